This design comes from an exercise in tuning for a short achievable clock period and few clock cycles on the open sky130 flow, not from production work. At most, simulation tests tie the RTL to the original design; equivalence was not proved. Runs are listed by start time; runs that overlapped did not see each other's results, and the first one shown may already differ from the original design. The series may have gaps, and a smaller design here may also do less where the tests do not look. Only the layout flow was run in runs 2, 3, 5 to 12, 14 to 16, 18 to 20, 22, 23, 25 to 28, 30 and 32; the RTL was not checked for function there. The clock port is modelled as an ideal driver; clocking choices that lean on that would not hold on a real chip. Power and IR drop assume default switching activity.

<file path="design/flow/config.mk">
export PLATFORM = sky130hd
export DESIGN_NAME = mipsSystem
export DESIGN_NICKNAME = mipsSystem
export VERILOG_FILES = /design/flow/design.v
export SDC_FILE = /design/flow/constraint.sdc
export NUM_CORES = 8
export LEC_CHECK = 0
export CAP_MARGIN = 20
export CORE_MARGIN = 2
export CORE_UTILIZATION = 40
export PLACE_DENSITY = 0.6
export SLEW_MARGIN = 20
</file>
<file path="design/flow/constraint.sdc">
create_clock -name core_clock -period 11.0 [get_ports {clk}]
set_input_delay 2.2000 -clock core_clock [delete_from_list [all_inputs] [get_ports {clk}]]
set_output_delay 2.2000 -clock core_clock [all_outputs]
set_load 0.01 [all_outputs]
</file>
<file path="design/flow/design.v">
module adder32(in1, in2, out);
input [31:0] in1, in2;
output [31:0] out;
assign out = (in1 + in2);
endmodule
module mux2#(parameter WIDTH = 8)
            (d0, d1, s, y);
	input [WIDTH-1:0] d0, d1;
	input s;
	output [WIDTH-1:0] y;
	assign y = s ? d1 : d0; 
endmodule
module pc(rst, clk, newPc, pc);
input rst, clk;
input [31:0] newPc;
output reg [31:0] pc;
always @(negedge rst or posedge clk)
begin
if (!rst)
	pc <= 0;
else
	pc <= newPc;
end
endmodule
module pcAdd(pc, pcPlus4);
input [31:0] pc;
output [31:0] pcPlus4;
assign pcPlus4=pc+4;
endmodule
module shiftLeft2#(parameter IN_WIDTH = 8, parameter OUT_WIDTH = 8)
            (in, out);
	input [IN_WIDTH-1:0] in;
	output [OUT_WIDTH-1:0] out;
	assign out = in << 2;
endmodule
module signExtend(imm, signImm);
input [15:0] imm;
output [31:0] signImm;
assign signImm={{16{imm[15]}}, imm[15:0]};
endmodule
module alu(srcA, srcB, aluControl, shamt, aluResult, zero);
input [31:0] srcA, srcB;
input [3:0] aluControl;
input [4:0] shamt;
output reg [31:0] aluResult;
output zero;
always @(*)
begin
	case(aluControl)
		4'b0000 : aluResult=srcA&srcB;
		4'b0001 : aluResult=srcA|srcB;
		4'b0010 : aluResult=srcA+srcB;
		4'b0110 : aluResult=srcA-srcB;
		4'b0111 : aluResult=srcA<srcB?1:0;
		4'b1010 : aluResult=srcB<<shamt;
		4'b1100 : aluResult=~(srcA|srcB);
		default : aluResult=0;
	endcase
end
assign zero=aluResult==0?1:0;
endmodule
module controlUnit(opcode, funct, regDst, aluSrc, memToReg, regWrite, memRead, memWrite, branch, jump, aluControl);
input [5:0] opcode, funct;
output regDst, aluSrc, memToReg, regWrite, memRead, memWrite, branch, jump;
output [3:0] aluControl;
wire [1:0] aluOp;
mainDecoder md(opcode, regDst, aluSrc, memToReg, regWrite, memRead, memWrite, branch, jump, aluOp);
aluDecoder ad(funct, aluOp, aluControl);
endmodule
module mainDecoder(opcode, regDst, aluSrc, memToReg, regWrite, memRead, memWrite, branch, jump, aluOp);
input [5:0] opcode;
output regDst, aluSrc, memToReg, regWrite, memRead, memWrite, branch, jump;
output [1:0] aluOp;
reg [9:0] controls;
assign {regDst, aluSrc, memToReg, regWrite, memRead, memWrite, branch, jump, aluOp} = controls;
always @(*)
begin
	case(opcode)
		6'b000000: controls <= 10'b1001000010;  
		6'b100011: controls <= 10'b0111100000;  
		6'b101011: controls <= 10'b0100010000;  
		6'b000100: controls <= 10'b0000001001;  
		6'b001000, 
		6'b001001: controls <= 10'b0101000000;  
		6'b001101: controls <= 10'b0101000000;  
		6'b000010: controls <= 10'b0000000100;  
		default:   controls <= 10'bxxxxxxxxxx;  
    endcase
end
endmodule
module aluDecoder(funct, aluOp, aluControl);
input [5:0] funct;
input [1:0] aluOp;
output reg [3:0] aluControl;
always @(*)
begin
	case(aluOp)
		2'b00: aluControl <= 4'b0010;   
		2'b01: aluControl <= 4'b0110;   
		default:	case(funct)           
			6'b100000,
			6'b100001: aluControl <= 4'b0010;  
			6'b100010,
			6'b100011: aluControl <= 4'b0110;  
			6'b100100: aluControl <= 4'b0000;  
			6'b100101: aluControl <= 4'b0001;  
			6'b101010: aluControl <= 4'b0111;  
			6'b000000: aluControl <= 4'b1010;  
			default:   aluControl <= 4'bxxxx;  
        endcase
    endcase
end
endmodule
module registerFile(clk, regWrite, readReg1, readReg2, writeReg, writeData, readData1, readData2);
	input clk, regWrite;
	input [4:0] readReg1, readReg2, writeReg;
	input [31:0] writeData;
	output [31:0] readData1, readData2;
	reg [31:0] rf [31:0];
	always @(posedge clk) begin
    if (regWrite) rf[writeReg] <= writeData;
	end
	assign readData1 = (readReg1 != 0) ? rf[readReg1] : 0;
	assign readData2 = (readReg2 != 0) ? rf[readReg2] : 0;
endmodule
module mipsSystem(rst, clk, imem_addr, imem_rdata, dmem_we, dmem_addr, dmem_wdata, dmem_rdata, wb_en, wb_reg, wb_data);
input rst, clk;
output [31:0] imem_addr;
input [31:0] imem_rdata;
output dmem_we;
output [31:0] dmem_addr, dmem_wdata;
input [31:0] dmem_rdata;
output wb_en;
output [4:0] wb_reg;
output [31:0] wb_data;
wire [31:0] pcIn, pcOut, pcP4;
wire [31:0] instruction;
wire [27:0] addrShifted;
wire regDst, aluSrc, memToReg, regWrite, memRead, memWrite, branch, jump;
wire [3:0] aluControl;
wire [4:0] writeAddr;
wire [31:0] writeBack, readData1, readData2;
wire [31:0] extendedImm, branchImm, branchAddr, aluIn, aluResult;
wire notZero;
wire [31:0] notJumpAddr, dataRead;
pc pcreg(.rst(rst), .clk(clk), .newPc(pcIn), .pc(pcOut));
pcAdd pcAdder(.pc(pcOut), .pcPlus4(pcP4));
assign imem_addr = pcOut;
assign instruction = imem_rdata;
shiftLeft2 #(26, 28) jumpSL (.in(instruction[25:0]), .out(addrShifted));
controlUnit controller(
.opcode(instruction[31:26]),
.funct(instruction[5:0]),
.regDst(regDst),
.aluSrc(aluSrc),
.memToReg(memToReg),
.regWrite(regWrite),
.memRead(memRead),
.memWrite(memWrite),
.branch(branch),
.jump(jump),
.aluControl(aluControl)
);
mux2 #(5) dstMux (.d0(instruction[20:16]), .d1(instruction[15:11]), .s(regDst), .y(writeAddr));
registerFile regFile(
.clk(clk), .regWrite(regWrite), .readReg1(instruction[25:21]), .readReg2(instruction[20:16]),
.writeReg(writeAddr), .writeData(writeBack), .readData1(readData1), .readData2(readData2));
signExtend signExt(.imm(instruction[15:0]), .signImm(extendedImm));
shiftLeft2 #(32, 32) branchSL (.in(extendedImm), .out(branchImm));
adder32 add32(.in1(pcP4), .in2(branchImm), .out(branchAddr));
alu mainALU(.srcA(readData1), .srcB(aluIn), .aluControl(aluControl), .shamt(instruction[10:6]), .aluResult(aluResult), .zero(notZero));
mux2 #(32) aluMux (.d0(readData2), .d1(extendedImm), .s(aluSrc), .y(aluIn));
mux2 #(32) branchMux (.d0(pcP4), .d1(branchAddr), .s(branch&notZero), .y(notJumpAddr));
mux2 #(32) jumpMux (.d0(notJumpAddr), .d1({pcP4[31:28], addrShifted}), .s(jump), .y(pcIn));
assign dmem_we = memWrite;
assign dmem_addr = aluResult;
assign dmem_wdata = readData2;
assign dataRead = dmem_rdata;
mux2 #(32) readMux (.d0(aluResult), .d1(dataRead), .s(memToReg), .y(writeBack));
assign wb_en = regWrite;
assign wb_reg = writeAddr;
assign wb_data = writeBack;
endmodule
</file>
<file path="design/flow/run.sh">
#!/bin/bash
# synth_recipe.tcl (not shown) runs the flow's synth.tcl, then flattens the netlist and writes it again
# the make line also repeats each setting of config.mk as NAME=value (left out here)
make -C /OpenROAD-flow-scripts/flow DESIGN_CONFIG=/design/flow/config.mk WORK_HOME=/design/flow/orfs CLKGATE_MAP_FILE= SYNTH_SCRIPT=/design/flow/synth_recipe.tcl finish
</file>
==> metrics.log, run 1 <==
[metrics] unrepaired setup endpoints after global routing: false
[metrics] mean routed wirelength per cell: between 30 and 40 um
[metrics] per-cell via count in the routed design: roughly 6.6
[metrics] source of the worst register-to-register timing path: regFile.rf[1][0]
[metrics] Final #Nets: 4630
[metrics] post-route standard cell area excluding fillers: 69630 um2
[metrics] timing-limited maximum frequency: about 0.092 GHz
[metrics] Max FO, Critical Path: 40
[metrics] library cell with the largest summed area after synthesis: edfxtp_1
[metrics] Tcrit/Tclk final: 0.9867
[metrics] Cell Area, Synth: 59210 um2
[metrics] area share of the largest cell type after synthesis: 0.5193
[metrics] number of register bits inferred by synthesis: 1054
[metrics] synthesized netlist cell count: ~4000
[metrics] Total GRT Usage: 0.2955
[metrics] leading register cell type out of synthesis: edfxtp_1
[metrics] sequential fraction of the synthesis area: 0.5320
[metrics] instance count along the most critical hold path: 2
[metrics] cells traversed along the worst timing path: clkbuf_8 > buf_6 > buf_16 > mux4_2 > mux2_2 > a22oi_1 > nand3_1 > o21ai_0 > buf_4 > ha_1 > buf_4 > nor2b_1 > a211oi_1 > o21bai_1 > o21ai_0 > a21oi_1 > o21ai_0 > nand4_1 > o221a_2 > a21oi_2 > buf_12 > clkdlybuf4s50_1
[metrics] cell repeated most along the worst path: o21ai_0
[metrics] area growth from synthesis to layout: 17.60%
[metrics] number of global-route vias before repair: 41629
[metrics] drc violations: 0
[metrics] initial antenna violation count: 19
[metrics] slew at the pin closest to its max-slew limit: 1244 ps
[metrics] Total Negative Setup Slacks: 0 ps
[metrics] final clock skew: roughly 65 ps
[metrics] buffering stage count on the worst path with inverters included: 7
[metrics] buffer levels on the longest clock path: 3
[metrics] hold-fix buffers at CTS: 0
[metrics] length in cells of the worst reg-to-reg path: 28
[metrics] Pre-antenna DRT Iters: 6
[metrics] kind of end point of the critical path: output pin
[metrics] TritonCTS clock tree: done
[metrics] instance count after placement with tap cells included: ~6300
[metrics] DPL Wire Length: ~160000 um
[metrics] total global routing overflow: 0
[metrics] number of flops mapped to enable cells by yosys: about 1000
[metrics] fill count: 12557
[metrics] hold worst-path end: pcreg.pc[31]
[metrics] Max Cap Viol: 0
[metrics] setup-violating endpoint count in the final report: 0
[metrics] Hold Path Class: reg2reg
[metrics] number of distinct standard cells referenced by the synthesized netlist: 100
[metrics] area of the core: 147300 um2
[metrics] Clock Root Buffer: clkbuf_16
[metrics] routability-driven placement congestion ratio: 1.023
[metrics] count of final hold-check violations: 0
[metrics] row count: 141
[metrics] final-report max-slew violation count: 0
[metrics] slack of the worst reg-to-reg path: 3330 ps
[metrics] Reg clk slew, reported paths: roughly 70 ps
[metrics] routed wire length: 226500 um
[metrics] category of the most critical setup path: in2out
[metrics] CP max-delay cell: mux4_2
[metrics] logic depth of the worst setup path including buffers: 22
[metrics] critical path launch point type: input port
[metrics] asr flop ratio synth: 0.02846
[metrics] static power due to leakage: ~24 nW
[metrics] top post-synthesis cells by area: edfxtp_1 (52%), mux4_2 (20%), mux2i_1 (3.1%)
[metrics] DIE AREA: 151100 um2
[metrics] total power density per cell area: 181.5 nW/um2
[metrics] vias: 42798
[metrics] Antenna Nets Post-Route: 0
[metrics] first-pass GRT wire length: 316800 um
[metrics] Max VDD drop: approximately 0.00017 V
[metrics] Area after DPL: approximately 66000 um2
[metrics] number of port buffers: 198
[metrics] count of warnings emitted by yosys: 5
[metrics] minimum period implied by the final worst setup slack: 10850 ps
[metrics] initial core utilization: 0.4020
[metrics] IO Pins: approximately 200
[metrics] die outline height: 388.7 um
[metrics] later-pin clock latency in the skew report: around 740 ps
[metrics] Max H-tree Level: 3
[metrics] Worst Min Path Start: pcreg.pc[31]
[metrics] data required time at the worst endpoint: 8800 ps
[metrics] horizontal die dimension: 388.7 um
[metrics] worst hold margin: 608.1 ps
[metrics] cts bufs inserted: 108
[metrics] arrival time at the worst endpoint: approximately 8700 ps
[metrics] non-filler cells, final: 6460
[metrics] largest net degree at the start of global routing: around 60
[metrics] Worst R2R End: pcreg.pc[13]
[metrics] DRC violation total after the first TritonRoute iteration: 6224
[metrics] family of cells with the greatest summed delay on the critical path: compound AO/OA/AOI/OAI gates
[metrics] layout cells sized above 1: 0.2766
[metrics] status: timing/DRC/antenna clean
[metrics] Synth Area per Inst: 14.79 um2
[metrics] Slew headroom: 0.1704
[metrics] maximum cell stage delay along the critical path: 540 ps
[metrics] clk sinks: 1054
-- worst reg2reg max path, delay by kind of cell (launching register included) --
kind            cells  cell delay [ps]
compound gates     10             3180
simple gates        8             1830
buf+inv             7             1210
mux                 1              460
fa+ha+maj           2              440
flops               1              390
-- cells by family after synthesis --
group / synth area share
fa+ha+maj: 0.02764
xor+xnor: 0.008431
flops: 0.5320
compound gates: 0.09270
buf+inv: 0.03292
other cells: 0.00006333
simple gates: 0.06817
mux: 0.2381
-- metal layers --
layer | global-route usage | routed length, um
met1 | 0.3986 | 85480
met5 | 0 | 75
met4 | 0.1295 | 11910
met3 | 0.07777 | 27570
met2 | 0.4506 | 101400
-- layout by cell type, fill, tap and decap left out, types with 24 or more instances in the layout --
cell             netlist  layout
edfxtp_1            1024    1024
mux4_2               519     519
buf_4                 16     372
clkdlybuf4s50_1        0     186
mux2i_1              181     181
nor2_1               203     170
nand2_1              165     165
inv_1                153     153
ha_1                 126     126
a21oi_1              128     124
clkbuf_16              0     108
a22oi_1               87      86
nand2b_1              79      79
o21ai_0               78      77
nand3_1               67      67
o22ai_1               67      67
nor3_1                62      59
a21o_1                58      57
mux2_2                48      48
nor2b_1               47      46
xnor2_1               35      35
clkinv_1               4      35
nor2_4                 0      33
buf_12                 0      32
dfrtp_1               30      30
and2_1                27      27
a31oi_1               28      27
nor4_1                25      25
clkinv_2               0      25
a211oi_1              24      24
a22o_1                25      24
-- worst max-delay path by stage --
stage / from / endpoint / slack [ps]
finish: imem_rdata[16] / wb_data[0] / 150
floorplan: imem_rdata[21] / wb_data[29] / 10
detailed placement: imem_rdata[17] / wb_data[31] / 70
global placement: imem_rdata[17] / wb_data[31] / 160
global route: imem_rdata[20] / wb_data[29] / 6
CTS: imem_rdata[17] / wb_data[31] / 70
-- synthesized netlist by cell type (all sizes together), types with 25 or more instances --
library cell / number
a21o: 58
a21oi: 130
a22o: 25
a22oi: 88
a31oi: 29
and2: 29
buf: 121
clkbuf: 160
dfrtp: 30
edfxtp: 1024
ha: 126
inv: 158
mux2: 52
mux2i: 181
mux4: 519
nand2: 165
nand2b: 79
nand3: 67
nor2: 204
nor2b: 47
nor3: 62
nor4: 25
o21ai: 83
o22ai: 67
xnor2: 35
-- final cells by class --
type / instances / area, um2 / share of cell area
flip-flops and latches: 1054 / 31500 / 0.4524
inverters: 162 / 608.1 / 0.008733
repair buffers: 602 / 5460 / 0.07841
clock inverters: 80 / 758.2 / 0.01089
clock buffers: 121 / 2751 / 0.03951
diodes: 4 / 10.01 / 0.0001437
multi-input cells: 2507 / 26130 / 0.3753
well taps: 1930 / 2415 / 0.03468
-- power breakdown --
| part | total [W] | switching (W) | internal (W) |
|---|---|---|---|
| logic | 0.00379 | 0.00238 | 0.00141 |
| clock network | 0.00368 | 0.00162 | 0.00206 |
| registers | 0.00516 | 0.0000745 | 0.00509 |
-- timing repair --
item                       4_1_cts  5_1_grt
resized for setup                0       15
buffers inserted                 0        2
setup endpoints to repair        0        5
-- through the flow --
stage | worst slack (ps) | power [W] | utilization
4_1_cts | 67.67 | 0.01260 | 0.4719
6_report | 146.8 | 0.01264 | 0.4727
3_3_place_gp | 161.9 | 0.008935 | 0.4480
2_1_floorplan | 10.87 | 0.007059 | -
3_5_place_dp | 70.17 | 0.008960 | 0.4480
5_1_grt | 5.501 | 0.01304 | 0.4726
-- sequential cells by signal, summed over array words and instances, names as in the netlist --
signal / cells
regFile.rf: 1024
pcreg.pc: 30
Testbench counts, summed over its fixed seeds: cycles 133,414.
==> run 2: changes to the inputs <==
--- a/design/flow/design.v
+++ b/design/flow/design.v
@@ -133,51 +133,126 @@
 output wb_en;
 output [4:0] wb_reg;
 output [31:0] wb_data;
-wire [31:0] pcIn, pcOut, pcP4;
-wire [31:0] instruction;
-wire [27:0] addrShifted;
-wire regDst, aluSrc, memToReg, regWrite, memRead, memWrite, branch, jump;
-wire [3:0] aluControl;
-wire [4:0] writeAddr;
-wire [31:0] writeBack, readData1, readData2;
-wire [31:0] extendedImm, branchImm, branchAddr, aluIn, aluResult;
-wire notZero;
-wire [31:0] notJumpAddr, dataRead;
-pc pcreg(.rst(rst), .clk(clk), .newPc(pcIn), .pc(pcOut));
-pcAdd pcAdder(.pc(pcOut), .pcPlus4(pcP4));
-assign imem_addr = pcOut;
-assign instruction = imem_rdata;
-shiftLeft2 #(26, 28) jumpSL (.in(instruction[25:0]), .out(addrShifted));
-controlUnit controller(
-.opcode(instruction[31:26]),
-.funct(instruction[5:0]),
-.regDst(regDst),
-.aluSrc(aluSrc),
-.memToReg(memToReg),
-.regWrite(regWrite),
-.memRead(memRead),
-.memWrite(memWrite),
-.branch(branch),
-.jump(jump),
-.aluControl(aluControl)
-);
-mux2 #(5) dstMux (.d0(instruction[20:16]), .d1(instruction[15:11]), .s(regDst), .y(writeAddr));
-registerFile regFile(
-.clk(clk), .regWrite(regWrite), .readReg1(instruction[25:21]), .readReg2(instruction[20:16]),
-.writeReg(writeAddr), .writeData(writeBack), .readData1(readData1), .readData2(readData2));
-signExtend signExt(.imm(instruction[15:0]), .signImm(extendedImm));
-shiftLeft2 #(32, 32) branchSL (.in(extendedImm), .out(branchImm));
-adder32 add32(.in1(pcP4), .in2(branchImm), .out(branchAddr));
-alu mainALU(.srcA(readData1), .srcB(aluIn), .aluControl(aluControl), .shamt(instruction[10:6]), .aluResult(aluResult), .zero(notZero));
-mux2 #(32) aluMux (.d0(readData2), .d1(extendedImm), .s(aluSrc), .y(aluIn));
-mux2 #(32) branchMux (.d0(pcP4), .d1(branchAddr), .s(branch&notZero), .y(notJumpAddr));
-mux2 #(32) jumpMux (.d0(notJumpAddr), .d1({pcP4[31:28], addrShifted}), .s(jump), .y(pcIn));
-assign dmem_we = memWrite;
-assign dmem_addr = aluResult;
-assign dmem_wdata = readData2;
-assign dataRead = dmem_rdata;
-mux2 #(32) readMux (.d0(aluResult), .d1(dataRead), .s(memToReg), .y(writeBack));
-assign wb_en = regWrite;
-assign wb_reg = writeAddr;
-assign wb_data = writeBack;
-endmodule
+reg [31:0] pc;
+reg        d_valid;
+reg [31:0] d_ir, d_pc;
+reg        e_valid, e_wr, e_load, e_store, e_br;
+reg [4:0]  e_dst;
+reg [31:0] e_a, e_b, e_imm, e_target;
+reg        e_useimm;
+reg [4:0]  e_shamt;
+reg        e_op_add, e_op_sub, e_op_and, e_op_or, e_op_slt, e_op_sll;
+reg [1:0]  e_fa, e_fb;    
+reg        m_valid, m_wr, m_load, m_we;
+reg [4:0]  m_dst;
+reg [31:0] m_res, m_wdata;
+reg        w_en;
+reg [4:0]  w_dst;
+reg [31:0] w_data;
+wire [31:0] rd1, rd2;
+registerFile regFile(.clk(clk), .regWrite(w_en), .readReg1(d_ir[25:21]), .readReg2(d_ir[20:16]),
+                     .writeReg(w_dst), .writeData(w_data), .readData1(rd1), .readData2(rd2));
+assign wb_en   = w_en;
+assign wb_reg  = w_dst;
+assign wb_data = w_data;
+assign dmem_we    = m_we;
+assign dmem_addr  = m_res;
+assign dmem_wdata = m_wdata;
+wire [31:0] fa = (e_fa == 2'd1) ? m_res : (e_fa == 2'd2) ? w_data : e_a;
+wire [31:0] fb = (e_fb == 2'd1) ? m_res : (e_fb == 2'd2) ? w_data : e_b;
+wire [31:0] srcb = e_useimm ? e_imm : fb;
+wire        subtract = e_op_sub | e_op_slt;
+wire [32:0] sum = {1'b0, fa} + {1'b0, subtract ? ~srcb : srcb} + {32'd0, subtract};
+wire [31:0] alu_res = ({32{e_op_add | e_op_sub}} & sum[31:0])
+                    | ({32{e_op_and}} & (fa & srcb))
+                    | ({32{e_op_or}}  & (fa | srcb))
+                    | ({32{e_op_slt}} & {31'd0, ~sum[32]})
+                    | ({32{e_op_sll}} & (srcb << e_shamt));
+wire e_redirect = e_valid & e_br & (fa == fb);
+wire [5:0] d_op = d_ir[31:26];
+wire [4:0] d_rs = d_ir[25:21];
+wire [4:0] d_rt = d_ir[20:16];
+wire [4:0] d_rd = d_ir[15:11];
+wire [5:0] d_fn = d_ir[5:0];
+wire [31:0] d_sext = {{16{d_ir[15]}}, d_ir[15:0]};
+wire d_rtype = (d_op == 6'b000000);
+wire d_lw    = (d_op == 6'b100011);
+wire d_sw    = (d_op == 6'b101011);
+wire d_beq   = (d_op == 6'b000100);
+wire d_addi  = (d_op == 6'b001000) | (d_op == 6'b001001) | (d_op == 6'b001101);
+wire d_bsame = d_beq & (d_rs == d_rt);       
+wire d_bcond = d_beq & (d_rs != d_rt);
+wire d_wr    = d_rtype | d_lw | d_addi;
+wire [4:0] d_dst = d_rtype ? d_rd : d_rt;
+wire d_sll   = d_rtype & (d_fn == 6'b000000);
+wire d_use_rs = (d_rtype & ~d_sll) | d_lw | d_sw | d_addi | d_bcond;
+wire d_use_rt = d_rtype | d_sw | d_bcond;
+wire [31:0] d_pc4 = d_pc + 32'd4;
+wire [31:0] d_target = d_pc4 + {d_sext[29:0], 2'b00};
+wire stall = d_valid & e_valid & e_load & (e_dst != 5'd0) &
+             ((d_use_rs & (e_dst == d_rs)) | (d_use_rt & (e_dst == d_rt)));
+wire d_redirect = d_valid & d_bsame;
+wire [31:0] d_a = (d_rs == 5'd0) ? 32'd0 : (w_en & (w_dst == d_rs)) ? w_data : rd1;
+wire [31:0] d_b = (d_rt == 5'd0) ? 32'd0 : (w_en & (w_dst == d_rt)) ? w_data : rd2;
+wire [1:0] d_fa = (d_rs != 5'd0 && e_valid && e_wr && e_dst == d_rs) ? 2'd1 :
+                  (d_rs != 5'd0 && m_valid && m_wr && m_dst == d_rs) ? 2'd2 : 2'd0;
+wire [1:0] d_fb = (d_rt != 5'd0 && e_valid && e_wr && e_dst == d_rt) ? 2'd1 :
+                  (d_rt != 5'd0 && m_valid && m_wr && m_dst == d_rt) ? 2'd2 : 2'd0;
+wire f_jump = (imem_rdata[31:26] == 6'b000010);
+wire [31:0] pc4 = pc + 32'd4;
+wire [31:0] pc_next = e_redirect ? e_target :
+                      stall      ? pc :
+                      d_redirect ? d_target :
+                      f_jump     ? {pc4[31:28], imem_rdata[25:0], 2'b00} : pc4;
+assign imem_addr = pc;
+always @(posedge clk or negedge rst) begin
+	if (!rst) begin
+		pc      <= 32'd0;
+		d_valid <= 1'b0;
+		e_valid <= 1'b0;
+		m_valid <= 1'b0;
+		m_we    <= 1'b0;
+		w_en    <= 1'b0;
+	end else begin
+		pc <= pc_next;
+		if (e_redirect | d_redirect) d_valid <= 1'b0;
+		else if (!stall) d_valid <= 1'b1;
+		e_valid <= d_valid & ~e_redirect & ~stall & ~d_bsame;
+		m_valid <= e_valid;
+		m_we    <= e_valid & e_store;
+		w_en    <= m_valid & m_wr;
+	end
+end
+always @(posedge clk) begin
+	if (!(stall & ~e_redirect)) begin
+		d_ir <= imem_rdata;
+		d_pc <= pc;
+	end
+	e_wr     <= d_wr;
+	e_load   <= d_lw;
+	e_store  <= d_sw;
+	e_br     <= d_bcond;
+	e_dst    <= d_dst;
+	e_a      <= d_a;
+	e_b      <= d_b;
+	e_imm    <= d_sext;
+	e_target <= d_target;
+	e_useimm <= ~d_rtype;
+	e_shamt  <= d_ir[10:6];
+	e_op_add <= ~d_rtype | (d_fn == 6'b100000) | (d_fn == 6'b100001);
+	e_op_sub <= d_rtype & ((d_fn == 6'b100010) | (d_fn == 6'b100011));
+	e_op_and <= d_rtype & (d_fn == 6'b100100);
+	e_op_or  <= d_rtype & (d_fn == 6'b100101);
+	e_op_slt <= d_rtype & (d_fn == 6'b101010);
+	e_op_sll <= d_sll;
+	e_fa     <= d_fa;
+	e_fb     <= d_fb;
+	m_wr    <= e_wr;
+	m_load  <= e_load;
+	m_dst   <= e_dst;
+	m_res   <= alu_res;
+	m_wdata <= fb;
+	w_dst  <= m_dst;
+	w_data <= m_load ? dmem_rdata : m_res;
+end
+endmodule
==> metrics.log, run 2 <==
[metrics] status: timing/DRC/antenna clean
[metrics] clk sinks: 1365
[metrics] top cell types by occurrence after synthesis: edfxtp_1 (1088), mux4_2 (627), mux2i_1 (348)
[metrics] commonest cells after routing, fill and taps aside: edfxtp_1 (1088), mux4_2 (627), mux2i_1 (348)
[metrics] routed length on met2: 102300 um
[metrics] slack of the worst reg-to-reg path: 5940 ps
[metrics] area growth from synthesis to layout: 14.36%
[metrics] Max VDD drop: 0.0001362 V
[metrics] routability-driven placement congestion ratio: 0.9464
[metrics] initial antenna violation count: 2
[metrics] Reg clk slew, reported paths: 60 ps
[metrics] per-cell via count in the routed design: 6.247
[metrics] Max Cap Viol: 0
[metrics] number of flip-flops in the largest register: just over 1000
[metrics] number of register bits inferred by synthesis: 1365
[metrics] setup-violating endpoint count in the final report: 0
[metrics] Final #Nets: 4575
[metrics] kind of end point of the critical path: flop
[metrics] synthesized netlist cell count: between 4000 and 5000
[metrics] number of flops mapped to enable cells by yosys: around 1100
[metrics] vias: 42247
[metrics] TritonCTS clock tree: done
[metrics] row count: approximately 150
[metrics] final-report max-slew violation count: 0
[metrics] Post-CTS Setup Bufs: 0
[metrics] total global routing overflow: 0
[metrics] top post-synthesis cells by area: edfxtp_1 (48%), mux4_2 (21%), dfxtp_1 (7.1%)
[metrics] layout cells sized above 1: 0.2413
[metrics] minimum period implied by the final worst setup slack: 5063 ps
[metrics] total power density per cell area: 189.4 nW/um2
[metrics] Hold Path Class: reg2reg
[metrics] non-filler cells, final: 6763
[metrics] critical path launch point type: flop
[metrics] met3 routed WL: 15130 um
[metrics] first-pass GRT wire length: 307300 um
[metrics] Pre-antenna DRT Iters: 6
[metrics] IO Pins: 201
[metrics] buffer levels on the longest clock path: 3
[metrics] mean routed wirelength per cell: 31.55 um
[metrics] leading register cell type out of synthesis: edfxtp_1
[metrics] number of global-route vias before repair: 42467
[metrics] arrival time at the worst endpoint: between 5000 and 6000 ps
[metrics] data required time at the worst endpoint: between 10000 and 15000 ps
[metrics] most flop-heavy register: regFile.rf
[metrics] die outline height: between 400 and 500 um
[metrics] initial core utilization: 0.4020
[metrics] count of final hold-check violations: 0
[metrics] static power due to leakage: 25.37 nW
[metrics] timing-limited maximum frequency: 0.1975 GHz
[metrics] dominant cell by count in the synthesized netlist: edfxtp_1
[metrics] Clock Root Buffer: clkbuf_16
[metrics] library cell with the largest summed area after synthesis: edfxtp_1
[metrics] Total GRT Usage: 0.2449
[metrics] hold-fix buffers at CTS: 0
[metrics] horizontal die dimension: 416.2 um
[metrics] DPL Wire Length: 133400 um
[metrics] drc violations: 0
[metrics] count of warnings emitted by yosys: 2
[metrics] instance count after placement with tap cells included: 6484
[metrics] slew at the pin closest to its max-slew limit: 1095 ps
[metrics] area of the core: 169100 um2
[metrics] detailed-routing wirelength on met1: 88820 um
[metrics] number of distinct standard cells referenced by the synthesized netlist: 90
[metrics] DRC violation total after the first TritonRoute iteration: about 4600
[metrics] later-pin clock latency in the skew report: 800 ps
[metrics] Max FO, Critical Path: 66
[metrics] number of port buffers: 200
[metrics] commonest non-fill, non-tap cell in the layout: edfxtp_1
[metrics] Tcrit/Tclk final: 0.4603
[metrics] category of the most critical setup path: reg2reg
[metrics] Antenna Nets Post-Route: 0
[metrics] cts bufs inserted: 150
[metrics] Synth Area per Inst: around 16 um2
[metrics] unrepaired setup endpoints after global routing: false
[metrics] Slew headroom: 0.2702
[metrics] largest net degree at the start of global routing: 109
[metrics] routed wire length: 213400 um
[metrics] final clock skew: 40.27 ps
[metrics] Total Negative Setup Slacks: 0 ps
[metrics] PostCTS Resize Cnt: 0
[metrics] asr flop ratio synth: 0.02711
[metrics] sequential fraction of the synthesis area: 0.5649
[metrics] Max H-tree Level: 4
[metrics] DIE AREA: 173200 um2
[metrics] area share of the largest cell type after synthesis: 0.4806
[metrics] top sig layer: met4
[metrics] Cell Area, Synth: ~68000 um2
[run 2: cell count changes after synthesis, sizes merged, moves of 37 or more]
cell / previous run / this run
a211oi: 24 / 152
a22oi: 88 / 4
dfxtp: 0 / 240
edfxtp: 1024 / 1088
ha: 126 / 89
inv: 158 / 43
mux2i: 181 / 349
mux4: 519 / 627
nand2b: 79 / 14
o22ai: 67 / 4
xnor2: 35 / 115
[run 2: kinds of logic after synthesis]
family,synth area share
buffers and inverters,0.02146
and+or+nand+nor,0.04524
muxes,0.2701
DFF,0.5649
adders and majority gates,0.01697
xor gates and xnor gates,0.02036
AOI/OAI and AO/OA,0.06089
[run 2: metrics by stage]
step | area [um2] | power [W] | worst slack, ps | utilization | hold slack [ps]
after global routing | 77730 | 0.01524 | 5667 | 0.4597 | 372.6
after floorplan | 67970 | 0.008344 | 6509 | - | 330.5
after global placement | 72790 | 0.009717 | 5906 | 0.4305 | 352.3
final | 77730 | 0.01473 | 5937 | 0.4597 | 358.5
after detailed placement | 72790 | 0.009741 | 5913 | 0.4305 | 352.6
after CTS | 77730 | 0.01479 | 6084 | 0.4597 | 360.6
[run 2: worst paths after layout]
path	start	end	cells after the start
worst min-delay path	e_wr	m_wr	0
max in group asynchronous	rst	pc[31]	2
worst max-delay path	e_fb[1]	d_pc[6]	9
worst max register to register	e_fb[1]	d_pc[6]	9
min in group asynchronous	rst	pc[7]	2
worst min register to register	e_wr	m_wr	0
[run 2: metal layers]
metal  vias up  global-route usage
met2      1770              0.3945
met3       324             0.03850
met1     22371              0.3394
met5         -                   0
li1      17782                   -
met4         0             0.08253
[run 2: where the power goes]
| group | total [W] | leakage [nW] | internal (W) | switching (W) |
|---|---|---|---|---|
| Combinational | 0.00302 | 10.7 | 0.00118 | 0.00184 |
| Sequential | 0.00663 | 12.3 | 0.00632 | 0.000312 |
| Clock | 0.00508 | 2.39 | 0.00289 | 0.00218 |
[run 2: area by class of cell]
class / instances / area (um2)
Tap cell: 2218 / 2775
Clock inverter: 89 / 982.2
Sequential cell: 1365 / 38410
Timing Repair Buffer: 317 / 3025
Fill cell: 14501 / 91360
Clock buffer: 188 / 3956
Inverter: 43 / 161.4
Multi-Input combinational cell: 2541 / 28410
Antenna cell: 2 / 5.005
[run 2: worst max-delay path, cell delays in order, from the launching register on]
cell,delay (ps)
dfxtp_4,1020
mux2i_1,360
mux2i_1,200
xnor2_1,600
nand4_1,180
nor4_2,700
nand3_1,160
buf_4,310
nand2_2,380
buf_4,620
==> run 3: changes to the inputs <==
--- a/design/flow/config.mk
+++ b/design/flow/config.mk
@@ -5,8 +5,10 @@
 export SDC_FILE = /design/flow/constraint.sdc
 export NUM_CORES = 8
 export LEC_CHECK = 0
+export ABC_CLOCK_PERIOD_IN_PS = 3000
 export CAP_MARGIN = 20
 export CORE_MARGIN = 2
 export CORE_UTILIZATION = 40
 export PLACE_DENSITY = 0.6
+export SETUP_SLACK_MARGIN = 5
 export SLEW_MARGIN = 20
==> metrics.log, run 3 <==
[metrics] critical path launch point type: flop
[metrics] hold-fix buffers at CTS: 0
[metrics] total global routing overflow: 0
[metrics] Max Cap Viol: 0
[metrics] area of the core: 169100 um2
[metrics] PostCTS Resize Cnt: 0
[metrics] library cell with the largest summed area after synthesis: edfxtp_1
[metrics] Clock Root Buffer: clkbuf_16
[metrics] horizontal die dimension: 416.2 um
[metrics] TritonCTS clock tree: done
[metrics] area share of the largest cell type after synthesis: 0.4806
[metrics] Total GRT Usage: 0.2449
[metrics] routed wire length: 213400 um
[metrics] number of flops mapped to enable cells by yosys: about 1100
[metrics] setup-violating endpoint count in the final report: 0
[metrics] routability-driven placement congestion ratio: around 0.95
[metrics] Hold Path Class: reg2reg
[metrics] kind of end point of the critical path: flop
[metrics] Max VDD drop: around 0.00014 V
[metrics] total power density per cell area: 189.4 nW/um2
[metrics] mean routed wirelength per cell: approximately 32 um
[metrics] CP max-delay cell: dfxtp_4
[metrics] Post-CTS Setup Bufs: 0
[metrics] area growth from synthesis to layout: 14.36%
[metrics] buffering stage count on the worst path with inverters included: 2
[metrics] first-pass GRT wire length: 307300 um
[metrics] timing-limited maximum frequency: 0.1975 GHz
[metrics] number of port buffers: 200
[metrics] Worst Slack Setup Final: 5937 ps
[metrics] DIE AREA: 173200 um2
[metrics] dominant cell by count in the synthesized netlist: edfxtp_1
[metrics] final-report max-slew violation count: 0
[metrics] initial antenna violation count: 2
[metrics] Reg clk slew, reported paths: 60 ps
[metrics] Cell Area, Synth: 67970 um2
[metrics] number of register bits inferred by synthesis: 1365
[metrics] worst hold margin: approximately 360 ps
[metrics] Synth Area per Inst: 16.00 um2
[metrics] category of the most critical setup path: reg2reg
[metrics] row count: 151
[metrics] top cell types by occurrence after synthesis: edfxtp_1 (1088), mux4_2 (627), mux2i_1 (348)
[metrics] unrepaired setup endpoints after global routing: false
[metrics] count of warnings emitted by yosys: 2
[metrics] drc violations: 0
[metrics] Area after DPL: around 73000 um2
[metrics] die outline height: 416.2 um
[metrics] asr flop ratio synth: 0.02711
[metrics] IO Pins: 201
[metrics] number of flip-flops in the largest register: around 1000
[metrics] cells traversed along the worst timing path: mux2i_1 > mux2i_1 > xnor2_1 > nand4_1 > nor4_2 > nand3_1 > buf_4 > nand2_2 > buf_4
[metrics] commonest non-fill, non-tap cell in the layout: edfxtp_1
[metrics] layout cells sized above 1: 0.2413
[metrics] DPL Wire Length: 133400 um
[metrics] initial core utilization: 0.4020
[metrics] per-cell via count in the routed design: roughly 6.2
[metrics] final clock skew: 40.27 ps
[metrics] minimum period implied by the final worst setup slack: just over 5000 ps
[metrics] worst slack after detailed placement: 5913 ps
[metrics] cts bufs inserted: 150
[metrics] Tcrit/Tclk final: 0.4603
[metrics] vias: 42247
[metrics] status: timing/DRC/antenna clean
[metrics] static power due to leakage: around 25 nW
[metrics] Slew headroom: 0.2702
[metrics] slew at the pin closest to its max-slew limit: 1095 ps
[metrics] family of cells with the greatest summed delay on the critical path: simple AND/OR/NAND/NOR gates
[metrics] sequential fraction of the synthesis area: 0.5649
[metrics] largest net degree at the start of global routing: 109
[metrics] arrival time at the worst endpoint: about 5500 ps
[metrics] number of distinct standard cells referenced by the synthesized netlist: 90
[metrics] synthesized netlist cell count: 4249
[metrics] buffer levels on the longest clock path: 3
[metrics] Antenna Nets Post-Route: 0
[metrics] most flop-heavy register: regFile.rf
[metrics] Final #Nets: 4575
[metrics] share of the core filled with cells: 0.4597
[metrics] DRC violation total after the first TritonRoute iteration: 4633
[metrics] count of final hold-check violations: 0
[metrics] leading register cell type out of synthesis: edfxtp_1
[metrics] later-pin clock latency in the skew report: 800 ps
[metrics] Max FO, Critical Path: between 60 and 70
[metrics] commonest cells after routing, fill and taps aside: edfxtp_1 (1088), mux4_2 (627), mux2i_1 (348)
[metrics] Pre-antenna DRT Iters: 6
[metrics] Max H-tree Level: 4
[metrics] Total Negative Setup Slacks: 0 ps
[metrics] data required time at the worst endpoint: 11410 ps
[metrics] clk sinks: 1365
[metrics] number of global-route vias before repair: 42467
[metrics] top post-synthesis cells by area: edfxtp_1 (48%), mux4_2 (21%), dfxtp_1 (7.1%)
[metrics] maximum cell stage delay along the critical path: 1020 ps
[metrics] post-route standard cell area excluding fillers: 77730 um2
-- run 3: cell counts after synthesis --
No cell type changed its count.
-- run 3: cell type report --
cell class	instances	area [um2]
Multi-Input combinational cell	2541	28410
Clock inverter	89	982.2
Tap cell	2218	2775
Clock buffer	188	3956
Inverter	43	161.4
Sequential cell	1365	38410
Fill cell	14501	91360
Timing Repair Buffer	317	3025
Antenna cell	2	5.005
-- run 3: metal layers --
metal / share of wire / GRT usage / vias to the layer above
met5: 0 / 0 / -
met4: 0.033 / 0.08253 / 0
met3: 0.071 / 0.03850 / 324
met2: 0.48 / 0.3945 / 1770
met1: 0.42 / 0.3394 / 22371
li1: - / - / 17782
-- run 3: final timing paths --
kind                            slack, ps     from  cells after the start      end
worst max-delay path                 5940  e_fb[1]                      9  d_pc[6]
worst min-delay path                  360     e_wr                      0     m_wr
worst max register to register       5940  e_fb[1]                      9  d_pc[6]
worst min register to register        360     e_wr                      0     m_wr
max in group asynchronous            9080      rst                      2   pc[31]
min in group asynchronous            1510      rst                      2    pc[7]
-- run 3: power breakdown --
part           total, W  switching, W  internal, W
registers       0.00663      0.000312      0.00632
clock network   0.00508       0.00218      0.00289
logic           0.00302       0.00184      0.00118
-- run 3: cell families after synthesis --
logic type	after synthesis	synth area share
DFF	1365	0.5649
muxes	1042	0.2701
buffers and inverters	343	0.02146
adders and majority gates	91	0.01697
and+or+nand+nor	642	0.04524
xor gates and xnor gates	158	0.02036
AOI/OAI and AO/OA	608	0.06089
-- run 3: per-stage QoR --
stage | total power [W] | instances
finish | 0.01473 | 6763
global placement | 0.009717 | 6484
global route | 0.01524 | 6762
detailed placement | 0.009741 | 6484
CTS | 0.01479 | 6761
floorplan | 0.008344 | 4249
==> run 4: changes to the inputs <==
--- a/design/flow/design.v
+++ b/design/flow/design.v
@@ -134,8 +134,6 @@
 output [4:0] wb_reg;
 output [31:0] wb_data;
 reg [31:0] pc;
-reg        d_valid;
-reg [31:0] d_ir, d_pc;
 reg        e_valid, e_wr, e_load, e_store, e_br;
 reg [4:0]  e_dst;
 reg [31:0] e_a, e_b, e_imm, e_target;
@@ -149,15 +147,38 @@
 reg        w_en;
 reg [4:0]  w_dst;
 reg [31:0] w_data;
+wire [31:0] ir = imem_rdata;
+wire [5:0] f_op = ir[31:26];
+wire [4:0] f_rs = ir[25:21];
+wire [4:0] f_rt = ir[20:16];
+wire [4:0] f_rd = ir[15:11];
+wire [5:0] f_fn = ir[5:0];
+wire [31:0] f_sext = {{16{ir[15]}}, ir[15:0]};
+wire f_rtype = (f_op == 6'b000000);
+wire f_lw    = (f_op == 6'b100011);
+wire f_sw    = (f_op == 6'b101011);
+wire f_beq   = (f_op == 6'b000100);
+wire f_j     = (f_op == 6'b000010);
+wire f_addi  = (f_op == 6'b001000) | (f_op == 6'b001001) | (f_op == 6'b001101);
+wire f_bsame = f_beq & (f_rs == f_rt);       
+wire f_bcond = f_beq & (f_rs != f_rt);
+wire f_wr    = f_rtype | f_lw | f_addi;
+wire [4:0] f_dst = f_rtype ? f_rd : f_rt;
+wire f_sll   = f_rtype & (f_fn == 6'b000000);
+wire f_use_rs = (f_rtype & ~f_sll) | f_lw | f_sw | f_addi | f_bcond;
+wire f_use_rt = f_rtype | f_sw | f_bcond;
+wire [31:0] pc4 = pc + 32'd4;
+wire [31:0] f_btarget = pc4 + {f_sext[29:0], 2'b00};
+wire [31:0] f_jtarget = {pc4[31:28], ir[25:0], 2'b00};
 wire [31:0] rd1, rd2;
-registerFile regFile(.clk(clk), .regWrite(w_en), .readReg1(d_ir[25:21]), .readReg2(d_ir[20:16]),
+registerFile regFile(.clk(clk), .regWrite(w_en), .readReg1(f_rs), .readReg2(f_rt),
                      .writeReg(w_dst), .writeData(w_data), .readData1(rd1), .readData2(rd2));
-assign wb_en   = w_en;
-assign wb_reg  = w_dst;
-assign wb_data = w_data;
-assign dmem_we    = m_we;
-assign dmem_addr  = m_res;
-assign dmem_wdata = m_wdata;
+wire [31:0] f_a = (f_rs == 5'd0) ? 32'd0 : (w_en & (w_dst == f_rs)) ? w_data : rd1;
+wire [31:0] f_b = (f_rt == 5'd0) ? 32'd0 : (w_en & (w_dst == f_rt)) ? w_data : rd2;
+wire [1:0] f_fa = (f_rs != 5'd0 && e_valid && e_wr && e_dst == f_rs) ? 2'd1 :
+                  (f_rs != 5'd0 && m_valid && m_wr && m_dst == f_rs) ? 2'd2 : 2'd0;
+wire [1:0] f_fb = (f_rt != 5'd0 && e_valid && e_wr && e_dst == f_rt) ? 2'd1 :
+                  (f_rt != 5'd0 && m_valid && m_wr && m_dst == f_rt) ? 2'd2 : 2'd0;
 wire [31:0] fa = (e_fa == 2'd1) ? m_res : (e_fa == 2'd2) ? w_data : e_a;
 wire [31:0] fb = (e_fb == 2'd1) ? m_res : (e_fb == 2'd2) ? w_data : e_b;
 wire [31:0] srcb = e_useimm ? e_imm : fb;
@@ -169,84 +190,54 @@
                     | ({32{e_op_slt}} & {31'd0, ~sum[32]})
                     | ({32{e_op_sll}} & (srcb << e_shamt));
 wire e_redirect = e_valid & e_br & (fa == fb);
-wire [5:0] d_op = d_ir[31:26];
-wire [4:0] d_rs = d_ir[25:21];
-wire [4:0] d_rt = d_ir[20:16];
-wire [4:0] d_rd = d_ir[15:11];
-wire [5:0] d_fn = d_ir[5:0];
-wire [31:0] d_sext = {{16{d_ir[15]}}, d_ir[15:0]};
-wire d_rtype = (d_op == 6'b000000);
-wire d_lw    = (d_op == 6'b100011);
-wire d_sw    = (d_op == 6'b101011);
-wire d_beq   = (d_op == 6'b000100);
-wire d_addi  = (d_op == 6'b001000) | (d_op == 6'b001001) | (d_op == 6'b001101);
-wire d_bsame = d_beq & (d_rs == d_rt);       
-wire d_bcond = d_beq & (d_rs != d_rt);
-wire d_wr    = d_rtype | d_lw | d_addi;
-wire [4:0] d_dst = d_rtype ? d_rd : d_rt;
-wire d_sll   = d_rtype & (d_fn == 6'b000000);
-wire d_use_rs = (d_rtype & ~d_sll) | d_lw | d_sw | d_addi | d_bcond;
-wire d_use_rt = d_rtype | d_sw | d_bcond;
-wire [31:0] d_pc4 = d_pc + 32'd4;
-wire [31:0] d_target = d_pc4 + {d_sext[29:0], 2'b00};
-wire stall = d_valid & e_valid & e_load & (e_dst != 5'd0) &
-             ((d_use_rs & (e_dst == d_rs)) | (d_use_rt & (e_dst == d_rt)));
-wire d_redirect = d_valid & d_bsame;
-wire [31:0] d_a = (d_rs == 5'd0) ? 32'd0 : (w_en & (w_dst == d_rs)) ? w_data : rd1;
-wire [31:0] d_b = (d_rt == 5'd0) ? 32'd0 : (w_en & (w_dst == d_rt)) ? w_data : rd2;
-wire [1:0] d_fa = (d_rs != 5'd0 && e_valid && e_wr && e_dst == d_rs) ? 2'd1 :
-                  (d_rs != 5'd0 && m_valid && m_wr && m_dst == d_rs) ? 2'd2 : 2'd0;
-wire [1:0] d_fb = (d_rt != 5'd0 && e_valid && e_wr && e_dst == d_rt) ? 2'd1 :
-                  (d_rt != 5'd0 && m_valid && m_wr && m_dst == d_rt) ? 2'd2 : 2'd0;
-wire f_jump = (imem_rdata[31:26] == 6'b000010);
-wire [31:0] pc4 = pc + 32'd4;
+wire stall = e_valid & e_load & (e_dst != 5'd0) &
+             ((f_use_rs & (e_dst == f_rs)) | (f_use_rt & (e_dst == f_rt)));
 wire [31:0] pc_next = e_redirect ? e_target :
                       stall      ? pc :
-                      d_redirect ? d_target :
-                      f_jump     ? {pc4[31:28], imem_rdata[25:0], 2'b00} : pc4;
+                      f_j        ? f_jtarget :
+                      f_bsame    ? f_btarget : pc4;
 assign imem_addr = pc;
+assign dmem_we    = m_we;
+assign dmem_addr  = m_res;
+assign dmem_wdata = m_wdata;
+assign wb_en   = w_en;
+assign wb_reg  = w_dst;
+assign wb_data = w_data;
 always @(posedge clk or negedge rst) begin
 	if (!rst) begin
 		pc      <= 32'd0;
-		d_valid <= 1'b0;
 		e_valid <= 1'b0;
 		m_valid <= 1'b0;
 		m_we    <= 1'b0;
 		w_en    <= 1'b0;
 	end else begin
-		pc <= pc_next;
-		if (e_redirect | d_redirect) d_valid <= 1'b0;
-		else if (!stall) d_valid <= 1'b1;
-		e_valid <= d_valid & ~e_redirect & ~stall & ~d_bsame;
+		pc      <= pc_next;
+		e_valid <= ~e_redirect & ~stall & (f_wr | f_sw | f_bcond);
 		m_valid <= e_valid;
 		m_we    <= e_valid & e_store;
 		w_en    <= m_valid & m_wr;
 	end
 end
 always @(posedge clk) begin
-	if (!(stall & ~e_redirect)) begin
-		d_ir <= imem_rdata;
-		d_pc <= pc;
-	end
-	e_wr     <= d_wr;
-	e_load   <= d_lw;
-	e_store  <= d_sw;
-	e_br     <= d_bcond;
-	e_dst    <= d_dst;
-	e_a      <= d_a;
-	e_b      <= d_b;
-	e_imm    <= d_sext;
-	e_target <= d_target;
-	e_useimm <= ~d_rtype;
-	e_shamt  <= d_ir[10:6];
-	e_op_add <= ~d_rtype | (d_fn == 6'b100000) | (d_fn == 6'b100001);
-	e_op_sub <= d_rtype & ((d_fn == 6'b100010) | (d_fn == 6'b100011));
-	e_op_and <= d_rtype & (d_fn == 6'b100100);
-	e_op_or  <= d_rtype & (d_fn == 6'b100101);
-	e_op_slt <= d_rtype & (d_fn == 6'b101010);
-	e_op_sll <= d_sll;
-	e_fa     <= d_fa;
-	e_fb     <= d_fb;
+	e_wr     <= f_wr;
+	e_load   <= f_lw;
+	e_store  <= f_sw;
+	e_br     <= f_bcond;
+	e_dst    <= f_dst;
+	e_a      <= f_a;
+	e_b      <= f_b;
+	e_imm    <= f_sext;
+	e_target <= f_btarget;
+	e_useimm <= ~f_rtype;
+	e_shamt  <= ir[10:6];
+	e_op_add <= ~f_rtype | (f_fn == 6'b100000) | (f_fn == 6'b100001);
+	e_op_sub <= f_rtype & ((f_fn == 6'b100010) | (f_fn == 6'b100011));
+	e_op_and <= f_rtype & (f_fn == 6'b100100);
+	e_op_or  <= f_rtype & (f_fn == 6'b100101);
+	e_op_slt <= f_rtype & (f_fn == 6'b101010);
+	e_op_sll <= f_sll;
+	e_fa     <= f_fa;
+	e_fb     <= f_fb;
 	m_wr    <= e_wr;
 	m_load  <= e_load;
 	m_dst   <= e_dst;
==> design/flow/flow/run.sh (new file) <==
#!/bin/bash
# Standard ORFS layout, with timing repair aimed at a setup margin well above
# the design's period (the SDC is unchanged), so that repair keeps improving
# paths that already meet the 11 ns clock.
set -euo pipefail
MARGIN=${MARGIN:-8.0}
bash standard.sh SETUP_SLACK_MARGIN=$MARGIN ABC_CLOCK_PERIOD_IN_PS=3000 finish > flow_make.log 2>&1
==> design/flow/standard.sh (new file) <==
#!/bin/bash
# synth_recipe.tcl (not shown) runs the flow's synth.tcl, then flattens the netlist and writes it again
# the make line also repeats each setting of config.mk as NAME=value (left out here)
make -C /OpenROAD-flow-scripts/flow DESIGN_CONFIG=/design/flow/config.mk WORK_HOME=/design/flow/orfs CLKGATE_MAP_FILE= SYNTH_SCRIPT=/design/flow/synth_recipe.tcl "${@:-finish}"
==> design/flow/config.mk (replaced) <==
export PLATFORM = sky130hd
export DESIGN_NAME = mipsSystem
export DESIGN_NICKNAME = mipsSystem
export VERILOG_FILES = /design/flow/design.v
export SDC_FILE = /design/flow/constraint.sdc
export NUM_CORES = 8
export LEC_CHECK = 0
export CAP_MARGIN = 20
export CORE_MARGIN = 2
export CORE_UTILIZATION = 40
export PLACE_DENSITY = 0.6
export SLEW_MARGIN = 20
removed: design/flow/run.sh
==> metrics.log, run 4 <==
[metrics] data required time at the worst endpoint: 11680 ps
[metrics] Slew headroom: 0.2681
[metrics] total global routing overflow: 0
[metrics] DRC violation total after the first TritonRoute iteration: 6906
[metrics] final-report max-slew violation count: 0
[metrics] static power due to leakage: 30.34 nW
[metrics] initial antenna violation count: 12
[metrics] layout cells sized above 1: 0.4840
[metrics] commonest non-fill, non-tap cell in the layout: edfxtp_1
[metrics] mean routed wirelength per cell: roughly 37 um
[metrics] number of port buffers: 200
[metrics] leading register cell type out of synthesis: edfxtp_1
[metrics] DPL Wire Length: 130400 um
[metrics] minimum period implied by the final worst setup slack: roughly 4200 ps
[metrics] Cell Area, Synth: approximately 65000 um2
[metrics] TritonCTS clock tree: done
[metrics] routability-driven placement congestion ratio: 0.9288
[metrics] drc violations: 0
[metrics] Tcrit/Tclk final: 0.3779
[metrics] multiplexer share of the synthesized area: 0.2639
[metrics] fill count: 12620
[metrics] count of warnings emitted by yosys: 2
[metrics] number of flip-flops in the largest register: 1024
[metrics] status: timing/DRC/antenna clean
[metrics] most flop-heavy register: regFile.rf
[metrics] combinational family with the most area after synthesis: multiplexers
[metrics] area share of the largest cell type after synthesis: 0.4724
[metrics] total power density per cell area: 182.1 nW/um2
[metrics] number of distinct standard cells referenced by the synthesized netlist: 87
[metrics] count of final hold-check violations: 0
[metrics] CP Capture Point: pc[30]
[metrics] xor/xnor cell area share of the yosys netlist: 0.02341
[metrics] CP startpoint: imem_rdata[0]
[metrics] area growth from synthesis to layout: 35.19%
[metrics] largest net degree at the start of global routing: 87
[metrics] horizontal die dimension: 407.4 um
[metrics] critical path launch point type: input port
[metrics] Hold Path Class: reg2reg
[metrics] Antenna Nets Post-Route: 0
[metrics] later-pin clock latency in the skew report: just over 800 ps
[metrics] Max VDD drop: 0.0001716 V
[metrics] Total GRT Usage: 0.3184
[metrics] final clock skew: 33.10 ps
[metrics] cts bufs inserted: 141
[metrics] Post-Synth Adder-Cell Area: 0.01234
[metrics] timing-limited maximum frequency: 0.2405 GHz
[metrics] routed length on met2: around 120000 um
[metrics] Reg clk slew, reported paths: 60 ps
[metrics] Max Cap Viol: 0
[metrics] Max FO, Critical Path: 2
[metrics] share of synthesized cell area in and, or, nand and nor gates: 0.05050
[metrics] category of the most critical setup path: in2reg
[metrics] post-route standard cell area excluding fillers: 88000 um2
[metrics] detailed-routing wirelength on met1: about 97000 um
[metrics] Pre-antenna DRT Iters: 6
[metrics] source of the worst register-to-register timing path: e_fb[1]
[metrics] Compound-Gate Fraction of Synth Area: 0.06712
[metrics] unrepaired setup endpoints after global routing: true
[metrics] Worst Min Path Start: e_load
[metrics] area of the core: between 150000 and 200000 um2
[metrics] DIE AREA: 166000 um2
[metrics] Synth Area per Inst: 15.63 um2
[metrics] setup-violating endpoint count in the final report: 0
[metrics] top post-synthesis cells by area: edfxtp_1 (47%), mux4_2 (21%), dfxtp_1 (7.4%)
[metrics] asr flop ratio synth: 0.02769
[metrics] top cell types by occurrence after synthesis: edfxtp_1 (1024), mux4_2 (614), mux2i_1 (268)
[metrics] commonest cells after routing, fill and taps aside: edfxtp_1 (1024), mux4_2 (614), buf_4 (429)
[metrics] met3 routed WL: 31680 um
[metrics] number of global-route vias before repair: 45781
[metrics] number of register bits inferred by synthesis: 1300
[metrics] initial core utilization: 0.4013
[metrics] buffer levels on the longest clock path: 3
[metrics] first-pass GRT wire length: 369500 um
[metrics] synthesized netlist cell count: 4165
[metrics] share of the core filled with cells: 0.5425
[metrics] Area after DPL: 70290 um2
[metrics] sequential fraction of the synthesis area: 0.5600
[metrics] Total Negative Setup Slacks: 0 ps
[metrics] IO Pins: between 200 and 250
[metrics] slew at the pin closest to its max-slew limit: 1098 ps
[metrics] arrival time at the worst endpoint: 4840 ps
[metrics] row count: between 100 and 150
[metrics] routed wire length: 271800 um
[metrics] die outline height: 407.4 um
[metrics] Final #Nets: 5102
[metrics] vias: between 40000 and 50000
[metrics] per-cell via count in the routed design: 6.597
[metrics] clk sinks: 1300
[metrics] Max H-tree Level: 4
[metrics] slack of the worst reg-to-reg path: 6870 ps
[metrics] kind of end point of the critical path: flop
[metrics] dominant cell by count in the synthesized netlist: edfxtp_1
[metrics] library cell with the largest summed area after synthesis: edfxtp_1
[metrics] length in cells of the worst reg-to-reg path: 17
[metrics] number of flops mapped to enable cells by yosys: 1024
[metrics] Worst R2R End: m_res[29]
[metrics] Clock Root Buffer: clkbuf_16
[metrics] top sig layer: met5
run 4: changes by cell type in the layout (fill, tap and decap cells not counted), moves of 91 or more:
cell	change
dfxtp_1	-92
mux2i_1	-161
buf_6	+183
buf_4	+324
buf_16	+112
clkdlybuf4s50_1	-166
buf_12	+91
run 4: worst max-delay path, cell delays in order:
cell and delay, ps:
buf_12 110, ha_4 150, fa_2 340, a211oi_2 250
o21bai_2 100, a221o_1 350, and2_4 170, o31a_1 290
o21a_1 220, a41oi_2 170, xnor2_1 120, o41a_1 370
run 4: logic make-up after synthesis:
logic type,Yosys count
AOI/OAI and AO/OA,651
xor gates and xnor gates,174
adders and majority gates,63
buffers and inverters,352
DFF,1300
muxes,941
and+or+nand+nor,684
run 4: timing repair:
item	4_1_cts	5_1_grt
setup endpoints to repair	504	365
pin swaps	162	164
gates resized for setup	1645	301
setup buffers	419	114
cloned	123	6
hold buffers	0	0
run 4: how the worst min path moves through the flow:
| stage | to | slack (ps) | cells after the start |
|---|---|---|---|
| after floorplan | m_load | 330 | 0 |
| after global placement | e_target[0] | 380 | 0 |
| after detailed placement | m_wr | 380 | 0 |
| after CTS | m_load | 390 | 0 |
| after global routing | m_wr | 390 | 0 |
| final | m_load | 400 | 0 |
run 4: cell type report:
cell class,instances,area (um2),share of cell area
Antenna cell,5,12.51,0.0001422
Clock buffer,178,3800,0.04318
Clock inverter,83,852.1,0.009683
Inverter,44,212.7,0.002417
Multi-Input combinational cell,2516,30770,0.3497
Sequential cell,1300,36790,0.4181
Tap cell,2175,2721,0.03093
Timing Repair Buffer,969,12820,0.1457
Timing Repair inverter,1,16.27,0.0001848
run 4: layer usage:
layer / global-route usage / vias up
li1: - / 18701
met1: 0.4070 / 25006
met2: 0.4958 / 3463
met3: 0.08254 / 787
met4: 0.1759 / 10
met5: 0 / -
run 4: metrics by stage:
step	hold WS, ps	instances	setup slack (ps)	total power (W)
after detailed placement	380.0	6343	4920	0.009117
after global placement	376.9	6343	4876	0.009089
after floorplan	331.0	4165	6161	0.007908
after global routing	393.4	7268	6778	0.01641
after CTS	392.4	7146	6852	0.01557
final	398.6	7271	6843	0.01602
run 4: power by group:
group          internal [W]  switching, W  leakage [nW]
combinational       0.00232       0.00255          16.4
clock               0.00276       0.00210          2.27
sequential          0.00600      0.000291          11.6
Testbench counts for the RTL of run 4, summed over its fixed seeds: cycles 139,507.
==> run 5: changes to the inputs <==
--- a/design/flow/design.v
+++ b/design/flow/design.v
@@ -144,6 +144,10 @@
 reg        m_valid, m_wr, m_load, m_we;
 reg [4:0]  m_dst;
 reg [31:0] m_res, m_wdata;
+reg        m_rep;     
+reg        r_en;
+reg [4:0]  r_dst;
+reg [31:0] r_data;
 reg        w_en;
 reg [4:0]  w_dst;
 reg [31:0] w_data;
@@ -190,19 +194,29 @@
                     | ({32{e_op_slt}} & {31'd0, ~sum[32]})
                     | ({32{e_op_sll}} & (srcb << e_shamt));
 wire e_redirect = e_valid & e_br & (fa == fb);
+wire [31:0] zx = fa;
+wire [31:0] zy = subtract ? ~srcb : srcb;
+wire        zsum = &(~(zx ^ zy ^ {zx[30:0] | zy[30:0], subtract}));
+wire        e_zero = (e_op_add | e_op_sub) ? zsum :
+                     e_op_and ? ~|(fa & srcb) : ~|(fa | srcb);
+wire        e_zok = e_valid & e_wr & ~e_load & (e_op_add | e_op_sub | e_op_and | e_op_or);
+wire f_fast = f_bcond & (f_rt == 5'd0) & (f_rs == e_dst) & e_zok;
+wire f_ftaken = f_fast & e_zero;
 wire stall = e_valid & e_load & (e_dst != 5'd0) &
              ((f_use_rs & (e_dst == f_rs)) | (f_use_rt & (e_dst == f_rt)));
 wire [31:0] pc_next = e_redirect ? e_target :
                       stall      ? pc :
                       f_j        ? f_jtarget :
-                      f_bsame    ? f_btarget : pc4;
+                      (f_bsame | f_ftaken) ? f_btarget : pc4;
 assign imem_addr = pc;
 assign dmem_we    = m_we;
 assign dmem_addr  = m_res;
 assign dmem_wdata = m_wdata;
-assign wb_en   = w_en;
-assign wb_reg  = w_dst;
-assign wb_data = w_data;
+wire m_rep_now = m_valid & m_wr & ~m_rep;
+wire e_rep_now = ~m_rep_now & e_valid & e_wr & ~e_load;
+assign wb_en   = r_en;
+assign wb_reg  = r_dst;
+assign wb_data = r_data;
 always @(posedge clk or negedge rst) begin
 	if (!rst) begin
 		pc      <= 32'd0;
@@ -210,9 +224,11 @@
 		m_valid <= 1'b0;
 		m_we    <= 1'b0;
 		w_en    <= 1'b0;
+		r_en    <= 1'b0;
 	end else begin
+		r_en    <= m_rep_now | e_rep_now;
 		pc      <= pc_next;
-		e_valid <= ~e_redirect & ~stall & (f_wr | f_sw | f_bcond);
+		e_valid <= ~e_redirect & ~stall & (f_wr | f_sw | (f_bcond & ~f_fast));
 		m_valid <= e_valid;
 		m_we    <= e_valid & e_store;
 		w_en    <= m_valid & m_wr;
@@ -238,6 +254,9 @@
 	e_op_sll <= f_sll;
 	e_fa     <= f_fa;
 	e_fb     <= f_fb;
+	m_rep   <= e_rep_now;
+	r_dst   <= m_rep_now ? m_dst : e_dst;
+	r_data  <= m_rep_now ? (m_load ? dmem_rdata : m_res) : alu_res;
 	m_wr    <= e_wr;
 	m_load  <= e_load;
 	m_dst   <= e_dst;
==> design/flow/flow/run.sh (replaced) <==
#!/bin/bash
# Standard ORFS layout with two changes to how it is made (the SDC is unchanged):
#  - no extraction of full/half adder cells in synthesis (ADDER_MAP_FILE empty),
#    so that ABC maps the adders for speed;
#  - timing repair aimed at a setup margin well above the 11 ns clock, so that
#    repair keeps improving paths that already meet it.
set -euo pipefail
MARGIN=${MARGIN:-7.5}
bash standard.sh ADDER_MAP_FILE= SETUP_SLACK_MARGIN=$MARGIN ABC_CLOCK_PERIOD_IN_PS=3000 finish > flow_make.log 2>&1
==> metrics.log, run 5 <==
[metrics] Total Negative Setup Slacks: 0 ps
[metrics] fill count: 14047
[metrics] Slew headroom: 0.07487
[metrics] drc violations: 0
[metrics] critical path launch point type: flop
[metrics] layout cells sized above 1: 0.4437
[metrics] total power density per cell area: 171.2 nW/um2
[metrics] Antenna Nets Post-Route: 0
[metrics] routability-driven placement congestion ratio: 0.9824
[metrics] DIE AREA: 181700 um2
[metrics] leading register cell type out of synthesis: edfxtp_1
[metrics] Clock Root Buffer: clkbuf_16
[metrics] commonest cells after routing, fill and taps aside: edfxtp_1 (1024), mux4_2 (606), buf_4 (423)
[metrics] category of the most critical setup path: reg2reg
[metrics] data required time at the worst endpoint: 11690 ps
[metrics] area of the core: 176700 um2
[metrics] minimum period implied by the final worst setup slack: 4565 ps
[metrics] dominant cell by count in the synthesized netlist: edfxtp_1
[metrics] most flop-heavy register: regFile.rf
[metrics] number of global-route vias before repair: 51877
[metrics] initial core utilization: 0.4036
[metrics] vias: 54404
[metrics] status: timing/DRC/antenna clean
[metrics] commonest non-fill, non-tap cell in the layout: edfxtp_1
[metrics] Reg clk slew, reported paths: 60 ps
[metrics] Cell Area, Synth: 71310 um2
[metrics] worst slack after detailed placement: 4450 ps
[metrics] row count: 154
[metrics] setup-violating endpoint count in the final report: 0
[metrics] area share of the largest cell type after synthesis: 0.4312
[metrics] count of warnings emitted by yosys: 2
[metrics] initial antenna violation count: 10
[metrics] number of flops mapped to enable cells by yosys: 1024
[metrics] final-report max-slew violation count: 0
[metrics] synthesized netlist cell count: 5097
[metrics] final clock skew: 59.57 ps
[metrics] switching share of power: 0.3174
[metrics] Max FO, Critical Path: 14
[metrics] mean routed wirelength per cell: 35.25 um
[metrics] hold-fix buffers at CTS: 0
[metrics] library cell with the largest summed area after synthesis: edfxtp_1
[metrics] Worst Slack Setup Final: 6435 ps
[metrics] unrepaired setup endpoints after global routing: true
[metrics] Pre-antenna DRT Iters: 6
[metrics] per-cell via count in the routed design: 6.599
[metrics] TritonCTS clock tree: done
[metrics] largest net degree at the start of global routing: 52
[metrics] later-pin clock latency in the skew report: 830 ps
[metrics] clk sinks: 1339
[metrics] net switching power: 0.005121 W
[metrics] Max Cap Viol: 0
[metrics] IO Pins: about 200
[metrics] arrival time at the worst endpoint: 5250 ps
[metrics] asr flop ratio synth: 0.02763
[metrics] combinational power share: 0.270
[metrics] number of port buffers: 200
[metrics] clock network power share: 0.319
[metrics] DPL Wire Length: 158500 um
[metrics] Total GRT Usage: 0.3044
[metrics] area growth from synthesis to layout: 32.21%
[metrics] Tcrit/Tclk final: 0.4150
[metrics] Hold Path Class: reg2reg
[metrics] cts bufs inserted: approximately 150
[metrics] first-pass GRT wire length: ~390000 um
[metrics] DRC violation total after the first TritonRoute iteration: ~7900
[metrics] top post-synthesis cells by area: edfxtp_1 (43%), mux4_2 (19%), dfxtp_1 (7.8%)
[metrics] kind of end point of the critical path: flop
[metrics] slew at the pin closest to its max-slew limit: between 1000 and 1500 ps
[metrics] total global routing overflow: 0
[metrics] Max VDD drop: 0.0001155 V
[metrics] top cell types by occurrence after synthesis: edfxtp_1 (1024), mux4_2 (606), nor2_1 (358)
[metrics] count of final hold-check violations: 0
[metrics] number of register bits inferred by synthesis: around 1300
[metrics] timing-limited maximum frequency: between 0.2 and 0.25 GHz
[metrics] Final #Nets: just under 6000
[metrics] die outline height: between 400 and 500 um
[metrics] sequential fraction of the synthesis area: 0.5222
[metrics] horizontal die dimension: 426.2 um
[metrics] relative contribution of sequential cells to total power: 0.411
[metrics] Synth Area per Inst: 13.99 um2
[metrics] Max H-tree Level: 4
[metrics] buffer levels on the longest clock path: 3
[metrics] number of flip-flops in the largest register: 1024
[metrics] routed wire length: a little under 300000 um
[metrics] static power due to leakage: about 32 nW
[metrics] number of distinct standard cells referenced by the synthesized netlist: 119
[metrics] Int Pwr: 0.01102 W
==> run 5: cell count changes in the layout (fill, tap and decap cells not counted), sizes merged, moves of 45 or more <==
cell / delta
nor2: +141
o21ai: +100
nand2: +92
xnor2: +88
mux2i: +67
ha: -61
a21oi: +58
nor3: +49
buf: -45
==> run 5: cell families after synthesis <==
| group | after synthesis | share of synthesized area |
|---|---|---|
| and+or+nand+nor | 1080 | 0.07296 |
| buffers and inverters | 456 | 0.02765 |
| AOI/OAI and AO/OA | 907 | 0.08680 |
| muxes | 1042 | 0.2555 |
| DFF | 1339 | 0.5222 |
| xor gates and xnor gates | 269 | 0.03427 |
| adders and majority gates | 4 | 0.0005615 |
==> run 5: power by group through the flow <==
stage	clock, W	combinational [W]	sequential [W]
CTS	0.00519	0.00383	0.00660
global route	0.00540	0.00451	0.00665
global placement	0	0.00291	0.00675
detailed placement	0	0.00293	0.00675
finish	0.00515	0.00435	0.00664
floorplan	0	0.00169	0.00661
==> run 5: metal layers <==
layer / wire length, um / global-route usage / vias to the layer above / share of wire
li1: - / - / 21847 / -
met1: 103000 / 0.3863 / 27949 / 0.35
met2: 136000 / 0.4929 / 3724 / 0.47
met3: 30260 / 0.05994 / 882 / 0.10
met4: 21340 / 0.1638 / 2 / 0.073
met5: 13 / 0 / - / 0.000045
==> run 5: worst paths after layout <==
check                           slack (ps)      to  cells after the start  startpoint
worst max register to register        6440  pc[16]                     14    e_op_sub
worst max-delay path                  6440  pc[16]                     14    e_op_sub
max in group asynchronous             9050   pc[8]                      1         rst
min in group asynchronous             1450  pc[30]                      1         rst
worst min register to register         360    m_wr                      0        e_wr
worst min-delay path                   360    m_wr                      0        e_wr
==> run 5: layout make-up <==
class	instances	area, um2	share of cell area
tap	2340	2928	0.03105
timing repair buffer	939	11390	0.1208
inverter	37	160.2	0.001699
multi-input combinational	3313	37220	0.3948
clock buffer	193	4008	0.04251
sequential	1339	37540	0.3982
clock inverter	80	1023	0.01086
antenna	3	7.507	0.00007963
==> run 5: per-stage QoR <==
step             util  cell area (um2)  std cells  total power (W)  hold WS, ps
2_1_floorplan       -            72740       5097         0.008303        330.6
4_1_cts        0.5080            89750       7994          0.01562        361.6
6_report       0.5336            94280       8244          0.01614        362.0
3_3_place_gp   0.4308            76110       7349         0.009661        342.5
3_5_place_dp   0.4308            76120       7349         0.009688        350.1
5_1_grt        0.5336            94280       8244          0.01656        374.8
==> run 5: timing repair <==
item	4_1_cts	5_1_grt
cloned	80	35
endpoints found under the setup margin	325	370
pin swaps	163	174
setup buffers	292	211
resized for setup	1657	397
==> run 5: worst max-delay path: stages (launching register included) <==
cell and delay [ps]:
dfxtp_4 430, o21ai_0 560, mux2i_4 150, or3_4 430, and4_1 210, a311o_1 320, a2111oi_4 350, nand4_1 260
or4_4 560, a21oi_4 210, o21bai_4 110, buf_12 160, buf_12 120, or3_1 380, a311oi_2 200
==> run 6: changes to the inputs <==
--- a/design/flow/flow/run.sh
+++ b/design/flow/flow/run.sh
@@ -6,4 +6,4 @@
 #    repair keeps improving paths that already meet it.
 set -euo pipefail
 MARGIN=${MARGIN:-7.5}
-bash standard.sh ADDER_MAP_FILE= SETUP_SLACK_MARGIN=$MARGIN ABC_CLOCK_PERIOD_IN_PS=3000 finish > flow_make.log 2>&1
+bash standard.sh SETUP_SLACK_MARGIN=$MARGIN ABC_CLOCK_PERIOD_IN_PS=3000 finish > flow_make.log 2>&1
==> metrics.log, run 6 <==
[metrics] status: timing/DRC/antenna clean
[metrics] critical path launch point type: flop
[metrics] slew at the pin closest to its max-slew limit: 1132 ps
[metrics] total power density per cell area: 175.4 nW/um2
[metrics] horizontal die dimension: 414.9 um
[metrics] first-pass GRT wire length: 344600 um
[metrics] multiplexer share of the synthesized area: 0.2743
[metrics] data required time at the worst endpoint: 11670 ps
[metrics] cts bufs inserted: ~150
[metrics] buffering stage count on the worst path with inverters included: 3
[metrics] post-route standard cell area excluding fillers: 86870 um2
[metrics] TritonCTS clock tree: done
[metrics] Max FO, Critical Path: 7
[metrics] Final #Nets: 5159
[metrics] setup-violating endpoint count in the final report: 0
[metrics] cells traversed along the worst timing path: buf_12 > buf_12 > buf_16 > mux2i_4 > mux2i_4 > mux2i_4 > xor2_4 > ha_4 > a2111oi_4 > nand2_1 > o21ai_2 > a211oi_4 > or4b_4 > a21oi_4 > o21ai_4 > xor2_2 > a221o_2 > mux2_4
[metrics] number of distinct standard cells referenced by the synthesized netlist: 85
[metrics] Slew headroom: 0.2455
[metrics] family of cells with the greatest summed delay on the critical path: compound AO/OA/AOI/OAI gates
[metrics] Antenna Nets Post-Route: 0
[metrics] count of warnings emitted by yosys: 2
[metrics] relative contribution of sequential cells to total power: 0.433
[metrics] number of global-route vias before repair: 45497
[metrics] minimum period implied by the final worst setup slack: 4455 ps
[metrics] row count: 150
[metrics] library cell with the largest summed area after synthesis: edfxtp_1
[metrics] top post-synthesis cells by area: edfxtp_1 (46%), mux4_2 (21%), dfxtp_1 (8.2%)
[metrics] Total Negative Setup Slacks: 0 ps
[metrics] category of the most critical setup path: reg2reg
[metrics] count of final hold-check violations: 0
[metrics] dominant cell by count in the synthesized netlist: edfxtp_1
[metrics] buffer levels on the longest clock path: 3
[metrics] leading register cell type out of synthesis: edfxtp_1
[metrics] timing-limited maximum frequency: 0.2244 GHz
[metrics] vias: 46633
[metrics] sequential fraction of the synthesis area: 0.5513
[metrics] number of flops mapped to enable cells by yosys: 1024
[metrics] Tcrit/Tclk final: 0.4050
[metrics] Int Pwr: approximately 0.011 W
[metrics] cell repeated most along the worst path: mux2i_4
[metrics] Area after DPL: around 73000 um2
[metrics] share of synthesized cell area in and, or, nand and nor gates: 0.04759
[metrics] Total GRT Usage: 0.2796
[metrics] Pre-antenna DRT Iters: 6
[metrics] static power due to leakage: 30.10 nW
[metrics] clk sinks: 1339
[metrics] IO Pins: 201
[metrics] DIE AREA: ~170000 um2
[metrics] DRC violation total after the first TritonRoute iteration: about 6000
[metrics] share of the core filled with cells: 0.5189
[metrics] most flop-heavy register: regFile.rf
[metrics] Synth Area per Inst: 15.45 um2
[metrics] Compound-Gate Fraction of Synth Area: 0.05398
[metrics] layout cells sized above 1: 0.4367
[metrics] arrival time at the worst endpoint: 5120 ps
[metrics] final-report max-slew violation count: 0
[metrics] synthesized netlist cell count: 4373
[metrics] Reg clk slew, reported paths: 60 ps
[metrics] later-pin clock latency in the skew report: 800 ps
[metrics] Max Cap Viol: 0
[metrics] per-cell via count in the routed design: 6.379
[metrics] die outline height: 414.9 um
[metrics] hold-fix buffers at CTS: 0
[metrics] mean routed wirelength per cell: 34.07 um
[metrics] combinational power share: 0.248
[metrics] final clock skew: about 44 ps
[metrics] fill count: roughly 13000
[metrics] DPL Wire Length: 136900 um
[metrics] area of the core: 167400 um2
[metrics] number of port buffers: 200
[metrics] kind of end point of the critical path: flop
[metrics] xor/xnor cell area share of the yosys netlist: 0.02697
[metrics] initial core utilization: 0.4035
[metrics] asr flop ratio synth: 0.02763
[metrics] routed wire length: 249000 um
[metrics] CP max-delay cell: or4b_4
[metrics] commonest cells after routing, fill and taps aside: edfxtp_1 (1024), mux4_2 (622), buf_4 (329)
[metrics] clock network power share: 0.319
[metrics] area of the multi-input gates: 32290 um2
[metrics] area share of the largest cell type after synthesis: 0.4552
[metrics] Cell Area, Synth: just under 70000 um2
[metrics] switching share of power: 0.2996
[metrics] Clock Root Buffer: clkbuf_16
[metrics] drc violations: 0
[metrics] routability-driven placement congestion ratio: 0.9546
[metrics] top cell types by occurrence after synthesis: edfxtp_1 (1024), mux4_2 (622), mux2i_1 (330)
[metrics] instance count after placement with tap cells included: 6592
[metrics] total global routing overflow: 0
[metrics] commonest non-fill, non-tap cell in the layout: edfxtp_1
[metrics] number of register bits inferred by synthesis: roughly 1300
[metrics] FF+latch area: 37460 um2
[metrics] number of flip-flops in the largest register: approximately 1000
[metrics] Hold Path Class: reg2reg
[metrics] net switching power: 0.004565 W
[metrics] Post-Synth Adder-Cell Area: 0.01930
[metrics] area growth from synthesis to layout: 28.60%
[metrics] unrepaired setup endpoints after global routing: true
[metrics] largest net degree at the start of global routing: 85
[metrics] maximum cell stage delay along the critical path: between 500 and 600 ps
[metrics] Max VDD drop: 0.0001636 V
[metrics] Max H-tree Level: 4
[metrics] initial antenna violation count: 9
[metrics] non-filler cells, final: 7310
[metrics] combinational family with the most area after synthesis: multiplexers
## run 6: cell count changes after synthesis, sizes merged, moves of 29 or more
cell	previous run	this run
nand2	252	142
a21oi	214	111
ha	0	101
o21ai	196	109
nor2	362	276
inv	35	120
clkbuf	270	189
xnor2	198	123
nor3	75	30
a211oi	147	109
and3	37	8
## run 6: what timing repair did
action / CTS / global route
setup buffers: 244 / 127
pin swaps: 120 / 126
gates cloned: 60 / 21
gates resized for setup: 1377 / 256
endpoints found under the setup margin: 318 / 561
## run 6: cells by family (layout without fill, tap and decap cells)
family          count (synthesis)  count (layout)
simple gates                  688             695
buf+inv                       432            1154
xor+xnor                      208             208
other cells                     0               2
flops                        1339            1339
mux                          1059            1059
fa+ha+maj                     103             103
compound gates                544             546
## run 6: path summary, 6_finish.rpt
check | from | to | slack, ps | cells past startpoint
max | e_fb[1] | r_data[21] | 6540 | 18
min | e_wr | m_wr | 370 | 0
max reg2reg | e_fb[1] | r_data[21] | 6540 | 18
min reg2reg | e_wr | m_wr | 370 | 0
max in group asynchronous | rst | pc[16] | 9090 | 2
min in group asynchronous | rst | pc[29] | 1390 | 1
## run 6: layout make-up
| type | count | share of cell area |
|---|---|---|
| inverters | 120 | 0.005214 |
| clock buffers | 204 | 0.04687 |
| clock inverters | 58 | 0.006957 |
| flip-flops and latches | 1339 | 0.4313 |
| multi-input cells | 2611 | 0.3718 |
| well taps | 2204 | 0.03175 |
| diodes | 2 | 0.00005762 |
| repair buffers | 772 | 0.1061 |
## run 6: power groups by stage
stage / Sequential [W] / Combinational, W / Clock, W
6_report: 0.00659 / 0.00378 / 0.00486
5_1_grt: 0.00661 / 0.00398 / 0.00511
4_1_cts: 0.00657 / 0.00345 / 0.00490
3_5_place_dp: 0.00669 / 0.00279 / 0
3_3_place_gp: 0.00668 / 0.00277 / 0
2_1_floorplan: 0.00669 / 0.00148 / 0
## run 6: routing by layer
| layer | GRT usage | share of wire | wire (um) |
|---|---|---|---|
| met2 | 0.4499 | 0.47 | 117900 |
| met1 | 0.3653 | 0.37 | 93250 |
| met3 | 0.05523 | 0.096 | 24010 |
| met4 | 0.1309 | 0.055 | 13810 |
| met5 | 0 | 0.00038 | 95 |
## run 6: stage by stage
stage,hold slack (ps),setup WS [ps],power (W)
floorplan,330.6,6325,0.008175
global placement,356.2,4726,0.009453
detailed placement,346.1,4686,0.009479
CTS,368.5,6743,0.01492
global route,374.3,6461,0.01570
finish,367.2,6545,0.01524
==> run 7: changes to the inputs <==
--- a/design/flow/design.v
+++ b/design/flow/design.v
@@ -136,15 +136,19 @@
 reg [31:0] pc;
 reg        e_valid, e_wr, e_load, e_store, e_br;
 reg [4:0]  e_dst;
-reg [31:0] e_a, e_b, e_imm, e_target;
-reg        e_useimm;
+reg [31:0] e_a;           
+reg [31:0] e_bx;          
+reg [31:0] e_sd;          
+reg [31:0] e_target;
 reg [4:0]  e_shamt;
-reg        e_op_add, e_op_sub, e_op_and, e_op_or, e_op_slt, e_op_sll;
-reg [1:0]  e_fa, e_fb;    
-reg        m_valid, m_wr, m_load, m_we;
+reg        e_sub;         
+reg        e_sel_sum, e_op_and, e_op_or, e_op_slt, e_op_sll;
+reg        e_fa, e_fb, e_fs;    
+reg        m_valid, m_wr, m_load, m_rep;
 reg [4:0]  m_dst;
-reg [31:0] m_res, m_wdata;
-reg        m_rep;     
+reg [31:0] m_res;
+reg        o_we;
+reg [31:0] o_addr, o_wdata;
 reg        r_en;
 reg [4:0]  r_dst;
 reg [31:0] r_data;
@@ -169,37 +173,43 @@
 wire f_wr    = f_rtype | f_lw | f_addi;
 wire [4:0] f_dst = f_rtype ? f_rd : f_rt;
 wire f_sll   = f_rtype & (f_fn == 6'b000000);
+wire f_sub   = f_rtype & ((f_fn == 6'b100010) | (f_fn == 6'b100011) | (f_fn == 6'b101010));
 wire f_use_rs = (f_rtype & ~f_sll) | f_lw | f_sw | f_addi | f_bcond;
 wire f_use_rt = f_rtype | f_sw | f_bcond;
 wire [31:0] pc4 = pc + 32'd4;
-wire [31:0] f_btarget = pc4 + {f_sext[29:0], 2'b00};
+wire [16:0] bt_lo = {1'b0, pc4[17:2]} + {1'b0, ir[15:0]};
+wire [13:0] pc4_hi = pc4[31:18];
+wire [13:0] pc4_hi_p1 = pc4_hi + 14'd1;
+wire [13:0] pc4_hi_m1 = pc4_hi - 14'd1;
+wire [13:0] bt_hi = (bt_lo[16] == ir[15]) ? pc4_hi : bt_lo[16] ? pc4_hi_p1 : pc4_hi_m1;
+wire [31:0] f_btarget = {bt_hi, bt_lo[15:0], 2'b00};
 wire [31:0] f_jtarget = {pc4[31:28], ir[25:0], 2'b00};
 wire [31:0] rd1, rd2;
 registerFile regFile(.clk(clk), .regWrite(w_en), .readReg1(f_rs), .readReg2(f_rt),
                      .writeReg(w_dst), .writeData(w_data), .readData1(rd1), .readData2(rd2));
-wire [31:0] f_a = (f_rs == 5'd0) ? 32'd0 : (w_en & (w_dst == f_rs)) ? w_data : rd1;
-wire [31:0] f_b = (f_rt == 5'd0) ? 32'd0 : (w_en & (w_dst == f_rt)) ? w_data : rd2;
-wire [1:0] f_fa = (f_rs != 5'd0 && e_valid && e_wr && e_dst == f_rs) ? 2'd1 :
-                  (f_rs != 5'd0 && m_valid && m_wr && m_dst == f_rs) ? 2'd2 : 2'd0;
-wire [1:0] f_fb = (f_rt != 5'd0 && e_valid && e_wr && e_dst == f_rt) ? 2'd1 :
-                  (f_rt != 5'd0 && m_valid && m_wr && m_dst == f_rt) ? 2'd2 : 2'd0;
-wire [31:0] fa = (e_fa == 2'd1) ? m_res : (e_fa == 2'd2) ? w_data : e_a;
-wire [31:0] fb = (e_fb == 2'd1) ? m_res : (e_fb == 2'd2) ? w_data : e_b;
-wire [31:0] srcb = e_useimm ? e_imm : fb;
-wire        subtract = e_op_sub | e_op_slt;
-wire [32:0] sum = {1'b0, fa} + {1'b0, subtract ? ~srcb : srcb} + {32'd0, subtract};
-wire [31:0] alu_res = ({32{e_op_add | e_op_sub}} & sum[31:0])
-                    | ({32{e_op_and}} & (fa & srcb))
-                    | ({32{e_op_or}}  & (fa | srcb))
-                    | ({32{e_op_slt}} & {31'd0, ~sum[32]})
-                    | ({32{e_op_sll}} & (srcb << e_shamt));
-wire e_redirect = e_valid & e_br & (fa == fb);
-wire [31:0] zx = fa;
-wire [31:0] zy = subtract ? ~srcb : srcb;
-wire        zsum = &(~(zx ^ zy ^ {zx[30:0] | zy[30:0], subtract}));
-wire        e_zero = (e_op_add | e_op_sub) ? zsum :
-                     e_op_and ? ~|(fa & srcb) : ~|(fa | srcb);
-wire        e_zok = e_valid & e_wr & ~e_load & (e_op_add | e_op_sub | e_op_and | e_op_or);
+wire [31:0] m_val = m_load ? dmem_rdata : m_res;
+wire f_a_e = e_valid & e_wr & (e_dst == f_rs);
+wire f_b_e = e_valid & e_wr & (e_dst == f_rt);
+wire f_a_m = m_valid & m_wr & (m_dst == f_rs);
+wire f_b_m = m_valid & m_wr & (m_dst == f_rt);
+wire f_a_w = w_en & (w_dst == f_rs);
+wire f_b_w = w_en & (w_dst == f_rt);
+wire [31:0] f_a = (f_rs == 5'd0) ? 32'd0 : f_a_m ? m_val : f_a_w ? w_data : rd1;
+wire [31:0] f_b = (f_rt == 5'd0) ? 32'd0 : f_b_m ? m_val : f_b_w ? w_data : rd2;
+wire [31:0] ea = e_fa ? m_res : e_a;
+wire [31:0] eb = e_fb ? (m_res ^ {32{e_sub}}) : e_bx;
+wire [32:0] sum1 = {ea, 1'b1} + {eb, e_sub};
+wire [31:0] sum = sum1[32:1];
+wire        carry = (ea[31] & eb[31]) | ((ea[31] | eb[31]) & ~sum[31]);    
+wire [31:0] other = ({32{e_op_and}} & (ea & eb))
+                  | ({32{e_op_or}}  & (ea | eb))
+                  | ({32{e_op_sll}} & (eb << e_shamt));
+wire [31:0] alu_res = e_sel_sum ? sum : {other[31:1], other[0] | (e_op_slt & ~carry)};
+wire        zsum = &(~(ea ^ eb ^ {ea[30:0] | eb[30:0], e_sub}));
+wire        e_redirect = e_valid & e_br & zsum;
+wire        e_zero = e_sel_sum ? zsum : e_op_and ? ~|(ea & eb) : ~|(ea | eb);
+wire        e_zok = e_valid & e_wr & ~e_load & (e_sel_sum | e_op_and | e_op_or);
+wire [31:0] e_sdata = e_fs ? m_res : e_sd;
 wire f_fast = f_bcond & (f_rt == 5'd0) & (f_rs == e_dst) & e_zok;
 wire f_ftaken = f_fast & e_zero;
 wire stall = e_valid & e_load & (e_dst != 5'd0) &
@@ -209,9 +219,9 @@
                       f_j        ? f_jtarget :
                       (f_bsame | f_ftaken) ? f_btarget : pc4;
 assign imem_addr = pc;
-assign dmem_we    = m_we;
-assign dmem_addr  = m_res;
-assign dmem_wdata = m_wdata;
+assign dmem_we    = o_we;
+assign dmem_addr  = o_addr;
+assign dmem_wdata = o_wdata;
 wire m_rep_now = m_valid & m_wr & ~m_rep;
 wire e_rep_now = ~m_rep_now & e_valid & e_wr & ~e_load;
 assign wb_en   = r_en;
@@ -222,47 +232,49 @@
 		pc      <= 32'd0;
 		e_valid <= 1'b0;
 		m_valid <= 1'b0;
-		m_we    <= 1'b0;
+		o_we    <= 1'b0;
 		w_en    <= 1'b0;
 		r_en    <= 1'b0;
 	end else begin
-		r_en    <= m_rep_now | e_rep_now;
 		pc      <= pc_next;
 		e_valid <= ~e_redirect & ~stall & (f_wr | f_sw | (f_bcond & ~f_fast));
 		m_valid <= e_valid;
-		m_we    <= e_valid & e_store;
+		o_we    <= e_valid & e_store;
 		w_en    <= m_valid & m_wr;
+		r_en    <= m_rep_now | e_rep_now;
 	end
 end
 always @(posedge clk) begin
-	e_wr     <= f_wr;
-	e_load   <= f_lw;
-	e_store  <= f_sw;
-	e_br     <= f_bcond;
-	e_dst    <= f_dst;
-	e_a      <= f_a;
-	e_b      <= f_b;
-	e_imm    <= f_sext;
-	e_target <= f_btarget;
-	e_useimm <= ~f_rtype;
-	e_shamt  <= ir[10:6];
-	e_op_add <= ~f_rtype | (f_fn == 6'b100000) | (f_fn == 6'b100001);
-	e_op_sub <= f_rtype & ((f_fn == 6'b100010) | (f_fn == 6'b100011));
-	e_op_and <= f_rtype & (f_fn == 6'b100100);
-	e_op_or  <= f_rtype & (f_fn == 6'b100101);
-	e_op_slt <= f_rtype & (f_fn == 6'b101010);
-	e_op_sll <= f_sll;
-	e_fa     <= f_fa;
-	e_fb     <= f_fb;
-	m_rep   <= e_rep_now;
-	r_dst   <= m_rep_now ? m_dst : e_dst;
-	r_data  <= m_rep_now ? (m_load ? dmem_rdata : m_res) : alu_res;
+	e_wr      <= f_wr;
+	e_load    <= f_lw;
+	e_store   <= f_sw;
+	e_br      <= f_bcond;
+	e_dst     <= f_dst;
+	e_a       <= f_a;
+	e_bx      <= (f_rtype | f_beq) ? (f_b ^ {32{f_sub | f_beq}}) : f_sext;
+	e_sd      <= f_b;
+	e_target  <= f_btarget;
+	e_shamt   <= ir[10:6];
+	e_sub     <= f_sub | f_beq;
+	e_sel_sum <= ~f_rtype | (f_fn == 6'b100000) | (f_fn == 6'b100001) |
+	             (f_fn == 6'b100010) | (f_fn == 6'b100011);
+	e_op_and  <= f_rtype & (f_fn == 6'b100100);
+	e_op_or   <= f_rtype & (f_fn == 6'b100101);
+	e_op_slt  <= f_rtype & (f_fn == 6'b101010);
+	e_op_sll  <= f_sll;
+	e_fa      <= (f_rs != 5'd0) & f_a_e;
+	e_fb      <= (f_rt != 5'd0) & f_b_e & (f_rtype | f_beq);
+	e_fs      <= (f_rt != 5'd0) & f_b_e;
 	m_wr    <= e_wr;
 	m_load  <= e_load;
 	m_dst   <= e_dst;
 	m_res   <= alu_res;
-	m_wdata <= fb;
+	m_rep   <= e_rep_now;
+	if (e_valid & (e_load | e_store)) o_addr <= alu_res;
+	if (e_valid & e_store) o_wdata <= e_sdata;
+	r_dst   <= m_rep_now ? m_dst : e_dst;
+	r_data  <= m_rep_now ? m_val : alu_res;
 	w_dst  <= m_dst;
-	w_data <= m_load ? dmem_rdata : m_res;
-end
-endmodule
+	w_data <= m_val;
+end
+endmodule
==> metrics.log, run 7 <==
[metrics] status: timing/DRC/antenna clean
[metrics] Max Cap Viol: 0
[metrics] DPL Wire Length: 139800 um
[metrics] Int Pwr: 0.01075 W
[metrics] synthesized netlist cell count: 4394
[metrics] dominant cell by count in the synthesized netlist: edfxtp_1
[metrics] Reg clk slew, reported paths: 70 ps
[metrics] row count: 151
[metrics] number of distinct standard cells referenced by the synthesized netlist: 84
[metrics] TritonCTS clock tree: done
[metrics] data required time at the worst endpoint: 11720 ps
[metrics] asr flop ratio synth: 0.02525
[metrics] category of the most critical setup path: in2reg
[metrics] layout cells sized above 1: 0.4439
[metrics] largest net degree at the start of global routing: 66
[metrics] CP max-delay cell: ha_4
[metrics] area of the multi-input gates: 31560 um2
[metrics] initial antenna violation count: 9
[metrics] number of register bits inferred by synthesis: 1386
[metrics] critical path launch point type: input port
[metrics] routed wire length: 260700 um
[metrics] area share of the largest cell type after synthesis: 0.4796
[metrics] buffer levels on the longest clock path: 3
[metrics] sequential fraction of the synthesis area: 0.5697
[metrics] per-cell via count in the routed design: 6.356
[metrics] Max VDD drop: 0.0001947 V
[metrics] number of flops mapped to enable cells by yosys: 1088
[metrics] DIE AREA: 173600 um2
[metrics] mean routed wirelength per cell: between 30 and 40 um
[metrics] cts bufs inserted: between 100 and 150
[metrics] count of warnings emitted by yosys: 2
[metrics] post-route standard cell area excluding fillers: about 88000 um2
[metrics] Pre-antenna DRT Iters: 6
[metrics] final-report max-slew violation count: 0
[metrics] total power density per cell area: about 180 nW/um2
[metrics] number of global-route vias before repair: 45623
[metrics] count of final hold-check violations: 0
[metrics] Clock Root Buffer: clkbuf_16
[metrics] initial core utilization: 0.4025
[metrics] top post-synthesis cells by area: edfxtp_1 (48%), mux4_2 (22%), dfxtp_1 (7.7%)
[metrics] Antenna Nets Post-Route: 0
[metrics] unrepaired setup endpoints after global routing: true
[metrics] setup-violating endpoint count in the final report: 0
[metrics] Area after DPL: between 70000 and 80000 um2
[metrics] slew at the pin closest to its max-slew limit: 1201 ps
[metrics] combinational power share: 0.228
[metrics] clk sinks: 1386
[metrics] clock network power share: 0.312
[metrics] Total Negative Setup Slacks: 0 ps
[metrics] maximum cell stage delay along the critical path: 340 ps
[metrics] fill count: ~14000
[metrics] switching share of power: 0.3065
[metrics] total global routing overflow: 0
[metrics] IO Pins: between 200 and 250
[metrics] non-filler cells, final: around 7300
[metrics] number of flip-flops in the largest register: about 1000
[metrics] area of the core: 169300 um2
[metrics] routability-driven placement congestion ratio: 0.9898
[metrics] DRC violation total after the first TritonRoute iteration: approximately 6300
[metrics] Final #Nets: between 5000 and 6000
[metrics] number of port buffers: 198
[metrics] die outline height: 416.7 um
[metrics] FF+latch area: around 40000 um2
[metrics] horizontal die dimension: 416.7 um
[metrics] static power due to leakage: about 30 nW
[metrics] later-pin clock latency in the skew report: 800 ps
[metrics] instance count after placement with tap cells included: 6596
[metrics] kind of end point of the critical path: flop
[metrics] commonest non-fill, non-tap cell in the layout: edfxtp_1
[metrics] area growth from synthesis to layout: 29.17%
[metrics] commonest cells after routing, fill and taps aside: edfxtp_1 (1088), mux4_2 (657), buf_4 (246)
[metrics] Max H-tree Level: 4
[metrics] Hold Path Class: reg2reg
[metrics] Max FO, Critical Path: 6
[metrics] library cell with the largest summed area after synthesis: edfxtp_1
[metrics] cells traversed along the worst timing path: clkdlybuf4s15_2 > ha_4 > nand4_1 > a211oi_2 > o21ai_2 > o21a_1 > buf_12 > buf_4 > ha_4 > a21boi_4 > a2bb2o_4 > a21oi_4 > a211oi_4 > o21ai_2 > mux2i_2 > mux2_4 > nor2_1
[metrics] Total GRT Usage: 0.2933
[metrics] top cell types by occurrence after synthesis: edfxtp_1 (1088), mux4_2 (657), nor2_1 (296)
[metrics] first-pass GRT wire length: 358200 um
[metrics] Cell Area, Synth: 68130 um2
[metrics] drc violations: 0
[metrics] Tcrit/Tclk final: 0.4585
[metrics] net switching power: 0.004750 W
[metrics] leading register cell type out of synthesis: edfxtp_1
[metrics] arrival time at the worst endpoint: 5760 ps
[metrics] minimum period implied by the final worst setup slack: between 5000 and 6000 ps
[metrics] relative contribution of sequential cells to total power: 0.460
[metrics] vias: 46591
[metrics] timing-limited maximum frequency: 0.1983 GHz
[metrics] Slew headroom: 0.1920
[metrics] Synth Area per Inst: 15.50 um2
[metrics] final clock skew: 18.75 ps
[metrics] most flop-heavy register: regFile.rf
-- run 7: power by group through the flow --
stage / registers, W / logic (W) / clock network (W)
2_1_floorplan: 0.00692 / 0.00160 / 0
3_3_place_gp: 0.00718 / 0.00245 / 0
3_5_place_dp: 0.00720 / 0.00245 / 0
4_1_cts: 0.00709 / 0.00313 / 0.00486
5_1_grt: 0.00718 / 0.00371 / 0.00506
6_report: 0.00713 / 0.00354 / 0.00483
-- run 7: per-stage QoR --
step | hold WS (ps) | utilization | power [W] | setup WS, ps
CTS | 359.4 | 0.5049 | 0.01508 | 6024
floorplan | 330.6 | - | 0.008521 | 5358
detailed placement | 342.0 | 0.4320 | 0.009652 | 3934
finish | 361.0 | 0.5198 | 0.01550 | 5957
global route | 376.3 | 0.5198 | 0.01594 | 5887
global placement | 344.0 | 0.4320 | 0.009635 | 3932
-- run 7: path summary, 6_finish.rpt --
path                       slack (ps)     end  cells after the start            from
hold reg to reg                   360    m_wr                      0            e_wr
max in group asynchronous        8620  pc[27]                      1             rst
min in group asynchronous        1610  pc[22]                      1             rst
setup / recovery                 5960  pc[29]                     17  imem_rdata[12]
setup reg to reg                 6100  pc[29]                     21           pc[3]
hold / removal                    360    m_wr                      0            e_wr
-- run 7: area by class of cell --
class | instances | area share
clock inverter | 65 | 0.006441
multi-input combinational | 2577 | 0.3587
tap | 2218 | 0.03154
timing repair buffer | 754 | 0.1095
clock buffer | 197 | 0.04530
inverter | 129 | 0.005972
antenna | 3 | 0.00008531
sequential | 1386 | 0.4423
timing repair inverter | 1 | 0.0001848
-- run 7: logic make-up (layout without fill, tap and decap cells) --
logic type                 Yosys count  in the layout  share of synthesized area
adders and majority gates           92             92                    0.01730
other                                1              5                 0.00005504
and+or+nand+nor                    714            719                    0.04740
muxes                              955            955                     0.2622
buffers and inverters              437           1146                    0.02514
AOI/OAI and AO/OA                  594            594                    0.05054
xor gates and xnor gates           215            215                    0.02764
DFF                               1386           1386                     0.5697
-- run 7: metal layers --
| metal | vias to the layer above | track usage | part of all wire | routed length, um |
|---|---|---|---|---|
| met4 | 2 | 0.1301 | 0.053 | 13930 |
| li1 | 18675 | - | - | - |
| met5 | - | 0 | 0.000031 | 8 |
| met2 | 2901 | 0.4760 | 0.48 | 124700 |
| met1 | 24410 | 0.3861 | 0.37 | 96730 |
| met3 | 603 | 0.05389 | 0.097 | 25400 |
-- run 7: critical path: cells and delay by family --
family	cells	cell delay, ps
AOI/OAI and AO/OA	8	1440
muxes	2	640
adders and majority gates	2	610
buffers and inverters	3	600
and+or+nand+nor	2	260
-- run 7: timing repair --
item | in CTS | in global routing
resized for setup | 1360 | 319
hold buffers | 0 | 0
endpoints found under the setup margin | 381 | 316
pin swaps | 143 | 168
setup buffers | 275 | 90
cloned | 90 | 14
==> run 8: changes to the inputs <==
--- a/design/flow/flow/run.sh
+++ b/design/flow/flow/run.sh
@@ -6,4 +6,4 @@
 #    repair keeps improving paths that already meet it.
 set -euo pipefail
 MARGIN=${MARGIN:-7.5}
-bash standard.sh SETUP_SLACK_MARGIN=$MARGIN ABC_CLOCK_PERIOD_IN_PS=3000 finish > flow_make.log 2>&1
+bash standard.sh ADDER_MAP_FILE= SETUP_SLACK_MARGIN=$MARGIN ABC_CLOCK_PERIOD_IN_PS=3000 finish > flow_make.log 2>&1
==> metrics.log, run 8 <==
[metrics] Worst Slack Setup Final: 6463 ps
[metrics] first-pass GRT wire length: between 300000 and 400000 um
[metrics] Synth Area per Inst: 14.87 um2
[metrics] Pre-antenna DRT Iters: 9
[metrics] timing-limited maximum frequency: ~0.22 GHz
[metrics] routed wire length: 268400 um
[metrics] Max FO, Critical Path: 9
[metrics] Cell Area, Synth: 69420 um2
[metrics] combinational power share: 0.202
[metrics] unrepaired setup endpoints after global routing: true
[metrics] sequential fraction of the synthesis area: 0.5591
[metrics] area of the core: ~170000 um2
[metrics] Max VDD drop: 0.0001609 V
[metrics] relative contribution of sequential cells to total power: 0.462
[metrics] top post-synthesis cells by area: edfxtp_1 (47%), mux4_2 (21%), dfxtp_1 (7.6%)
[metrics] library cell with the largest summed area after synthesis: edfxtp_1
[metrics] later-pin clock latency in the skew report: around 830 ps
[metrics] Final #Nets: between 5000 and 6000
[metrics] largest net degree at the start of global routing: 62
[metrics] setup-violating endpoint count in the final report: 0
[metrics] Int Pwr: 0.01070 W
[metrics] minimum period implied by the final worst setup slack: 4537 ps
[metrics] DIE AREA: 176900 um2
[metrics] TritonCTS clock tree: done
[metrics] Total Negative Setup Slacks: 0 ps
[metrics] layout cells sized above 1: 0.4508
[metrics] slew at the pin closest to its max-slew limit: 1112 ps
[metrics] kind of end point of the critical path: flop
[metrics] data required time at the worst endpoint: 11720 ps
[metrics] most flop-heavy register: regFile.rf
[metrics] critical path launch point type: input port
[metrics] per-cell via count in the routed design: 6.389
[metrics] number of distinct standard cells referenced by the synthesized netlist: 100
[metrics] commonest non-fill, non-tap cell in the layout: edfxtp_1
[metrics] final-report max-slew violation count: 0
[metrics] number of flops mapped to enable cells by yosys: 1088
[metrics] worst hold margin: 360.0 ps
[metrics] share of the core filled with cells: 0.5314
[metrics] die outline height: 420.6 um
[metrics] number of flip-flops in the largest register: between 1000 and 1500
[metrics] dominant cell by count in the synthesized netlist: edfxtp_1
[metrics] Max Cap Viol: 0
[metrics] routability-driven placement congestion ratio: 1.024
[metrics] static power due to leakage: 31.21 nW
[metrics] switching share of power: 0.2945
[metrics] total power density per cell area: 166.0 nW/um2
[metrics] area growth from synthesis to layout: 31.61%
[metrics] initial core utilization: 0.4038
[metrics] arrival time at the worst endpoint: approximately 5300 ps
[metrics] drc violations: 0
[metrics] total global routing overflow: 0
[metrics] number of port buffers: a little under 200
[metrics] Tcrit/Tclk final: 0.4124
[metrics] clk sinks: 1386
[metrics] Total GRT Usage: 0.2994
[metrics] DPL Wire Length: 148200 um
[metrics] Clock Root Buffer: clkbuf_16
[metrics] count of final hold-check violations: 0
[metrics] worst slack after detailed placement: 4537 ps
[metrics] commonest cells after routing, fill and taps aside: edfxtp_1 (1088), mux4_2 (649), buf_4 (291)
[metrics] Max H-tree Level: 4
[metrics] Antenna Nets Post-Route: 0
[metrics] row count: 152
[metrics] cts bufs inserted: 147
[metrics] initial antenna violation count: 7
[metrics] asr flop ratio synth: 0.02525
[metrics] count of warnings emitted by yosys: 2
[metrics] number of global-route vias before repair: roughly 48000
[metrics] hold-fix buffers at CTS: 0
[metrics] status: timing/DRC/antenna clean
[metrics] Slew headroom: 0.2571
[metrics] vias: slightly below 50000
[metrics] net switching power: 0.004466 W
[metrics] clock network power share: 0.336
[metrics] Reg clk slew, reported paths: 60 ps
[metrics] top cell types by occurrence after synthesis: edfxtp_1 (1088), mux4_2 (649), nor2_1 (377)
[metrics] leading register cell type out of synthesis: edfxtp_1
[metrics] final clock skew: 39.90 ps
[metrics] Hold Path Class: reg2reg
[metrics] buffer levels on the longest clock path: 3
[metrics] horizontal die dimension: ~420 um
[metrics] DRC violation total after the first TritonRoute iteration: 7131
[metrics] number of register bits inferred by synthesis: 1386
[metrics] synthesized netlist cell count: 4669
[metrics] IO Pins: 201
[metrics] mean routed wirelength per cell: 34.55 um
[metrics] category of the most critical setup path: in2reg
[metrics] area share of the largest cell type after synthesis: 0.4706
## run 8: kinds of logic (layout without fill, tap and decap cells)
group,Yosys count,after routing,synth area share
and+or+nand+nor,908,913,0.05923
buffers and inverters,423,1202,0.02536
xor gates and xnor gates,280,280,0.03554
muxes,941,941,0.2556
AOI/OAI and AO/OA,718,719,0.06337
DFF,1386,1386,0.5591
adders and majority gates,12,12,0.001730
other,1,6,0.00005402
## run 8: worst paths after layout
kind	startpoint	cells past startpoint	slack (ps)	to
setup / recovery	imem_rdata[5]	14	6460	pc[27]
hold / removal	e_wr	0	360	m_wr
setup reg to reg	pc[6]	13	6630	pc[31]
hold reg to reg	e_wr	0	360	m_wr
max in group asynchronous	rst	2	9040	pc[28]
min in group asynchronous	rst	2	1470	pc[31]
## run 8: what timing repair did
| item | 4_1_cts | 5_1_grt |
|---|---|---|
| pin swaps | 140 | 208 |
| cloned | 104 | 6 |
| endpoints found under the setup margin | 385 | 331 |
| buffers inserted | 314 | 136 |
| resized for setup | 1509 | 386 |
## run 8: per-layer routing
metal	GRT usage	routed length, um	share of wire
met2	0.4691	125500	0.47
met5	0	77	0.00029
met3	0.06300	26150	0.097
met4	0.1690	17800	0.066
met1	0.3877	98820	0.37
## run 8: critical path: stages
cell	delay (ps)
dlygate4sd2_1	440
clkinv_2	260
nor2_1	310
nor4_2	100
o211ai_1	170
buf_4	180
a21oi_4	70
o31ai_4	390
a21boi_4	110
buf_12	170
buf_12	120
mux2i_4	180
o221a_2	340
a311oi_2	200
## run 8: stage by stage
stage | instances | total power, W | instance area (um2)
finish | 7769 | 0.01516 | 91360
global route | 7768 | 0.01560 | 91360
CTS | 7622 | 0.01487 | 88170
detailed placement | 6935 | 0.009241 | 74270
global placement | 6934 | 0.009220 | 74250
floorplan | 4670 | 0.008242 | 70750
## run 8: final cells by class
type	instances	area [um2]
fill	13717	80560
timing repair buffer	858	11160
sequential	1386	38920
multi-input combinational	2867	33150
inverter	74	315.3
clock inverter	78	813.3
antenna	4	10.01
tap	2310	2890
timing repair inverter	1	8.758
clock buffer	191	4088
## run 8: power by group through the flow
stage	Clock [W]	Sequential (W)	Combinational, W
floorplan	0	0.00682	0.00142
global placement	0	0.00707	0.00215
detailed placement	0	0.00709	0.00215
CTS	0.00514	0.00696	0.00276
global route	0.00534	0.00705	0.00321
finish	0.00509	0.00700	0.00307
==> run 9: changes to the inputs <==
--- a/design/flow/design.v
+++ b/design/flow/design.v
@@ -139,10 +139,9 @@
 reg [31:0] e_a;           
 reg [31:0] e_bx;          
 reg [31:0] e_sd;          
-reg [31:0] e_target;
+reg [31:0] e_pc4;
 reg [4:0]  e_shamt;
-reg        e_sub;         
-reg        e_sel_sum, e_op_and, e_op_or, e_op_slt, e_op_sll;
+reg        e_op_add, e_op_sub, e_op_and, e_op_or, e_op_slt, e_op_sll;
 reg        e_fa, e_fb, e_fs;    
 reg        m_valid, m_wr, m_load, m_rep;
 reg [4:0]  m_dst;
@@ -168,21 +167,21 @@
 wire f_beq   = (f_op == 6'b000100);
 wire f_j     = (f_op == 6'b000010);
 wire f_addi  = (f_op == 6'b001000) | (f_op == 6'b001001) | (f_op == 6'b001101);
-wire f_bsame = f_beq & (f_rs == f_rt);       
-wire f_bcond = f_beq & (f_rs != f_rt);
+wire f_bsame = f_beq & (f_rs == f_rt) & f_short;    
+wire f_bcond = f_beq & ~f_bsame;
 wire f_wr    = f_rtype | f_lw | f_addi;
 wire [4:0] f_dst = f_rtype ? f_rd : f_rt;
 wire f_sll   = f_rtype & (f_fn == 6'b000000);
-wire f_sub   = f_rtype & ((f_fn == 6'b100010) | (f_fn == 6'b100011) | (f_fn == 6'b101010));
 wire f_use_rs = (f_rtype & ~f_sll) | f_lw | f_sw | f_addi | f_bcond;
 wire f_use_rt = f_rtype | f_sw | f_bcond;
 wire [31:0] pc4 = pc + 32'd4;
-wire [16:0] bt_lo = {1'b0, pc4[17:2]} + {1'b0, ir[15:0]};
-wire [13:0] pc4_hi = pc4[31:18];
-wire [13:0] pc4_hi_p1 = pc4_hi + 14'd1;
-wire [13:0] pc4_hi_m1 = pc4_hi - 14'd1;
-wire [13:0] bt_hi = (bt_lo[16] == ir[15]) ? pc4_hi : bt_lo[16] ? pc4_hi_p1 : pc4_hi_m1;
-wire [31:0] f_btarget = {bt_hi, bt_lo[15:0], 2'b00};
+wire f_short = (ir[15:5] == 11'h000) | (ir[15:5] == 11'h7ff);
+wire [6:0]  bt_lo = {1'b0, pc4[7:2]} + {1'b0, ir[5:0]};
+wire [23:0] pc4_hi = pc4[31:8];
+wire [23:0] pc4_hi_p1 = pc4_hi + 24'd1;
+wire [23:0] pc4_hi_m1 = pc4_hi - 24'd1;
+wire [23:0] bt_hi = (bt_lo[6] == ir[5]) ? pc4_hi : bt_lo[6] ? pc4_hi_p1 : pc4_hi_m1;
+wire [31:0] f_btarget = {bt_hi, bt_lo[5:0], 2'b00};
 wire [31:0] f_jtarget = {pc4[31:28], ir[25:0], 2'b00};
 wire [31:0] rd1, rd2;
 registerFile regFile(.clk(clk), .regWrite(w_en), .readReg1(f_rs), .readReg2(f_rt),
@@ -197,20 +196,21 @@
 wire [31:0] f_a = (f_rs == 5'd0) ? 32'd0 : f_a_m ? m_val : f_a_w ? w_data : rd1;
 wire [31:0] f_b = (f_rt == 5'd0) ? 32'd0 : f_b_m ? m_val : f_b_w ? w_data : rd2;
 wire [31:0] ea = e_fa ? m_res : e_a;
-wire [31:0] eb = e_fb ? (m_res ^ {32{e_sub}}) : e_bx;
-wire [32:0] sum1 = {ea, 1'b1} + {eb, e_sub};
-wire [31:0] sum = sum1[32:1];
-wire        carry = (ea[31] & eb[31]) | ((ea[31] | eb[31]) & ~sum[31]);    
+wire [31:0] eb = e_fb ? m_res : e_bx;
+wire [31:0] e_sdata = e_fs ? m_res : e_sd;    
+wire [31:0] add = ea + eb;
+wire [32:0] sub = {1'b0, ea} - {1'b0, eb};
 wire [31:0] other = ({32{e_op_and}} & (ea & eb))
                   | ({32{e_op_or}}  & (ea | eb))
                   | ({32{e_op_sll}} & (eb << e_shamt));
-wire [31:0] alu_res = e_sel_sum ? sum : {other[31:1], other[0] | (e_op_slt & ~carry)};
-wire        zsum = &(~(ea ^ eb ^ {ea[30:0] | eb[30:0], e_sub}));
-wire        e_redirect = e_valid & e_br & zsum;
-wire        e_zero = e_sel_sum ? zsum : e_op_and ? ~|(ea & eb) : ~|(ea | eb);
-wire        e_zok = e_valid & e_wr & ~e_load & (e_sel_sum | e_op_and | e_op_or);
-wire [31:0] e_sdata = e_fs ? m_res : e_sd;
-wire f_fast = f_bcond & (f_rt == 5'd0) & (f_rs == e_dst) & e_zok;
+wire [31:0] alu_res = e_op_add ? add : e_op_sub ? sub[31:0] : {other[31:1], other[0] | (e_op_slt & sub[32])};
+wire        zadd = &(~(ea ^ eb ^ {ea[30:0] | eb[30:0], 1'b0}));
+wire        eq = (ea == eb);
+wire        e_redirect = e_valid & e_br & (ea == e_sdata);
+wire        e_zero = e_op_add ? zadd : e_op_sub ? eq : e_op_and ? ~|(ea & eb) : ~|(ea | eb);
+wire        e_zok = e_valid & e_wr & ~e_load & (e_op_add | e_op_sub | e_op_and | e_op_or);
+wire [31:0] e_target = e_pc4 + {e_bx[29:0], 2'b00};
+wire f_fast = f_beq & f_short & (f_rt == 5'd0) & (f_rs == e_dst) & e_zok;
 wire f_ftaken = f_fast & e_zero;
 wire stall = e_valid & e_load & (e_dst != 5'd0) &
              ((f_use_rs & (e_dst == f_rs)) | (f_use_rt & (e_dst == f_rt)));
@@ -251,19 +251,18 @@
 	e_br      <= f_bcond;
 	e_dst     <= f_dst;
 	e_a       <= f_a;
-	e_bx      <= (f_rtype | f_beq) ? (f_b ^ {32{f_sub | f_beq}}) : f_sext;
+	e_bx      <= f_rtype ? f_b : f_sext;
 	e_sd      <= f_b;
-	e_target  <= f_btarget;
+	e_pc4     <= pc4;
 	e_shamt   <= ir[10:6];
-	e_sub     <= f_sub | f_beq;
-	e_sel_sum <= ~f_rtype | (f_fn == 6'b100000) | (f_fn == 6'b100001) |
-	             (f_fn == 6'b100010) | (f_fn == 6'b100011);
+	e_op_add  <= ~f_rtype | (f_fn == 6'b100000) | (f_fn == 6'b100001);
+	e_op_sub  <= f_rtype & ((f_fn == 6'b100010) | (f_fn == 6'b100011));
 	e_op_and  <= f_rtype & (f_fn == 6'b100100);
 	e_op_or   <= f_rtype & (f_fn == 6'b100101);
 	e_op_slt  <= f_rtype & (f_fn == 6'b101010);
 	e_op_sll  <= f_sll;
 	e_fa      <= (f_rs != 5'd0) & f_a_e;
-	e_fb      <= (f_rt != 5'd0) & f_b_e & (f_rtype | f_beq);
+	e_fb      <= (f_rt != 5'd0) & f_b_e & f_rtype;
 	e_fs      <= (f_rt != 5'd0) & f_b_e;
 	m_wr    <= e_wr;
 	m_load  <= e_load;
--- a/design/flow/config.mk
+++ b/design/flow/config.mk
@@ -7,6 +7,6 @@
 export LEC_CHECK = 0
 export CAP_MARGIN = 20
 export CORE_MARGIN = 2
-export CORE_UTILIZATION = 40
-export PLACE_DENSITY = 0.6
+export CORE_UTILIZATION = 65
+export PLACE_DENSITY = 0.75
 export SLEW_MARGIN = 20
==> metrics.log, run 9 <==
[metrics] Cell Area, Synth: 72940 um2
[metrics] number of distinct standard cells referenced by the synthesized netlist: 110
[metrics] first-pass GRT wire length: 615500 um
[metrics] row count: 122
[metrics] Synth Area per Inst: 14.01 um2
[metrics] top post-synthesis cells by area: edfxtp_1 (45%), mux4_2 (20%), dfxtp_1 (7.3%)
[metrics] number of port buffers: 200
[metrics] number of global-route vias before repair: 71481
[metrics] Clock Root Buffer: clkbuf_16
[metrics] DPL Wire Length: 198400 um
[metrics] hold-fix buffers at CTS: 0
[metrics] horizontal die dimension: 339.0 um
[metrics] number of register bits inferred by synthesis: 1390
[metrics] count of warnings emitted by yosys: 2
[metrics] IO Pins: 201
[metrics] initial core utilization: 0.6573
[metrics] die outline height: around 340 um
[metrics] library cell with the largest summed area after synthesis: edfxtp_1
[metrics] status: did not finish
[metrics] stopping stage: global routing
[metrics] dominant cell by count in the synthesized netlist: edfxtp_1
[metrics] cts bufs inserted: 141
[metrics] top cell types by occurrence after synthesis: edfxtp_1 (1088), mux4_2 (654), nor2_1 (396)
[metrics] instance count after placement with tap cells included: 6606
[metrics] clk sinks: approximately 1400
[metrics] asr flop ratio synth: 0.02662
[metrics] buffer levels on the longest clock path: 3
[metrics] sequential fraction of the synthesis area: 0.5334
[metrics] largest net degree at the start of global routing: 73
[metrics] worst slack after detailed placement: 4081 ps
[metrics] leading register cell type out of synthesis: edfxtp_1
[metrics] synthesized netlist cell count: 5206
[metrics] number of flops mapped to enable cells by yosys: ~1100
[metrics] area share of the largest cell type after synthesis: 0.4479
[metrics] Log Error: [ERROR GRT-0116] Global routing finished with congestion. Check the congestion regions in the DRC Viewer.
[metrics] total global routing overflow: 3
[metrics] Total GRT Usage: 0.7875
[metrics] Max H-tree Level: 4
[metrics] routability-driven placement congestion ratio: 1.072
run 9: timing repair:
action                     in CTS
gates cloned                   75
setup buffers                 275
pin swaps                     138
setup endpoints to repair     363
resized for setup            1401
run 9: worst max path at each step:
stage / cells after the start / end / slack, ps / start
2_1_floorplan: 14 / pc[14] / 5910 / imem_rdata[18]
3_3_place_gp: 14 / pc[16] / 4420 / imem_rdata[5]
3_5_place_dp: 9 / e_bx[3] / 4080 / imem_rdata[16]
4_1_cts: 16 / pc[11] / 6460 / imem_rdata[27]
run 9: routing by layer:
metal | overflow | track usage
met5 | 0 | 0.4792
met3 | 0 | 0.6972
met1 | 0 | 0.7906
met4 | 3 | 0.7313
met2 | 0 | 0.9104
run 9: power by group through the flow:
stage                     Combinational [W]  Clock, W  Sequential (W)
after detailed placement            0.00282         0         0.00722
after CTS                           0.00352   0.00528         0.00711
after floorplan                     0.00181         0         0.00685
after global placement              0.00275         0         0.00718
run 9: logic make-up after synthesis:
group / share of synthesized area
simple gates: 0.06860
xor+xnor: 0.03326
fa+ha+maj: 0.005369
flops: 0.5334
buf+inv: 0.02990
mux: 0.2413
compound gates: 0.08817
run 9: stage by stage:
stage	total power (W)	cell area, um2	utilization
2_1_floorplan	0.008656	73990	-
3_3_place_gp	0.009932	76580	0.6900
4_1_cts	0.01591	88760	0.7998
3_5_place_dp	0.01004	76580	0.6901
==> run 10: changes to the inputs <==
--- a/design/flow/config.mk
+++ b/design/flow/config.mk
@@ -7,6 +7,6 @@
 export LEC_CHECK = 0
 export CAP_MARGIN = 20
 export CORE_MARGIN = 2
-export CORE_UTILIZATION = 65
-export PLACE_DENSITY = 0.75
+export CORE_UTILIZATION = 40
+export PLACE_DENSITY = 0.6
 export SLEW_MARGIN = 20
==> metrics.log, run 10 <==
[metrics] Total GRT Usage: 0.3312
[metrics] Slew headroom: 0.1761
[metrics] commonest cells after routing, fill and taps aside: edfxtp_1 (1088), mux4_2 (654), nor2_1 (337)
[metrics] clk sinks: 1390
[metrics] Max H-tree Level: 4
[metrics] Total Negative Setup Slacks: 0 ps
[metrics] row count: 156
[metrics] drc violations: 0
[metrics] number of flops mapped to enable cells by yosys: around 1100
[metrics] Pre-antenna DRT Iters: 9
[metrics] sequential fraction of the synthesis area: 0.5334
[metrics] area of the multi-input gates: roughly 35000 um2
[metrics] asr flop ratio synth: 0.02662
[metrics] vias: 56006
[metrics] setup-violating endpoint count in the final report: 0
[metrics] Clock Root Buffer: clkbuf_16
[metrics] layout cells sized above 1: 0.3976
[metrics] most flop-heavy register: regFile.rf
[metrics] buffer levels on the longest clock path: 3
[metrics] fill count: between 10000 and 15000
[metrics] worst hold margin: 415.2 ps
[metrics] number of global-route vias before repair: 53674
[metrics] count of warnings emitted by yosys: 2
[metrics] critical path launch point type: input port
[metrics] static power due to leakage: 31.54 nW
[metrics] maximum cell stage delay along the critical path: 520 ps
[metrics] FF+latch area: 39020 um2
[metrics] final-report max-slew violation count: 0
[metrics] Max FO, Critical Path: 6
[metrics] dominant cell by count in the synthesized netlist: edfxtp_1
[metrics] top post-synthesis cells by area: edfxtp_1 (45%), mux4_2 (20%), dfxtp_1 (7.3%)
[metrics] routability-driven placement congestion ratio: between 1 and 1.5
[metrics] library cell with the largest summed area after synthesis: edfxtp_1
[metrics] number of register bits inferred by synthesis: 1390
[metrics] horizontal die dimension: 431.0 um
[metrics] Power Total: roughly 0.016 W
[metrics] buffering stage count on the worst path with inverters included: 5
[metrics] number of port buffers: 200
[metrics] Cell Area, Synth: 72940 um2
[metrics] area of the core: around 180000 um2
[metrics] initial antenna violation count: 18
[metrics] first-pass GRT wire length: about 430000 um
[metrics] DIE AREA: 185800 um2
[metrics] slew at the pin closest to its max-slew limit: 1201 ps
[metrics] DPL Wire Length: approximately 180000 um
[metrics] Max VDD drop: 0.0001760 V
[metrics] timing-limited maximum frequency: 0.2099 GHz
[metrics] share of synthesized cell area in and, or, nand and nor gates: 0.06860
[metrics] largest net degree at the start of global routing: 55
[metrics] area share of the largest cell type after synthesis: 0.4479
[metrics] mean routed wirelength per cell: 38.11 um
[metrics] later-pin clock latency in the skew report: 840 ps
[metrics] IO Pins: 201
[metrics] Synth Area per Inst: 14.01 um2
[metrics] unrepaired setup endpoints after global routing: true
[metrics] Max Cap Viol: 0
[metrics] leading register cell type out of synthesis: edfxtp_1
[metrics] family of cells with the greatest summed delay on the critical path: simple AND/OR/NAND/NOR gates
[metrics] final clock skew: 46.43 ps
[metrics] status: timing/DRC/antenna clean
[metrics] die outline height: around 430 um
[metrics] per-cell via count in the routed design: 6.778
[metrics] Antenna Nets Post-Route: 0
[metrics] multiplexer share of the synthesized area: 0.2413
[metrics] area growth from synthesis to layout: 27.42%
[metrics] combinational family with the most area after synthesis: multiplexers
[metrics] Tcrit/Tclk final: 0.4330
[metrics] data required time at the worst endpoint: 11730 ps
[metrics] kind of end point of the critical path: flop
[metrics] category of the most critical setup path: in2reg
[metrics] initial core utilization: 0.4031
[metrics] total power density per cell area: 174.0 nW/um2
[metrics] top cell types by occurrence after synthesis: edfxtp_1 (1088), mux4_2 (654), nor2_1 (396)
[metrics] DRC violation total after the first TritonRoute iteration: 9157
[metrics] number of distinct standard cells referenced by the synthesized netlist: 110
[metrics] arrival time at the worst endpoint: 5490 ps
[metrics] TritonCTS clock tree: done
[metrics] xor/xnor cell area share of the yosys netlist: 0.03326
[metrics] Hold Path Class: reg2reg
[metrics] count of final hold-check violations: 0
[metrics] cell repeated most along the worst path: buf_12
[metrics] Compound-Gate Fraction of Synth Area: 0.08817
[metrics] total global routing overflow: 0
[metrics] commonest non-fill, non-tap cell in the layout: edfxtp_1
[metrics] Post-Synth Adder-Cell Area: 0.005369
[metrics] hold-fix buffers at CTS: 0
[metrics] routed wire length: 314900 um
[metrics] cells traversed along the worst timing path: buf_16 > or4_4 > nor2_4 > buf_12 > and4_4 > o2111ai_2 > or4_4 > nor4_4 > nor3_4 > buf_12 > buf_12 > nand2b_4 > buf_12 > a21oi_4 > xor2_1 > mux2i_1 > o21ai_1
[metrics] number of flip-flops in the largest register: 1024
[metrics] CP max-delay cell: or4_4
[metrics] Reg clk slew, reported paths: 60 ps
[metrics] minimum period implied by the final worst setup slack: 4763 ps
[metrics] synthesized netlist cell count: 5206
[metrics] Final #Nets: 5826
[metrics] cts bufs inserted: 147
## run 10: cell counts after synthesis
Identical to the previous run, type by type.
## run 10: cell type report
type / instances / area share
repair buffers: 815 / 0.1109
multi-input cells: 3283 / 0.3780
clock buffers: 195 / 0.04384
flip-flops and latches: 1390 / 0.4198
inverters: 123 / 0.005143
clock inverters: 79 / 0.01018
diodes: 8 / 0.0002154
well taps: 2370 / 0.03191
## run 10: what timing repair did
| item | CTS | global route |
|---|---|---|
| setup buffers | 297 | 92 |
| pin swaps | 170 | 112 |
| endpoints found under the hold margin | 0 | 0 |
| setup endpoints to repair | 361 | 569 |
| gates cloned | 95 | 7 |
| gates resized for setup | 1467 | 219 |
## run 10: power breakdown
group,internal (W),switching [W],total (W),leakage (nW)
clock,0.00297,0.00224,0.00521,2.44
combinational,0.00160,0.00216,0.00376,16.7
sequential,0.00638,0.000825,0.00720,12.4
## run 10: per-stage QoR
step / std cells / utilization / instance area, um2 / setup slack (ps)
after global routing: 8260 / 0.5136 / 92930 / 6186
after floorplan: 5206 / - / 73990 / 5911
after global placement: 7487 / 0.4295 / 77720 / 4071
after detailed placement: 7489 / 0.4299 / 77780 / 4131
final: 8263 / 0.5136 / 92940 / 6237
after CTS: 8155 / 0.5026 / 90930 / 6340
## run 10: kinds of logic after synthesis
| family | Yosys count |
|---|---|
| muxes | 921 |
| buffers and inverters | 538 |
| AOI/OAI and AO/OA | 965 |
| adders and majority gates | 39 |
| and+or+nand+nor | 1076 |
| xor gates and xnor gates | 277 |
| DFF | 1390 |
## run 10: worst paths after layout
path / startpoint / end / slack (ps) / cells after the start
setup / recovery: imem_rdata[18] / pc[30] / 6240 / 17
hold / removal: m_dst[2] / w_dst[2] / 420 / 0
setup reg to reg: e_fb / pc[30] / 6310 / 19
hold reg to reg: m_dst[2] / w_dst[2] / 420 / 0
max in group asynchronous: rst / pc[6] / 9110 / 1
min in group asynchronous: rst / pc[8] / 1390 / 1
## run 10: per-layer routing
metal	wire length, um	vias up	global-route usage	share of wire
met1	106500	28462	0.4024	0.34
met3	36980	1186	0.08710	0.12
met2	142500	4486	0.5136	0.45
li1	-	21858	-	-
met4	28850	14	0.2362	0.092
met5	85	-	0	0.00027
==> run 11: changes to the inputs <==
--- a/design/flow/design.v
+++ b/design/flow/design.v
@@ -134,14 +134,15 @@
 output [4:0] wb_reg;
 output [31:0] wb_data;
 reg [31:0] pc;
-reg        e_valid, e_wr, e_load, e_store, e_br;
+reg [31:0] rf [1:31];
+reg        e_valid, e_wr, e_load, e_store, e_br, e_ld;
 reg [4:0]  e_dst;
 reg [31:0] e_a;           
 reg [31:0] e_bx;          
 reg [31:0] e_sd;          
 reg [31:0] e_pc4;
 reg [4:0]  e_shamt;
-reg        e_op_add, e_op_sub, e_op_and, e_op_or, e_op_slt, e_op_sll;
+reg        e_op_add, e_op_sub, e_op_and, e_op_or, e_op_slt, e_op_sll, e_zop;
 reg        e_fa, e_fb, e_fs;    
 reg        m_valid, m_wr, m_load, m_rep;
 reg [4:0]  m_dst;
@@ -164,60 +165,49 @@
 wire f_rtype = (f_op == 6'b000000);
 wire f_lw    = (f_op == 6'b100011);
 wire f_sw    = (f_op == 6'b101011);
-wire f_beq   = (f_op == 6'b000100);
-wire f_j     = (f_op == 6'b000010);
 wire f_addi  = (f_op == 6'b001000) | (f_op == 6'b001001) | (f_op == 6'b001101);
-wire f_bsame = f_beq & (f_rs == f_rt) & f_short;    
-wire f_bcond = f_beq & ~f_bsame;
 wire f_wr    = f_rtype | f_lw | f_addi;
 wire [4:0] f_dst = f_rtype ? f_rd : f_rt;
 wire f_sll   = f_rtype & (f_fn == 6'b000000);
-wire f_use_rs = (f_rtype & ~f_sll) | f_lw | f_sw | f_addi | f_bcond;
-wire f_use_rt = f_rtype | f_sw | f_bcond;
 wire [31:0] pc4 = pc + 32'd4;
-wire f_short = (ir[15:5] == 11'h000) | (ir[15:5] == 11'h7ff);
-wire [6:0]  bt_lo = {1'b0, pc4[7:2]} + {1'b0, ir[5:0]};
 wire [23:0] pc4_hi = pc4[31:8];
 wire [23:0] pc4_hi_p1 = pc4_hi + 24'd1;
 wire [23:0] pc4_hi_m1 = pc4_hi - 24'd1;
+wire [31:0] alu_res, e_sdata;
+wire        e_zero, e_eq;
+wire        stall, sel_j, sel_b, f_bcond;
+wire [6:0]  bt_lo;
+fctl fc(.ir(ir), .pc4_lo(pc4[7:2]), .e_dst(e_dst), .e_ld(e_ld), .e_zok(e_valid & e_zop), .e_zero(e_zero),
+        .stall(stall), .sel_j(sel_j), .sel_b(sel_b), .bcond(f_bcond), .bt_lo(bt_lo));
 wire [23:0] bt_hi = (bt_lo[6] == ir[5]) ? pc4_hi : bt_lo[6] ? pc4_hi_p1 : pc4_hi_m1;
 wire [31:0] f_btarget = {bt_hi, bt_lo[5:0], 2'b00};
 wire [31:0] f_jtarget = {pc4[31:28], ir[25:0], 2'b00};
-wire [31:0] rd1, rd2;
-registerFile regFile(.clk(clk), .regWrite(w_en), .readReg1(f_rs), .readReg2(f_rt),
-                     .writeReg(w_dst), .writeData(w_data), .readData1(rd1), .readData2(rd2));
+wire [1023:0] rfv;
+genvar gi;
+generate
+	for (gi = 0; gi < 32; gi = gi + 1) begin : rfread
+		if (gi == 0) assign rfv[31:0] = 32'd0;
+		else assign rfv[gi*32 +: 32] = rf[gi];
+	end
+endgenerate
 wire [31:0] m_val = m_load ? dmem_rdata : m_res;
-wire f_a_e = e_valid & e_wr & (e_dst == f_rs);
-wire f_b_e = e_valid & e_wr & (e_dst == f_rt);
-wire f_a_m = m_valid & m_wr & (m_dst == f_rs);
-wire f_b_m = m_valid & m_wr & (m_dst == f_rt);
-wire f_a_w = w_en & (w_dst == f_rs);
-wire f_b_w = w_en & (w_dst == f_rt);
-wire [31:0] f_a = (f_rs == 5'd0) ? 32'd0 : f_a_m ? m_val : f_a_w ? w_data : rd1;
-wire [31:0] f_b = (f_rt == 5'd0) ? 32'd0 : f_b_m ? m_val : f_b_w ? w_data : rd2;
-wire [31:0] ea = e_fa ? m_res : e_a;
-wire [31:0] eb = e_fb ? m_res : e_bx;
-wire [31:0] e_sdata = e_fs ? m_res : e_sd;    
-wire [31:0] add = ea + eb;
-wire [32:0] sub = {1'b0, ea} - {1'b0, eb};
-wire [31:0] other = ({32{e_op_and}} & (ea & eb))
-                  | ({32{e_op_or}}  & (ea | eb))
-                  | ({32{e_op_sll}} & (eb << e_shamt));
-wire [31:0] alu_res = e_op_add ? add : e_op_sub ? sub[31:0] : {other[31:1], other[0] | (e_op_slt & sub[32])};
-wire        zadd = &(~(ea ^ eb ^ {ea[30:0] | eb[30:0], 1'b0}));
-wire        eq = (ea == eb);
-wire        e_redirect = e_valid & e_br & (ea == e_sdata);
-wire        e_zero = e_op_add ? zadd : e_op_sub ? eq : e_op_and ? ~|(ea & eb) : ~|(ea | eb);
-wire        e_zok = e_valid & e_wr & ~e_load & (e_op_add | e_op_sub | e_op_and | e_op_or);
+wire [31:0] f_a, f_b;
+rdport rpa(.rf(rfv), .idx(f_rs), .m_hit(m_valid & m_wr), .m_dst(m_dst), .m_val(m_val),
+           .w_hit(w_en), .w_dst(w_dst), .w_val(w_data), .val(f_a));
+rdport rpb(.rf(rfv), .idx(f_rt), .m_hit(m_valid & m_wr), .m_dst(m_dst), .m_val(m_val),
+           .w_hit(w_en), .w_dst(w_dst), .w_val(w_data), .val(f_b));
+wire f_a_e = e_valid & e_wr & (e_dst == f_rs) & (f_rs != 5'd0);
+wire f_b_e = e_valid & e_wr & (e_dst == f_rt) & (f_rt != 5'd0);
+ealu alu0(.a(e_a), .bx(e_bx), .sd(e_sd), .fwd(m_res), .fa(e_fa), .fb(e_fb), .fs(e_fs),
+          .op_add(e_op_add), .op_sub(e_op_sub), .op_and(e_op_and), .op_or(e_op_or),
+          .op_slt(e_op_slt), .op_sll(e_op_sll), .shamt(e_shamt),
+          .res(alu_res), .sdata(e_sdata), .zero(e_zero), .eq(e_eq));
+wire        e_redirect = e_valid & e_br & e_eq;
 wire [31:0] e_target = e_pc4 + {e_bx[29:0], 2'b00};
-wire f_fast = f_beq & f_short & (f_rt == 5'd0) & (f_rs == e_dst) & e_zok;
-wire f_ftaken = f_fast & e_zero;
-wire stall = e_valid & e_load & (e_dst != 5'd0) &
-             ((f_use_rs & (e_dst == f_rs)) | (f_use_rt & (e_dst == f_rt)));
 wire [31:0] pc_next = e_redirect ? e_target :
                       stall      ? pc :
-                      f_j        ? f_jtarget :
-                      (f_bsame | f_ftaken) ? f_btarget : pc4;
+                      sel_j      ? f_jtarget :
+                      sel_b      ? f_btarget : pc4;
 assign imem_addr = pc;
 assign dmem_we    = o_we;
 assign dmem_addr  = o_addr;
@@ -237,7 +227,7 @@
 		r_en    <= 1'b0;
 	end else begin
 		pc      <= pc_next;
-		e_valid <= ~e_redirect & ~stall & (f_wr | f_sw | (f_bcond & ~f_fast));
+		e_valid <= ~e_redirect & ~stall & (f_wr | f_sw | f_bcond);
 		m_valid <= e_valid;
 		o_we    <= e_valid & e_store;
 		w_en    <= m_valid & m_wr;
@@ -245,8 +235,10 @@
 	end
 end
 always @(posedge clk) begin
+	if (w_en && w_dst != 5'd0) rf[w_dst] <= w_data;
 	e_wr      <= f_wr;
 	e_load    <= f_lw;
+	e_ld      <= f_lw & (f_rt != 5'd0) & ~e_redirect & ~stall;
 	e_store   <= f_sw;
 	e_br      <= f_bcond;
 	e_dst     <= f_dst;
@@ -261,9 +253,12 @@
 	e_op_or   <= f_rtype & (f_fn == 6'b100101);
 	e_op_slt  <= f_rtype & (f_fn == 6'b101010);
 	e_op_sll  <= f_sll;
-	e_fa      <= (f_rs != 5'd0) & f_a_e;
-	e_fb      <= (f_rt != 5'd0) & f_b_e & f_rtype;
-	e_fs      <= (f_rt != 5'd0) & f_b_e;
+	e_zop     <= (f_rtype & ((f_fn == 6'b100000) | (f_fn == 6'b100001) | (f_fn == 6'b100010) |
+	                         (f_fn == 6'b100011) | (f_fn == 6'b100100) | (f_fn == 6'b100101)) |
+	              f_addi) & (f_dst != 5'd0);
+	e_fa      <= f_a_e;
+	e_fb      <= f_b_e & f_rtype;
+	e_fs      <= f_b_e;
 	m_wr    <= e_wr;
 	m_load  <= e_load;
 	m_dst   <= e_dst;
@@ -277,3 +272,76 @@
 	w_data <= m_val;
 end
 endmodule
+module fctl(ir, pc4_lo, e_dst, e_ld, e_zok, e_zero, stall, sel_j, sel_b, bcond, bt_lo);
+input  [31:0] ir;
+input  [5:0]  pc4_lo;    
+input  [4:0]  e_dst;
+input         e_ld;      
+input         e_zok;     
+input         e_zero;    
+output        stall;     
+output        sel_j;     
+output        sel_b;     
+output        bcond;     
+output [6:0]  bt_lo;     
+wire [5:0] op = ir[31:26];
+wire [4:0] rs = ir[25:21];
+wire [4:0] rt = ir[20:16];
+wire [5:0] fn = ir[5:0];
+wire rtype = (op == 6'b000000);
+wire sw    = (op == 6'b101011);
+wire beq   = (op == 6'b000100);
+wire jmp   = (op == 6'b000010);
+wire sll   = rtype & (fn == 6'b000000);
+wire short = (ir[15:5] == 11'h000) | (ir[15:5] == 11'h7ff);    
+wire rs_e  = (rs == e_dst);
+wire rt_e  = (rt == e_dst);
+wire bsame = beq & (rs == rt) & short;                 
+wire fast  = beq & short & (rt == 5'd0) & rs_e & e_zok;  
+assign bcond = beq & ~bsame & ~fast;
+wire use_rs = ~jmp & ~sll & ~bsame;
+wire use_rt = rtype | sw | (beq & ~bsame);
+assign stall = e_ld & ((use_rs & rs_e) | (use_rt & rt_e));
+assign sel_j = jmp;
+assign sel_b = bsame | (fast & e_zero);
+assign bt_lo = {1'b0, pc4_lo} + {1'b0, ir[5:0]};
+endmodule
+module rdport(rf, idx, m_hit, m_dst, m_val, w_hit, w_dst, w_val, val);
+input  [1023:0] rf;       
+input  [4:0]    idx;
+input           m_hit;
+input  [4:0]    m_dst;
+input  [31:0]   m_val;
+input           w_hit;
+input  [4:0]    w_dst;
+input  [31:0]   w_val;
+output [31:0]   val;
+wire [31:0] r = rf[idx*32 +: 32];
+assign val = (idx == 5'd0) ? 32'd0 :
+             (m_hit && m_dst == idx) ? m_val :
+             (w_hit && w_dst == idx) ? w_val : r;
+endmodule
+module ealu(a, bx, sd, fwd, fa, fb, fs, op_add, op_sub, op_and, op_or, op_slt, op_sll, shamt,
+            res, sdata, zero, eq);
+input  [31:0] a, bx, sd, fwd;
+input         fa, fb, fs;
+input         op_add, op_sub, op_and, op_or, op_slt, op_sll;
+input  [4:0]  shamt;
+output [31:0] res;
+output [31:0] sdata;     
+output        zero;      
+output        eq;        
+wire [31:0] ea = fa ? fwd : a;
+wire [31:0] eb = fb ? fwd : bx;
+assign sdata = fs ? fwd : sd;
+wire [31:0] add = ea + eb;
+wire [32:0] sub = {1'b0, ea} - {1'b0, eb};
+wire [31:0] other = ({32{op_and}} & (ea & eb))
+                  | ({32{op_or}}  & (ea | eb))
+                  | ({32{op_sll}} & (eb << shamt));
+assign res = op_add ? add : op_sub ? sub[31:0] : {other[31:1], other[0] | (op_slt & sub[32])};
+wire zadd = &(~(ea ^ eb ^ {ea[30:0] | eb[30:0], 1'b0}));
+wire eqb  = (ea == eb);
+assign zero = op_add ? zadd : op_sub ? eqb : op_and ? ~|(ea & eb) : ~|(ea | eb);
+assign eq = (ea == sdata);
+endmodule
--- a/design/flow/config.mk
+++ b/design/flow/config.mk
@@ -10,3 +10,5 @@
 export CORE_UTILIZATION = 40
 export PLACE_DENSITY = 0.6
 export SLEW_MARGIN = 20
+export SYNTH_HIERARCHICAL = 1
+export SYNTH_MINIMUM_KEEP_SIZE = 0
==> metrics.log, run 11 <==
[metrics] most flop-heavy register: rf
[metrics] DPL Wire Length: 180500 um
[metrics] IO Pins: 201
[metrics] drc violations: 0
[metrics] dominant cell by count in the synthesized netlist: edfxtp_1
[metrics] commonest non-fill, non-tap cell in the layout: edfxtp_1
[metrics] cts bufs inserted: between 100 and 150
[metrics] routability-driven placement congestion ratio: 0.9962
[metrics] arrival time at the worst endpoint: 5790 ps
[metrics] largest net degree at the start of global routing: 50
[metrics] synthesized netlist cell count: 5350
[metrics] DRC violation total after the first TritonRoute iteration: 8204
[metrics] Post-Synth Adder-Cell Area: 0.006855
[metrics] share of synthesized cell area in and, or, nand and nor gates: 0.07327
[metrics] layout cells sized above 1: 0.4103
[metrics] combinational family with the most area after synthesis: multiplexers
[metrics] fill count: 14764
[metrics] area of the multi-input gates: 38000 um2
[metrics] sequential fraction of the synthesis area: 0.5242
[metrics] buffer levels on the longest clock path: 3
[metrics] later-pin clock latency in the skew report: 810 ps
[metrics] Max H-tree Level: 4
[metrics] horizontal die dimension: 429.6 um
[metrics] CP max-delay cell: maj3_4
[metrics] Total GRT Usage: 0.3259
[metrics] area share of the largest cell type after synthesis: 0.4376
[metrics] number of port buffers: 200
[metrics] kind of end point of the critical path: flop
[metrics] number of global-route vias before repair: between 50000 and 60000
[metrics] routed wire length: 310500 um
[metrics] count of warnings emitted by yosys: 7
[metrics] data required time at the worst endpoint: ~12000 ps
[metrics] leading register cell type out of synthesis: edfxtp_1
[metrics] FF+latch area: approximately 38000 um2
[metrics] instance count along the most critical hold path: 0
[metrics] DIE AREA: between 150000 and 200000 um2
[metrics] number of distinct standard cells referenced by the synthesized netlist: 126
[metrics] Clock Root Buffer: clkbuf_16
[metrics] Hold Path Class: reg2reg
[metrics] final clock skew: approximately 36 ps
[metrics] maximum cell stage delay along the critical path: between 400 and 500 ps
[metrics] Worst R2R End: pc[31]
[metrics] Final #Nets: 6099
[metrics] area growth from synthesis to layout: 31.13%
[metrics] TritonCTS clock tree: done
[metrics] Cell Area, Synth: 72460 um2
[metrics] top cell types by occurrence after synthesis: edfxtp_1 (1056), mux4_2 (402), nand2_1 (359)
[metrics] die outline height: 429.6 um
[metrics] slack of the worst reg-to-reg path: 6020 ps
[metrics] number of flops mapped to enable cells by yosys: 1056
[metrics] unrepaired setup endpoints after global routing: true
[metrics] timing-limited maximum frequency: roughly 0.20 GHz
[metrics] setup-violating endpoint count in the final report: 0
[metrics] Max VDD drop: 0.0001399 V
[metrics] library cell with the largest summed area after synthesis: edfxtp_1
[metrics] row count: around 160
[metrics] initial antenna violation count: 16
[metrics] top post-synthesis cells by area: edfxtp_1 (44%), mux4_2 (12%), dfxtp_1 (7.4%)
[metrics] initial core utilization: 0.4018
[metrics] number of register bits inferred by synthesis: roughly 1400
[metrics] per-cell via count in the routed design: 6.639
[metrics] static power due to leakage: 33.31 nW
[metrics] Worst Min Path Start: e_wr
[metrics] Tcrit/Tclk final: 0.4646
[metrics] minimum period implied by the final worst setup slack: 5111 ps
[metrics] Antenna Nets Post-Route: 0
[metrics] Compound-Gate Fraction of Synth Area: 0.1197
[metrics] count of final hold-check violations: 0
[metrics] Reg clk slew, reported paths: 60 ps
[metrics] clk sinks: 1360
[metrics] Pre-antenna DRT Iters: 6
[metrics] source of the worst register-to-register timing path: e_fa
[metrics] category of the most critical setup path: in2reg
[metrics] commonest cells after routing, fill and taps aside: edfxtp_1 (1056), mux4_2 (402), buf_4 (353)
[metrics] first-pass GRT wire length: 427600 um
[metrics] critical path launch point type: input port
[metrics] cells traversed along the worst timing path: buf_12 > a31oi_4 > nor3_1 > a211o_1 > maj3_2 > maj3_4 > clkinvlp_4 > a221o_1 > buf_4 > nand3_4 > o32a_1 > o22a_2 > nor4_2 > a221oi_2 > or3_1 > a311oi_2
[metrics] share of the core filled with cells: 0.5268
[metrics] Synth Area per Inst: 13.54 um2
[metrics] vias: 56660
[metrics] status: timing/DRC/antenna clean
[metrics] total global routing overflow: 0
[metrics] length in cells of the worst reg-to-reg path: 26
[metrics] asr flop ratio synth: 0.02721
[metrics] multiplexer share of the synthesized area: 0.2107
[metrics] Total Negative Setup Slacks: 0 ps
[metrics] mean routed wirelength per cell: 36.38 um
[metrics] xor/xnor cell area share of the yosys netlist: 0.03329
[metrics] total power density per cell area: around 170 nW/um2
[metrics] number of flip-flops in the largest register: ~1000
[metrics] area of the core: 180400 um2
[metrics] Max Cap Viol: 0
[metrics] final-report max-slew violation count: 0
[metrics] hold worst-path end: m_wr
[metrics] Max FO, Critical Path: 6
[metrics] Slew headroom: 0.2349
[metrics] slew at the pin closest to its max-slew limit: 1148 ps
[run 11: worst max-delay path by stage]
stage	startpoint	to	slack (ps)
after global placement	imem_rdata[1]	pc[27]	3160
final	imem_rdata[1]	pc[31]	5890
after floorplan	imem_rdata[0]	pc[28]	5460
after CTS	imem_rdata[1]	pc[28]	5980
after global routing	imem_rdata[1]	pc[31]	5800
after detailed placement	imem_rdata[1]	pc[27]	3160
[run 11: cell type report]
type                       instances  area share
timing repair buffer             869      0.1135
clock inverter                    86    0.008533
tap                             2370     0.03121
sequential                      1360      0.4009
multi-input combinational       3588      0.3999
clock buffer                     188     0.04262
antenna                            7   0.0001844
inverter                          66    0.003200
[run 11: through the flow]
stage | cell area, um2 | power (W) | instances | hold slack, ps | worst slack (ps)
floorplan | 74800 | 0.008589 | 5413 | 331.1 | 5464
global placement | 78270 | 0.009948 | 7716 | 334.6 | 3165
detailed placement | 78280 | 0.009973 | 7716 | 342.8 | 3156
CTS | 92570 | 0.01586 | 8402 | 345.7 | 5979
global route | 95010 | 0.01660 | 8532 | 354.7 | 5804
finish | 95020 | 0.01620 | 8534 | 342.8 | 5889
[run 11: worst max-delay path: cells and delay by family]
kind / cells / cell delay (ps)
buffers and inverters: 3 / 380
adder cells (fa/ha/maj): 2 / 750
AO/OA/AOI/OAI: 7 / 1620
AND/OR/NAND/NOR: 4 / 830
[run 11: kinds of logic (layout without fill, tap and decap cells)]
logic type / Yosys count / after routing
other: 1 / 71
buffers and inverters: 468 / 1209
xor gates and xnor gates: 272 / 272
AOI/OAI and AO/OA: 1150 / 1150
DFF: 1360 / 1360
adders and majority gates: 49 / 50
muxes: 982 / 982
and+or+nand+nor: 1068 / 1070
[run 11: per-layer routing]
metal  GRT usage  share of wire
met5           0        0.00014
met4      0.1758          0.067
met3     0.06722           0.10
met2      0.5169           0.46
met1      0.4197           0.37
[run 11: where the power goes]
group / switching, W / leakage (nW) / internal, W / total, W
logic: 0.00235 / 18.8 / 0.00178 / 0.00413
registers: 0.000807 / 12.2 / 0.00621 / 0.00702
clock network: 0.00221 / 2.38 / 0.00284 / 0.00505
total: 0.00537 / 33.3 / 0.0108 / 0.0162
[run 11: timing repair]
| item | CTS | global route |
|---|---|---|
| endpoints found under the setup margin | 368 | 308 |
| resized for setup | 1633 | 244 |
| pin swaps | 235 | 146 |
| hold buffers | 0 | 0 |
| cloned | 84 | 12 |
| buffers inserted | 328 | 112 |
[run 11: modules after synthesis (local to each module, per instance)]
| module | area, um2 | times used | cells | flip-flops and latches |
|---|---|---|---|---|
| mipsSystem | 44930 | 1 | 2438 | 1360 |
| fctl | 550.5 | 1 | 79 | 0 |
| rdport | 8870 | 2 | 749 | 0 |
| ealu | 9240 | 1 | 1335 | 0 |
==> run 12: changes to the inputs <==
--- a/design/flow/config.mk
+++ b/design/flow/config.mk
@@ -10,5 +10,3 @@
 export CORE_UTILIZATION = 40
 export PLACE_DENSITY = 0.6
 export SLEW_MARGIN = 20
-export SYNTH_HIERARCHICAL = 1
-export SYNTH_MINIMUM_KEEP_SIZE = 0
==> metrics.log, run 12 <==
[metrics] critical path launch point type: input port
[metrics] most flop-heavy register: rf
[metrics] DIE AREA: 184800 um2
[metrics] layout cells sized above 1: 0.3904
[metrics] later-pin clock latency in the skew report: 820 ps
[metrics] kind of end point of the critical path: flop
[metrics] final clock skew: ~45 ps
[metrics] initial core utilization: 0.4018
[metrics] number of flops mapped to enable cells by yosys: 1056
[metrics] Slew headroom: 0.1271
[metrics] sequential fraction of the synthesis area: 0.5236
[metrics] number of distinct standard cells referenced by the synthesized netlist: 97
[metrics] data required time at the worst endpoint: 11690 ps
[metrics] top post-synthesis cells by area: edfxtp_1 (44%), mux4_2 (18%), dfxtp_1 (7.4%)
[metrics] clk sinks: 1360
[metrics] Hold Path Class: reg2reg
[metrics] slack of the worst reg-to-reg path: 6260 ps
[metrics] static power due to leakage: approximately 32 nW
[metrics] number of global-route vias before repair: 54211
[metrics] category of the most critical setup path: in2reg
[metrics] Total GRT Usage: 0.3224
[metrics] area growth from synthesis to layout: 27.00%
[metrics] maximum cell stage delay along the critical path: 440 ps
[metrics] CP max-delay cell: or4_4
[metrics] Final #Nets: about 6000
[metrics] IO Pins: 201
[metrics] DPL Wire Length: 178400 um
[metrics] Synth Area per Inst: 13.54 um2
[metrics] count of final hold-check violations: 0
[metrics] status: timing/DRC/antenna clean
[metrics] cts bufs inserted: 143
[metrics] Antenna Nets Post-Route: 0
[metrics] row count: 156
[metrics] non-filler cells, final: ~8400
[metrics] final-report max-slew violation count: 0
[metrics] unrepaired setup endpoints after global routing: true
[metrics] worst slack after detailed placement: 3944 ps
[metrics] per-cell via count in the routed design: 6.744
[metrics] Total Negative Setup Slacks: 0 ps
[metrics] slew at the pin closest to its max-slew limit: 1308 ps
[metrics] DRC violation total after the first TritonRoute iteration: 9346
[metrics] count of warnings emitted by yosys: 1
[metrics] mean routed wirelength per cell: 36.73 um
[metrics] leading register cell type out of synthesis: edfxtp_1
[metrics] asr flop ratio synth: 0.02721
[metrics] TritonCTS clock tree: done
[metrics] setup-violating endpoint count in the final report: 0
[metrics] routed wire length: 308100 um
[metrics] area share of the largest cell type after synthesis: 0.4371
[metrics] commonest cells after routing, fill and taps aside: edfxtp_1 (1056), mux4_2 (593), nand2_1 (325)
[metrics] first-pass GRT wire length: between 400000 and 500000 um
[metrics] die outline height: 429.9 um
[metrics] Tcrit/Tclk final: 0.4359
[metrics] horizontal die dimension: 429.9 um
[metrics] top cell types by occurrence after synthesis: edfxtp_1 (1056), mux4_2 (593), nor2_1 (344)
[metrics] cells traversed along the worst timing path: buf_12 > or2_4 > o221ai_4 > o31ai_4 > a32o_4 > or4_4 > a211oi_4 > buf_6 > a31oi_4 > a211oi_4 > buf_4 > mux2_4 > nand2_4 > xnor2_2 > a221oi_2
[metrics] Cell Area, Synth: 72540 um2
[metrics] Max H-tree Level: 4
[metrics] Max FO, Critical Path: 8
[metrics] buffer levels on the longest clock path: 3
[metrics] commonest non-fill, non-tap cell in the layout: edfxtp_1
[metrics] Worst Slack Setup Final: 6205 ps
[metrics] Max Cap Viol: 0
[metrics] Clock Root Buffer: clkbuf_16
[metrics] Area after DPL: 77290 um2
[metrics] largest net degree at the start of global routing: 74
[metrics] number of register bits inferred by synthesis: between 1000 and 1500
[metrics] number of port buffers: 200
[metrics] library cell with the largest summed area after synthesis: edfxtp_1
[metrics] instance count after placement with tap cells included: 7622
[metrics] vias: around 57000
[metrics] family of cells with the greatest summed delay on the critical path: compound AO/OA/AOI/OAI gates
[metrics] buffering stage count on the worst path with inverters included: 3
[metrics] number of flip-flops in the largest register: approximately 990
[metrics] total global routing overflow: 0
[metrics] routability-driven placement congestion ratio: 1.017
[metrics] minimum period implied by the final worst setup slack: 4795 ps
[metrics] total power density per cell area: 173.4 nW/um2
[metrics] post-route standard cell area excluding fillers: slightly above 90000 um2
[metrics] Max VDD drop: 0.0001770 V
[metrics] Reg clk slew, reported paths: about 60 ps
[metrics] area of the core: 180500 um2
[metrics] Pre-antenna DRT Iters: 8
[metrics] synthesized netlist cell count: 5356
[metrics] arrival time at the worst endpoint: 5480 ps
[metrics] initial antenna violation count: 12
[metrics] drc violations: 0
[metrics] dominant cell by count in the synthesized netlist: edfxtp_1
[metrics] cell repeated most along the worst path: a211oi_4
[metrics] timing-limited maximum frequency: 0.2086 GHz
-- run 12: power breakdown --
part           switching, W  internal, W
Combinational       0.00236      0.00178
Sequential         0.000779      0.00624
Clock               0.00217      0.00264
-- run 12: through the flow --
step / power (W) / util / hold slack (ps)
floorplan: 0.008611 / - / 331.1
global placement: 0.009994 / 0.4280 / 336.9
detailed placement: 0.01001 / 0.4281 / 346.6
CTS: 0.01556 / 0.4968 / 354.8
global route: 0.01636 / 0.5101 / 368.2
finish: 0.01597 / 0.5102 / 362.2
-- run 12: cells by family after synthesis --
group                    share of synthesized area
AO/OA/AOI/OAI                               0.1074
flip-flops                                  0.5236
adder cells (fa/ha/maj)                   0.004830
AND/OR/NAND/NOR                            0.07308
multiplexers                                0.2293
buffers and inverters                      0.03072
XOR/XNOR                                   0.03103
-- run 12: worst register-to-register path: stages, from the launching register on --
cell	delay (ps)
dfxtp_4	420
buf_6	120
buf_6	90
buf_6	100
clkinvlp_4	170
buf_6	170
buf_6	100
buf_6	100
buf_6	110
buf_12	140
o22ai_2	150
a211oi_1	120
buf_4	210
o21a_2	290
nor4_1	290
nand4_1	440
nor4_4	470
or2_4	210
buf_4	110
nand3_1	60
o21ai_0	130
mux2_2	380
a31o_2	230
-- run 12: metal layers --
metal,share of wire,up-vias,global-route usage
li1,-,22510,-
met1,0.34,28580,0.3979
met4,0.087,20,0.2217
met5,0.00047,-,0
met3,0.11,1049,0.06857
met2,0.46,4401,0.5086
-- run 12: worst paths after layout --
path,startpoint,endpoint,cells after the start
max reg2reg,e_fb,pc[18],22
max in group asynchronous,rst,pc[23],2
min reg2reg,e_wr,m_wr,0
min in group asynchronous,rst,pc[1],2
max,imem_rdata[1],pc[26],15
min,e_wr,m_wr,0
-- run 12: final cells by class --
| cell class | instances | area (um2) |
|---|---|---|
| diodes | 8 | 20.02 |
| clock buffers | 185 | 3837 |
| clock inverters | 76 | 718.2 |
| fillers | 14834 | 88430 |
| inverters | 95 | 369.1 |
| multi-input cells | 3461 | 35820 |
| flip-flops and latches | 1360 | 38070 |
| well taps | 2370 | 2965 |
| repair buffers | 832 | 10320 |
-- run 12: repair_timing --
action | in CTS | in global routing
pin swaps | 153 | 175
setup buffers | 283 | 106
gates cloned | 90 | 17
hold buffers | 0 | 0
endpoints found under the setup margin | 377 | 319
gates resized for setup | 1457 | 242
==> run 13: changes to the inputs <==
==> design/flow/design.v: back to that of run 4 <==
==> design/flow/flow/run.sh (replaced) <==
#!/bin/bash
# Standard ORFS layout, with timing repair aimed at a setup margin well above
# the design's period (the SDC is unchanged), so that repair keeps improving
# paths that already meet the 11 ns clock.
set -euo pipefail
MARGIN=${MARGIN:-7.5}
bash standard.sh SETUP_SLACK_MARGIN=$MARGIN ABC_CLOCK_PERIOD_IN_PS=3000 finish > flow_make.log 2>&1
==> metrics.log, run 13 <==
[metrics] slack of the worst reg-to-reg path: 6850 ps
[metrics] sequential fraction of the synthesis area: 0.5600
[metrics] source of the worst register-to-register timing path: e_fb[1]
[metrics] net switching power: 0.004766 W
[metrics] clock network power share: 0.307
[metrics] Total Negative Setup Slacks: 0 ps
[metrics] commonest cells after routing, fill and taps aside: edfxtp_1 (1024), mux4_2 (614), buf_4 (373)
[metrics] minimum period implied by the final worst setup slack: a little over 4000 ps
[metrics] fill count: 13020
[metrics] FF+latch area: 36760 um2
[metrics] first-pass GRT wire length: between 300000 and 400000 um
[metrics] combinational power share: 0.293
[metrics] most flop-heavy register: regFile.rf
[metrics] CP Capture Point: pc[22]
[metrics] die outline height: 407.4 um
[metrics] category of the most critical setup path: in2reg
[metrics] area of the multi-input gates: 29980 um2
[metrics] static power due to leakage: 28.66 nW
[metrics] routed wire length: 256800 um
[metrics] timing-limited maximum frequency: ~0.24 GHz
[metrics] largest net degree at the start of global routing: about 80
[metrics] hold-fix buffers at CTS: 0
[metrics] Synth Area per Inst: about 16 um2
[metrics] total power density per cell area: 187.2 nW/um2
[metrics] kind of end point of the critical path: flop
[metrics] number of flops mapped to enable cells by yosys: about 1000
[metrics] Hold Path Class: reg2reg
[metrics] per-cell via count in the routed design: 6.506
[metrics] area growth from synthesis to layout: 29.03%
[metrics] Worst Min Path Start: e_load
[metrics] final clock skew: 30.34 ps
[metrics] CP startpoint: imem_rdata[0]
[metrics] area share of the largest cell type after synthesis: 0.4724
[metrics] DIE AREA: 166000 um2
[metrics] number of flip-flops in the largest register: 1024
[metrics] unrepaired setup endpoints after global routing: true
[metrics] Clock Root Buffer: clkbuf_16
[metrics] horizontal die dimension: 407.4 um
[metrics] relative contribution of sequential cells to total power: 0.400
[metrics] number of distinct standard cells referenced by the synthesized netlist: 87
[metrics] mean routed wirelength per cell: 36.26 um
[metrics] worst slack after detailed placement: 5052 ps
[metrics] Slew headroom: 0.3003
[metrics] Tcrit/Tclk final: 0.3776
[metrics] IO Pins: 201
[metrics] Worst R2R End: m_res[29]
[metrics] length in cells of the worst reg-to-reg path: 16
[metrics] DPL Wire Length: ~130000 um
[metrics] setup-violating endpoint count in the final report: 0
[metrics] drc violations: 0
[metrics] Antenna Nets Post-Route: 0
[metrics] switching share of power: 0.3032
[metrics] library cell with the largest summed area after synthesis: edfxtp_1
[metrics] area of the core: 162200 um2
[metrics] Int Pwr: 0.01096 W
[metrics] Max H-tree Level: 4
[metrics] Pre-antenna DRT Iters: 5
[metrics] number of register bits inferred by synthesis: 1300
[metrics] count of final hold-check violations: 0
[metrics] dominant cell by count in the synthesized netlist: edfxtp_1
[metrics] top post-synthesis cells by area: edfxtp_1 (47%), mux4_2 (21%), dfxtp_1 (7.4%)
[metrics] vias: 46081
[metrics] Max Cap Viol: 0
[metrics] count of warnings emitted by yosys: 2
[metrics] layout cells sized above 1: 0.4332
[metrics] DRC violation total after the first TritonRoute iteration: 6660
[metrics] initial core utilization: 0.4013
[metrics] buffer levels on the longest clock path: 3
[metrics] TritonCTS clock tree: done
[metrics] data required time at the worst endpoint: 11660 ps
[metrics] slew at the pin closest to its max-slew limit: ~1000 ps
[metrics] synthesized netlist cell count: 4165
[metrics] Cell Area, Synth: 65090 um2
[metrics] number of port buffers: 200
[metrics] arrival time at the worst endpoint: 4820 ps
[metrics] Max VDD drop: 0.0001778 V
[metrics] routability-driven placement congestion ratio: 0.9387
[metrics] asr flop ratio synth: 0.02769
[metrics] row count: 148
[metrics] share of the core filled with cells: 0.5178
[metrics] later-pin clock latency in the skew report: approximately 810 ps
[metrics] Reg clk slew, reported paths: 70 ps
[metrics] commonest non-fill, non-tap cell in the layout: edfxtp_1
[metrics] worst hold margin: 375.4 ps
[metrics] final-report max-slew violation count: 0
[metrics] Total GRT Usage: 0.2927
[metrics] status: timing/DRC/antenna clean
[metrics] total global routing overflow: 0
[metrics] Max FO, Critical Path: 2
[metrics] initial antenna violation count: 20
[metrics] critical path launch point type: input port
[metrics] leading register cell type out of synthesis: edfxtp_1
[metrics] cts bufs inserted: roughly 140
[metrics] Worst Slack Setup Final: 6846 ps
[metrics] Final #Nets: between 4000 and 5000
[metrics] top cell types by occurrence after synthesis: edfxtp_1 (1024), mux4_2 (614), mux2i_1 (268)
[metrics] clk sinks: 1300
[metrics] number of global-route vias before repair: 43822
[run 13: cell type report]
type                    count  area share
clock buffers             177     0.04511
repair inverters            2   0.0002682
multi-input cells        2518      0.3569
flip-flops and latches   1300      0.4377
inverters                  44    0.002458
repair buffers            786      0.1150
clock inverters            76    0.009966
diodes                      5   0.0001490
well taps                2175     0.03240
[run 13: worst max-delay path: stages]
cell and delay, ps:
buf_12 100, ha_4 160, fa_2 370, a211oi_2 250, o21bai_2 110, a221o_1 350, and2_4 160, o31a_1 270
o21a_1 230, buf_6 130, or3_1 310, nand4_1 100, a31oi_1 80
[run 13: timing repair]
action | CTS | global route
pin swaps | 96 | 138
setup endpoints to repair | 306 | 231
cloned | 67 | 30
gates resized for setup | 1364 | 234
endpoints found under the hold margin | 0 | 0
setup buffers | 254 | 125
[run 13: stage by stage]
| stage | cell area, um2 | power (W) | std cells |
|---|---|---|---|
| 2_1_floorplan | 66800 | 0.007896 | 4165 |
| 3_3_place_gp | 70280 | 0.009090 | 6349 |
| 3_5_place_dp | 70280 | 0.009115 | 6349 |
| 4_1_cts | 81100 | 0.01527 | 6923 |
| 5_1_grt | 83980 | 0.01615 | 7080 |
| 6_report | 83990 | 0.01572 | 7083 |
[run 13: cell families (layout without fill, tap and decap cells)]
group / after synthesis / in the layout / share of synthesized area
flops: 1300 / 1300 / 0.5600
xor+xnor: 174 / 174 / 0.02341
mux: 941 / 941 / 0.2639
other cells: 0 / 5 / 0
fa+ha+maj: 63 / 63 / 0.01234
compound gates: 651 / 652 / 0.06712
buf+inv: 352 / 1085 / 0.02268
simple gates: 684 / 688 / 0.05050
[run 13: power by group through the flow]
stage / combinational [W] / clock (W) / sequential [W]
after detailed placement: 0.00271 / 0 / 0.00640
after CTS: 0.00414 / 0.00487 / 0.00627
after global placement: 0.00269 / 0 / 0.00640
after floorplan: 0.00140 / 0 / 0.00649
after global routing: 0.00479 / 0.00506 / 0.00630
final: 0.00461 / 0.00483 / 0.00629
[run 13: how the worst min path moves through the flow]
stage                   to  slack (ps)  depth (start not counted)
2_1_floorplan       m_load         330                          0
3_3_place_gp   e_target[0]         380                          0
3_5_place_dp        m_load         380                          0
4_1_cts             m_load         380                          0
5_1_grt             m_load         380                          0
6_report            m_load         380                          0
[run 13: routing by layer]
layer / share of wire / global-route usage / vias to the layer above
li1: - / - / 18294
met1: 0.36 / 0.3807 / 23920
met2: 0.46 / 0.4601 / 3189
met3: 0.12 / 0.07703 / 660
met4: 0.057 / 0.1342 / 18
met5: 0.00045 / 0 / -
Testbench counts for the RTL of run 13, summed over its fixed seeds: cycles 139,507.
==> run 14: changes to the inputs <==
--- a/design/flow/design.v
+++ b/design/flow/design.v
@@ -134,116 +134,202 @@
 output [4:0] wb_reg;
 output [31:0] wb_data;
 reg [31:0] pc;
-reg        e_valid, e_wr, e_load, e_store, e_br;
+reg [31:0] rf [1:31];
+reg        d_valid, d_fdone;    
+reg [31:0] d_ir, d_pc4;
+reg        e_valid, e_wr, e_load, e_store, e_br, e_ld;
 reg [4:0]  e_dst;
-reg [31:0] e_a, e_b, e_imm, e_target;
-reg        e_useimm;
+reg [31:0] e_a;           
+reg [31:0] e_bx;          
+reg [31:0] e_sd;          
+reg [31:0] e_target;
 reg [4:0]  e_shamt;
-reg        e_op_add, e_op_sub, e_op_and, e_op_or, e_op_slt, e_op_sll;
-reg [1:0]  e_fa, e_fb;    
-reg        m_valid, m_wr, m_load, m_we;
+reg        e_op_add, e_op_sub, e_op_and, e_op_or, e_op_slt, e_op_sll, e_zop;
+reg        e_fa, e_fb, e_fs;    
+reg        m_valid, m_wr, m_load, m_rep;
 reg [4:0]  m_dst;
-reg [31:0] m_res, m_wdata;
+reg [31:0] m_res;
+reg        o_we;
+reg [31:0] o_addr, o_wdata;
+reg        r_en;
+reg [4:0]  r_dst;
+reg [31:0] r_data;
 reg        w_en;
 reg [4:0]  w_dst;
 reg [31:0] w_data;
+wire [31:0] pc4 = pc + 32'd4;
+wire [23:0] pc4_hi = pc4[31:8];
+wire [23:0] pc4_hi_p1 = pc4_hi + 24'd1;
+wire [23:0] pc4_hi_m1 = pc4_hi - 24'd1;
 wire [31:0] ir = imem_rdata;
-wire [5:0] f_op = ir[31:26];
-wire [4:0] f_rs = ir[25:21];
-wire [4:0] f_rt = ir[20:16];
-wire [4:0] f_rd = ir[15:11];
-wire [5:0] f_fn = ir[5:0];
-wire [31:0] f_sext = {{16{ir[15]}}, ir[15:0]};
-wire f_rtype = (f_op == 6'b000000);
-wire f_lw    = (f_op == 6'b100011);
-wire f_sw    = (f_op == 6'b101011);
-wire f_beq   = (f_op == 6'b000100);
-wire f_j     = (f_op == 6'b000010);
-wire f_addi  = (f_op == 6'b001000) | (f_op == 6'b001001) | (f_op == 6'b001101);
-wire f_bsame = f_beq & (f_rs == f_rt);       
-wire f_bcond = f_beq & (f_rs != f_rt);
-wire f_wr    = f_rtype | f_lw | f_addi;
-wire [4:0] f_dst = f_rtype ? f_rd : f_rt;
-wire f_sll   = f_rtype & (f_fn == 6'b000000);
-wire f_use_rs = (f_rtype & ~f_sll) | f_lw | f_sw | f_addi | f_bcond;
-wire f_use_rt = f_rtype | f_sw | f_bcond;
-wire [31:0] pc4 = pc + 32'd4;
-wire [31:0] f_btarget = pc4 + {f_sext[29:0], 2'b00};
+wire        f_j = (ir[31:26] == 6'b000010);
+wire        f_short = (ir[15:5] == 11'h000) | (ir[15:5] == 11'h7ff);    
+wire        f_bsame = (ir[31:26] == 6'b000100) & (ir[25:21] == ir[20:16]) & f_short;
+wire [6:0]  bt_lo = {1'b0, pc4[7:2]} + {1'b0, ir[5:0]};
+wire [23:0] bt_hi = (bt_lo[6] == ir[5]) ? pc4_hi : bt_lo[6] ? pc4_hi_p1 : pc4_hi_m1;
+wire [31:0] f_btarget = {bt_hi, bt_lo[5:0], 2'b00};
 wire [31:0] f_jtarget = {pc4[31:28], ir[25:0], 2'b00};
-wire [31:0] rd1, rd2;
-registerFile regFile(.clk(clk), .regWrite(w_en), .readReg1(f_rs), .readReg2(f_rt),
-                     .writeReg(w_dst), .writeData(w_data), .readData1(rd1), .readData2(rd2));
-wire [31:0] f_a = (f_rs == 5'd0) ? 32'd0 : (w_en & (w_dst == f_rs)) ? w_data : rd1;
-wire [31:0] f_b = (f_rt == 5'd0) ? 32'd0 : (w_en & (w_dst == f_rt)) ? w_data : rd2;
-wire [1:0] f_fa = (f_rs != 5'd0 && e_valid && e_wr && e_dst == f_rs) ? 2'd1 :
-                  (f_rs != 5'd0 && m_valid && m_wr && m_dst == f_rs) ? 2'd2 : 2'd0;
-wire [1:0] f_fb = (f_rt != 5'd0 && e_valid && e_wr && e_dst == f_rt) ? 2'd1 :
-                  (f_rt != 5'd0 && m_valid && m_wr && m_dst == f_rt) ? 2'd2 : 2'd0;
-wire [31:0] fa = (e_fa == 2'd1) ? m_res : (e_fa == 2'd2) ? w_data : e_a;
-wire [31:0] fb = (e_fb == 2'd1) ? m_res : (e_fb == 2'd2) ? w_data : e_b;
-wire [31:0] srcb = e_useimm ? e_imm : fb;
-wire        subtract = e_op_sub | e_op_slt;
-wire [32:0] sum = {1'b0, fa} + {1'b0, subtract ? ~srcb : srcb} + {32'd0, subtract};
-wire [31:0] alu_res = ({32{e_op_add | e_op_sub}} & sum[31:0])
-                    | ({32{e_op_and}} & (fa & srcb))
-                    | ({32{e_op_or}}  & (fa | srcb))
-                    | ({32{e_op_slt}} & {31'd0, ~sum[32]})
-                    | ({32{e_op_sll}} & (srcb << e_shamt));
-wire e_redirect = e_valid & e_br & (fa == fb);
-wire stall = e_valid & e_load & (e_dst != 5'd0) &
-             ((f_use_rs & (e_dst == f_rs)) | (f_use_rt & (e_dst == f_rt)));
+wire [5:0] d_op = d_ir[31:26];
+wire [4:0] d_rs = d_ir[25:21];
+wire [4:0] d_rt = d_ir[20:16];
+wire [4:0] d_rd = d_ir[15:11];
+wire [5:0] d_fn = d_ir[5:0];
+wire [31:0] d_sext = {{16{d_ir[15]}}, d_ir[15:0]};
+wire d_rtype = (d_op == 6'b000000);
+wire d_lw    = (d_op == 6'b100011);
+wire d_sw    = (d_op == 6'b101011);
+wire d_beq   = (d_op == 6'b000100) & ~d_fdone;
+wire d_jmp   = (d_op == 6'b000010);
+wire d_addi  = (d_op == 6'b001000) | (d_op == 6'b001001) | (d_op == 6'b001101);
+wire d_wr    = d_rtype | d_lw | d_addi;
+wire [4:0] d_dst = d_rtype ? d_rd : d_rt;
+wire d_sll   = d_rtype & (d_fn == 6'b000000);
+wire [31:0] alu_res, e_sdata;
+wire        e_zero, e_eq;
+wire        e_zok = e_valid & e_zop;
+wire d_bsame = d_beq & (d_rs == d_rt);                                     
+wire d_fast  = d_beq & (d_rt == 5'd0) & (d_rs == e_dst) & e_zok;           
+wire d_bcond = d_beq & ~d_bsame & ~d_fast;
+wire [31:0] d_target = d_pc4 + {d_sext[29:0], 2'b00};
+wire d_use_rs = ~d_jmp & ~d_sll & ~d_fdone & ~d_bsame;
+wire d_use_rt = d_rtype | d_sw | d_bcond;
+wire stall = d_valid & e_ld & ((d_use_rs & (d_rs == e_dst)) | (d_use_rt & (d_rt == e_dst)));
+wire [1023:0] rfv;
+genvar gi;
+generate
+	for (gi = 0; gi < 32; gi = gi + 1) begin : rfread
+		if (gi == 0) assign rfv[31:0] = 32'd0;
+		else assign rfv[gi*32 +: 32] = rf[gi];
+	end
+endgenerate
+wire [31:0] m_val = m_load ? dmem_rdata : m_res;
+wire [31:0] d_a, d_b;
+rdport rpa(.rf(rfv), .idx(d_rs), .m_hit(m_valid & m_wr), .m_dst(m_dst), .m_val(m_val),
+           .w_hit(w_en), .w_dst(w_dst), .w_val(w_data), .val(d_a));
+rdport rpb(.rf(rfv), .idx(d_rt), .m_hit(m_valid & m_wr), .m_dst(m_dst), .m_val(m_val),
+           .w_hit(w_en), .w_dst(w_dst), .w_val(w_data), .val(d_b));
+wire d_a_e = e_valid & e_wr & (e_dst == d_rs) & (d_rs != 5'd0);
+wire d_b_e = e_valid & e_wr & (e_dst == d_rt) & (d_rt != 5'd0);
+ealu alu0(.a(e_a), .bx(e_bx), .sd(e_sd), .fwd(m_res), .fa(e_fa), .fb(e_fb), .fs(e_fs),
+          .op_add(e_op_add), .op_sub(e_op_sub), .op_and(e_op_and), .op_or(e_op_or),
+          .op_slt(e_op_slt), .op_sll(e_op_sll), .shamt(e_shamt),
+          .res(alu_res), .sdata(e_sdata), .zero(e_zero), .eq(e_eq));
+wire e_redirect = e_valid & e_br & e_eq;
+wire d_redirect = d_valid & (d_bsame | (d_fast & e_zero));
 wire [31:0] pc_next = e_redirect ? e_target :
+                      d_redirect ? d_target :
                       stall      ? pc :
                       f_j        ? f_jtarget :
                       f_bsame    ? f_btarget : pc4;
 assign imem_addr = pc;
-assign dmem_we    = m_we;
-assign dmem_addr  = m_res;
-assign dmem_wdata = m_wdata;
-assign wb_en   = w_en;
-assign wb_reg  = w_dst;
-assign wb_data = w_data;
+assign dmem_we    = o_we;
+assign dmem_addr  = o_addr;
+assign dmem_wdata = o_wdata;
+wire m_rep_now = m_valid & m_wr & ~m_rep;
+wire e_rep_now = ~m_rep_now & e_valid & e_wr & ~e_load;
+assign wb_en   = r_en;
+assign wb_reg  = r_dst;
+assign wb_data = r_data;
+wire e_take = d_valid & ~e_redirect & ~stall;
 always @(posedge clk or negedge rst) begin
 	if (!rst) begin
 		pc      <= 32'd0;
+		d_valid <= 1'b0;
 		e_valid <= 1'b0;
 		m_valid <= 1'b0;
-		m_we    <= 1'b0;
+		o_we    <= 1'b0;
 		w_en    <= 1'b0;
+		r_en    <= 1'b0;
 	end else begin
 		pc      <= pc_next;
-		e_valid <= ~e_redirect & ~stall & (f_wr | f_sw | f_bcond);
+		if (e_redirect | d_redirect) d_valid <= 1'b0;
+		else if (!stall) d_valid <= 1'b1;
+		e_valid <= e_take & (d_wr | d_sw | d_bcond);
 		m_valid <= e_valid;
-		m_we    <= e_valid & e_store;
+		o_we    <= e_valid & e_store;
 		w_en    <= m_valid & m_wr;
+		r_en    <= m_rep_now | e_rep_now;
 	end
 end
 always @(posedge clk) begin
-	e_wr     <= f_wr;
-	e_load   <= f_lw;
-	e_store  <= f_sw;
-	e_br     <= f_bcond;
-	e_dst    <= f_dst;
-	e_a      <= f_a;
-	e_b      <= f_b;
-	e_imm    <= f_sext;
-	e_target <= f_btarget;
-	e_useimm <= ~f_rtype;
-	e_shamt  <= ir[10:6];
-	e_op_add <= ~f_rtype | (f_fn == 6'b100000) | (f_fn == 6'b100001);
-	e_op_sub <= f_rtype & ((f_fn == 6'b100010) | (f_fn == 6'b100011));
-	e_op_and <= f_rtype & (f_fn == 6'b100100);
-	e_op_or  <= f_rtype & (f_fn == 6'b100101);
-	e_op_slt <= f_rtype & (f_fn == 6'b101010);
-	e_op_sll <= f_sll;
-	e_fa     <= f_fa;
-	e_fb     <= f_fb;
+	if (w_en && w_dst != 5'd0) rf[w_dst] <= w_data;
+	if (!stall) begin
+		d_ir    <= ir;
+		d_pc4   <= pc4;
+		d_fdone <= f_j | f_bsame;
+	end
+	e_wr      <= d_wr;
+	e_load    <= d_lw;
+	e_ld      <= e_take & d_lw & (d_rt != 5'd0);
+	e_store   <= d_sw;
+	e_br      <= d_bcond;
+	e_dst     <= d_dst;
+	e_a       <= d_a;
+	e_bx      <= d_rtype ? d_b : d_sext;
+	e_sd      <= d_b;
+	e_target  <= d_target;
+	e_shamt   <= d_ir[10:6];
+	e_op_add  <= ~d_rtype | (d_fn == 6'b100000) | (d_fn == 6'b100001);
+	e_op_sub  <= d_rtype & ((d_fn == 6'b100010) | (d_fn == 6'b100011));
+	e_op_and  <= d_rtype & (d_fn == 6'b100100);
+	e_op_or   <= d_rtype & (d_fn == 6'b100101);
+	e_op_slt  <= d_rtype & (d_fn == 6'b101010);
+	e_op_sll  <= d_sll;
+	e_zop     <= (d_rtype & ((d_fn == 6'b100000) | (d_fn == 6'b100001) | (d_fn == 6'b100010) |
+	                         (d_fn == 6'b100011) | (d_fn == 6'b100100) | (d_fn == 6'b100101)) |
+	              d_addi) & (d_dst != 5'd0);
+	e_fa      <= d_a_e;
+	e_fb      <= d_b_e & d_rtype;
+	e_fs      <= d_b_e;
 	m_wr    <= e_wr;
 	m_load  <= e_load;
 	m_dst   <= e_dst;
 	m_res   <= alu_res;
-	m_wdata <= fb;
+	m_rep   <= e_rep_now;
+	if (e_valid & (e_load | e_store)) o_addr <= alu_res;
+	if (e_valid & e_store) o_wdata <= e_sdata;
+	r_dst   <= m_rep_now ? m_dst : e_dst;
+	r_data  <= m_rep_now ? m_val : alu_res;
 	w_dst  <= m_dst;
-	w_data <= m_load ? dmem_rdata : m_res;
-end
-endmodule
+	w_data <= m_val;
+end
+endmodule
+module rdport(rf, idx, m_hit, m_dst, m_val, w_hit, w_dst, w_val, val);
+input  [1023:0] rf;       
+input  [4:0]    idx;
+input           m_hit;
+input  [4:0]    m_dst;
+input  [31:0]   m_val;
+input           w_hit;
+input  [4:0]    w_dst;
+input  [31:0]   w_val;
+output [31:0]   val;
+wire [31:0] r = rf[idx*32 +: 32];
+assign val = (idx == 5'd0) ? 32'd0 :
+             (m_hit && m_dst == idx) ? m_val :
+             (w_hit && w_dst == idx) ? w_val : r;
+endmodule
+module ealu(a, bx, sd, fwd, fa, fb, fs, op_add, op_sub, op_and, op_or, op_slt, op_sll, shamt,
+            res, sdata, zero, eq);
+input  [31:0] a, bx, sd, fwd;
+input         fa, fb, fs;
+input         op_add, op_sub, op_and, op_or, op_slt, op_sll;
+input  [4:0]  shamt;
+output [31:0] res;
+output [31:0] sdata;     
+output        zero;      
+output        eq;        
+wire [31:0] ea = fa ? fwd : a;
+wire [31:0] eb = fb ? fwd : bx;
+assign sdata = fs ? fwd : sd;
+wire [31:0] add = ea + eb;
+wire [32:0] sub = {1'b0, ea} - {1'b0, eb};
+wire [31:0] other = ({32{op_and}} & (ea & eb))
+                  | ({32{op_or}}  & (ea | eb))
+                  | ({32{op_sll}} & (eb << shamt));
+assign res = op_add ? add : op_sub ? sub[31:0] : {other[31:1], other[0] | (op_slt & sub[32])};
+wire zadd = &(~(ea ^ eb ^ {ea[30:0] | eb[30:0], 1'b0}));
+wire eqb  = (ea == eb);
+assign zero = op_add ? zadd : op_sub ? eqb : op_and ? ~|(ea & eb) : ~|(ea | eb);
+assign eq = (ea == sdata);
+endmodule
==> design/flow/flow/run.sh (replaced) <==
#!/bin/bash
# Standard ORFS layout with two changes to how it is made (the SDC is unchanged):
#  - no extraction of full/half adder cells in synthesis (ADDER_MAP_FILE empty),
#    so that ABC maps the adders for speed;
#  - timing repair aimed at a setup margin well above the 11 ns clock, so that
#    repair keeps improving paths that already meet it.
set -euo pipefail
MARGIN=${MARGIN:-7.5}
bash standard.sh ADDER_MAP_FILE= SETUP_SLACK_MARGIN=$MARGIN ABC_CLOCK_PERIOD_IN_PS=3000 finish > flow_make.log 2>&1
==> metrics.log, run 14 <==
[metrics] status: timing/DRC/antenna clean
[metrics] total power density per cell area: 180.1 nW/um2
[metrics] Max H-tree Level: 4
[metrics] initial antenna violation count: 10
[metrics] dominant cell by count in the synthesized netlist: edfxtp_1
[metrics] commonest non-fill, non-tap cell in the layout: edfxtp_1
[metrics] number of distinct standard cells referenced by the synthesized netlist: roughly 100
[metrics] Pre-antenna DRT Iters: 18
[metrics] number of flip-flops in the largest register: 992
[metrics] category of the most critical setup path: in2reg
[metrics] Synth Area per Inst: ~14 um2
[metrics] static power due to leakage: about 31 nW
[metrics] TritonCTS clock tree: done
[metrics] minimum period implied by the final worst setup slack: about 4200 ps
[metrics] Power Total: 0.01666 W
[metrics] top cell types by occurrence after synthesis: edfxtp_1 (1121), mux4_2 (599), nor2_1 (360)
[metrics] later-pin clock latency in the skew report: 820 ps
[metrics] DIE AREA: 192400 um2
[metrics] layout cells sized above 1: 0.3605
[metrics] Tcrit/Tclk final: 0.3859
[metrics] Max Cap Viol: 0
[metrics] top post-synthesis cells by area: edfxtp_1 (45%), mux4_2 (18%), dfxtp_1 (7.1%)
[metrics] Hold Path Class: reg2reg
[metrics] sequential fraction of the synthesis area: 0.5289
[metrics] cts bufs inserted: around 150
[metrics] largest net degree at the start of global routing: between 70 and 80
[metrics] area growth from synthesis to layout: 22.45%
[metrics] number of port buffers: 200
[metrics] area share of the largest cell type after synthesis: 0.4456
[metrics] number of flops mapped to enable cells by yosys: 1121
[metrics] Antenna Nets Post-Route: 0
[metrics] commonest cells after routing, fill and taps aside: edfxtp_1 (1121), mux4_2 (599), nand2_1 (350)
[metrics] Max FO, Critical Path: 5
[metrics] vias: 56977
[metrics] share of the core filled with cells: 0.4926
[metrics] Final #Nets: 6040
[metrics] critical path launch point type: input port
[metrics] Max VDD drop: 0.0001172 V
[metrics] number of global-route vias before repair: roughly 55000
[metrics] data required time at the worst endpoint: 11680 ps
[metrics] Reg clk slew, reported paths: ~60 ps
[metrics] most flop-heavy register: rf
[metrics] Total GRT Usage: 0.3061
[metrics] area of the core: 187800 um2
[metrics] unrepaired setup endpoints after global routing: true
[metrics] Total Negative Setup Slacks: 0 ps
[metrics] initial core utilization: 0.4023
[metrics] mean routed wirelength per cell: between 30 and 40 um
[metrics] clk sinks: approximately 1400
[metrics] library cell with the largest summed area after synthesis: edfxtp_1
[metrics] slew at the pin closest to its max-slew limit: 1192 ps
[metrics] arrival time at the worst endpoint: 4920 ps
[metrics] die outline height: 438.6 um
[metrics] DPL Wire Length: 179000 um
[metrics] Cell Area, Synth: about 76000 um2
[metrics] Clock Root Buffer: clkbuf_16
[metrics] leading register cell type out of synthesis: edfxtp_1
[metrics] count of final hold-check violations: 0
[metrics] setup-violating endpoint count in the final report: 0
[metrics] count of warnings emitted by yosys: 1
[metrics] routability-driven placement congestion ratio: 1.017
[metrics] per-cell via count in the routed design: roughly 6.6
[metrics] horizontal die dimension: 438.6 um
[metrics] final-report max-slew violation count: 0
[metrics] Slew headroom: 0.1850
[metrics] routed wire length: 302700 um
[metrics] asr flop ratio synth: 0.02665
[metrics] hold-fix buffers at CTS: 0
[metrics] buffer levels on the longest clock path: 3
[metrics] DRC violation total after the first TritonRoute iteration: slightly above 8000
[metrics] IO Pins: 201
[metrics] number of register bits inferred by synthesis: 1426
[metrics] timing-limited maximum frequency: 0.2356 GHz
[metrics] synthesized netlist cell count: 5564
[metrics] total global routing overflow: 0
[metrics] kind of end point of the critical path: flop
[metrics] row count: 159
[metrics] final clock skew: 36.90 ps
[metrics] first-pass GRT wire length: 419100 um
[metrics] drc violations: 0
## run 14: layout make-up
| type | instances | area [um2] |
|---|---|---|
| repair buffers | 709 | 7545 |
| multi-input cells | 3575 | 36280 |
| clock inverters | 82 | 835.8 |
| inverters | 109 | 434.2 |
| clock buffers | 204 | 4208 |
| flip-flops and latches | 1426 | 40060 |
| well taps | 2495 | 3122 |
| diodes | 5 | 12.51 |
| fillers | 16008 | 95300 |
## run 14: logic make-up after synthesis
logic type / after synthesis / share of synthesized area
simple gates: 1242 / 0.07919
compound gates: 1121 / 0.1034
mux: 915 / 0.2233
buf+inv: 571 / 0.03129
xor+xnor: 267 / 0.03096
fa+ha+maj: 22 / 0.002932
flops: 1426 / 0.5289
## run 14: metal layers
| metal | share of wire | vias up | wire length (um) | global-route usage |
|---|---|---|---|---|
| met1 | 0.37 | 29232 | 111700 | 0.4005 |
| met5 | 0.000089 | - | 27 | 0 |
| li1 | - | 23002 | - | - |
| met2 | 0.46 | 3878 | 138200 | 0.4786 |
| met3 | 0.11 | 861 | 33510 | 0.06914 |
| met4 | 0.064 | 4 | 19260 | 0.1561 |
## run 14: path summary, 6_finish.rpt
kind                          startpoint  endpoint  slack (ps)  cells after the start
max                        imem_rdata[0]    pc[26]        6760                     13
min                                 e_wr      m_wr         360                      0
max reg2reg                         e_fb    pc[13]        6900                     17
min reg2reg                         e_wr      m_wr         360                      0
max in group asynchronous            rst    pc[17]        9090                      1
min in group asynchronous            rst    pc[29]        1430                      1
## run 14: timing repair
item                       4_1_cts  5_1_grt
cloned                          48        5
setup endpoints to repair      416      297
hold endpoints to repair         0        0
resized for setup             1176      239
buffers inserted               246       85
pin swaps                      160      147
## run 14: report_power, final
part / leakage [nW] / internal, W / switching (W) / total (W)
combinational: 16.1 / 0.00166 / 0.00232 / 0.00398
clock: 2.46 / 0.00293 / 0.00228 / 0.00522
sequential: 12.8 / 0.00660 / 0.000857 / 0.00746
## run 14: critical path, cell delays in order
cell      delay [ps]
buf_12           100
or3_4            370
o211a_4          160
and3_4           170
o41a_1           450
buf_6            140
nand3_4          120
o21ai_2           80
o22a_1           240
o211ai_1         220
o41ai_2          120
nor4b_2          410
o41ai_2          110
## run 14: through the flow
stage	hold slack [ps]	cells	instance area (um2)	setup WS [ps]
2_1_floorplan	331.1	5564	75920	6355
3_3_place_gp	341.3	7929	80440	5198
3_5_place_dp	341.2	7929	80440	5175
4_1_cts	353.9	8509	90670	6810
5_1_grt	371.5	8601	92500	6648
6_report	356.4	8605	92510	6756
==> run 15: changes to the inputs <==
--- a/design/flow/design.v
+++ b/design/flow/design.v
@@ -140,12 +140,11 @@
 reg        e_valid, e_wr, e_load, e_store, e_br, e_ld;
 reg [4:0]  e_dst;
 reg [31:0] e_a;           
-reg [31:0] e_bx;          
+reg [31:0] e_b;           
 reg [31:0] e_sd;          
 reg [31:0] e_target;
 reg [4:0]  e_shamt;
 reg        e_op_add, e_op_sub, e_op_and, e_op_or, e_op_slt, e_op_sll, e_zop;
-reg        e_fa, e_fb, e_fs;    
 reg        m_valid, m_wr, m_load, m_rep;
 reg [4:0]  m_dst;
 reg [31:0] m_res;
@@ -184,7 +183,7 @@
 wire d_wr    = d_rtype | d_lw | d_addi;
 wire [4:0] d_dst = d_rtype ? d_rd : d_rt;
 wire d_sll   = d_rtype & (d_fn == 6'b000000);
-wire [31:0] alu_res, e_sdata;
+wire [31:0] alu_res;
 wire        e_zero, e_eq;
 wire        e_zok = e_valid & e_zop;
 wire d_bsame = d_beq & (d_rs == d_rt);                                     
@@ -210,10 +209,12 @@
            .w_hit(w_en), .w_dst(w_dst), .w_val(w_data), .val(d_b));
 wire d_a_e = e_valid & e_wr & (e_dst == d_rs) & (d_rs != 5'd0);
 wire d_b_e = e_valid & e_wr & (e_dst == d_rt) & (d_rt != 5'd0);
-ealu alu0(.a(e_a), .bx(e_bx), .sd(e_sd), .fwd(m_res), .fa(e_fa), .fb(e_fb), .fs(e_fs),
+wire [31:0] d_a_f = d_a_e ? alu_res : d_a;
+wire [31:0] d_b_f = d_b_e ? alu_res : d_b;
+ealu alu0(.a(e_a), .b(e_b), .sd(e_sd),
           .op_add(e_op_add), .op_sub(e_op_sub), .op_and(e_op_and), .op_or(e_op_or),
           .op_slt(e_op_slt), .op_sll(e_op_sll), .shamt(e_shamt),
-          .res(alu_res), .sdata(e_sdata), .zero(e_zero), .eq(e_eq));
+          .res(alu_res), .zero(e_zero), .eq(e_eq));
 wire e_redirect = e_valid & e_br & e_eq;
 wire d_redirect = d_valid & (d_bsame | (d_fast & e_zero));
 wire [31:0] pc_next = e_redirect ? e_target :
@@ -264,9 +265,9 @@
 	e_store   <= d_sw;
 	e_br      <= d_bcond;
 	e_dst     <= d_dst;
-	e_a       <= d_a;
-	e_bx      <= d_rtype ? d_b : d_sext;
-	e_sd      <= d_b;
+	e_a       <= d_a_f;
+	e_b       <= d_rtype ? d_b_f : d_sext;
+	e_sd      <= d_b_f;
 	e_target  <= d_target;
 	e_shamt   <= d_ir[10:6];
 	e_op_add  <= ~d_rtype | (d_fn == 6'b100000) | (d_fn == 6'b100001);
@@ -278,16 +279,13 @@
 	e_zop     <= (d_rtype & ((d_fn == 6'b100000) | (d_fn == 6'b100001) | (d_fn == 6'b100010) |
 	                         (d_fn == 6'b100011) | (d_fn == 6'b100100) | (d_fn == 6'b100101)) |
 	              d_addi) & (d_dst != 5'd0);
-	e_fa      <= d_a_e;
-	e_fb      <= d_b_e & d_rtype;
-	e_fs      <= d_b_e;
 	m_wr    <= e_wr;
 	m_load  <= e_load;
 	m_dst   <= e_dst;
 	m_res   <= alu_res;
 	m_rep   <= e_rep_now;
 	if (e_valid & (e_load | e_store)) o_addr <= alu_res;
-	if (e_valid & e_store) o_wdata <= e_sdata;
+	if (e_valid & e_store) o_wdata <= e_sd;
 	r_dst   <= m_rep_now ? m_dst : e_dst;
 	r_data  <= m_rep_now ? m_val : alu_res;
 	w_dst  <= m_dst;
@@ -309,27 +307,21 @@
              (m_hit && m_dst == idx) ? m_val :
              (w_hit && w_dst == idx) ? w_val : r;
 endmodule
-module ealu(a, bx, sd, fwd, fa, fb, fs, op_add, op_sub, op_and, op_or, op_slt, op_sll, shamt,
-            res, sdata, zero, eq);
-input  [31:0] a, bx, sd, fwd;
-input         fa, fb, fs;
+module ealu(a, b, sd, op_add, op_sub, op_and, op_or, op_slt, op_sll, shamt, res, zero, eq);
+input  [31:0] a, b, sd;    
 input         op_add, op_sub, op_and, op_or, op_slt, op_sll;
 input  [4:0]  shamt;
 output [31:0] res;
-output [31:0] sdata;     
 output        zero;      
 output        eq;        
-wire [31:0] ea = fa ? fwd : a;
-wire [31:0] eb = fb ? fwd : bx;
-assign sdata = fs ? fwd : sd;
-wire [31:0] add = ea + eb;
-wire [32:0] sub = {1'b0, ea} - {1'b0, eb};
-wire [31:0] other = ({32{op_and}} & (ea & eb))
-                  | ({32{op_or}}  & (ea | eb))
-                  | ({32{op_sll}} & (eb << shamt));
-assign res = op_add ? add : op_sub ? sub[31:0] : {other[31:1], other[0] | (op_slt & sub[32])};
-wire zadd = &(~(ea ^ eb ^ {ea[30:0] | eb[30:0], 1'b0}));
-wire eqb  = (ea == eb);
-assign zero = op_add ? zadd : op_sub ? eqb : op_and ? ~|(ea & eb) : ~|(ea | eb);
-assign eq = (ea == sdata);
+wire [31:0] add = a + b;
+wire [32:0] sub = {1'b0, a} - {1'b0, b};
+wire [31:0] other = ({32{op_and}} & (a & b))
+                  | ({32{op_or}}  & (a | b))
+                  | ({32{op_sll}} & (b << shamt));
+assign res = ({32{op_add}} & add) | ({32{op_sub}} & sub[31:0]) |
+             {other[31:1], other[0] | (op_slt & sub[32])};
+wire zadd = &(~(a ^ b ^ {a[30:0] | b[30:0], 1'b0}));
+assign zero = op_add ? zadd : op_sub ? (a == b) : op_and ? ~|(a & b) : ~|(a | b);
+assign eq = (a == sd);
 endmodule
==> metrics.log, run 15 <==
[metrics] status: timing/DRC/antenna clean
[metrics] met2 track demand over resource in global routing: 0.4627
[metrics] top cell types by occurrence after synthesis: edfxtp_1 (1121), mux4_2 (579), nor2_1 (393)
[metrics] M1 GR Usage: 0.3664
[metrics] minimum period implied by the final worst setup slack: 4305 ps
[metrics] area of the core: 180700 um2
[metrics] number of global-route vias before repair: 51087
[metrics] FF+latch area: 40150 um2
[metrics] unrepaired setup endpoints after global routing: true
[metrics] Synth Area per Inst: 13.67 um2
[metrics] instance count along the most critical hold path: 0
[metrics] Cell Area, Synth: 72690 um2
[metrics] count of final hold-check violations: 0
[metrics] final clock skew: 35.42 ps
[metrics] leading register cell type out of synthesis: edfxtp_1
[metrics] initial antenna violation count: 6
[metrics] final-report max-slew violation count: 0
[metrics] Antenna Nets Post-Route: 0
[metrics] IO Pins: 201
[metrics] dominant cell by count in the synthesized netlist: edfxtp_1
[metrics] hold worst-path end: m_wr
[metrics] Final #Nets: between 5000 and 6000
[metrics] most utilized layer in the global route result: met2
[metrics] Clock Root Buffer: clkbuf_16
[metrics] DPL Wire Length: 167200 um
[metrics] sequential fraction of the synthesis area: 0.5489
[metrics] Worst Min Path Start: e_wr
[metrics] clock network power share: 0.338
[metrics] area of the multi-input gates: around 33000 um2
[metrics] drc violations: 0
[metrics] number of flops mapped to enable cells by yosys: roughly 1100
[metrics] initial core utilization: 0.4022
[metrics] first-pass GRT wire length: 381200 um
[metrics] net switching power: 0.004956 W
[metrics] Max Cap Viol: 0
[metrics] row count: approximately 160
[metrics] number of register bits inferred by synthesis: approximately 1400
[metrics] number of distinct standard cells referenced by the synthesized netlist: ~100
[metrics] total power density per cell area: about 180 nW/um2
[metrics] routed wire length: 275400 um
[metrics] static power due to leakage: 29.81 nW
[metrics] Hold Path Class: reg2reg
[metrics] switching share of power: 0.3081
[metrics] later-pin clock latency in the skew report: about 840 ps
[metrics] critical path launch point type: input port
[metrics] routability-driven placement congestion ratio: about 1
[metrics] mean routed wirelength per cell: 33.88 um
[metrics] length in cells of the worst reg-to-reg path: 12
[metrics] area growth from synthesis to layout: 21.09%
[metrics] arrival time at the worst endpoint: 5040 ps
[metrics] library cell with the largest summed area after synthesis: edfxtp_1
[metrics] commonest cells after routing, fill and taps aside: edfxtp_1 (1121), mux4_2 (579), nor2_1 (344)
[metrics] TritonCTS clock tree: done
[metrics] buffer levels on the longest clock path: 3
[metrics] layout cells sized above 1: 0.3321
[metrics] timing-limited maximum frequency: between 0.2 and 0.25 GHz
[metrics] top post-synthesis cells by area: edfxtp_1 (46%), mux4_2 (18%), dfxtp_1 (7.3%)
[metrics] vias: ~53000
[metrics] Tcrit/Tclk final: 0.3914
[metrics] multiplexer share of the synthesized area: 0.2136
[metrics] slew at the pin closest to its max-slew limit: about 1200 ps
[metrics] fill count: between 15000 and 20000
[metrics] setup-violating endpoint count in the final report: 0
[metrics] Max FO, Critical Path: 3
[metrics] Slew headroom: 0.1930
[metrics] Pre-antenna DRT Iters: 8
[metrics] total global routing overflow: 0
[metrics] slack of the worst reg-to-reg path: 6960 ps
[metrics] largest net degree at the start of global routing: ~70
[metrics] Max VDD drop: 0.0001254 V
[metrics] cts bufs inserted: approximately 160
[metrics] combinational family with the most area after synthesis: multiplexers
[metrics] DIE AREA: 185200 um2
[metrics] Reg clk slew, reported paths: 60 ps
[metrics] area share of the largest cell type after synthesis: 0.4631
[metrics] DRC violation total after the first TritonRoute iteration: 7274
[metrics] share of synthesized cell area in and, or, nand and nor gates: 0.08078
[metrics] Power Total: 0.01609 W
[metrics] clk sinks: 1423
[metrics] Post-Synth Adder-Cell Area: 0.007487
[metrics] number of port buffers: 200
[metrics] number of flip-flops in the largest register: between 900 and 1000
[metrics] most flop-heavy register: rf
[metrics] Int Pwr: 0.01113 W
[metrics] xor/xnor cell area share of the yosys netlist: 0.02993
[metrics] combinational power share: 0.216
[metrics] kind of end point of the critical path: flop
[metrics] synthesized netlist cell count: 5317
[metrics] Total Negative Setup Slacks: 0 ps
[metrics] GR met3 Demand/Resource: 0.05421
[metrics] die outline height: 430.3 um
[metrics] per-cell via count in the routed design: around 6.5
[metrics] asr flop ratio synth: 0.02670
[metrics] data required time at the worst endpoint: roughly 12000 ps
[metrics] hold-fix buffers at CTS: 0
[metrics] Max H-tree Level: 4
[metrics] Compound-Gate Fraction of Synth Area: 0.08906
[metrics] Worst R2R End: pc[30]
[metrics] horizontal die dimension: 430.3 um
[metrics] Total GRT Usage: 0.2879
[metrics] category of the most critical setup path: in2reg
[metrics] count of warnings emitted by yosys: 1
[metrics] commonest non-fill, non-tap cell in the layout: edfxtp_1
[metrics] source of the worst register-to-register timing path: pc[9]
[metrics] relative contribution of sequential cells to total power: 0.446
## run 15: per-stage QoR
stage	std cells	setup WS (ps)	area, um2	utilization	hold WS (ps)
finish	8129	6695	88020	0.4870	376.0
floorplan	5317	6236	72970	-	330.6
global route	8128	6618	88020	0.4870	384.7
global placement	7599	5090	77660	0.4297	347.4
CTS	8055	6711	86360	0.4778	376.7
detailed placement	7599	5102	77660	0.4297	362.2
## run 15: how the worst max path moves through the flow
stage | endpoint | startpoint
global route | pc[24] | imem_rdata[5]
finish | pc[30] | imem_rdata[5]
global placement | pc[30] | imem_rdata[5]
CTS | pc[30] | imem_rdata[4]
detailed placement | pc[30] | imem_rdata[5]
floorplan | pc[30] | imem_rdata[5]
## run 15: power by group through the flow
| stage | registers (W) | clock network, W | logic [W] |
|---|---|---|---|
| 6_report | 0.00718 | 0.00543 | 0.00347 |
| 3_3_place_gp | 0.00728 | 0 | 0.00268 |
| 3_5_place_dp | 0.00731 | 0 | 0.00268 |
| 4_1_cts | 0.00715 | 0.00547 | 0.00322 |
| 2_1_floorplan | 0.00696 | 0 | 0.00171 |
| 5_1_grt | 0.00722 | 0.00569 | 0.00361 |
## run 15: layout make-up
type                       instances  area share
clock inverter                    77    0.009495
antenna                            1  0.00002843
sequential                      1423      0.4562
clock buffer                     208     0.05012
inverter                         113    0.004975
tap                             2370     0.03369
timing repair buffer             595     0.07075
multi-input combinational       3342      0.3748
## run 15: worst max-delay path, cell delays in order
cell and delay (ps):
buf_8 100, buf_12 120, xnor2_4 120, or4_4 490, o311ai_4 110, buf_4 180, a32o_4 260, o21ai_2 70
a221o_1 410, or2_4 270, o41ai_4 250, xor2_1 180, nor3_1 70, o41ai_2 200
## run 15: what timing repair did
action                                   CTS  global route
buffers inserted                         147            60
resized for setup                       1145           214
gates cloned                              24            13
endpoints found under the setup margin   396           276
pin swaps                                102            76
## run 15: routing by layer
layer | part of all wire | wire length [um]
met4 | 0.068 | 18770
met3 | 0.096 | 26310
met5 | 0.000084 | 23
met1 | 0.36 | 99980
met2 | 0.47 | 130300
## run 15: logic make-up after synthesis
family,Yosys count
fa+ha+maj,54
compound gates,980
mux,819
buf+inv,553
simple gates,1243
xor+xnor,245
flops,1423
==> run 16: changes to the inputs <==
==> design/flow/flow/run.sh (replaced) <==
#!/bin/bash
# Standard ORFS layout with these changes to how it is made (the SDC is unchanged):
#  - no extraction of full/half adder cells in synthesis (ADDER_MAP_FILE empty),
#    so that ABC maps the adders for speed;
#  - timing repair aimed at a setup margin well above the 11 ns clock, so that
#    repair keeps improving paths that already meet it;
#  - repair may resize cells to other footprints (MATCH_CELL_FOOTPRINT 0).
set -euo pipefail
MARGIN=${MARGIN:-7.5}
bash standard.sh ADDER_MAP_FILE= SETUP_SLACK_MARGIN=$MARGIN MATCH_CELL_FOOTPRINT=0 finish > flow_make.log 2>&1
==> metrics.log, run 16 <==
[metrics] number of flip-flops in the largest register: around 1000
[metrics] setup-violating endpoint count in the final report: 0
[metrics] buffering stage count on the worst path with inverters included: 5
[metrics] kind of end point of the critical path: flop
[metrics] minimum period implied by the final worst setup slack: 4330 ps
[metrics] sequential fraction of the synthesis area: 0.5489
[metrics] layout cells sized above 1: 0.3368
[metrics] Slew headroom: 0.2285
[metrics] Pre-antenna DRT Iters: 6
[metrics] TritonCTS clock tree: done
[metrics] IO Pins: 201
[metrics] final-report max-slew violation count: 0
[metrics] Total Negative Setup Slacks: 0 ps
[metrics] instance count after placement with tap cells included: between 7000 and 8000
[metrics] critical path launch point type: input port
[metrics] Synth Area per Inst: 13.67 um2
[metrics] unrepaired setup endpoints after global routing: true
[metrics] commonest non-fill, non-tap cell in the layout: edfxtp_1
[metrics] first-pass GRT wire length: 385300 um
[metrics] number of distinct standard cells referenced by the synthesized netlist: 101
[metrics] top cell types by occurrence after synthesis: edfxtp_1 (1121), mux4_2 (579), nor2_1 (393)
[metrics] CP max-delay cell: or4_4
[metrics] drc violations: 0
[metrics] GR met3 Demand/Resource: 0.06454
[metrics] data required time at the worst endpoint: 11780 ps
[metrics] Total GRT Usage: 0.2907
[metrics] Max Cap Viol: 0
[metrics] most flop-heavy register: rf
[metrics] dominant cell by count in the synthesized netlist: edfxtp_1
[metrics] cells traversed along the worst timing path: buf_12 > buf_12 > xnor2_4 > or4_4 > o311ai_4 > a32o_4 > buf_12 > buf_4 > buf_8 > o21ai_1 > o211a_4 > or4b_4 > o22a_1 > a21oi_2 > nor2_1 > nand2_1
[metrics] number of port buffers: 200
[metrics] synthesized netlist cell count: 5317
[metrics] buffer levels on the longest clock path: 3
[metrics] Hold Path Class: reg2reg
[metrics] static power due to leakage: 30.03 nW
[metrics] area share of the largest cell type after synthesis: 0.4631
[metrics] per-cell via count in the routed design: 6.528
[metrics] count of warnings emitted by yosys: 1
[metrics] fill count: 15411
[metrics] die outline height: 430.3 um
[metrics] maximum cell stage delay along the critical path: 500 ps
[metrics] largest net degree at the start of global routing: ~110
[metrics] post-route standard cell area excluding fillers: a little under 90000 um2
[metrics] slew at the pin closest to its max-slew limit: ~1100 ps
[metrics] met2 track demand over resource in global routing: 0.4623
[metrics] count of final hold-check violations: 0
[metrics] routability-driven placement congestion ratio: 1.008
[metrics] Cell Area, Synth: 72690 um2
[metrics] FF+latch area: between 40000 and 50000 um2
[metrics] M1 GR Usage: 0.3678
[metrics] mean routed wirelength per cell: about 34 um
[metrics] area of the core: roughly 180000 um2
[metrics] leading register cell type out of synthesis: edfxtp_1
[metrics] area growth from synthesis to layout: 21.19%
[metrics] top post-synthesis cells by area: edfxtp_1 (46%), mux4_2 (18%), dfxtp_1 (7.3%)
[metrics] asr flop ratio synth: 0.02670
[metrics] routed wire length: 277400 um
[metrics] initial antenna violation count: 7
[metrics] commonest cells after routing, fill and taps aside: edfxtp_1 (1121), mux4_2 (579), nor2_1 (343)
[metrics] Max VDD drop: 0.0001756 V
[metrics] family of cells with the greatest summed delay on the critical path: simple AND/OR/NAND/NOR gates
[metrics] library cell with the largest summed area after synthesis: edfxtp_1
[metrics] Worst Slack Setup Final: roughly 6700 ps
[metrics] vias: 53266
[metrics] initial core utilization: 0.4022
[metrics] row count: between 150 and 200
[metrics] Antenna Nets Post-Route: 0
[metrics] most utilized layer in the global route result: met2
[metrics] total power density per cell area: roughly 180 nW/um2
[metrics] horizontal die dimension: 430.3 um
[metrics] DPL Wire Length: approximately 160000 um
[metrics] category of the most critical setup path: in2reg
[metrics] total global routing overflow: 0
[metrics] cell repeated most along the worst path: buf_12
[metrics] Max H-tree Level: 4
[metrics] final clock skew: 56.13 ps
[metrics] worst slack after detailed placement: just over 5000 ps
[metrics] number of global-route vias before repair: 51065
[metrics] Reg clk slew, reported paths: 60 ps
[metrics] Final #Nets: 5726
[metrics] Area after DPL: slightly below 80000 um2
[metrics] Tcrit/Tclk final: 0.3937
[metrics] hold-fix buffers at CTS: 0
[metrics] DRC violation total after the first TritonRoute iteration: between 7000 and 8000
[metrics] later-pin clock latency in the skew report: 820 ps
[metrics] clk sinks: roughly 1400
[metrics] DIE AREA: between 150000 and 200000 um2
[metrics] arrival time at the worst endpoint: 5110 ps
[metrics] area of the multi-input gates: between 30000 and 40000 um2
[metrics] timing-limited maximum frequency: 0.2309 GHz
[metrics] Clock Root Buffer: clkbuf_16
[metrics] Power Total: 0.01583 W
[metrics] cts bufs inserted: ~150
[metrics] non-filler cells, final: 8159
[metrics] Max FO, Critical Path: 5
[metrics] number of flops mapped to enable cells by yosys: approximately 1100
[metrics] status: timing/DRC/antenna clean
[metrics] number of register bits inferred by synthesis: 1423
==> run 16: cell counts after synthesis <==
No cell type changed its count.
==> run 16: final cells by class <==
| class | instances | share of cell area |
|---|---|---|
| inverters | 113 | 0.004943 |
| well taps | 2370 | 0.03366 |
| diodes | 2 | 0.00005681 |
| clock inverters | 82 | 0.009857 |
| flip-flops and latches | 1423 | 0.4560 |
| clock buffers | 199 | 0.04752 |
| repair buffers | 623 | 0.07187 |
| multi-input cells | 3347 | 0.3761 |
==> run 16: final timing paths <==
check	from	to	slack, ps	cells past startpoint
worst max-delay path	imem_rdata[5]	pc[24]	6670	16
worst min-delay path	e_wr	m_wr	350	0
max in group asynchronous	rst	pc[21]	8990	2
worst min register to register	e_wr	m_wr	350	0
min in group asynchronous	rst	pc[26]	1480	2
worst max register to register	pc[9]	pc[30]	6840	12
==> run 16: power by group <==
group | total, W | switching [W] | internal, W
registers | 0.00720 | 0.000685 | 0.00652
logic | 0.00341 | 0.00200 | 0.00141
clock network | 0.00522 | 0.00229 | 0.00293
==> run 16: timing repair <==
item | CTS | global route
pin swaps | 96 | 77
resized for setup | 917 | 211
cloned | 33 | 14
setup buffers | 167 | 77
endpoints found under the setup margin | 400 | 249
endpoints found under the hold margin | 0 | 0
==> run 16: per-layer routing <==
metal	share of wire	vias to the layer above	wire, um
met1	0.36	27376	100900
met5	0.00021	-	57
met4	0.064	8	17890
met3	0.10	757	27930
li1	-	21753	-
met2	0.47	3372	130600
==> run 16: cells by family (layout without fill, tap and decap cells) <==
| family | after synthesis | in the layout | share of synthesized area |
|---|---|---|---|
| AOI/OAI and AO/OA | 980 | 982 | 0.08906 |
| other | 0 | 2 | 0 |
| muxes | 819 | 819 | 0.2136 |
| adders and majority gates | 54 | 54 | 0.007487 |
| DFF | 1423 | 1423 | 0.5489 |
| buffers and inverters | 553 | 1017 | 0.03023 |
| and+or+nand+nor | 1243 | 1247 | 0.08078 |
| xor gates and xnor gates | 245 | 245 | 0.02993 |
==> run 16: stage by stage <==
step / util / hold WS [ps]
6_report: 0.4874 / 354.5
5_1_grt: 0.4874 / 363.3
4_1_cts: 0.4771 / 356.1
3_5_place_dp: 0.4293 / 350.5
3_3_place_gp: 0.4292 / 342.3
2_1_floorplan: - / 330.6
==> run 17: changes to the inputs <==
--- a/design/flow/design.v
+++ b/design/flow/design.v
@@ -135,7 +135,7 @@
 output [31:0] wb_data;
 reg [31:0] pc;
 reg [31:0] rf [1:31];
-reg        d_valid, d_fdone;    
+reg        d_valid;
 reg [31:0] d_ir, d_pc4;
 reg        e_valid, e_wr, e_load, e_store, e_br, e_ld;
 reg [4:0]  e_dst;
@@ -157,16 +157,8 @@
 reg [4:0]  w_dst;
 reg [31:0] w_data;
 wire [31:0] pc4 = pc + 32'd4;
-wire [23:0] pc4_hi = pc4[31:8];
-wire [23:0] pc4_hi_p1 = pc4_hi + 24'd1;
-wire [23:0] pc4_hi_m1 = pc4_hi - 24'd1;
 wire [31:0] ir = imem_rdata;
 wire        f_j = (ir[31:26] == 6'b000010);
-wire        f_short = (ir[15:5] == 11'h000) | (ir[15:5] == 11'h7ff);    
-wire        f_bsame = (ir[31:26] == 6'b000100) & (ir[25:21] == ir[20:16]) & f_short;
-wire [6:0]  bt_lo = {1'b0, pc4[7:2]} + {1'b0, ir[5:0]};
-wire [23:0] bt_hi = (bt_lo[6] == ir[5]) ? pc4_hi : bt_lo[6] ? pc4_hi_p1 : pc4_hi_m1;
-wire [31:0] f_btarget = {bt_hi, bt_lo[5:0], 2'b00};
 wire [31:0] f_jtarget = {pc4[31:28], ir[25:0], 2'b00};
 wire [5:0] d_op = d_ir[31:26];
 wire [4:0] d_rs = d_ir[25:21];
@@ -177,7 +169,7 @@
 wire d_rtype = (d_op == 6'b000000);
 wire d_lw    = (d_op == 6'b100011);
 wire d_sw    = (d_op == 6'b101011);
-wire d_beq   = (d_op == 6'b000100) & ~d_fdone;
+wire d_beq   = (d_op == 6'b000100);
 wire d_jmp   = (d_op == 6'b000010);
 wire d_addi  = (d_op == 6'b001000) | (d_op == 6'b001001) | (d_op == 6'b001101);
 wire d_wr    = d_rtype | d_lw | d_addi;
@@ -190,7 +182,7 @@
 wire d_fast  = d_beq & (d_rt == 5'd0) & (d_rs == e_dst) & e_zok;           
 wire d_bcond = d_beq & ~d_bsame & ~d_fast;
 wire [31:0] d_target = d_pc4 + {d_sext[29:0], 2'b00};
-wire d_use_rs = ~d_jmp & ~d_sll & ~d_fdone & ~d_bsame;
+wire d_use_rs = ~d_jmp & ~d_sll & ~d_bsame;
 wire d_use_rt = d_rtype | d_sw | d_bcond;
 wire stall = d_valid & e_ld & ((d_use_rs & (d_rs == e_dst)) | (d_use_rt & (d_rt == e_dst)));
 wire [1023:0] rfv;
@@ -220,8 +212,7 @@
 wire [31:0] pc_next = e_redirect ? e_target :
                       d_redirect ? d_target :
                       stall      ? pc :
-                      f_j        ? f_jtarget :
-                      f_bsame    ? f_btarget : pc4;
+                      f_j        ? f_jtarget : pc4;
 assign imem_addr = pc;
 assign dmem_we    = o_we;
 assign dmem_addr  = o_addr;
@@ -257,7 +248,6 @@
 	if (!stall) begin
 		d_ir    <= ir;
 		d_pc4   <= pc4;
-		d_fdone <= f_j | f_bsame;
 	end
 	e_wr      <= d_wr;
 	e_load    <= d_lw;
==> metrics.log, run 17 <==
[metrics] share of the core filled with cells: 0.4695
[metrics] Max Cap Viol: 0
[metrics] number of flip-flops in the largest register: 992
[metrics] asr flop ratio synth: 0.02672
[metrics] DPL Wire Length: ~160000 um
[metrics] arrival time at the worst endpoint: 1500 ps
[metrics] commonest cells after routing, fill and taps aside: edfxtp_1 (1120), mux4_2 (585), nor2_1 (357)
[metrics] Pre-antenna DRT Iters: 7
[metrics] instance count after placement with tap cells included: 7318
[metrics] Synth Area per Inst: 14.23 um2
[metrics] number of port buffers: 200
[metrics] Reg clk slew, reported paths: 60 ps
[metrics] Tcrit/Tclk final: 0.3366
[metrics] relative contribution of sequential cells to total power: 0.475
[metrics] hold-fix buffers at CTS: 0
[metrics] sequential fraction of the synthesis area: 0.5586
[metrics] final clock skew: ~26 ps
[metrics] vias: 49837
[metrics] fill count: 15268
[metrics] synthesized netlist cell count: 5016
[metrics] Compound-Gate Fraction of Synth Area: 0.08197
[metrics] buffer levels on the longest clock path: 3
[metrics] count of warnings emitted by yosys: 1
[metrics] DIE AREA: approximately 180000 um2
[metrics] multiplexer share of the synthesized area: 0.2244
[metrics] hold worst-path end: m_wr
[metrics] Final #Nets: about 5300
[metrics] CP max-delay cell: edfxtp_1
[metrics] setup-violating endpoint count in the final report: 0
[metrics] number of distinct standard cells referenced by the synthesized netlist: 105
[metrics] largest net degree at the start of global routing: 80
[metrics] drc violations: 0
[metrics] data required time at the worst endpoint: 8800 ps
[metrics] die outline height: between 400 and 500 um
[metrics] clk sinks: 1422
[metrics] family of cells with the greatest summed delay on the critical path: flip-flops
[metrics] Worst R2R End: e_b[4]
[metrics] kind of end point of the critical path: output pin
[metrics] status: timing/DRC/antenna clean
[metrics] most flop-heavy register: rf
[metrics] post-route standard cell area excluding fillers: 83490 um2
[metrics] area of the core: 177800 um2
[metrics] Slew headroom: 0.2319
[metrics] number of global-route vias before repair: about 49000
[metrics] top post-synthesis cells by area: edfxtp_1 (47%), mux4_2 (18%), dfxtp_1 (7.4%)
[metrics] DRC violation total after the first TritonRoute iteration: 6912
[metrics] first-pass GRT wire length: roughly 370000 um
[metrics] initial antenna violation count: 6
[metrics] Antenna Nets Post-Route: 0
[metrics] layout cells sized above 1: 0.3039
[metrics] horizontal die dimension: 426.4 um
[metrics] slew at the pin closest to its max-slew limit: 1151 ps
[metrics] Max H-tree Level: 4
[metrics] top cell types by occurrence after synthesis: edfxtp_1 (1120), mux4_2 (585), nor2_1 (391)
[metrics] Cell Area, Synth: 71380 um2
[metrics] mean routed wirelength per cell: 34.10 um
[metrics] unrepaired setup endpoints after global routing: true
[metrics] cells traversed along the worst timing path: clkbuf_2
[metrics] area growth from synthesis to layout: 16.97%
[metrics] area share of the largest cell type after synthesis: 0.4712
[metrics] cts bufs inserted: 152
[metrics] TritonCTS clock tree: done
[metrics] IO Pins: 201
[metrics] Total Negative Setup Slacks: 0 ps
[metrics] category of the most critical setup path: reg2out
[metrics] maximum cell stage delay along the critical path: ~520 ps
[metrics] xor/xnor cell area share of the yosys netlist: 0.03050
[metrics] commonest non-fill, non-tap cell in the layout: edfxtp_1
[metrics] final-report max-slew violation count: 0
[metrics] logic depth of the worst setup path including buffers: 1
[metrics] total global routing overflow: 0
[metrics] initial core utilization: 0.4014
[metrics] leading register cell type out of synthesis: edfxtp_1
[metrics] Worst Min Path Start: e_wr
[metrics] Max FO, Critical Path: 1
[metrics] Area after DPL: 76250 um2
[metrics] dominant cell by count in the synthesized netlist: edfxtp_1
[metrics] non-filler cells, final: just under 8000
[metrics] routability-driven placement congestion ratio: 1.030
[metrics] later-pin clock latency in the skew report: roughly 800 ps
[metrics] slack of the worst reg-to-reg path: roughly 7500 ps
[metrics] combinational family with the most area after synthesis: multiplexers
[metrics] net switching power: 0.004517 W
[metrics] per-cell via count in the routed design: 6.466
[metrics] routed wire length: 262800 um
[metrics] Post-Synth Adder-Cell Area: 0.006065
[metrics] minimum period implied by the final worst setup slack: 3703 ps
[metrics] Hold Path Class: reg2reg
[metrics] Int Pwr: 0.01059 W
[metrics] share of synthesized cell area in and, or, nand and nor gates: 0.06980
[metrics] Max VDD drop: 0.0002030 V
[metrics] count of final hold-check violations: 0
[metrics] source of the worst register-to-register timing path: e_b[0]
[metrics] total power density per cell area: roughly 180 nW/um2
[metrics] buffering stage count on the worst path with inverters included: 1
[metrics] number of flops mapped to enable cells by yosys: ~1100
[metrics] Total GRT Usage: 0.2828
[metrics] switching share of power: 0.2991
[metrics] timing-limited maximum frequency: 0.2701 GHz
[metrics] instance count along the most critical hold path: 0
[metrics] number of register bits inferred by synthesis: 1422
[metrics] static power due to leakage: 28.26 nW
[metrics] Clock Root Buffer: clkbuf_16
[metrics] library cell with the largest summed area after synthesis: edfxtp_1
[metrics] clock network power share: 0.336
[metrics] length in cells of the worst reg-to-reg path: 10
[metrics] combinational power share: 0.189
[metrics] row count: between 150 and 200
[metrics] critical path launch point type: flop
==> run 17: cell count changes in the layout (fill, tap and decap cells not counted), moves of 18 or more <==
cell             before  now
buf_4               297  180
clkdlybuf4s50_1      33   64
dfxtp_1             153  198
dfxtp_4              38    9
dlymetal6s2s_1       36    2
inv_1               106   86
mux2_2               64   93
nand2_1             333  268
nor3_1               81   63
==> run 17: stage by stage <==
step / total power, W / hold WS [ps] / setup slack (ps)
floorplan: 0.008463 / 330.6 / 7247
global placement: 0.009759 / 338.6 / 6014
detailed placement: 0.009783 / 339.5 / 5967
CTS: 0.01499 / 357.8 / 7262
global route: 0.01553 / 372.9 / 7273
finish: 0.01510 / 361.0 / 7297
==> run 17: repair_timing <==
item | CTS | global route
gates cloned | 17 | 10
hold endpoints to repair | 0 | 0
resized for setup | 625 | 135
pin swaps | 15 | 14
setup endpoints to repair | 392 | 273
buffers inserted | 58 | 23
==> run 17: worst max path at each step <==
stage	startpoint	endpoint	slack, ps
after global routing	o_wdata[7]	dmem_wdata[7]	7270
final	o_addr[2]	dmem_addr[2]	7300
after detailed placement	d_ir[21]	e_a[19]	5970
after CTS	o_wdata[7]	dmem_wdata[7]	7260
after global placement	d_ir[21]	e_a[19]	6010
after floorplan	w_en	rf[9][0]	7250
==> run 17: layer usage <==
| layer | routed length (um) | GRT usage |
|---|---|---|
| met1 | 97380 | 0.3614 |
| met2 | 123200 | 0.4465 |
| met3 | 24120 | 0.05385 |
| met4 | 18080 | 0.1732 |
| met5 | 31 | 0 |
==> run 17: area by class of cell <==
class	instances	area, um2	area share
repair inverters	2	10.01	0.0001199
repair buffers	458	4498	0.05388
inverters	94	360.3	0.004316
multi-input cells	3095	30800	0.3689
clock buffers	207	4204	0.05036
clock inverters	69	658.1	0.007883
flip-flops and latches	1422	40000	0.4791
diodes	5	12.51	0.0001499
well taps	2355	2947	0.03529
==> run 17: cells by family after synthesis <==
| logic type | count (synthesis) |
|---|---|
| XOR/XNOR | 240 |
| buffers and inverters | 500 |
| multiplexers | 857 |
| flip-flops | 1422 |
| AO/OA/AOI/OAI | 881 |
| AND/OR/NAND/NOR | 1073 |
| adder cells (fa/ha/maj) | 43 |
==> run 17: power by group through the flow <==
stage	logic [W]	registers (W)	clock network (W)
4_1_cts	0.00271	0.00715	0.00513
6_report	0.00285	0.00717	0.00508
3_3_place_gp	0.00251	0.00725	0
5_1_grt	0.00297	0.00721	0.00535
2_1_floorplan	0.00148	0.00698	0
3_5_place_dp	0.00251	0.00727	0
Testbench counts for the RTL of run 17, summed over its fixed seeds: cycles 142,673.
==> run 18: changes to the inputs <==
--- a/design/flow/design.v
+++ b/design/flow/design.v
@@ -272,10 +272,10 @@
 	m_wr    <= e_wr;
 	m_load  <= e_load;
 	m_dst   <= e_dst;
-	m_res   <= alu_res;
+	if (e_valid & e_wr) m_res <= alu_res;
 	m_rep   <= e_rep_now;
-	if (e_valid & (e_load | e_store)) o_addr <= alu_res;
-	if (e_valid & e_store) o_wdata <= e_sd;
+	o_addr  <= alu_res;
+	o_wdata <= e_sd;
 	r_dst   <= m_rep_now ? m_dst : e_dst;
 	r_data  <= m_rep_now ? m_val : alu_res;
 	w_dst  <= m_dst;
==> metrics.log, run 18 <==
[metrics] post-route standard cell area excluding fillers: 82330 um2
[metrics] net switching power: approximately 0.004 W
[metrics] horizontal die dimension: 421.5 um
[metrics] number of flip-flops in the largest register: 992
[metrics] later-pin clock latency in the skew report: 820 ps
[metrics] Int Pwr: ~0.01 W
[metrics] synthesized netlist cell count: 4864
[metrics] clock network power share: 0.365
[metrics] commonest cells after routing, fill and taps aside: edfxtp_1 (1088), mux4_2 (576), nor2_1 (353)
[metrics] share of the core filled with cells: 0.4747
[metrics] DPL Wire Length: roughly 150000 um
[metrics] count of final hold-check violations: 0
[metrics] maximum cell stage delay along the critical path: roughly 490 ps
[metrics] top cell types by occurrence after synthesis: edfxtp_1 (1088), mux4_2 (576), nor2_1 (388)
[metrics] routed wire length: between 200000 and 300000 um
[metrics] number of global-route vias before repair: between 40000 and 50000
[metrics] initial antenna violation count: 7
[metrics] Final #Nets: 5174
[metrics] number of port buffers: 200
[metrics] Area after DPL: 74510 um2
[metrics] critical path launch point type: flop
[metrics] Reg clk slew, reported paths: 60 ps
[metrics] length in cells of the worst reg-to-reg path: 14
[metrics] combinational power share: 0.184
[metrics] asr flop ratio synth: 0.02672
[metrics] category of the most critical setup path: reg2reg
[metrics] mean routed wirelength per cell: ~33 um
[metrics] slack of the worst reg-to-reg path: 7370 ps
[metrics] Slew headroom: 0.2241
[metrics] layout cells sized above 1: 0.3158
[metrics] TritonCTS clock tree: done
[metrics] unrepaired setup endpoints after global routing: true
[metrics] buffer levels on the longest clock path: 3
[metrics] kind of end point of the critical path: flop
[metrics] area of the core: 173400 um2
[metrics] final-report max-slew violation count: 0
[metrics] first-pass GRT wire length: 348000 um
[metrics] fill count: between 10000 and 15000
[metrics] Antenna Nets Post-Route: 0
[metrics] initial core utilization: 0.4020
[metrics] worst hold margin: ~350 ps
[metrics] total global routing overflow: 0
[metrics] Max FO, Critical Path: 4
[metrics] drc violations: 0
[metrics] sequential fraction of the synthesis area: 0.5673
[metrics] Hold Path Class: reg2reg
[metrics] status: timing/DRC/antenna clean
[metrics] clk sinks: 1422
[metrics] area share of the largest cell type after synthesis: 0.4686
[metrics] count of warnings emitted by yosys: 1
[metrics] Max VDD drop: ~0.00018 V
[metrics] FF+latch area: 39800 um2
[metrics] area growth from synthesis to layout: 18.09%
[metrics] vias: 47851
[metrics] timing-limited maximum frequency: 0.2754 GHz
[metrics] Synth Area per Inst: 14.33 um2
[metrics] DIE AREA: 177600 um2
[metrics] number of distinct standard cells referenced by the synthesized netlist: 95
[metrics] number of flops mapped to enable cells by yosys: 1088
[metrics] CP startpoint: e_b[10]
[metrics] largest net degree at the start of global routing: 70
[metrics] Pre-antenna DRT Iters: 6
[metrics] cts bufs inserted: 151
[metrics] IO Pins: 201
[metrics] Clock Root Buffer: clkbuf_16
[metrics] CP Capture Point: r_data[24]
[metrics] minimum period implied by the final worst setup slack: 3631 ps
[metrics] Tcrit/Tclk final: 0.3301
[metrics] CP max-delay cell: a221o_2
[metrics] library cell with the largest summed area after synthesis: edfxtp_1
[metrics] most flop-heavy register: rf
[metrics] DRC violation total after the first TritonRoute iteration: approximately 6500
[metrics] Worst Min Path Start: e_sd[5]
[metrics] slew at the pin closest to its max-slew limit: approximately 1200 ps
[metrics] instance count after placement with tap cells included: 7115
[metrics] Total Negative Setup Slacks: 0 ps
[metrics] area of the multi-input gates: a little under 30000 um2
[metrics] Cell Area, Synth: 69720 um2
[metrics] Total GRT Usage: 0.2730
[metrics] relative contribution of sequential cells to total power: 0.451
[metrics] non-filler cells, final: 7560
[metrics] Max Cap Viol: 0
[metrics] cell repeated most along the worst path: maj3_2
[metrics] setup-violating endpoint count in the final report: 0
[metrics] routability-driven placement congestion ratio: 0.9282
[metrics] top post-synthesis cells by area: edfxtp_1 (47%), mux4_2 (19%), dfxtp_1 (8.5%)
[metrics] commonest non-fill, non-tap cell in the layout: edfxtp_1
[metrics] number of register bits inferred by synthesis: 1422
[metrics] die outline height: ~420 um
[metrics] buffering stage count on the worst path with inverters included: 2
[metrics] per-cell via count in the routed design: 6.329
[metrics] dominant cell by count in the synthesized netlist: edfxtp_1
[metrics] arrival time at the worst endpoint: 4290 ps
[metrics] cells traversed along the worst timing path: nand2b_4 > maj3_2 > maj3_2 > maj3_2 > a211o_1 > a21oi_2 > buf_6 > nor2_4 > or4_4 > mux2i_1 > a221o_2 > buf_6 > nor2_1 > a21oi_1
[metrics] static power due to leakage: 27.98 nW
[metrics] switching share of power: 0.2823
[metrics] source of the worst register-to-register timing path: e_b[10]
[metrics] logic depth of the worst setup path including buffers: 14
[metrics] family of cells with the greatest summed delay on the critical path: adder cells
[metrics] leading register cell type out of synthesis: edfxtp_1
[metrics] row count: 153
[metrics] Max H-tree Level: 4
[metrics] final clock skew: 27.64 ps
[metrics] Worst R2R End: r_data[24]
[metrics] data required time at the worst endpoint: 11660 ps
[metrics] total power density per cell area: between 150 and 200 nW/um2
==> run 18: final cells by class <==
cell class | instances | area share
multi-input combinational | 2944 | 0.3595
sequential | 1422 | 0.4834
tap | 2325 | 0.03533
antenna | 1 | 0.00003040
clock buffer | 208 | 0.05061
timing repair buffer | 484 | 0.05699
clock inverter | 71 | 0.009331
inverter | 105 | 0.004833
==> run 18: what timing repair did <==
item / 4_1_cts / 5_1_grt
hold buffers: 0 / 0
endpoints found under the setup margin: 400 / 196
pin swaps: 24 / 41
buffers inserted: 79 / 61
gates resized for setup: 710 / 132
cloned: 14 / 11
hold endpoints to repair: 0 / 0
==> run 18: per-stage QoR <==
step,power (W),setup WS [ps]
floorplan,0.007679,7093
CTS,0.01397,7325
global placement,0.008707,5905
detailed placement,0.008717,5933
finish,0.01409,7369
global route,0.01450,7289
==> run 18: kinds of logic after synthesis <==
kind of cell / synth area share
adders and majority gates: 0.008794
AOI/OAI and AO/OA: 0.07997
and+or+nand+nor: 0.06330
DFF: 0.5673
xor gates and xnor gates: 0.03123
buffers and inverters: 0.02791
muxes: 0.2215
==> run 18: worst register-to-register path: stages, from the launching register on <==
cell      delay, ps
dfxtp_4         390
nand2b_4        160
maj3_2          300
maj3_2          310
maj3_2          330
a211o_1         270
a21oi_2         120
buf_6           160
nor2_4           50
or4_4           430
mux2i_1         140
a221o_2         490
buf_6           190
nor2_1           80
a21oi_1          50
==> run 18: power by group through the flow <==
stage | combinational (W) | sequential [W] | clock [W]
3_3_place_gp | 0.00225 | 0.00646 | 0
6_report | 0.00259 | 0.00636 | 0.00514
4_1_cts | 0.00242 | 0.00635 | 0.00519
2_1_floorplan | 0.00134 | 0.00633 | 0
5_1_grt | 0.00272 | 0.00638 | 0.00540
3_5_place_dp | 0.00225 | 0.00646 | 0
==> run 18: worst min-delay path by stage <==
stage	to	slack [ps]	cells past startpoint
after floorplan	m_wr	330	0
after global placement	m_wr	350	0
after detailed placement	m_wr	340	0
after CTS	o_wdata[5]	360	0
after global routing	o_wdata[5]	360	0
final	o_wdata[5]	350	0
==> run 18: metal layers <==
| layer | routed length (um) | share of wire | global-route usage | up-vias |
|---|---|---|---|---|
| met5 | 0 | 0 | 0 | - |
| met4 | 15010 | 0.060 | 0.1431 | 0 |
| met3 | 21690 | 0.087 | 0.04382 | 635 |
| met2 | 121400 | 0.48 | 0.4508 | 2799 |
| met1 | 92300 | 0.37 | 0.3472 | 24694 |
| li1 | - | - | - | 19723 |
==> run 19: changes to the inputs <==
--- a/design/flow/design.v
+++ b/design/flow/design.v
@@ -137,6 +137,12 @@
 reg [31:0] rf [1:31];
 reg        d_valid;
 reg [31:0] d_ir, d_pc4;
+reg [31:2] d_pc;
+reg        d_pred;        
+reg [3:0]  bt_v;
+reg [31:2] bt_tag [0:3];
+reg [31:2] bt_tgt [0:3];
+reg [1:0]  bt_ptr;
 reg        e_valid, e_wr, e_load, e_store, e_br, e_ld;
 reg [4:0]  e_dst;
 reg [31:0] e_a;           
@@ -208,11 +214,25 @@
           .op_slt(e_op_slt), .op_sll(e_op_sll), .shamt(e_shamt),
           .res(alu_res), .zero(e_zero), .eq(e_eq));
 wire e_redirect = e_valid & e_br & e_eq;
-wire d_redirect = d_valid & (d_bsame | (d_fast & e_zero));
+wire d_mispred = d_pred & ~d_bsame;
+wire d_redirect = d_valid & ((d_bsame & ~d_pred) | d_mispred | (d_fast & e_zero));
+wire [31:0] d_rtarget = d_mispred ? d_pc4 : d_target;
+wire d_install = d_valid & d_bsame & ~d_pred & ~e_redirect;
+wire [3:0] bt_hit;
+genvar bi;
+generate
+	for (bi = 0; bi < 4; bi = bi + 1) begin : btb
+		assign bt_hit[bi] = bt_v[bi] & (bt_tag[bi] == pc[31:2]);
+	end
+endgenerate
+wire        f_hit = |bt_hit;
+wire [31:2] f_htgt = ({30{bt_hit[0]}} & bt_tgt[0]) | ({30{bt_hit[1]}} & bt_tgt[1]) |
+                     ({30{bt_hit[2]}} & bt_tgt[2]) | ({30{bt_hit[3]}} & bt_tgt[3]);
 wire [31:0] pc_next = e_redirect ? e_target :
-                      d_redirect ? d_target :
+                      d_redirect ? d_rtarget :
                       stall      ? pc :
-                      f_j        ? f_jtarget : pc4;
+                      f_j        ? f_jtarget :
+                      f_hit      ? {f_htgt, 2'b00} : pc4;
 assign imem_addr = pc;
 assign dmem_we    = o_we;
 assign dmem_addr  = o_addr;
@@ -232,7 +252,13 @@
 		o_we    <= 1'b0;
 		w_en    <= 1'b0;
 		r_en    <= 1'b0;
+		bt_v    <= 4'd0;
+		bt_ptr  <= 2'd0;
 	end else begin
+		if (d_install) begin
+			bt_v[bt_ptr] <= 1'b1;
+			bt_ptr       <= bt_ptr + 2'd1;
+		end
 		pc      <= pc_next;
 		if (e_redirect | d_redirect) d_valid <= 1'b0;
 		else if (!stall) d_valid <= 1'b1;
@@ -248,6 +274,12 @@
 	if (!stall) begin
 		d_ir    <= ir;
 		d_pc4   <= pc4;
+		d_pc    <= pc[31:2];
+		d_pred  <= f_hit & ~f_j;
+	end
+	if (d_install) begin
+		bt_tag[bt_ptr] <= d_pc;
+		bt_tgt[bt_ptr] <= d_target[31:2];
 	end
 	e_wr      <= d_wr;
 	e_load    <= d_lw;
==> metrics.log, run 19 <==
[metrics] status: timing/DRC/antenna clean
[metrics] horizontal die dimension: roughly 460 um
[metrics] Tcrit/Tclk final: 0.3403
[metrics] Total Negative Setup Slacks: 0 ps
[metrics] TritonCTS clock tree: done
[metrics] routed wire length: a little over 300000 um
[metrics] Pre-antenna DRT Iters: 9
[metrics] initial core utilization: 0.4015
[metrics] Max Cap Viol: 0
[metrics] commonest cells after routing, fill and taps aside: edfxtp_1 (1359), mux4_2 (585), nor2_1 (354), buf_4 (354), nand2_1 (319)
[metrics] row count: 166
[metrics] share of synthesized cell area in and, or, nand and nor gates: 0.07005
[metrics] Final #Nets: 6230
[metrics] maximum cell stage delay along the critical path: 540 ps
[metrics] CP max-delay cell: dfrtp_4
[metrics] net switching power: 0.005252 W
[metrics] number of global-route vias before repair: 54830
[metrics] vias: 57625
[metrics] Clock Root Buffer: clkbuf_16
[metrics] clk sinks: 1699
[metrics] fill count: approximately 17000
[metrics] DPL Wire Length: 184900 um
[metrics] sequential fraction of the synthesis area: 0.5841
[metrics] static power due to leakage: about 34 nW
[metrics] M1 GR Usage: 0.3733
[metrics] clock network power share: 0.350
[metrics] DIE AREA: 208400 um2
[metrics] largest net degree at the start of global routing: 67
[metrics] unrepaired setup endpoints after global routing: true
[metrics] met2 track demand over resource in global routing: 0.4484
[metrics] xor/xnor cell area share of the yosys netlist: 0.04090
[metrics] number of distinct standard cells referenced by the synthesized netlist: 95
[metrics] combinational power share: 0.210
[metrics] biggest registers after layout: rf (992), bt_tag (120), bt_tgt (120)
[metrics] asr flop ratio synth: 0.02590
[metrics] mean routed wirelength per cell: 34.23 um
[metrics] multiplexer share of the synthesized area: 0.1895
[metrics] Max FO, Critical Path: 5
[metrics] dominant cell by count in the synthesized netlist: edfxtp_1
[metrics] total power density per cell area: 179.3 nW/um2
[metrics] Compound-Gate Fraction of Synth Area: 0.08270
[metrics] Slew headroom: 0.2064
[metrics] routability-driven placement congestion ratio: 0.9677
[metrics] Int Pwr: 0.01264 W
[metrics] Area after DPL: 87210 um2
[metrics] slew at the pin closest to its max-slew limit: about 1200 ps
[metrics] count of final hold-check violations: 0
[metrics] most utilized layer in the global route result: met2
[metrics] kind of end point of the critical path: output pin
[metrics] cells traversed along the worst timing path: buf_6
[metrics] die outline height: ~460 um
[metrics] number of flip-flops in the largest register: a little under 1000
[metrics] post-route standard cell area excluding fillers: 99830 um2
[metrics] DRC violation total after the first TritonRoute iteration: 8068
[metrics] initial antenna violation count: 9
[metrics] leading register cell type out of synthesis: edfxtp_1
[metrics] timing-limited maximum frequency: 0.2671 GHz
[metrics] Max H-tree Level: 4
[metrics] switching share of power: 0.2935
[metrics] area of the core: between 200000 and 250000 um2
[metrics] minimum period implied by the final worst setup slack: 3744 ps
[metrics] data required time at the worst endpoint: 8800 ps
[metrics] Post-Synth Adder-Cell Area: 0.005134
[metrics] synthesized netlist cell count: 5729
[metrics] area growth from synthesis to layout: 21.90%
[metrics] most flop-heavy register: rf
[metrics] count of warnings emitted by yosys: 1
[metrics] top post-synthesis cells by area: edfxtp_1 (50%), mux4_2 (16%), dfxtp_1 (7.2%)
[metrics] relative contribution of sequential cells to total power: 0.439
[metrics] Reg clk slew, reported paths: 60 ps
[metrics] layout cells sized above 1: 0.3386
[metrics] final clock skew: 90.02 ps
[metrics] total global routing overflow: 0
[metrics] arrival time at the worst endpoint: 1540 ps
[metrics] IO Pins: 201
[metrics] number of register bits inferred by synthesis: 1699
[metrics] final-report max-slew violation count: 0
[metrics] family of cells with the greatest summed delay on the critical path: flip-flops
[metrics] Total GRT Usage: 0.2833
[metrics] FF+latch area: a little under 50000 um2
[metrics] later-pin clock latency in the skew report: 870 ps
[metrics] commonest non-fill, non-tap cell in the layout: edfxtp_1
[metrics] number of flops mapped to enable cells by yosys: 1359
[metrics] combinational family with the most area after synthesis: multiplexers
[metrics] number of port buffers: 200
[metrics] drc violations: 0
[metrics] area of the multi-input gates: 34350 um2
[metrics] buffer levels on the longest clock path: 3
[metrics] Max VDD drop: 0.0001690 V
[metrics] top cell types by occurrence after synthesis: edfxtp_1 (1359), mux4_2 (585), nor2_1 (400)
[metrics] per-cell via count in the routed design: 6.397
[metrics] GR met3 Demand/Resource: 0.05663
[metrics] library cell with the largest summed area after synthesis: edfxtp_1
[metrics] Cell Area, Synth: 81890 um2
[metrics] Hold Path Class: reg2reg
[metrics] cts bufs inserted: 183
[metrics] category of the most critical setup path: reg2out
[metrics] buffering stage count on the worst path with inverters included: 1
[metrics] critical path launch point type: flop
[metrics] Antenna Nets Post-Route: 0
[metrics] hold-fix buffers at CTS: 0
[metrics] first-pass GRT wire length: 420900 um
[metrics] area share of the largest cell type after synthesis: 0.4983
[metrics] setup-violating endpoint count in the final report: 0
[metrics] Synth Area per Inst: 14.29 um2
-- run 19: final timing paths --
check / start / to / slack, ps / cells after the start
setup / recovery: pc[12] / imem_addr[12] / 7260 / 1
hold / removal: e_wr / m_wr / 360 / 0
setup reg to reg: w_en / rf[19][13] / 7310 / 3
hold reg to reg: e_wr / m_wr / 360 / 0
max in group asynchronous: rst / pc[11] / 8820 / 2
min in group asynchronous: rst / bt_v[2] / 1500 / 2
-- run 19: logic make-up after synthesis --
group	Yosys count
xor+xnor	379
flops	1699
buf+inv	562
mux	811
simple gates	1205
compound gates	1032
fa+ha+maj	41
-- run 19: layer usage --
layer / up-vias / part of all wire
li1: 23519 / -
met1: 29666 / 0.38
met2: 3664 / 0.47
met3: 770 / 0.097
met4: 6 / 0.060
met5: - / 0.00016
-- run 19: area by class of cell --
| class | count | area share |
|---|---|---|
| flip-flops and latches | 1699 | 0.4822 |
| multi-input cells | 3471 | 0.3441 |
| repair buffers | 704 | 0.07474 |
| clock buffers | 246 | 0.05091 |
| well taps | 2688 | 0.03369 |
| clock inverters | 89 | 0.01004 |
| inverters | 105 | 0.004186 |
| diodes | 6 | 0.0001504 |
-- run 19: what timing repair did --
action / 4_1_cts / 5_1_grt
cloned: 29 / 19
setup endpoints to repair: 714 / 432
pin swaps: 41 / 85
gates resized for setup: 1014 / 300
setup buffers: 163 / 121
-- run 19: stage by stage --
stage                 util  power, W  hold WS (ps)  setup slack, ps  cells
floorplan                -  0.009557         330.6             6718   5729
global placement    0.4275   0.01090         336.9             5674   8334
detailed placement  0.4276   0.01092         348.8             5675   8335
CTS                 0.4754   0.01755         358.8             7186   8862
global route        0.4894   0.01838         365.9             7226   9002
finish              0.4894   0.01789         358.9             7256   9008
-- run 19: power by group through the flow --
| stage | clock [W] | combinational (W) | sequential, W |
|---|---|---|---|
| 6_report | 0.00627 | 0.00376 | 0.00786 |
| 5_1_grt | 0.00659 | 0.00391 | 0.00788 |
| 4_1_cts | 0.00632 | 0.00336 | 0.00786 |
| 3_5_place_dp | 0 | 0.00289 | 0.00803 |
| 3_3_place_gp | 0 | 0.00288 | 0.00802 |
| 2_1_floorplan | 0 | 0.00183 | 0.00772 |
==> run 20: changes to the inputs <==
==> design/flow/flow/run.sh (replaced) <==
#!/bin/bash
# Standard ORFS layout with these changes to how it is made (the SDC is unchanged):
#  - synthesis is the standard flow's, but ABC maps with flow/abc.script (a delay-driven
#    mapping), and no full/half adder cells are extracted (ADDER_MAP_FILE empty);
#  - timing repair aimed at a setup margin well above the 11 ns clock, so that
#    repair keeps improving paths that already meet it;
#  - repair may resize cells to other footprints (MATCH_CELL_FOOTPRINT 0).
set -euo pipefail
MARGIN=${MARGIN:-7.5}
export MY_ABC_SCRIPT=$PWD/flow/abc.script
bash standard.sh ADDER_MAP_FILE= SETUP_SLACK_MARGIN=$MARGIN MATCH_CELL_FOOTPRINT=0 SYNTH_SCRIPT=$PWD/flow/synth.tcl finish > flow_make.log 2>&1
==> design/flow/flow/abc.script (new file) <==
strash
dch -f
map -D 1200
topo
buffer -c
upsize -c
dnsize -c
==> design/flow/flow/synth.tcl (new file) <==
# The standard flow's synthesis script (synth_recipe.tcl), with ABC's mapping script
# replaced by the one named in MY_ABC_SCRIPT; registers are unchanged.
proc synth {args} { yosys synth -nofsm -noshare {*}$args }
proc abc {args} {
  set i [lsearch -exact $args -script]
  if {$i >= 0 && [info exists ::env(MY_ABC_SCRIPT)]} { lset args [expr {$i + 1}] $::env(MY_ABC_SCRIPT) }
  yosys abc {*}$args
}
source $::env(SCRIPTS_DIR)/synth.tcl
# left out here: clear keep_hierarchy, flatten, clean up, hide names made inside functions, write 1_2_yosys.v
==> metrics.log, run 20 <==
[metrics] status: timing/DRC/antenna clean
[metrics] DRC violation total after the first TritonRoute iteration: 13481
[metrics] initial core utilization: 0.4012
[metrics] number of register bits inferred by synthesis: 1699
[metrics] fill count: roughly 20000
[metrics] DIE AREA: 218600 um2
[metrics] data required time at the worst endpoint: 8800 ps
[metrics] Slew headroom: 0.1863
[metrics] Antenna Nets Post-Route: 0
[metrics] Tcrit/Tclk final: 0.3439
[metrics] post-route standard cell area excluding fillers: 100700 um2
[metrics] category of the most critical setup path: reg2out
[metrics] Worst Slack Setup Final: about 7200 ps
[metrics] share of synthesized cell area in and, or, nand and nor gates: 0.1605
[metrics] vias: between 80000 and 90000
[metrics] IO Pins: 201
[metrics] hold-fix buffers at CTS: 0
[metrics] number of flip-flops in the largest register: 992
[metrics] Reg clk slew, reported paths: approximately 60 ps
[metrics] leading register cell type out of synthesis: edfxtp_1
[metrics] Post-Synth Adder-Cell Area: 0
[metrics] Clock Root Buffer: clkbuf_16
[metrics] layout cells sized above 1: 0.1286
[metrics] number of flops mapped to enable cells by yosys: about 1400
[metrics] top post-synthesis cells by area: edfxtp_1 (47%), o21ai_0 (7.1%), dfxtp_1 (6.9%)
[metrics] die outline height: 467.5 um
[metrics] Hold Path Class: reg2reg
[metrics] area of the multi-input gates: 34630 um2
[metrics] count of final hold-check violations: 0
[metrics] slew at the pin closest to its max-slew limit: 1219 ps
[metrics] number of distinct standard cells referenced by the synthesized netlist: 83
[metrics] horizontal die dimension: between 400 and 500 um
[metrics] Max FO, Critical Path: 2
[metrics] unrepaired setup endpoints after global routing: true
[metrics] area share of the largest cell type after synthesis: 0.4748
[metrics] mean routed wirelength per cell: 34.08 um
[metrics] number of port buffers: 200
[metrics] buffering stage count on the worst path with inverters included: 1
[metrics] setup-violating endpoint count in the final report: 0
[metrics] Synth Area per Inst: between 9 and 10 um2
[metrics] Total Negative Setup Slacks: 0 ps
[metrics] Compound-Gate Fraction of Synth Area: 0.2133
[metrics] top cell types by occurrence after synthesis: edfxtp_1 (1359), o21ai_0 (1224), nand2_1 (1158)
[metrics] share of the core filled with cells: 0.4699
[metrics] largest net degree at the start of global routing: 85
[metrics] Max H-tree Level: 4
[metrics] buffer levels on the longest clock path: 3
[metrics] FF+latch area: 48060 um2
[metrics] cells traversed along the worst timing path: buf_6
[metrics] Pre-antenna DRT Iters: 10
[metrics] Total GRT Usage: 0.3655
[metrics] routability-driven placement congestion ratio: 1.091
[metrics] timing-limited maximum frequency: around 0.26 GHz
[metrics] Cell Area, Synth: approximately 86000 um2
[metrics] static power due to leakage: 35.73 nW
[metrics] total power density per cell area: 178.2 nW/um2
[metrics] routed wire length: ~420000 um
[metrics] synthesized netlist cell count: 9101
[metrics] arrival time at the worst endpoint: 1580 ps
[metrics] clock network power share: 0.356
[metrics] combinational power share: 0.218
[metrics] total global routing overflow: 0
[metrics] first-pass GRT wire length: 572000 um
[metrics] CP max-delay cell: dfrtp_4
[metrics] most flop-heavy register: rf
[metrics] clk sinks: between 1500 and 2000
[metrics] dominant cell by count in the synthesized netlist: edfxtp_1
[metrics] final-report max-slew violation count: 0
[metrics] maximum cell stage delay along the critical path: roughly 550 ps
[metrics] Int Pwr: roughly 0.012 W
[metrics] asr flop ratio synth: 0.02590
[metrics] combinational family with the most area after synthesis: compound AO/OA/AOI/OAI gates
[metrics] number of global-route vias before repair: 75476
[metrics] TritonCTS clock tree: done
[metrics] initial antenna violation count: 25
[metrics] Max Cap Viol: 0
[metrics] Final #Nets: 9318
[metrics] per-cell via count in the routed design: 6.670
[metrics] relative contribution of sequential cells to total power: 0.426
[metrics] count of warnings emitted by yosys: 1
[metrics] area growth from synthesis to layout: 17.12%
[metrics] sequential fraction of the synthesis area: 0.5566
[metrics] later-pin clock latency in the skew report: 900 ps
[metrics] area of the core: 214200 um2
[metrics] xor/xnor cell area share of the yosys netlist: 0.008255
[metrics] Max VDD drop: 0.0001895 V
[metrics] kind of end point of the critical path: output pin
[metrics] row count: between 150 and 200
[metrics] critical path launch point type: flop
[metrics] worst slack after detailed placement: 5994 ps
[metrics] commonest cells after routing, fill and taps aside: edfxtp_1 (1359), o21ai_0 (1169), nand2_1 (1132)
[metrics] net switching power: 0.005917 W
[metrics] final clock skew: 64.48 ps
[metrics] Area after DPL: between 90000 and 100000 um2
[metrics] drc violations: 0
[metrics] biggest registers after layout: rf (992), bt_tag (120), bt_tgt (120)
[metrics] family of cells with the greatest summed delay on the critical path: flip-flops
[metrics] multiplexer share of the synthesized area: 0.004091
[metrics] DPL Wire Length: between 200000 and 300000 um
[metrics] minimum period implied by the final worst setup slack: 3783 ps
[metrics] switching share of power: 0.3298
[metrics] library cell with the largest summed area after synthesis: edfxtp_1
[metrics] commonest non-fill, non-tap cell in the layout: edfxtp_1
[metrics] cts bufs inserted: 180
[run 20: cell types whose count changed after synthesis, sizes merged, moves of 268 or more]
cell,delta
nand3,+402
nand2,+835
o21ai,+1029
nand4,+268
mux4,-585
a21oi,+343
nor2,+414
inv,+584
[run 20: routing by layer]
metal | GRT usage | part of all wire | wire, um | up-vias
li1 | - | - | - | 34157
met1 | 0.4712 | 0.36 | 152400 | 39801
met2 | 0.5534 | 0.43 | 181300 | 6420
met3 | 0.08733 | 0.13 | 52370 | 1395
met4 | 0.2273 | 0.076 | 31720 | 14
met5 | 0 | 0.00041 | 171 | -
[run 20: repair_timing]
action                     4_1_cts  5_1_grt
buffers inserted                76       29
gates cloned                    18       12
pin swaps                       21       26
gates resized for setup        904      208
setup endpoints to repair      628      539
[run 20: power by group through the flow]
stage / Combinational, W / Clock [W] / Sequential (W)
final: 0.00391 / 0.00639 / 0.00764
after global routing: 0.00403 / 0.00666 / 0.00766
after CTS: 0.00367 / 0.00640 / 0.00762
after detailed placement: 0.00341 / 0 / 0.00778
after global placement: 0.00341 / 0 / 0.00778
after floorplan: 0.00180 / 0 / 0.00764
[run 20: final cells by class]
class | count | area share
clock buffers | 238 | 0.04968
multi-input cells | 6155 | 0.3440
flip-flops and latches | 1699 | 0.4775
well taps | 2838 | 0.03528
clock inverters | 102 | 0.01170
diodes | 14 | 0.0003480
inverters | 694 | 0.02707
repair inverters | 4 | 0.0002735
repair buffers | 518 | 0.05413
[run 20: cell families after synthesis]
| family | after synthesis |
|---|---|
| AND/OR/NAND/NOR | 3082 |
| XOR/XNOR | 81 |
| buffers and inverters | 1252 |
| flip-flops | 1699 |
| multiplexers | 33 |
| AO/OA/AOI/OAI | 2954 |
[run 20: path summary, 6_finish.rpt]
check / slack, ps / to / startpoint / depth (start not counted)
worst max-delay path: 7220 / imem_addr[27] / pc[27] / 1
worst min-delay path: 330 / o_wdata[9] / e_sd[9] / 0
worst max register to register: 7310 / e_a[16] / d_ir[22] / 13
worst min register to register: 330 / o_wdata[9] / e_sd[9] / 0
max in group asynchronous: 8900 / pc[24] / rst / 2
min in group asynchronous: 1430 / r_en / rst / 2
[run 20: metrics by stage]
stage | cells | hold slack [ps] | total power [W]
after global placement | 11772 | 335.6 | 0.01120
after floorplan | 9101 | 330.6 | 0.009436
after CTS | 12207 | 327.5 | 0.01769
after detailed placement | 11773 | 336.3 | 0.01120
final | 12262 | 326.0 | 0.01794
after global routing | 12251 | 344.1 | 0.01835
==> run 21: changes to the inputs <==
--- a/design/flow/design.v
+++ b/design/flow/design.v
@@ -134,6 +134,7 @@
 output [4:0] wb_reg;
 output [31:0] wb_data;
 reg [31:0] pc;
+reg [31:0] pc_o;          
 reg [31:0] rf [1:31];
 reg        d_valid;
 reg [31:0] d_ir, d_pc4;
@@ -160,6 +161,7 @@
 reg [4:0]  r_dst;
 reg [31:0] r_data;
 reg        w_en;
+reg [31:1] w_we;          
 reg [4:0]  w_dst;
 reg [31:0] w_data;
 wire [31:0] pc4 = pc + 32'd4;
@@ -233,10 +235,21 @@
                       stall      ? pc :
                       f_j        ? f_jtarget :
                       f_hit      ? {f_htgt, 2'b00} : pc4;
-assign imem_addr = pc;
+wire hold = stall & ~e_redirect & ~d_redirect;
+wire [31:0] pc_adv = e_redirect ? e_target :
+                     d_redirect ? d_rtarget :
+                     f_j        ? f_jtarget :
+                     f_hit      ? {f_htgt, 2'b00} : pc4;
+assign imem_addr = pc_o;
 assign dmem_we    = o_we;
 assign dmem_addr  = o_addr;
 assign dmem_wdata = o_wdata;
+wire [31:0] m_dec = 32'd1 << m_dst;
+generate
+	for (gi = 1; gi < 32; gi = gi + 1) begin : rfw
+		always @(posedge clk) if (w_we[gi]) rf[gi] <= w_data;
+	end
+endgenerate
 wire m_rep_now = m_valid & m_wr & ~m_rep;
 wire e_rep_now = ~m_rep_now & e_valid & e_wr & ~e_load;
 assign wb_en   = r_en;
@@ -246,6 +259,7 @@
 always @(posedge clk or negedge rst) begin
 	if (!rst) begin
 		pc      <= 32'd0;
+		pc_o    <= 32'd0;
 		d_valid <= 1'b0;
 		e_valid <= 1'b0;
 		m_valid <= 1'b0;
@@ -260,6 +274,7 @@
 			bt_ptr       <= bt_ptr + 2'd1;
 		end
 		pc      <= pc_next;
+		pc_o    <= hold ? pc : pc_adv;
 		if (e_redirect | d_redirect) d_valid <= 1'b0;
 		else if (!stall) d_valid <= 1'b1;
 		e_valid <= e_take & (d_wr | d_sw | d_bcond);
@@ -270,7 +285,6 @@
 	end
 end
 always @(posedge clk) begin
-	if (w_en && w_dst != 5'd0) rf[w_dst] <= w_data;
 	if (!stall) begin
 		d_ir    <= ir;
 		d_pc4   <= pc4;
@@ -311,6 +325,7 @@
 	r_dst   <= m_rep_now ? m_dst : e_dst;
 	r_data  <= m_rep_now ? m_val : alu_res;
 	w_dst  <= m_dst;
+	w_we   <= {31{m_valid & m_wr}} & m_dec[31:1];
 	w_data <= m_val;
 end
 endmodule
==> design/flow/flow/run.sh (replaced) <==
#!/bin/bash
# Standard ORFS layout with these changes to how it is made (the SDC is unchanged):
#  - no extraction of full/half adder cells in synthesis (ADDER_MAP_FILE empty),
#    so that ABC maps the adders for speed;
#  - timing repair aimed at a setup margin well above the 11 ns clock, so that
#    repair keeps improving paths that already meet it;
#  - repair may resize cells to other footprints (MATCH_CELL_FOOTPRINT 0).
set -euo pipefail
MARGIN=${MARGIN:-7.5}
bash standard.sh ADDER_MAP_FILE= SETUP_SLACK_MARGIN=$MARGIN MATCH_CELL_FOOTPRINT=0 finish > flow_make.log 2>&1
removed: design/flow/flow/abc.script
removed: design/flow/flow/synth.tcl
==> metrics.log, run 21 <==
[metrics] Worst Min Path Start: e_sd[25]
[metrics] DPL Wire Length: around 180000 um
[metrics] Hold Path Class: reg2reg
[metrics] largest net degree at the start of global routing: 65
[metrics] number of global-route vias before repair: 55349
[metrics] dominant cell by count in the synthesized netlist: edfxtp_1
[metrics] sequential fraction of the synthesis area: 0.5957
[metrics] layout cells sized above 1: 0.3418
[metrics] number of flip-flops in the largest register: 992
[metrics] setup-violating endpoint count in the final report: 0
[metrics] per-cell via count in the routed design: 6.455
[metrics] Max H-tree Level: 4
[metrics] clock network power share: 0.361
[metrics] number of distinct standard cells referenced by the synthesized netlist: 80
[metrics] DIE AREA: 210400 um2
[metrics] cells traversed along the worst timing path: buf_2
[metrics] synthesized netlist cell count: 5701
[metrics] Clock Root Buffer: clkbuf_16
[metrics] IO Pins: 201
[metrics] count of final hold-check violations: 0
[metrics] slew at the pin closest to its max-slew limit: 1180 ps
[metrics] buffer levels on the longest clock path: 3
[metrics] Total GRT Usage: 0.2847
[metrics] Int Pwr: 0.01289 W
[metrics] area share of the largest cell type after synthesis: 0.4936
[metrics] biggest registers after layout: rf (992), bt_tag (120), bt_tgt (120)
[metrics] cts bufs inserted: 184
[metrics] Cell Area, Synth: slightly above 80000 um2
[metrics] number of port buffers: 200
[metrics] drc violations: 0
[metrics] routed wire length: 310300 um
[metrics] count of warnings emitted by yosys: 2
[metrics] DRC violation total after the first TritonRoute iteration: 8651
[metrics] TritonCTS clock tree: done
[metrics] Final #Nets: just over 6000
[metrics] first-pass GRT wire length: 425800 um
[metrics] family of cells with the greatest summed delay on the critical path: flip-flops
[metrics] Pre-antenna DRT Iters: 8
[metrics] Tcrit/Tclk final: 0.3355
[metrics] Max FO, Critical Path: 1
[metrics] routability-driven placement congestion ratio: 1.004
[metrics] initial antenna violation count: 11
[metrics] unrepaired setup endpoints after global routing: true
[metrics] leading register cell type out of synthesis: edfxtp_1
[metrics] number of flops mapped to enable cells by yosys: ~1400
[metrics] vias: 57815
[metrics] later-pin clock latency in the skew report: 870 ps
[metrics] top post-synthesis cells by area: edfxtp_1 (49%), mux4_2 (16%), dfxtp_1 (7.9%)
[metrics] net switching power: approximately 0.0052 W
[metrics] area of the core: 205000 um2
[metrics] Reg clk slew, reported paths: 70 ps
[metrics] source of the worst register-to-register timing path: e_a[21]
[metrics] instance count after placement with tap cells included: 8286
[metrics] horizontal die dimension: 458.7 um
[metrics] kind of end point of the critical path: output pin
[metrics] number of register bits inferred by synthesis: 1762
[metrics] row count: approximately 170
[metrics] maximum cell stage delay along the critical path: 450 ps
[metrics] CP max-delay cell: dfrtp_1
[metrics] initial core utilization: 0.4033
[metrics] mean routed wirelength per cell: 34.65 um
[metrics] total global routing overflow: 0
[metrics] library cell with the largest summed area after synthesis: edfxtp_1
[metrics] Slew headroom: 0.2123
[metrics] die outline height: 458.7 um
[metrics] commonest cells after routing, fill and taps aside: edfxtp_1 (1359), mux4_2 (590), nor2_1 (366)
[metrics] buffering stage count on the worst path with inverters included: 1
[metrics] hold-fix buffers at CTS: 0
[metrics] data required time at the worst endpoint: 8800 ps
[metrics] Synth Area per Inst: around 15 um2
[metrics] combinational power share: 0.190
[metrics] top cell types by occurrence after synthesis: edfxtp_1 (1359), mux4_2 (590), nor2_1 (381)
[metrics] final-report max-slew violation count: 0
[metrics] most flop-heavy register: rf
[metrics] Max VDD drop: 0.0001728 V
[metrics] static power due to leakage: 34.05 nW
[metrics] CP startpoint: pc_o[19]
[metrics] critical path launch point type: flop
[metrics] final clock skew: about 68 ps
[metrics] asr flop ratio synth: 0.04313
[metrics] status: timing/DRC/antenna clean
[metrics] Max Cap Viol: 0
[metrics] commonest non-fill, non-tap cell in the layout: edfxtp_1
[metrics] switching share of power: 0.2894
[metrics] clk sinks: approximately 1800
[metrics] area growth from synthesis to layout: 21.82%
[metrics] Antenna Nets Post-Route: 0
[metrics] arrival time at the worst endpoint: around 1500 ps
[metrics] Total Negative Setup Slacks: 0 ps
[metrics] timing-limited maximum frequency: around 0.27 GHz
[metrics] total power density per cell area: ~180 nW/um2
[metrics] category of the most critical setup path: reg2out
[metrics] minimum period implied by the final worst setup slack: 3690 ps
[metrics] non-filler cells, final: 8956
[metrics] relative contribution of sequential cells to total power: 0.449
run 21: path summary, 6_finish.rpt:
kind,endpoint,slack (ps),depth (start not counted)
setup / recovery,imem_addr[19],7310,1
hold / removal,o_wdata[25],370,0
setup reg to reg,bt_v[0],7360,11
hold reg to reg,o_wdata[25],370,0
max in group asynchronous,pc[27],8380,2
min in group asynchronous,bt_v[3],1240,1
run 21: area by class of cell:
cell class	count	area, um2
well taps	2688	3363
repair buffers	659	6750
clock buffers	264	5338
fillers	17192	104300
diodes	5	12.51
clock inverters	85	1022
inverters	91	351.6
flip-flops and latches	1762	49620
multi-input cells	3402	34260
run 21: power groups by stage:
stage                     Clock [W]  Sequential [W]  Combinational, W
after floorplan                   0         0.00795           0.00171
after global placement            0         0.00822           0.00277
after detailed placement          0         0.00822           0.00277
after CTS                   0.00659         0.00813           0.00302
after global routing        0.00685         0.00818           0.00357
final                       0.00655         0.00815           0.00344
run 21: per-layer routing:
| metal | routed length, um | global-route usage |
|---|---|---|
| met1 | 114600 | 0.3717 |
| met2 | 144200 | 0.4490 |
| met3 | 32890 | 0.06066 |
| met4 | 18530 | 0.1456 |
| met5 | 40 | 0 |
run 21: worst reg2reg max path: cells and delay by family (launching register included):
kind,cells,cell delay [ps]
and+or+nand+nor,7,1780
buffers and inverters,3,760
xor gates and xnor gates,1,660
DFF,1,300
run 21: metrics by stage:
stage / setup WS, ps / cell area (um2) / hold WS [ps] / utilization / power, W
global route: 7287 / 100700 / 377.1 / 0.4913 / 0.01860
finish: 7310 / 100700 / 365.8 / 0.4913 / 0.01813
CTS: 7271 / 97780 / 372.2 / 0.4770 / 0.01774
floorplan: 7502 / 82750 / 329.0 / - / 0.009660
detailed placement: 5627 / 87780 / 357.5 / 0.4282 / 0.01099
global placement: 5647 / 87780 / 357.1 / 0.4282 / 0.01099
run 21: logic make-up after synthesis:
logic type,count (synthesis),share of synthesized area
AO/OA/AOI/OAI,947,0.07536
XOR/XNOR,382,0.04046
adder cells (fa/ha/maj),51,0.006219
buffers and inverters,543,0.02479
flip-flops,1762,0.5957
multiplexers,818,0.1894
AND/OR/NAND/NOR,1198,0.06806
run 21: what timing repair did:
| item | in CTS | in global routing |
|---|---|---|
| buffers inserted | 114 | 150 |
| resized for setup | 1019 | 326 |
| pin swaps | 58 | 85 |
| gates cloned | 38 | 14 |
| setup endpoints to repair | 790 | 384 |
Testbench counts for the RTL of run 21, summed over its fixed seeds: cycles 140,910.
==> run 22: changes to the inputs <==
--- a/design/flow/design.v
+++ b/design/flow/design.v
@@ -139,6 +139,8 @@
 reg        d_valid;
 reg [31:0] d_ir, d_pc4;
 reg [31:2] d_pc;
+reg [31:1] d_sa, d_sb;
+reg        d_fe_a, d_fm_a, d_fw_a, d_fe_b, d_fm_b, d_fw_b;
 reg        d_pred;        
 reg [3:0]  bt_v;
 reg [31:2] bt_tag [0:3];
@@ -168,6 +170,10 @@
 wire [31:0] ir = imem_rdata;
 wire        f_j = (ir[31:26] == 6'b000010);
 wire [31:0] f_jtarget = {pc4[31:28], ir[25:0], 2'b00};
+wire [4:0]  f_rs = ir[25:21];
+wire [4:0]  f_rt = ir[20:16];
+wire [31:0] f_sa = 32'd1 << f_rs;
+wire [31:0] f_sb = 32'd1 << f_rt;
 wire [5:0] d_op = d_ir[31:26];
 wire [4:0] d_rs = d_ir[25:21];
 wire [4:0] d_rt = d_ir[20:16];
@@ -187,30 +193,32 @@
 wire        e_zero, e_eq;
 wire        e_zok = e_valid & e_zop;
 wire d_bsame = d_beq & (d_rs == d_rt);                                     
-wire d_fast  = d_beq & (d_rt == 5'd0) & (d_rs == e_dst) & e_zok;           
+wire d_fast  = d_beq & (d_rt == 5'd0) & d_fe_a & e_zok;                    
 wire d_bcond = d_beq & ~d_bsame & ~d_fast;
 wire [31:0] d_target = d_pc4 + {d_sext[29:0], 2'b00};
 wire d_use_rs = ~d_jmp & ~d_sll & ~d_bsame;
 wire d_use_rt = d_rtype | d_sw | d_bcond;
-wire stall = d_valid & e_ld & ((d_use_rs & (d_rs == e_dst)) | (d_use_rt & (d_rt == e_dst)));
-wire [1023:0] rfv;
+wire stall = d_valid & e_ld & ((d_use_rs & d_fe_a) | (d_use_rt & d_fe_b));
 genvar gi;
-generate
-	for (gi = 0; gi < 32; gi = gi + 1) begin : rfread
-		if (gi == 0) assign rfv[31:0] = 32'd0;
-		else assign rfv[gi*32 +: 32] = rf[gi];
-	end
-endgenerate
 wire [31:0] m_val = m_load ? dmem_rdata : m_res;
-wire [31:0] d_a, d_b;
-rdport rpa(.rf(rfv), .idx(d_rs), .m_hit(m_valid & m_wr), .m_dst(m_dst), .m_val(m_val),
-           .w_hit(w_en), .w_dst(w_dst), .w_val(w_data), .val(d_a));
-rdport rpb(.rf(rfv), .idx(d_rt), .m_hit(m_valid & m_wr), .m_dst(m_dst), .m_val(m_val),
-           .w_hit(w_en), .w_dst(w_dst), .w_val(w_data), .val(d_b));
-wire d_a_e = e_valid & e_wr & (e_dst == d_rs) & (d_rs != 5'd0);
-wire d_b_e = e_valid & e_wr & (e_dst == d_rt) & (d_rt != 5'd0);
-wire [31:0] d_a_f = d_a_e ? alu_res : d_a;
-wire [31:0] d_b_f = d_b_e ? alu_res : d_b;
+reg  [31:0] d_ra, d_rb;
+integer ri;
+always @(*) begin
+	d_ra = 32'd0;
+	d_rb = 32'd0;
+	for (ri = 1; ri < 32; ri = ri + 1) begin
+		d_ra = d_ra | ({32{d_sa[ri]}} & rf[ri]);
+		d_rb = d_rb | ({32{d_sb[ri]}} & rf[ri]);
+	end
+end
+wire [31:0] d_a_f = d_fe_a ? alu_res : d_fm_a ? m_val : d_fw_a ? w_data : d_ra;
+wire [31:0] d_b_f = d_fe_b ? alu_res : d_fm_b ? m_val : d_fw_b ? w_data : d_rb;
+wire f_fe_a = d_valid & d_wr & (d_dst == f_rs) & (f_rs != 5'd0);
+wire f_fe_b = d_valid & d_wr & (d_dst == f_rt) & (f_rt != 5'd0);
+wire f_fm_a = e_valid & e_wr & (e_dst == f_rs) & (f_rs != 5'd0);
+wire f_fm_b = e_valid & e_wr & (e_dst == f_rt) & (f_rt != 5'd0);
+wire f_fw_a = m_valid & m_wr & (m_dst == f_rs) & (f_rs != 5'd0);
+wire f_fw_b = m_valid & m_wr & (m_dst == f_rt) & (f_rt != 5'd0);
 ealu alu0(.a(e_a), .b(e_b), .sd(e_sd),
           .op_add(e_op_add), .op_sub(e_op_sub), .op_and(e_op_and), .op_or(e_op_or),
           .op_slt(e_op_slt), .op_sll(e_op_sll), .shamt(e_shamt),
@@ -289,7 +297,22 @@
 		d_ir    <= ir;
 		d_pc4   <= pc4;
 		d_pc    <= pc[31:2];
+		d_sa    <= f_sa[31:1];
+		d_sb    <= f_sb[31:1];
+		d_fe_a  <= f_fe_a;
+		d_fm_a  <= f_fm_a;
+		d_fw_a  <= f_fw_a;
+		d_fe_b  <= f_fe_b;
+		d_fm_b  <= f_fm_b;
+		d_fw_b  <= f_fw_b;
 		d_pred  <= f_hit & ~f_j;
+	end else begin
+		d_fe_a  <= 1'b0;
+		d_fm_a  <= d_fe_a;
+		d_fw_a  <= d_fm_a;
+		d_fe_b  <= 1'b0;
+		d_fm_b  <= d_fe_b;
+		d_fw_b  <= d_fm_b;
 	end
 	if (d_install) begin
 		bt_tag[bt_ptr] <= d_pc;
@@ -329,21 +352,6 @@
 	w_data <= m_val;
 end
 endmodule
-module rdport(rf, idx, m_hit, m_dst, m_val, w_hit, w_dst, w_val, val);
-input  [1023:0] rf;       
-input  [4:0]    idx;
-input           m_hit;
-input  [4:0]    m_dst;
-input  [31:0]   m_val;
-input           w_hit;
-input  [4:0]    w_dst;
-input  [31:0]   w_val;
-output [31:0]   val;
-wire [31:0] r = rf[idx*32 +: 32];
-assign val = (idx == 5'd0) ? 32'd0 :
-             (m_hit && m_dst == idx) ? m_val :
-             (w_hit && w_dst == idx) ? w_val : r;
-endmodule
 module ealu(a, b, sd, op_add, op_sub, op_and, op_or, op_slt, op_sll, shamt, res, zero, eq);
 input  [31:0] a, b, sd;    
 input         op_add, op_sub, op_and, op_or, op_slt, op_sll;
==> metrics.log, run 22 <==
[metrics] IO Pins: 201
[metrics] Worst R2R End: pc[15]
[metrics] number of distinct standard cells referenced by the synthesized netlist: between 100 and 150
[metrics] count of warnings emitted by yosys: 2
[metrics] row count: 163
[metrics] Int Pwr: 0.01261 W
[metrics] cts bufs inserted: 187
[metrics] CP max-delay cell: dfrtp_2
[metrics] slew at the pin closest to its max-slew limit: 1252 ps
[metrics] asr flop ratio synth: 0.04112
[metrics] buffer levels on the longest clock path: 3
[metrics] most flop-heavy register: rf
[metrics] Max Cap Viol: 0
[metrics] minimum period implied by the final worst setup slack: 3686 ps
[metrics] Final #Nets: 6365
[metrics] Cell Area, Synth: 79680 um2
[metrics] total power density per cell area: 188.5 nW/um2
[metrics] number of flip-flops in the largest register: 992
[metrics] clock network power share: 0.374
[metrics] final-report max-slew violation count: 0
[metrics] dominant cell by count in the synthesized netlist: edfxtp_1
[metrics] number of flops mapped to enable cells by yosys: 1421
[metrics] library cell with the largest summed area after synthesis: edfxtp_1
[metrics] kind of end point of the critical path: output pin
[metrics] top post-synthesis cells by area: edfxtp_1 (54%), dfxtp_1 (8.2%), a221oi_1 (3.6%)
[metrics] biggest registers after layout: rf (992), bt_tag (120), bt_tgt (120)
[metrics] category of the most critical setup path: reg2out
[metrics] number of global-route vias before repair: 60844
[metrics] cells traversed along the worst timing path: buf_6
[metrics] DIE AREA: 202800 um2
[metrics] family of cells with the greatest summed delay on the critical path: flip-flops
[metrics] status: timing/DRC/antenna clean
[metrics] Synth Area per Inst: about 13 um2
[metrics] count of final hold-check violations: 0
[metrics] initial antenna violation count: 28
[metrics] die outline height: 450.3 um
[metrics] Pre-antenna DRT Iters: 10
[metrics] Hold Path Class: reg2reg
[metrics] instance count along the most critical hold path: 0
[metrics] drc violations: 0
[metrics] initial core utilization: 0.4032
[metrics] commonest cells after routing, fill and taps aside: edfxtp_1 (1421), a22oi_1 (384), nor2_1 (344)
[metrics] final clock skew: 82.63 ps
[metrics] per-cell via count in the routed design: 7.085
[metrics] maximum cell stage delay along the critical path: 470 ps
[metrics] switching share of power: 0.2829
[metrics] Max VDD drop: 0.0001700 V
[metrics] Worst Min Path Start: e_wr
[metrics] TritonCTS clock tree: done
[metrics] number of port buffers: 200
[metrics] area of the core: 197600 um2
[metrics] routability-driven placement congestion ratio: about 1
[metrics] clk sinks: 1824
[metrics] setup-violating endpoint count in the final report: 0
[metrics] net switching power: 0.004977 W
[metrics] area growth from synthesis to layout: 17.14%
[metrics] sequential fraction of the synthesis area: 0.6415
[metrics] timing-limited maximum frequency: about 0.27 GHz
[metrics] commonest non-fill, non-tap cell in the layout: edfxtp_1
[metrics] Clock Root Buffer: clkbuf_16
[metrics] hold worst-path end: m_wr
[metrics] critical path launch point type: flop
[metrics] routed wire length: 367300 um
[metrics] largest net degree at the start of global routing: 66
[metrics] arrival time at the worst endpoint: roughly 1500 ps
[metrics] number of register bits inferred by synthesis: 1824
[metrics] static power due to leakage: 31.29 nW
[metrics] top cell types by occurrence after synthesis: edfxtp_1 (1421), a22oi_1 (385), nor2_1 (366)
[metrics] leading register cell type out of synthesis: edfxtp_1
[metrics] DRC violation total after the first TritonRoute iteration: 13417
[metrics] Power Total: 0.01759 W
[metrics] data required time at the worst endpoint: between 8000 and 9000 ps
[metrics] layout cells sized above 1: 0.1906
[metrics] buffering stage count on the worst path with inverters included: 1
[metrics] source of the worst register-to-register timing path: e_a[10]
[metrics] Tcrit/Tclk final: 0.3351
[metrics] length in cells of the worst reg-to-reg path: 12
[metrics] Total GRT Usage: 0.3494
[metrics] Total Negative Setup Slacks: 0 ps
[metrics] Max FO, Critical Path: 1
[metrics] relative contribution of sequential cells to total power: 0.478
[metrics] total global routing overflow: 0
[metrics] DPL Wire Length: 215100 um
[metrics] fill count: between 15000 and 20000
[metrics] synthesized netlist cell count: 6083
[metrics] later-pin clock latency in the skew report: 890 ps
[metrics] Antenna Nets Post-Route: 0
[metrics] first-pass GRT wire length: just under 500000 um
[metrics] horizontal die dimension: 450.3 um
[metrics] combinational power share: 0.147
[metrics] vias: 64598
[metrics] logic depth of the worst setup path including buffers: 1
[metrics] area share of the largest cell type after synthesis: 0.5355
[metrics] Reg clk slew, reported paths: 60 ps
[metrics] Max H-tree Level: 4
[metrics] slack of the worst reg-to-reg path: 7380 ps
[metrics] Slew headroom: 0.1603
[metrics] mean routed wirelength per cell: 40.29 um
[metrics] unrepaired setup endpoints after global routing: true
-- run 22: changes by cell type in the layout (fill, tap and decap cells not counted), moves of 82 or more --
cell / delta
a221oi_1: +304
a22o_1: +302
a22oi_1: +372
mux2i_1: -82
mux4_2: -572
nand4_1: +105
-- run 22: how the worst max path moves through the flow --
| stage | from | endpoint | slack (ps) |
|---|---|---|---|
| 2_1_floorplan | imem_rdata[30] | pc[6] | 7430 |
| 3_3_place_gp | d_ir[26] | pc[31] | 6180 |
| 3_5_place_dp | d_ir[26] | pc[31] | 6150 |
| 4_1_cts | pc_o[15] | imem_addr[15] | 7290 |
| 5_1_grt | pc_o[15] | imem_addr[15] | 7300 |
| 6_report | pc_o[20] | imem_addr[20] | 7310 |
-- run 22: power by group through the flow --
stage / sequential [W] / clock [W] / combinational, W
3_5_place_dp: 0.00849 / 0 / 0.00240
4_1_cts: 0.00838 / 0.00658 / 0.00242
5_1_grt: 0.00845 / 0.00686 / 0.00270
6_report: 0.00841 / 0.00659 / 0.00259
2_1_floorplan: 0.00822 / 0 / 0.00146
3_3_place_gp: 0.00848 / 0 / 0.00240
-- run 22: worst reg2reg max path, stage by stage (launching register included) --
cell and delay (ps):
dfxtp_4 430, a22oi_1 470, nand3_1 250, nor4_1 370, nand4_1 140, a211o_1 340, and4_4 230, buf_4 160
nor2_1 380, buf_4 340, and3_1 210, nor2_1 50, o21ai_1 150
-- run 22: per-stage QoR --
| stage | utilization | cells | setup slack, ps | area (um2) | hold slack, ps |
|---|---|---|---|---|---|
| finish | 0.4723 | 9118 | 7314 | 93340 | 351.1 |
| global placement | 0.4290 | 8674 | 6176 | 84790 | 333.9 |
| detailed placement | 0.4290 | 8674 | 6154 | 84790 | 340.1 |
| CTS | 0.4657 | 9066 | 7285 | 92030 | 351.9 |
| global route | 0.4722 | 9107 | 7301 | 93310 | 358.9 |
| floorplan | - | 6083 | 7433 | 79770 | 331.1 |
-- run 22: logic make-up (layout without fill, tap and decap cells) --
| kind of cell | count (synthesis) | count (layout) | share of synthesized area |
|---|---|---|---|
| buf+inv | 554 | 935 | 0.02845 |
| mux | 163 | 163 | 0.02454 |
| simple gates | 1297 | 1298 | 0.08071 |
| flops | 1824 | 1824 | 0.6415 |
| other cells | 0 | 13 | 0 |
| fa+ha+maj | 52 | 52 | 0.006595 |
| compound gates | 1826 | 1826 | 0.1768 |
| xor+xnor | 367 | 367 | 0.04142 |
-- run 22: final cells by class --
class                      count  area, um2  share of cell area
sequential                  1824      51450              0.5513
multi-input combinational   3706      27450              0.2941
clock buffer                 246       5141             0.05508
timing repair buffer         484       4344             0.04654
tap                         2640       3303             0.03539
clock inverter               109       1206             0.01292
inverter                      94      386.6            0.004142
antenna                       13      32.53           0.0003485
timing repair inverter         2      17.52           0.0001877
-- run 22: per-layer routing --
metal | up-vias | global-route usage | part of all wire
met2 | 6299 | 0.4889 | 0.41
li1 | 24735 | - | -
met5 | - | 0.002367 | 0.0012
met4 | 34 | 0.2330 | 0.084
met3 | 1606 | 0.1392 | 0.16
met1 | 31924 | 0.4436 | 0.35
-- run 22: repair_timing --
item / in CTS / in global routing
setup buffers: 30 / 35
hold buffers: 0 / 0
hold endpoints to repair: 0 / 0
gates cloned: 7 / 3
resized for setup: 694 / 207
pin swaps: 16 / 26
setup endpoints to repair: 690 / 482
==> run 23: changes to the inputs <==
--- a/design/flow/config.mk
+++ b/design/flow/config.mk
@@ -7,6 +7,6 @@
 export LEC_CHECK = 0
 export CAP_MARGIN = 20
 export CORE_MARGIN = 2
-export CORE_UTILIZATION = 40
-export PLACE_DENSITY = 0.6
+export CORE_UTILIZATION = 50
+export PLACE_DENSITY = 0.65
 export SLEW_MARGIN = 20
==> metrics.log, run 23 <==
[metrics] status: timing/DRC/antenna clean
[metrics] CP max-delay cell: edfxtp_1
[metrics] Total GRT Usage: 0.4254
[metrics] data required time at the worst endpoint: ~12000 ps
[metrics] number of port buffers: 200
[metrics] critical path launch point type: flop
[metrics] minimum period implied by the final worst setup slack: 3733 ps
[metrics] top cell types by occurrence after synthesis: edfxtp_1 (1421), a22oi_1 (385), nor2_1 (366)
[metrics] top post-synthesis cells by area: edfxtp_1 (54%), dfxtp_1 (8.2%), a221oi_1 (3.6%)
[metrics] share of the core filled with cells: 0.5838
[metrics] number of flops mapped to enable cells by yosys: 1421
[metrics] area growth from synthesis to layout: 16.05%
[metrics] synthesized netlist cell count: 6083
[metrics] layout cells sized above 1: 0.1909
[metrics] buffer levels on the longest clock path: 3
[metrics] DRC violation total after the first TritonRoute iteration: 14615
[metrics] die outline height: 403.2 um
[metrics] commonest non-fill, non-tap cell in the layout: edfxtp_1
[metrics] IO Pins: about 200
[metrics] slack of the worst reg-to-reg path: 7270 ps
[metrics] GR met3 Demand/Resource: 0.1725
[metrics] Hold Path Class: reg2reg
[metrics] combinational power share: 0.147
[metrics] horizontal die dimension: 403.2 um
[metrics] unrepaired setup endpoints after global routing: true
[metrics] Area after DPL: ~84000 um2
[metrics] Pre-antenna DRT Iters: 13
[metrics] DIE AREA: 162600 um2
[metrics] Total Negative Setup Slacks: 0 ps
[metrics] final-report max-slew violation count: 0
[metrics] setup-violating endpoint count in the final report: 0
[metrics] routability-driven placement congestion ratio: roughly 1.0
[metrics] clock network power share: 0.378
[metrics] switching share of power: 0.2795
[metrics] number of distinct standard cells referenced by the synthesized netlist: 117
[metrics] Synth Area per Inst: 13.10 um2
[metrics] first-pass GRT wire length: 480200 um
[metrics] Clock Root Buffer: clkbuf_16
[metrics] total power density per cell area: between 150 and 200 nW/um2
[metrics] area of the core: around 160000 um2
[metrics] vias: 64975
[metrics] Slew headroom: 0.1919
[metrics] Tcrit/Tclk final: 0.3394
[metrics] hold-fix buffers at CTS: 0
[metrics] Max H-tree Level: 4
[metrics] number of flip-flops in the largest register: 992
[metrics] total global routing overflow: 0
[metrics] Max VDD drop: a little under 0.0002 V
[metrics] routed wire length: 356700 um
[metrics] slew at the pin closest to its max-slew limit: 1211 ps
[metrics] Final #Nets: 6335
[metrics] area share of the largest cell type after synthesis: 0.5355
[metrics] final clock skew: between 50 and 60 ps
[metrics] asr flop ratio synth: 0.04112
[metrics] number of register bits inferred by synthesis: 1824
[metrics] length in cells of the worst reg-to-reg path: 8
[metrics] cells traversed along the worst timing path: buf_4 > a22o_1 > a221oi_1 > nand4_1 > o32ai_1 > nor2_1 > a211oi_1 > a21oi_1
[metrics] initial core utilization: 0.5031
[metrics] library cell with the largest summed area after synthesis: edfxtp_1
[metrics] kind of end point of the critical path: flop
[metrics] row count: ~150
[metrics] timing-limited maximum frequency: 0.2679 GHz
[metrics] Worst R2R End: e_a[18]
[metrics] family of cells with the greatest summed delay on the critical path: compound AO/OA/AOI/OAI gates
[metrics] sequential fraction of the synthesis area: 0.6415
[metrics] post-route standard cell area excluding fillers: 92470 um2
[metrics] cts bufs inserted: 184
[metrics] most utilized layer in the global route result: met2
[metrics] worst slack after detailed placement: 6362 ps
[metrics] most flop-heavy register: rf
[metrics] static power due to leakage: between 30 and 40 nW
[metrics] Cell Area, Synth: about 80000 um2
[metrics] Worst Slack Setup Final: 7267 ps
[metrics] Antenna Nets Post-Route: 0
[metrics] met2 track demand over resource in global routing: 0.5767
[metrics] relative contribution of sequential cells to total power: 0.475
[metrics] per-cell via count in the routed design: 7.633
[metrics] Max FO, Critical Path: 22
[metrics] arrival time at the worst endpoint: 4380 ps
[metrics] dominant cell by count in the synthesized netlist: edfxtp_1
[metrics] leading register cell type out of synthesis: edfxtp_1
[metrics] largest net degree at the start of global routing: around 70
[metrics] category of the most critical setup path: reg2reg
[metrics] net switching power: 0.004950 W
[metrics] Int Pwr: 0.01276 W
[metrics] count of warnings emitted by yosys: 2
[metrics] commonest cells after routing, fill and taps aside: edfxtp_1 (1421), a22oi_1 (385), nor2_1 (354)
[metrics] count of final hold-check violations: 0
[metrics] buffering stage count on the worst path with inverters included: 1
[metrics] later-pin clock latency in the skew report: around 870 ps
[metrics] instance count along the most critical hold path: 0
[metrics] mean routed wirelength per cell: about 42 um
[metrics] clk sinks: 1824
[metrics] Power Total: between 0.015 and 0.02 W
[metrics] number of global-route vias before repair: 60339
[metrics] CP Capture Point: e_a[18]
[metrics] initial antenna violation count: 13
[metrics] TritonCTS clock tree: done
[metrics] DPL Wire Length: around 210000 um
[metrics] Max Cap Viol: 0
[metrics] biggest registers after layout: rf (992), bt_tag (120), bt_tgt (120)
[metrics] Reg clk slew, reported paths: around 70 ps
[metrics] source of the worst register-to-register timing path: d_sa[16]
[metrics] drc violations: 0
[metrics] CP startpoint: d_sa[16]
[metrics] maximum cell stage delay along the critical path: 830 ps
[metrics] logic depth of the worst setup path including buffers: 8
[metrics] M1 GR Usage: 0.5630
==> run 23: cell counts after synthesis <==
Identical to the previous run, type by type.
==> run 23: cell type report <==
type | count | area [um2]
diodes | 11 | 27.53
fillers | 12414 | 65910
clock inverters | 116 | 1436
clock buffers | 230 | 4951
multi-input cells | 3705 | 27500
repair inverters | 1 | 11.26
inverters | 94 | 394.1
flip-flops and latches | 1824 | 51420
repair buffers | 459 | 4135
well taps | 2072 | 2592
==> run 23: power by group through the flow <==
stage	Clock, W	Combinational, W	Sequential, W
finish	0.00670	0.00260	0.00841
global route	0.00693	0.00270	0.00844
CTS	0.00667	0.00242	0.00837
detailed placement	0	0.00239	0.00847
global placement	0	0.00239	0.00847
floorplan	0	0.00146	0.00822
==> run 23: cell families after synthesis <==
| kind of cell | synth area share |
|---|---|
| buf+inv | 0.02845 |
| simple gates | 0.08071 |
| fa+ha+maj | 0.006595 |
| flops | 0.6415 |
| mux | 0.02454 |
| xor+xnor | 0.04142 |
| compound gates | 0.1768 |
==> run 23: stage by stage <==
step / std cells / hold WS, ps
floorplan: 6083 / 331.1
global placement: 8093 / 344.1
detailed placement: 8096 / 360.3
CTS: 8474 / 354.4
global route: 8501 / 358.3
finish: 8512 / 349.2
==> run 23: timing repair <==
item | CTS | global route
cloned | 5 | 3
pin swaps | 10 | 16
buffers inserted | 27 | 23
setup endpoints to repair | 783 | 463
gates resized for setup | 710 | 205
==> run 23: how the worst min path moves through the flow <==
stage / startpoint / slack (ps) / to
floorplan: e_wr / 330 / m_wr
global placement: e_wr / 340 / m_wr
detailed placement: e_wr / 360 / m_wr
CTS: e_sd[15] / 350 / o_wdata[15]
global route: e_sd[15] / 360 / o_wdata[15]
finish: e_sd[15] / 350 / o_wdata[15]
==> run 23: layer usage <==
metal | wire (um) | vias to the layer above | share of wire
met5 | 84 | - | 0.00024
met4 | 29890 | 12 | 0.084
met3 | 61140 | 1706 | 0.17
met2 | 141500 | 6861 | 0.40
met1 | 124100 | 31740 | 0.35
li1 | - | 24656 | -
==> run 23: worst register-to-register path: stages (launching register included) <==
cell,delay [ps]
edfxtp_1,830
buf_4,550
a22o_1,340
a221oi_1,260
nand4_1,180
o32ai_1,770
nor2_1,130
a211oi_1,310
a21oi_1,160
==> run 24: changes to the inputs <==
==> design/flow/design.v: back to that of run 21 <==
==> design/flow/flow/run.sh (replaced) <==
#!/bin/bash
# Standard ORFS layout with these changes to how it is made (the SDC is unchanged):
#  - synthesis is the standard flow's, but ABC maps with flow/abc.script (a delay-driven
#    mapping), and no full/half adder cells are extracted (ADDER_MAP_FILE empty);
#  - timing repair aimed at a setup margin well above the 11 ns clock, so that
#    repair keeps improving paths that already meet it;
#  - repair may resize cells to other footprints (MATCH_CELL_FOOTPRINT 0).
set -euo pipefail
MARGIN=${MARGIN:-7.5}
export MY_ABC_SCRIPT=$PWD/flow/abc.script
bash standard.sh ADDER_MAP_FILE= SETUP_SLACK_MARGIN=$MARGIN MATCH_CELL_FOOTPRINT=0 SYNTH_SCRIPT=$PWD/flow/synth.tcl finish > flow_make.log 2>&1
==> design/flow/flow/abc.script (new file) <==
strash
dch -f
map -D 1200
topo
buffer -c
upsize -c
dnsize -c
==> design/flow/flow/synth.tcl (new file) <==
# The standard flow's synthesis script (synth_recipe.tcl), with ABC's mapping script
# replaced by the one named in MY_ABC_SCRIPT; registers are unchanged.
proc synth {args} { yosys synth -nofsm -noshare {*}$args }
proc abc {args} {
  set i [lsearch -exact $args -script]
  if {$i >= 0 && [info exists ::env(MY_ABC_SCRIPT)]} { lset args [expr {$i + 1}] $::env(MY_ABC_SCRIPT) }
  yosys abc {*}$args
}
source $::env(SCRIPTS_DIR)/synth.tcl
# left out here: clear keep_hierarchy, flatten, clean up, hide names made inside functions, write 1_2_yosys.v
--- a/design/flow/config.mk
+++ b/design/flow/config.mk
@@ -7,6 +7,6 @@
 export LEC_CHECK = 0
 export CAP_MARGIN = 20
 export CORE_MARGIN = 2
-export CORE_UTILIZATION = 50
-export PLACE_DENSITY = 0.65
+export CORE_UTILIZATION = 40
+export PLACE_DENSITY = 0.6
 export SLEW_MARGIN = 20
==> metrics.log, run 24 <==
[metrics] initial core utilization: 0.4021
[metrics] Total Negative Setup Slacks: 0 ps
[metrics] number of flops mapped to enable cells by yosys: 1359
[metrics] dominant cell by count in the synthesized netlist: edfxtp_1
[metrics] biggest registers after layout: rf (992), bt_tag (120), bt_tgt (120)
[metrics] minimum period implied by the final worst setup slack: 3704 ps
[metrics] count of warnings emitted by yosys: 2
[metrics] row count: 171
[metrics] Pre-antenna DRT Iters: 9
[metrics] number of global-route vias before repair: ~76000
[metrics] CP max-delay cell: dfrtp_2
[metrics] Power Total: 0.01798 W
[metrics] final clock skew: roughly 86 ps
[metrics] leading register cell type out of synthesis: edfxtp_1
[metrics] kind of end point of the critical path: output pin
[metrics] top cell types by occurrence after synthesis: edfxtp_1 (1359), nand2_1 (1237), o21ai_0 (1172)
[metrics] DRC violation total after the first TritonRoute iteration: 13927
[metrics] Total GRT Usage: 0.3514
[metrics] buffering stage count on the worst path with inverters included: 1
[metrics] commonest non-fill, non-tap cell in the layout: edfxtp_1
[metrics] critical path launch point type: flop
[metrics] static power due to leakage: approximately 36 nW
[metrics] setup-violating endpoint count in the final report: 0
[metrics] synthesized netlist cell count: 9176
[metrics] number of flip-flops in the largest register: 992
[metrics] clk sinks: 1762
[metrics] DPL Wire Length: about 260000 um
[metrics] vias: 81575
[metrics] Hold Path Class: reg2reg
[metrics] total power density per cell area: 178.2 nW/um2
[metrics] total global routing overflow: 0
[metrics] mean routed wirelength per cell: 33.18 um
[metrics] Slew headroom: 0.2364
[metrics] final-report max-slew violation count: 0
[metrics] family of cells with the greatest summed delay on the critical path: flip-flops
[metrics] area of the core: 217200 um2
[metrics] count of final hold-check violations: 0
[metrics] unrepaired setup endpoints after global routing: true
[metrics] Cell Area, Synth: just under 90000 um2
[metrics] commonest cells after routing, fill and taps aside: edfxtp_1 (1359), nand2_1 (1228), o21ai_0 (1136)
[metrics] horizontal die dimension: 471.2 um
[metrics] Antenna Nets Post-Route: 0
[metrics] area share of the largest cell type after synthesis: 0.4674
[metrics] routability-driven placement congestion ratio: 1.061
[metrics] data required time at the worst endpoint: 8800 ps
[metrics] first-pass GRT wire length: 565100 um
[metrics] fill count: 20212
[metrics] Tcrit/Tclk final: 0.3367
[metrics] Max H-tree Level: 4
[metrics] timing-limited maximum frequency: 0.2700 GHz
[metrics] number of distinct standard cells referenced by the synthesized netlist: 85
[metrics] Max Cap Viol: 0
[metrics] top post-synthesis cells by area: edfxtp_1 (47%), dfxtp_1 (7.5%), o21ai_0 (6.7%)
[metrics] number of register bits inferred by synthesis: 1762
[metrics] category of the most critical setup path: reg2out
[metrics] status: timing/DRC/antenna clean
[metrics] library cell with the largest summed area after synthesis: edfxtp_1
[metrics] cts bufs inserted: 186
[metrics] die outline height: 471.2 um
[metrics] Clock Root Buffer: clkbuf_16
[metrics] cells traversed along the worst timing path: clkbuf_2
[metrics] sequential fraction of the synthesis area: 0.5641
[metrics] later-pin clock latency in the skew report: ~900 ps
[metrics] largest net degree at the start of global routing: 112
[metrics] Synth Area per Inst: 9.516 um2
[metrics] Final #Nets: approximately 9400
[metrics] source of the worst register-to-register timing path: d_ir[21]
[metrics] arrival time at the worst endpoint: 1500 ps
[metrics] routed wire length: 408700 um
[metrics] drc violations: 0
[metrics] asr flop ratio synth: 0.04313
[metrics] slew at the pin closest to its max-slew limit: 1144 ps
[metrics] CP startpoint: pc_o[20]
[metrics] IO Pins: 201
[metrics] Worst Min Path Start: e_wr
[metrics] number of port buffers: 200
[metrics] initial antenna violation count: 13
[metrics] Max FO, Critical Path: 1
[metrics] DIE AREA: 222000 um2
[metrics] Reg clk slew, reported paths: approximately 70 ps
[metrics] most flop-heavy register: rf
[metrics] buffer levels on the longest clock path: 3
[metrics] layout cells sized above 1: 0.1246
[metrics] TritonCTS clock tree: done
[metrics] maximum cell stage delay along the critical path: 470 ps
[metrics] per-cell via count in the routed design: 6.622
[metrics] area growth from synthesis to layout: 15.53%
[metrics] Max VDD drop: 0.0001882 V
## run 24: cell types whose count changed in the layout (fill, tap and decap cells not counted), sizes merged, moves of 115 or more
cell / change
o21ai: +1113
nand2: +987
inv: +608
nor2: +456
a21oi: +394
nand3: +383
a22o: -325
a22oi: -309
xnor2: -235
nand4: +151
o221ai: +115
## run 24: area by class of cell
cell class,instances,area [um2],share of cell area
Timing Repair inverter,3,21.27,0.0002109
Multi-Input combinational cell,6167,34010,0.3372
Inverter,703,2781,0.02757
Tap cell,2854,3571,0.03540
Timing Repair Buffer,480,4810,0.04768
Clock buffer,240,5165,0.05120
Antenna cell,5,12.51,0.0001240
Sequential cell,1762,49520,0.4909
Clock inverter,105,983.4,0.009749
## run 24: repair_timing
action                     in CTS  in global routing
resized for setup             756                184
setup endpoints to repair     681                391
setup buffers                  50                 43
hold buffers                    0                  0
pin swaps                      29                 21
cloned                         18                 10
## run 24: layer usage
layer / routed length [um] / global-route usage / up-vias / part of all wire
met1: 151400 / 0.4604 / 39455 / 0.37
met2: 174900 / 0.5267 / 6568 / 0.43
li1: - / - / 34117 / -
met5: 44 / 0 / - / 0.00011
met3: 51870 / 0.08212 / 1429 / 0.13
met4: 30420 / 0.2158 / 6 / 0.074
## run 24: kinds of logic after synthesis
logic type,share of synthesized area
buf+inv,0.05800
mux,0.002880
compound gates,0.2022
flops,0.5641
xor+xnor,0.01013
simple gates,0.1626
## run 24: report_power, final
part           internal [W]  switching (W)  total (W)
clock               0.00357        0.00283    0.00640
combinational      0.000976        0.00251    0.00349
sequential          0.00759       0.000498    0.00809
## run 24: through the flow
step                  util  cells  worst slack (ps)  area [um2]  hold slack (ps)
CTS                 0.4587  12260              7257       99620            343.0
finish              0.4645  12319              7296      100900            346.7
floorplan                -   9176              7322       87340            329.0
global placement    0.4240  11846              6205       92080            332.7
detailed placement  0.4241  11847              6129       92110            338.8
global route        0.4645  12314              7283      100900            349.5
## run 24: path summary, 6_finish.rpt
| kind | to | cells after the start | slack [ps] |
|---|---|---|---|
| max | imem_addr[20] | 1 | 7300 |
| min | m_wr | 0 | 350 |
| max reg2reg | e_a[12] | 12 | 7420 |
| min reg2reg | m_wr | 0 | 350 |
| max in group asynchronous | pc[7] | 2 | 8380 |
| min in group asynchronous | bt_v[2] | 1 | 1320 |
Testbench counts for the RTL of run 24, summed over its fixed seeds: cycles 140,910.
==> run 25: changes to the inputs <==
--- a/design/flow/design.v
+++ b/design/flow/design.v
@@ -139,6 +139,8 @@
 reg        d_valid;
 reg [31:0] d_ir, d_pc4;
 reg [31:2] d_pc;
+reg [31:1] d_sa, d_sb;
+reg        d_fe_a, d_fm_a, d_fw_a, d_fe_b, d_fm_b, d_fw_b;
 reg        d_pred;        
 reg [3:0]  bt_v;
 reg [31:2] bt_tag [0:3];
@@ -168,6 +170,10 @@
 wire [31:0] ir = imem_rdata;
 wire        f_j = (ir[31:26] == 6'b000010);
 wire [31:0] f_jtarget = {pc4[31:28], ir[25:0], 2'b00};
+wire [4:0]  f_rs = ir[25:21];
+wire [4:0]  f_rt = ir[20:16];
+wire [31:0] f_sa = 32'd1 << f_rs;
+wire [31:0] f_sb = 32'd1 << f_rt;
 wire [5:0] d_op = d_ir[31:26];
 wire [4:0] d_rs = d_ir[25:21];
 wire [4:0] d_rt = d_ir[20:16];
@@ -187,30 +193,34 @@
 wire        e_zero, e_eq;
 wire        e_zok = e_valid & e_zop;
 wire d_bsame = d_beq & (d_rs == d_rt);                                     
-wire d_fast  = d_beq & (d_rt == 5'd0) & (d_rs == e_dst) & e_zok;           
+wire d_fast  = d_beq & (d_rt == 5'd0) & d_fe_a & e_zok;                    
 wire d_bcond = d_beq & ~d_bsame & ~d_fast;
 wire [31:0] d_target = d_pc4 + {d_sext[29:0], 2'b00};
 wire d_use_rs = ~d_jmp & ~d_sll & ~d_bsame;
 wire d_use_rt = d_rtype | d_sw | d_bcond;
-wire stall = d_valid & e_ld & ((d_use_rs & (d_rs == e_dst)) | (d_use_rt & (d_rt == e_dst)));
-wire [1023:0] rfv;
+wire stall = d_valid & e_ld & ((d_use_rs & d_fe_a) | (d_use_rt & d_fe_b));
 genvar gi;
-generate
-	for (gi = 0; gi < 32; gi = gi + 1) begin : rfread
-		if (gi == 0) assign rfv[31:0] = 32'd0;
-		else assign rfv[gi*32 +: 32] = rf[gi];
-	end
-endgenerate
 wire [31:0] m_val = m_load ? dmem_rdata : m_res;
-wire [31:0] d_a, d_b;
-rdport rpa(.rf(rfv), .idx(d_rs), .m_hit(m_valid & m_wr), .m_dst(m_dst), .m_val(m_val),
-           .w_hit(w_en), .w_dst(w_dst), .w_val(w_data), .val(d_a));
-rdport rpb(.rf(rfv), .idx(d_rt), .m_hit(m_valid & m_wr), .m_dst(m_dst), .m_val(m_val),
-           .w_hit(w_en), .w_dst(w_dst), .w_val(w_data), .val(d_b));
-wire d_a_e = e_valid & e_wr & (e_dst == d_rs) & (d_rs != 5'd0);
-wire d_b_e = e_valid & e_wr & (e_dst == d_rt) & (d_rt != 5'd0);
-wire [31:0] d_a_f = d_a_e ? alu_res : d_a;
-wire [31:0] d_b_f = d_b_e ? alu_res : d_b;
+reg  [31:0] d_ra, d_rb;
+integer ri;
+always @(*) begin
+	d_ra = 32'd0;
+	d_rb = 32'd0;
+	for (ri = 1; ri < 32; ri = ri + 1) begin
+		d_ra = d_ra | ({32{d_sa[ri]}} & rf[ri]);
+		d_rb = d_rb | ({32{d_sb[ri]}} & rf[ri]);
+	end
+end
+wire [31:0] d_a_f = ({32{d_fe_a}} & alu_res) | ({32{d_fm_a}} & m_val) | ({32{d_fw_a}} & w_data) | d_ra;
+wire [31:0] d_b_f = ({32{d_fe_b}} & alu_res) | ({32{d_fm_b}} & m_val) | ({32{d_fw_b}} & w_data) | d_rb;
+wire f_fe_a = d_valid & d_wr & (d_dst == f_rs) & (f_rs != 5'd0);
+wire f_fe_b = d_valid & d_wr & (d_dst == f_rt) & (f_rt != 5'd0);
+wire f_fm_a = e_valid & e_wr & (e_dst == f_rs) & (f_rs != 5'd0);
+wire f_fm_b = e_valid & e_wr & (e_dst == f_rt) & (f_rt != 5'd0);
+wire f_fw_a = m_valid & m_wr & (m_dst == f_rs) & (f_rs != 5'd0);
+wire f_fw_b = m_valid & m_wr & (m_dst == f_rt) & (f_rt != 5'd0);
+wire [31:0] d_sa_h = 32'd1 << d_rs;
+wire [31:0] d_sb_h = 32'd1 << d_rt;
 ealu alu0(.a(e_a), .b(e_b), .sd(e_sd),
           .op_add(e_op_add), .op_sub(e_op_sub), .op_and(e_op_and), .op_or(e_op_or),
           .op_slt(e_op_slt), .op_sll(e_op_sll), .shamt(e_shamt),
@@ -291,6 +301,25 @@
 		d_pc    <= pc[31:2];
 		d_pred  <= f_hit & ~f_j;
 	end
+	if (!stall) begin
+		d_fe_a <= f_fe_a;
+		d_fm_a <= f_fm_a & ~f_fe_a;
+		d_fw_a <= f_fw_a & ~f_fm_a & ~f_fe_a;
+		d_sa   <= (f_fe_a | f_fm_a | f_fw_a) ? 31'd0 : f_sa[31:1];
+		d_fe_b <= f_fe_b;
+		d_fm_b <= f_fm_b & ~f_fe_b;
+		d_fw_b <= f_fw_b & ~f_fm_b & ~f_fe_b;
+		d_sb   <= (f_fe_b | f_fm_b | f_fw_b) ? 31'd0 : f_sb[31:1];
+	end else begin
+		d_fe_a <= 1'b0;
+		d_fm_a <= d_fe_a;
+		d_fw_a <= d_fm_a;
+		d_sa   <= (d_fe_a | d_fm_a) ? 31'd0 : d_sa_h[31:1];
+		d_fe_b <= 1'b0;
+		d_fm_b <= d_fe_b;
+		d_fw_b <= d_fm_b;
+		d_sb   <= (d_fe_b | d_fm_b) ? 31'd0 : d_sb_h[31:1];
+	end
 	if (d_install) begin
 		bt_tag[bt_ptr] <= d_pc;
 		bt_tgt[bt_ptr] <= d_target[31:2];
@@ -329,21 +358,6 @@
 	w_data <= m_val;
 end
 endmodule
-module rdport(rf, idx, m_hit, m_dst, m_val, w_hit, w_dst, w_val, val);
-input  [1023:0] rf;       
-input  [4:0]    idx;
-input           m_hit;
-input  [4:0]    m_dst;
-input  [31:0]   m_val;
-input           w_hit;
-input  [4:0]    w_dst;
-input  [31:0]   w_val;
-output [31:0]   val;
-wire [31:0] r = rf[idx*32 +: 32];
-assign val = (idx == 5'd0) ? 32'd0 :
-             (m_hit && m_dst == idx) ? m_val :
-             (w_hit && w_dst == idx) ? w_val : r;
-endmodule
 module ealu(a, b, sd, op_add, op_sub, op_and, op_or, op_slt, op_sll, shamt, res, zero, eq);
 input  [31:0] a, b, sd;    
 input         op_add, op_sub, op_and, op_or, op_slt, op_sll;
==> design/flow/flow/run.sh (replaced) <==
#!/bin/bash
# Standard ORFS layout with these changes to how it is made (the SDC is unchanged):
#  - no extraction of full/half adder cells in synthesis (ADDER_MAP_FILE empty),
#    so that ABC maps the adders for speed;
#  - timing repair aimed at a setup margin well above the 11 ns clock, so that
#    repair keeps improving paths that already meet it;
#  - repair may resize cells to other footprints (MATCH_CELL_FOOTPRINT 0).
set -euo pipefail
MARGIN=${MARGIN:-7.5}
bash standard.sh ADDER_MAP_FILE= SETUP_SLACK_MARGIN=$MARGIN MATCH_CELL_FOOTPRINT=0 finish > flow_make.log 2>&1
removed: design/flow/flow/abc.script
removed: design/flow/flow/synth.tcl
==> metrics.log, run 25 <==
[metrics] die outline height: 446.5 um
[metrics] number of global-route vias before repair: slightly above 60000
[metrics] data required time at the worst endpoint: ~12000 ps
[metrics] final clock skew: approximately 74 ps
[metrics] post-route standard cell area excluding fillers: 94880 um2
[metrics] minimum period implied by the final worst setup slack: 3847 ps
[metrics] Worst Min Path Start: d_pc4[0]
[metrics] dominant cell by count in the synthesized netlist: edfxtp_1
[metrics] asr flop ratio synth: 0.04112
[metrics] total power density per cell area: 193.9 nW/um2
[metrics] cells traversed along the worst timing path: a222oi_1 > nand2_1 > o21a_1 > maj3_2 > maj3_2 > a211o_4 > maj3_2 > xnor2_1 > a221o_2 > a221o_2
[metrics] routability-driven placement congestion ratio: 0.9745
[metrics] maximum cell stage delay along the critical path: 520 ps
[metrics] instance count after placement with tap cells included: 8681
[metrics] number of distinct standard cells referenced by the synthesized netlist: 92
[metrics] number of flops mapped to enable cells by yosys: between 1000 and 1500
[metrics] cts bufs inserted: 187
[metrics] vias: 65647
[metrics] drc violations: 0
[metrics] sequential fraction of the synthesis area: 0.6448
[metrics] row count: around 160
[metrics] most flop-heavy register: rf
[metrics] horizontal die dimension: roughly 450 um
[metrics] biggest registers after layout: rf (992), bt_tag (120), bt_tgt (120)
[metrics] slew at the pin closest to its max-slew limit: 1347 ps
[metrics] top post-synthesis cells by area: edfxtp_1 (52%), dfxtp_1 (10%), a22oi_1 (8.6%)
[metrics] Area after DPL: 83560 um2
[metrics] initial antenna violation count: 29
[metrics] net switching power: between 0.005 and 0.006 W
[metrics] static power due to leakage: 31.91 nW
[metrics] clock network power share: 0.366
[metrics] DIE AREA: 199300 um2
[metrics] per-cell via count in the routed design: slightly above 7
[metrics] Antenna Nets Post-Route: 0
[metrics] largest net degree at the start of global routing: 64
[metrics] count of warnings emitted by yosys: 2
[metrics] Synth Area per Inst: around 13 um2
[metrics] share of the core filled with cells: 0.4871
[metrics] Reg clk slew, reported paths: 80 ps
[metrics] area growth from synthesis to layout: 21.17%
[metrics] Tcrit/Tclk final: 0.3497
[metrics] Slew headroom: 0.1020
[metrics] TritonCTS clock tree: done
[metrics] Max H-tree Level: 4
[metrics] clk sinks: 1824
[metrics] non-filler cells, final: 9282
[metrics] timing-limited maximum frequency: 0.2599 GHz
[metrics] arrival time at the worst endpoint: 4590 ps
[metrics] area of the core: 194800 um2
[metrics] switching share of power: 0.2923
[metrics] initial core utilization: 0.4020
[metrics] total global routing overflow: 0
[metrics] source of the worst register-to-register timing path: e_b[4]
[metrics] Int Pwr: 0.01302 W
[metrics] number of register bits inferred by synthesis: 1824
[metrics] Pre-antenna DRT Iters: 17
[metrics] top cell types by occurrence after synthesis: edfxtp_1 (1359), a22oi_1 (897), dfxtp_1 (390)
[metrics] setup-violating endpoint count in the final report: 0
[metrics] unrepaired setup endpoints after global routing: true
[metrics] Max VDD drop: between 0.00015 and 0.0002 V
[metrics] later-pin clock latency in the skew report: 890 ps
[metrics] commonest non-fill, non-tap cell in the layout: edfxtp_1
[metrics] category of the most critical setup path: reg2reg
[metrics] synthesized netlist cell count: 6142
[metrics] area share of the largest cell type after synthesis: 0.5212
[metrics] cell repeated most along the worst path: maj3_2
[metrics] Worst Slack Setup Final: 7153 ps
[metrics] Final #Nets: 6542
[metrics] Max Cap Viol: 0
[metrics] mean routed wirelength per cell: 40.59 um
[metrics] buffer levels on the longest clock path: 3
[metrics] DRC violation total after the first TritonRoute iteration: about 14000
[metrics] count of final hold-check violations: 0
[metrics] routed wire length: 376800 um
[metrics] Clock Root Buffer: clkbuf_16
[metrics] critical path launch point type: flop
[metrics] hold-fix buffers at CTS: 0
[metrics] layout cells sized above 1: 0.2357
[metrics] number of port buffers: 200
[metrics] CP max-delay cell: a221o_2
[metrics] Cell Area, Synth: 78310 um2
[metrics] leading register cell type out of synthesis: edfxtp_1
[metrics] commonest cells after routing, fill and taps aside: edfxtp_1 (1359), a22oi_1 (895), buf_4 (319)
[metrics] IO Pins: 201
[metrics] Total GRT Usage: 0.3642
[metrics] final-report max-slew violation count: 0
[metrics] status: timing/DRC/antenna clean
[metrics] first-pass GRT wire length: 503000 um
[metrics] Max FO, Critical Path: 3
[metrics] Hold Path Class: reg2reg
[metrics] DPL Wire Length: around 220000 um
[metrics] relative contribution of sequential cells to total power: 0.462
[metrics] Total Negative Setup Slacks: 0 ps
[metrics] kind of end point of the critical path: flop
[metrics] number of flip-flops in the largest register: 992
[metrics] CP startpoint: e_b[4]
[metrics] combinational power share: 0.172
[metrics] worst slack after detailed placement: 5712 ps
[metrics] library cell with the largest summed area after synthesis: edfxtp_1
[run 25: cell count changes after synthesis, sizes merged, moves of 66 or more]
| cell | previous run | this run |
|---|---|---|
| o21ai | 1240 | 155 |
| nand2 | 1266 | 309 |
| a22oi | 76 | 897 |
| inv | 697 | 91 |
| nor2 | 816 | 298 |
| a21oi | 634 | 174 |
| nand3 | 520 | 136 |
| xnor2 | 46 | 273 |
| a221oi | 242 | 102 |
| buf | 227 | 92 |
| o221ai | 130 | 22 |
| a22o | 1 | 92 |
| nand4 | 348 | 282 |
[run 25: critical path, delay by kind of cell (launching register included)]
family	cells	cell delay, ps
AOI/OAI and AO/OA	5	2020
adders and majority gates	3	1020
DFF	1	350
and+or+nand+nor	1	180
xor gates and xnor gates	1	140
[run 25: power groups by stage]
stage / combinational (W) / sequential [W] / clock (W)
6_report: 0.00316 / 0.00851 / 0.00673
5_1_grt: 0.00327 / 0.00853 / 0.00698
4_1_cts: 0.00281 / 0.00847 / 0.00672
3_5_place_dp: 0.00261 / 0.00855 / 0
3_3_place_gp: 0.00261 / 0.00854 / 0
2_1_floorplan: 0.00148 / 0.00824 / 0
[run 25: through the flow]
stage	hold slack, ps	power [W]
after floorplan	331.1	0.009714
after global placement	349.6	0.01115
after detailed placement	339.9	0.01116
after CTS	368.9	0.01800
after global routing	376.2	0.01878
final	370.0	0.01840
[run 25: layout make-up]
| type | count | area, um2 |
|---|---|---|
| antenna | 19 | 47.55 |
| timing repair buffer | 598 | 5444 |
| tap | 2624 | 3283 |
| sequential | 1824 | 50950 |
| clock inverter | 99 | 1197 |
| inverter | 92 | 365.4 |
| multi-input combinational | 3773 | 28310 |
| clock buffer | 253 | 5286 |
| fill | 16821 | 99910 |
[run 25: worst paths after layout]
| kind | end | slack, ps | depth (start not counted) |
|---|---|---|---|
| max | e_a[18] | 7150 | 10 |
| min | e_target[0] | 370 | 0 |
| max reg2reg | e_a[18] | 7150 | 10 |
| min reg2reg | e_target[0] | 370 | 0 |
| max in group asynchronous | pc[20] | 8570 | 2 |
| min in group asynchronous | bt_v[0] | 1200 | 1 |
[run 25: repair_timing]
item,CTS,global route
buffers inserted,111,110
pin swaps,63,93
setup endpoints to repair,805,530
resized for setup,958,296
gates cloned,7,2
[run 25: kinds of logic after synthesis]
family	synth area share
AOI/OAI and AO/OA	0.1686
xor gates and xnor gates	0.04070
adders and majority gates	0.006823
buffers and inverters	0.02686
DFF	0.6448
muxes	0.01863
and+or+nand+nor	0.09355
[run 25: per-layer routing]
metal | global-route usage | vias to the layer above | share of wire
met4 | 0.2487 | 30 | 0.090
met3 | 0.1379 | 1921 | 0.15
li1 | - | 25114 | -
met5 | 0.004396 | - | 0.0014
met2 | 0.5344 | 6404 | 0.42
met1 | 0.4432 | 32178 | 0.34
==> run 26: changes to the inputs <==
==> design/flow/flow/run.sh (replaced) <==
#!/bin/bash
# Standard ORFS layout with these changes to how it is made (the SDC is unchanged):
#  - synthesis is the standard flow's, but ABC maps with flow/abc.script (a delay-driven
#    mapping), and no full/half adder cells are extracted (ADDER_MAP_FILE empty);
#  - timing repair aimed at a setup margin well above the 11 ns clock, so that
#    repair keeps improving paths that already meet it;
#  - repair may resize cells to other footprints (MATCH_CELL_FOOTPRINT 0).
set -euo pipefail
MARGIN=${MARGIN:-7.5}
export MY_ABC_SCRIPT=$PWD/flow/abc.script
bash standard.sh ADDER_MAP_FILE= SETUP_SLACK_MARGIN=$MARGIN MATCH_CELL_FOOTPRINT=0 SYNTH_SCRIPT=$PWD/flow/synth.tcl finish > flow_make.log 2>&1
==> design/flow/flow/abc.script (new file) <==
strash
dch -f
map -D 1200
topo
buffer -c
upsize -c
dnsize -c
==> design/flow/flow/synth.tcl (new file) <==
# The standard flow's synthesis script (synth_recipe.tcl), with ABC's mapping script
# replaced by the one named in MY_ABC_SCRIPT; registers are unchanged.
proc synth {args} { yosys synth -nofsm -noshare {*}$args }
proc abc {args} {
  set i [lsearch -exact $args -script]
  if {$i >= 0 && [info exists ::env(MY_ABC_SCRIPT)]} { lset args [expr {$i + 1}] $::env(MY_ABC_SCRIPT) }
  yosys abc {*}$args
}
source $::env(SCRIPTS_DIR)/synth.tcl
# left out here: clear keep_hierarchy, flatten, clean up, hide names made inside functions, write 1_2_yosys.v
--- a/design/flow/config.mk
+++ b/design/flow/config.mk
@@ -8,5 +8,7 @@
 export CAP_MARGIN = 20
 export CORE_MARGIN = 2
 export CORE_UTILIZATION = 40
+export CTS_CLUSTER_DIAMETER = 100
+export CTS_CLUSTER_SIZE = 30
 export PLACE_DENSITY = 0.6
 export SLEW_MARGIN = 20
==> metrics.log, run 26 <==
[metrics] area growth from synthesis to layout: 11.32%
[metrics] number of flip-flops in the largest register: 992
[metrics] final clock skew: 60.24 ps
[metrics] CP max-delay cell: dfrtp_2
[metrics] initial core utilization: 0.4022
[metrics] top cell types by occurrence after synthesis: edfxtp_1 (1359), nand2_1 (1258), a22oi_1 (827)
[metrics] commonest non-fill, non-tap cell in the layout: edfxtp_1
[metrics] logic depth of the worst setup path including buffers: 1
[metrics] hold-fix buffers at CTS: 0
[metrics] mean routed wirelength per cell: 39.51 um
[metrics] Pre-antenna DRT Iters: 10
[metrics] routability-driven placement congestion ratio: 1.013
[metrics] Synth Area per Inst: 10.58 um2
[metrics] asr flop ratio synth: 0.04112
[metrics] largest net degree at the start of global routing: 62
[metrics] static power due to leakage: ~33 nW
[metrics] Slew headroom: 0.1794
[metrics] cells traversed along the worst timing path: buf_6
[metrics] total global routing overflow: 0
[metrics] Max VDD drop: 0.0001298 V
[metrics] DIE AREA: 214400 um2
[metrics] CP startpoint: pc_o[31]
[metrics] slack of the worst reg-to-reg path: between 7000 and 8000 ps
[metrics] count of final hold-check violations: 0
[metrics] M1 GR Usage: 0.5018
[metrics] minimum period implied by the final worst setup slack: 3662 ps
[metrics] Max FO, Critical Path: 1
[metrics] number of distinct standard cells referenced by the synthesized netlist: 106
[metrics] synthesized netlist cell count: 7966
[metrics] dominant cell by count in the synthesized netlist: edfxtp_1
[metrics] Reg clk slew, reported paths: 120 ps
[metrics] number of register bits inferred by synthesis: 1824
[metrics] row count: between 150 and 200
[metrics] timing-limited maximum frequency: about 0.27 GHz
[metrics] leading register cell type out of synthesis: edfxtp_1
[metrics] source of the worst register-to-register timing path: d_ir[0]
[metrics] biggest registers after layout: rf (992), bt_tag (120), bt_tgt (120)
[metrics] data required time at the worst endpoint: approximately 9000 ps
[metrics] CP Capture Point: imem_addr[31]
[metrics] die outline height: approximately 460 um
[metrics] Clock Root Buffer: clkbuf_16
[metrics] unrepaired setup endpoints after global routing: true
[metrics] per-cell via count in the routed design: 6.959
[metrics] Total Negative Setup Slacks: 0 ps
[metrics] commonest cells after routing, fill and taps aside: edfxtp_1 (1359), nand2_1 (1247), a22oi_1 (826)
[metrics] top post-synthesis cells by area: edfxtp_1 (48%), dfxtp_1 (9.3%), a22oi_1 (7.4%)
[metrics] most flop-heavy register: rf
[metrics] number of flops mapped to enable cells by yosys: 1359
[metrics] arrival time at the worst endpoint: 1460 ps
[metrics] library cell with the largest summed area after synthesis: edfxtp_1
[metrics] GR met3 Demand/Resource: 0.1348
[metrics] most utilized layer in the global route result: met2
[metrics] Max Cap Viol: 0
[metrics] clk sinks: 1824
[metrics] IO Pins: 201
[metrics] layout cells sized above 1: 0.1244
[metrics] Worst Min Path Start: e_sd[13]
[metrics] met2 track demand over resource in global routing: 0.5543
[metrics] critical path launch point type: flop
[metrics] category of the most critical setup path: reg2out
[metrics] area share of the largest cell type after synthesis: 0.4842
[metrics] final-report max-slew violation count: 0
[metrics] DRC violation total after the first TritonRoute iteration: 15633
[metrics] Antenna Nets Post-Route: 0
[metrics] kind of end point of the critical path: output pin
[metrics] buffering stage count on the worst path with inverters included: 1
[metrics] number of port buffers: 200
[metrics] horizontal die dimension: 463.0 um
[metrics] DPL Wire Length: 275000 um
[metrics] family of cells with the greatest summed delay on the critical path: flip-flops
[metrics] vias: between 70000 and 80000
[metrics] drc violations: 0
[metrics] buffer levels on the longest clock path: 3
[metrics] Final #Nets: 8174
[metrics] sequential fraction of the synthesis area: 0.5991
[metrics] initial antenna violation count: 32
[metrics] Worst R2R End: pc_o[26]
[metrics] later-pin clock latency in the skew report: 800 ps
[metrics] status: timing/DRC/antenna clean
[metrics] cts bufs inserted: 78
[metrics] Hold Path Class: reg2reg
[metrics] Tcrit/Tclk final: 0.3329
[metrics] number of global-route vias before repair: 70034
[metrics] setup-violating endpoint count in the final report: 0
[metrics] routed wire length: 434800 um
[metrics] total power density per cell area: 162.6 nW/um2
[metrics] first-pass GRT wire length: 581100 um
[metrics] slew at the pin closest to its max-slew limit: 1231 ps
[metrics] fill count: between 15000 and 20000
[metrics] Total GRT Usage: 0.3884
[metrics] count of warnings emitted by yosys: 2
[metrics] TritonCTS clock tree: done
[metrics] maximum cell stage delay along the critical path: between 400 and 500 ps
[metrics] area of the core: between 200000 and 250000 um2
[metrics] Max H-tree Level: 3
[metrics] length in cells of the worst reg-to-reg path: 9
[metrics] worst hold margin: 357.3 ps
[metrics] Cell Area, Synth: 84280 um2
-- run 26: cell types whose count changed in the layout (fill, tap and decap cells not counted), sizes merged, moves of 54 or more --
| cell | before | now |
|---|---|---|
| nand2 | 309 | 1282 |
| inv | 104 | 596 |
| nand3 | 136 | 395 |
| xnor2 | 273 | 33 |
| buf | 504 | 279 |
| nor2 | 299 | 514 |
| o21ai | 155 | 362 |
| nand4 | 282 | 470 |
| clkbuf | 291 | 203 |
| a22oi | 897 | 828 |
| a21oi | 174 | 240 |
| a22o | 92 | 32 |
| o2111ai | 3 | 57 |
-- run 26: cells by family after synthesis --
logic type / Yosys count / synth area share
AO/OA/AOI/OAI: 2048 / 0.1723
AND/OR/NAND/NOR: 2992 / 0.1691
XOR/XNOR: 80 / 0.008314
buffers and inverters: 985 / 0.04663
flip-flops: 1824 / 0.5991
multiplexers: 37 / 0.004602
-- run 26: repair_timing --
item | 4_1_cts | 5_1_grt
resized for setup | 482 | 139
buffers inserted | 22 | 32
pin swaps | 14 | 21
gates cloned | 10 | 6
endpoints found under the setup margin | 611 | 445
-- run 26: stage by stage --
step / cell area [um2] / instances / total power, W / util / worst slack [ps]
2_1_floorplan: 84450 / 7966 / 0.009731 / - / 6495
3_3_place_gp: 89870 / 10760 / 0.01138 / 0.4288 / 5771
3_5_place_dp: 89880 / 10761 / 0.01137 / 0.4289 / 5769
4_1_cts: 92990 / 10937 / 0.01504 / 0.4437 / 7179
5_1_grt: 93770 / 10985 / 0.01559 / 0.4474 / 7293
6_report: 93820 / 11004 / 0.01526 / 0.4477 / 7338
-- run 26: final cells by class --
type                            instances  area, um2  area share
Tap cell                             2805       3510     0.03741
Clock buffer                          120       2215     0.02361
Inverter                              594       2262     0.02411
Clock inverter                         24      350.3    0.003734
Antenna cell                           27      67.56   0.0007202
Timing Repair Buffer                  440       3810     0.04061
Timing Repair inverter                  1      7.507  0.00008002
Sequential cell                      1824      50760      0.5410
Multi-Input combinational cell       5169      30840      0.3287
-- run 26: report_power, final --
group | total [W] | internal, W | leakage [nW] | switching (W)
sequential | 0.00828 | 0.00780 | 16.7 | 0.000477
combinational | 0.00313 | 0.000879 | 15.0 | 0.00225
clock | 0.00385 | 0.00150 | 1.23 | 0.00235
-- run 26: how the worst min path moves through the flow --
stage                  end  depth (start not counted)
3_5_place_dp   o_wdata[13]                          0
2_1_floorplan  o_wdata[13]                          0
4_1_cts        o_wdata[13]                          0
6_report       o_wdata[13]                          0
5_1_grt         o_wdata[8]                          0
3_3_place_gp   o_wdata[13]                          0
-- run 26: layer usage --
| layer | part of all wire | wire [um] |
|---|---|---|
| met1 | 0.35 | 153200 |
| met2 | 0.41 | 178400 |
| met3 | 0.15 | 66690 |
| met4 | 0.083 | 36280 |
| met5 | 0.00055 | 237 |
==> run 27: changes to the inputs <==
==> design/flow/flow/run.sh (replaced) <==
#!/bin/bash
# Standard ORFS layout with these changes to how it is made (the SDC is unchanged):
#  - synthesis is the standard flow's, but ABC maps with flow/abc.script (a delay-driven
#    mapping), and no full/half adder cells are extracted (ADDER_MAP_FILE empty);
#  - timing repair aimed at a setup margin well above the 11 ns clock, so that
#    repair keeps improving paths that already meet it;
#  - repair may resize cells to other footprints (MATCH_CELL_FOOTPRINT 0);
#  - after CTS, flow/post_cts.tcl strengthens the output port buffers and runs
#    more repair.
set -euo pipefail
MARGIN=${MARGIN:-7.5}
export MY_ABC_SCRIPT=$PWD/flow/abc.script
bash standard.sh ADDER_MAP_FILE= SETUP_SLACK_MARGIN=$MARGIN MATCH_CELL_FOOTPRINT=0 \
  SYNTH_SCRIPT=$PWD/flow/synth.tcl POST_CTS_TCL=$PWD/flow/post_cts.tcl finish > flow_make.log 2>&1
==> design/flow/flow/post_cts.tcl (new file) <==
# Run after ORFS's own CTS-stage repair (POST_CTS_TCL hook). Constraints are
# the design's; the output delays are relaxed only while one repair pass runs,
# and put back before anything is written.
estimate_parasitics -placement

# Each output port's buffer goes next to the register that drives it and is
# made strong, so that the buffer rather than the register drives the wire to
# the pin.
set blk [ord::get_db_block]
foreach bterm [$blk getBTerms] {
  if {[$bterm getIoType] != "OUTPUT"} continue
  set buf ""
  foreach it [[$bterm getNet] getITerms] { if {[$it isOutputSignal]} { set buf [$it getInst] } }
  if {$buf == ""} continue
  set in_net ""
  foreach it [$buf getITerms] { if {[$it isInputSignal]} { set in_net [$it getNet] } }
  if {$in_net == ""} continue
  set ff ""
  foreach it [$in_net getITerms] { if {[$it isOutputSignal]} { set ff [$it getInst] } }
  if {$ff == ""} continue
  set loc [$ff getLocation]
  $buf setLocation [lindex $loc 0] [lindex $loc 1]
  replace_cell [$buf getName] sky130_fd_sc_hd__buf_8
}
detailed_placement
estimate_parasitics -placement

# Repair the register-to-register paths with the output paths out of the way,
# then everything against the real constraints.
set outs [all_outputs]
set_output_delay 0.5 -clock core_clock $outs
repair_timing -setup -setup_margin 7.6 -repair_tns 100
set_output_delay 2.2 -clock core_clock $outs
repair_timing -setup -setup_margin 7.6 -repair_tns 100
detailed_placement
check_placement -verbose
estimate_parasitics -placement
puts "post_cts: worst setup slack [worst_slack -max]"
--- a/design/flow/config.mk
+++ b/design/flow/config.mk
@@ -8,7 +8,7 @@
 export CAP_MARGIN = 20
 export CORE_MARGIN = 2
 export CORE_UTILIZATION = 40
-export CTS_CLUSTER_DIAMETER = 100
-export CTS_CLUSTER_SIZE = 30
+export CTS_CLUSTER_DIAMETER = 80
+export CTS_CLUSTER_SIZE = 25
 export PLACE_DENSITY = 0.6
 export SLEW_MARGIN = 20
==> metrics.log, run 27 <==
[metrics] Total Negative Setup Slacks: 0 ps
[metrics] static power due to leakage: 33.56 nW
[metrics] worst slack after detailed placement: 5769 ps
[metrics] row count: 168
[metrics] clk sinks: 1824
[metrics] commonest non-fill, non-tap cell in the layout: edfxtp_1
[metrics] share of the core filled with cells: 0.4573
[metrics] kind of end point of the critical path: flop
[metrics] final-report max-slew violation count: 0
[metrics] fill count: slightly below 20000
[metrics] source of the worst register-to-register timing path: e_shamt[1]
[metrics] later-pin clock latency in the skew report: just over 800 ps
[metrics] Max FO, Critical Path: 30
[metrics] area of the core: about 210000 um2
[metrics] library cell with the largest summed area after synthesis: edfxtp_1
[metrics] number of distinct standard cells referenced by the synthesized netlist: 106
[metrics] setup-violating endpoint count in the final report: 0
[metrics] area share of the largest cell type after synthesis: 0.4842
[metrics] routed wire length: ~440000 um
[metrics] dominant cell by count in the synthesized netlist: edfxtp_1
[metrics] drc violations: 0
[metrics] Post-Synth Adder-Cell Area: 0
[metrics] Total GRT Usage: 0.3919
[metrics] die outline height: 463.0 um
[metrics] vias: 76873
[metrics] unrepaired setup endpoints after global routing: true
[metrics] TritonCTS clock tree: done
[metrics] Max Cap Viol: 0
[metrics] combinational family with the most area after synthesis: compound AO/OA/AOI/OAI gates
[metrics] synthesized netlist cell count: 7966
[metrics] combinational power share: 0.209
[metrics] DPL Wire Length: 275000 um
[metrics] switching share of power: 0.3308
[metrics] count of warnings emitted by yosys: 2
[metrics] initial core utilization: 0.4022
[metrics] Int Pwr: 0.01083 W
[metrics] clock network power share: 0.279
[metrics] DIE AREA: 214400 um2
[metrics] share of synthesized cell area in and, or, nand and nor gates: 0.1691
[metrics] CP startpoint: e_shamt[1]
[metrics] cell repeated most along the worst path: buf_4
[metrics] Slew headroom: 0.1588
[metrics] total global routing overflow: 0
[metrics] asr flop ratio synth: 0.04112
[metrics] relative contribution of sequential cells to total power: 0.512
[metrics] top cell types by occurrence after synthesis: edfxtp_1 (1359), nand2_1 (1258), a22oi_1 (827)
[metrics] Max VDD drop: 0.0001433 V
[metrics] slew at the pin closest to its max-slew limit: 1262 ps
[metrics] sequential fraction of the synthesis area: 0.5991
[metrics] cells traversed along the worst timing path: buf_4 > inv_1 > buf_4 > mux2i_1 > mux2i_1 > o21ai_0 > o22ai_1 > a21oi_1 > o211ai_2 > buf_4 > nand2_1 > nand3_2
[metrics] Synth Area per Inst: 10.58 um2
[metrics] non-filler cells, final: 11056
[metrics] Pre-antenna DRT Iters: 9
[metrics] largest net degree at the start of global routing: 62
[metrics] mean routed wirelength per cell: 39.59 um
[metrics] number of flip-flops in the largest register: approximately 990
[metrics] CP max-delay cell: o21ai_0
[metrics] first-pass GRT wire length: 586800 um
[metrics] number of global-route vias before repair: between 70000 and 80000
[metrics] initial antenna violation count: 26
[metrics] Cell Area, Synth: roughly 84000 um2
[metrics] Compound-Gate Fraction of Synth Area: 0.1723
[metrics] multiplexer share of the synthesized area: 0.004602
[metrics] critical path launch point type: flop
[metrics] net switching power: 0.005354 W
[metrics] commonest cells after routing, fill and taps aside: edfxtp_1 (1359), nand2_1 (1242), a22oi_1 (825)
[metrics] most flop-heavy register: rf
[metrics] category of the most critical setup path: reg2reg
[metrics] top post-synthesis cells by area: edfxtp_1 (48%), dfxtp_1 (9.3%), a22oi_1 (7.4%)
[metrics] number of flops mapped to enable cells by yosys: 1359
[metrics] horizontal die dimension: 463.0 um
[metrics] Power Total: between 0.015 and 0.02 W
[metrics] timing-limited maximum frequency: approximately 0.28 GHz
[metrics] Reg clk slew, reported paths: approximately 100 ps
[metrics] Hold Path Class: reg2reg
[metrics] biggest registers after layout: rf (992), bt_tag (120), bt_tgt (120)
[metrics] Final #Nets: ~8200
[metrics] routability-driven placement congestion ratio: just over 1
[metrics] Worst Min Path Start: e_sd[8]
[metrics] leading register cell type out of synthesis: edfxtp_1
[metrics] Antenna Nets Post-Route: 0
[metrics] number of port buffers: 200
[metrics] xor/xnor cell area share of the yosys netlist: 0.008314
[metrics] Worst Slack Setup Final: approximately 7400 ps
[metrics] arrival time at the worst endpoint: 4170 ps
[metrics] instance count after placement with tap cells included: 10761
[metrics] data required time at the worst endpoint: 11540 ps
[metrics] area growth from synthesis to layout: 13.72%
[metrics] count of final hold-check violations: 0
[metrics] DRC violation total after the first TritonRoute iteration: 16256
[metrics] total power density per cell area: 168.9 nW/um2
[metrics] per-cell via count in the routed design: 6.953
[metrics] minimum period implied by the final worst setup slack: 3636 ps
[metrics] IO Pins: 201
[metrics] Tcrit/Tclk final: 0.3306
[metrics] number of register bits inferred by synthesis: 1824
[metrics] status: timing/DRC/antenna clean
[metrics] layout cells sized above 1: 0.1439
[metrics] maximum cell stage delay along the critical path: 570 ps
[metrics] final clock skew: 57.85 ps
==> run 27: power by group through the flow <==
stage / clock [W] / sequential, W / combinational (W)
after floorplan: 0 / 0.00815 / 0.00158
after global placement: 0 / 0.00838 / 0.00300
after detailed placement: 0 / 0.00838 / 0.00299
after global routing: 0.00471 / 0.00831 / 0.00350
final: 0.00451 / 0.00829 / 0.00338
==> run 27: path summary, 6_finish.rpt <==
check	slack, ps	endpoint	cells after the start
max	7360	e_a[12]	12
min	350	o_wdata[8]	0
max reg2reg	7360	e_a[12]	12
min reg2reg	350	o_wdata[8]	0
max in group asynchronous	8470	pc[18]	2
min in group asynchronous	1240	pc[7]	1
==> run 27: layer usage <==
metal,vias up,GRT usage,wire (um)
li1,30337,-,-
met2,7448,0.5597,178800
met1,37364,0.5050,154000
met4,22,0.2521,37150
met5,-,0,153
met3,1702,0.1347,67700
==> run 27: cells by family after synthesis <==
logic type / Yosys count
flops: 1824
compound gates: 2048
mux: 37
buf+inv: 985
simple gates: 2992
xor+xnor: 80
==> run 27: area by class of cell <==
cell class / instances / area (um2) / share of cell area
Timing Repair Buffer: 442 / 4733 / 0.04939
Inverter: 594 / 2268 / 0.02367
Sequential cell: 1824 / 50850 / 0.5306
Clock inverter: 54 / 691.9 / 0.007219
Timing Repair inverter: 1 / 7.507 / 0.00007833
Antenna cell: 31 / 77.57 / 0.0008094
Clock buffer: 136 / 2804 / 0.02926
Tap cell: 2805 / 3510 / 0.03662
Multi-Input combinational cell: 5169 / 30900 / 0.3224
==> run 27: stage by stage <==
| stage | area [um2] | hold WS [ps] |
|---|---|---|
| after global routing | 95790 | 362.1 |
| after detailed placement | 89880 | 344.1 |
| after global placement | 89870 | 339.7 |
| final | 95840 | 351.8 |
| after floorplan | 84450 | 330.8 |
==> run 27: worst max-delay path: cells and delay by family, from the launching register on <==
family / cells / cell delay [ps]
muxes: 2 / 550
DFF: 1 / 300
AOI/OAI and AO/OA: 4 / 1030
buffers and inverters: 4 / 900
and+or+nand+nor: 2 / 530
==> run 28: changes to the inputs <==
--- a/design/flow/design.v
+++ b/design/flow/design.v
@@ -147,6 +147,7 @@
 reg [31:2] bt_tgt [0:3];
 reg [1:0]  bt_ptr;
 reg        e_valid, e_wr, e_load, e_store, e_br, e_ld;
+reg        e_sdl;         
 reg [4:0]  e_dst;
 reg [31:0] e_a;           
 reg [31:0] e_b;           
@@ -197,7 +198,7 @@
 wire d_bcond = d_beq & ~d_bsame & ~d_fast;
 wire [31:0] d_target = d_pc4 + {d_sext[29:0], 2'b00};
 wire d_use_rs = ~d_jmp & ~d_sll & ~d_bsame;
-wire d_use_rt = d_rtype | d_sw | d_bcond;
+wire d_use_rt = d_rtype | d_bcond;
 wire stall = d_valid & e_ld & ((d_use_rs & d_fe_a) | (d_use_rt & d_fe_b));
 genvar gi;
 wire [31:0] m_val = m_load ? dmem_rdata : m_res;
@@ -327,6 +328,7 @@
 	e_wr      <= d_wr;
 	e_load    <= d_lw;
 	e_ld      <= e_take & d_lw & (d_rt != 5'd0);
+	e_sdl     <= d_fe_b & e_load;
 	e_store   <= d_sw;
 	e_br      <= d_bcond;
 	e_dst     <= d_dst;
@@ -350,7 +352,7 @@
 	if (e_valid & e_wr) m_res <= alu_res;
 	m_rep   <= e_rep_now;
 	o_addr  <= alu_res;
-	o_wdata <= e_sd;
+	o_wdata <= e_sdl ? dmem_rdata : e_sd;
 	r_dst   <= m_rep_now ? m_dst : e_dst;
 	r_data  <= m_rep_now ? m_val : alu_res;
 	w_dst  <= m_dst;
==> metrics.log, run 28 <==
[metrics] DRC violation total after the first TritonRoute iteration: 16656
[metrics] maximum cell stage delay along the critical path: 610 ps
[metrics] Max VDD drop: 0.0001422 V
[metrics] static power due to leakage: 34.32 nW
[metrics] per-cell via count in the routed design: 6.978
[metrics] status: timing/DRC/antenna clean
[metrics] timing-limited maximum frequency: 0.2714 GHz
[metrics] Cell Area, Synth: between 80000 and 90000 um2
[metrics] setup-violating endpoint count in the final report: 0
[metrics] TritonCTS clock tree: done
[metrics] total power density per cell area: about 170 nW/um2
[metrics] synthesized netlist cell count: just over 8000
[metrics] critical path launch point type: flop
[metrics] area growth from synthesis to layout: 14.05%
[metrics] Tcrit/Tclk final: 0.3350
[metrics] clk sinks: approximately 1800
[metrics] Worst Slack Setup Final: 7315 ps
[metrics] routability-driven placement congestion ratio: 1.039
[metrics] layout cells sized above 1: 0.1424
[metrics] largest net degree at the start of global routing: 84
[metrics] number of register bits inferred by synthesis: about 1800
[metrics] IO Pins: 201
[metrics] count of warnings emitted by yosys: 2
[metrics] total global routing overflow: 0
[metrics] cells traversed along the worst timing path: and2_1 > nor2_2 > a22oi_2 > buf_4 > nand3_1 > a21oi_4 > o21ai_0 > nand3_1 > o311ai_4 > buf_12 > nand2_1 > nand4_1
[metrics] commonest cells after routing, fill and taps aside: edfxtp_1 (1359), nand2_1 (1310), a22oi_1 (859)
[metrics] fill count: 19816
[metrics] Total GRT Usage: 0.4046
[metrics] Pre-antenna DRT Iters: 12
[metrics] FF+latch area: 50900 um2
[metrics] library cell with the largest summed area after synthesis: edfxtp_1
[metrics] category of the most critical setup path: reg2reg
[metrics] family of cells with the greatest summed delay on the critical path: simple AND/OR/NAND/NOR gates
[metrics] Synth Area per Inst: about 10 um2
[metrics] first-pass GRT wire length: around 610000 um
[metrics] arrival time at the worst endpoint: 4100 ps
[metrics] unrepaired setup endpoints after global routing: true
[metrics] data required time at the worst endpoint: 11410 ps
[metrics] final-report max-slew violation count: 0
[metrics] buffering stage count on the worst path with inverters included: 2
[metrics] Slew headroom: 0.1984
[metrics] number of distinct standard cells referenced by the synthesized netlist: between 90 and 100
[metrics] area share of the largest cell type after synthesis: 0.4788
[metrics] later-pin clock latency in the skew report: ~850 ps
[metrics] Antenna Nets Post-Route: 0
[metrics] slew at the pin closest to its max-slew limit: around 1200 ps
[metrics] number of global-route vias before repair: 73102
[metrics] CP max-delay cell: nand4_1
[metrics] leading register cell type out of synthesis: edfxtp_1
[metrics] top cell types by occurrence after synthesis: edfxtp_1 (1359), nand2_1 (1326), a22oi_1 (860)
[metrics] initial core utilization: 0.4023
[metrics] commonest non-fill, non-tap cell in the layout: edfxtp_1
[metrics] drc violations: 0
[metrics] minimum period implied by the final worst setup slack: 3685 ps
[metrics] Max Cap Viol: 0
[metrics] DPL Wire Length: 297800 um
[metrics] routed wire length: 455100 um
[metrics] most flop-heavy register: rf
[metrics] sequential fraction of the synthesis area: 0.5926
[metrics] top post-synthesis cells by area: edfxtp_1 (48%), dfxtp_1 (9.2%), a22oi_1 (7.6%)
[metrics] Reg clk slew, reported paths: 100 ps
[metrics] area of the core: 211900 um2
[metrics] Hold Path Class: reg2reg
[metrics] horizontal die dimension: 465.6 um
[metrics] vias: approximately 79000
[metrics] final clock skew: 103.6 ps
[metrics] initial antenna violation count: 35
[metrics] DIE AREA: 216800 um2
[metrics] number of flops mapped to enable cells by yosys: roughly 1400
[metrics] Final #Nets: 8508
[metrics] dominant cell by count in the synthesized netlist: edfxtp_1
[metrics] die outline height: 465.6 um
[metrics] worst slack after detailed placement: between 6000 and 7000 ps
[metrics] Max FO, Critical Path: 8
[metrics] biggest registers after layout: rf (992), bt_tag (120), bt_tgt (120)
[metrics] count of final hold-check violations: 0
[metrics] mean routed wirelength per cell: ~40 um
[metrics] cell repeated most along the worst path: nand3_1
[metrics] kind of end point of the critical path: flop
[metrics] asr flop ratio synth: 0.04110
[metrics] Total Negative Setup Slacks: 0 ps
[metrics] area of the multi-input gates: 31730 um2
[metrics] row count: ~170
[metrics] number of port buffers: 200
[metrics] number of flip-flops in the largest register: 992
-- run 28: cell types whose count changed after synthesis, sizes merged, moves of 20 or more --
cell / delta
o21ai: +50
a21oi: -24
nor3: +41
o31ai: -48
clkbuf: -20
nand3: -29
nor2: +168
nand2: +63
a22oi: +37
-- run 28: final cells by class --
| type | instances | area share |
|---|---|---|
| Clock buffer | 135 | 0.02952 |
| Timing Repair Buffer | 478 | 0.05116 |
| Multi-Input combinational cell | 5430 | 0.3264 |
| Inverter | 604 | 0.02443 |
| Antenna cell | 23 | 0.0005920 |
| Sequential cell | 1825 | 0.5235 |
| Tap cell | 2821 | 0.03631 |
| Clock inverter | 60 | 0.008070 |
-- run 28: kinds of logic (layout without fill, tap and decap cells) --
kind of cell	count (synthesis)	after routing	share of synthesized area
and+or+nand+nor	3202	3208	0.1740
AOI/OAI and AO/OA	2091	2091	0.1727
DFF	1825	1825	0.5926
buffers and inverters	988	1277	0.04624
xor gates and xnor gates	90	90	0.009248
muxes	41	41	0.005123
other	0	23	0
-- run 28: per-stage QoR --
step | cell area, um2 | utilization | hold slack (ps) | power, W | instances
global placement | 90880 | 0.4289 | 335.6 | 0.01165 | 11075
detailed placement | 90890 | 0.4290 | 345.8 | 0.01165 | 11075
floorplan | 85390 | - | 331.1 | 0.009882 | 8237
global route | 97190 | 0.4587 | 377.2 | 0.01702 | 11366
finish | 97210 | 0.4588 | 364.9 | 0.01668 | 11376
-- run 28: per-layer routing --
| layer | GRT usage | up-vias | routed length (um) |
|---|---|---|---|
| met5 | 0 | - | 190 |
| met4 | 0.2802 | 32 | 41250 |
| met3 | 0.1489 | 1910 | 69110 |
| met2 | 0.5717 | 7777 | 184200 |
| met1 | 0.5126 | 38404 | 160400 |
| li1 | - | 31261 | - |
-- run 28: worst reg2reg max path, delay by kind of cell (launching register included) --
family          cells  cell delay (ps)
flops               1              580
simple gates        6             1360
buf+inv             2              420
compound gates      4              920
-- run 28: power by group --
part / switching [W] / total [W] / internal (W)
clock network: 0.00263 / 0.00466 / 0.00203
logic: 0.00256 / 0.00368 / 0.00112
registers: 0.000503 / 0.00834 / 0.00783
total: 0.00569 / 0.0167 / 0.0110
-- run 28: final timing paths --
path | from | end | slack (ps) | cells past startpoint
hold reg to reg | e_wr | m_wr | 360 | 0
max in group asynchronous | rst | e_valid | 8410 | 2
min in group asynchronous | rst | pc_o[7] | 1270 | 1
setup reg to reg | e_a[2] | e_a[15] | 7310 | 12
hold / removal | e_wr | m_wr | 360 | 0
setup / recovery | e_a[2] | e_a[15] | 7310 | 12
==> run 29: changes to the inputs <==
--- a/design/flow/design.v
+++ b/design/flow/design.v
@@ -270,13 +270,10 @@
 always @(posedge clk or negedge rst) begin
 	if (!rst) begin
 		pc      <= 32'd0;
-		pc_o    <= 32'd0;
 		d_valid <= 1'b0;
 		e_valid <= 1'b0;
 		m_valid <= 1'b0;
-		o_we    <= 1'b0;
 		w_en    <= 1'b0;
-		r_en    <= 1'b0;
 		bt_v    <= 4'd0;
 		bt_ptr  <= 2'd0;
 	end else begin
@@ -285,17 +282,17 @@
 			bt_ptr       <= bt_ptr + 2'd1;
 		end
 		pc      <= pc_next;
-		pc_o    <= hold ? pc : pc_adv;
 		if (e_redirect | d_redirect) d_valid <= 1'b0;
 		else if (!stall) d_valid <= 1'b1;
 		e_valid <= e_take & (d_wr | d_sw | d_bcond);
 		m_valid <= e_valid;
-		o_we    <= e_valid & e_store;
 		w_en    <= m_valid & m_wr;
-		r_en    <= m_rep_now | e_rep_now;
 	end
 end
 always @(posedge clk) begin
+	pc_o <= !rst ? 32'd0 : hold ? pc : pc_adv;
+	o_we <= e_valid & e_store;
+	r_en <= m_rep_now | e_rep_now;
 	if (!stall) begin
 		d_ir    <= ir;
 		d_pc4   <= pc4;
--- a/design/flow/flow/run.sh
+++ b/design/flow/flow/run.sh
@@ -6,9 +6,9 @@
 #    repair keeps improving paths that already meet it;
 #  - repair may resize cells to other footprints (MATCH_CELL_FOOTPRINT 0);
 #  - after CTS, flow/post_cts.tcl strengthens the output port buffers and runs
-#    more repair.
+#    more repair, and flow/post_grt.tcl repairs again after global routing.
 set -euo pipefail
 MARGIN=${MARGIN:-7.5}
 export MY_ABC_SCRIPT=$PWD/flow/abc.script
 bash standard.sh ADDER_MAP_FILE= SETUP_SLACK_MARGIN=$MARGIN MATCH_CELL_FOOTPRINT=0 \
-  SYNTH_SCRIPT=$PWD/flow/synth.tcl POST_CTS_TCL=$PWD/flow/post_cts.tcl finish > flow_make.log 2>&1
+  SYNTH_SCRIPT=$PWD/flow/synth.tcl POST_CTS_TCL=$PWD/flow/post_cts.tcl POST_GLOBAL_ROUTE_TCL=$PWD/flow/post_grt.tcl finish > flow_make.log 2>&1
==> design/flow/flow/post_cts.tcl (replaced) <==
# Run after ORFS's own CTS-stage repair (POST_CTS_TCL hook). Constraints are
# the design's; the output delays are relaxed only while one repair pass runs
# (so that it works on the register-to-register paths), and put back before
# anything is written. Output port buffers are moved next to the registers that
# drive them and made strong, and those registers get their strongest size.
estimate_parasitics -placement
set blk [ord::get_db_block]
foreach bterm [$blk getBTerms] {
  if {[$bterm getIoType] != "OUTPUT"} continue
  set buf ""
  foreach it [[$bterm getNet] getITerms] { if {[$it isOutputSignal]} { set buf [$it getInst] } }
  if {$buf == ""} continue
  set in_net ""
  foreach it [$buf getITerms] { if {[$it isInputSignal]} { set in_net [$it getNet] } }
  if {$in_net == ""} continue
  set ff ""
  foreach it [$in_net getITerms] { if {[$it isOutputSignal]} { set ff [$it getInst] } }
  if {$ff == ""} continue
  set loc [$ff getLocation]
  $buf setLocation [lindex $loc 0] [lindex $loc 1]
  replace_cell [$buf getName] sky130_fd_sc_hd__buf_8
  set m [[$ff getMaster] getName]
  if {[regsub {_[0-9]+$} $m {_4} m4] && $m4 != $m && [llength [get_lib_cells -quiet */$m4]]} { replace_cell [$ff getName] $m4 }
}
detailed_placement
estimate_parasitics -placement
set outs [all_outputs]
set_output_delay 0.5 -clock core_clock $outs
repair_timing -setup -setup_margin 7.9 -repair_tns 100

set_output_delay 2.2 -clock core_clock $outs
repair_timing -setup -setup_margin 7.6 -repair_tns 100
detailed_placement
check_placement -verbose
estimate_parasitics -placement
puts "post_cts: worst setup slack [worst_slack -max]"
==> design/flow/flow/post_grt.tcl (new file) <==
# Run after ORFS's global routing and its repair (POST_GLOBAL_ROUTE_TCL hook):
# one more repair pass with global-route parasitics, output delays relaxed only
# while it runs, then the modified nets are routed again and the guides rewritten.
estimate_parasitics -global_routing

set outs [all_outputs]
set_output_delay 0.5 -clock core_clock $outs
repair_timing -setup -setup_margin 7.9 -repair_tns 100
set_output_delay 2.2 -clock core_clock $outs
repair_timing -setup -hold -setup_margin 7.6 -repair_tns 100
global_route -start_incremental
detailed_placement
global_route -end_incremental
estimate_parasitics -global_routing
puts "post_grt: worst setup slack [worst_slack -max]"
write_guides $::env(RESULTS_DIR)/route.guide
==> metrics.log, run 29 <==
[metrics] status: timing/DRC/antenna clean
[metrics] area growth from synthesis to layout: 18.62%
[metrics] asr flop ratio synth: 0.02247
[metrics] Compound-Gate Fraction of Synth Area: 0.1727
[metrics] Hold Path Class: reg2reg
[metrics] Synth Area per Inst: 10.40 um2
[metrics] CP max-delay cell: dfxtp_4
[metrics] DPL Wire Length: ~270000 um
[metrics] most flop-heavy register: rf
[metrics] cells traversed along the worst timing path: buf_12
[metrics] clk sinks: 1825
[metrics] Total GRT Usage: 0.3967
[metrics] multiplexer share of the synthesized area: 0.004916
[metrics] vias: 78678
[metrics] slack of the worst reg-to-reg path: around 7700 ps
[metrics] number of port buffers: 200
[metrics] critical path launch point type: flop
[metrics] CP startpoint: r_data[22]
[metrics] routed wire length: 438500 um
[metrics] total global routing overflow: 0
[metrics] Post-Synth Adder-Cell Area: 0
[metrics] sequential fraction of the synthesis area: 0.6013
[metrics] biggest registers after layout: rf (992), bt_tag (120), bt_tgt (120)
[metrics] IO Pins: 201
[metrics] Slew headroom: 0.1897
[metrics] xor/xnor cell area share of the yosys netlist: 0.008563
[metrics] Max VDD drop: roughly 0.00014 V
[metrics] top post-synthesis cells by area: edfxtp_1 (49%), dfxtp_1 (10%), a22oi_1 (7.6%)
[metrics] share of the core filled with cells: 0.4787
[metrics] synthesized netlist cell count: 8047
[metrics] maximum cell stage delay along the critical path: 370 ps
[metrics] Cell Area, Synth: 83730 um2
[metrics] Final #Nets: 8468
[metrics] library cell with the largest summed area after synthesis: edfxtp_1
[metrics] combinational family with the most area after synthesis: compound AO/OA/AOI/OAI gates
[metrics] worst slack after detailed placement: 5875 ps
[metrics] count of final hold-check violations: 0
[metrics] leading register cell type out of synthesis: edfxtp_1
[metrics] arrival time at the worst endpoint: 1380 ps
[metrics] number of register bits inferred by synthesis: 1825
[metrics] Pre-antenna DRT Iters: 10
[metrics] Total Negative Setup Slacks: 0 ps
[metrics] drc violations: 0
[metrics] number of flip-flops in the largest register: about 990
[metrics] Antenna Nets Post-Route: 0
[metrics] category of the most critical setup path: reg2out
[metrics] commonest non-fill, non-tap cell in the layout: edfxtp_1
[metrics] routability-driven placement congestion ratio: 1.033
[metrics] die outline height: 461.5 um
[metrics] share of synthesized cell area in and, or, nand and nor gates: 0.1670
[metrics] horizontal die dimension: ~460 um
[metrics] DRC violation total after the first TritonRoute iteration: 17493
[metrics] row count: approximately 170
[metrics] buffering stage count on the worst path with inverters included: 1
[metrics] minimum period implied by the final worst setup slack: between 3000 and 4000 ps
[metrics] area of the core: about 210000 um2
[metrics] Area after DPL: 89440 um2
[metrics] timing-limited maximum frequency: 0.2790 GHz
[metrics] slew at the pin closest to its max-slew limit: 1212 ps
[metrics] area share of the largest cell type after synthesis: 0.4874
[metrics] top cell types by occurrence after synthesis: edfxtp_1 (1359), nand2_1 (1312), a22oi_1 (851)
[metrics] commonest cells after routing, fill and taps aside: edfxtp_1 (1359), nand2_1 (1231), a22oi_1 (846)
[metrics] Max FO, Critical Path: 1
[metrics] mean routed wirelength per cell: 38.79 um
[metrics] CP Capture Point: wb_data[22]
[metrics] initial core utilization: 0.4035
[metrics] data required time at the worst endpoint: 8800 ps
[metrics] total power density per cell area: between 150 and 200 nW/um2
[metrics] count of warnings emitted by yosys: 2
[metrics] number of distinct standard cells referenced by the synthesized netlist: just under 90
[metrics] final clock skew: 77.63 ps
[metrics] Tcrit/Tclk final: 0.3258
[metrics] number of flops mapped to enable cells by yosys: 1359
[metrics] setup-violating endpoint count in the final report: 0
[metrics] logic depth of the worst setup path including buffers: 1
[metrics] kind of end point of the critical path: output pin
[metrics] per-cell via count in the routed design: 6.960
[metrics] final-report max-slew violation count: 0
[metrics] fill count: between 15000 and 20000
[metrics] Worst Slack Setup Final: approximately 7400 ps
[metrics] Worst R2R End: e_a[19]
[metrics] layout cells sized above 1: 0.1923
[metrics] post-route standard cell area excluding fillers: just under 100000 um2
[metrics] number of global-route vias before repair: 72521
[metrics] initial antenna violation count: 34
[metrics] DIE AREA: 213000 um2
[metrics] Power Total: 0.01653 W
[metrics] first-pass GRT wire length: 586500 um
[metrics] dominant cell by count in the synthesized netlist: edfxtp_1
[metrics] TritonCTS clock tree: done
[metrics] later-pin clock latency in the skew report: about 850 ps
[metrics] static power due to leakage: between 30 and 40 nW
[metrics] largest net degree at the start of global routing: 63
[metrics] Reg clk slew, reported paths: 100 ps
[metrics] Max Cap Viol: 0
[metrics] source of the worst register-to-register timing path: e_a[3]
[metrics] family of cells with the greatest summed delay on the critical path: flip-flops
[metrics] length in cells of the worst reg-to-reg path: 10
[run 29: cell types whose count changed after synthesis, moves of 23 or more]
cell / before / now
clkbuf_1: 228 / 257
a31oi_1: 32 / 63
nor2_1: 641 / 574
dfxtp_1: 391 / 425
nor3_1: 132 / 109
o21ai_1: 50 / 7
dfrtp_1: 75 / 41
o21ai_0: 355 / 379
nand3_1: 353 / 387
[run 29: worst min-delay path by stage]
stage | from | end | slack [ps] | cells after the start
6_report | e_wr | m_wr | 370 | 0
3_5_place_dp | e_wr | m_wr | 340 | 0
3_3_place_gp | e_wr | m_wr | 330 | 0
2_1_floorplan | e_wr | m_wr | 330 | 0
[run 29: routing by layer]
layer  GRT usage  vias to the layer above  part of all wire
met1      0.4979                    37836              0.34
met2      0.5545                     7877              0.40
li1            -                    30940                 -
met4      0.2996                       22             0.099
met5           0                        -           0.00039
met3      0.1457                     2003              0.16
[run 29: where the power goes]
part	total (W)	leakage [nW]	internal, W	switching [W]
sequential	0.00827	16.6	0.00784	0.000426
combinational	0.00361	16.9	0.00120	0.00241
clock	0.00465	1.78	0.00203	0.00262
total	0.0165	35.2	0.0111	0.00546
[run 29: layout make-up]
type	count	area (um2)	area share
Multi-Input combinational cell	5252	31830	0.3205
Antenna cell	27	67.56	0.0006803
Tap cell	2788	3488	0.03512
Inverter	576	2306	0.02322
Clock buffer	135	2919	0.02939
Clock inverter	58	734.5	0.007395
Timing Repair Buffer	641	6794	0.06841
Sequential cell	1825	51150	0.5150
Timing Repair inverter	3	25.02	0.0002520
[run 29: cells by family (layout without fill, tap and decap cells)]
family	count (synthesis)	after routing
buf+inv	976	1413
xor+xnor	81	81
simple gates	3061	3067
mux	39	39
compound gates	2065	2065
flops	1825	1825
other cells	0	27
[run 29: metrics by stage]
stage / hold slack, ps / instances
after floorplan: 331.1 / 8047
after global placement: 332.4 / 10841
after detailed placement: 336.0 / 10841
final: 367.5 / 11305
Testbench counts for the RTL of run 29, summed over its fixed seeds: cycles 140,680.
==> run 30: changes to the inputs <==
--- a/design/flow/design.v
+++ b/design/flow/design.v
@@ -146,6 +146,13 @@
 reg [31:2] bt_tag [0:3];
 reg [31:2] bt_tgt [0:3];
 reg [1:0]  bt_ptr;
+reg [3:0]  lp_v, lp_pt;
+reg [31:2] lp_tag [0:3];
+reg [31:2] lp_tgt [0:3];
+reg [3:0]  lp_cnt [0:3];
+reg [3:0]  lp_trip [0:3];
+reg [1:0]  lp_ptr;
+reg        d_lp;          
 reg        e_valid, e_wr, e_load, e_store, e_br, e_ld;
 reg        e_sdl;         
 reg [4:0]  e_dst;
@@ -203,7 +210,7 @@
 genvar gi;
 wire [31:0] m_val = m_load ? dmem_rdata : m_res;
 reg  [31:0] d_ra, d_rb;
-integer ri;
+integer ri, lj;
 always @(*) begin
 	d_ra = 32'd0;
 	d_rb = 32'd0;
@@ -228,8 +235,22 @@
           .res(alu_res), .zero(e_zero), .eq(e_eq));
 wire e_redirect = e_valid & e_br & e_eq;
 wire d_mispred = d_pred & ~d_bsame;
-wire d_redirect = d_valid & ((d_bsame & ~d_pred) | d_mispred | (d_fast & e_zero));
-wire [31:0] d_rtarget = d_mispred ? d_pc4 : d_target;
+wire d_lpfix = d_lp & ~(d_fast & e_zero);
+wire d_redirect = d_valid & ((d_bsame & ~d_pred) | d_mispred | d_lpfix | (d_fast & e_zero & ~d_lp));
+wire [31:0] d_rtarget = (d_mispred | d_lp) ? d_pc4 : d_target;
+wire [3:0] lp_hit, lp_m;
+genvar li;
+generate
+	for (li = 0; li < 4; li = li + 1) begin : lpt
+		assign lp_hit[li] = lp_v[li] & lp_pt[li] & (lp_tag[li] == pc[31:2]);
+		assign lp_m[li]   = lp_v[li] & (lp_tag[li] == d_pc);
+	end
+endgenerate
+wire        f_lph = |lp_hit;
+wire [31:2] f_lptgt = ({30{lp_hit[0]}} & lp_tgt[0]) | ({30{lp_hit[1]}} & lp_tgt[1]) |
+                      ({30{lp_hit[2]}} & lp_tgt[2]) | ({30{lp_hit[3]}} & lp_tgt[3]);
+wire        lp_upd = d_valid & d_fast & ~e_redirect;
+wire        lp_new = lp_upd & ~|lp_m;
 wire d_install = d_valid & d_bsame & ~d_pred & ~e_redirect;
 wire [3:0] bt_hit;
 genvar bi;
@@ -245,12 +266,14 @@
                       d_redirect ? d_rtarget :
                       stall      ? pc :
                       f_j        ? f_jtarget :
-                      f_hit      ? {f_htgt, 2'b00} : pc4;
+                      f_hit      ? {f_htgt, 2'b00} :
+                      f_lph      ? {f_lptgt, 2'b00} : pc4;
 wire hold = stall & ~e_redirect & ~d_redirect;
 wire [31:0] pc_adv = e_redirect ? e_target :
                      d_redirect ? d_rtarget :
                      f_j        ? f_jtarget :
-                     f_hit      ? {f_htgt, 2'b00} : pc4;
+                     f_hit      ? {f_htgt, 2'b00} :
+                     f_lph      ? {f_lptgt, 2'b00} : pc4;
 assign imem_addr = pc_o;
 assign dmem_we    = o_we;
 assign dmem_addr  = o_addr;
@@ -276,7 +299,13 @@
 		w_en    <= 1'b0;
 		bt_v    <= 4'd0;
 		bt_ptr  <= 2'd0;
+		lp_v    <= 4'd0;
+		lp_ptr  <= 2'd0;
 	end else begin
+		if (lp_new) begin
+			lp_v[lp_ptr] <= 1'b1;
+			lp_ptr       <= lp_ptr + 2'd1;
+		end
 		if (d_install) begin
 			bt_v[bt_ptr] <= 1'b1;
 			bt_ptr       <= bt_ptr + 2'd1;
@@ -298,6 +327,7 @@
 		d_pc4   <= pc4;
 		d_pc    <= pc[31:2];
 		d_pred  <= f_hit & ~f_j;
+		d_lp    <= f_lph & ~f_hit & ~f_j;
 	end
 	if (!stall) begin
 		d_fe_a <= f_fe_a;
@@ -318,6 +348,25 @@
 		d_fw_b <= d_fm_b;
 		d_sb   <= (d_fe_b | d_fm_b) ? 31'd0 : d_sb_h[31:1];
 	end
+	if (lp_new) begin
+		lp_tag[lp_ptr]  <= d_pc;
+		lp_tgt[lp_ptr]  <= d_target[31:2];
+		lp_cnt[lp_ptr]  <= e_zero ? 4'd0 : 4'd1;
+		lp_trip[lp_ptr] <= e_zero ? 4'd1 : 4'd0;
+		lp_pt[lp_ptr]   <= e_zero;
+	end
+	for (lj = 0; lj < 4; lj = lj + 1) begin
+		if (lp_upd & lp_m[lj]) begin
+			if (e_zero) begin
+				lp_trip[lj] <= (lp_cnt[lj] == 4'd15) ? 4'd0 : lp_cnt[lj] + 4'd1;
+				lp_cnt[lj]  <= 4'd0;
+				lp_pt[lj]   <= (lp_cnt[lj] == 4'd0);
+			end else begin
+				lp_cnt[lj]  <= (lp_cnt[lj] == 4'd15) ? 4'd15 : lp_cnt[lj] + 4'd1;
+				lp_pt[lj]   <= (lp_trip[lj] != 4'd0) & (lp_cnt[lj] + 4'd2 == lp_trip[lj]);
+			end
+		end
+	end
 	if (d_install) begin
 		bt_tag[bt_ptr] <= d_pc;
 		bt_tgt[bt_ptr] <= d_target[31:2];
==> metrics.log, run 30 <==
[metrics] mean routed wirelength per cell: between 40 and 50 um
[metrics] number of flops mapped to enable cells by yosys: 1636
[metrics] length in cells of the worst reg-to-reg path: 14
[metrics] leading register cell type out of synthesis: edfxtp_1
[metrics] DPL Wire Length: 344000 um
[metrics] dominant cell by count in the synthesized netlist: edfxtp_1
[metrics] Total Negative Setup Slacks: 0 ps
[metrics] fill count: 21837
[metrics] sequential fraction of the synthesis area: 0.5973
[metrics] Max Cap Viol: 0
[metrics] routed wire length: 551900 um
[metrics] commonest cells after routing, fill and taps aside: edfxtp_1 (1636), nand2_1 (1421), a22oi_1 (818)
[metrics] source of the worst register-to-register timing path: e_a[27]
[metrics] number of port buffers: 200
[metrics] hold worst-path end: m_wr
[metrics] total global routing overflow: 0
[metrics] count of final hold-check violations: 0
[metrics] row count: 182
[metrics] Reg clk slew, reported paths: 100 ps
[metrics] TritonCTS clock tree: done
[metrics] Synth Area per Inst: roughly 10 um2
[metrics] Max VDD drop: around 0.00016 V
[metrics] instance count along the most critical hold path: 0
[metrics] area of the core: 245300 um2
[metrics] static power due to leakage: 43.86 nW
[metrics] slew at the pin closest to its max-slew limit: 1310 ps
[metrics] share of the core filled with cells: 0.4956
[metrics] DRC violation total after the first TritonRoute iteration: roughly 20000
[metrics] number of global-route vias before repair: 86996
[metrics] initial core utilization: 0.4015
[metrics] data required time at the worst endpoint: 8800 ps
[metrics] routability-driven placement congestion ratio: 1.032
[metrics] category of the most critical setup path: reg2out
[metrics] setup-violating endpoint count in the final report: 0
[metrics] library cell with the largest summed area after synthesis: edfxtp_1
[metrics] die outline height: 500.2 um
[metrics] initial antenna violation count: 64
[metrics] timing-limited maximum frequency: 0.2783 GHz
[metrics] Slew headroom: 0.1175
[metrics] kind of end point of the critical path: output pin
[metrics] most utilized layer in the global route result: met2
[metrics] IO Pins: 201
[metrics] count of warnings emitted by yosys: 2
[metrics] family of cells with the greatest summed delay on the critical path: flip-flops
[metrics] commonest non-fill, non-tap cell in the layout: edfxtp_1
[metrics] clk sinks: 2108
[metrics] Hold Path Class: reg2reg
[metrics] M1 GR Usage: 0.5263
[metrics] CP max-delay cell: dfxtp_4
[metrics] Total GRT Usage: 0.4212
[metrics] per-cell via count in the routed design: approximately 7
[metrics] DIE AREA: 250200 um2
[metrics] layout cells sized above 1: 0.2256
[metrics] final clock skew: 111.0 ps
[metrics] Pre-antenna DRT Iters: 9
[metrics] first-pass GRT wire length: 727800 um
[metrics] area share of the largest cell type after synthesis: 0.4989
[metrics] maximum cell stage delay along the critical path: 360 ps
[metrics] met2 track demand over resource in global routing: 0.5933
[metrics] Final #Nets: 10270
[metrics] Worst R2R End: pc_o[0]
[metrics] minimum period implied by the final worst setup slack: 3593 ps
[metrics] Worst Min Path Start: e_wr
[metrics] status: timing/DRC/antenna clean
[metrics] top cell types by occurrence after synthesis: edfxtp_1 (1636), nand2_1 (1549), a22oi_1 (827), inv_1 (827), nor2_1 (753)
[metrics] asr flop ratio synth: 0.02230
[metrics] critical path launch point type: flop
[metrics] Tcrit/Tclk final: 0.3266
[metrics] cells traversed along the worst timing path: buf_12
[metrics] buffering stage count on the worst path with inverters included: 1
[metrics] non-filler cells, final: 13554
[metrics] arrival time at the worst endpoint: 1390 ps
[metrics] area growth from synthesis to layout: 23.44%
[metrics] synthesized netlist cell count: 9502
[metrics] instance count after placement with tap cells included: 12798
[metrics] number of flip-flops in the largest register: just under 1000
[metrics] CP startpoint: r_data[23]
[metrics] top post-synthesis cells by area: edfxtp_1 (50%), dfxtp_1 (8.6%), a22oi_1 (6.3%)
[metrics] horizontal die dimension: 500.2 um
[metrics] number of distinct standard cells referenced by the synthesized netlist: 98
[metrics] vias: 94816
[metrics] GR met3 Demand/Resource: 0.1546
[metrics] later-pin clock latency in the skew report: 890 ps
[metrics] final-report max-slew violation count: 0
[metrics] largest net degree at the start of global routing: 62
[metrics] slack of the worst reg-to-reg path: 7550 ps
[metrics] Max FO, Critical Path: 1
[metrics] Antenna Nets Post-Route: 0
[metrics] total power density per cell area: 174.2 nW/um2
[metrics] most flop-heavy register: rf
[metrics] Cell Area, Synth: between 90000 and 100000 um2
[metrics] drc violations: 0
[metrics] number of register bits inferred by synthesis: 2108
==> run 30: cell count changes in the layout (fill, tap and decap cells not counted), moves of 48 or more <==
cell,change
nor2_1,+175
edfxtp_1,+277
buf_6,+62
buf_12,+59
buf_4,+178
nand4_1,+94
nand2_1,+190
nand3_1,-48
inv_1,+236
xnor2_1,+58
==> run 30: worst max-delay path by stage <==
stage	end	slack, ps	cells past startpoint
finish	wb_data[23]	7410	1
detailed placement	d_sb[4]	5370	12
global placement	d_sb[8]	5300	12
floorplan	bt_tag[0][0]	7390	9
==> run 30: stage by stage <==
step	setup WS, ps	hold WS, ps	cell area [um2]	power (W)
after global placement	5303	344.1	105300	0.01432
final	7407	373.3	121600	0.02117
after floorplan	7387	331.1	98640	0.01168
after detailed placement	5375	352.5	105400	0.01431
==> run 30: report_power, final <==
group,internal [W],switching [W]
sequential,0.00919,0.000348
clock,0.00246,0.00309
combinational,0.00188,0.00421
==> run 30: kinds of logic (layout without fill, tap and decap cells) <==
kind of cell | count (synthesis) | in the layout | share of synthesized area
flops | 2108 | 2108 | 0.5973
mux | 36 | 36 | 0.003888
xor+xnor | 185 | 185 | 0.01646
compound gates | 2234 | 2235 | 0.1594
other cells | 0 | 23 | 0
buf+inv | 1292 | 2091 | 0.05193
simple gates | 3647 | 3656 | 0.1711
==> run 30: cell type report <==
cell class              count  area (um2)  share of cell area
inverters                 876        3656             0.03008
repair buffers            983       11040             0.09082
clock inverters            66        1032            0.008492
well taps                3220        4029             0.03314
flip-flops and latches   2108       59580              0.4902
clock buffers             163        3354             0.02760
multi-input cells        6112       38780              0.3190
diodes                     23       57.56           0.0004735
repair inverters            3       23.77           0.0001956
==> run 30: layer usage <==
layer / vias to the layer above / share of wire
met3: 2639 / 0.16
met4: 54 / 0.10
met5: - / 0.0011
met1: 45796 / 0.34
met2: 9570 / 0.40
li1: 36757 / -
==> run 30: worst register-to-register path, stage by stage (launching register included) <==
cell and delay [ps]:
dfxtp_4 390, and2_4 170, o21ai_1 110, nand4_1 360, nor2_1 220, nand4_1 270
o211ai_2 300, buf_12 170, nand3_4 140, a31oi_4 250, buf_12 180, nand2_2 60
nand2_1 60, o211ai_1 170, a21oi_2 380
==> run 31: changes to the inputs <==
==> design/flow/design.v: back to that of run 29 <==
--- a/design/flow/flow/run.sh
+++ b/design/flow/flow/run.sh
@@ -5,10 +5,11 @@
 #  - timing repair aimed at a setup margin well above the 11 ns clock, so that
 #    repair keeps improving paths that already meet it;
 #  - repair may resize cells to other footprints (MATCH_CELL_FOOTPRINT 0);
+#  - before CTS, flow/pre_cts.tcl puts output registers next to their pins;
 #  - after CTS, flow/post_cts.tcl strengthens the output port buffers and runs
 #    more repair, and flow/post_grt.tcl repairs again after global routing.
 set -euo pipefail
 MARGIN=${MARGIN:-7.5}
 export MY_ABC_SCRIPT=$PWD/flow/abc.script
 bash standard.sh ADDER_MAP_FILE= SETUP_SLACK_MARGIN=$MARGIN MATCH_CELL_FOOTPRINT=0 \
-  SYNTH_SCRIPT=$PWD/flow/synth.tcl POST_CTS_TCL=$PWD/flow/post_cts.tcl POST_GLOBAL_ROUTE_TCL=$PWD/flow/post_grt.tcl finish > flow_make.log 2>&1
+  SYNTH_SCRIPT=$PWD/flow/synth.tcl PRE_CTS_TCL=$PWD/flow/pre_cts.tcl POST_CTS_TCL=$PWD/flow/post_cts.tcl POST_GLOBAL_ROUTE_TCL=$PWD/flow/post_grt.tcl finish > flow_make.log 2>&1
==> design/flow/flow/pre_cts.tcl (new file) <==
# Before CTS: each output port's register and buffer go next to the pin.
set blk [ord::get_db_block]
set core [$blk getCoreArea]
set cx0 [$core xMin]; set cy0 [$core yMin]; set cx1 [$core xMax]; set cy1 [$core yMax]
foreach bterm [$blk getBTerms] {
  if {[$bterm getIoType] != "OUTPUT"} continue
  set buf ""
  foreach it [[$bterm getNet] getITerms] { if {[$it isOutputSignal]} { set buf [$it getInst] } }
  if {$buf == ""} continue
  set in_net ""
  foreach it [$buf getITerms] { if {[$it isInputSignal]} { set in_net [$it getNet] } }
  if {$in_net == ""} continue
  set ff ""
  foreach it [$in_net getITerms] { if {[$it isOutputSignal]} { set ff [$it getInst] } }
  if {$ff == ""} continue
  set bb [$bterm getBBox]
  set x [expr {([$bb xMin] + [$bb xMax]) / 2}]
  set y [expr {([$bb yMin] + [$bb yMax]) / 2}]
  set x [expr {max($cx0, min($cx1 - 20000, $x))}]
  set y [expr {max($cy0, min($cy1 - 5440, $y))}]
  $ff setLocation $x $y
  $buf setLocation $x $y
}
detailed_placement
==> metrics.log, run 31 <==
[metrics] Final #Nets: around 8500
[metrics] arrival time at the worst endpoint: 1350 ps
[metrics] commonest cells after routing, fill and taps aside: edfxtp_1 (1359), nand2_1 (1205), a22oi_1 (845)
[metrics] Max Cap Viol: 0
[metrics] initial antenna violation count: 61
[metrics] synthesized netlist cell count: between 8000 and 9000
[metrics] number of distinct standard cells referenced by the synthesized netlist: 89
[metrics] timing-limited maximum frequency: 0.2813 GHz
[metrics] Synth Area per Inst: 10.40 um2
[metrics] top post-synthesis cells by area: edfxtp_1 (49%), dfxtp_1 (10%), a22oi_1 (7.6%)
[metrics] multiplexer share of the synthesized area: 0.004916
[metrics] buffering stage count on the worst path with inverters included: 1
[metrics] library cell with the largest summed area after synthesis: edfxtp_1
[metrics] count of warnings emitted by yosys: 2
[metrics] final clock skew: 94.58 ps
[metrics] setup-violating endpoint count in the final report: 0
[metrics] Worst Slack Setup Final: 7445 ps
[metrics] DIE AREA: 213000 um2
[metrics] number of flip-flops in the largest register: around 990
[metrics] xor/xnor cell area share of the yosys netlist: 0.008563
[metrics] Worst R2R End: pc_o[28]
[metrics] critical path launch point type: flop
[metrics] row count: 167
[metrics] drc violations: 0
[metrics] static power due to leakage: 35.65 nW
[metrics] slack of the worst reg-to-reg path: roughly 7600 ps
[metrics] share of the core filled with cells: 0.4861
[metrics] horizontal die dimension: 461.5 um
[metrics] sequential fraction of the synthesis area: 0.6013
[metrics] Compound-Gate Fraction of Synth Area: 0.1727
[metrics] hold worst-path end: m_wr
[metrics] per-cell via count in the routed design: approximately 7.0
[metrics] routability-driven placement congestion ratio: around 1.0
[metrics] later-pin clock latency in the skew report: 870 ps
[metrics] number of register bits inferred by synthesis: between 1500 and 2000
[metrics] Reg clk slew, reported paths: approximately 100 ps
[metrics] Max VDD drop: around 0.00015 V
[metrics] family of cells with the greatest summed delay on the critical path: flip-flops
[metrics] area growth from synthesis to layout: 20.47%
[metrics] length in cells of the worst reg-to-reg path: 15
[metrics] maximum cell stage delay along the critical path: 370 ps
[metrics] TritonCTS clock tree: done
[metrics] clk sinks: 1825
[metrics] Total Negative Setup Slacks: 0 ps
[metrics] DRC violation total after the first TritonRoute iteration: 17720
[metrics] mean routed wirelength per cell: between 30 and 40 um
[metrics] count of final hold-check violations: 0
[metrics] routed wire length: about 440000 um
[metrics] share of synthesized cell area in and, or, nand and nor gates: 0.1670
[metrics] asr flop ratio synth: 0.02247
[metrics] cells traversed along the worst timing path: buf_8
[metrics] total global routing overflow: 0
[metrics] non-filler cells, final: roughly 11000
[metrics] combinational family with the most area after synthesis: compound AO/OA/AOI/OAI gates
[metrics] minimum period implied by the final worst setup slack: 3555 ps
[metrics] number of flops mapped to enable cells by yosys: approximately 1400
[metrics] largest net degree at the start of global routing: 63
[metrics] final-report max-slew violation count: 0
[metrics] Total GRT Usage: 0.4000
[metrics] Slew headroom: 0.1864
[metrics] Max FO, Critical Path: 1
[metrics] layout cells sized above 1: 0.2158
[metrics] Hold Path Class: reg2reg
[metrics] die outline height: 461.5 um
[metrics] first-pass GRT wire length: between 500000 and 600000 um
[metrics] area share of the largest cell type after synthesis: 0.4874
[metrics] dominant cell by count in the synthesized netlist: edfxtp_1
[metrics] DPL Wire Length: 271800 um
[metrics] IO Pins: around 200
[metrics] number of port buffers: 200
[metrics] Antenna Nets Post-Route: 0
[metrics] top cell types by occurrence after synthesis: edfxtp_1 (1359), nand2_1 (1312), a22oi_1 (851)
[metrics] Cell Area, Synth: about 84000 um2
[metrics] leading register cell type out of synthesis: edfxtp_1
[metrics] Post-Synth Adder-Cell Area: 0
[metrics] slew at the pin closest to its max-slew limit: 1220 ps
[metrics] post-route standard cell area excluding fillers: 100900 um2
[metrics] fill count: 18656
[metrics] category of the most critical setup path: reg2out
[metrics] instance count after placement with tap cells included: about 11000
[metrics] area of the core: 207500 um2
[metrics] number of global-route vias before repair: about 74000
[metrics] Tcrit/Tclk final: 0.3232
[metrics] source of the worst register-to-register timing path: e_a[6]
[metrics] CP max-delay cell: dfxtp_4
[metrics] Pre-antenna DRT Iters: 10
[metrics] commonest non-fill, non-tap cell in the layout: edfxtp_1
[metrics] kind of end point of the critical path: output pin
[metrics] initial core utilization: 0.4035
[metrics] Area after DPL: 89440 um2
[metrics] biggest registers after layout: rf (992), bt_tag (120), bt_tgt (120)
[metrics] instance count along the most critical hold path: 0
[metrics] total power density per cell area: 164.0 nW/um2
[metrics] vias: 79315
[metrics] status: timing/DRC/antenna clean
[metrics] most flop-heavy register: rf
[metrics] worst slack after detailed placement: 5875 ps
[metrics] Worst Min Path Start: e_wr
[metrics] data required time at the worst endpoint: between 8000 and 9000 ps
[run 31: metal layers]
| layer | routed length [um] | GRT usage | vias up |
|---|---|---|---|
| met1 | 150900 | 0.5002 | 38146 |
| li1 | - | - | 31136 |
| met4 | 44010 | 0.3010 | 46 |
| met5 | 338 | 0.001357 | - |
| met3 | 69610 | 0.1498 | 2083 |
| met2 | 176500 | 0.5594 | 7904 |
[run 31: layout make-up]
cell class | instances | area (um2) | area share
inverters | 576 | 2344 | 0.02323
clock buffers | 141 | 2932 | 0.02906
well taps | 2788 | 3488 | 0.03458
diodes | 60 | 150.1 | 0.001489
flip-flops and latches | 1825 | 51170 | 0.5073
repair buffers | 705 | 7261 | 0.07198
clock inverters | 51 | 643.1 | 0.006376
repair inverters | 2 | 16.27 | 0.0001613
multi-input cells | 5254 | 32870 | 0.3258
[run 31: cells by family (layout without fill, tap and decap cells)]
family          count (synthesis)  count (layout)
simple gates                 3061            3069
compound gates               2065            2065
flops                        1825            1825
buf+inv                       976            1475
xor+xnor                       81              81
mux                            39              39
other cells                     0              60
[run 31: through the flow]
step	hold WS [ps]	power [W]
final	342.5	0.01655
after global placement	332.4	0.01122
after detailed placement	336.0	0.01123
after floorplan	331.1	0.009654
[run 31: worst max-delay path by stage]
| stage | start | end | slack [ps] | depth (start not counted) |
|---|---|---|---|---|
| final | o_addr[23] | dmem_addr[23] | 7450 | 1 |
| after detailed placement | imem_rdata[28] | pc_o[21] | 5870 | 11 |
| after global placement | imem_rdata[29] | pc_o[6] | 5950 | 12 |
| after floorplan | d_ir[18] | bt_tag[1][0] | 6530 | 9 |
[run 31: report_power, final]
group / total, W / switching (W) / internal [W]
Clock: 0.00456 / 0.00257 / 0.00199
Sequential: 0.00826 / 0.000419 / 0.00784
Combinational: 0.00372 / 0.00248 / 0.00124
Testbench counts for the RTL of run 31, summed over its fixed seeds: cycles 140,680.
==> run 32: changes to the inputs <==
==> design/flow/design.v: back to that of run 30 <==
==> metrics.log, run 32 <==
[metrics] status: timing/DRC/antenna clean
[metrics] Tcrit/Tclk final: 0.3262
[metrics] critical path launch point type: flop
[metrics] DRC violation total after the first TritonRoute iteration: 19825
[metrics] Cell Area, Synth: 98470 um2
[metrics] layout cells sized above 1: 0.2301
[metrics] Pre-antenna DRT Iters: 10
[metrics] Worst Slack Setup Final: roughly 7400 ps
[metrics] combinational power share: 0.295
[metrics] commonest non-fill, non-tap cell in the layout: edfxtp_1
[metrics] top cell types by occurrence after synthesis: edfxtp_1 (1636), nand2_1 (1549), a22oi_1 (827), inv_1 (827), nor2_1 (753)
[metrics] routed wire length: 553700 um
[metrics] synthesized netlist cell count: about 9500
[metrics] timing-limited maximum frequency: 0.2787 GHz
[metrics] Int Pwr: 0.01353 W
[metrics] Max FO, Critical Path: 8
[metrics] mean routed wirelength per cell: 40.69 um
[metrics] fill count: 21678
[metrics] Max Cap Viol: 0
[metrics] count of final hold-check violations: 0
[metrics] Reg clk slew, reported paths: 100 ps
[metrics] minimum period implied by the final worst setup slack: roughly 3600 ps
[metrics] clock network power share: 0.256
[metrics] relative contribution of sequential cells to total power: 0.449
[metrics] Max VDD drop: 0.0001533 V
[metrics] number of distinct standard cells referenced by the synthesized netlist: a little under 100
[metrics] initial antenna violation count: 71
[metrics] switching share of power: 0.3639
[metrics] number of global-route vias before repair: 87178
[metrics] data required time at the worst endpoint: 11740 ps
[metrics] share of the core filled with cells: 0.4991
[metrics] count of warnings emitted by yosys: 2
[metrics] Hold Path Class: reg2reg
[metrics] vias: 95416
[metrics] total power density per cell area: roughly 170 nW/um2
[metrics] final-report max-slew violation count: 0
[metrics] top post-synthesis cells by area: edfxtp_1 (50%), dfxtp_1 (8.6%), a22oi_1 (6.3%)
[metrics] library cell with the largest summed area after synthesis: edfxtp_1
[metrics] per-cell via count in the routed design: 7.011
[metrics] kind of end point of the critical path: flop
[metrics] Synth Area per Inst: 10.36 um2
[metrics] slew at the pin closest to its max-slew limit: 1254 ps
[metrics] static power due to leakage: approximately 44 nW
[metrics] number of register bits inferred by synthesis: 2108
[metrics] sequential fraction of the synthesis area: 0.5973
[metrics] Antenna Nets Post-Route: 0
[metrics] area share of the largest cell type after synthesis: 0.4989
[metrics] setup-violating endpoint count in the final report: 0
[metrics] Slew headroom: 0.1575
[metrics] row count: 182
[metrics] final clock skew: around 120 ps
[metrics] largest net degree at the start of global routing: 62
[metrics] net switching power: 0.007741 W
[metrics] drc violations: 0
[metrics] commonest cells after routing, fill and taps aside: edfxtp_1 (1636), nand2_1 (1409), a22oi_1 (808)
[metrics] arrival time at the worst endpoint: 4330 ps
[metrics] most flop-heavy register: rf
[metrics] clk sinks: 2108
[metrics] area growth from synthesis to layout: 24.31%
[metrics] first-pass GRT wire length: 728000 um
[metrics] asr flop ratio synth: 0.02230
[metrics] category of the most critical setup path: reg2reg
[metrics] worst slack after detailed placement: 5375 ps
[metrics] number of port buffers: 200
[metrics] dominant cell by count in the synthesized netlist: edfxtp_1
[metrics] Total GRT Usage: 0.4210
[metrics] area of the core: 245300 um2
[metrics] later-pin clock latency in the skew report: 900 ps
[metrics] leading register cell type out of synthesis: edfxtp_1
[metrics] DPL Wire Length: approximately 340000 um
[metrics] DIE AREA: 250200 um2
[metrics] total global routing overflow: 0
[metrics] TritonCTS clock tree: done
[metrics] number of flops mapped to enable cells by yosys: 1636
[metrics] Power Total: ~0.021 W
[metrics] number of flip-flops in the largest register: 992
[metrics] routability-driven placement congestion ratio: 1.032
[metrics] instance count after placement with tap cells included: 12798
[metrics] Final #Nets: 10302
[metrics] horizontal die dimension: about 500 um
[metrics] Total Negative Setup Slacks: 0 ps
[metrics] die outline height: about 500 um
[metrics] initial core utilization: 0.4015
[metrics] non-filler cells, final: 13610
[metrics] IO Pins: 201
run 32: cell types whose count changed after synthesis, sizes merged, moves of 36 or more:
cell / change
xnor2: +63
nor4: +64
nor2: +197
a221oi: +37
edfxtp: +277
nand4: +100
nand2: +242
o22ai: +55
inv: +294
o221ai: +36
xor2: +41
run 32: power groups by stage:
| stage | sequential [W] | clock (W) | combinational, W |
|---|---|---|---|
| after floorplan | 0.00958 | 0 | 0.00210 |
| after global placement | 0.00962 | 0 | 0.00470 |
| after detailed placement | 0.00961 | 0 | 0.00469 |
| final | 0.00954 | 0.00545 | 0.00628 |
run 32: critical path, cell delays in order (launching register included):
cell and delay (ps):
dfxtp_4 410, nand2_2 180, inv_1 110, o21ai_1 200, nand4_1 150, nor2_1 140
nand4_1 260, o211ai_2 290, buf_12 170, nand2_4 60, nand2_4 110, buf_4 130
buf_6 140, a31oi_4 110, buf_6 170, buf_6 110, o21ai_2 60, o211ai_1 170
a211oi_4 440
run 32: logic make-up (layout without fill, tap and decap cells):
kind of cell | after synthesis | in the layout | synth area share
buf+inv | 1292 | 2123 | 0.05193
compound gates | 2234 | 2236 | 0.1594
mux | 36 | 36 | 0.003888
xor+xnor | 185 | 185 | 0.01646
other cells | 0 | 47 | 0
flops | 2108 | 2108 | 0.5973
simple gates | 3647 | 3655 | 0.1711
run 32: path summary, 6_finish.rpt:
path,slack (ps),endpoint,from,cells past startpoint
worst max-delay path,7410,pc_o[9],e_a[2],18
worst min-delay path,370,m_wr,e_wr,0
worst max register to register,7410,pc_o[9],e_a[2],18
worst min register to register,370,m_wr,e_wr,0
max in group asynchronous,8570,pc[1],rst,2
min in group asynchronous,1230,bt_v[2],rst,1
run 32: per-stage QoR:
stage               cell area [um2]  hold slack (ps)
floorplan                     98640            331.1
global placement             105300            344.1
detailed placement           105400            352.5
finish                       122400            366.1
run 32: cell type report:
type / count / area [um2] / area share
antenna: 47 / 117.6 / 0.0009608
clock buffer: 165 / 3296 / 0.02692
clock inverter: 63 / 994.7 / 0.008126
inverter: 876 / 3638 / 0.02972
multi-input combinational: 6112 / 39220 / 0.3204
sequential: 2108 / 59590 / 0.4868
tap: 3220 / 4029 / 0.03291
timing repair buffer: 1016 / 11500 / 0.09395
timing repair inverter: 3 / 21.27 / 0.0001738
run 32: layer usage:
metal / track usage / up-vias / share of wire
met5: 0 / - / 0.00087
met4: 0.3196 / 52 / 0.10
met3: 0.1525 / 2730 / 0.15
met2: 0.5924 / 9652 / 0.40
met1: 0.5256 / 46138 / 0.34
li1: - / 36844 / -
==> run 33: changes to the inputs <==
--- a/design/flow/design.v
+++ b/design/flow/design.v
@@ -236,7 +236,7 @@
 wire e_redirect = e_valid & e_br & e_eq;
 wire d_mispred = d_pred & ~d_bsame;
 wire d_lpfix = d_lp & ~(d_fast & e_zero);
-wire d_redirect = d_valid & ((d_bsame & ~d_pred) | d_mispred | d_lpfix | (d_fast & e_zero & ~d_lp));
+wire d_redirect = d_valid & ~stall & ((d_bsame & ~d_pred) | d_mispred | d_lpfix | (d_fast & e_zero & ~d_lp));
 wire [31:0] d_rtarget = (d_mispred | d_lp) ? d_pc4 : d_target;
 wire [3:0] lp_hit, lp_m;
 genvar li;
==> design/flow/flow/run.sh (replaced) <==
#!/bin/bash
# Standard ORFS layout with these changes to how it is made (the SDC is unchanged):
#  - synthesis is the standard flow's, but ABC maps with flow/abc.script (a delay-driven
#    mapping), and no full/half adder cells are extracted (ADDER_MAP_FILE empty);
#  - timing repair aimed at a setup margin well above the 11 ns clock, so that
#    repair keeps improving paths that already meet it;
#  - repair may resize cells to other footprints (MATCH_CELL_FOOTPRINT 0);
#  - after CTS, flow/post_cts.tcl strengthens the output port buffers and runs
#    more repair, and flow/post_grt.tcl repairs again after global routing.
set -euo pipefail
MARGIN=${MARGIN:-7.5}
export MY_ABC_SCRIPT=$PWD/flow/abc.script
bash standard.sh ADDER_MAP_FILE= SETUP_SLACK_MARGIN=$MARGIN MATCH_CELL_FOOTPRINT=0 \
  SYNTH_SCRIPT=$PWD/flow/synth.tcl POST_CTS_TCL=$PWD/flow/post_cts.tcl POST_GLOBAL_ROUTE_TCL=$PWD/flow/post_grt.tcl finish > flow_make.log 2>&1
removed: design/flow/flow/pre_cts.tcl
==> metrics.log, run 33 <==
[metrics] status: timing/DRC/antenna clean
[metrics] total power density per cell area: 173.8 nW/um2
[metrics] static power due to leakage: around 43 nW
[metrics] routed wire length: 546800 um
[metrics] maximum cell stage delay along the critical path: 360 ps
[metrics] arrival time at the worst endpoint: 1390 ps
[metrics] Total GRT Usage: 0.4195
[metrics] initial antenna violation count: between 50 and 60
[metrics] DIE AREA: 249900 um2
[metrics] area share of the largest cell type after synthesis: 0.4995
[metrics] net switching power: 0.007538 W
[metrics] relative contribution of sequential cells to total power: 0.461
[metrics] Max VDD drop: about 0.00014 V
[metrics] asr flop ratio synth: 0.02230
[metrics] top cell types by occurrence after synthesis: edfxtp_1 (1636), nand2_1 (1444), a22oi_1 (972)
[metrics] Pre-antenna DRT Iters: 8
[metrics] DPL Wire Length: 345600 um
[metrics] buffering stage count on the worst path with inverters included: 1
[metrics] count of final hold-check violations: 0
[metrics] Slew headroom: 0.1084
[metrics] switching share of power: 0.3639
[metrics] most flop-heavy register: rf
[metrics] Tcrit/Tclk final: 0.3263
[metrics] number of flip-flops in the largest register: 992
[metrics] setup-violating endpoint count in the final report: 0
[metrics] Synth Area per Inst: 10.54 um2
[metrics] mean routed wirelength per cell: between 40 and 50 um
[metrics] horizontal die dimension: around 500 um
[metrics] timing-limited maximum frequency: 0.2786 GHz
[metrics] leading register cell type out of synthesis: edfxtp_1
[metrics] initial core utilization: 0.4010
[metrics] layout cells sized above 1: 0.2173
[metrics] per-cell via count in the routed design: 7.018
[metrics] library cell with the largest summed area after synthesis: edfxtp_1
[metrics] final clock skew: ~95 ps
[metrics] vias: slightly above 90000
[metrics] Int Pwr: 0.01318 W
[metrics] count of warnings emitted by yosys: 2
[metrics] clk sinks: 2108
[metrics] IO Pins: roughly 200
[metrics] critical path launch point type: flop
[metrics] Hold Path Class: reg2reg
[metrics] kind of end point of the critical path: output pin
[metrics] Total Negative Setup Slacks: 0 ps
[metrics] later-pin clock latency in the skew report: 910 ps
[metrics] largest net degree at the start of global routing: 72
[metrics] clock network power share: 0.250
[metrics] top post-synthesis cells by area: edfxtp_1 (50%), dfxtp_1 (8.7%), a22oi_1 (7.4%)
[metrics] Cell Area, Synth: between 90000 and 100000 um2
[metrics] total global routing overflow: 0
[metrics] final-report max-slew violation count: 0
[metrics] worst slack after detailed placement: approximately 5300 ps
[metrics] data required time at the worst endpoint: 8800 ps
[metrics] slew at the pin closest to its max-slew limit: between 1000 and 1500 ps
[metrics] synthesized netlist cell count: between 9000 and 10000
[metrics] die outline height: 499.9 um
[metrics] Worst Slack Setup Final: 7411 ps
[metrics] TritonCTS clock tree: done
[metrics] number of flops mapped to enable cells by yosys: 1636
[metrics] CP max-delay cell: dfxtp_4
[metrics] first-pass GRT wire length: approximately 720000 um
[metrics] combinational power share: 0.288
[metrics] dominant cell by count in the synthesized netlist: edfxtp_1
[metrics] category of the most critical setup path: reg2out
[metrics] routability-driven placement congestion ratio: 1.046
[metrics] commonest non-fill, non-tap cell in the layout: edfxtp_1
[metrics] number of register bits inferred by synthesis: 2108
[metrics] number of port buffers: 200
[metrics] commonest cells after routing, fill and taps aside: edfxtp_1 (1636), nand2_1 (1333), a22oi_1 (949)
[metrics] number of distinct standard cells referenced by the synthesized netlist: 96
[metrics] number of global-route vias before repair: roughly 85000
[metrics] DRC violation total after the first TritonRoute iteration: 18927
[metrics] Antenna Nets Post-Route: 0
[metrics] Final #Nets: around 10000
[metrics] sequential fraction of the synthesis area: 0.5979
[metrics] cells traversed along the worst timing path: buf_8
[metrics] area growth from synthesis to layout: 21.16%
[metrics] drc violations: 0
[metrics] minimum period implied by the final worst setup slack: 3589 ps
[metrics] Max FO, Critical Path: 1
[metrics] area of the core: 245300 um2
[metrics] Reg clk slew, reported paths: 110 ps
[metrics] family of cells with the greatest summed delay on the critical path: flip-flops
[metrics] row count: 182
[metrics] Max Cap Viol: 0
[run 33: final timing paths]
path | startpoint | to | slack [ps] | depth (start not counted)
max | r_data[28] | wb_data[28] | 7410 | 1
min | e_wr | m_wr | 350 | 0
max reg2reg | e_b[5] | e_a[28] | 7740 | 15
min reg2reg | e_wr | m_wr | 350 | 0
min in group asynchronous | rst | pc[7] | 1700 | 2
max in group asynchronous | rst | lp_v[0] | 8530 | 2
[run 33: area by class of cell]
type                    count  area, um2
fillers                 22148     126100
repair buffers            905       9841
diodes                     41      102.6
flip-flops and latches   2108      59640
clock buffers             162       3158
inverters                 811       3319
repair inverters            5      55.05
well taps                3220       4029
multi-input cells        5986      38220
clock inverters            60      799.5
[run 33: stage by stage]
step	hold slack [ps]	utilization	power [W]	instances	cell area [um2]
floorplan	331.1	-	0.01170	9334	98620
global placement	336.2	0.4277	0.01434	12595	104900
detailed placement	339.4	0.4280	0.01432	12599	105000
finish	353.4	0.4859	0.02072	13298	119200
[run 33: per-layer routing]
layer	wire length, um	share of wire	global-route usage	up-vias
li1	-	-	-	36247
met1	184900	0.34	0.5198	45086
met2	218900	0.40	0.5886	9436
met3	86100	0.16	0.1522	2529
met4	56560	0.10	0.3318	26
met5	331	0.00061	0.002122	-
[run 33: logic make-up (layout without fill, tap and decap cells)]
| kind of cell | Yosys count | after routing | synth area share |
|---|---|---|---|
| AO/OA/AOI/OAI | 2378 | 2378 | 0.1698 |
| XOR/XNOR | 198 | 198 | 0.01763 |
| buffers and inverters | 1249 | 1943 | 0.05147 |
| flip-flops | 2108 | 2108 | 0.5979 |
| multiplexers | 36 | 36 | 0.003956 |
| other | 0 | 41 | 0 |
| AND/OR/NAND/NOR | 3365 | 3374 | 0.1592 |
[run 33: worst register-to-register path, stage by stage (launching register included)]
cell	delay, ps
dfxtp_4	470
inv_6	80
nand2_4	110
nand2_4	70
buf_4	170
a21boi_4	210
o21ai_1	130
a21oi_1	240
nand2_2	140
nand2_1	90
o211ai_1	150
o21ai_1	200
o211ai_2	110
buf_6	200
nand2_1	140
nand4_1	440
[run 33: power groups by stage]
| stage | logic, W | clock network, W | registers, W |
|---|---|---|---|
| floorplan | 0.00213 | 0 | 0.00957 |
| global placement | 0.00469 | 0 | 0.00965 |
| detailed placement | 0.00467 | 0 | 0.00965 |
| finish | 0.00598 | 0.00518 | 0.00956 |
Testbench counts for the RTL of run 33, summed over its fixed seeds: cycles 139,596.
==> run 34: changes to the inputs <==
--- a/design/flow/flow/run.sh
+++ b/design/flow/flow/run.sh
@@ -5,10 +5,11 @@
 #  - timing repair aimed at a setup margin well above the 11 ns clock, so that
 #    repair keeps improving paths that already meet it;
 #  - repair may resize cells to other footprints (MATCH_CELL_FOOTPRINT 0);
+#  - before CTS, flow/pre_cts.tcl puts output registers next to their pins;
 #  - after CTS, flow/post_cts.tcl strengthens the output port buffers and runs
 #    more repair, and flow/post_grt.tcl repairs again after global routing.
 set -euo pipefail
 MARGIN=${MARGIN:-7.5}
 export MY_ABC_SCRIPT=$PWD/flow/abc.script
 bash standard.sh ADDER_MAP_FILE= SETUP_SLACK_MARGIN=$MARGIN MATCH_CELL_FOOTPRINT=0 \
-  SYNTH_SCRIPT=$PWD/flow/synth.tcl POST_CTS_TCL=$PWD/flow/post_cts.tcl POST_GLOBAL_ROUTE_TCL=$PWD/flow/post_grt.tcl finish > flow_make.log 2>&1
+  SYNTH_SCRIPT=$PWD/flow/synth.tcl PRE_CTS_TCL=$PWD/flow/pre_cts.tcl POST_CTS_TCL=$PWD/flow/post_cts.tcl POST_GLOBAL_ROUTE_TCL=$PWD/flow/post_grt.tcl finish > flow_make.log 2>&1
==> design/flow/flow/pre_cts.tcl (new file) <==
# Before CTS: each output port's register and buffer (but imem_addr's) go next
# to the pin.
set blk [ord::get_db_block]
set core [$blk getCoreArea]
set cx0 [$core xMin]; set cy0 [$core yMin]; set cx1 [$core xMax]; set cy1 [$core yMax]
foreach bterm [$blk getBTerms] {
  if {[$bterm getIoType] != "OUTPUT"} continue
  # imem_addr's registers stay where placement put them: their inputs are
  # the critical next-pc logic
  if {[string match "imem_addr*" [$bterm getName]]} continue
  set buf ""
  foreach it [[$bterm getNet] getITerms] { if {[$it isOutputSignal]} { set buf [$it getInst] } }
  if {$buf == ""} continue
  set in_net ""
  foreach it [$buf getITerms] { if {[$it isInputSignal]} { set in_net [$it getNet] } }
  if {$in_net == ""} continue
  set ff ""
  foreach it [$in_net getITerms] { if {[$it isOutputSignal]} { set ff [$it getInst] } }
  if {$ff == ""} continue
  set bb [$bterm getBBox]
  set x [expr {([$bb xMin] + [$bb xMax]) / 2}]
  set y [expr {([$bb yMin] + [$bb yMax]) / 2}]
  set x [expr {max($cx0, min($cx1 - 20000, $x))}]
  set y [expr {max($cy0, min($cy1 - 5440, $y))}]
  $ff setLocation $x $y
  $buf setLocation $x $y
}
detailed_placement
==> metrics.log, run 34 <==
[metrics] hold worst-path end: m_wr
[metrics] Pre-antenna DRT Iters: 8
[metrics] Cell Area, Synth: 98360 um2
[metrics] cells traversed along the worst timing path: buf_8
[metrics] mean routed wirelength per cell: between 40 and 50 um
[metrics] die outline height: 499.9 um
[metrics] later-pin clock latency in the skew report: about 880 ps
[metrics] number of flip-flops in the largest register: 992
[metrics] vias: 93620
[metrics] maximum cell stage delay along the critical path: ~370 ps
[metrics] Worst Slack Setup Final: around 7400 ps
[metrics] number of distinct standard cells referenced by the synthesized netlist: 96
[metrics] final-report max-slew violation count: 0
[metrics] slew at the pin closest to its max-slew limit: 1266 ps
[metrics] most flop-heavy register: rf
[metrics] Max Cap Viol: 0
[metrics] static power due to leakage: 42.56 nW
[metrics] number of flops mapped to enable cells by yosys: 1636
[metrics] Reg clk slew, reported paths: 100 ps
[metrics] top post-synthesis cells by area: edfxtp_1 (50%), dfxtp_1 (8.7%), a22oi_1 (7.4%)
[metrics] commonest cells after routing, fill and taps aside: edfxtp_1 (1636), nand2_1 (1340), a22oi_1 (951)
[metrics] data required time at the worst endpoint: 8800 ps
[metrics] final clock skew: 85.41 ps
[metrics] minimum period implied by the final worst setup slack: 3570 ps
[metrics] number of port buffers: 200
[metrics] DPL Wire Length: approximately 350000 um
[metrics] worst slack after detailed placement: 5254 ps
[metrics] top cell types by occurrence after synthesis: edfxtp_1 (1636), nand2_1 (1444), a22oi_1 (972)
[metrics] family of cells with the greatest summed delay on the critical path: flip-flops
[metrics] category of the most critical setup path: reg2out
[metrics] area share of the largest cell type after synthesis: 0.4995
[metrics] area of the core: 245300 um2
[metrics] Max VDD drop: 0.0001437 V
[metrics] Max FO, Critical Path: 1
[metrics] count of warnings emitted by yosys: 2
[metrics] Tcrit/Tclk final: 0.3246
[metrics] buffering stage count on the worst path with inverters included: 1
[metrics] Hold Path Class: reg2reg
[metrics] asr flop ratio synth: 0.02230
[metrics] Slew headroom: 0.1495
[metrics] clk sinks: 2108
[metrics] dominant cell by count in the synthesized netlist: edfxtp_1
[metrics] routability-driven placement congestion ratio: around 1.0
[metrics] commonest non-fill, non-tap cell in the layout: edfxtp_1
[metrics] initial core utilization: 0.4010
[metrics] DRC violation total after the first TritonRoute iteration: between 15000 and 20000
[metrics] library cell with the largest summed area after synthesis: edfxtp_1
[metrics] kind of end point of the critical path: output pin
[metrics] Synth Area per Inst: 10.54 um2
[metrics] total global routing overflow: 0
[metrics] Area after DPL: about 100000 um2
[metrics] leading register cell type out of synthesis: edfxtp_1
[metrics] area growth from synthesis to layout: 21.37%
[metrics] post-route standard cell area excluding fillers: 119400 um2
[metrics] horizontal die dimension: approximately 500 um
[metrics] critical path launch point type: flop
[metrics] slack of the worst reg-to-reg path: 7690 ps
[metrics] instance count along the most critical hold path: 0
[metrics] Total Negative Setup Slacks: 0 ps
[metrics] TritonCTS clock tree: done
[metrics] total power density per cell area: 174.6 nW/um2
[metrics] routed wire length: 547500 um
[metrics] drc violations: 0
[metrics] number of global-route vias before repair: roughly 85000
[metrics] Power Total: 0.02085 W
[metrics] source of the worst register-to-register timing path: pc[24]
[metrics] number of register bits inferred by synthesis: 2108
[metrics] status: timing/DRC/antenna clean
[metrics] largest net degree at the start of global routing: 72
[metrics] length in cells of the worst reg-to-reg path: 13
[metrics] synthesized netlist cell count: roughly 9300
[metrics] Worst R2R End: pc_o[25]
[metrics] DIE AREA: 249900 um2
[metrics] Final #Nets: 9985
[metrics] CP max-delay cell: dfxtp_4
[metrics] first-pass GRT wire length: 721700 um
[metrics] fill count: between 20000 and 25000
[metrics] IO Pins: 201
[metrics] per-cell via count in the routed design: 7.045
[metrics] Total GRT Usage: 0.4187
[metrics] Worst Min Path Start: e_wr
[metrics] sequential fraction of the synthesis area: 0.5979
[metrics] setup-violating endpoint count in the final report: 0
[metrics] timing-limited maximum frequency: 0.2801 GHz
[metrics] Antenna Nets Post-Route: 0
[metrics] logic depth of the worst setup path including buffers: 1
[metrics] row count: 182
[metrics] arrival time at the worst endpoint: 1370 ps
[metrics] count of final hold-check violations: 0
[metrics] initial antenna violation count: 65
[metrics] layout cells sized above 1: 0.2157
-- run 34: worst max-delay path by stage --
stage | start | end | slack, ps
3_3_place_gp | dmem_rdata[20] | e_a[20] | 5250
3_5_place_dp | dmem_rdata[20] | e_a[20] | 5250
6_report | r_data[16] | wb_data[16] | 7430
2_1_floorplan | d_ir[19] | bt_tag[0][0] | 6500
-- run 34: worst register-to-register path, stage by stage, from the launching register on --
cell	delay [ps]
dfrtp_1	360
buf_4	340
inv_4	210
nand2_1	100
nand4_1	100
nand3b_1	190
nor2_2	160
nand4_4	340
buf_4	290
o2111ai_2	330
a21oi_1	110
o211ai_1	320
o211ai_1	210
a21oi_1	170
-- run 34: where the power goes --
part / leakage, nW / internal [W] / switching, W
logic: 21.4 / 0.00183 / 0.00414
clock network: 1.98 / 0.00228 / 0.00304
registers: 19.1 / 0.00918 / 0.000380
-- run 34: cell type report --
class,count,area [um2],share of cell area
sequential,2108,59640,0.4996
inverter,811,3309,0.02772
clock inverter,64,914.6,0.007662
timing repair inverter,8,122.6,0.001027
timing repair buffer,888,9783,0.08195
tap,3220,4029,0.03375
clock buffer,157,3214,0.02693
multi-input combinational,5985,38250,0.3204
antenna,48,120.1,0.001006
-- run 34: kinds of logic after synthesis --
logic type | count (synthesis) | share of synthesized area
mux | 36 | 0.003956
simple gates | 3365 | 0.1592
flops | 2108 | 0.5979
compound gates | 2378 | 0.1698
buf+inv | 1249 | 0.05147
xor+xnor | 198 | 0.01763
-- run 34: metal layers --
layer | GRT usage | routed length [um]
met3 | 0.1524 | 84900
met4 | 0.3259 | 55010
met1 | 0.5187 | 186900
met5 | 0.006174 | 483
met2 | 0.5891 | 220200
-- run 34: stage by stage --
| step | utilization | cells | hold slack, ps |
|---|---|---|---|
| 2_1_floorplan | - | 9334 | 331.1 |
| 3_5_place_dp | 0.4280 | 12599 | 339.4 |
| 3_3_place_gp | 0.4277 | 12595 | 336.2 |
| 6_report | 0.4868 | 13289 | 353.2 |
==> run 35: changes to the inputs <==
--- a/design/flow/config.mk
+++ b/design/flow/config.mk
@@ -8,7 +8,7 @@
 export CAP_MARGIN = 20
 export CORE_MARGIN = 2
 export CORE_UTILIZATION = 40
-export CTS_CLUSTER_DIAMETER = 80
-export CTS_CLUSTER_SIZE = 25
+export CTS_CLUSTER_DIAMETER = 60
+export CTS_CLUSTER_SIZE = 40
 export PLACE_DENSITY = 0.6
 export SLEW_MARGIN = 20
==> metrics.log, run 35 <==
[metrics] status: timing/DRC/antenna clean
[metrics] row count: 182
[metrics] final-report max-slew violation count: 0
[metrics] area of the core: ~250000 um2
[metrics] slack of the worst reg-to-reg path: 7700 ps
[metrics] Max VDD drop: 0.0001295 V
[metrics] minimum period implied by the final worst setup slack: 3614 ps
[metrics] leading register cell type out of synthesis: edfxtp_1
[metrics] library cell with the largest summed area after synthesis: edfxtp_1
[metrics] met3 routed WL: 85190 um
[metrics] top post-synthesis cells by area: edfxtp_1 (50%), dfxtp_1 (8.7%), a22oi_1 (7.4%)
[metrics] DPL Wire Length: 345600 um
[metrics] Hold Path Class: reg2reg
[metrics] count of final hold-check violations: 0
[metrics] TritonCTS clock tree: done
[metrics] maximum cell stage delay along the critical path: 380 ps
[metrics] instance count along the most critical hold path: 0
[metrics] initial antenna violation count: 66
[metrics] length in cells of the worst reg-to-reg path: 14
[metrics] Max Cap Viol: 0
[metrics] Pre-antenna DRT Iters: 21
[metrics] drc violations: 0
[metrics] arrival time at the worst endpoint: 1410 ps
[metrics] DIE AREA: approximately 250000 um2
[metrics] Worst Slack Setup Final: ~7400 ps
[metrics] number of distinct standard cells referenced by the synthesized netlist: 96
[metrics] buffering stage count on the worst path with inverters included: 1
[metrics] timing-limited maximum frequency: approximately 0.28 GHz
[metrics] largest net degree at the start of global routing: 72
[metrics] Tcrit/Tclk final: 0.3285
[metrics] critical path launch point type: flop
[metrics] initial core utilization: 0.4010
[metrics] routed length on met2: 218900 um
[metrics] top sig layer: met5
[metrics] Worst Min Path Start: e_wr
[metrics] fill count: 21876
[metrics] commonest non-fill, non-tap cell in the layout: edfxtp_1
[metrics] worst hold margin: about 360 ps
[metrics] worst slack after detailed placement: between 5000 and 6000 ps
[metrics] routed wire length: 546200 um
[metrics] clk sinks: 2108
[metrics] asr flop ratio synth: 0.02230
[metrics] mean routed wirelength per cell: 41.01 um
[metrics] detailed-routing wirelength on met1: 185700 um
[metrics] first-pass GRT wire length: about 720000 um
[metrics] total global routing overflow: 0
[metrics] layout cells sized above 1: 0.2186
[metrics] commonest cells after routing, fill and taps aside: edfxtp_1 (1636), nand2_1 (1343), a22oi_1 (954)
[metrics] area of the multi-input gates: about 38000 um2
[metrics] cells traversed along the worst timing path: buf_8
[metrics] IO Pins: between 200 and 250
[metrics] kind of end point of the critical path: output pin
[metrics] number of flops mapped to enable cells by yosys: 1636
[metrics] total power density per cell area: 183.6 nW/um2
[metrics] Antenna Nets Post-Route: 0
[metrics] Slew headroom: 0.09834
[metrics] DRC violation total after the first TritonRoute iteration: 18902
[metrics] count of warnings emitted by yosys: 2
[metrics] data required time at the worst endpoint: 8800 ps
[metrics] synthesized netlist cell count: between 9000 and 10000
[metrics] setup-violating endpoint count in the final report: 0
[metrics] number of global-route vias before repair: 85830
[metrics] static power due to leakage: 43.17 nW
[metrics] Total Negative Setup Slacks: 0 ps
[metrics] family of cells with the greatest summed delay on the critical path: flip-flops
[metrics] FF+latch area: about 60000 um2
[metrics] hold worst-path end: m_wr
[metrics] Max FO, Critical Path: 1
[metrics] Final #Nets: 9984
[metrics] final clock skew: 72.87 ps
[metrics] area share of the largest cell type after synthesis: 0.4995
[metrics] Total GRT Usage: 0.4203
[metrics] number of flip-flops in the largest register: ~990
[metrics] horizontal die dimension: ~500 um
[metrics] number of port buffers: 200
[metrics] area growth from synthesis to layout: 22.47%
[metrics] most flop-heavy register: rf
[metrics] die outline height: about 500 um
[metrics] number of register bits inferred by synthesis: 2108
[metrics] vias: 93230
[metrics] per-cell via count in the routed design: 6.999
[metrics] routability-driven placement congestion ratio: 1.046
[metrics] Synth Area per Inst: between 10 and 15 um2
[metrics] slew at the pin closest to its max-slew limit: between 1000 and 1500 ps
[metrics] Power Total: 0.02212 W
[metrics] Cell Area, Synth: slightly below 100000 um2
[metrics] top cell types by occurrence after synthesis: edfxtp_1 (1636), nand2_1 (1444), a22oi_1 (972)
[metrics] sequential fraction of the synthesis area: 0.5979
[metrics] category of the most critical setup path: reg2out
[metrics] later-pin clock latency in the skew report: 920 ps
[metrics] dominant cell by count in the synthesized netlist: edfxtp_1
[metrics] CP max-delay cell: dfxtp_4
[metrics] Worst R2R End: e_a[28]
[metrics] source of the worst register-to-register timing path: e_b[5]
[metrics] Reg clk slew, reported paths: about 110 ps
-- run 35: cell counts after synthesis --
Identical to the previous run, type by type.
-- run 35: metrics by stage --
| step | instance area (um2) | std cells | utilization |
|---|---|---|---|
| 2_1_floorplan | 98620 | 9334 | - |
| 3_3_place_gp | 104900 | 12595 | 0.4277 |
| 3_5_place_dp | 105000 | 12599 | 0.4280 |
| 6_report | 120500 | 13320 | 0.4912 |
-- run 35: area by class of cell --
class,instances,area share
sequential,2108,0.4950
multi-input combinational,5985,0.3162
timing repair buffer,855,0.07775
tap,3220,0.03345
clock buffer,164,0.03319
inverter,811,0.02740
clock inverter,124,0.01567
antenna,49,0.001018
timing repair inverter,4,0.0003635
-- run 35: cells by family after synthesis --
logic type / share of synthesized area
buffers and inverters: 0.05147
muxes: 0.003956
AOI/OAI and AO/OA: 0.1698
xor gates and xnor gates: 0.01763
DFF: 0.5979
and+or+nand+nor: 0.1592
-- run 35: per-layer routing --
layer / global-route usage / vias to the layer above
li1: - / 36283
met2: 0.5897 / 9261
met5: 0.005788 / -
met1: 0.5178 / 45095
met4: 0.3334 / 30
met3: 0.1560 / 2561
-- run 35: report_power, final --
group	leakage, nW	switching (W)	internal [W]
registers	19.1	0.000382	0.00918
logic	21.2	0.00411	0.00179
clock network	2.83	0.00353	0.00312
total	43.2	0.00802	0.0141
-- run 35: how the worst max path moves through the flow --
stage / start / to / slack, ps / cells past startpoint
final: r_data[5] / wb_data[5] / 7390 / 1
after global placement: dmem_rdata[20] / e_a[20] / 5250 / 7
after floorplan: d_ir[19] / bt_tag[0][0] / 6500 / 11
after detailed placement: dmem_rdata[20] / e_a[20] / 5250 / 7
==> run 36: changes to the inputs <==
--- a/design/flow/config.mk
+++ b/design/flow/config.mk
@@ -9,6 +9,6 @@
 export CORE_MARGIN = 2
 export CORE_UTILIZATION = 40
 export CTS_CLUSTER_DIAMETER = 60
-export CTS_CLUSTER_SIZE = 40
+export CTS_CLUSTER_SIZE = 20
 export PLACE_DENSITY = 0.6
 export SLEW_MARGIN = 20
==> metrics.log, run 36 <==
[metrics] arrival time at the worst endpoint: 1370 ps
[metrics] number of flops mapped to enable cells by yosys: 1636
[metrics] maximum cell stage delay along the critical path: 350 ps
[metrics] Tcrit/Tclk final: 0.3244
[metrics] timing-limited maximum frequency: approximately 0.28 GHz
[metrics] leading register cell type out of synthesis: edfxtp_1
[metrics] later-pin clock latency in the skew report: 890 ps
[metrics] number of distinct standard cells referenced by the synthesized netlist: between 90 and 100
[metrics] kind of end point of the critical path: output pin
[metrics] setup-violating endpoint count in the final report: 0
[metrics] DIE AREA: 249900 um2
[metrics] Max VDD drop: 0.0001275 V
[metrics] final-report max-slew violation count: 0
[metrics] logic depth of the worst setup path including buffers: 1
[metrics] number of register bits inferred by synthesis: 2108
[metrics] row count: 182
[metrics] combinational power share: 0.266
[metrics] buffering stage count on the worst path with inverters included: 1
[metrics] Max Cap Viol: 0
[metrics] mean routed wirelength per cell: ~40 um
[metrics] relative contribution of sequential cells to total power: 0.434
[metrics] total global routing overflow: 0
[metrics] slew at the pin closest to its max-slew limit: 1288 ps
[metrics] top cell types by occurrence after synthesis: edfxtp_1 (1636), nand2_1 (1444), a22oi_1 (972)
[metrics] net switching power: 0.007811 W
[metrics] synthesized netlist cell count: just over 9000
[metrics] category of the most critical setup path: reg2out
[metrics] area of the core: 245300 um2
[metrics] Cell Area, Synth: ~98000 um2
[metrics] first-pass GRT wire length: approximately 720000 um
[metrics] initial antenna violation count: 63
[metrics] DPL Wire Length: approximately 350000 um
[metrics] asr flop ratio synth: 0.02230
[metrics] TritonCTS clock tree: done
[metrics] count of final hold-check violations: 0
[metrics] top post-synthesis cells by area: edfxtp_1 (50%), dfxtp_1 (8.7%), a22oi_1 (7.4%)
[metrics] routability-driven placement congestion ratio: 1.046
[metrics] Total GRT Usage: 0.4194
[metrics] count of warnings emitted by yosys: 2
[metrics] Total Negative Setup Slacks: 0 ps
[metrics] clock network power share: 0.300
[metrics] area share of the largest cell type after synthesis: 0.4995
[metrics] static power due to leakage: roughly 43 nW
[metrics] final clock skew: between 40 and 50 ps
[metrics] source of the worst register-to-register timing path: pc[20]
[metrics] CP Capture Point: imem_addr[22]
[metrics] instance count along the most critical hold path: 0
[metrics] DRC violation total after the first TritonRoute iteration: ~19000
[metrics] die outline height: around 500 um
[metrics] total power density per cell area: 183.9 nW/um2
[metrics] slack of the worst reg-to-reg path: 7740 ps
[metrics] per-cell via count in the routed design: 6.994
[metrics] Synth Area per Inst: ~11 um2
[metrics] sequential fraction of the synthesis area: 0.5979
[metrics] routed wire length: 543800 um
[metrics] Max FO, Critical Path: 1
[metrics] commonest cells after routing, fill and taps aside: edfxtp_1 (1636), nand2_1 (1344), a22oi_1 (954)
[metrics] number of global-route vias before repair: 85683
[metrics] CP startpoint: pc_o[22]
[metrics] dominant cell by count in the synthesized netlist: edfxtp_1
[metrics] worst hold margin: ~350 ps
[metrics] vias: 92965
[metrics] family of cells with the greatest summed delay on the critical path: flip-flops
[metrics] Final #Nets: between 9000 and 10000
[metrics] status: timing/DRC/antenna clean
[metrics] IO Pins: 201
[metrics] horizontal die dimension: 499.9 um
[metrics] Hold Path Class: reg2reg
[metrics] switching share of power: 0.3546
[metrics] Antenna Nets Post-Route: 0
[metrics] commonest non-fill, non-tap cell in the layout: edfxtp_1
[metrics] library cell with the largest summed area after synthesis: edfxtp_1
[metrics] Pre-antenna DRT Iters: 13
[metrics] most flop-heavy register: rf
[metrics] largest net degree at the start of global routing: 72
[metrics] critical path launch point type: flop
[metrics] CP max-delay cell: dfxtp_4
[metrics] data required time at the worst endpoint: roughly 8800 ps
[metrics] minimum period implied by the final worst setup slack: 3568 ps
[metrics] drc violations: 0
[metrics] cells traversed along the worst timing path: buf_8
[metrics] area growth from synthesis to layout: 21.78%
[metrics] number of port buffers: 200
[metrics] Slew headroom: 0.1412
[metrics] Worst R2R End: pc_o[2]
[metrics] length in cells of the worst reg-to-reg path: 14
[metrics] number of flip-flops in the largest register: 992
[metrics] layout cells sized above 1: 0.2117
[metrics] Int Pwr: 0.01422 W
[metrics] clk sinks: 2108
[metrics] Reg clk slew, reported paths: 80 ps
[metrics] initial core utilization: 0.4010
run 36: power groups by stage:
stage               clock [W]  combinational, W  sequential (W)
floorplan                   0           0.00213         0.00957
global placement            0           0.00469         0.00965
detailed placement          0           0.00467         0.00965
finish                0.00661           0.00587         0.00955
run 36: how the worst min path moves through the flow:
stage          slack, ps  startpoint   end
3_3_place_gp         340        e_wr  m_wr
3_5_place_dp         340        e_wr  m_wr
6_report             350        e_wr  m_wr
2_1_floorplan        330        e_wr  m_wr
run 36: through the flow:
stage               std cells  power, W  cell area [um2]  setup slack [ps]  utilization
finish                  13292   0.02203           119800              7432       0.4884
detailed placement      12599   0.01432           105000              5254       0.4280
floorplan                9334   0.01170            98620              6500            -
global placement        12595   0.01434           104900              5251       0.4277
run 36: cell families (layout without fill, tap and decap cells):
group	Yosys count	in the layout	synth area share
buffers and inverters	1249	1938	0.05147
AND/OR/NAND/NOR	3365	3372	0.1592
multiplexers	36	36	0.003956
XOR/XNOR	198	198	0.01763
other	0	42	0
flip-flops	2108	2108	0.5979
AO/OA/AOI/OAI	2378	2378	0.1698
run 36: area by class of cell:
cell class | instances | area (um2)
Fill cell | 21974 | 125500
Timing Repair inverter | 4 | 56.30
Antenna cell | 42 | 105.1
Multi-Input combinational cell | 5984 | 37980
Inverter | 811 | 3287
Timing Repair Buffer | 810 | 8864
Clock buffer | 208 | 4573
Tap cell | 3220 | 4029
Clock inverter | 105 | 1271
Sequential cell | 2108 | 59610
run 36: metal layers:
| metal | up-vias | global-route usage | wire [um] |
|---|---|---|---|
| met4 | 36 | 0.3398 | 56230 |
| met5 | - | 0.005981 | 301 |
| met3 | 2437 | 0.1543 | 84900 |
| met1 | 44912 | 0.5179 | 185200 |
| li1 | 36217 | - | - |
| met2 | 9363 | 0.5849 | 217100 |
==> run 37: changes to the inputs <==
--- a/design/flow/flow/post_cts.tcl
+++ b/design/flow/flow/post_cts.tcl
@@ -2,9 +2,11 @@
 # the design's; the output delays are relaxed only while one repair pass runs
 # (so that it works on the register-to-register paths), and put back before
 # anything is written. Output port buffers are moved next to the registers that
-# drive them and made strong, and those registers get their strongest size.
+# drive them, and each such register and buffer pair gets the sizes that time
+# best (and is then left alone by repair).
 estimate_parasitics -placement
 set blk [ord::get_db_block]
+set out_pairs {}
 foreach bterm [$blk getBTerms] {
   if {[$bterm getIoType] != "OUTPUT"} continue
   set buf ""
@@ -18,9 +20,31 @@
   if {$ff == ""} continue
   set loc [$ff getLocation]
   $buf setLocation [lindex $loc 0] [lindex $loc 1]
-  replace_cell [$buf getName] sky130_fd_sc_hd__buf_8
-  set m [[$ff getMaster] getName]
-  if {[regsub {_[0-9]+$} $m {_4} m4] && $m4 != $m && [llength [get_lib_cells -quiet */$m4]]} { replace_cell [$ff getName] $m4 }
+  lappend out_pairs [list [$bterm getName] [$ff getName] [$buf getName]]
+}
+detailed_placement
+estimate_parasitics -placement
+
+# Size each output's register and buffer together: the pair with the best
+# slack at the port.
+foreach pr $out_pairs {
+  lassign $pr port ffn bufn
+  set base [get_property [get_lib_cells -of_objects [get_cells $ffn]] name]
+  regsub {_[0-9]+$} $base {} fam
+  set best_s -1e9; set best {}
+  foreach fsz {1 2 4} {
+    if {![llength [get_lib_cells -quiet */${fam}_$fsz]]} continue
+    replace_cell $ffn ${fam}_$fsz
+    foreach bsz {4 6 8 12} {
+      replace_cell $bufn sky130_fd_sc_hd__buf_$bsz
+      set sl [get_property [get_ports $port] slack_max]
+      if {$sl > $best_s} { set best_s $sl; set best [list ${fam}_$fsz sky130_fd_sc_hd__buf_$bsz] }
+    }
+  }
+  replace_cell $ffn [lindex $best 0]
+  replace_cell $bufn [lindex $best 1]
+  set_dont_touch [get_cells $ffn]
+  set_dont_touch [get_cells $bufn]
 }
 detailed_placement
 estimate_parasitics -placement
--- a/design/flow/flow/pre_cts.tcl
+++ b/design/flow/flow/pre_cts.tcl
@@ -1,13 +1,9 @@
-# Before CTS: each output port's register and buffer (but imem_addr's) go next
-# to the pin.
+# Before CTS: each output port's register and buffer go next to the pin.
 set blk [ord::get_db_block]
 set core [$blk getCoreArea]
 set cx0 [$core xMin]; set cy0 [$core yMin]; set cx1 [$core xMax]; set cy1 [$core yMax]
 foreach bterm [$blk getBTerms] {
   if {[$bterm getIoType] != "OUTPUT"} continue
-  # imem_addr's registers stay where placement put them: their inputs are
-  # the critical next-pc logic
-  if {[string match "imem_addr*" [$bterm getName]]} continue
   set buf ""
   foreach it [[$bterm getNet] getITerms] { if {[$it isOutputSignal]} { set buf [$it getInst] } }
   if {$buf == ""} continue
--- a/design/flow/config.mk
+++ b/design/flow/config.mk
@@ -8,7 +8,7 @@
 export CAP_MARGIN = 20
 export CORE_MARGIN = 2
 export CORE_UTILIZATION = 40
-export CTS_CLUSTER_DIAMETER = 60
-export CTS_CLUSTER_SIZE = 20
+export CTS_CLUSTER_DIAMETER = 80
+export CTS_CLUSTER_SIZE = 25
 export PLACE_DENSITY = 0.6
 export SLEW_MARGIN = 20
==> metrics.log, run 37 <==
[metrics] Cell Area, Synth: 98360 um2
[metrics] status: did not finish
[metrics] initial core utilization: 0.4010
[metrics] asr flop ratio synth: 0.02230
[metrics] multiplexer share of the synthesized area: 0.003956
[metrics] xor/xnor cell area share of the yosys netlist: 0.01763
[metrics] leading register cell type out of synthesis: edfxtp_1
[metrics] number of port buffers: 200
[metrics] dominant cell by count in the synthesized netlist: edfxtp_1
[metrics] instance count after placement with tap cells included: ~13000
[metrics] Log Error: [ERROR RSZ-3006] Failed to insert buffer before loads for net _00181_
[metrics] Synth Area per Inst: roughly 11 um2
[metrics] library cell with the largest summed area after synthesis: edfxtp_1
[metrics] top cell types by occurrence after synthesis: edfxtp_1 (1636), nand2_1 (1444), a22oi_1 (972)
[metrics] largest net degree at the start of global routing: 72
[metrics] top post-synthesis cells by area: edfxtp_1 (50%), dfxtp_1 (8.7%), a22oi_1 (7.4%)
[metrics] Post-Synth Adder-Cell Area: 0
[metrics] count of warnings emitted by yosys: 2
[metrics] number of register bits inferred by synthesis: 2108
[metrics] row count: 182
[metrics] stopping stage: global routing
[metrics] combinational family with the most area after synthesis: compound AO/OA/AOI/OAI gates
[metrics] routability-driven placement congestion ratio: 1.046
[metrics] Compound-Gate Fraction of Synth Area: 0.1698
[metrics] IO Pins: 201
[metrics] sequential fraction of the synthesis area: 0.5979
[metrics] die outline height: 499.9 um
[metrics] area share of the largest cell type after synthesis: 0.4995
[metrics] number of distinct standard cells referenced by the synthesized netlist: 96
[metrics] number of flops mapped to enable cells by yosys: approximately 1600
[metrics] share of synthesized cell area in and, or, nand and nor gates: 0.1592
[metrics] horizontal die dimension: 499.9 um
[metrics] clk sinks: 2108
[metrics] synthesized netlist cell count: 9334
[metrics] DPL Wire Length: 345600 um
[metrics] Area after DPL: 105000 um2
## run 37: cell counts after synthesis
No cell type changed its count.
## run 37: metrics by stage
| stage | total power, W | hold WS [ps] | util | setup slack (ps) |
|---|---|---|---|---|
| after floorplan | 0.01170 | 331.1 | - | 6500 |
| after global placement | 0.01434 | 336.2 | 0.4277 | 5251 |
| after detailed placement | 0.01432 | 339.4 | 0.4280 | 5254 |
## run 37: worst min-delay path by stage
| stage | start | to | depth (start not counted) |
|---|---|---|---|
| after detailed placement | e_wr | m_wr | 0 |
| after global placement | e_wr | m_wr | 0 |
| after floorplan | e_wr | m_wr | 0 |
## run 37: power by group through the flow
stage | Clock [W] | Combinational, W | Sequential, W
3_5_place_dp | 0 | 0.00467 | 0.00965
2_1_floorplan | 0 | 0.00213 | 0.00957
3_3_place_gp | 0 | 0.00469 | 0.00965
## run 37: kinds of logic after synthesis
group	after synthesis
simple gates	3365
compound gates	2378
buf+inv	1249
xor+xnor	198
mux	36
flops	2108
==> run 38: changes to the inputs <==
--- a/design/flow/flow/pre_cts.tcl
+++ b/design/flow/flow/pre_cts.tcl
@@ -1,9 +1,13 @@
-# Before CTS: each output port's register and buffer go next to the pin.
+# Before CTS: each output port's register and buffer (but imem_addr's) go next
+# to the pin.
 set blk [ord::get_db_block]
 set core [$blk getCoreArea]
 set cx0 [$core xMin]; set cy0 [$core yMin]; set cx1 [$core xMax]; set cy1 [$core yMax]
 foreach bterm [$blk getBTerms] {
   if {[$bterm getIoType] != "OUTPUT"} continue
+  # imem_addr's registers stay where placement put them: their inputs are
+  # the critical next-pc logic
+  if {[string match "imem_addr*" [$bterm getName]]} continue
   set buf ""
   foreach it [[$bterm getNet] getITerms] { if {[$it isOutputSignal]} { set buf [$it getInst] } }
   if {$buf == ""} continue
==> metrics.log, run 38 <==
[metrics] count of warnings emitted by yosys: 2
[metrics] number of distinct standard cells referenced by the synthesized netlist: 96
[metrics] top cell types by occurrence after synthesis: edfxtp_1 (1636), nand2_1 (1444), a22oi_1 (972)
[metrics] stopping stage: global routing
[metrics] IO Pins: 201
[metrics] Cell Area, Synth: approximately 98000 um2
[metrics] horizontal die dimension: 499.9 um
[metrics] clk sinks: 2108
[metrics] number of flops mapped to enable cells by yosys: 1636
[metrics] Synth Area per Inst: 10.54 um2
[metrics] Area after DPL: between 100000 and 150000 um2
[metrics] library cell with the largest summed area after synthesis: edfxtp_1
[metrics] synthesized netlist cell count: 9334
[metrics] number of port buffers: 200
[metrics] routability-driven placement congestion ratio: 1.046
[metrics] largest net degree at the start of global routing: 72
[metrics] dominant cell by count in the synthesized netlist: edfxtp_1
[metrics] asr flop ratio synth: 0.02230
[metrics] status: did not finish
[metrics] leading register cell type out of synthesis: edfxtp_1
[metrics] number of register bits inferred by synthesis: around 2100
[metrics] row count: 182
[metrics] die outline height: 499.9 um
[metrics] initial core utilization: 0.4010
[metrics] sequential fraction of the synthesis area: 0.5979
[metrics] top post-synthesis cells by area: edfxtp_1 (50%), dfxtp_1 (8.7%), a22oi_1 (7.4%)
[metrics] Log Error: [ERROR RSZ-3006] Failed to insert buffer before loads for net _00181_
[metrics] area share of the largest cell type after synthesis: 0.4995
[metrics] DPL Wire Length: approximately 350000 um
-- run 38: cell counts after synthesis --
Identical to the previous run, type by type.
-- run 38: cell families after synthesis --
family	share of synthesized area
mux	0.003956
flops	0.5979
buf+inv	0.05147
compound gates	0.1698
simple gates	0.1592
xor+xnor	0.01763
-- run 38: per-stage QoR --
step | std cells | util | worst slack, ps
after floorplan | 9334 | - | 6500
after global placement | 12595 | 0.4277 | 5251
after detailed placement | 12599 | 0.4280 | 5254
-- run 38: how the worst min path moves through the flow --
stage / slack, ps / end / cells past startpoint
3_5_place_dp: 340 / m_wr / 0
3_3_place_gp: 340 / m_wr / 0
2_1_floorplan: 330 / m_wr / 0
-- run 38: power groups by stage --
stage | clock [W] | sequential, W | combinational [W]
floorplan | 0 | 0.00957 | 0.00213
global placement | 0 | 0.00965 | 0.00469
detailed placement | 0 | 0.00965 | 0.00467
==> run 39: changes to the inputs <==
--- a/design/flow/flow/post_cts.tcl
+++ b/design/flow/flow/post_cts.tcl
@@ -3,10 +3,11 @@
 # (so that it works on the register-to-register paths), and put back before
 # anything is written. Output port buffers are moved next to the registers that
 # drive them, and each such register and buffer pair gets the sizes that time
-# best (and is then left alone by repair).
+# best (and is left alone by the repair passes here).
 estimate_parasitics -placement
 set blk [ord::get_db_block]
 set out_pairs {}
+set sized {}
 foreach bterm [$blk getBTerms] {
   if {[$bterm getIoType] != "OUTPUT"} continue
   set buf ""
@@ -43,17 +44,18 @@
   }
   replace_cell $ffn [lindex $best 0]
   replace_cell $bufn [lindex $best 1]
-  set_dont_touch [get_cells $ffn]
-  set_dont_touch [get_cells $bufn]
+  lappend sized $ffn $bufn
 }
 detailed_placement
 estimate_parasitics -placement
+set_dont_touch [get_cells $sized]
 set outs [all_outputs]
 set_output_delay 0.5 -clock core_clock $outs
 repair_timing -setup -setup_margin 7.9 -repair_tns 100
 
 set_output_delay 2.2 -clock core_clock $outs
 repair_timing -setup -setup_margin 7.6 -repair_tns 100
+unset_dont_touch [get_cells $sized]
 detailed_placement
 check_placement -verbose
 estimate_parasitics -placement
--- a/design/flow/flow/pre_cts.tcl
+++ b/design/flow/flow/pre_cts.tcl
@@ -1,13 +1,9 @@
-# Before CTS: each output port's register and buffer (but imem_addr's) go next
-# to the pin.
+# Before CTS: each output port's register and buffer go next to the pin.
 set blk [ord::get_db_block]
 set core [$blk getCoreArea]
 set cx0 [$core xMin]; set cy0 [$core yMin]; set cx1 [$core xMax]; set cy1 [$core yMax]
 foreach bterm [$blk getBTerms] {
   if {[$bterm getIoType] != "OUTPUT"} continue
-  # imem_addr's registers stay where placement put them: their inputs are
-  # the critical next-pc logic
-  if {[string match "imem_addr*" [$bterm getName]]} continue
   set buf ""
   foreach it [[$bterm getNet] getITerms] { if {[$it isOutputSignal]} { set buf [$it getInst] } }
   if {$buf == ""} continue
==> metrics.log, run 39 <==
[metrics] slack of the worst reg-to-reg path: about 7500 ps
[metrics] Hold Path Class: reg2reg
[metrics] Pre-antenna DRT Iters: 17
[metrics] maximum cell stage delay along the critical path: ~560 ps
[metrics] first-pass GRT wire length: a little over 700000 um
[metrics] largest net degree at the start of global routing: 72
[metrics] drc violations: 0
[metrics] dominant cell by count in the synthesized netlist: edfxtp_1
[metrics] DRC violation total after the first TritonRoute iteration: 19479
[metrics] count of warnings emitted by yosys: 2
[metrics] Worst Min Path Start: e_wr
[metrics] row count: 182
[metrics] Tcrit/Tclk final: 0.3242
[metrics] Total Negative Setup Slacks: 0 ps
[metrics] Final #Nets: 10095
[metrics] kind of end point of the critical path: flop
[metrics] area growth from synthesis to layout: 22.17%
[metrics] routability-driven placement congestion ratio: roughly 1.0
[metrics] fill count: about 22000
[metrics] slew at the pin closest to its max-slew limit: 1268 ps
[metrics] area of the core: 245300 um2
[metrics] Total GRT Usage: 0.4205
[metrics] Max Cap Viol: 0
[metrics] TritonCTS clock tree: done
[metrics] family of cells with the greatest summed delay on the critical path: simple AND/OR/NAND/NOR gates
[metrics] setup-violating endpoint count in the final report: 0
[metrics] source of the worst register-to-register timing path: pc[2]
[metrics] DIE AREA: about 250000 um2
[metrics] library cell with the largest summed area after synthesis: edfxtp_1
[metrics] data required time at the worst endpoint: 11650 ps
[metrics] layout cells sized above 1: 0.2321
[metrics] number of port buffers: 200
[metrics] IO Pins: between 200 and 250
[metrics] number of flip-flops in the largest register: 992
[metrics] asr flop ratio synth: 0.02230
[metrics] Max VDD drop: 0.0001514 V
[metrics] hold worst-path end: m_wr
[metrics] leading register cell type out of synthesis: edfxtp_1
[metrics] total power density per cell area: 173.5 nW/um2
[metrics] top cell types by occurrence after synthesis: edfxtp_1 (1636), nand2_1 (1444), a22oi_1 (972)
[metrics] cells traversed along the worst timing path: buf_6 > or4_4 > nor2_4 > buf_12 > buf_8 > buf_6 > a21oi_2 > nand3_2 > o2111ai_4 > a311oi_4
[metrics] static power due to leakage: about 43 nW
[metrics] cell repeated most along the worst path: buf_6
[metrics] Max FO, Critical Path: 6
[metrics] status: timing/DRC/antenna clean
[metrics] length in cells of the worst reg-to-reg path: 20
[metrics] FF+latch area: just under 60000 um2
[metrics] number of register bits inferred by synthesis: approximately 2100
[metrics] Slew headroom: 0.1545
[metrics] later-pin clock latency in the skew report: 890 ps
[metrics] number of global-route vias before repair: between 80000 and 90000
[metrics] initial antenna violation count: 63
[metrics] initial core utilization: 0.4010
[metrics] vias: approximately 94000
[metrics] Reg clk slew, reported paths: 100 ps
[metrics] buffering stage count on the worst path with inverters included: 4
[metrics] total global routing overflow: 0
[metrics] Cell Area, Synth: 98360 um2
[metrics] top post-synthesis cells by area: edfxtp_1 (50%), dfxtp_1 (8.7%), a22oi_1 (7.4%)
[metrics] area share of the largest cell type after synthesis: 0.4995
[metrics] number of flops mapped to enable cells by yosys: 1636
[metrics] arrival time at the worst endpoint: 4220 ps
[metrics] per-cell via count in the routed design: 6.989
[metrics] final clock skew: between 90 and 100 ps
[metrics] instance count along the most critical hold path: 0
[metrics] routed wire length: approximately 550000 um
[metrics] sequential fraction of the synthesis area: 0.5979
[metrics] count of final hold-check violations: 0
[metrics] commonest cells after routing, fill and taps aside: edfxtp_1 (1636), nand2_1 (1323), a22oi_1 (942)
[metrics] final-report max-slew violation count: 0
[metrics] CP max-delay cell: or4_4
[metrics] critical path launch point type: input port
[metrics] Power Total: 0.02085 W
[metrics] Worst R2R End: pc_o[15]
[metrics] mean routed wirelength per cell: 40.96 um
[metrics] area of the multi-input gates: about 40000 um2
[metrics] clk sinks: 2108
[metrics] horizontal die dimension: 499.9 um
[metrics] DPL Wire Length: 345600 um
[metrics] synthesized netlist cell count: 9334
[metrics] Antenna Nets Post-Route: 0
[metrics] most flop-heavy register: rf
[metrics] number of distinct standard cells referenced by the synthesized netlist: 96
[metrics] die outline height: 499.9 um
[metrics] commonest non-fill, non-tap cell in the layout: edfxtp_1
[metrics] Synth Area per Inst: roughly 11 um2
[metrics] category of the most critical setup path: in2reg
[metrics] worst hold margin: 354.6 ps
[metrics] minimum period implied by the final worst setup slack: 3566 ps
[metrics] timing-limited maximum frequency: 0.2804 GHz
-- run 39: final cells by class --
| cell class | count | area share |
|---|---|---|
| diodes | 42 | 0.0008747 |
| clock buffers | 160 | 0.02702 |
| clock inverters | 59 | 0.006977 |
| inverters | 811 | 0.02794 |
| multi-input cells | 5981 | 0.3237 |
| flip-flops and latches | 2108 | 0.4937 |
| well taps | 3220 | 0.03353 |
| repair buffers | 1007 | 0.08585 |
| repair inverters | 4 | 0.0003957 |
-- run 39: per-stage QoR --
step	worst slack, ps	area, um2	std cells	util
2_1_floorplan	6500	98620	9334	-
3_5_place_dp	5254	105000	12599	0.4280
6_report	7434	120200	13392	0.4899
3_3_place_gp	5251	104900	12595	0.4277
-- run 39: cell families (layout without fill, tap and decap cells) --
group                  count (synthesis)  in the layout  share of synthesized area
AO/OA/AOI/OAI                       2378           2378                     0.1698
flip-flops                          2108           2108                     0.5979
XOR/XNOR                             198            198                    0.01763
AND/OR/NAND/NOR                     3365           3369                     0.1592
other                                  0             42                          0
buffers and inverters               1249           2041                    0.05147
multiplexers                          36             36                   0.003956
-- run 39: worst reg2reg max path: cells and delay by family, from the launching register on --
kind | cells | cell delay (ps)
compound gates | 3 | 710
simple gates | 8 | 1000
flops | 1 | 410
buf+inv | 9 | 1190
-- run 39: per-layer routing --
| metal | track usage | routed length, um |
|---|---|---|
| met5 | 0.009454 | 460 |
| met4 | 0.3391 | 57320 |
| met3 | 0.1563 | 84100 |
| met2 | 0.5858 | 219400 |
| met1 | 0.5192 | 187200 |
-- run 39: worst max-delay path by stage --
stage	from	to	slack, ps	cells after the start
2_1_floorplan	d_ir[19]	bt_tag[0][0]	6500	11
3_3_place_gp	dmem_rdata[20]	e_a[20]	5250	7
3_5_place_dp	dmem_rdata[20]	e_a[20]	5250	7
6_report	imem_rdata[28]	pc_o[15]	7430	10
-- run 39: report_power, final --
| group | switching (W) | total [W] | internal (W) | leakage [nW] |
|---|---|---|---|---|
| Combinational | 0.00421 | 0.00605 | 0.00184 | 22.1 |
| Clock | 0.00301 | 0.00528 | 0.00226 | 1.96 |
| Sequential | 0.000368 | 0.00952 | 0.00915 | 19.1 |
| Total | 0.00759 | 0.0208 | 0.0133 | 43.1 |
==> run 40: changes to the inputs <==
--- a/design/flow/flow/pre_cts.tcl
+++ b/design/flow/flow/pre_cts.tcl
@@ -1,9 +1,13 @@
-# Before CTS: each output port's register and buffer go next to the pin.
+# Before CTS: each output port's register and buffer (but imem_addr's) go next
+# to the pin.
 set blk [ord::get_db_block]
 set core [$blk getCoreArea]
 set cx0 [$core xMin]; set cy0 [$core yMin]; set cx1 [$core xMax]; set cy1 [$core yMax]
 foreach bterm [$blk getBTerms] {
   if {[$bterm getIoType] != "OUTPUT"} continue
+  # imem_addr's registers stay where placement put them: their inputs are
+  # the critical next-pc logic
+  if {[string match "imem_addr*" [$bterm getName]]} continue
   set buf ""
   foreach it [[$bterm getNet] getITerms] { if {[$it isOutputSignal]} { set buf [$it getInst] } }
   if {$buf == ""} continue
==> metrics.log, run 40 <==
[metrics] routability-driven placement congestion ratio: 1.046
[metrics] Max VDD drop: 0.0001437 V
[metrics] area growth from synthesis to layout: 19.28%
[metrics] data required time at the worst endpoint: slightly below 9000 ps
[metrics] Final #Nets: around 9900
[metrics] sequential fraction of the synthesis area: 0.5979
[metrics] die outline height: between 400 and 500 um
[metrics] CP max-delay cell: dfxtp_2
[metrics] number of distinct standard cells referenced by the synthesized netlist: 96
[metrics] Tcrit/Tclk final: 0.3250
[metrics] total power density per cell area: roughly 180 nW/um2
[metrics] commonest cells after routing, fill and taps aside: edfxtp_1 (1636), nand2_1 (1365), a22oi_1 (955)
[metrics] layout cells sized above 1: 0.2022
[metrics] Max Cap Viol: 0
[metrics] asr flop ratio synth: 0.02230
[metrics] timing-limited maximum frequency: 0.2797 GHz
[metrics] static power due to leakage: 41.88 nW
[metrics] number of port buffers: 200
[metrics] area of the core: between 200000 and 250000 um2
[metrics] cells traversed along the worst timing path: buf_8
[metrics] synthesized netlist cell count: roughly 9300
[metrics] Pre-antenna DRT Iters: 10
[metrics] instance count after placement with tap cells included: 12599
[metrics] vias: slightly above 90000
[metrics] DPL Wire Length: 345600 um
[metrics] kind of end point of the critical path: output pin
[metrics] Reg clk slew, reported paths: 100 ps
[metrics] DRC violation total after the first TritonRoute iteration: 19398
[metrics] number of global-route vias before repair: 85313
[metrics] worst hold margin: roughly 360 ps
[metrics] IO Pins: ~200
[metrics] non-filler cells, final: 13226
[metrics] number of register bits inferred by synthesis: 2108
[metrics] xor/xnor cell area share of the yosys netlist: 0.01763
[metrics] initial core utilization: 0.4010
[metrics] Antenna Nets Post-Route: 0
[metrics] top post-synthesis cells by area: edfxtp_1 (50%), dfxtp_1 (8.7%), a22oi_1 (7.4%)
[metrics] Power Total: a little over 0.02 W
[metrics] category of the most critical setup path: reg2out
[metrics] initial antenna violation count: between 60 and 70
[metrics] critical path launch point type: flop
[metrics] DIE AREA: 249900 um2
[metrics] total global routing overflow: 0
[metrics] multiplexer share of the synthesized area: 0.003956
[metrics] share of the core filled with cells: 0.4783
[metrics] family of cells with the greatest summed delay on the critical path: flip-flops
[metrics] clk sinks: 2108
[metrics] commonest non-fill, non-tap cell in the layout: edfxtp_1
[metrics] Total Negative Setup Slacks: 0 ps
[metrics] most flop-heavy register: rf
[metrics] routed length on met2: about 220000 um
[metrics] met3 routed WL: 85000 um
[metrics] number of flops mapped to enable cells by yosys: ~1600
[metrics] largest net degree at the start of global routing: 72
[metrics] minimum period implied by the final worst setup slack: 3576 ps
[metrics] Synth Area per Inst: 10.54 um2
[metrics] buffering stage count on the worst path with inverters included: 1
[metrics] library cell with the largest summed area after synthesis: edfxtp_1
[metrics] setup-violating endpoint count in the final report: 0
[metrics] TritonCTS clock tree: done
[metrics] number of flip-flops in the largest register: around 1000
[metrics] later-pin clock latency in the skew report: 890 ps
[metrics] Post-Synth Adder-Cell Area: 0
[metrics] slack of the worst reg-to-reg path: 7640 ps
[metrics] slew at the pin closest to its max-slew limit: 1210 ps
[metrics] maximum cell stage delay along the critical path: 350 ps
[metrics] count of final hold-check violations: 0
[metrics] final-report max-slew violation count: 0
[metrics] top sig layer: met5
[metrics] Total GRT Usage: 0.4189
[metrics] detailed-routing wirelength on met1: ~190000 um
[metrics] per-cell via count in the routed design: approximately 7
[metrics] combinational family with the most area after synthesis: compound AO/OA/AOI/OAI gates
[metrics] area share of the largest cell type after synthesis: 0.4995
[metrics] horizontal die dimension: 499.9 um
[metrics] Cell Area, Synth: 98360 um2
[metrics] row count: 182
[metrics] count of warnings emitted by yosys: 2
[metrics] first-pass GRT wire length: approximately 720000 um
[metrics] share of synthesized cell area in and, or, nand and nor gates: 0.1592
[metrics] Compound-Gate Fraction of Synth Area: 0.1698
[metrics] status: timing/DRC/antenna clean
[metrics] Slew headroom: 0.1922
[metrics] top cell types by occurrence after synthesis: edfxtp_1 (1636), nand2_1 (1444), a22oi_1 (972)
[metrics] final clock skew: around 91 ps
[metrics] mean routed wirelength per cell: 41.25 um
[metrics] Hold Path Class: reg2reg
[metrics] drc violations: 0
[metrics] routed wire length: 545600 um
[metrics] arrival time at the worst endpoint: 1380 ps
[metrics] dominant cell by count in the synthesized netlist: edfxtp_1
[metrics] Max FO, Critical Path: 1
[metrics] leading register cell type out of synthesis: edfxtp_1
-- run 40: per-stage QoR --
stage,setup WS [ps],area [um2]
finish,7424,117300
detailed placement,5254,105000
global placement,5251,104900
floorplan,6500,98620
-- run 40: logic make-up (layout without fill, tap and decap cells) --
family | after synthesis | count (layout)
other | 0 | 43
xor gates and xnor gates | 198 | 198
and+or+nand+nor | 3365 | 3372
DFF | 2108 | 2108
muxes | 36 | 36
buffers and inverters | 1249 | 1871
AOI/OAI and AO/OA | 2378 | 2378
-- run 40: report_power, final --
group	total, W	internal [W]	leakage, nW	switching [W]
clock network	0.00531	0.00228	1.98	0.00303
logic	0.00575	0.00165	20.8	0.00410
registers	0.00951	0.00915	19.1	0.000358
total	0.0206	0.0131	41.9	0.00749
-- run 40: area by class of cell --
type                            count  area, um2
Multi-Input combinational cell   5984      37810
Fill cell                       22233     127900
Antenna cell                       43      107.6
Clock inverter                     64      914.6
Timing Repair inverter              8      135.1
Timing Repair Buffer              831       8552
Inverter                          811       3283
Clock buffer                      157       3214
Sequential cell                  2108      59270
Tap cell                         3220       4029
-- run 40: metal layers --
metal  GRT usage  vias to the layer above
met3      0.1517                     2476
met1      0.5208                    45197
met2      0.5851                     9414
met5     0.01042                        -
met4      0.3317                       37
li1            -                    36078
-- run 40: worst paths after layout --
kind | end | start | cells past startpoint
min reg2reg | m_wr | e_wr | 0
max reg2reg | e_a[28] | e_a[14] | 12
max | imem_addr[20] | pc_o[20] | 1
min in group asynchronous | pc[7] | rst | 2
min | m_wr | e_wr | 0
max in group asynchronous | lp_v[0] | rst | 2
==> run 41: changes to the inputs <==
--- a/design/flow/flow/run.sh
+++ b/design/flow/flow/run.sh
@@ -5,6 +5,7 @@
 #  - timing repair aimed at a setup margin well above the 11 ns clock, so that
 #    repair keeps improving paths that already meet it;
 #  - repair may resize cells to other footprints (MATCH_CELL_FOOTPRINT 0);
+#  - clock nets get the double-spacing non-default routing rule (CTS_ARGS);
 #  - before CTS, flow/pre_cts.tcl puts output registers next to their pins;
 #  - after CTS, flow/post_cts.tcl strengthens the output port buffers and runs
 #    more repair, and flow/post_grt.tcl repairs again after global routing.
@@ -12,4 +13,4 @@
 MARGIN=${MARGIN:-7.5}
 export MY_ABC_SCRIPT=$PWD/flow/abc.script
 bash standard.sh ADDER_MAP_FILE= SETUP_SLACK_MARGIN=$MARGIN MATCH_CELL_FOOTPRINT=0 \
-  SYNTH_SCRIPT=$PWD/flow/synth.tcl PRE_CTS_TCL=$PWD/flow/pre_cts.tcl POST_CTS_TCL=$PWD/flow/post_cts.tcl POST_GLOBAL_ROUTE_TCL=$PWD/flow/post_grt.tcl finish > flow_make.log 2>&1
+  "CTS_ARGS=-sink_clustering_enable -repair_clock_nets -sink_clustering_size 25 -sink_clustering_max_diameter 80 -apply_ndr full" SYNTH_SCRIPT=$PWD/flow/synth.tcl PRE_CTS_TCL=$PWD/flow/pre_cts.tcl POST_CTS_TCL=$PWD/flow/post_cts.tcl POST_GLOBAL_ROUTE_TCL=$PWD/flow/post_grt.tcl finish > flow_make.log 2>&1
==> design/flow/flow/post_cts.tcl (replaced) <==
# Run after ORFS's own CTS-stage repair (POST_CTS_TCL hook). Constraints are
# the design's; the output delays are relaxed only while one repair pass runs
# (so that it works on the register-to-register paths), and put back before
# anything is written. Output port buffers are moved next to the registers that
# drive them and made strong, and those registers get their strongest size.
estimate_parasitics -placement
set blk [ord::get_db_block]
foreach bterm [$blk getBTerms] {
  if {[$bterm getIoType] != "OUTPUT"} continue
  set buf ""
  foreach it [[$bterm getNet] getITerms] { if {[$it isOutputSignal]} { set buf [$it getInst] } }
  if {$buf == ""} continue
  set in_net ""
  foreach it [$buf getITerms] { if {[$it isInputSignal]} { set in_net [$it getNet] } }
  if {$in_net == ""} continue
  set ff ""
  foreach it [$in_net getITerms] { if {[$it isOutputSignal]} { set ff [$it getInst] } }
  if {$ff == ""} continue
  set loc [$ff getLocation]
  $buf setLocation [lindex $loc 0] [lindex $loc 1]
  replace_cell [$buf getName] sky130_fd_sc_hd__buf_8
  set m [[$ff getMaster] getName]
  if {[regsub {_[0-9]+$} $m {_4} m4] && $m4 != $m && [llength [get_lib_cells -quiet */$m4]]} { replace_cell [$ff getName] $m4 }
}
detailed_placement
estimate_parasitics -placement
set outs [all_outputs]
set_output_delay 0.5 -clock core_clock $outs
repair_timing -setup -setup_margin 7.9 -repair_tns 100

set_output_delay 2.2 -clock core_clock $outs
repair_timing -setup -setup_margin 7.6 -repair_tns 100
detailed_placement
check_placement -verbose
estimate_parasitics -placement
puts "post_cts: worst setup slack [worst_slack -max]"
==> metrics.log, run 41 <==
[metrics] area of the core: 245300 um2
[metrics] final-report max-slew violation count: 0
[metrics] number of distinct standard cells referenced by the synthesized netlist: 96
[metrics] slew at the pin closest to its max-slew limit: 1266 ps
[metrics] Slew headroom: 0.1495
[metrics] DPL Wire Length: 345600 um
[metrics] horizontal die dimension: between 400 and 500 um
[metrics] number of flip-flops in the largest register: 992
[metrics] commonest cells after routing, fill and taps aside: edfxtp_1 (1636), nand2_1 (1340), a22oi_1 (951)
[metrics] CP max-delay cell: dfxtp_4
[metrics] minimum period implied by the final worst setup slack: between 3000 and 4000 ps
[metrics] commonest non-fill, non-tap cell in the layout: edfxtp_1
[metrics] asr flop ratio synth: 0.02230
[metrics] die outline height: 499.9 um
[metrics] mean routed wirelength per cell: 41.20 um
[metrics] timing-limited maximum frequency: 0.2801 GHz
[metrics] area growth from synthesis to layout: 21.37%
[metrics] Hold Path Class: reg2reg
[metrics] switching share of power: 0.3625
[metrics] leading register cell type out of synthesis: edfxtp_1
[metrics] Max VDD drop: 0.0001437 V
[metrics] share of synthesized cell area in and, or, nand and nor gates: 0.1592
[metrics] DIE AREA: around 250000 um2
[metrics] data required time at the worst endpoint: between 8000 and 9000 ps
[metrics] status: timing/DRC/antenna clean
[metrics] largest net degree at the start of global routing: just over 70
[metrics] Final #Nets: 9985
[metrics] cells traversed along the worst timing path: buf_8
[metrics] clock network power share: 0.255
[metrics] category of the most critical setup path: reg2out
[metrics] most flop-heavy register: rf
[metrics] synthesized netlist cell count: 9334
[metrics] clk sinks: 2108
[metrics] initial antenna violation count: between 60 and 70
[metrics] count of final hold-check violations: 0
[metrics] xor/xnor cell area share of the yosys netlist: 0.01763
[metrics] Max Cap Viol: 0
[metrics] maximum cell stage delay along the critical path: 370 ps
[metrics] first-pass GRT wire length: roughly 720000 um
[metrics] Synth Area per Inst: 10.54 um2
[metrics] static power due to leakage: ~43 nW
[metrics] multiplexer share of the synthesized area: 0.003956
[metrics] arrival time at the worst endpoint: around 1400 ps
[metrics] top post-synthesis cells by area: edfxtp_1 (50%), dfxtp_1 (8.7%), a22oi_1 (7.4%)
[metrics] Reg clk slew, reported paths: about 100 ps
[metrics] area share of the largest cell type after synthesis: 0.4995
[metrics] TritonCTS clock tree: done
[metrics] routed wire length: between 500000 and 600000 um
[metrics] Cell Area, Synth: 98360 um2
[metrics] Max FO, Critical Path: 1
[metrics] setup-violating endpoint count in the final report: 0
[metrics] routability-driven placement congestion ratio: 1.046
[metrics] per-cell via count in the routed design: 7.045
[metrics] row count: about 180
[metrics] vias: between 90000 and 100k
[metrics] worst hold margin: 353.2 ps
[metrics] family of cells with the greatest summed delay on the critical path: flip-flops
[metrics] number of global-route vias before repair: 85187
[metrics] critical path launch point type: flop
[metrics] Antenna Nets Post-Route: 0
[metrics] sequential fraction of the synthesis area: 0.5979
[metrics] DRC violation total after the first TritonRoute iteration: roughly 19000
[metrics] total global routing overflow: 0
[metrics] top cell types by occurrence after synthesis: edfxtp_1 (1636), nand2_1 (1444), a22oi_1 (972)
[metrics] number of port buffers: 200
[metrics] total power density per cell area: between 150 and 200 nW/um2
[metrics] Pre-antenna DRT Iters: 8
[metrics] library cell with the largest summed area after synthesis: edfxtp_1
[metrics] later-pin clock latency in the skew report: slightly below 900 ps
[metrics] drc violations: 0
[metrics] net switching power: 0.007557 W
[metrics] dominant cell by count in the synthesized netlist: edfxtp_1
[metrics] count of warnings emitted by yosys: 2
[metrics] Int Pwr: 0.01329 W
[metrics] initial core utilization: 0.4010
[metrics] Compound-Gate Fraction of Synth Area: 0.1698
[metrics] kind of end point of the critical path: output pin
[metrics] Total Negative Setup Slacks: 0 ps
[metrics] layout cells sized above 1: 0.2157
[metrics] relative contribution of sequential cells to total power: 0.459
[metrics] buffering stage count on the worst path with inverters included: 1
[metrics] number of register bits inferred by synthesis: between 2000 and 2500
[metrics] Total GRT Usage: 0.4187
[metrics] combinational family with the most area after synthesis: compound AO/OA/AOI/OAI gates
[metrics] combinational power share: 0.286
[metrics] Post-Synth Adder-Cell Area: 0
[metrics] Tcrit/Tclk final: 0.3246
[metrics] final clock skew: 85.41 ps
[metrics] IO Pins: 201
[metrics] number of flops mapped to enable cells by yosys: 1636
[run 41: cell count changes in the layout (fill, tap and decap cells not counted), moves of 14 or more]
cell     delta
buf_6     -123
nand2_4    +14
nand2_1    -25
dfxtp_2   -137
buf_8     +136
o21ai_0    -16
inv_1      -16
buf_4      +28
dfxtp_4   +144
[run 41: power by group through the flow]
| stage | registers, W | logic (W) | clock network (W) |
|---|---|---|---|
| 2_1_floorplan | 0.00957 | 0.00213 | 0 |
| 3_3_place_gp | 0.00965 | 0.00469 | 0 |
| 3_5_place_dp | 0.00965 | 0.00467 | 0 |
| 6_report | 0.00956 | 0.00597 | 0.00531 |
[run 41: area by class of cell]
class	count	area, um2
antenna	48	120.1
clock buffer	157	3214
clock inverter	64	914.6
fill	22008	125900
inverter	811	3309
multi-input combinational	5985	38250
sequential	2108	59640
tap	3220	4029
timing repair buffer	888	9783
timing repair inverter	8	122.6
[run 41: cell families after synthesis]
logic type	Yosys count
AND/OR/NAND/NOR	3365
flip-flops	2108
buffers and inverters	1249
multiplexers	36
XOR/XNOR	198
AO/OA/AOI/OAI	2378
[run 41: path summary, 6_finish.rpt]
kind | start | cells after the start | end | slack, ps
setup / recovery | r_data[16] | 1 | wb_data[16] | 7430
hold / removal | e_wr | 0 | m_wr | 350
setup reg to reg | pc[24] | 13 | pc_o[25] | 7690
hold reg to reg | e_wr | 0 | m_wr | 350
max in group asynchronous | rst | 2 | lp_v[0] | 8540
min in group asynchronous | rst | 2 | pc[7] | 1690
[run 41: layer usage]
| metal | GRT usage | part of all wire | vias to the layer above |
|---|---|---|---|
| met2 | 0.5891 | 0.40 | 9559 |
| met3 | 0.1524 | 0.16 | 2470 |
| li1 | - | - | 36215 |
| met1 | 0.5187 | 0.34 | 45336 |
| met4 | 0.3259 | 0.10 | 40 |
| met5 | 0.006174 | 0.00088 | - |
[run 41: metrics by stage]
stage | instances | total power [W] | worst slack, ps | util | cell area [um2]
after floorplan | 9334 | 0.01170 | 6500 | - | 98620
after global placement | 12595 | 0.01434 | 5251 | 0.4277 | 104900
after detailed placement | 12599 | 0.01432 | 5254 | 0.4280 | 105000
final | 13289 | 0.02085 | 7430 | 0.4868 | 119400
==> run 42: changes to the inputs <==
==> design/flow/flow/run.sh (replaced) <==
#!/bin/bash
# Standard ORFS layout with these changes to how it is made (the SDC is unchanged):
#  - synthesis is the standard flow's, but ABC maps with flow/abc.script (a delay-driven
#    mapping), and no full/half adder cells are extracted (ADDER_MAP_FILE empty);
#  - timing repair aimed at a setup margin well above the 11 ns clock, so that
#    repair keeps improving paths that already meet it;
#  - repair may resize cells to other footprints (MATCH_CELL_FOOTPRINT 0);
#  - before CTS, flow/pre_cts.tcl puts output registers next to their pins;
#  - after CTS, flow/post_cts.tcl strengthens the output port buffers and runs
#    more repair, and flow/post_grt.tcl repairs again after global routing.
set -euo pipefail
MARGIN=${MARGIN:-7.5}
export MY_ABC_SCRIPT=$PWD/flow/abc.script
bash standard.sh ADDER_MAP_FILE= SETUP_SLACK_MARGIN=$MARGIN MATCH_CELL_FOOTPRINT=0 \
  SYNTH_SCRIPT=$PWD/flow/synth.tcl PRE_CTS_TCL=$PWD/flow/pre_cts.tcl POST_CTS_TCL=$PWD/flow/post_cts.tcl POST_GLOBAL_ROUTE_TCL=$PWD/flow/post_grt.tcl finish > flow_make.log 2>&1
--- a/design/flow/config.mk
+++ b/design/flow/config.mk
@@ -7,7 +7,7 @@
 export LEC_CHECK = 0
 export CAP_MARGIN = 20
 export CORE_MARGIN = 2
-export CORE_UTILIZATION = 40
+export CORE_UTILIZATION = 45
 export CTS_CLUSTER_DIAMETER = 80
 export CTS_CLUSTER_SIZE = 25
 export PLACE_DENSITY = 0.6
==> metrics.log, run 42 <==
[metrics] area of the core: 217200 um2
[metrics] Max Cap Viol: 0
[metrics] fill count: 18718
[metrics] leading register cell type out of synthesis: edfxtp_1
[metrics] Max FO, Critical Path: 1
[metrics] initial antenna violation count: 78
[metrics] Tcrit/Tclk final: 0.3252
[metrics] minimum period implied by the final worst setup slack: 3577 ps
[metrics] library cell with the largest summed area after synthesis: edfxtp_1
[metrics] IO Pins: 201
[metrics] data required time at the worst endpoint: around 9000 ps
[metrics] slack of the worst reg-to-reg path: 7730 ps
[metrics] Total GRT Usage: 0.4817
[metrics] timing-limited maximum frequency: 0.2795 GHz
[metrics] Antenna Nets Post-Route: 0
[metrics] Final #Nets: 10039
[metrics] routability-driven placement congestion ratio: slightly above 1
[metrics] Worst Slack Setup Final: 7423 ps
[metrics] commonest non-fill, non-tap cell in the layout: edfxtp_1
[metrics] count of final hold-check violations: 0
[metrics] total power density per cell area: 176.5 nW/um2
[metrics] area growth from synthesis to layout: 21.97%
[metrics] static power due to leakage: 43.07 nW
[metrics] top post-synthesis cells by area: edfxtp_1 (50%), dfxtp_1 (8.7%), a22oi_1 (7.4%)
[metrics] setup-violating endpoint count in the final report: 0
[metrics] GR met3 Demand/Resource: 0.1888
[metrics] cells traversed along the worst timing path: buf_8
[metrics] top cell types by occurrence after synthesis: edfxtp_1 (1636), nand2_1 (1444), a22oi_1 (972)
[metrics] number of global-route vias before repair: about 87000
[metrics] largest net degree at the start of global routing: 61
[metrics] count of warnings emitted by yosys: 2
[metrics] total global routing overflow: 0
[metrics] Max VDD drop: 0.0001614 V
[metrics] number of distinct standard cells referenced by the synthesized netlist: 96
[metrics] area share of the largest cell type after synthesis: 0.4995
[metrics] Pre-antenna DRT Iters: 13
[metrics] mean routed wirelength per cell: 43.02 um
[metrics] sequential fraction of the synthesis area: 0.5979
[metrics] horizontal die dimension: around 470 um
[metrics] TritonCTS clock tree: done
[metrics] number of flip-flops in the largest register: 992
[metrics] Reg clk slew, reported paths: 100 ps
[metrics] vias: 94584
[metrics] Total Negative Setup Slacks: 0 ps
[metrics] number of register bits inferred by synthesis: 2108
[metrics] Synth Area per Inst: approximately 11 um2
[metrics] routed wire length: 558400 um
[metrics] synthesized netlist cell count: 9334
[metrics] later-pin clock latency in the skew report: around 900 ps
[metrics] maximum cell stage delay along the critical path: between 300 and 400 ps
[metrics] status: timing/DRC/antenna clean
[metrics] most flop-heavy register: rf
[metrics] die outline height: 471.5 um
[metrics] Hold Path Class: reg2reg
[metrics] row count: ~170
[metrics] worst slack after detailed placement: approximately 5300 ps
[metrics] number of flops mapped to enable cells by yosys: 1636
[metrics] critical path launch point type: flop
[metrics] final clock skew: 67.52 ps
[metrics] DPL Wire Length: between 300000 and 400000 um
[metrics] Cell Area, Synth: 98360 um2
[metrics] number of port buffers: 200
[metrics] family of cells with the greatest summed delay on the critical path: flip-flops
[metrics] initial core utilization: 0.4529
[metrics] most utilized layer in the global route result: met2
[metrics] DRC violation total after the first TritonRoute iteration: 19840
[metrics] slew at the pin closest to its max-slew limit: 1247 ps
[metrics] commonest cells after routing, fill and taps aside: edfxtp_1 (1636), nand2_1 (1317), a22oi_1 (955)
[metrics] layout cells sized above 1: 0.2277
[metrics] dominant cell by count in the synthesized netlist: edfxtp_1
[metrics] per-cell via count in the routed design: between 7 and 8
[metrics] buffering stage count on the worst path with inverters included: 1
[metrics] arrival time at the worst endpoint: 1380 ps
[metrics] asr flop ratio synth: 0.02230
[metrics] Slew headroom: 0.1685
[metrics] M1 GR Usage: 0.5871
[metrics] first-pass GRT wire length: 734000 um
[metrics] DIE AREA: between 200000 and 250000 um2
[metrics] drc violations: 0
[metrics] final-report max-slew violation count: 0
[metrics] kind of end point of the critical path: output pin
[metrics] met2 track demand over resource in global routing: 0.6722
[metrics] clk sinks: 2108
[metrics] CP max-delay cell: dfxtp_4
[metrics] category of the most critical setup path: reg2out
run 42: cell counts after synthesis:
Identical to the previous run, type by type.
run 42: final timing paths:
path / start / to / cells after the start
hold reg to reg: e_wr / m_wr / 0
hold / removal: e_wr / m_wr / 0
setup / recovery: pc_o[20] / imem_addr[20] / 1
setup reg to reg: m_load / e_b[11] / 10
min in group asynchronous: rst / bt_v[3] / 2
max in group asynchronous: rst / pc[4] / 2
run 42: layer usage:
| layer | wire length [um] | share of wire |
|---|---|---|
| met5 | 848 | 0.0015 |
| met4 | 59530 | 0.11 |
| met3 | 87350 | 0.16 |
| met2 | 223500 | 0.40 |
| met1 | 187200 | 0.34 |
run 42: cell type report:
cell class	instances	area (um2)	area share
sequential	2108	59610	0.4969
multi-input combinational	5985	38670	0.3224
timing repair buffer	943	10330	0.08608
tap	2854	3571	0.02977
inverter	811	3354	0.02796
clock buffer	162	3338	0.02783
clock inverter	66	882.1	0.007353
antenna	48	120.1	0.001001
timing repair inverter	5	80.08	0.0006675
run 42: stage by stage:
stage	instances	hold WS [ps]	instance area (um2)	power [W]	utilization
2_1_floorplan	9334	331.1	98620	0.01170	-
3_3_place_gp	12218	338.2	104400	0.01435	0.4806
3_5_place_dp	12229	348.1	104500	0.01435	0.4814
6_report	12982	363.9	120000	0.02118	0.5524
run 42: kinds of logic (layout without fill, tap and decap cells):
logic type,Yosys count,count (layout),synth area share
other,0,48,0
AOI/OAI and AO/OA,2378,2379,0.1698
xor gates and xnor gates,198,198,0.01763
DFF,2108,2108,0.5979
buffers and inverters,1249,1987,0.05147
and+or+nand+nor,3365,3372,0.1592
muxes,36,36,0.003956
run 42: power breakdown:
group / leakage [nW] / internal [W] / switching (W)
clock network: 2.05 / 0.00235 / 0.00305
registers: 19.1 / 0.00918 / 0.000356
logic: 21.9 / 0.00193 / 0.00431

re-timing with driven ports:
Ports are ideal in the flow. The routed layouts listed here were re-timed in OpenROAD.
Step 1 (the two cells are an assumption about what drives the block):
set clk [get_ports {clk}]
set_driving_cell -lib_cell sky130_fd_sc_hd__clkbuf_16 $clk
set_driving_cell -lib_cell sky130_fd_sc_hd__buf_2 [delete_from_list [all_inputs] $clk]
Step 2 also shifts input and output timing later by t, the mid clock arrival at the registers, as if the neighbouring blocks saw the same clock.
Three values: no drivers, after step 1, after step 2; two values: the first two.
run | t, ns | setup slack, ns | latest minus earliest clock arrival (ns)
run 1 | 0.787 | 0.147 / 0.106 / 0.106 | 0.065 / 0.065
run 2 | 0.861 | 5.937 / 5.937 / 5.909 | 0.053 / 0.053
run 3 | 0.861 | 5.937 / 5.937 / 5.909 | 0.053 / 0.053
run 4 | 0.879 | 6.843 / 6.858 / 5.998 | 0.037 / 0.038
run 5 | 0.877 | 6.435 / 6.435 / 5.593 | 0.067 / 0.067
run 6 | 0.860 | 6.545 / 6.545 / 5.931 | 0.046 / 0.046
run 7 | 0.876 | 5.957 / 5.895 / 5.019 | 0.025 / 0.026
run 8 | 0.899 | 6.463 / 6.441 / 5.542 | 0.041 / 0.042
run 10 | 0.911 | 6.237 / 6.190 / 5.279 | 0.049 / 0.048
run 11 | 0.889 | 5.889 / 5.934 / 5.045 | 0.041 / 0.040
run 12 | 0.891 | 6.205 / 6.240 / 5.349 | 0.044 / 0.045
run 13 | 0.877 | 6.846 / 6.850 / 6.004 | 0.035 / 0.035
run 14 | 0.885 | 6.756 / 6.792 / 5.907 | 0.038 / 0.038
run 15 | 0.897 | 6.695 / 6.737 / 5.840 | 0.049 / 0.049
run 16 | 0.887 | 6.670 / 6.701 / 5.814 | 0.073 / 0.073
run 17 | 0.881 | 7.297 / 7.211 / 6.643 | 0.035 / 0.035
run 18 | 0.901 | 7.369 / 7.283 / 6.722 | 0.031 / 0.030
run 19 | 0.900 | 7.256 / 7.175 / 6.707 | 0.094 / 0.093
run 20 | 0.962 | 7.217 / 7.132 / 6.421 | 0.074 / 0.075
run 21 | 0.934 | 7.310 / 7.213 / 6.570 | 0.074 / 0.074
run 22 | 0.955 | 7.314 / 7.212 / 6.597 | 0.082 / 0.083
run 23 | 0.927 | 7.267 / 7.255 / 6.685 | 0.060 / 0.059
run 24 | 0.943 | 7.296 / 7.208 / 6.637 | 0.087 / 0.087
run 25 | 0.933 | 7.153 / 7.153 / 6.631 | 0.076 / 0.076
run 26 | 0.873 | 7.338 / 7.243 / 6.574 | 0.078 / 0.078
run 27 | 0.896 | 7.364 / 7.298 / 6.668 | 0.060 / 0.060
run 28 | 0.892 | 7.315 / 7.282 / 6.665 | 0.105 / 0.105
run 29 | 0.911 | 7.416 / 7.323 / 6.938 | 0.087 / 0.087
run 30 | 0.935 | 7.407 / 7.307 / 6.814 | 0.115 / 0.115
run 31 | 0.910 | 7.445 / 7.359 / 6.706 | 0.095 / 0.095
run 32 | 0.933 | 7.411 / 7.331 / 6.842 | 0.126 / 0.126
run 33 | 0.954 | 7.411 / 7.319 / 6.863 | 0.105 / 0.104
run 34 | 0.949 | 7.430 / 7.337 / 6.795 | 0.117 / 0.118
run 35 | 0.986 | 7.386 / 7.281 / 6.802 | 0.076 / 0.076
run 36 | 0.960 | 7.432 / 7.338 / 6.783 | 0.057 / 0.056
run 39 | 0.941 | 7.434 / 7.360 / 6.556 | 0.116 / 0.116
run 40 | 0.954 | 7.424 / 7.328 / 6.810 | 0.117 / 0.117
run 41 | 0.949 | 7.430 / 7.337 / 6.795 | 0.117 / 0.118
run 42 | 0.961 | 7.423 / 7.325 / 6.796 | 0.071 / 0.071
After both steps every run listed still meets setup and hold. For run 10, which loses most, drivers alone change the setup slack by -0.047 ns; drivers and shift together by -0.958 ns.
